Source: an optimization exercise on an open RTL-to-GDS flow (aim: small area and a short achievable clock period). Production flows keep margins and buffers that such runs may drop. In this exercise RTL edits were held to simulation tests only and were not proved equivalent to the original. Runs are listed by start time; runs that overlapped did not see each other's results, and the first one shown may already differ from the original design. Some runs may be left out. An edit can pass the tests and still lose a function that they never use. Power and IR drop assume default switching activity.

## design/flow/run.sh

```bash
#!/bin/bash
# synth_recipe.tcl (not shown) runs the flow's synth.tcl, then flattens the netlist and writes it again
# the make line also repeats each setting of config.mk as NAME=value (left out here)
make -C /OpenROAD-flow-scripts/flow DESIGN_CONFIG=/design/flow/config.mk WORK_HOME=/design/flow/orfs CLKGATE_MAP_FILE= SYNTH_SCRIPT=/design/flow/synth_recipe.tcl finish
```

## design/flow/config.mk

```make
export PLATFORM = sky130hd
export DESIGN_NAME = PE_array
export DESIGN_NICKNAME = PE_array
export VERILOG_FILES = /design/flow/design.v
export SDC_FILE = /design/flow/constraint.sdc
export NUM_CORES = 4
export LEC_CHECK = 0
export CAP_MARGIN = 20
export CORE_MARGIN = 2
export CORE_UTILIZATION = 40
export PLACE_DENSITY = 0.6
export SLEW_MARGIN = 20
```

## design/flow/constraint.sdc

```tcl
create_clock -name core_clock -period 6.5 [get_ports {clk}]
set_input_delay 1.3000 -clock core_clock [delete_from_list [all_inputs] [get_ports {clk}]]
set_output_delay 1.3000 -clock core_clock [all_outputs]
set_load 0.01 [all_outputs]
```

## design/flow/design.v

```verilog
module PE #(
	parameter DATA_WIDTH = 16
) (
	input                           clk          ,
	input                           rst_n        ,
	input                           reset_pe     ,
	input                           write_out_en ,
	input      [DATA_WIDTH - 1 : 0] top_in       ,
	input      [DATA_WIDTH - 1 : 0] left_in      ,
	input      [DATA_WIDTH - 1 : 0] mac_in       ,
	output reg [DATA_WIDTH - 1 : 0] bottom_out   ,
	output reg [DATA_WIDTH - 1 : 0] right_out    ,
	output reg [DATA_WIDTH - 1 : 0] mac_out
);
	reg  [DATA_WIDTH - 1 : 0] result ;
	wire [DATA_WIDTH - 1 : 0] mult   ;
	always @(posedge clk or negedge rst_n) begin
		if (!rst_n) begin
			result     <= {DATA_WIDTH{1'b0}} ;
			bottom_out <= {DATA_WIDTH{1'b0}} ;
			right_out  <= {DATA_WIDTH{1'b0}} ;
			mac_out    <= {DATA_WIDTH{1'b0}} ;
		end
		else begin
			result     <= (reset_pe) ? {DATA_WIDTH{1'b0}} : (mult + result) ;  
			bottom_out <= top_in                                            ;
			right_out  <= left_in                                           ;
			mac_out    <= (write_out_en) ? mac_in : result                  ;
		end
	end
	assign mult = $signed(top_in) * $signed(left_in) ;
endmodule
module PE_array #(
    parameter DATA_WIDTH    = 16 , 
    parameter SYSTOLIC_SIZE = 4 
) (
    input                                       clk          ,
    input                                       rst_n        ,
    input                                       reset_pe     ,
    input                                       write_out_en ,
    input  [SYSTOLIC_SIZE * DATA_WIDTH - 1 : 0] wgt_in       ,
    input  [SYSTOLIC_SIZE * DATA_WIDTH - 1 : 0] ifm_in       ,
    output [SYSTOLIC_SIZE * DATA_WIDTH - 1 : 0] ofm_out
);
    wire [SYSTOLIC_SIZE * SYSTOLIC_SIZE * DATA_WIDTH - 1 : 0] right_out  ;  
    wire [SYSTOLIC_SIZE * SYSTOLIC_SIZE * DATA_WIDTH - 1 : 0] bottom_out ;
    wire [SYSTOLIC_SIZE * SYSTOLIC_SIZE * DATA_WIDTH - 1 : 0] mac_out    ;
    genvar i, j;
    generate
        for (i = 0; i < SYSTOLIC_SIZE; i = i + 1) begin : row
            for (j = 0; j < SYSTOLIC_SIZE; j = j + 1) begin : col
                PE #(.DATA_WIDTH (DATA_WIDTH)) pe_inst (
                    .clk          ( clk                                                                                                                                ) ,
                    .rst_n        ( rst_n                                                                                                                              ) ,
                    .write_out_en ( write_out_en                                                                                                                       ) , 
                    .reset_pe     ( reset_pe                                                                                                                           ) ,
                    .top_in       ( (i == 0                ) ? wgt_in [j*DATA_WIDTH +: DATA_WIDTH] : bottom_out [((i-1)*SYSTOLIC_SIZE + j) * DATA_WIDTH +: DATA_WIDTH] ) ,
                    .left_in      ( (j == 0                ) ? ifm_in [i*DATA_WIDTH +: DATA_WIDTH] : right_out  [(i*SYSTOLIC_SIZE + (j-1)) * DATA_WIDTH +: DATA_WIDTH] ) ,
                    .mac_in       ( (j == SYSTOLIC_SIZE - 1) ? {DATA_WIDTH{1'b0}}                  : mac_out    [(i*SYSTOLIC_SIZE + (j+1)) * DATA_WIDTH +: DATA_WIDTH] ) ,
                    .bottom_out   ( bottom_out [(i*SYSTOLIC_SIZE + j) * DATA_WIDTH +: DATA_WIDTH]                                                                      ) ,
                    .right_out    ( right_out  [(i*SYSTOLIC_SIZE + j) * DATA_WIDTH +: DATA_WIDTH]                                                                      ) ,
                    .mac_out      ( mac_out    [(i*SYSTOLIC_SIZE + j) * DATA_WIDTH +: DATA_WIDTH]                                                                      )
                );
            end
        end
    endgenerate
    generate
        for (i = 0; i < SYSTOLIC_SIZE; i = i + 1) begin : ofm
            assign ofm_out[i*DATA_WIDTH +: DATA_WIDTH] = mac_out[i*SYSTOLIC_SIZE*DATA_WIDTH +: DATA_WIDTH];
        end
    endgenerate    
endmodule
```

==> metrics.csv, run 1 <==
metric;value;unit
status;timing/DRC/antenna clean;
r2r_cells;19;
cp.arrival;6750;ps
hold_violations;0;
ctsLongestPathBuffers;3;
die_w;510;µm
dominantRegCellSynth;dfrtp_1;
skew;33.9;ps
antenna_left;0;
synth_area_leaders;fa_1, dfrtp_1, ha_1;
grt_pass1_vias;76000;
drt_iter0_markers;3867;
ys_ff_latch;896;
max_freq;163;MHz
path_max_fanout;9;
routed_wl;264000;µm
cts_setup_buffers;0;
worstHoldPathType;register to register;
drive_gt1_share;7.01;%
dp_hpwl;212000;µm
antenna_found_initial;27;
period_share;94.4;%
synth_edf_count;0;
yosysUniqueCellTypes;43;
area_growth;10.6;%
async_flop_share;100;%
grtUsageTotal;21.1;%
route.met3.wl;12500;µm
cts_hold_buf;0;
insertion_delay;760;ps
slew_headroom;39.3;%
grt_remaining_overflow;0;
worstPathRequired;7110;ps
ys_warn_count;1;
yosys.area.top_type_share;29.1;%
tritoncts;done;
portBuffers;195;
yosysSeqAreaShare;21.9;%
path_clk_slew;70;ps
place_congestion;0.908;
coreArea;254000;µm²
firstDrtPassIters;5;
cts_sinks;896;
rsz0062_at_grt;no;
met2_length;127000;µm
initial_core_util;40.3;%
path_common_cell;fa_1;
grt_max_degree;137;
layout_min_cycle_time;6140;ps
dieArea;260000;µm²
via_count;68100;
synth_top_area_cell;fa_1;
final_nets;13400;
cts-root-buf;clkbuf_16;
slew_violations;0;
met1_length;115000;µm
synth_area_per_cell;9.81;µm²
final_core_util;44.5;%
route.detailed.drc;0;
max_stage_delay;610;ps
vias_per_cell;4.80;
htreeDepth;3;
finalSetupTns;0;ps
grt_pass1_wl;428000;µm
end_kind;register;
syn-instance-count;10400;
worst_pin_slew;911;ps
slowest_stage;clkdlybuf4s50_1;
syn-cell-area;102000;µm²
layoutNonFillerInstCount;14200;
startpoint_type;input pin;
io_pins;196;
cts_resized;0;
maxCapViolations;0;
worstPathCellList;clkdlybuf4s50_1, and2_1, fa_1, inv_1, fa_1, fa_1, fa_1, inv_1, fa_1, inv_1, fa_1, inv_1, ha_1, a21o_1, a21o_1, a21oi_1, nor2b_1, a211oi_1, xnor2_1, nor2_1;
wl_per_cell;18.6;µm
cts_buffers;101;
num_rows;185;
fp.dieH;510;µm
reg2reg_slack;510;ps
min_delay_path_depth;0;
dp.cells;14000;
path_class;input pin to register;
top_layer;met5;
setup_viol;0;
worst paths after layout:
kind	startpoint	endpoint
worst max-delay path	ifm_in[20]	row[1].col[0].pe_inst.result[15]$_DFF_PN0_
worst min-delay path	row[1].col[0].pe_inst.right_out[14]$_DFF_PN0_	row[1].col[1].pe_inst.right_out[14]$_DFF_PN0_
worst max register to register	row[3].col[2].pe_inst.right_out[1]$_DFF_PN0_	row[3].col[3].pe_inst.result[15]$_DFF_PN0_
worst min register to register	row[1].col[0].pe_inst.right_out[14]$_DFF_PN0_	row[1].col[1].pe_inst.right_out[14]$_DFF_PN0_
max in group asynchronous	rst_n	row[3].col[0].pe_inst.result[4]$_DFF_PN0_
min in group asynchronous	rst_n	row[0].col[0].pe_inst.right_out[9]$_DFF_PN0_
final cells by class:
cell class                 count  area [µm²]
sequential                   896       22400
antenna                       12        30.0
fill                       24100      141000
multi-input combinational   6461       68200
inverter                    2753       10300
tap                         3366        4210
clock inverter                60         708
clock buffer                 126        2780
timing repair buffer         510        4670
flip-flops by register name, indices dropped and copies added (netlist names):
| signal | flops |
|---|---|
| row.col.pe_inst.right_out | 192 |
| row.col.pe_inst.mac_out | 256 |
| row.col.pe_inst.result | 256 |
| row.col.pe_inst.bottom_out | 192 |
placed cells by master, fill, tap and decap left out, drive strengths merged, types with 42 or more instances in the layout:
cell type,synthesis,layout
nor2,195,195
a21oi,123,123
nand2b,42,42
ha,1056,1056
xnor2,456,456
inv,2753,2768
a21o,128,128
nor2b,167,167
mux2,192,192
nand2,869,869
dfrtp,896,896
fa,1488,1488
o21ai,71,71
buf,75,318
xor2,168,168
clkdlybuf4s50,0,192
and2,1296,1296
clkbuf,256,126
per-stage QoR:
step	instance area [µm²]	hold WS, ps	setup slack (ps)
final	113000	421	364
after global routing	113000	428	159
after CTS	113000	423	381
after floorplan	102000	352	328
after detailed placement	110000	410	-393
after global placement	110000	412	-416
worst max-delay path: cells and delay by family:
kind / cells / cell delay [ps]
XOR/XNOR: 1 / 150
AO/OA/AOI/OAI: 4 / 830
AND/OR/NAND/NOR: 3 / 400
buffers and inverters: 5 / 800
adder cells (fa/ha/maj): 7 / 3260
Yosys cell counts (3+ instances only):
cell         n
buf_4       66
xor2_1     168
and2_2      42
fa_1      1488
nand2_2     16
nor4b_1     12
ha_1      1056
nor2b_2      7
nand2_1    851
xnor2_1    456
nand2b_1    42
a21o_1     128
a211oi_2     6
buf_1        3
dfrtp_1    896
buf_2        3
o21a_1       8
clkbuf_1   245
clkbuf_2    11
and4_1      16
a21oi_1    123
nor2b_1    160
nor4_1      10
and2_1    1254
xnor3_1     32
a32oi_1      7
nor3_1      18
nand3_1     19
inv_1     2753
nor2_1     195
buf_6        3
o21ai_0     71
o211ai_1    13
a221oi_1     3
a211oi_1    15
mux2_2     192
o41ai_1      6
a311o_1      7
a31oi_1     23
o311a_1     14
logic make-up after synthesis:
logic type / count (synthesis) / synth area share, %
AO/OA/AOI/OAI: 424 / 2.71
XOR/XNOR: 656 / 6.04
adder cells (fa/ha/maj): 2544 / 42.0
buffers and inverters: 3085 / 11.6
flip-flops: 896 / 21.9
multiplexers: 192 / 2.11
AND/OR/NAND/NOR: 2645 / 13.7
per-layer routing:
layer,up-vias,global-route usage (%)
met5,-,0
met4,8,5.99
met3,397,2.79
met2,1561,35.6
met1,35100,28.4
li1,31000,-
Power of run 1 is not shown: the default activity estimate is doubtful for this run.
==> run 2: changes to the inputs <==
==> design/flow/design.v (replaced) <==
module PE (
	input              clk          ,
	input              rst_n        ,
	input              reset_pe     ,
	input              write_out_en ,
	input      [15:0]  top_in       ,
	input      [15:0]  left_in      ,
	input      [15:0]  mac_in       ,
	output reg [15:0]  bottom_out   ,
	output reg [15:0]  right_out    ,
	output reg [15:0]  mac_out
);
	wire [15:0] pp [0:15];
	genvar gi;
	generate
		for (gi = 0; gi < 16; gi = gi + 1) begin : g_pp
			assign pp[gi] = left_in[gi] ? top_in : 16'd0;
		end
	endgenerate
	reg  [15:0] acc ;
	wire n0 = acc[1] ^ pp[0][1];
	wire n1 = acc[1] & pp[0][1];
	wire n2 = acc[2] ^ pp[0][2] ^ pp[1][1];
	wire n3 = (acc[2] & pp[0][2]) | (acc[2] & pp[1][1]) | (pp[0][2] & pp[1][1]);
	wire n4 = pp[2][0] ^ n1;
	wire n5 = pp[2][0] & n1;
	wire n6 = acc[3] ^ pp[0][3] ^ pp[1][2];
	wire n7 = (acc[3] & pp[0][3]) | (acc[3] & pp[1][2]) | (pp[0][3] & pp[1][2]);
	wire n8 = pp[2][1] ^ pp[3][0] ^ n3;
	wire n9 = (pp[2][1] & pp[3][0]) | (pp[2][1] & n3) | (pp[3][0] & n3);
	wire n10 = n5 ^ n6;
	wire n11 = n5 & n6;
	wire n12 = acc[4] ^ pp[0][4] ^ pp[1][3];
	wire n13 = (acc[4] & pp[0][4]) | (acc[4] & pp[1][3]) | (pp[0][4] & pp[1][3]);
	wire n14 = pp[2][2] ^ pp[3][1] ^ pp[4][0];
	wire n15 = (pp[2][2] & pp[3][1]) | (pp[2][2] & pp[4][0]) | (pp[3][1] & pp[4][0]);
	wire n16 = n7 ^ n12 ^ n14;
	wire n17 = (n7 & n12) | (n7 & n14) | (n12 & n14);
	wire n18 = n11 ^ n9;
	wire n19 = n11 & n9;
	wire n20 = acc[5] ^ pp[0][5] ^ pp[1][4];
	wire n21 = (acc[5] & pp[0][5]) | (acc[5] & pp[1][4]) | (pp[0][5] & pp[1][4]);
	wire n22 = pp[2][3] ^ pp[3][2] ^ pp[4][1];
	wire n23 = (pp[2][3] & pp[3][2]) | (pp[2][3] & pp[4][1]) | (pp[3][2] & pp[4][1]);
	wire n24 = pp[5][0] ^ n13 ^ n15;
	wire n25 = (pp[5][0] & n13) | (pp[5][0] & n15) | (n13 & n15);
	wire n26 = n20 ^ n22 ^ n17;
	wire n27 = (n20 & n22) | (n20 & n17) | (n22 & n17);
	wire n28 = n24 ^ n19;
	wire n29 = n24 & n19;
	wire n30 = acc[6] ^ pp[0][6] ^ pp[1][5];
	wire n31 = (acc[6] & pp[0][6]) | (acc[6] & pp[1][5]) | (pp[0][6] & pp[1][5]);
	wire n32 = pp[2][4] ^ pp[3][3] ^ pp[4][2];
	wire n33 = (pp[2][4] & pp[3][3]) | (pp[2][4] & pp[4][2]) | (pp[3][3] & pp[4][2]);
	wire n34 = pp[5][1] ^ pp[6][0] ^ n21;
	wire n35 = (pp[5][1] & pp[6][0]) | (pp[5][1] & n21) | (pp[6][0] & n21);
	wire n36 = n23 ^ n30 ^ n32;
	wire n37 = (n23 & n30) | (n23 & n32) | (n30 & n32);
	wire n38 = n25 ^ n34 ^ n36;
	wire n39 = (n25 & n34) | (n25 & n36) | (n34 & n36);
	wire n40 = n27 ^ n29;
	wire n41 = n27 & n29;
	wire n42 = acc[7] ^ pp[0][7] ^ pp[1][6];
	wire n43 = (acc[7] & pp[0][7]) | (acc[7] & pp[1][6]) | (pp[0][7] & pp[1][6]);
	wire n44 = pp[2][5] ^ pp[3][4] ^ pp[4][3];
	wire n45 = (pp[2][5] & pp[3][4]) | (pp[2][5] & pp[4][3]) | (pp[3][4] & pp[4][3]);
	wire n46 = pp[5][2] ^ pp[6][1] ^ pp[7][0];
	wire n47 = (pp[5][2] & pp[6][1]) | (pp[5][2] & pp[7][0]) | (pp[6][1] & pp[7][0]);
	wire n48 = n31 ^ n33 ^ n42;
	wire n49 = (n31 & n33) | (n31 & n42) | (n33 & n42);
	wire n50 = n44 ^ n46 ^ n35;
	wire n51 = (n44 & n46) | (n44 & n35) | (n46 & n35);
	wire n52 = n37 ^ n48 ^ n50;
	wire n53 = (n37 & n48) | (n37 & n50) | (n48 & n50);
	wire n54 = n39 ^ n41;
	wire n55 = n39 & n41;
	wire n56 = acc[8] ^ pp[0][8] ^ pp[1][7];
	wire n57 = (acc[8] & pp[0][8]) | (acc[8] & pp[1][7]) | (pp[0][8] & pp[1][7]);
	wire n58 = pp[2][6] ^ pp[3][5] ^ pp[4][4];
	wire n59 = (pp[2][6] & pp[3][5]) | (pp[2][6] & pp[4][4]) | (pp[3][5] & pp[4][4]);
	wire n60 = pp[5][3] ^ pp[6][2] ^ pp[7][1];
	wire n61 = (pp[5][3] & pp[6][2]) | (pp[5][3] & pp[7][1]) | (pp[6][2] & pp[7][1]);
	wire n62 = pp[8][0] ^ n43 ^ n45;
	wire n63 = (pp[8][0] & n43) | (pp[8][0] & n45) | (n43 & n45);
	wire n64 = n47 ^ n56 ^ n58;
	wire n65 = (n47 & n56) | (n47 & n58) | (n56 & n58);
	wire n66 = n60 ^ n49 ^ n62;
	wire n67 = (n60 & n49) | (n60 & n62) | (n49 & n62);
	wire n68 = n64 ^ n51 ^ n66;
	wire n69 = (n64 & n51) | (n64 & n66) | (n51 & n66);
	wire n70 = n53 ^ n55;
	wire n71 = n53 & n55;
	wire n72 = acc[9] ^ pp[0][9] ^ pp[1][8];
	wire n73 = (acc[9] & pp[0][9]) | (acc[9] & pp[1][8]) | (pp[0][9] & pp[1][8]);
	wire n74 = pp[2][7] ^ pp[3][6] ^ pp[4][5];
	wire n75 = (pp[2][7] & pp[3][6]) | (pp[2][7] & pp[4][5]) | (pp[3][6] & pp[4][5]);
	wire n76 = pp[5][4] ^ pp[6][3] ^ pp[7][2];
	wire n77 = (pp[5][4] & pp[6][3]) | (pp[5][4] & pp[7][2]) | (pp[6][3] & pp[7][2]);
	wire n78 = pp[8][1] ^ pp[9][0] ^ n57;
	wire n79 = (pp[8][1] & pp[9][0]) | (pp[8][1] & n57) | (pp[9][0] & n57);
	wire n80 = n59 ^ n61 ^ n72;
	wire n81 = (n59 & n61) | (n59 & n72) | (n61 & n72);
	wire n82 = n74 ^ n76 ^ n63;
	wire n83 = (n74 & n76) | (n74 & n63) | (n76 & n63);
	wire n84 = n65 ^ n78 ^ n80;
	wire n85 = (n65 & n78) | (n65 & n80) | (n78 & n80);
	wire n86 = n67 ^ n82 ^ n84;
	wire n87 = (n67 & n82) | (n67 & n84) | (n82 & n84);
	wire n88 = n69 ^ n86;
	wire n89 = n69 & n86;
	wire n90 = acc[10] ^ pp[0][10] ^ pp[10][0];
	wire n91 = (acc[10] & pp[0][10]) | (acc[10] & pp[10][0]) | (pp[0][10] & pp[10][0]);
	wire n92 = pp[1][9] ^ pp[2][8] ^ pp[3][7];
	wire n93 = (pp[1][9] & pp[2][8]) | (pp[1][9] & pp[3][7]) | (pp[2][8] & pp[3][7]);
	wire n94 = pp[4][6] ^ pp[5][5] ^ pp[6][4];
	wire n95 = (pp[4][6] & pp[5][5]) | (pp[4][6] & pp[6][4]) | (pp[5][5] & pp[6][4]);
	wire n96 = pp[7][3] ^ pp[8][2] ^ pp[9][1];
	wire n97 = (pp[7][3] & pp[8][2]) | (pp[7][3] & pp[9][1]) | (pp[8][2] & pp[9][1]);
	wire n98 = n73 ^ n75 ^ n77;
	wire n99 = (n73 & n75) | (n73 & n77) | (n75 & n77);
	wire n100 = n90 ^ n92 ^ n94;
	wire n101 = (n90 & n92) | (n90 & n94) | (n92 & n94);
	wire n102 = n96 ^ n79 ^ n81;
	wire n103 = (n96 & n79) | (n96 & n81) | (n79 & n81);
	wire n104 = n98 ^ n100 ^ n83;
	wire n105 = (n98 & n100) | (n98 & n83) | (n100 & n83);
	wire n106 = n102 ^ n85 ^ n104;
	wire n107 = (n102 & n85) | (n102 & n104) | (n85 & n104);
	wire n108 = n87 ^ n89;
	wire n109 = n87 & n89;
	wire n110 = acc[11] ^ pp[0][11] ^ pp[10][1];
	wire n111 = (acc[11] & pp[0][11]) | (acc[11] & pp[10][1]) | (pp[0][11] & pp[10][1]);
	wire n112 = pp[11][0] ^ pp[1][10] ^ pp[2][9];
	wire n113 = (pp[11][0] & pp[1][10]) | (pp[11][0] & pp[2][9]) | (pp[1][10] & pp[2][9]);
	wire n114 = pp[3][8] ^ pp[4][7] ^ pp[5][6];
	wire n115 = (pp[3][8] & pp[4][7]) | (pp[3][8] & pp[5][6]) | (pp[4][7] & pp[5][6]);
	wire n116 = pp[6][5] ^ pp[7][4] ^ pp[8][3];
	wire n117 = (pp[6][5] & pp[7][4]) | (pp[6][5] & pp[8][3]) | (pp[7][4] & pp[8][3]);
	wire n118 = pp[9][2] ^ n91 ^ n93;
	wire n119 = (pp[9][2] & n91) | (pp[9][2] & n93) | (n91 & n93);
	wire n120 = n95 ^ n97 ^ n110;
	wire n121 = (n95 & n97) | (n95 & n110) | (n97 & n110);
	wire n122 = n112 ^ n114 ^ n116;
	wire n123 = (n112 & n114) | (n112 & n116) | (n114 & n116);
	wire n124 = n99 ^ n101 ^ n118;
	wire n125 = (n99 & n101) | (n99 & n118) | (n101 & n118);
	wire n126 = n120 ^ n122 ^ n103;
	wire n127 = (n120 & n122) | (n120 & n103) | (n122 & n103);
	wire n128 = n124 ^ n105 ^ n126;
	wire n129 = (n124 & n105) | (n124 & n126) | (n105 & n126);
	wire n130 = n107 ^ n128;
	wire n131 = n107 & n128;
	wire n132 = acc[12] ^ pp[0][12] ^ pp[10][2];
	wire n133 = (acc[12] & pp[0][12]) | (acc[12] & pp[10][2]) | (pp[0][12] & pp[10][2]);
	wire n134 = pp[11][1] ^ pp[12][0] ^ pp[1][11];
	wire n135 = (pp[11][1] & pp[12][0]) | (pp[11][1] & pp[1][11]) | (pp[12][0] & pp[1][11]);
	wire n136 = pp[2][10] ^ pp[3][9] ^ pp[4][8];
	wire n137 = (pp[2][10] & pp[3][9]) | (pp[2][10] & pp[4][8]) | (pp[3][9] & pp[4][8]);
	wire n138 = pp[5][7] ^ pp[6][6] ^ pp[7][5];
	wire n139 = (pp[5][7] & pp[6][6]) | (pp[5][7] & pp[7][5]) | (pp[6][6] & pp[7][5]);
	wire n140 = pp[8][4] ^ pp[9][3] ^ n111;
	wire n141 = (pp[8][4] & pp[9][3]) | (pp[8][4] & n111) | (pp[9][3] & n111);
	wire n142 = n113 ^ n115 ^ n117;
	wire n143 = (n113 & n115) | (n113 & n117) | (n115 & n117);
	wire n144 = n132 ^ n134 ^ n136;
	wire n145 = (n132 & n134) | (n132 & n136) | (n134 & n136);
	wire n146 = n138 ^ n119 ^ n121;
	wire n147 = (n138 & n119) | (n138 & n121) | (n119 & n121);
	wire n148 = n123 ^ n140 ^ n142;
	wire n149 = (n123 & n140) | (n123 & n142) | (n140 & n142);
	wire n150 = n144 ^ n125 ^ n146;
	wire n151 = (n144 & n125) | (n144 & n146) | (n125 & n146);
	wire n152 = n148 ^ n127 ^ n150;
	wire n153 = (n148 & n127) | (n148 & n150) | (n127 & n150);
	wire n154 = n129 ^ n152;
	wire n155 = n129 & n152;
	wire n156 = acc[13] ^ pp[0][13] ^ pp[10][3];
	wire n157 = (acc[13] & pp[0][13]) | (acc[13] & pp[10][3]) | (pp[0][13] & pp[10][3]);
	wire n158 = pp[11][2] ^ pp[12][1] ^ pp[13][0];
	wire n159 = (pp[11][2] & pp[12][1]) | (pp[11][2] & pp[13][0]) | (pp[12][1] & pp[13][0]);
	wire n160 = pp[1][12] ^ pp[2][11] ^ pp[3][10];
	wire n161 = (pp[1][12] & pp[2][11]) | (pp[1][12] & pp[3][10]) | (pp[2][11] & pp[3][10]);
	wire n162 = pp[4][9] ^ pp[5][8] ^ pp[6][7];
	wire n163 = (pp[4][9] & pp[5][8]) | (pp[4][9] & pp[6][7]) | (pp[5][8] & pp[6][7]);
	wire n164 = pp[7][6] ^ pp[8][5] ^ pp[9][4];
	wire n165 = (pp[7][6] & pp[8][5]) | (pp[7][6] & pp[9][4]) | (pp[8][5] & pp[9][4]);
	wire n166 = n133 ^ n135 ^ n137;
	wire n167 = (n133 & n135) | (n133 & n137) | (n135 & n137);
	wire n168 = n139 ^ n156 ^ n158;
	wire n169 = (n139 & n156) | (n139 & n158) | (n156 & n158);
	wire n170 = n160 ^ n162 ^ n164;
	wire n171 = (n160 & n162) | (n160 & n164) | (n162 & n164);
	wire n172 = n141 ^ n143 ^ n145;
	wire n173 = (n141 & n143) | (n141 & n145) | (n143 & n145);
	wire n174 = n166 ^ n168 ^ n170;
	wire n175 = (n166 & n168) | (n166 & n170) | (n168 & n170);
	wire n176 = n147 ^ n149 ^ n172;
	wire n177 = (n147 & n149) | (n147 & n172) | (n149 & n172);
	wire n178 = n174 ^ n151 ^ n176;
	wire n179 = (n174 & n151) | (n174 & n176) | (n151 & n176);
	wire n180 = n153 ^ n178;
	wire n181 = n153 & n178;
	wire n182 = acc[14] ^ pp[0][14] ^ pp[10][4];
	wire n183 = (acc[14] & pp[0][14]) | (acc[14] & pp[10][4]) | (pp[0][14] & pp[10][4]);
	wire n184 = pp[11][3] ^ pp[12][2] ^ pp[13][1];
	wire n185 = (pp[11][3] & pp[12][2]) | (pp[11][3] & pp[13][1]) | (pp[12][2] & pp[13][1]);
	wire n186 = pp[14][0] ^ pp[1][13] ^ pp[2][12];
	wire n187 = (pp[14][0] & pp[1][13]) | (pp[14][0] & pp[2][12]) | (pp[1][13] & pp[2][12]);
	wire n188 = pp[3][11] ^ pp[4][10] ^ pp[5][9];
	wire n189 = (pp[3][11] & pp[4][10]) | (pp[3][11] & pp[5][9]) | (pp[4][10] & pp[5][9]);
	wire n190 = pp[6][8] ^ pp[7][7] ^ pp[8][6];
	wire n191 = (pp[6][8] & pp[7][7]) | (pp[6][8] & pp[8][6]) | (pp[7][7] & pp[8][6]);
	wire n192 = pp[9][5] ^ n157 ^ n159;
	wire n193 = (pp[9][5] & n157) | (pp[9][5] & n159) | (n157 & n159);
	wire n194 = n161 ^ n163 ^ n165;
	wire n195 = (n161 & n163) | (n161 & n165) | (n163 & n165);
	wire n196 = n182 ^ n184 ^ n186;
	wire n197 = (n182 & n184) | (n182 & n186) | (n184 & n186);
	wire n198 = n188 ^ n190 ^ n167;
	wire n199 = (n188 & n190) | (n188 & n167) | (n190 & n167);
	wire n200 = n169 ^ n171 ^ n192;
	wire n201 = (n169 & n171) | (n169 & n192) | (n171 & n192);
	wire n202 = n194 ^ n196 ^ n173;
	wire n203 = (n194 & n196) | (n194 & n173) | (n196 & n173);
	wire n204 = n198 ^ n175 ^ n200;
	wire n205 = (n198 & n175) | (n198 & n200) | (n175 & n200);
	wire n206 = n177 ^ n202 ^ n204;
	wire n207 = (n177 & n202) | (n177 & n204) | (n202 & n204);
	wire n208 = n179 ^ n206;
	wire n209 = n179 & n206;
	wire n210 = acc[15] ^ pp[0][15] ^ pp[10][5];
	wire n211 = pp[11][4] ^ pp[12][3] ^ pp[13][2];
	wire n212 = pp[14][1] ^ pp[15][0] ^ pp[1][14];
	wire n213 = pp[2][13] ^ pp[3][12] ^ pp[4][11];
	wire n214 = pp[5][10] ^ pp[6][9] ^ pp[7][8];
	wire n215 = pp[8][7] ^ pp[9][6] ^ n183;
	wire n216 = n185 ^ n187 ^ n189;
	wire n217 = n191 ^ n210 ^ n211;
	wire n218 = n212 ^ n213 ^ n214;
	wire n219 = n193 ^ n195 ^ n197;
	wire n220 = n215 ^ n216 ^ n217;
	wire n221 = n218 ^ n199 ^ n201;
	wire n222 = n219 ^ n220 ^ n203;
	wire n223 = n205 ^ n221 ^ n222;
	wire n224 = n207 ^ n209;
	wire [15:0] ra = {n223, n181, n155, n131, n109, n106, n71, n68, n52, n38, n28, n16, n10, n2, pp[1][0], acc[0]};
	wire [15:0] rb = {n224, n208, n180, n154, n130, n108, n88, n70, n54, n40, n26, n18, n8, n4, n0, pp[0][0]};
	always @(posedge clk or negedge rst_n) begin
		if (!rst_n) begin
			acc        <= 16'd0 ;
			bottom_out <= 16'd0 ;
			right_out  <= 16'd0 ;
			mac_out    <= 16'd0 ;
		end
		else begin
			acc        <= reset_pe ? 16'd0 : (ra + rb) ;
			bottom_out <= top_in ;
			right_out  <= left_in ;
			mac_out    <= write_out_en ? mac_in : acc ;
		end
	end
endmodule
module PE_cs (
	input              clk          ,
	input              rst_n        ,
	input              reset_pe     ,
	input              write_out_en ,
	input      [15:0]  top_in       ,
	input      [15:0]  left_in      ,
	input      [15:0]  mac_in       ,
	output reg [15:0]  bottom_out   ,
	output reg [15:0]  right_out    ,
	output reg [15:0]  mac_out
);
	wire [15:0] pp [0:15];
	genvar gi;
	generate
		for (gi = 0; gi < 16; gi = gi + 1) begin : g_pp
			assign pp[gi] = left_in[gi] ? top_in : 16'd0;
		end
	endgenerate
	reg  [15:0] accs ;
	reg  [15:1] accc ;
	wire n0 = accc[1] ^ accs[1] ^ pp[0][1];
	wire n1 = (accc[1] & accs[1]) | (accc[1] & pp[0][1]) | (accs[1] & pp[0][1]);
	wire n2 = accc[2] ^ accs[2] ^ pp[0][2];
	wire n3 = (accc[2] & accs[2]) | (accc[2] & pp[0][2]) | (accs[2] & pp[0][2]);
	wire n4 = pp[1][1] ^ pp[2][0] ^ n1;
	wire n5 = (pp[1][1] & pp[2][0]) | (pp[1][1] & n1) | (pp[2][0] & n1);
	wire n6 = accc[3] ^ accs[3] ^ pp[0][3];
	wire n7 = (accc[3] & accs[3]) | (accc[3] & pp[0][3]) | (accs[3] & pp[0][3]);
	wire n8 = pp[1][2] ^ pp[2][1] ^ pp[3][0];
	wire n9 = (pp[1][2] & pp[2][1]) | (pp[1][2] & pp[3][0]) | (pp[2][1] & pp[3][0]);
	wire n10 = n3 ^ n6 ^ n8;
	wire n11 = (n3 & n6) | (n3 & n8) | (n6 & n8);
	wire n12 = accc[4] ^ accs[4] ^ pp[0][4];
	wire n13 = (accc[4] & accs[4]) | (accc[4] & pp[0][4]) | (accs[4] & pp[0][4]);
	wire n14 = pp[1][3] ^ pp[2][2] ^ pp[3][1];
	wire n15 = (pp[1][3] & pp[2][2]) | (pp[1][3] & pp[3][1]) | (pp[2][2] & pp[3][1]);
	wire n16 = pp[4][0] ^ n7 ^ n9;
	wire n17 = (pp[4][0] & n7) | (pp[4][0] & n9) | (n7 & n9);
	wire n18 = n12 ^ n14 ^ n11;
	wire n19 = (n12 & n14) | (n12 & n11) | (n14 & n11);
	wire n20 = accc[5] ^ accs[5] ^ pp[0][5];
	wire n21 = (accc[5] & accs[5]) | (accc[5] & pp[0][5]) | (accs[5] & pp[0][5]);
	wire n22 = pp[1][4] ^ pp[2][3] ^ pp[3][2];
	wire n23 = (pp[1][4] & pp[2][3]) | (pp[1][4] & pp[3][2]) | (pp[2][3] & pp[3][2]);
	wire n24 = pp[4][1] ^ pp[5][0] ^ n13;
	wire n25 = (pp[4][1] & pp[5][0]) | (pp[4][1] & n13) | (pp[5][0] & n13);
	wire n26 = n15 ^ n20 ^ n22;
	wire n27 = (n15 & n20) | (n15 & n22) | (n20 & n22);
	wire n28 = n17 ^ n24 ^ n26;
	wire n29 = (n17 & n24) | (n17 & n26) | (n24 & n26);
	wire n30 = accc[6] ^ accs[6] ^ pp[0][6];
	wire n31 = (accc[6] & accs[6]) | (accc[6] & pp[0][6]) | (accs[6] & pp[0][6]);
	wire n32 = pp[1][5] ^ pp[2][4] ^ pp[3][3];
	wire n33 = (pp[1][5] & pp[2][4]) | (pp[1][5] & pp[3][3]) | (pp[2][4] & pp[3][3]);
	wire n34 = pp[4][2] ^ pp[5][1] ^ pp[6][0];
	wire n35 = (pp[4][2] & pp[5][1]) | (pp[4][2] & pp[6][0]) | (pp[5][1] & pp[6][0]);
	wire n36 = n21 ^ n23 ^ n30;
	wire n37 = (n21 & n23) | (n21 & n30) | (n23 & n30);
	wire n38 = n32 ^ n34 ^ n25;
	wire n39 = (n32 & n34) | (n32 & n25) | (n34 & n25);
	wire n40 = n27 ^ n36 ^ n38;
	wire n41 = (n27 & n36) | (n27 & n38) | (n36 & n38);
	wire n42 = accc[7] ^ accs[7] ^ pp[0][7];
	wire n43 = (accc[7] & accs[7]) | (accc[7] & pp[0][7]) | (accs[7] & pp[0][7]);
	wire n44 = pp[1][6] ^ pp[2][5] ^ pp[3][4];
	wire n45 = (pp[1][6] & pp[2][5]) | (pp[1][6] & pp[3][4]) | (pp[2][5] & pp[3][4]);
	wire n46 = pp[4][3] ^ pp[5][2] ^ pp[6][1];
	wire n47 = (pp[4][3] & pp[5][2]) | (pp[4][3] & pp[6][1]) | (pp[5][2] & pp[6][1]);
	wire n48 = pp[7][0] ^ n31 ^ n33;
	wire n49 = (pp[7][0] & n31) | (pp[7][0] & n33) | (n31 & n33);
	wire n50 = n35 ^ n42 ^ n44;
	wire n51 = (n35 & n42) | (n35 & n44) | (n42 & n44);
	wire n52 = n46 ^ n37 ^ n48;
	wire n53 = (n46 & n37) | (n46 & n48) | (n37 & n48);
	wire n54 = n50 ^ n39 ^ n52;
	wire n55 = (n50 & n39) | (n50 & n52) | (n39 & n52);
	wire n56 = accc[8] ^ accs[8] ^ pp[0][8];
	wire n57 = (accc[8] & accs[8]) | (accc[8] & pp[0][8]) | (accs[8] & pp[0][8]);
	wire n58 = pp[1][7] ^ pp[2][6] ^ pp[3][5];
	wire n59 = (pp[1][7] & pp[2][6]) | (pp[1][7] & pp[3][5]) | (pp[2][6] & pp[3][5]);
	wire n60 = pp[4][4] ^ pp[5][3] ^ pp[6][2];
	wire n61 = (pp[4][4] & pp[5][3]) | (pp[4][4] & pp[6][2]) | (pp[5][3] & pp[6][2]);
	wire n62 = pp[7][1] ^ pp[8][0] ^ n43;
	wire n63 = (pp[7][1] & pp[8][0]) | (pp[7][1] & n43) | (pp[8][0] & n43);
	wire n64 = n45 ^ n47 ^ n56;
	wire n65 = (n45 & n47) | (n45 & n56) | (n47 & n56);
	wire n66 = n58 ^ n60 ^ n49;
	wire n67 = (n58 & n60) | (n58 & n49) | (n60 & n49);
	wire n68 = n51 ^ n62 ^ n64;
	wire n69 = (n51 & n62) | (n51 & n64) | (n62 & n64);
	wire n70 = n53 ^ n66 ^ n68;
	wire n71 = (n53 & n66) | (n53 & n68) | (n66 & n68);
	wire n72 = accc[9] ^ accs[9] ^ pp[0][9];
	wire n73 = (accc[9] & accs[9]) | (accc[9] & pp[0][9]) | (accs[9] & pp[0][9]);
	wire n74 = pp[1][8] ^ pp[2][7] ^ pp[3][6];
	wire n75 = (pp[1][8] & pp[2][7]) | (pp[1][8] & pp[3][6]) | (pp[2][7] & pp[3][6]);
	wire n76 = pp[4][5] ^ pp[5][4] ^ pp[6][3];
	wire n77 = (pp[4][5] & pp[5][4]) | (pp[4][5] & pp[6][3]) | (pp[5][4] & pp[6][3]);
	wire n78 = pp[7][2] ^ pp[8][1] ^ pp[9][0];
	wire n79 = (pp[7][2] & pp[8][1]) | (pp[7][2] & pp[9][0]) | (pp[8][1] & pp[9][0]);
	wire n80 = n57 ^ n59 ^ n61;
	wire n81 = (n57 & n59) | (n57 & n61) | (n59 & n61);
	wire n82 = n72 ^ n74 ^ n76;
	wire n83 = (n72 & n74) | (n72 & n76) | (n74 & n76);
	wire n84 = n78 ^ n63 ^ n65;
	wire n85 = (n78 & n63) | (n78 & n65) | (n63 & n65);
	wire n86 = n80 ^ n82 ^ n67;
	wire n87 = (n80 & n82) | (n80 & n67) | (n82 & n67);
	wire n88 = n69 ^ n84 ^ n86;
	wire n89 = (n69 & n84) | (n69 & n86) | (n84 & n86);
	wire n90 = accc[10] ^ accs[10] ^ pp[0][10];
	wire n91 = (accc[10] & accs[10]) | (accc[10] & pp[0][10]) | (accs[10] & pp[0][10]);
	wire n92 = pp[10][0] ^ pp[1][9] ^ pp[2][8];
	wire n93 = (pp[10][0] & pp[1][9]) | (pp[10][0] & pp[2][8]) | (pp[1][9] & pp[2][8]);
	wire n94 = pp[3][7] ^ pp[4][6] ^ pp[5][5];
	wire n95 = (pp[3][7] & pp[4][6]) | (pp[3][7] & pp[5][5]) | (pp[4][6] & pp[5][5]);
	wire n96 = pp[6][4] ^ pp[7][3] ^ pp[8][2];
	wire n97 = (pp[6][4] & pp[7][3]) | (pp[6][4] & pp[8][2]) | (pp[7][3] & pp[8][2]);
	wire n98 = pp[9][1] ^ n73 ^ n75;
	wire n99 = (pp[9][1] & n73) | (pp[9][1] & n75) | (n73 & n75);
	wire n100 = n77 ^ n79 ^ n90;
	wire n101 = (n77 & n79) | (n77 & n90) | (n79 & n90);
	wire n102 = n92 ^ n94 ^ n96;
	wire n103 = (n92 & n94) | (n92 & n96) | (n94 & n96);
	wire n104 = n81 ^ n83 ^ n98;
	wire n105 = (n81 & n83) | (n81 & n98) | (n83 & n98);
	wire n106 = n100 ^ n102 ^ n85;
	wire n107 = (n100 & n102) | (n100 & n85) | (n102 & n85);
	wire n108 = n104 ^ n87 ^ n106;
	wire n109 = (n104 & n87) | (n104 & n106) | (n87 & n106);
	wire n110 = accc[11] ^ accs[11] ^ pp[0][11];
	wire n111 = (accc[11] & accs[11]) | (accc[11] & pp[0][11]) | (accs[11] & pp[0][11]);
	wire n112 = pp[10][1] ^ pp[11][0] ^ pp[1][10];
	wire n113 = (pp[10][1] & pp[11][0]) | (pp[10][1] & pp[1][10]) | (pp[11][0] & pp[1][10]);
	wire n114 = pp[2][9] ^ pp[3][8] ^ pp[4][7];
	wire n115 = (pp[2][9] & pp[3][8]) | (pp[2][9] & pp[4][7]) | (pp[3][8] & pp[4][7]);
	wire n116 = pp[5][6] ^ pp[6][5] ^ pp[7][4];
	wire n117 = (pp[5][6] & pp[6][5]) | (pp[5][6] & pp[7][4]) | (pp[6][5] & pp[7][4]);
	wire n118 = pp[8][3] ^ pp[9][2] ^ n91;
	wire n119 = (pp[8][3] & pp[9][2]) | (pp[8][3] & n91) | (pp[9][2] & n91);
	wire n120 = n93 ^ n95 ^ n97;
	wire n121 = (n93 & n95) | (n93 & n97) | (n95 & n97);
	wire n122 = n110 ^ n112 ^ n114;
	wire n123 = (n110 & n112) | (n110 & n114) | (n112 & n114);
	wire n124 = n116 ^ n99 ^ n101;
	wire n125 = (n116 & n99) | (n116 & n101) | (n99 & n101);
	wire n126 = n103 ^ n118 ^ n120;
	wire n127 = (n103 & n118) | (n103 & n120) | (n118 & n120);
	wire n128 = n122 ^ n105 ^ n124;
	wire n129 = (n122 & n105) | (n122 & n124) | (n105 & n124);
	wire n130 = n126 ^ n107 ^ n128;
	wire n131 = (n126 & n107) | (n126 & n128) | (n107 & n128);
	wire n132 = accc[12] ^ accs[12] ^ pp[0][12];
	wire n133 = (accc[12] & accs[12]) | (accc[12] & pp[0][12]) | (accs[12] & pp[0][12]);
	wire n134 = pp[10][2] ^ pp[11][1] ^ pp[12][0];
	wire n135 = (pp[10][2] & pp[11][1]) | (pp[10][2] & pp[12][0]) | (pp[11][1] & pp[12][0]);
	wire n136 = pp[1][11] ^ pp[2][10] ^ pp[3][9];
	wire n137 = (pp[1][11] & pp[2][10]) | (pp[1][11] & pp[3][9]) | (pp[2][10] & pp[3][9]);
	wire n138 = pp[4][8] ^ pp[5][7] ^ pp[6][6];
	wire n139 = (pp[4][8] & pp[5][7]) | (pp[4][8] & pp[6][6]) | (pp[5][7] & pp[6][6]);
	wire n140 = pp[7][5] ^ pp[8][4] ^ pp[9][3];
	wire n141 = (pp[7][5] & pp[8][4]) | (pp[7][5] & pp[9][3]) | (pp[8][4] & pp[9][3]);
	wire n142 = n111 ^ n113 ^ n115;
	wire n143 = (n111 & n113) | (n111 & n115) | (n113 & n115);
	wire n144 = n117 ^ n132 ^ n134;
	wire n145 = (n117 & n132) | (n117 & n134) | (n132 & n134);
	wire n146 = n136 ^ n138 ^ n140;
	wire n147 = (n136 & n138) | (n136 & n140) | (n138 & n140);
	wire n148 = n119 ^ n121 ^ n123;
	wire n149 = (n119 & n121) | (n119 & n123) | (n121 & n123);
	wire n150 = n142 ^ n144 ^ n146;
	wire n151 = (n142 & n144) | (n142 & n146) | (n144 & n146);
	wire n152 = n125 ^ n127 ^ n148;
	wire n153 = (n125 & n127) | (n125 & n148) | (n127 & n148);
	wire n154 = n150 ^ n129 ^ n152;
	wire n155 = (n150 & n129) | (n150 & n152) | (n129 & n152);
	wire n156 = accc[13] ^ accs[13] ^ pp[0][13];
	wire n157 = (accc[13] & accs[13]) | (accc[13] & pp[0][13]) | (accs[13] & pp[0][13]);
	wire n158 = pp[10][3] ^ pp[11][2] ^ pp[12][1];
	wire n159 = (pp[10][3] & pp[11][2]) | (pp[10][3] & pp[12][1]) | (pp[11][2] & pp[12][1]);
	wire n160 = pp[13][0] ^ pp[1][12] ^ pp[2][11];
	wire n161 = (pp[13][0] & pp[1][12]) | (pp[13][0] & pp[2][11]) | (pp[1][12] & pp[2][11]);
	wire n162 = pp[3][10] ^ pp[4][9] ^ pp[5][8];
	wire n163 = (pp[3][10] & pp[4][9]) | (pp[3][10] & pp[5][8]) | (pp[4][9] & pp[5][8]);
	wire n164 = pp[6][7] ^ pp[7][6] ^ pp[8][5];
	wire n165 = (pp[6][7] & pp[7][6]) | (pp[6][7] & pp[8][5]) | (pp[7][6] & pp[8][5]);
	wire n166 = pp[9][4] ^ n133 ^ n135;
	wire n167 = (pp[9][4] & n133) | (pp[9][4] & n135) | (n133 & n135);
	wire n168 = n137 ^ n139 ^ n141;
	wire n169 = (n137 & n139) | (n137 & n141) | (n139 & n141);
	wire n170 = n156 ^ n158 ^ n160;
	wire n171 = (n156 & n158) | (n156 & n160) | (n158 & n160);
	wire n172 = n162 ^ n164 ^ n143;
	wire n173 = (n162 & n164) | (n162 & n143) | (n164 & n143);
	wire n174 = n145 ^ n147 ^ n166;
	wire n175 = (n145 & n147) | (n145 & n166) | (n147 & n166);
	wire n176 = n168 ^ n170 ^ n149;
	wire n177 = (n168 & n170) | (n168 & n149) | (n170 & n149);
	wire n178 = n172 ^ n151 ^ n174;
	wire n179 = (n172 & n151) | (n172 & n174) | (n151 & n174);
	wire n180 = n153 ^ n176 ^ n178;
	wire n181 = (n153 & n176) | (n153 & n178) | (n176 & n178);
	wire n182 = accc[14] ^ accs[14] ^ pp[0][14];
	wire n183 = (accc[14] & accs[14]) | (accc[14] & pp[0][14]) | (accs[14] & pp[0][14]);
	wire n184 = pp[10][4] ^ pp[11][3] ^ pp[12][2];
	wire n185 = (pp[10][4] & pp[11][3]) | (pp[10][4] & pp[12][2]) | (pp[11][3] & pp[12][2]);
	wire n186 = pp[13][1] ^ pp[14][0] ^ pp[1][13];
	wire n187 = (pp[13][1] & pp[14][0]) | (pp[13][1] & pp[1][13]) | (pp[14][0] & pp[1][13]);
	wire n188 = pp[2][12] ^ pp[3][11] ^ pp[4][10];
	wire n189 = (pp[2][12] & pp[3][11]) | (pp[2][12] & pp[4][10]) | (pp[3][11] & pp[4][10]);
	wire n190 = pp[5][9] ^ pp[6][8] ^ pp[7][7];
	wire n191 = (pp[5][9] & pp[6][8]) | (pp[5][9] & pp[7][7]) | (pp[6][8] & pp[7][7]);
	wire n192 = pp[8][6] ^ pp[9][5] ^ n157;
	wire n193 = (pp[8][6] & pp[9][5]) | (pp[8][6] & n157) | (pp[9][5] & n157);
	wire n194 = n159 ^ n161 ^ n163;
	wire n195 = (n159 & n161) | (n159 & n163) | (n161 & n163);
	wire n196 = n165 ^ n182 ^ n184;
	wire n197 = (n165 & n182) | (n165 & n184) | (n182 & n184);
	wire n198 = n186 ^ n188 ^ n190;
	wire n199 = (n186 & n188) | (n186 & n190) | (n188 & n190);
	wire n200 = n167 ^ n169 ^ n171;
	wire n201 = (n167 & n169) | (n167 & n171) | (n169 & n171);
	wire n202 = n192 ^ n194 ^ n196;
	wire n203 = (n192 & n194) | (n192 & n196) | (n194 & n196);
	wire n204 = n198 ^ n173 ^ n175;
	wire n205 = (n198 & n173) | (n198 & n175) | (n173 & n175);
	wire n206 = n200 ^ n202 ^ n177;
	wire n207 = (n200 & n202) | (n200 & n177) | (n202 & n177);
	wire n208 = n179 ^ n204 ^ n206;
	wire n209 = (n179 & n204) | (n179 & n206) | (n204 & n206);
	wire n210 = accc[15] ^ accs[15] ^ pp[0][15];
	wire n211 = pp[10][5] ^ pp[11][4] ^ pp[12][3];
	wire n212 = pp[13][2] ^ pp[14][1] ^ pp[15][0];
	wire n213 = pp[1][14] ^ pp[2][13] ^ pp[3][12];
	wire n214 = pp[4][11] ^ pp[5][10] ^ pp[6][9];
	wire n215 = pp[7][8] ^ pp[8][7] ^ pp[9][6];
	wire n216 = n183 ^ n185 ^ n187;
	wire n217 = n189 ^ n191 ^ n210;
	wire n218 = n211 ^ n212 ^ n213;
	wire n219 = n214 ^ n215 ^ n193;
	wire n220 = n195 ^ n197 ^ n199;
	wire n221 = n216 ^ n217 ^ n218;
	wire n222 = n201 ^ n219 ^ n203;
	wire n223 = n220 ^ n221 ^ n205;
	wire n224 = n222 ^ n207 ^ n223;
	wire [15:0] ra = {n209, n181, n155, n131, n109, n89, n71, n55, n41, n29, n19, n16, n5, n2, pp[1][0], accs[0]};
	wire [15:0] rb = {n224, n208, n180, n154, n130, n108, n88, n70, n54, n40, n28, n18, n10, n4, n0, pp[0][0]};
	wire [15:0] acc = accs + {accc, 1'b0} ;
	always @(posedge clk or negedge rst_n) begin
		if (!rst_n) begin
			accs       <= 16'd0 ;
			accc       <= 15'd0 ;
			bottom_out <= 16'd0 ;
			right_out  <= 16'd0 ;
			mac_out    <= 16'd0 ;
		end
		else begin
			accs       <= reset_pe ? 16'd0 : ra ;
			accc       <= reset_pe ? 15'd0 : rb[15:1] ;
			bottom_out <= top_in ;
			right_out  <= left_in ;
			mac_out    <= write_out_en ? mac_in : acc ;
		end
	end
endmodule
module PE_array #(
    parameter DATA_WIDTH    = 16 ,
    parameter SYSTOLIC_SIZE = 4
) (
    input                                       clk          ,
    input                                       rst_n        ,
    input                                       reset_pe     ,
    input                                       write_out_en ,
    input  [SYSTOLIC_SIZE * DATA_WIDTH - 1 : 0] wgt_in       ,
    input  [SYSTOLIC_SIZE * DATA_WIDTH - 1 : 0] ifm_in       ,
    output [SYSTOLIC_SIZE * DATA_WIDTH - 1 : 0] ofm_out
);
    wire [SYSTOLIC_SIZE * SYSTOLIC_SIZE * DATA_WIDTH - 1 : 0] right_out  ;
    wire [SYSTOLIC_SIZE * SYSTOLIC_SIZE * DATA_WIDTH - 1 : 0] bottom_out ;
    wire [SYSTOLIC_SIZE * SYSTOLIC_SIZE * DATA_WIDTH - 1 : 0] mac_out    ;
    genvar i, j;
    generate
        for (i = 0; i < SYSTOLIC_SIZE; i = i + 1) begin : row
            for (j = 0; j < SYSTOLIC_SIZE; j = j + 1) begin : col
                wire [DATA_WIDTH - 1 : 0] t_in = (i == 0) ? wgt_in [j*DATA_WIDTH +: DATA_WIDTH] : bottom_out [((i-1)*SYSTOLIC_SIZE + j) * DATA_WIDTH +: DATA_WIDTH] ;
                wire [DATA_WIDTH - 1 : 0] l_in = (j == 0) ? ifm_in [i*DATA_WIDTH +: DATA_WIDTH] : right_out  [(i*SYSTOLIC_SIZE + (j-1)) * DATA_WIDTH +: DATA_WIDTH] ;
                wire [DATA_WIDTH - 1 : 0] m_in = (j == SYSTOLIC_SIZE - 1) ? {DATA_WIDTH{1'b0}} : mac_out [(i*SYSTOLIC_SIZE + (j+1)) * DATA_WIDTH +: DATA_WIDTH] ;
                if (0) begin : cs
                    PE_cs pe_inst (
                        .clk (clk), .rst_n (rst_n), .reset_pe (reset_pe), .write_out_en (write_out_en),
                        .top_in (t_in), .left_in (l_in), .mac_in (m_in),
                        .bottom_out (bottom_out [(i*SYSTOLIC_SIZE + j) * DATA_WIDTH +: DATA_WIDTH]),
                        .right_out  (right_out  [(i*SYSTOLIC_SIZE + j) * DATA_WIDTH +: DATA_WIDTH]),
                        .mac_out    (mac_out    [(i*SYSTOLIC_SIZE + j) * DATA_WIDTH +: DATA_WIDTH])
                    );
                end else begin : pl
                    PE pe_inst (
                        .clk (clk), .rst_n (rst_n), .reset_pe (reset_pe), .write_out_en (write_out_en),
                        .top_in (t_in), .left_in (l_in), .mac_in (m_in),
                        .bottom_out (bottom_out [(i*SYSTOLIC_SIZE + j) * DATA_WIDTH +: DATA_WIDTH]),
                        .right_out  (right_out  [(i*SYSTOLIC_SIZE + j) * DATA_WIDTH +: DATA_WIDTH]),
                        .mac_out    (mac_out    [(i*SYSTOLIC_SIZE + j) * DATA_WIDTH +: DATA_WIDTH])
                    );
                end
            end
        end
    endgenerate
    generate
        for (i = 0; i < SYSTOLIC_SIZE; i = i + 1) begin : ofm
            assign ofm_out[i*DATA_WIDTH +: DATA_WIDTH] = mac_out[i*SYSTOLIC_SIZE*DATA_WIDTH +: DATA_WIDTH];
        end
    endgenerate
endmodule
==> run 2 against run 1 <==
  * Sequential share of layout area grew 2.5 points
  * First-iteration DRC count is 6.2% higher
  * Still clean on timing, DRC and antenna
  * Design area down 11%
  * Area after synthesis is 11% lower
  * Via count is 8.9% lower
  * Non-clock buffer count is 101 lower
  * Sequential cell count did not move
  * Synthesized cell count shrank 14%
  * Count of clock-buffer cells in the layout decreased by 7
==> metrics.csv, run 2 <==
metric;value;unit
ctsLongestPathBuffers;3;
worstPathCellList;clkdlybuf4s50_1, and2_1, fa_1, inv_1, fa_1, inv_1, fa_1, inv_1, fa_1, fa_1, inv_1, ha_1, ha_1, nand3_1, nor2_1, a211oi_1, a21o_1, a31oi_1, xnor2_1, nor2_1;
fp.dieH;481;µm
synth.most_common_cell;inv_1;
slew_headroom;43.0;%
syn-instance-count;8985;
vias_per_cell;5.06;
cts_setup_buffers;0;
synth_area_leaders;fa_1, dfrtp_1, and2_1;
dominantRegCellSynth;dfrtp_1;
skew;31.8;ps
die_w;481;µm
cts_buffers;98;
synth.top_cells.by_count;inv_1, fa_1, and2_1, nand2_1, dfrtp_1;
route.detailed.drc;0;
wl_per_cell;20.4;µm
grt_pass1_vias;69000;
ys_ff_latch;896;
via_count;62100;
finalSetupTns;0;ps
routed_wl;251000;µm
mostFrequentLayoutCells;inv_1, fa_1, and2_1, nand2_1, dfrtp_1;
max_stage_delay;630;ps
yosysSeqAreaShare;24.7;%
grt_max_degree;135;
regArea;22400;µm²
cts_hold_buf;0;
worstPathRequired;7090;ps
rsz0062_at_grt;no;
yosysUniqueCellTypes;62;
drive_gt1_share;6.16;%
maxCapViolations;0;
path_common_cell;fa_1;
cts_sinks;896;
portBuffers;195;
num_rows;175;
insertion_delay;750;ps
hold_violations;0;
grtUsageTotal;22.4;%
area_growth;10.8;%
async_flop_share;100;%
tritoncts;done;
cts_resized;0;
drt_iter0_markers;4107;
synth_area_per_cell;10.1;µm²
grt_pass1_wl;399000;µm
multi_input_area;61500;µm²
cp.arrival;6370;ps
syn-cell-area;90900;µm²
grt_remaining_overflow;0;
slowest_stage;clkdlybuf4s50_1;
status;timing/DRC/antenna clean;
max_freq;173;MHz
startpoint_type;input pin;
path_class;input pin to register;
dieArea;231000;µm²
setup_viol;0;
fillers;21500;
place_congestion;0.903;
layout_min_cycle_time;5780;ps
path_max_fanout;10;
synth_top_area_cell;fa_1;
antenna_left;0;
firstDrtPassIters;6;
yosys.area.top_type_share;32.4;%
path_clk_slew;60;ps
dp_hpwl;194000;µm
cts-root-buf;clkbuf_16;
worstHoldPathType;register to register;
ys_warn_count;1;
period_share;88.9;%
coreArea;227000;µm²
antenna_found_initial;13;
layout_commonest_cell;inv_1;
io_pins;196;
cp_num_buf_inv;5;
final_nets;11300;
htreeDepth;3;
top_regs;row.col.pl.pe_inst.acc: 256 flops, row.col.pl.pe_inst.mac_out: 256 flops;
worst_pin_slew;833;ps
critPathTopFamily;adder cells;
end_kind;register;
initial_core_util;40.1;%
slew_violations;0;
synth_edf_count;0;
run 2: cell type report:
type / instances / area share (%)
antenna: 5 / 0.0124
inverter: 1561 / 5.82
tap: 3009 / 3.74
timing repair buffer: 409 / 3.75
clock inverter: 64 / 0.757
sequential: 896 / 22.3
clock buffer: 119 / 2.64
multi-input combinational: 6216 / 61.0
run 2: metal layers:
layer	vias up	GRT usage [%]	share of wire (%)
li1	27300	-	-
met1	32500	29.9	42
met2	1821	37.7	49
met3	442	2.96	5.5
met4	2	6.97	3.3
met5	-	0	0.0040
run 2: worst paths after layout:
path	from	to	slack [ps]	cells after the start
min in group asynchronous	rst_n	row[3].col[3].pl.pe_inst.acc[4]$_DFF_PN0_	560	1
hold / removal	row[0].col[1].pl.pe_inst.bottom_out[15]$_DFF_PN0_	row[1].col[1].pl.pe_inst.bottom_out[15]$_DFF_PN0_	410	0
setup / recovery	wgt_in[20]	row[0].col[1].pl.pe_inst.acc[15]$_DFF_PN0_	720	20
hold reg to reg	row[0].col[1].pl.pe_inst.bottom_out[15]$_DFF_PN0_	row[1].col[1].pl.pe_inst.bottom_out[15]$_DFF_PN0_	410	0
setup reg to reg	row[1].col[2].pl.pe_inst.right_out[1]$_DFF_PN0_	row[1].col[3].pl.pe_inst.acc[15]$_DFF_PN0_	960	17
max in group asynchronous	rst_n	row[0].col[0].pl.pe_inst.acc[6]$_DFF_PN0_	4600	2
run 2: cell families (layout without fill, tap and decap cells):
family | Yosys count | in the layout | share of synthesized area [%]
buffers and inverters | 1873 | 2153 | 7.74
AO/OA/AOI/OAI | 556 | 556 | 4.09
adder cells (fa/ha/maj) | 1936 | 1936 | 38.8
flip-flops | 896 | 896 | 24.7
multiplexers | 161 | 161 | 1.99
AND/OR/NAND/NOR | 2964 | 2964 | 16.7
other | 0 | 5 | 0
XOR/XNOR | 599 | 599 | 6.01
run 2: metrics by stage:
| step | setup slack [ps] | cells | utilization, % | instance area (µm²) | hold WS, ps |
|---|---|---|---|---|---|
| global route | 463 | 12300 | 44.4 | 101000 | 423 |
| finish | 718 | 12300 | 44.4 | 101000 | 413 |
| CTS | 746 | 12300 | 44.4 | 101000 | 419 |
| detailed placement | -48.0 | 12100 | 42.9 | 97300 | 402 |
| floorplan | 554 | 8985 | - | 90900 | 349 |
| global placement | -28.3 | 12100 | 42.9 | 97300 | 391 |
Power of run 2 is not shown: the default activity estimate is doubtful for this run.
==> run 3: changes to the inputs <==
==> design/flow/design.v (replaced) <==
module PE (
	input              clk          ,
	input              rst_n        ,
	input              reset_pe     ,
	input              write_out_en ,
	input      [15:0]  top_in       ,
	input      [15:0]  left_in      ,
	input      [15:0]  mac_in       ,
	output reg [15:0]  bottom_out   ,
	output reg [15:0]  right_out    ,
	output reg [15:0]  mac_out
);
	wire [15:0] pp0 = {16{left_in[0]}} & top_in[15:0];
	wire [14:0] pp1 = {15{left_in[1]}} & top_in[14:0];
	wire [13:0] pp2 = {14{left_in[2]}} & top_in[13:0];
	wire [12:0] pp3 = {13{left_in[3]}} & top_in[12:0];
	wire [11:0] pp4 = {12{left_in[4]}} & top_in[11:0];
	wire [10:0] pp5 = {11{left_in[5]}} & top_in[10:0];
	wire [9:0] pp6 = {10{left_in[6]}} & top_in[9:0];
	wire [8:0] pp7 = {9{left_in[7]}} & top_in[8:0];
	wire [7:0] pp8 = {8{left_in[8]}} & top_in[7:0];
	wire [6:0] pp9 = {7{left_in[9]}} & top_in[6:0];
	wire [5:0] pp10 = {6{left_in[10]}} & top_in[5:0];
	wire [4:0] pp11 = {5{left_in[11]}} & top_in[4:0];
	wire [3:0] pp12 = {4{left_in[12]}} & top_in[3:0];
	wire [2:0] pp13 = {3{left_in[13]}} & top_in[2:0];
	wire [1:0] pp14 = {2{left_in[14]}} & top_in[1:0];
	wire [0:0] pp15 = {1{left_in[15]}} & top_in[0:0];
	reg  [15:0] acc ;
	wire n0, n1;
	HA u_n0 (.a(acc[0]), .b(pp0[0]), .s(n0), .co(n1));
	wire n2, n3;
	FA u_n2 (.a(acc[1]), .b(pp0[1]), .c(pp1[0]), .s(n2), .co(n3));
	wire n4, n5;
	HA u_n4 (.a(n1), .b(n2), .s(n4), .co(n5));
	wire n6, n7;
	FA u_n6 (.a(acc[2]), .b(pp0[2]), .c(pp1[1]), .s(n6), .co(n7));
	wire n8, n9;
	FA u_n8 (.a(pp2[0]), .b(n3), .c(n6), .s(n8), .co(n9));
	wire n10, n11;
	HA u_n10 (.a(n5), .b(n8), .s(n10), .co(n11));
	wire n12, n13;
	FA u_n12 (.a(acc[3]), .b(pp0[3]), .c(pp1[2]), .s(n12), .co(n13));
	wire n14, n15;
	FA u_n14 (.a(pp2[1]), .b(pp3[0]), .c(n7), .s(n14), .co(n15));
	wire n16, n17;
	FA u_n16 (.a(n12), .b(n14), .c(n9), .s(n16), .co(n17));
	wire n18, n19;
	HA u_n18 (.a(n11), .b(n16), .s(n18), .co(n19));
	wire n20, n21;
	FA u_n20 (.a(acc[4]), .b(pp0[4]), .c(pp1[3]), .s(n20), .co(n21));
	wire n22, n23;
	FA u_n22 (.a(pp2[2]), .b(pp3[1]), .c(pp4[0]), .s(n22), .co(n23));
	wire n24, n25;
	FA u_n24 (.a(n13), .b(n20), .c(n22), .s(n24), .co(n25));
	wire n26, n27;
	FA u_n26 (.a(n15), .b(n24), .c(n17), .s(n26), .co(n27));
	wire n28, n29;
	HA u_n28 (.a(n19), .b(n26), .s(n28), .co(n29));
	wire n30, n31;
	FA u_n30 (.a(acc[5]), .b(pp0[5]), .c(pp1[4]), .s(n30), .co(n31));
	wire n32, n33;
	FA u_n32 (.a(pp2[3]), .b(pp3[2]), .c(pp4[1]), .s(n32), .co(n33));
	wire n34, n35;
	FA u_n34 (.a(pp5[0]), .b(n21), .c(n23), .s(n34), .co(n35));
	wire n36, n37;
	FA u_n36 (.a(n30), .b(n32), .c(n25), .s(n36), .co(n37));
	wire n38, n39;
	FA u_n38 (.a(n34), .b(n36), .c(n27), .s(n38), .co(n39));
	wire n40, n41;
	HA u_n40 (.a(n29), .b(n38), .s(n40), .co(n41));
	wire n42, n43;
	FA u_n42 (.a(acc[6]), .b(pp0[6]), .c(pp1[5]), .s(n42), .co(n43));
	wire n44, n45;
	FA u_n44 (.a(pp2[4]), .b(pp3[3]), .c(pp4[2]), .s(n44), .co(n45));
	wire n46, n47;
	FA u_n46 (.a(pp5[1]), .b(pp6[0]), .c(n31), .s(n46), .co(n47));
	wire n48, n49;
	FA u_n48 (.a(n33), .b(n42), .c(n44), .s(n48), .co(n49));
	wire n50, n51;
	FA u_n50 (.a(n35), .b(n46), .c(n48), .s(n50), .co(n51));
	wire n52, n53;
	FA u_n52 (.a(n37), .b(n50), .c(n39), .s(n52), .co(n53));
	wire n54, n55;
	FA u_n54 (.a(acc[7]), .b(pp0[7]), .c(pp1[6]), .s(n54), .co(n55));
	wire n56, n57;
	FA u_n56 (.a(pp2[5]), .b(pp3[4]), .c(pp4[3]), .s(n56), .co(n57));
	wire n58, n59;
	FA u_n58 (.a(pp5[2]), .b(pp6[1]), .c(pp7[0]), .s(n58), .co(n59));
	wire n60, n61;
	FA u_n60 (.a(n43), .b(n45), .c(n54), .s(n60), .co(n61));
	wire n62, n63;
	FA u_n62 (.a(n56), .b(n58), .c(n47), .s(n62), .co(n63));
	wire n64, n65;
	FA u_n64 (.a(n49), .b(n60), .c(n62), .s(n64), .co(n65));
	wire n66, n67;
	HA u_n66 (.a(n51), .b(n64), .s(n66), .co(n67));
	wire n68, n69;
	FA u_n68 (.a(acc[8]), .b(pp0[8]), .c(pp1[7]), .s(n68), .co(n69));
	wire n70, n71;
	FA u_n70 (.a(pp2[6]), .b(pp3[5]), .c(pp4[4]), .s(n70), .co(n71));
	wire n72, n73;
	FA u_n72 (.a(pp5[3]), .b(pp6[2]), .c(pp7[1]), .s(n72), .co(n73));
	wire n74, n75;
	FA u_n74 (.a(pp8[0]), .b(n55), .c(n57), .s(n74), .co(n75));
	wire n76, n77;
	FA u_n76 (.a(n59), .b(n68), .c(n70), .s(n76), .co(n77));
	wire n78, n79;
	FA u_n78 (.a(n72), .b(n61), .c(n74), .s(n78), .co(n79));
	wire n80, n81;
	FA u_n80 (.a(n76), .b(n63), .c(n78), .s(n80), .co(n81));
	wire n82, n83;
	HA u_n82 (.a(n65), .b(n80), .s(n82), .co(n83));
	wire n84, n85;
	FA u_n84 (.a(acc[9]), .b(pp0[9]), .c(pp1[8]), .s(n84), .co(n85));
	wire n86, n87;
	FA u_n86 (.a(pp2[7]), .b(pp3[6]), .c(pp4[5]), .s(n86), .co(n87));
	wire n88, n89;
	FA u_n88 (.a(pp5[4]), .b(pp6[3]), .c(pp7[2]), .s(n88), .co(n89));
	wire n90, n91;
	FA u_n90 (.a(pp8[1]), .b(pp9[0]), .c(n69), .s(n90), .co(n91));
	wire n92, n93;
	FA u_n92 (.a(n71), .b(n73), .c(n84), .s(n92), .co(n93));
	wire n94, n95;
	FA u_n94 (.a(n86), .b(n88), .c(n75), .s(n94), .co(n95));
	wire n96, n97;
	FA u_n96 (.a(n77), .b(n90), .c(n92), .s(n96), .co(n97));
	wire n98, n99;
	FA u_n98 (.a(n79), .b(n94), .c(n96), .s(n98), .co(n99));
	wire n100, n101;
	HA u_n100 (.a(n81), .b(n98), .s(n100), .co(n101));
	wire n102, n103;
	FA u_n102 (.a(acc[10]), .b(pp0[10]), .c(pp10[0]), .s(n102), .co(n103));
	wire n104, n105;
	FA u_n104 (.a(pp1[9]), .b(pp2[8]), .c(pp3[7]), .s(n104), .co(n105));
	wire n106, n107;
	FA u_n106 (.a(pp4[6]), .b(pp5[5]), .c(pp6[4]), .s(n106), .co(n107));
	wire n108, n109;
	FA u_n108 (.a(pp7[3]), .b(pp8[2]), .c(pp9[1]), .s(n108), .co(n109));
	wire n110, n111;
	FA u_n110 (.a(n85), .b(n87), .c(n89), .s(n110), .co(n111));
	wire n112, n113;
	FA u_n112 (.a(n102), .b(n104), .c(n106), .s(n112), .co(n113));
	wire n114, n115;
	FA u_n114 (.a(n108), .b(n91), .c(n110), .s(n114), .co(n115));
	wire n116, n117;
	FA u_n116 (.a(n93), .b(n112), .c(n95), .s(n116), .co(n117));
	wire n118, n119;
	FA u_n118 (.a(n114), .b(n97), .c(n116), .s(n118), .co(n119));
	wire n120, n121;
	HA u_n120 (.a(n99), .b(n101), .s(n120), .co(n121));
	wire n122, n123;
	FA u_n122 (.a(acc[11]), .b(pp0[11]), .c(pp10[1]), .s(n122), .co(n123));
	wire n124, n125;
	FA u_n124 (.a(pp11[0]), .b(pp1[10]), .c(pp2[9]), .s(n124), .co(n125));
	wire n126, n127;
	FA u_n126 (.a(pp3[8]), .b(pp4[7]), .c(pp5[6]), .s(n126), .co(n127));
	wire n128, n129;
	FA u_n128 (.a(pp6[5]), .b(pp7[4]), .c(pp8[3]), .s(n128), .co(n129));
	wire n130, n131;
	FA u_n130 (.a(pp9[2]), .b(n103), .c(n105), .s(n130), .co(n131));
	wire n132, n133;
	FA u_n132 (.a(n107), .b(n109), .c(n122), .s(n132), .co(n133));
	wire n134, n135;
	FA u_n134 (.a(n124), .b(n126), .c(n128), .s(n134), .co(n135));
	wire n136, n137;
	FA u_n136 (.a(n111), .b(n113), .c(n130), .s(n136), .co(n137));
	wire n138, n139;
	FA u_n138 (.a(n132), .b(n134), .c(n115), .s(n138), .co(n139));
	wire n140, n141;
	FA u_n140 (.a(n136), .b(n117), .c(n138), .s(n140), .co(n141));
	wire n142, n143;
	HA u_n142 (.a(n119), .b(n140), .s(n142), .co(n143));
	wire n144, n145;
	FA u_n144 (.a(acc[12]), .b(pp0[12]), .c(pp10[2]), .s(n144), .co(n145));
	wire n146, n147;
	FA u_n146 (.a(pp11[1]), .b(pp12[0]), .c(pp1[11]), .s(n146), .co(n147));
	wire n148, n149;
	FA u_n148 (.a(pp2[10]), .b(pp3[9]), .c(pp4[8]), .s(n148), .co(n149));
	wire n150, n151;
	FA u_n150 (.a(pp5[7]), .b(pp6[6]), .c(pp7[5]), .s(n150), .co(n151));
	wire n152, n153;
	FA u_n152 (.a(pp8[4]), .b(pp9[3]), .c(n123), .s(n152), .co(n153));
	wire n154, n155;
	FA u_n154 (.a(n125), .b(n127), .c(n129), .s(n154), .co(n155));
	wire n156, n157;
	FA u_n156 (.a(n144), .b(n146), .c(n148), .s(n156), .co(n157));
	wire n158, n159;
	FA u_n158 (.a(n150), .b(n131), .c(n133), .s(n158), .co(n159));
	wire n160, n161;
	FA u_n160 (.a(n135), .b(n152), .c(n154), .s(n160), .co(n161));
	wire n162, n163;
	FA u_n162 (.a(n156), .b(n137), .c(n158), .s(n162), .co(n163));
	wire n164, n165;
	FA u_n164 (.a(n160), .b(n139), .c(n162), .s(n164), .co(n165));
	wire n166, n167;
	HA u_n166 (.a(n141), .b(n164), .s(n166), .co(n167));
	wire n168, n169;
	FA u_n168 (.a(acc[13]), .b(pp0[13]), .c(pp10[3]), .s(n168), .co(n169));
	wire n170, n171;
	FA u_n170 (.a(pp11[2]), .b(pp12[1]), .c(pp13[0]), .s(n170), .co(n171));
	wire n172, n173;
	FA u_n172 (.a(pp1[12]), .b(pp2[11]), .c(pp3[10]), .s(n172), .co(n173));
	wire n174, n175;
	FA u_n174 (.a(pp4[9]), .b(pp5[8]), .c(pp6[7]), .s(n174), .co(n175));
	wire n176, n177;
	FA u_n176 (.a(pp7[6]), .b(pp8[5]), .c(pp9[4]), .s(n176), .co(n177));
	wire n178, n179;
	FA u_n178 (.a(n145), .b(n147), .c(n149), .s(n178), .co(n179));
	wire n180, n181;
	FA u_n180 (.a(n151), .b(n168), .c(n170), .s(n180), .co(n181));
	wire n182, n183;
	FA u_n182 (.a(n172), .b(n174), .c(n176), .s(n182), .co(n183));
	wire n184, n185;
	FA u_n184 (.a(n153), .b(n155), .c(n157), .s(n184), .co(n185));
	wire n186, n187;
	FA u_n186 (.a(n178), .b(n180), .c(n182), .s(n186), .co(n187));
	wire n188, n189;
	FA u_n188 (.a(n159), .b(n161), .c(n184), .s(n188), .co(n189));
	wire n190, n191;
	FA u_n190 (.a(n186), .b(n163), .c(n188), .s(n190), .co(n191));
	wire n192, n193;
	HA u_n192 (.a(n165), .b(n190), .s(n192), .co(n193));
	wire n194, n195;
	FA u_n194 (.a(acc[14]), .b(pp0[14]), .c(pp10[4]), .s(n194), .co(n195));
	wire n196, n197;
	FA u_n196 (.a(pp11[3]), .b(pp12[2]), .c(pp13[1]), .s(n196), .co(n197));
	wire n198, n199;
	FA u_n198 (.a(pp14[0]), .b(pp1[13]), .c(pp2[12]), .s(n198), .co(n199));
	wire n200, n201;
	FA u_n200 (.a(pp3[11]), .b(pp4[10]), .c(pp5[9]), .s(n200), .co(n201));
	wire n202, n203;
	FA u_n202 (.a(pp6[8]), .b(pp7[7]), .c(pp8[6]), .s(n202), .co(n203));
	wire n204, n205;
	FA u_n204 (.a(pp9[5]), .b(n169), .c(n171), .s(n204), .co(n205));
	wire n206, n207;
	FA u_n206 (.a(n173), .b(n175), .c(n177), .s(n206), .co(n207));
	wire n208, n209;
	FA u_n208 (.a(n194), .b(n196), .c(n198), .s(n208), .co(n209));
	wire n210, n211;
	FA u_n210 (.a(n200), .b(n202), .c(n179), .s(n210), .co(n211));
	wire n212, n213;
	FA u_n212 (.a(n181), .b(n183), .c(n204), .s(n212), .co(n213));
	wire n214, n215;
	FA u_n214 (.a(n206), .b(n208), .c(n185), .s(n214), .co(n215));
	wire n216, n217;
	FA u_n216 (.a(n210), .b(n187), .c(n212), .s(n216), .co(n217));
	wire n218, n219;
	FA u_n218 (.a(n189), .b(n214), .c(n216), .s(n218), .co(n219));
	wire n220, n221;
	HA u_n220 (.a(n191), .b(n218), .s(n220), .co(n221));
	wire n222 = acc[15] ^ pp0[15] ^ pp10[5] ^ pp11[4] ^ pp12[3] ^ pp13[2] ^ pp14[1] ^ pp15[0] ^ pp1[14] ^ pp2[13] ^ pp3[12] ^ pp4[11] ^ pp5[10] ^ pp6[9] ^ pp7[8] ^ pp8[7] ^ pp9[6] ^ n195 ^ n197 ^ n199 ^ n201 ^ n203 ^ n205 ^ n207 ^ n209 ^ n211 ^ n213 ^ n215 ^ n217 ^ n219;
	wire [15:0] ra = {n221, n193, n167, n143, n121, n118, n83, n67, n66, n41, n40, n28, n18, n10, n4, n0};
	wire [15:0] rb = {n222, n220, n192, n166, n142, n120, n100, n82, n53, n52, 1'b0, 1'b0, 1'b0, 1'b0, 1'b0, 1'b0};
	wire [15:0] nxt;
	assign nxt[5:0] = ra[5:0];
	assign nxt[15:6] = ra[15:6] + rb[15:6];
	always @(posedge clk or negedge rst_n) begin
		if (!rst_n) begin
			acc        <= 16'd0 ;
			bottom_out <= 16'd0 ;
			right_out  <= 16'd0 ;
			mac_out    <= 16'd0 ;
		end
		else begin
			acc        <= reset_pe ? 16'd0 : nxt ;
			bottom_out <= top_in ;
			right_out  <= left_in ;
			mac_out    <= write_out_en ? mac_in : acc ;
		end
	end
endmodule
module FA (input a, input b, input c, output s, output co);
	assign s  = a ^ b ^ c ;
	assign co = (a & b) | (a & c) | (b & c) ;
endmodule
module HA (input a, input b, output s, output co);
	assign s  = a ^ b ;
	assign co = a & b ;
endmodule
module PE_array #(
    parameter DATA_WIDTH    = 16 ,
    parameter SYSTOLIC_SIZE = 4
) (
    input                                       clk          ,
    input                                       rst_n        ,
    input                                       reset_pe     ,
    input                                       write_out_en ,
    input  [SYSTOLIC_SIZE * DATA_WIDTH - 1 : 0] wgt_in       ,
    input  [SYSTOLIC_SIZE * DATA_WIDTH - 1 : 0] ifm_in       ,
    output [SYSTOLIC_SIZE * DATA_WIDTH - 1 : 0] ofm_out
);
    wire [15:0] dn  [0:3][0:3] ;
    wire [15:0] rt  [0:3][0:3] ;
    wire [15:0] mo  [0:3][0:3] ;
    PE pe_0_0 (
        .clk (clk), .rst_n (rst_n), .reset_pe (reset_pe), .write_out_en (write_out_en),
        .top_in (wgt_in[15:0]), .left_in (ifm_in[15:0]), .mac_in (mo[0][1]),
        .bottom_out (dn[0][0]), .right_out (rt[0][0]), .mac_out (mo[0][0])
    );
    PE pe_0_1 (
        .clk (clk), .rst_n (rst_n), .reset_pe (reset_pe), .write_out_en (write_out_en),
        .top_in (wgt_in[31:16]), .left_in (rt[0][0]), .mac_in (mo[0][2]),
        .bottom_out (dn[0][1]), .right_out (rt[0][1]), .mac_out (mo[0][1])
    );
    PE pe_0_2 (
        .clk (clk), .rst_n (rst_n), .reset_pe (reset_pe), .write_out_en (write_out_en),
        .top_in (wgt_in[47:32]), .left_in (rt[0][1]), .mac_in (mo[0][3]),
        .bottom_out (dn[0][2]), .right_out (rt[0][2]), .mac_out (mo[0][2])
    );
    PE pe_0_3 (
        .clk (clk), .rst_n (rst_n), .reset_pe (reset_pe), .write_out_en (write_out_en),
        .top_in (wgt_in[63:48]), .left_in (rt[0][2]), .mac_in (16'd0),
        .bottom_out (dn[0][3]), .right_out (rt[0][3]), .mac_out (mo[0][3])
    );
    PE pe_1_0 (
        .clk (clk), .rst_n (rst_n), .reset_pe (reset_pe), .write_out_en (write_out_en),
        .top_in (dn[0][0]), .left_in (ifm_in[31:16]), .mac_in (mo[1][1]),
        .bottom_out (dn[1][0]), .right_out (rt[1][0]), .mac_out (mo[1][0])
    );
    PE pe_1_1 (
        .clk (clk), .rst_n (rst_n), .reset_pe (reset_pe), .write_out_en (write_out_en),
        .top_in (dn[0][1]), .left_in (rt[1][0]), .mac_in (mo[1][2]),
        .bottom_out (dn[1][1]), .right_out (rt[1][1]), .mac_out (mo[1][1])
    );
    PE pe_1_2 (
        .clk (clk), .rst_n (rst_n), .reset_pe (reset_pe), .write_out_en (write_out_en),
        .top_in (dn[0][2]), .left_in (rt[1][1]), .mac_in (mo[1][3]),
        .bottom_out (dn[1][2]), .right_out (rt[1][2]), .mac_out (mo[1][2])
    );
    PE pe_1_3 (
        .clk (clk), .rst_n (rst_n), .reset_pe (reset_pe), .write_out_en (write_out_en),
        .top_in (dn[0][3]), .left_in (rt[1][2]), .mac_in (16'd0),
        .bottom_out (dn[1][3]), .right_out (rt[1][3]), .mac_out (mo[1][3])
    );
    PE pe_2_0 (
        .clk (clk), .rst_n (rst_n), .reset_pe (reset_pe), .write_out_en (write_out_en),
        .top_in (dn[1][0]), .left_in (ifm_in[47:32]), .mac_in (mo[2][1]),
        .bottom_out (dn[2][0]), .right_out (rt[2][0]), .mac_out (mo[2][0])
    );
    PE pe_2_1 (
        .clk (clk), .rst_n (rst_n), .reset_pe (reset_pe), .write_out_en (write_out_en),
        .top_in (dn[1][1]), .left_in (rt[2][0]), .mac_in (mo[2][2]),
        .bottom_out (dn[2][1]), .right_out (rt[2][1]), .mac_out (mo[2][1])
    );
    PE pe_2_2 (
        .clk (clk), .rst_n (rst_n), .reset_pe (reset_pe), .write_out_en (write_out_en),
        .top_in (dn[1][2]), .left_in (rt[2][1]), .mac_in (mo[2][3]),
        .bottom_out (dn[2][2]), .right_out (rt[2][2]), .mac_out (mo[2][2])
    );
    PE pe_2_3 (
        .clk (clk), .rst_n (rst_n), .reset_pe (reset_pe), .write_out_en (write_out_en),
        .top_in (dn[1][3]), .left_in (rt[2][2]), .mac_in (16'd0),
        .bottom_out (dn[2][3]), .right_out (rt[2][3]), .mac_out (mo[2][3])
    );
    PE pe_3_0 (
        .clk (clk), .rst_n (rst_n), .reset_pe (reset_pe), .write_out_en (write_out_en),
        .top_in (dn[2][0]), .left_in (ifm_in[63:48]), .mac_in (mo[3][1]),
        .bottom_out (dn[3][0]), .right_out (rt[3][0]), .mac_out (mo[3][0])
    );
    PE pe_3_1 (
        .clk (clk), .rst_n (rst_n), .reset_pe (reset_pe), .write_out_en (write_out_en),
        .top_in (dn[2][1]), .left_in (rt[3][0]), .mac_in (mo[3][2]),
        .bottom_out (dn[3][1]), .right_out (rt[3][1]), .mac_out (mo[3][1])
    );
    PE pe_3_2 (
        .clk (clk), .rst_n (rst_n), .reset_pe (reset_pe), .write_out_en (write_out_en),
        .top_in (dn[2][2]), .left_in (rt[3][1]), .mac_in (mo[3][3]),
        .bottom_out (dn[3][2]), .right_out (rt[3][2]), .mac_out (mo[3][2])
    );
    PE pe_3_3 (
        .clk (clk), .rst_n (rst_n), .reset_pe (reset_pe), .write_out_en (write_out_en),
        .top_in (dn[2][3]), .left_in (rt[3][2]), .mac_in (16'd0),
        .bottom_out (dn[3][3]), .right_out (rt[3][3]), .mac_out (mo[3][3])
    );
    assign ofm_out[15:0] = mo[0][0] ;
    assign ofm_out[31:16] = mo[1][0] ;
    assign ofm_out[47:32] = mo[2][0] ;
    assign ofm_out[63:48] = mo[3][0] ;
endmodule
--- a/design/flow/config.mk
+++ b/design/flow/config.mk
@@ -12 +12,3 @@
 export SLEW_MARGIN = 20
+export SYNTH_HIERARCHICAL = 1
+export SYNTH_MINIMUM_KEEP_SIZE = 0
==> run 3 against run 2 <==
  * Final cell count is 20% lower
  * Non-clock buffer count is 53 lower
  * Sequential cell count stayed put
  * Worst setup slack better by 68 ps
  * Wire length is 9.9% lower
  * Area after synthesis is 8.1% lower
  * First-iteration DRC count is 26% lower
  * Sequential share of layout area is 1.8 points higher
  * Register-to-register slack worse by 50 ps
  * Utilization is 0.47 points higher
  * Via count is 19% lower
  * Critical path depth is 3 lower
==> metrics.csv, run 3 <==
metric;value;unit
grt_pass1_vias;58100;
layoutNonFillerInstCount;9812;
r2r_start;pe_2_0.right_out[0]$_DFF_PN0_;
cp.arrival;6270;ps
skew;34.3;ps
layout_min_cycle_time;5710;ps
firstDrtPassIters;5;
setup_viol;0;
dp_hpwl;171000;µm
drt_iter0_markers;3044;
finalSetupTns;0;ps
wl_per_cell;23.1;µm
ctsLongestPathBuffers;3;
place_congestion;0.889;
die_w;461;µm
period_share;87.9;%
path_class;input pin to register;
dp.cells;9624;
startpoint_type;input pin;
grt_max_degree;169;
coreArea;207000;µm²
grt_remaining_overflow;0;
rsz0062_at_grt;no;
slew_headroom;29.6;%
cts-root-buf;clkbuf_16;
reg2reg_slack;910;ps
htreeDepth;3;
portBuffers;195;
worst_pin_slew;1060;ps
tritoncts;done;
route.detailed.drc;0;
slew_violations;0;
initial_core_util;40.3;%
cts_sinks;896;
ys_warn_count;8;
routed_wl;226000;µm
dieArea;213000;µm²
path_max_fanout;5;
io_pins;196;
maxCapViolations;0;
worstHoldPathType;register to register;
status;timing/DRC/antenna clean;
layout_commonest_cell;and2_1;
drive_gt1_share;8.75;%
insertion_delay;740;ps
grtUsageTotal;22.1;%
mostFrequentLayoutCells;and2_1, fa_1, dfrtp_1, xnor2_1, ha_1;
final_nets;9006;
r2r_cells;16;
cts_hold_buf;0;
end_kind;register;
antenna_found_initial;10;
min_to;pe_1_1.bottom_out[15]$_DFF_PN0_;
num_rows;167;
syn-cell-area;83500;µm²
grt_pass1_wl;357000;µm
min_delay_path_depth;0;
vias_per_cell;5.13;
worstPathRequired;7050;ps
worstReg2RegEnd;pe_2_1.acc[14]$_DFF_PN0_;
cts_resized;0;
hold_violations;0;
antenna_left;0;
cts_buffers;100;
cts_setup_buffers;0;
via_count;50300;
area_growth;11.4;%
path_clk_slew;70;ps
fp.dieH;461;µm
min_from;pe_0_1.bottom_out[15]$_DFF_PN0_;
syn-instance-count;6657;
max_freq;175;MHz
synth_area_per_cell;12.5;µm²
[run 3: layout make-up]
class | instances | area (µm²)
Timing Repair Buffer | 356 | 3290
Clock buffer | 117 | 2670
Multi-Input combinational cell | 5568 | 60400
Clock inverter | 68 | 763
Antenna cell | 3 | 7.51
Inverter | 16 | 60.1
Tap cell | 2788 | 3490
Fill cell | 19100 | 114000
Sequential cell | 896 | 22400
[run 3: worst max path at each step]
| stage | from | endpoint | slack (ps) | cells past startpoint |
|---|---|---|---|---|
| 3_5_place_dp | ifm_in[16] | pe_1_0.acc[14]$_DFF_PN0_ | 80 | 17 |
| 3_3_place_gp | ifm_in[48] | pe_3_0.acc[14]$_DFF_PN0_ | 20 | 17 |
| 6_report | ifm_in[0] | pe_0_0.acc[14]$_DFF_PN0_ | 790 | 17 |
| 4_1_cts | ifm_in[0] | pe_0_0.acc[14]$_DFF_PN0_ | 870 | 17 |
| 2_1_floorplan | ifm_in[0] | pe_0_0.acc[14]$_DFF_PN0_ | 930 | 16 |
| 5_1_grt | ifm_in[0] | pe_0_0.acc[14]$_DFF_PN0_ | 550 | 17 |
[run 3: metrics by stage]
stage | setup slack [ps] | instance area (µm²) | util, % | hold WS, ps
floorplan | 929 | 83800 | - | 354
global placement | 17.7 | 89700 | 43.3 | 380
detailed placement | 81.3 | 89700 | 43.3 | 380
CTS | 869 | 93100 | 44.9 | 403
global route | 548 | 93100 | 44.9 | 409
finish | 786 | 93100 | 44.9 | 407
[run 3: routing by layer]
metal / GRT usage, % / wire, µm / share of wire (%) / up-vias
met5: 0 / 13 / 0.0057 / -
met2: 36.8 / 111000 / 49 / 1514
met3: 3.15 / 11400 / 5.0 / 425
met4: 6.76 / 7470 / 3.3 / 2
met1: 30.0 / 95900 / 42 / 27000
li1: - / - / - / 21300
[run 3: critical path, cell delays in order]
cell and delay (ps):
clkdlybuf4s50_1 470, and2_1 200, fa_1 420, fa_1 470, fa_1 450, fa_1 410, fa_1 410, fa_1 440
ha_1 220, fa_1 420, a21o_1 180, a21oi_1 210, o21bai_1 90, a21oi_1 220, o21ai_0 150, xnor2_1 160
nor2_1 60
Power of run 3 is not shown: the default activity estimate is doubtful for this run.
==> run 4: changes to the inputs <==
--- a/design/flow/design.v
+++ b/design/flow/design.v
@@ -272,2 +272,326 @@
 endmodule
+module PE_cs (
+	input              clk          ,
+	input              rst_n        ,
+	input              reset_pe     ,
+	input              write_out_en ,
+	input      [15:0]  top_in       ,
+	input      [15:0]  left_in      ,
+	input      [15:0]  mac_in       ,
+	output reg [15:0]  bottom_out   ,
+	output reg [15:0]  right_out    ,
+	output reg [15:0]  mac_out
+);
+	wire [15:0] pp0 = {16{left_in[0]}} & top_in[15:0];
+	wire [14:0] pp1 = {15{left_in[1]}} & top_in[14:0];
+	wire [13:0] pp2 = {14{left_in[2]}} & top_in[13:0];
+	wire [12:0] pp3 = {13{left_in[3]}} & top_in[12:0];
+	wire [11:0] pp4 = {12{left_in[4]}} & top_in[11:0];
+	wire [10:0] pp5 = {11{left_in[5]}} & top_in[10:0];
+	wire [9:0] pp6 = {10{left_in[6]}} & top_in[9:0];
+	wire [8:0] pp7 = {9{left_in[7]}} & top_in[8:0];
+	wire [7:0] pp8 = {8{left_in[8]}} & top_in[7:0];
+	wire [6:0] pp9 = {7{left_in[9]}} & top_in[6:0];
+	wire [5:0] pp10 = {6{left_in[10]}} & top_in[5:0];
+	wire [4:0] pp11 = {5{left_in[11]}} & top_in[4:0];
+	wire [3:0] pp12 = {4{left_in[12]}} & top_in[3:0];
+	wire [2:0] pp13 = {3{left_in[13]}} & top_in[2:0];
+	wire [1:0] pp14 = {2{left_in[14]}} & top_in[1:0];
+	wire [0:0] pp15 = {1{left_in[15]}} & top_in[0:0];
+	reg  [15:0] accs ;
+	reg  [15:1] accc ;
+	wire n0, n1;
+	HA u_n0 (.a(accs[0]), .b(pp0[0]), .s(n0), .co(n1));
+	wire n2, n3;
+	FA u_n2 (.a(accc[1]), .b(accs[1]), .c(pp0[1]), .s(n2), .co(n3));
+	wire n4, n5;
+	HA u_n4 (.a(pp1[0]), .b(n1), .s(n4), .co(n5));
+	wire n6, n7;
+	FA u_n6 (.a(accc[2]), .b(accs[2]), .c(pp0[2]), .s(n6), .co(n7));
+	wire n8, n9;
+	FA u_n8 (.a(pp1[1]), .b(pp2[0]), .c(n3), .s(n8), .co(n9));
+	wire n10, n11;
+	HA u_n10 (.a(n6), .b(n5), .s(n10), .co(n11));
+	wire n12, n13;
+	FA u_n12 (.a(accc[3]), .b(accs[3]), .c(pp0[3]), .s(n12), .co(n13));
+	wire n14, n15;
+	FA u_n14 (.a(pp1[2]), .b(pp2[1]), .c(pp3[0]), .s(n14), .co(n15));
+	wire n16, n17;
+	FA u_n16 (.a(n7), .b(n12), .c(n14), .s(n16), .co(n17));
+	wire n18, n19;
+	HA u_n18 (.a(n11), .b(n9), .s(n18), .co(n19));
+	wire n20, n21;
+	FA u_n20 (.a(accc[4]), .b(accs[4]), .c(pp0[4]), .s(n20), .co(n21));
+	wire n22, n23;
+	FA u_n22 (.a(pp1[3]), .b(pp2[2]), .c(pp3[1]), .s(n22), .co(n23));
+	wire n24, n25;
+	FA u_n24 (.a(pp4[0]), .b(n13), .c(n15), .s(n24), .co(n25));
+	wire n26, n27;
+	FA u_n26 (.a(n20), .b(n22), .c(n17), .s(n26), .co(n27));
+	wire n28, n29;
+	HA u_n28 (.a(n24), .b(n19), .s(n28), .co(n29));
+	wire n30, n31;
+	FA u_n30 (.a(accc[5]), .b(accs[5]), .c(pp0[5]), .s(n30), .co(n31));
+	wire n32, n33;
+	FA u_n32 (.a(pp1[4]), .b(pp2[3]), .c(pp3[2]), .s(n32), .co(n33));
+	wire n34, n35;
+	FA u_n34 (.a(pp4[1]), .b(pp5[0]), .c(n21), .s(n34), .co(n35));
+	wire n36, n37;
+	FA u_n36 (.a(n23), .b(n30), .c(n32), .s(n36), .co(n37));
+	wire n38, n39;
+	FA u_n38 (.a(n25), .b(n34), .c(n36), .s(n38), .co(n39));
+	wire n40, n41;
+	HA u_n40 (.a(n27), .b(n29), .s(n40), .co(n41));
+	wire n42, n43;
+	FA u_n42 (.a(accc[6]), .b(accs[6]), .c(pp0[6]), .s(n42), .co(n43));
+	wire n44, n45;
+	FA u_n44 (.a(pp1[5]), .b(pp2[4]), .c(pp3[3]), .s(n44), .co(n45));
+	wire n46, n47;
+	FA u_n46 (.a(pp4[2]), .b(pp5[1]), .c(pp6[0]), .s(n46), .co(n47));
+	wire n48, n49;
+	FA u_n48 (.a(n31), .b(n33), .c(n42), .s(n48), .co(n49));
+	wire n50, n51;
+	FA u_n50 (.a(n44), .b(n46), .c(n35), .s(n50), .co(n51));
+	wire n52, n53;
+	FA u_n52 (.a(n37), .b(n48), .c(n50), .s(n52), .co(n53));
+	wire n54, n55;
+	HA u_n54 (.a(n39), .b(n41), .s(n54), .co(n55));
+	wire n56, n57;
+	FA u_n56 (.a(accc[7]), .b(accs[7]), .c(pp0[7]), .s(n56), .co(n57));
+	wire n58, n59;
+	FA u_n58 (.a(pp1[6]), .b(pp2[5]), .c(pp3[4]), .s(n58), .co(n59));
+	wire n60, n61;
+	FA u_n60 (.a(pp4[3]), .b(pp5[2]), .c(pp6[1]), .s(n60), .co(n61));
+	wire n62, n63;
+	FA u_n62 (.a(pp7[0]), .b(n43), .c(n45), .s(n62), .co(n63));
+	wire n64, n65;
+	FA u_n64 (.a(n47), .b(n56), .c(n58), .s(n64), .co(n65));
+	wire n66, n67;
+	FA u_n66 (.a(n60), .b(n49), .c(n62), .s(n66), .co(n67));
+	wire n68, n69;
+	FA u_n68 (.a(n64), .b(n51), .c(n66), .s(n68), .co(n69));
+	wire n70, n71;
+	HA u_n70 (.a(n53), .b(n68), .s(n70), .co(n71));
+	wire n72, n73;
+	FA u_n72 (.a(accc[8]), .b(accs[8]), .c(pp0[8]), .s(n72), .co(n73));
+	wire n74, n75;
+	FA u_n74 (.a(pp1[7]), .b(pp2[6]), .c(pp3[5]), .s(n74), .co(n75));
+	wire n76, n77;
+	FA u_n76 (.a(pp4[4]), .b(pp5[3]), .c(pp6[2]), .s(n76), .co(n77));
+	wire n78, n79;
+	FA u_n78 (.a(pp7[1]), .b(pp8[0]), .c(n57), .s(n78), .co(n79));
+	wire n80, n81;
+	FA u_n80 (.a(n59), .b(n61), .c(n72), .s(n80), .co(n81));
+	wire n82, n83;
+	FA u_n82 (.a(n74), .b(n76), .c(n63), .s(n82), .co(n83));
+	wire n84, n85;
+	FA u_n84 (.a(n65), .b(n78), .c(n80), .s(n84), .co(n85));
+	wire n86, n87;
+	FA u_n86 (.a(n67), .b(n82), .c(n84), .s(n86), .co(n87));
+	wire n88, n89;
+	HA u_n88 (.a(n69), .b(n86), .s(n88), .co(n89));
+	wire n90, n91;
+	FA u_n90 (.a(accc[9]), .b(accs[9]), .c(pp0[9]), .s(n90), .co(n91));
+	wire n92, n93;
+	FA u_n92 (.a(pp1[8]), .b(pp2[7]), .c(pp3[6]), .s(n92), .co(n93));
+	wire n94, n95;
+	FA u_n94 (.a(pp4[5]), .b(pp5[4]), .c(pp6[3]), .s(n94), .co(n95));
+	wire n96, n97;
+	FA u_n96 (.a(pp7[2]), .b(pp8[1]), .c(pp9[0]), .s(n96), .co(n97));
+	wire n98, n99;
+	FA u_n98 (.a(n73), .b(n75), .c(n77), .s(n98), .co(n99));
+	wire n100, n101;
+	FA u_n100 (.a(n90), .b(n92), .c(n94), .s(n100), .co(n101));
+	wire n102, n103;
+	FA u_n102 (.a(n96), .b(n79), .c(n81), .s(n102), .co(n103));
+	wire n104, n105;
+	FA u_n104 (.a(n98), .b(n100), .c(n83), .s(n104), .co(n105));
+	wire n106, n107;
+	FA u_n106 (.a(n102), .b(n85), .c(n104), .s(n106), .co(n107));
+	wire n108, n109;
+	HA u_n108 (.a(n87), .b(n89), .s(n108), .co(n109));
+	wire n110, n111;
+	FA u_n110 (.a(accc[10]), .b(accs[10]), .c(pp0[10]), .s(n110), .co(n111));
+	wire n112, n113;
+	FA u_n112 (.a(pp10[0]), .b(pp1[9]), .c(pp2[8]), .s(n112), .co(n113));
+	wire n114, n115;
+	FA u_n114 (.a(pp3[7]), .b(pp4[6]), .c(pp5[5]), .s(n114), .co(n115));
+	wire n116, n117;
+	FA u_n116 (.a(pp6[4]), .b(pp7[3]), .c(pp8[2]), .s(n116), .co(n117));
+	wire n118, n119;
+	FA u_n118 (.a(pp9[1]), .b(n91), .c(n93), .s(n118), .co(n119));
+	wire n120, n121;
+	FA u_n120 (.a(n95), .b(n97), .c(n110), .s(n120), .co(n121));
+	wire n122, n123;
+	FA u_n122 (.a(n112), .b(n114), .c(n116), .s(n122), .co(n123));
+	wire n124, n125;
+	FA u_n124 (.a(n99), .b(n101), .c(n118), .s(n124), .co(n125));
+	wire n126, n127;
+	FA u_n126 (.a(n120), .b(n122), .c(n103), .s(n126), .co(n127));
+	wire n128, n129;
+	FA u_n128 (.a(n124), .b(n105), .c(n126), .s(n128), .co(n129));
+	wire n130, n131;
+	HA u_n130 (.a(n107), .b(n128), .s(n130), .co(n131));
+	wire n132, n133;
+	FA u_n132 (.a(accc[11]), .b(accs[11]), .c(pp0[11]), .s(n132), .co(n133));
+	wire n134, n135;
+	FA u_n134 (.a(pp10[1]), .b(pp11[0]), .c(pp1[10]), .s(n134), .co(n135));
+	wire n136, n137;
+	FA u_n136 (.a(pp2[9]), .b(pp3[8]), .c(pp4[7]), .s(n136), .co(n137));
+	wire n138, n139;
+	FA u_n138 (.a(pp5[6]), .b(pp6[5]), .c(pp7[4]), .s(n138), .co(n139));
+	wire n140, n141;
+	FA u_n140 (.a(pp8[3]), .b(pp9[2]), .c(n111), .s(n140), .co(n141));
+	wire n142, n143;
+	FA u_n142 (.a(n113), .b(n115), .c(n117), .s(n142), .co(n143));
+	wire n144, n145;
+	FA u_n144 (.a(n132), .b(n134), .c(n136), .s(n144), .co(n145));
+	wire n146, n147;
+	FA u_n146 (.a(n138), .b(n119), .c(n121), .s(n146), .co(n147));
+	wire n148, n149;
+	FA u_n148 (.a(n123), .b(n140), .c(n142), .s(n148), .co(n149));
+	wire n150, n151;
+	FA u_n150 (.a(n144), .b(n125), .c(n146), .s(n150), .co(n151));
+	wire n152, n153;
+	FA u_n152 (.a(n148), .b(n127), .c(n150), .s(n152), .co(n153));
+	wire n154, n155;
+	HA u_n154 (.a(n129), .b(n152), .s(n154), .co(n155));
+	wire n156, n157;
+	FA u_n156 (.a(accc[12]), .b(accs[12]), .c(pp0[12]), .s(n156), .co(n157));
+	wire n158, n159;
+	FA u_n158 (.a(pp10[2]), .b(pp11[1]), .c(pp12[0]), .s(n158), .co(n159));
+	wire n160, n161;
+	FA u_n160 (.a(pp1[11]), .b(pp2[10]), .c(pp3[9]), .s(n160), .co(n161));
+	wire n162, n163;
+	FA u_n162 (.a(pp4[8]), .b(pp5[7]), .c(pp6[6]), .s(n162), .co(n163));
+	wire n164, n165;
+	FA u_n164 (.a(pp7[5]), .b(pp8[4]), .c(pp9[3]), .s(n164), .co(n165));
+	wire n166, n167;
+	FA u_n166 (.a(n133), .b(n135), .c(n137), .s(n166), .co(n167));
+	wire n168, n169;
+	FA u_n168 (.a(n139), .b(n156), .c(n158), .s(n168), .co(n169));
+	wire n170, n171;
+	FA u_n170 (.a(n160), .b(n162), .c(n164), .s(n170), .co(n171));
+	wire n172, n173;
+	FA u_n172 (.a(n141), .b(n143), .c(n145), .s(n172), .co(n173));
+	wire n174, n175;
+	FA u_n174 (.a(n166), .b(n168), .c(n170), .s(n174), .co(n175));
+	wire n176, n177;
+	FA u_n176 (.a(n147), .b(n149), .c(n172), .s(n176), .co(n177));
+	wire n178, n179;
+	FA u_n178 (.a(n174), .b(n151), .c(n176), .s(n178), .co(n179));
+	wire n180, n181;
+	HA u_n180 (.a(n153), .b(n178), .s(n180), .co(n181));
+	wire n182, n183;
+	FA u_n182 (.a(accc[13]), .b(accs[13]), .c(pp0[13]), .s(n182), .co(n183));
+	wire n184, n185;
+	FA u_n184 (.a(pp10[3]), .b(pp11[2]), .c(pp12[1]), .s(n184), .co(n185));
+	wire n186, n187;
+	FA u_n186 (.a(pp13[0]), .b(pp1[12]), .c(pp2[11]), .s(n186), .co(n187));
+	wire n188, n189;
+	FA u_n188 (.a(pp3[10]), .b(pp4[9]), .c(pp5[8]), .s(n188), .co(n189));
+	wire n190, n191;
+	FA u_n190 (.a(pp6[7]), .b(pp7[6]), .c(pp8[5]), .s(n190), .co(n191));
+	wire n192, n193;
+	FA u_n192 (.a(pp9[4]), .b(n157), .c(n159), .s(n192), .co(n193));
+	wire n194, n195;
+	FA u_n194 (.a(n161), .b(n163), .c(n165), .s(n194), .co(n195));
+	wire n196, n197;
+	FA u_n196 (.a(n182), .b(n184), .c(n186), .s(n196), .co(n197));
+	wire n198, n199;
+	FA u_n198 (.a(n188), .b(n190), .c(n167), .s(n198), .co(n199));
+	wire n200, n201;
+	FA u_n200 (.a(n169), .b(n171), .c(n192), .s(n200), .co(n201));
+	wire n202, n203;
+	FA u_n202 (.a(n194), .b(n196), .c(n173), .s(n202), .co(n203));
+	wire n204, n205;
+	FA u_n204 (.a(n198), .b(n175), .c(n200), .s(n204), .co(n205));
+	wire n206, n207;
+	FA u_n206 (.a(n177), .b(n202), .c(n204), .s(n206), .co(n207));
+	wire n208, n209;
+	HA u_n208 (.a(n179), .b(n206), .s(n208), .co(n209));
+	wire n210, n211;
+	FA u_n210 (.a(accc[14]), .b(accs[14]), .c(pp0[14]), .s(n210), .co(n211));
+	wire n212, n213;
+	FA u_n212 (.a(pp10[4]), .b(pp11[3]), .c(pp12[2]), .s(n212), .co(n213));
+	wire n214, n215;
+	FA u_n214 (.a(pp13[1]), .b(pp14[0]), .c(pp1[13]), .s(n214), .co(n215));
+	wire n216, n217;
+	FA u_n216 (.a(pp2[12]), .b(pp3[11]), .c(pp4[10]), .s(n216), .co(n217));
+	wire n218, n219;
+	FA u_n218 (.a(pp5[9]), .b(pp6[8]), .c(pp7[7]), .s(n218), .co(n219));
+	wire n220, n221;
+	FA u_n220 (.a(pp8[6]), .b(pp9[5]), .c(n183), .s(n220), .co(n221));
+	wire n222, n223;
+	FA u_n222 (.a(n185), .b(n187), .c(n189), .s(n222), .co(n223));
+	wire n224, n225;
+	FA u_n224 (.a(n191), .b(n210), .c(n212), .s(n224), .co(n225));
+	wire n226, n227;
+	FA u_n226 (.a(n214), .b(n216), .c(n218), .s(n226), .co(n227));
+	wire n228, n229;
+	FA u_n228 (.a(n193), .b(n195), .c(n197), .s(n228), .co(n229));
+	wire n230, n231;
+	FA u_n230 (.a(n220), .b(n222), .c(n224), .s(n230), .co(n231));
+	wire n232, n233;
+	FA u_n232 (.a(n226), .b(n199), .c(n201), .s(n232), .co(n233));
+	wire n234, n235;
+	FA u_n234 (.a(n228), .b(n230), .c(n203), .s(n234), .co(n235));
+	wire n236, n237;
+	FA u_n236 (.a(n205), .b(n232), .c(n234), .s(n236), .co(n237));
+	wire n238, n239;
+	HA u_n238 (.a(n207), .b(n209), .s(n238), .co(n239));
+	wire n240, n241;
+	FA u_n240 (.a(accc[15]), .b(accs[15]), .c(pp0[15]), .s(n240), .co(n241));
+	wire n242, n243;
+	FA u_n242 (.a(pp10[5]), .b(pp11[4]), .c(pp12[3]), .s(n242), .co(n243));
+	wire n244, n245;
+	FA u_n244 (.a(pp13[2]), .b(pp14[1]), .c(pp15[0]), .s(n244), .co(n245));
+	wire n246, n247;
+	FA u_n246 (.a(pp1[14]), .b(pp2[13]), .c(pp3[12]), .s(n246), .co(n247));
+	wire n248, n249;
+	FA u_n248 (.a(pp4[11]), .b(pp5[10]), .c(pp6[9]), .s(n248), .co(n249));
+	wire n250, n251;
+	FA u_n250 (.a(pp7[8]), .b(pp8[7]), .c(pp9[6]), .s(n250), .co(n251));
+	wire n252, n253;
+	FA u_n252 (.a(n211), .b(n213), .c(n215), .s(n252), .co(n253));
+	wire n254, n255;
+	FA u_n254 (.a(n217), .b(n219), .c(n240), .s(n254), .co(n255));
+	wire n256, n257;
+	FA u_n256 (.a(n242), .b(n244), .c(n246), .s(n256), .co(n257));
+	wire n258, n259;
+	FA u_n258 (.a(n248), .b(n250), .c(n221), .s(n258), .co(n259));
+	wire n260, n261;
+	FA u_n260 (.a(n223), .b(n225), .c(n227), .s(n260), .co(n261));
+	wire n262, n263;
+	FA u_n262 (.a(n252), .b(n254), .c(n256), .s(n262), .co(n263));
+	wire n264, n265;
+	FA u_n264 (.a(n229), .b(n258), .c(n231), .s(n264), .co(n265));
+	wire n266, n267;
+	FA u_n266 (.a(n260), .b(n262), .c(n233), .s(n266), .co(n267));
+	wire n268, n269;
+	FA u_n268 (.a(n264), .b(n235), .c(n266), .s(n268), .co(n269));
+	wire n270, n271;
+	HA u_n270 (.a(n237), .b(n268), .s(n270), .co(n271));
+	wire [15:0] ra = {n239, n236, n181, n155, n131, n109, n106, n71, n55, n52, n38, n26, n16, n10, n2, n0};
+	wire [15:0] rb = {n270, n238, n208, n180, n154, n130, n108, n88, n70, n54, n40, n28, n18, n8, n4, 1'b0};
+	wire [15:0] nxs = ra;
+	wire [15:1] nxc = rb[15:1];
+	wire [15:0] acc = accs + {accc, 1'b0} ;
+	always @(posedge clk or negedge rst_n) begin
+		if (!rst_n) begin
+			accs       <= 16'd0 ;
+			accc       <= 15'd0 ;
+			bottom_out <= 16'd0 ;
+			right_out  <= 16'd0 ;
+			mac_out    <= 16'd0 ;
+		end
+		else begin
+			accs       <= reset_pe ? 16'd0 : nxs ;
+			accc       <= reset_pe ? 15'd0 : nxc ;
+			bottom_out <= top_in ;
+			right_out  <= left_in ;
+			mac_out    <= write_out_en ? mac_in : acc ;
+		end
+	end
+endmodule
 module FA (input a, input b, input c, output s, output co);
@@ -295,3 +619,3 @@
     wire [15:0] mo  [0:3][0:3] ;
-    PE pe_0_0 (
+    PE_cs pe_0_0 (
         .clk (clk), .rst_n (rst_n), .reset_pe (reset_pe), .write_out_en (write_out_en),
@@ -300,3 +624,3 @@
     );
-    PE pe_0_1 (
+    PE_cs pe_0_1 (
         .clk (clk), .rst_n (rst_n), .reset_pe (reset_pe), .write_out_en (write_out_en),
@@ -305,3 +629,3 @@
     );
-    PE pe_0_2 (
+    PE_cs pe_0_2 (
         .clk (clk), .rst_n (rst_n), .reset_pe (reset_pe), .write_out_en (write_out_en),
@@ -310,3 +634,3 @@
     );
-    PE pe_0_3 (
+    PE_cs pe_0_3 (
         .clk (clk), .rst_n (rst_n), .reset_pe (reset_pe), .write_out_en (write_out_en),
@@ -315,3 +639,3 @@
     );
-    PE pe_1_0 (
+    PE_cs pe_1_0 (
         .clk (clk), .rst_n (rst_n), .reset_pe (reset_pe), .write_out_en (write_out_en),
@@ -335,3 +659,3 @@
     );
-    PE pe_2_0 (
+    PE_cs pe_2_0 (
         .clk (clk), .rst_n (rst_n), .reset_pe (reset_pe), .write_out_en (write_out_en),
@@ -355,3 +679,3 @@
     );
-    PE pe_3_0 (
+    PE_cs pe_3_0 (
         .clk (clk), .rst_n (rst_n), .reset_pe (reset_pe), .write_out_en (write_out_en),
==> run 4 against run 3 <==
  * Final cell count is 8.2% higher
  * Utilization is 0.40 points lower
  * Critical path depth is 1 lower
  * Synthesized cell count is 9.7% higher
  * Maximum frequency is 5.3% higher
  * Register-to-register slack better by 160 ps
  * Non-clock buffer count is 80 lower
  * Largest cell class unchanged
==> metrics.csv, run 4 <==
metric;value;unit
status;timing/DRC/antenna clean;
critPathLaunch;pe_2_1.right_out[1]$_DFF_PN0_;
path_depth;16;
syn-cell-area;91100;µm²
grtUsageTotal;22.1;%
cp_num_buf_inv;0;
post-route-cell-area;101000;µm²
period_share;83.5;%
path_class;register to register;
vias_per_cell;5.19;
place_congestion;0.876;
fp.dieH;481;µm
coreArea;227000;µm²
hold_violations;0;
mostFrequentLayoutCells;and2_1, fa_1, dfrtp_1, ha_1, nand2_1;
path_common_cell;fa_1;
wl_per_cell;23.1;µm
rsz0062_at_grt;no;
path_clk_slew;70;ps
synth_area_per_cell;12.5;µm²
maxCapViolations;0;
worstPathCellList;and2_1, fa_1, fa_1, fa_1, fa_1, fa_1, fa_1, ha_1, fa_1, a21o_1, a21oi_1, o21bai_1, a21oi_1, o21ai_0, xnor2_1, nor2_1;
syn-instance-count;7301;
die_w;481;µm
power_density;480;nW/µm²
slowest_stage;dfrtp_1;
regArea;25000;µm²
p_total;48.5;mW
cts_sinks;1001;
initial_core_util;40.2;%
r2r_cells;16;
ys_warn_count;9;
setup_viol;0;
dp.cells;10400;
worstPathRequired;7120;ps
layout_min_cycle_time;5430;ps
max_freq;184;MHz
fillers;20700;
drt_iter0_markers;3095;
dieArea;232000;µm²
worst_pin_slew;946;ps
hold_slack;382;ps
firstDrtPassIters;7;
antenna_left;0;
worstHoldPathType;register to register;
crit_path_end;pe_2_2.acc[14]$_DFF_PN0_;
cp.arrival;6040;ps
final_nets;9775;
area_growth;10.8;%
end_kind;register;
grt_pass1_vias;64300;
finalSetupTns;0;ps
htreeDepth;3;
dp_hpwl;186000;µm
path_max_fanout;16;
portBuffers;195;
r2r_start;pe_2_1.right_out[1]$_DFF_PN0_;
cts_setup_buffers;0;
multi_input_area;65200;µm²
via_count;55100;
slew_violations;0;
grt_max_degree;157;
cts_resized;0;
io_pins;196;
skew;45.2;ps
worstReg2RegEnd;pe_2_2.acc[14]$_DFF_PN0_;
cts-root-buf;clkbuf_16;
route.detailed.drc;0;
startpoint_type;register;
grt_pass1_wl;390000;µm
place_area;96900;µm²
ctsLongestPathBuffers;3;
routed_wl;245000;µm
slew_headroom;36.9;%
layout_commonest_cell;and2_1;
critPathTopFamily;adder cells;
num_rows;175;
grt_remaining_overflow;0;
antenna_found_initial;21;
insertion_delay;800;ps
cts_hold_buf;0;
drive_gt1_share;6.57;%
layoutNonFillerInstCount;10600;
tritoncts;done;
reg2reg_slack;1070;ps
max_stage_delay;830;ps
p_leak;45.5;nW
min_from;pe_3_1.right_out[15]$_DFF_PN0_;
cts_buffers;116;
worst_ir_drop_vdd;0.000411;V
run 4: through the flow:
step / utilization [%] / worst slack [ps]
5_1_grt: 44.5 / 826
3_3_place_gp: 42.7 / 760
3_5_place_dp: 42.7 / 701
4_1_cts: 44.5 / 1100
6_report: 44.5 / 1070
2_1_floorplan: - / 1750
run 4: worst min path at each step:
stage | endpoint | cells after the start
global route | pe_3_2.right_out[15]$_DFF_PN0_ | 0
finish | pe_3_2.right_out[15]$_DFF_PN0_ | 0
floorplan | pe_0_1.right_out[15]$_DFF_PN0_ | 0
detailed placement | pe_3_2.right_out[15]$_DFF_PN0_ | 0
global placement | pe_3_2.right_out[15]$_DFF_PN0_ | 0
CTS | pe_3_2.right_out[15]$_DFF_PN0_ | 0
run 4: where the power goes:
group	switching, mW	internal [mW]	leakage [nW]	total (mW)
registers	1.44	7.89	12.4	9.33
clock network	2.97	4.04	1.98	7.00
logic	16.1	16.1	31.1	32.2
run 4: final cells by class:
type | count | share of cell area, %
Sequential cell | 1001 | 24.8
Multi-Input combinational cell | 6058 | 64.5
Timing Repair Buffer | 276 | 2.69
Tap cell | 3009 | 3.73
Clock buffer | 146 | 3.16
Clock inverter | 72 | 0.880
Inverter | 44 | 0.164
Antenna cell | 9 | 0.0223
run 4: metal layers:
metal  wire (µm)  GRT usage (%)  share of wire (%)  vias to the layer above
met5          69              0              0.028                        -
met4        7940           6.66                3.2                       12
met3       12300           3.25                5.0                      455
met2      122000           37.2                 50                     1561
met1      103000           29.6                 42                    29700
li1            -              -                  -                    23300
==> run 5: changes to the inputs <==
--- a/design/flow/design.v
+++ b/design/flow/design.v
@@ -1,273 +1 @@
-module PE (
-	input              clk          ,
-	input              rst_n        ,
-	input              reset_pe     ,
-	input              write_out_en ,
-	input      [15:0]  top_in       ,
-	input      [15:0]  left_in      ,
-	input      [15:0]  mac_in       ,
-	output reg [15:0]  bottom_out   ,
-	output reg [15:0]  right_out    ,
-	output reg [15:0]  mac_out
-);
-	wire [15:0] pp0 = {16{left_in[0]}} & top_in[15:0];
-	wire [14:0] pp1 = {15{left_in[1]}} & top_in[14:0];
-	wire [13:0] pp2 = {14{left_in[2]}} & top_in[13:0];
-	wire [12:0] pp3 = {13{left_in[3]}} & top_in[12:0];
-	wire [11:0] pp4 = {12{left_in[4]}} & top_in[11:0];
-	wire [10:0] pp5 = {11{left_in[5]}} & top_in[10:0];
-	wire [9:0] pp6 = {10{left_in[6]}} & top_in[9:0];
-	wire [8:0] pp7 = {9{left_in[7]}} & top_in[8:0];
-	wire [7:0] pp8 = {8{left_in[8]}} & top_in[7:0];
-	wire [6:0] pp9 = {7{left_in[9]}} & top_in[6:0];
-	wire [5:0] pp10 = {6{left_in[10]}} & top_in[5:0];
-	wire [4:0] pp11 = {5{left_in[11]}} & top_in[4:0];
-	wire [3:0] pp12 = {4{left_in[12]}} & top_in[3:0];
-	wire [2:0] pp13 = {3{left_in[13]}} & top_in[2:0];
-	wire [1:0] pp14 = {2{left_in[14]}} & top_in[1:0];
-	wire [0:0] pp15 = {1{left_in[15]}} & top_in[0:0];
-	reg  [15:0] acc ;
-	wire n0, n1;
-	HA u_n0 (.a(acc[0]), .b(pp0[0]), .s(n0), .co(n1));
-	wire n2, n3;
-	FA u_n2 (.a(acc[1]), .b(pp0[1]), .c(pp1[0]), .s(n2), .co(n3));
-	wire n4, n5;
-	HA u_n4 (.a(n1), .b(n2), .s(n4), .co(n5));
-	wire n6, n7;
-	FA u_n6 (.a(acc[2]), .b(pp0[2]), .c(pp1[1]), .s(n6), .co(n7));
-	wire n8, n9;
-	FA u_n8 (.a(pp2[0]), .b(n3), .c(n6), .s(n8), .co(n9));
-	wire n10, n11;
-	HA u_n10 (.a(n5), .b(n8), .s(n10), .co(n11));
-	wire n12, n13;
-	FA u_n12 (.a(acc[3]), .b(pp0[3]), .c(pp1[2]), .s(n12), .co(n13));
-	wire n14, n15;
-	FA u_n14 (.a(pp2[1]), .b(pp3[0]), .c(n7), .s(n14), .co(n15));
-	wire n16, n17;
-	FA u_n16 (.a(n12), .b(n14), .c(n9), .s(n16), .co(n17));
-	wire n18, n19;
-	HA u_n18 (.a(n11), .b(n16), .s(n18), .co(n19));
-	wire n20, n21;
-	FA u_n20 (.a(acc[4]), .b(pp0[4]), .c(pp1[3]), .s(n20), .co(n21));
-	wire n22, n23;
-	FA u_n22 (.a(pp2[2]), .b(pp3[1]), .c(pp4[0]), .s(n22), .co(n23));
-	wire n24, n25;
-	FA u_n24 (.a(n13), .b(n20), .c(n22), .s(n24), .co(n25));
-	wire n26, n27;
-	FA u_n26 (.a(n15), .b(n24), .c(n17), .s(n26), .co(n27));
-	wire n28, n29;
-	HA u_n28 (.a(n19), .b(n26), .s(n28), .co(n29));
-	wire n30, n31;
-	FA u_n30 (.a(acc[5]), .b(pp0[5]), .c(pp1[4]), .s(n30), .co(n31));
-	wire n32, n33;
-	FA u_n32 (.a(pp2[3]), .b(pp3[2]), .c(pp4[1]), .s(n32), .co(n33));
-	wire n34, n35;
-	FA u_n34 (.a(pp5[0]), .b(n21), .c(n23), .s(n34), .co(n35));
-	wire n36, n37;
-	FA u_n36 (.a(n30), .b(n32), .c(n25), .s(n36), .co(n37));
-	wire n38, n39;
-	FA u_n38 (.a(n34), .b(n36), .c(n27), .s(n38), .co(n39));
-	wire n40, n41;
-	HA u_n40 (.a(n29), .b(n38), .s(n40), .co(n41));
-	wire n42, n43;
-	FA u_n42 (.a(acc[6]), .b(pp0[6]), .c(pp1[5]), .s(n42), .co(n43));
-	wire n44, n45;
-	FA u_n44 (.a(pp2[4]), .b(pp3[3]), .c(pp4[2]), .s(n44), .co(n45));
-	wire n46, n47;
-	FA u_n46 (.a(pp5[1]), .b(pp6[0]), .c(n31), .s(n46), .co(n47));
-	wire n48, n49;
-	FA u_n48 (.a(n33), .b(n42), .c(n44), .s(n48), .co(n49));
-	wire n50, n51;
-	FA u_n50 (.a(n35), .b(n46), .c(n48), .s(n50), .co(n51));
-	wire n52, n53;
-	FA u_n52 (.a(n37), .b(n50), .c(n39), .s(n52), .co(n53));
-	wire n54, n55;
-	FA u_n54 (.a(acc[7]), .b(pp0[7]), .c(pp1[6]), .s(n54), .co(n55));
-	wire n56, n57;
-	FA u_n56 (.a(pp2[5]), .b(pp3[4]), .c(pp4[3]), .s(n56), .co(n57));
-	wire n58, n59;
-	FA u_n58 (.a(pp5[2]), .b(pp6[1]), .c(pp7[0]), .s(n58), .co(n59));
-	wire n60, n61;
-	FA u_n60 (.a(n43), .b(n45), .c(n54), .s(n60), .co(n61));
-	wire n62, n63;
-	FA u_n62 (.a(n56), .b(n58), .c(n47), .s(n62), .co(n63));
-	wire n64, n65;
-	FA u_n64 (.a(n49), .b(n60), .c(n62), .s(n64), .co(n65));
-	wire n66, n67;
-	HA u_n66 (.a(n51), .b(n64), .s(n66), .co(n67));
-	wire n68, n69;
-	FA u_n68 (.a(acc[8]), .b(pp0[8]), .c(pp1[7]), .s(n68), .co(n69));
-	wire n70, n71;
-	FA u_n70 (.a(pp2[6]), .b(pp3[5]), .c(pp4[4]), .s(n70), .co(n71));
-	wire n72, n73;
-	FA u_n72 (.a(pp5[3]), .b(pp6[2]), .c(pp7[1]), .s(n72), .co(n73));
-	wire n74, n75;
-	FA u_n74 (.a(pp8[0]), .b(n55), .c(n57), .s(n74), .co(n75));
-	wire n76, n77;
-	FA u_n76 (.a(n59), .b(n68), .c(n70), .s(n76), .co(n77));
-	wire n78, n79;
-	FA u_n78 (.a(n72), .b(n61), .c(n74), .s(n78), .co(n79));
-	wire n80, n81;
-	FA u_n80 (.a(n76), .b(n63), .c(n78), .s(n80), .co(n81));
-	wire n82, n83;
-	HA u_n82 (.a(n65), .b(n80), .s(n82), .co(n83));
-	wire n84, n85;
-	FA u_n84 (.a(acc[9]), .b(pp0[9]), .c(pp1[8]), .s(n84), .co(n85));
-	wire n86, n87;
-	FA u_n86 (.a(pp2[7]), .b(pp3[6]), .c(pp4[5]), .s(n86), .co(n87));
-	wire n88, n89;
-	FA u_n88 (.a(pp5[4]), .b(pp6[3]), .c(pp7[2]), .s(n88), .co(n89));
-	wire n90, n91;
-	FA u_n90 (.a(pp8[1]), .b(pp9[0]), .c(n69), .s(n90), .co(n91));
-	wire n92, n93;
-	FA u_n92 (.a(n71), .b(n73), .c(n84), .s(n92), .co(n93));
-	wire n94, n95;
-	FA u_n94 (.a(n86), .b(n88), .c(n75), .s(n94), .co(n95));
-	wire n96, n97;
-	FA u_n96 (.a(n77), .b(n90), .c(n92), .s(n96), .co(n97));
-	wire n98, n99;
-	FA u_n98 (.a(n79), .b(n94), .c(n96), .s(n98), .co(n99));
-	wire n100, n101;
-	HA u_n100 (.a(n81), .b(n98), .s(n100), .co(n101));
-	wire n102, n103;
-	FA u_n102 (.a(acc[10]), .b(pp0[10]), .c(pp10[0]), .s(n102), .co(n103));
-	wire n104, n105;
-	FA u_n104 (.a(pp1[9]), .b(pp2[8]), .c(pp3[7]), .s(n104), .co(n105));
-	wire n106, n107;
-	FA u_n106 (.a(pp4[6]), .b(pp5[5]), .c(pp6[4]), .s(n106), .co(n107));
-	wire n108, n109;
-	FA u_n108 (.a(pp7[3]), .b(pp8[2]), .c(pp9[1]), .s(n108), .co(n109));
-	wire n110, n111;
-	FA u_n110 (.a(n85), .b(n87), .c(n89), .s(n110), .co(n111));
-	wire n112, n113;
-	FA u_n112 (.a(n102), .b(n104), .c(n106), .s(n112), .co(n113));
-	wire n114, n115;
-	FA u_n114 (.a(n108), .b(n91), .c(n110), .s(n114), .co(n115));
-	wire n116, n117;
-	FA u_n116 (.a(n93), .b(n112), .c(n95), .s(n116), .co(n117));
-	wire n118, n119;
-	FA u_n118 (.a(n114), .b(n97), .c(n116), .s(n118), .co(n119));
-	wire n120, n121;
-	HA u_n120 (.a(n99), .b(n101), .s(n120), .co(n121));
-	wire n122, n123;
-	FA u_n122 (.a(acc[11]), .b(pp0[11]), .c(pp10[1]), .s(n122), .co(n123));
-	wire n124, n125;
-	FA u_n124 (.a(pp11[0]), .b(pp1[10]), .c(pp2[9]), .s(n124), .co(n125));
-	wire n126, n127;
-	FA u_n126 (.a(pp3[8]), .b(pp4[7]), .c(pp5[6]), .s(n126), .co(n127));
-	wire n128, n129;
-	FA u_n128 (.a(pp6[5]), .b(pp7[4]), .c(pp8[3]), .s(n128), .co(n129));
-	wire n130, n131;
-	FA u_n130 (.a(pp9[2]), .b(n103), .c(n105), .s(n130), .co(n131));
-	wire n132, n133;
-	FA u_n132 (.a(n107), .b(n109), .c(n122), .s(n132), .co(n133));
-	wire n134, n135;
-	FA u_n134 (.a(n124), .b(n126), .c(n128), .s(n134), .co(n135));
-	wire n136, n137;
-	FA u_n136 (.a(n111), .b(n113), .c(n130), .s(n136), .co(n137));
-	wire n138, n139;
-	FA u_n138 (.a(n132), .b(n134), .c(n115), .s(n138), .co(n139));
-	wire n140, n141;
-	FA u_n140 (.a(n136), .b(n117), .c(n138), .s(n140), .co(n141));
-	wire n142, n143;
-	HA u_n142 (.a(n119), .b(n140), .s(n142), .co(n143));
-	wire n144, n145;
-	FA u_n144 (.a(acc[12]), .b(pp0[12]), .c(pp10[2]), .s(n144), .co(n145));
-	wire n146, n147;
-	FA u_n146 (.a(pp11[1]), .b(pp12[0]), .c(pp1[11]), .s(n146), .co(n147));
-	wire n148, n149;
-	FA u_n148 (.a(pp2[10]), .b(pp3[9]), .c(pp4[8]), .s(n148), .co(n149));
-	wire n150, n151;
-	FA u_n150 (.a(pp5[7]), .b(pp6[6]), .c(pp7[5]), .s(n150), .co(n151));
-	wire n152, n153;
-	FA u_n152 (.a(pp8[4]), .b(pp9[3]), .c(n123), .s(n152), .co(n153));
-	wire n154, n155;
-	FA u_n154 (.a(n125), .b(n127), .c(n129), .s(n154), .co(n155));
-	wire n156, n157;
-	FA u_n156 (.a(n144), .b(n146), .c(n148), .s(n156), .co(n157));
-	wire n158, n159;
-	FA u_n158 (.a(n150), .b(n131), .c(n133), .s(n158), .co(n159));
-	wire n160, n161;
-	FA u_n160 (.a(n135), .b(n152), .c(n154), .s(n160), .co(n161));
-	wire n162, n163;
-	FA u_n162 (.a(n156), .b(n137), .c(n158), .s(n162), .co(n163));
-	wire n164, n165;
-	FA u_n164 (.a(n160), .b(n139), .c(n162), .s(n164), .co(n165));
-	wire n166, n167;
-	HA u_n166 (.a(n141), .b(n164), .s(n166), .co(n167));
-	wire n168, n169;
-	FA u_n168 (.a(acc[13]), .b(pp0[13]), .c(pp10[3]), .s(n168), .co(n169));
-	wire n170, n171;
-	FA u_n170 (.a(pp11[2]), .b(pp12[1]), .c(pp13[0]), .s(n170), .co(n171));
-	wire n172, n173;
-	FA u_n172 (.a(pp1[12]), .b(pp2[11]), .c(pp3[10]), .s(n172), .co(n173));
-	wire n174, n175;
-	FA u_n174 (.a(pp4[9]), .b(pp5[8]), .c(pp6[7]), .s(n174), .co(n175));
-	wire n176, n177;
-	FA u_n176 (.a(pp7[6]), .b(pp8[5]), .c(pp9[4]), .s(n176), .co(n177));
-	wire n178, n179;
-	FA u_n178 (.a(n145), .b(n147), .c(n149), .s(n178), .co(n179));
-	wire n180, n181;
-	FA u_n180 (.a(n151), .b(n168), .c(n170), .s(n180), .co(n181));
-	wire n182, n183;
-	FA u_n182 (.a(n172), .b(n174), .c(n176), .s(n182), .co(n183));
-	wire n184, n185;
-	FA u_n184 (.a(n153), .b(n155), .c(n157), .s(n184), .co(n185));
-	wire n186, n187;
-	FA u_n186 (.a(n178), .b(n180), .c(n182), .s(n186), .co(n187));
-	wire n188, n189;
-	FA u_n188 (.a(n159), .b(n161), .c(n184), .s(n188), .co(n189));
-	wire n190, n191;
-	FA u_n190 (.a(n186), .b(n163), .c(n188), .s(n190), .co(n191));
-	wire n192, n193;
-	HA u_n192 (.a(n165), .b(n190), .s(n192), .co(n193));
-	wire n194, n195;
-	FA u_n194 (.a(acc[14]), .b(pp0[14]), .c(pp10[4]), .s(n194), .co(n195));
-	wire n196, n197;
-	FA u_n196 (.a(pp11[3]), .b(pp12[2]), .c(pp13[1]), .s(n196), .co(n197));
-	wire n198, n199;
-	FA u_n198 (.a(pp14[0]), .b(pp1[13]), .c(pp2[12]), .s(n198), .co(n199));
-	wire n200, n201;
-	FA u_n200 (.a(pp3[11]), .b(pp4[10]), .c(pp5[9]), .s(n200), .co(n201));
-	wire n202, n203;
-	FA u_n202 (.a(pp6[8]), .b(pp7[7]), .c(pp8[6]), .s(n202), .co(n203));
-	wire n204, n205;
-	FA u_n204 (.a(pp9[5]), .b(n169), .c(n171), .s(n204), .co(n205));
-	wire n206, n207;
-	FA u_n206 (.a(n173), .b(n175), .c(n177), .s(n206), .co(n207));
-	wire n208, n209;
-	FA u_n208 (.a(n194), .b(n196), .c(n198), .s(n208), .co(n209));
-	wire n210, n211;
-	FA u_n210 (.a(n200), .b(n202), .c(n179), .s(n210), .co(n211));
-	wire n212, n213;
-	FA u_n212 (.a(n181), .b(n183), .c(n204), .s(n212), .co(n213));
-	wire n214, n215;
-	FA u_n214 (.a(n206), .b(n208), .c(n185), .s(n214), .co(n215));
-	wire n216, n217;
-	FA u_n216 (.a(n210), .b(n187), .c(n212), .s(n216), .co(n217));
-	wire n218, n219;
-	FA u_n218 (.a(n189), .b(n214), .c(n216), .s(n218), .co(n219));
-	wire n220, n221;
-	HA u_n220 (.a(n191), .b(n218), .s(n220), .co(n221));
-	wire n222 = acc[15] ^ pp0[15] ^ pp10[5] ^ pp11[4] ^ pp12[3] ^ pp13[2] ^ pp14[1] ^ pp15[0] ^ pp1[14] ^ pp2[13] ^ pp3[12] ^ pp4[11] ^ pp5[10] ^ pp6[9] ^ pp7[8] ^ pp8[7] ^ pp9[6] ^ n195 ^ n197 ^ n199 ^ n201 ^ n203 ^ n205 ^ n207 ^ n209 ^ n211 ^ n213 ^ n215 ^ n217 ^ n219;
-	wire [15:0] ra = {n221, n193, n167, n143, n121, n118, n83, n67, n66, n41, n40, n28, n18, n10, n4, n0};
-	wire [15:0] rb = {n222, n220, n192, n166, n142, n120, n100, n82, n53, n52, 1'b0, 1'b0, 1'b0, 1'b0, 1'b0, 1'b0};
-	wire [15:0] nxt;
-	assign nxt[5:0] = ra[5:0];
-	assign nxt[15:6] = ra[15:6] + rb[15:6];
-	always @(posedge clk or negedge rst_n) begin
-		if (!rst_n) begin
-			acc        <= 16'd0 ;
-			bottom_out <= 16'd0 ;
-			right_out  <= 16'd0 ;
-			mac_out    <= 16'd0 ;
-		end
-		else begin
-			acc        <= reset_pe ? 16'd0 : nxt ;
-			bottom_out <= top_in ;
-			right_out  <= left_in ;
-			mac_out    <= write_out_en ? mac_in : acc ;
-		end
-	end
-endmodule
 module PE_cs (
@@ -644,3 +372,3 @@
     );
-    PE pe_1_1 (
+    PE_cs pe_1_1 (
         .clk (clk), .rst_n (rst_n), .reset_pe (reset_pe), .write_out_en (write_out_en),
@@ -649,3 +377,3 @@
     );
-    PE pe_1_2 (
+    PE_cs pe_1_2 (
         .clk (clk), .rst_n (rst_n), .reset_pe (reset_pe), .write_out_en (write_out_en),
@@ -654,3 +382,3 @@
     );
-    PE pe_1_3 (
+    PE_cs pe_1_3 (
         .clk (clk), .rst_n (rst_n), .reset_pe (reset_pe), .write_out_en (write_out_en),
@@ -664,3 +392,3 @@
     );
-    PE pe_2_1 (
+    PE_cs pe_2_1 (
         .clk (clk), .rst_n (rst_n), .reset_pe (reset_pe), .write_out_en (write_out_en),
@@ -669,3 +397,3 @@
     );
-    PE pe_2_2 (
+    PE_cs pe_2_2 (
         .clk (clk), .rst_n (rst_n), .reset_pe (reset_pe), .write_out_en (write_out_en),
@@ -674,3 +402,3 @@
     );
-    PE pe_2_3 (
+    PE_cs pe_2_3 (
         .clk (clk), .rst_n (rst_n), .reset_pe (reset_pe), .write_out_en (write_out_en),
@@ -684,3 +412,3 @@
     );
-    PE pe_3_1 (
+    PE_cs pe_3_1 (
         .clk (clk), .rst_n (rst_n), .reset_pe (reset_pe), .write_out_en (write_out_en),
@@ -689,3 +417,3 @@
     );
-    PE pe_3_2 (
+    PE_cs pe_3_2 (
         .clk (clk), .rst_n (rst_n), .reset_pe (reset_pe), .write_out_en (write_out_en),
@@ -694,3 +422,3 @@
     );
-    PE pe_3_3 (
+    PE_cs pe_3_3 (
         .clk (clk), .rst_n (rst_n), .reset_pe (reset_pe), .write_out_en (write_out_en),
==> run 5 against run 4 <==
  * Still clean
  * Clock power grew 12%
  * Maximum frequency grew 9.4%
  * Sequential power grew 13%
  * Hold slack lost 6.1 ps
  * Utilization shrank 0.20 points
  * Critical endpoint is now pe_1_0.accc[15]$_DFF_PN0_
==> metrics.csv, run 5 <==
metric;value;unit
cts_setup_buffers;0;
cts_resized;0;
dp_hpwl;203000;µm
route.detailed.drc;0;
reg2reg_slack;2100;ps
io_pins;196;
hold_slack;376;ps
via_count;60800;
cts_buffers;135;
p_leak;50.6;nW
grt_pass1_wl;426000;µm
skew;33.3;ps
fp.dieH;506;µm
drive_gt1_share;4.83;%
maxCapViolations;0;
initial_core_util;40.2;%
startpoint_type;input pin;
ys_warn_count;8;
path_class;input pin to register;
synth_area_per_cell;12.4;µm²
area_growth;10.3;%
syn-cell-area;101000;µm²
grt_max_degree;155;
worst_pin_slew;913;ps
worstHoldPathType;register to register;
dieArea;256000;µm²
slew_headroom;39.1;%
cts_sinks;1136;
hold_violations;0;
period_share;76.3;%
firstDrtPassIters;5;
final_nets;10800;
max_freq;202;MHz
grtUsageTotal;21.7;%
cts_hold_buf;0;
comb_power_share;56.3;%
setup_viol;0;
grt_pass1_vias;71000;
p_int;25.3;mW
num_rows;184;
power_frac_clock;18.8;%
layout_min_cycle_time;4960;ps
place_congestion;0.892;
routed_wl;267000;µm
die_w;506;µm
mostFrequentLayoutCells;and2_1, fa_1, dfrtp_1, nor2b_1, ha_1;
cts-root-buf;clkbuf_16;
final_core_util;44.3;%
drt_iter0_markers;3966;
antenna_found_initial;33;
worstPathRequired;7140;ps
dp.cells;11500;
worst_ir_drop_vdd;0.000308;V
rsz0062_at_grt;no;
wl_per_cell;22.7;µm
finalSetupTns;0;ps
cp.arrival;5600;ps
power_switching;16.7;mW
portBuffers;195;
status;timing/DRC/antenna clean;
layout_commonest_cell;and2_1;
insertion_delay;810;ps
r2r_cells;9;
htreeDepth;4;
slew_violations;0;
min_delay_path_depth;0;
antenna_left;0;
syn-instance-count;8129;
power_density;377;nW/µm²
path_max_fanout;15;
seq_power_share;25.0;%
ctsLongestPathBuffers;3;
layoutNonFillerInstCount;11700;
path_clk_slew;50;ps
vias_per_cell;5.17;
grt_remaining_overflow;0;
end_kind;register;
tritoncts;done;
switching_share;39.7;%
coreArea;251000;µm²
==> run 5: routing by layer <==
layer	up-vias	global-route usage, %	part of all wire, %
met2	1622	36.7	50
li1	25900	-	-
met4	10	6.55	3.1
met3	486	3.15	4.7
met5	-	0	0.021
met1	32700	28.9	42
==> run 5: power groups by stage <==
stage | clock [mW] | combinational (mW) | sequential [mW]
finish | 7.87 | 23.6 | 10.5
global route | 8.40 | 27.5 | 10.7
CTS | 8.08 | 24.0 | 10.5
detailed placement | 0 | 23.8 | 10.6
global placement | 0 | 23.2 | 10.6
floorplan | 0 | 17.5 | 9.89
==> run 5: path summary, 6_finish.rpt <==
path	startpoint	endpoint
min reg2reg	pe_0_0.right_out[15]$_DFF_PN0_	pe_0_1.right_out[15]$_DFF_PN0_
min in group asynchronous	rst_n	pe_3_3.accc[6]$_DFF_PN0_
max in group asynchronous	rst_n	pe_1_3.bottom_out[6]$_DFF_PN0_
max	ifm_in[18]	pe_1_0.accc[15]$_DFF_PN0_
max reg2reg	pe_2_0.right_out[2]$_DFF_PN0_	pe_2_1.accc[15]$_DFF_PN0_
min	pe_0_0.right_out[15]$_DFF_PN0_	pe_0_1.right_out[15]$_DFF_PN0_
==> run 5: cell type report <==
cell class                 count  area (µm²)
multi-input combinational   6688       71300
clock buffer                 168        3700
timing repair buffer         241        2480
inverter                      80         300
tap                         3348        4190
clock inverter                74         862
sequential                  1136       28400
antenna                       10        25.0
fill                       22800      140000
==> run 5: per-stage QoR <==
| stage | instance area [µm²] | setup WS, ps | total power, mW |
|---|---|---|---|
| 6_report | 111000 | 1540 | 41.9 |
| 5_1_grt | 111000 | 1470 | 46.6 |
| 4_1_cts | 111000 | 1590 | 42.6 |
| 3_5_place_dp | 107000 | 758 | 34.4 |
| 3_3_place_gp | 107000 | 786 | 33.8 |
| 2_1_floorplan | 101000 | 1750 | 27.4 |
==> run 5: worst max-delay path, cell delays in order <==
cell             delay, ps
clkdlybuf4s50_1        770
and2_1                 370
fa_1                   510
fa_1                   480
fa_1                   420
fa_1                   390
fa_1                   510
fa_1                   420
ha_1                   290
nor2b_1                130
==> run 6: changes to the inputs <==
==> design/flow/design.v: back to that of run 3 <==
--- a/design/flow/config.mk
+++ b/design/flow/config.mk
@@ -11,2 +11,3 @@
 export PLACE_DENSITY = 0.6
+export SETUP_SLACK_MARGIN = 1.0
 export SLEW_MARGIN = 20
==> run 6 against run 5 <==
  * Utilization is 0.89 points higher
  * Area after synthesis fell by 17%
  * Still clean on timing, DRC and antenna
  * Highest routed layer unchanged
  * Non-clock buffer count increased by 115
  * Worst setup slack lost 460 ps
  * Register-to-register slack worse by 910 ps
==> metrics.csv, run 6 <==
metric;value;unit
min_delay_path_depth;0;
hold_violations;0;
ctsLongestPathBuffers;3;
worstPathRequired;7090;ps
path_clk_slew;70;ps
insertion_delay;770;ps
min_to;pe_0_1.right_out[15]$_DFF_PN0_;
regArea;22500;µm²
grt_pass1_vias;58600;
syn-cell-area;83500;µm²
drt_iter0_markers;3034;
tritoncts;done;
coreArea;207000;µm²
worst_pin_slew;904;ps
max_freq;185;MHz
grt_max_degree;184;
hold_slack;403;ps
htreeDepth;3;
die_w;461;µm
vias_per_cell;5.13;
path_class;input pin to register;
slew_headroom;39.7;%
end_kind;register;
slew_violations;0;
num_rows;167;
rsz0062_at_grt;yes;
initial_core_util;40.3;%
mostFrequentLayoutCells;and2_1, fa_1, dfrtp_1, xnor2_1, ha_1;
cts-root-buf;clkbuf_16;
grtUsageTotal;22.3;%
cp.arrival;6010;ps
wl_per_cell;23.3;µm
status;timing/DRC/antenna clean;
cts_sinks;896;
dp_hpwl;173000;µm
layout_commonest_cell;and2_1;
final_core_util;45.2;%
place_congestion;0.888;
min_from;pe_0_0.right_out[15]$_DFF_PN0_;
path_max_fanout;5;
fillers;18900;
layout_min_cycle_time;5420;ps
worstReg2RegEnd;pe_3_3.acc[14]$_DFF_PN0_;
reg2reg_slack;1190;ps
startpoint_type;input pin;
portBuffers;195;
cts_hold_buf;0;
finalSetupTns;0;ps
multi_input_area;60600;µm²
route.detailed.drc;0;
via_count;50300;
antenna_left;0;
dieArea;213000;µm²
maxCapViolations;0;
grt_remaining_overflow;0;
firstDrtPassIters;7;
period_share;83.4;%
synth_area_per_cell;12.5;µm²
fp.dieH;461;µm
r2r_cells;16;
area_growth;12.2;%
final_nets;9007;
routed_wl;229000;µm
drive_gt1_share;9.71;%
io_pins;196;
worstHoldPathType;register to register;
antenna_found_initial;12;
setup_viol;0;
skew;45.0;ps
r2r_start;pe_3_2.right_out[0]$_DFF_PN0_;
cts_buffers;101;
ys_warn_count;8;
syn-instance-count;6657;
grt_pass1_wl;359000;µm
[run 6: per-stage QoR]
step / std cells / setup slack, ps / instance area (µm²)
2_1_floorplan: 6720 / 1000 / 83800
3_3_place_gp: 9606 / 178 / 89500
3_5_place_dp: 9606 / 116 / 89500
4_1_cts: 9793 / 1010 / 93200
5_1_grt: 9812 / 986 / 93700
6_report: 9819 / 1080 / 93700
[run 6: what timing repair did]
item | 4_1_cts | 5_1_grt
pin swaps | 0 | 15
setup buffers | 0 | 17
resized for setup | 10 | 133
endpoints found under the setup margin | 6 | 48
[run 6: layout make-up]
class,count,area share (%)
Tap cell,2788,3.72
Timing Repair Buffer,356,3.73
Clock buffer,126,2.98
Sequential cell,896,24.0
Antenna cell,8,0.0214
Inverter,16,0.0641
Clock inverter,61,0.868
Multi-Input combinational cell,5568,64.6
[run 6: how the worst max path moves through the flow]
| stage | startpoint | to | slack [ps] | depth (start not counted) |
|---|---|---|---|---|
| finish | ifm_in[44] | pe_2_0.acc[15]$_DFF_PN0_ | 1080 | 15 |
| global route | ifm_in[44] | pe_2_0.acc[15]$_DFF_PN0_ | 990 | 15 |
| CTS | ifm_in[20] | pe_1_0.acc[15]$_DFF_PN0_ | 1010 | 15 |
| detailed placement | ifm_in[39] | pe_2_0.acc[15]$_DFF_PN0_ | 120 | 15 |
| global placement | ifm_in[50] | pe_3_0.acc[15]$_DFF_PN0_ | 180 | 15 |
| floorplan | ifm_in[0] | pe_0_0.acc[14]$_DFF_PN0_ | 1000 | 16 |
[run 6: critical path, cell delays in order]
cell             delay [ps]
clkdlybuf4s50_1         550
and2_1                  250
fa_1                    540
fa_1                    440
fa_1                    430
fa_1                    550
fa_1                    450
ha_1                    240
xnor2_2                 160
xnor2_2                 140
xnor2_1                 200
xnor2_1                 140
xnor3_1                 410
xnor2_1                 150
nor2_1                   50
[run 6: metal layers]
metal | vias to the layer above | wire length (µm) | GRT usage [%]
met5 | - | 15 | 0
met4 | 2 | 6860 | 6.33
met1 | 27200 | 95600 | 29.7
met3 | 403 | 11400 | 3.14
li1 | 21300 | - | -
met2 | 1456 | 115000 | 38.0
Power of run 6 is not shown: the default activity estimate is doubtful for this run.
==> run 7: changes to the inputs <==
--- a/design/flow/config.mk
+++ b/design/flow/config.mk
@@ -11,3 +11,3 @@
 export PLACE_DENSITY = 0.6
-export SETUP_SLACK_MARGIN = 1.0
+export SETUP_SLACK_MARGIN = 1.5
 export SLEW_MARGIN = 20
==> run 7 against run 6 <==
  * First-iteration DRC count is 13% lower
  * Final cell count is 0.22% higher
  * Count of clock-buffer cells in the layout is 8 higher
  * Area after synthesis stayed put
  * Global-route usage is 0.17 points lower
  * Sequential cell count stayed put
  * Synthesized cell count stayed put
  * Utilization is 0.37 points higher
  * Non-clock buffer count is 36 higher
  * Maximum frequency is 9.1% higher
  * Critical path depth is 1 higher
==> metrics.csv, run 7 <==
metric;value;unit
status;timing/DRC/antenna clean;
slew_violations;0;
place_area;90100;µm²
syn-instance-count;6657;
post-route-cell-area;94500;µm²
grt_pass1_wl;358000;µm
ctsLongestPathBuffers;3;
mostFrequentLayoutCells;and2_1, fa_1, dfrtp_1, xnor2_1, ha_1;
worstHoldPathType;register to register;
reg2reg_slack;1580;ps
tritoncts;done;
syn-cell-area;83500;µm²
grt_pass1_vias;59000;
skew;45.0;ps
setup_viol;0;
fillers;18900;
slew_headroom;32.9;%
layout_min_cycle_time;4970;ps
final_core_util;45.6;%
cts_hold_buf;0;
antenna_found_initial;20;
maxCapViolations;0;
startpoint_type;input pin;
path_clk_slew;60;ps
grt_max_degree;153;
drive_gt1_share;16.3;%
vias_per_cell;5.11;
insertion_delay;740;ps
layout_commonest_cell;and2_1;
coreArea;207000;µm²
finalSetupTns;0;ps
dieArea;213000;µm²
route.detailed.drc;0;
cts-root-buf;clkbuf_16;
routed_wl;227000;µm
place_congestion;0.883;
wl_per_cell;23.0;µm
rsz0062_at_grt;yes;
num_rows;167;
firstDrtPassIters;7;
max_freq;201;MHz
grtUsageTotal;22.1;%
synth_area_per_cell;12.5;µm²
via_count;50300;
fp.dieH;461;µm
worst_pin_slew;1010;ps
hold_violations;0;
dp_hpwl;170000;µm
drt_iter0_markers;2637;
worstPathRequired;7080;ps
portBuffers;195;
final_nets;9040;
grt_remaining_overflow;0;
ys_warn_count;8;
antenna_left;0;
end_kind;register;
period_share;76.4;%
path_max_fanout;8;
cp.arrival;5540;ps
initial_core_util;40.3;%
area_growth;13.1;%
path_class;input pin to register;
die_w;461;µm
htreeDepth;3;
cts_buffers;98;
io_pins;196;
cts_sinks;896;
==> run 7: final timing paths <==
| check | start | end | depth (start not counted) |
|---|---|---|---|
| setup / recovery | wgt_in[38] | pe_0_2.acc[15]$_DFF_PN0_ | 16 |
| hold / removal | pe_0_1.bottom_out[15]$_DFF_PN0_ | pe_1_1.bottom_out[15]$_DFF_PN0_ | 0 |
| setup reg to reg | pe_3_1.right_out[7]$_DFF_PN0_ | pe_3_2.acc[15]$_DFF_PN0_ | 14 |
| hold reg to reg | pe_0_1.bottom_out[15]$_DFF_PN0_ | pe_1_1.bottom_out[15]$_DFF_PN0_ | 0 |
| max in group asynchronous | rst_n | pe_3_2.right_out[2]$_DFF_PN0_ | 3 |
| min in group asynchronous | rst_n | pe_3_3.acc[7]$_DFF_PN0_ | 1 |
==> run 7: layout make-up <==
| cell class | count | area (µm²) | area share [%] |
|---|---|---|---|
| antenna | 3 | 7.51 | 0.00795 |
| clock inverter | 44 | 571 | 0.604 |
| tap | 2788 | 3490 | 3.69 |
| timing repair buffer | 392 | 3320 | 3.52 |
| clock buffer | 134 | 2760 | 2.92 |
| sequential | 896 | 22500 | 23.9 |
| multi-input combinational | 5568 | 61700 | 65.3 |
| inverter | 16 | 60.1 | 0.0636 |
==> run 7: stage by stage <==
step | hold WS, ps | setup WS [ps] | std cells
2_1_floorplan | 354 | 1300 | 6720
3_3_place_gp | 430 | 268 | 9584
3_5_place_dp | 430 | 221 | 9584
4_1_cts | 437 | 1450 | 9812
5_1_grt | 450 | 1380 | 9839
6_report | 427 | 1530 | 9841
==> run 7: what timing repair did <==
| item | in CTS | in global routing |
|---|---|---|
| pin swaps | 35 | 123 |
| hold endpoints to repair | 0 | 0 |
| buffers inserted | 47 | 25 |
| gates resized for setup | 318 | 344 |
| gates cloned | 3 | 1 |
| endpoints found under the setup margin | 71 | 59 |
==> run 7: critical path: stages <==
cell	delay [ps]
dlygate4sd2_1	310
buf_6	180
and2_1	160
fa_1	510
fa_1	410
fa_1	430
fa_1	530
fa_1	420
ha_1	320
ha_4	290
o21ai_0	80
nand2b_1	130
o31ai_4	100
o21ai_2	180
xnor2_1	140
nor2_1	60
==> run 7: per-layer routing <==
metal,global-route usage (%),share of wire (%),vias up
li1,-,-,21400
met1,29.4,42,27100
met3,3.14,4.5,432
met5,0,0.014,-
met4,7.18,3.7,6
met2,37.4,50,1359
Power of run 7 is not shown: the default activity estimate is doubtful for this run.
==> run 8: changes to the inputs <==
--- a/design/flow/config.mk
+++ b/design/flow/config.mk
@@ -11,3 +11,3 @@
 export PLACE_DENSITY = 0.6
-export SETUP_SLACK_MARGIN = 1.5
+export SETUP_SLACK_MARGIN = 2.0
 export SLEW_MARGIN = 20
==> run 8 against run 7 <==
  * Still clean
  * Final cell count increased by 2.5%
  * First-iteration DRC count increased by 18%
  * Worst setup slack improved by 72 ps
  * Die area unchanged
  * Wire length increased by 3.4%
  * Critical endpoint is now pe_0_0.acc[15]$_DFF_PN0_
  * Highest routed layer unchanged
==> metrics.csv, run 8 <==
metric;value;unit
status;timing/DRC/antenna clean;
hold_slack;407;ps
period_share;75.3;%
rsz0062_at_grt;yes;
drt_iter0_markers;3102;
ctsLongestPathBuffers;3;
tritoncts;done;
slew_violations;0;
path_max_fanout;5;
max_freq;204;MHz
insertion_delay;750;ps
drive_gt1_share;27.0;%
cts_sinks;896;
portBuffers;195;
maxCapViolations;0;
routed_wl;234000;µm
firstDrtPassIters;7;
ys_warn_count;8;
grt_max_degree;161;
use_met2;38.2;%
coreArea;207000;µm²
dp_hpwl;170000;µm
worstPathRequired;7080;ps
antenna_found_initial;10;
finalSetupTns;0;ps
layout_commonest_cell;and2_1;
critPathTopFamily;adder cells;
area_growth;19.2;%
via_count;51700;
layoutNonFillerInstCount;10100;
fp.dieH;461;µm
setup_viol;0;
dieArea;213000;µm²
hold_violations;0;
grt_use_met1;29.9;%
mostFrequentLayoutCells;and2_1, fa_1, dfrtp_1, fa_2, xnor2_1;
grt_use_met3;3.20;%
vias_per_cell;5.12;
cp.arrival;5480;ps
worst_pin_slew;959;ps
grt_pass1_vias;60400;
syn-instance-count;6657;
path_class;input pin to register;
final_nets;9282;
cts-root-buf;clkbuf_16;
place_area;90600;µm²
antenna_left;0;
max_stage_delay;550;ps
cp_num_buf_inv;2;
skew;32.4;ps
post-route-cell-area;99600;µm²
die_w;461;µm
grt.busiest_layer;met2;
route.detailed.drc;0;
syn-cell-area;83500;µm²
htreeDepth;3;
synth_area_per_cell;12.5;µm²
worstHoldPathType;register to register;
layout_min_cycle_time;4890;ps
dp.cells;9556;
end_kind;register;
grtUsageTotal;22.7;%
grt_pass1_wl;365000;µm
num_rows;167;
wl_per_cell;23.2;µm
startpoint_type;input pin;
worstPathCellList;buf_6, buf_8, and2_4, fa_1, fa_2, fa_1, fa_1, fa_1, ha_2, xnor2_2, xnor2_1, xnor2_1, xnor2_1, xnor3_1, xnor2_1, nor2_1;
io_pins;196;
cts_buffers;101;
path_clk_slew;60;ps
place_congestion;0.876;
slew_headroom;36.1;%
grt_remaining_overflow;0;
initial_core_util;40.3;%
slowest_stage;fa_1;
-- run 8: final cells by class --
type	count	area [µm²]
inverter	16	60.1
sequential	896	22700
multi-input combinational	5568	64000
antenna	5	12.5
clock buffer	134	2820
fill	18400	108000
tap	2788	3490
clock inverter	49	641
timing repair buffer	631	5760
-- run 8: worst paths after layout --
path	from	to	slack (ps)	cells after the start
worst max-delay path	ifm_in[4]	pe_0_0.acc[15]$_DFF_PN0_	1610	16
worst min-delay path	pe_0_2.bottom_out[15]$_DFF_PN0_	pe_1_2.bottom_out[15]$_DFF_PN0_	410	0
worst max register to register	pe_0_1.bottom_out[1]$_DFF_PN0_	pe_1_1.acc[14]$_DFF_PN0_	1690	17
worst min register to register	pe_0_2.bottom_out[15]$_DFF_PN0_	pe_1_2.bottom_out[15]$_DFF_PN0_	410	0
max in group asynchronous	rst_n	pe_0_0.bottom_out[2]$_DFF_PN0_	4370	2
min in group asynchronous	rst_n	pe_3_3.acc[14]$_DFF_PN0_	600	1
-- run 8: layer usage --
layer | vias to the layer above | share of wire (%)
met4 | 6 | 3.8
met1 | 27900 | 42
met2 | 1445 | 50
met3 | 452 | 4.7
met5 | - | 0.015
li1 | 21900 | -
-- run 8: what timing repair did --
item,CTS,global route
endpoints found under the setup margin,129,76
gates resized for setup,1225,252
pin swaps,335,295
hold buffers,0,0
buffers inserted,253,89
cloned,0,1
-- run 8: stage by stage --
step	util [%]	worst slack [ps]
6_report	48.0	1610
5_1_grt	48.0	1480
2_1_floorplan	-	1300
3_5_place_dp	43.7	194
3_3_place_gp	43.7	242
4_1_cts	47.2	1580
Power of run 8 is not shown: the default activity estimate is doubtful for this run.
==> run 9: changes to the inputs <==
--- a/design/flow/design.v
+++ b/design/flow/design.v
@@ -12,27 +12,28 @@
 );
-	wire [15:0] pp0 = {16{left_in[0]}} & top_in[15:0];
-	wire [14:0] pp1 = {15{left_in[1]}} & top_in[14:0];
-	wire [13:0] pp2 = {14{left_in[2]}} & top_in[13:0];
-	wire [12:0] pp3 = {13{left_in[3]}} & top_in[12:0];
-	wire [11:0] pp4 = {12{left_in[4]}} & top_in[11:0];
-	wire [10:0] pp5 = {11{left_in[5]}} & top_in[10:0];
-	wire [9:0] pp6 = {10{left_in[6]}} & top_in[9:0];
-	wire [8:0] pp7 = {9{left_in[7]}} & top_in[8:0];
-	wire [7:0] pp8 = {8{left_in[8]}} & top_in[7:0];
-	wire [6:0] pp9 = {7{left_in[9]}} & top_in[6:0];
-	wire [5:0] pp10 = {6{left_in[10]}} & top_in[5:0];
-	wire [4:0] pp11 = {5{left_in[11]}} & top_in[4:0];
-	wire [3:0] pp12 = {4{left_in[12]}} & top_in[3:0];
-	wire [2:0] pp13 = {3{left_in[13]}} & top_in[2:0];
-	wire [1:0] pp14 = {2{left_in[14]}} & top_in[1:0];
-	wire [0:0] pp15 = {1{left_in[15]}} & top_in[0:0];
+	wire [15:0] pp0 = ~({16{left_in[0]}} & top_in[15:0]);
+	wire [14:0] pp1 = ~({15{left_in[1]}} & top_in[14:0]);
+	wire [13:0] pp2 = ~({14{left_in[2]}} & top_in[13:0]);
+	wire [12:0] pp3 = ~({13{left_in[3]}} & top_in[12:0]);
+	wire [11:0] pp4 = ~({12{left_in[4]}} & top_in[11:0]);
+	wire [10:0] pp5 = ~({11{left_in[5]}} & top_in[10:0]);
+	wire [9:0] pp6 = ~({10{left_in[6]}} & top_in[9:0]);
+	wire [8:0] pp7 = ~({9{left_in[7]}} & top_in[8:0]);
+	wire [7:0] pp8 = ~({8{left_in[8]}} & top_in[7:0]);
+	wire [6:0] pp9 = ~({7{left_in[9]}} & top_in[6:0]);
+	wire [5:0] pp10 = ~({6{left_in[10]}} & top_in[5:0]);
+	wire [4:0] pp11 = ~({5{left_in[11]}} & top_in[4:0]);
+	wire [3:0] pp12 = ~({4{left_in[12]}} & top_in[3:0]);
+	wire [2:0] pp13 = ~({3{left_in[13]}} & top_in[2:0]);
+	wire [1:0] pp14 = ~({2{left_in[14]}} & top_in[1:0]);
+	wire [0:0] pp15 = ~({1{left_in[15]}} & top_in[0:0]);
 	reg  [15:0] acc ;
+	wire [15:0] acc_n = ~acc ;
 	wire n0, n1;
-	HA u_n0 (.a(acc[0]), .b(pp0[0]), .s(n0), .co(n1));
+	FA u_n0 (.a(acc_n[0]), .b(pp0[0]), .c(1'b1), .s(n0), .co(n1));
 	wire n2, n3;
-	FA u_n2 (.a(acc[1]), .b(pp0[1]), .c(pp1[0]), .s(n2), .co(n3));
+	FA u_n2 (.a(acc_n[1]), .b(pp0[1]), .c(pp1[0]), .s(n2), .co(n3));
 	wire n4, n5;
-	HA u_n4 (.a(n1), .b(n2), .s(n4), .co(n5));
+	FA u_n4 (.a(n1), .b(n2), .c(1'b1), .s(n4), .co(n5));
 	wire n6, n7;
-	FA u_n6 (.a(acc[2]), .b(pp0[2]), .c(pp1[1]), .s(n6), .co(n7));
+	FA u_n6 (.a(acc_n[2]), .b(pp0[2]), .c(pp1[1]), .s(n6), .co(n7));
 	wire n8, n9;
@@ -40,5 +41,5 @@
 	wire n10, n11;
-	HA u_n10 (.a(n5), .b(n8), .s(n10), .co(n11));
+	FA u_n10 (.a(n5), .b(n8), .c(1'b1), .s(n10), .co(n11));
 	wire n12, n13;
-	FA u_n12 (.a(acc[3]), .b(pp0[3]), .c(pp1[2]), .s(n12), .co(n13));
+	FA u_n12 (.a(acc_n[3]), .b(pp0[3]), .c(pp1[2]), .s(n12), .co(n13));
 	wire n14, n15;
@@ -48,5 +49,5 @@
 	wire n18, n19;
-	HA u_n18 (.a(n11), .b(n16), .s(n18), .co(n19));
+	FA u_n18 (.a(n11), .b(n16), .c(1'b1), .s(n18), .co(n19));
 	wire n20, n21;
-	FA u_n20 (.a(acc[4]), .b(pp0[4]), .c(pp1[3]), .s(n20), .co(n21));
+	FA u_n20 (.a(acc_n[4]), .b(pp0[4]), .c(pp1[3]), .s(n20), .co(n21));
 	wire n22, n23;
@@ -58,5 +59,5 @@
 	wire n28, n29;
-	HA u_n28 (.a(n19), .b(n26), .s(n28), .co(n29));
+	FA u_n28 (.a(n19), .b(n26), .c(1'b1), .s(n28), .co(n29));
 	wire n30, n31;
-	FA u_n30 (.a(acc[5]), .b(pp0[5]), .c(pp1[4]), .s(n30), .co(n31));
+	FA u_n30 (.a(acc_n[5]), .b(pp0[5]), .c(pp1[4]), .s(n30), .co(n31));
 	wire n32, n33;
@@ -70,5 +71,5 @@
 	wire n40, n41;
-	HA u_n40 (.a(n29), .b(n38), .s(n40), .co(n41));
+	FA u_n40 (.a(n29), .b(n38), .c(1'b1), .s(n40), .co(n41));
 	wire n42, n43;
-	FA u_n42 (.a(acc[6]), .b(pp0[6]), .c(pp1[5]), .s(n42), .co(n43));
+	FA u_n42 (.a(acc_n[6]), .b(pp0[6]), .c(pp1[5]), .s(n42), .co(n43));
 	wire n44, n45;
@@ -84,3 +85,3 @@
 	wire n54, n55;
-	FA u_n54 (.a(acc[7]), .b(pp0[7]), .c(pp1[6]), .s(n54), .co(n55));
+	FA u_n54 (.a(acc_n[7]), .b(pp0[7]), .c(pp1[6]), .s(n54), .co(n55));
 	wire n56, n57;
@@ -96,5 +97,5 @@
 	wire n66, n67;
-	HA u_n66 (.a(n51), .b(n64), .s(n66), .co(n67));
+	FA u_n66 (.a(n51), .b(n64), .c(1'b1), .s(n66), .co(n67));
 	wire n68, n69;
-	FA u_n68 (.a(acc[8]), .b(pp0[8]), .c(pp1[7]), .s(n68), .co(n69));
+	FA u_n68 (.a(acc_n[8]), .b(pp0[8]), .c(pp1[7]), .s(n68), .co(n69));
 	wire n70, n71;
@@ -112,5 +113,5 @@
 	wire n82, n83;
-	HA u_n82 (.a(n65), .b(n80), .s(n82), .co(n83));
+	FA u_n82 (.a(n65), .b(n80), .c(1'b1), .s(n82), .co(n83));
 	wire n84, n85;
-	FA u_n84 (.a(acc[9]), .b(pp0[9]), .c(pp1[8]), .s(n84), .co(n85));
+	FA u_n84 (.a(acc_n[9]), .b(pp0[9]), .c(pp1[8]), .s(n84), .co(n85));
 	wire n86, n87;
@@ -130,5 +131,5 @@
 	wire n100, n101;
-	HA u_n100 (.a(n81), .b(n98), .s(n100), .co(n101));
+	FA u_n100 (.a(n81), .b(n98), .c(1'b1), .s(n100), .co(n101));
 	wire n102, n103;
-	FA u_n102 (.a(acc[10]), .b(pp0[10]), .c(pp10[0]), .s(n102), .co(n103));
+	FA u_n102 (.a(acc_n[10]), .b(pp0[10]), .c(pp10[0]), .s(n102), .co(n103));
 	wire n104, n105;
@@ -150,5 +151,5 @@
 	wire n120, n121;
-	HA u_n120 (.a(n99), .b(n101), .s(n120), .co(n121));
+	FA u_n120 (.a(n99), .b(n101), .c(1'b1), .s(n120), .co(n121));
 	wire n122, n123;
-	FA u_n122 (.a(acc[11]), .b(pp0[11]), .c(pp10[1]), .s(n122), .co(n123));
+	FA u_n122 (.a(acc_n[11]), .b(pp0[11]), .c(pp10[1]), .s(n122), .co(n123));
 	wire n124, n125;
@@ -172,5 +173,5 @@
 	wire n142, n143;
-	HA u_n142 (.a(n119), .b(n140), .s(n142), .co(n143));
+	FA u_n142 (.a(n119), .b(n140), .c(1'b1), .s(n142), .co(n143));
 	wire n144, n145;
-	FA u_n144 (.a(acc[12]), .b(pp0[12]), .c(pp10[2]), .s(n144), .co(n145));
+	FA u_n144 (.a(acc_n[12]), .b(pp0[12]), .c(pp10[2]), .s(n144), .co(n145));
 	wire n146, n147;
@@ -196,5 +197,5 @@
 	wire n166, n167;
-	HA u_n166 (.a(n141), .b(n164), .s(n166), .co(n167));
+	FA u_n166 (.a(n141), .b(n164), .c(1'b1), .s(n166), .co(n167));
 	wire n168, n169;
-	FA u_n168 (.a(acc[13]), .b(pp0[13]), .c(pp10[3]), .s(n168), .co(n169));
+	FA u_n168 (.a(acc_n[13]), .b(pp0[13]), .c(pp10[3]), .s(n168), .co(n169));
 	wire n170, n171;
@@ -222,5 +223,5 @@
 	wire n192, n193;
-	HA u_n192 (.a(n165), .b(n190), .s(n192), .co(n193));
+	FA u_n192 (.a(n165), .b(n190), .c(1'b1), .s(n192), .co(n193));
 	wire n194, n195;
-	FA u_n194 (.a(acc[14]), .b(pp0[14]), .c(pp10[4]), .s(n194), .co(n195));
+	FA u_n194 (.a(acc_n[14]), .b(pp0[14]), .c(pp10[4]), .s(n194), .co(n195));
 	wire n196, n197;
@@ -250,9 +251,9 @@
 	wire n220, n221;
-	HA u_n220 (.a(n191), .b(n218), .s(n220), .co(n221));
-	wire n222 = acc[15] ^ pp0[15] ^ pp10[5] ^ pp11[4] ^ pp12[3] ^ pp13[2] ^ pp14[1] ^ pp15[0] ^ pp1[14] ^ pp2[13] ^ pp3[12] ^ pp4[11] ^ pp5[10] ^ pp6[9] ^ pp7[8] ^ pp8[7] ^ pp9[6] ^ n195 ^ n197 ^ n199 ^ n201 ^ n203 ^ n205 ^ n207 ^ n209 ^ n211 ^ n213 ^ n215 ^ n217 ^ n219;
+	FA u_n220 (.a(n191), .b(n218), .c(1'b1), .s(n220), .co(n221));
+	wire n222 = ~(acc_n[15] ^ pp0[15] ^ pp10[5] ^ pp11[4] ^ pp12[3] ^ pp13[2] ^ pp14[1] ^ pp15[0] ^ pp1[14] ^ pp2[13] ^ pp3[12] ^ pp4[11] ^ pp5[10] ^ pp6[9] ^ pp7[8] ^ pp8[7] ^ pp9[6] ^ n195 ^ n197 ^ n199 ^ n201 ^ n203 ^ n205 ^ n207 ^ n209 ^ n211 ^ n213 ^ n215 ^ n217 ^ n219);
 	wire [15:0] ra = {n221, n193, n167, n143, n121, n118, n83, n67, n66, n41, n40, n28, n18, n10, n4, n0};
-	wire [15:0] rb = {n222, n220, n192, n166, n142, n120, n100, n82, n53, n52, 1'b0, 1'b0, 1'b0, 1'b0, 1'b0, 1'b0};
+	wire [15:0] rb = {n222, n220, n192, n166, n142, n120, n100, n82, n53, n52, 1'b1, 1'b1, 1'b1, 1'b1, 1'b1, 1'b1};
 	wire [15:0] nxt;
-	assign nxt[5:0] = ra[5:0];
-	assign nxt[15:6] = ra[15:6] + rb[15:6];
+	assign nxt[5:0] = ~ra[5:0];
+	assign nxt[15:6] = ~(ra[15:6] + rb[15:6] + 1'b1);
 	always @(posedge clk or negedge rst_n) begin
@@ -276,2 +277,5 @@
 endmodule
+module BS (input a1, input a0, input one, input two, input neg, output y);
+	assign y = ((one & a1) | (two & a0)) ^ neg ;
+endmodule
 module HA (input a, input b, output s, output co);
--- a/design/flow/config.mk
+++ b/design/flow/config.mk
@@ -11,3 +11,3 @@
 export PLACE_DENSITY = 0.6
-export SETUP_SLACK_MARGIN = 2.0
+export SETUP_SLACK_MARGIN = 1.5
 export SLEW_MARGIN = 20
==> run 9 against run 8 <==
  * Maximum frequency decreased by 5.2%
  * Clock skew increased by 4.3 ps
  * Design area increased by 0.18%
  * Utilization increased by 0.87 points
  * Area after synthesis decreased by 2.0%
  * Register-to-register slack got worse by 270 ps
  * Wire length increased by 1.3%
  * Critical path depth decreased by 2
  * Sequential share of layout area decreased by 0.11 points
  * First-iteration DRC count increased by 36%
  * Sequential cell count unchanged
  * Critical endpoint is now pe_0_2.acc[15]$_DFF_PN0_
  * Largest cell class unchanged
  * Highest routed layer unchanged
==> metrics.csv, run 9 <==
metric;value;unit
period_share;79.4;%
coreArea;204000;µm²
fp.dieH;456;µm
fillers;18400;
status;timing/DRC/antenna clean;
dp.cells;10500;
via_count;56900;
finalSetupTns;0;ps
cts-root-buf;clkbuf_16;
die_w;456;µm
path_clk_slew;70;ps
worstPathRequired;7080;ps
routed_wl;238000;µm
slew_headroom;23.7;%
skew;36.8;ps
maxCapViolations;0;
grt_pass1_vias;63900;
ys_warn_count;8;
grt_pass1_wl;372000;µm
mostFrequentLayoutCells;nand2_1, fa_1, dfrtp_1, buf_4, fa_2;
route.detailed.drc;0;
cts_buffers;101;
htreeDepth;3;
grt_remaining_overflow;0;
min_from;pe_0_1.mac_out[12]$_DFF_PN0_;
path_max_fanout;3;
io_pins;196;
final_core_util;48.9;%
dp_hpwl;178000;µm
setup_viol;0;
drt_iter0_markers;4231;
syn-cell-area;81800;µm²
worstHoldPathType;register to register;
startpoint_type;input pin;
r2r_start;pe_2_0.right_out[1]$_DFF_PN0_;
grtUsageTotal;23.2;%
vias_per_cell;5.16;
synth_area_per_cell;11.0;µm²
layoutNonFillerInstCount;11000;
slew_violations;0;
cts_hold_buf;0;
insertion_delay;760;ps
cts_sinks;896;
dieArea;208000;µm²
grt_max_degree;173;
final_nets;10300;
hold_slack;452;ps
path_class;input pin to register;
wl_per_cell;21.5;µm
area_growth;21.9;%
tritoncts;done;
portBuffers;195;
num_rows;166;
initial_core_util;40.1;%
max_freq;194;MHz
rsz0062_at_grt;yes;
antenna_found_initial;4;
layout_commonest_cell;nand2_1;
layout_min_cycle_time;5160;ps
critPathLaunch;wgt_in[46];
drive_gt1_share;22.9;%
syn-instance-count;7425;
worst_pin_slew;1140;ps
cp.arrival;5750;ps
firstDrtPassIters;6;
ctsLongestPathBuffers;3;
end_kind;register;
hold_violations;0;
place_congestion;0.928;
antenna_left;0;
run 9: stage by stage:
| stage | setup slack [ps] | area, µm² |
|---|---|---|
| floorplan | 1150 | 84300 |
| CTS | 1390 | 97200 |
| finish | 1340 | 99700 |
| global route | 1290 | 99700 |
| global placement | -24.0 | 90000 |
| detailed placement | -52.7 | 90000 |
run 9: layout make-up:
class	count	area (µm²)	share of cell area, %
clock buffers	124	2790	2.79
well taps	2688	3360	3.37
inverters	304	1140	1.14
multi-input cells	6112	61000	61.2
clock inverters	65	821	0.823
repair buffers	833	7940	7.96
flip-flops and latches	896	22700	22.7
diodes	2	5.00	0.00502
run 9: final timing paths:
path	to	slack, ps	depth (start not counted)
worst max-delay path	pe_0_2.acc[15]$_DFF_PN0_	1340	14
worst min-delay path	pe_0_0.mac_out[12]$_DFF_PN0_	450	2
worst max register to register	pe_2_1.acc[15]$_DFF_PN0_	1420	15
worst min register to register	pe_0_0.mac_out[12]$_DFF_PN0_	450	2
max in group asynchronous	pe_2_0.bottom_out[3]$_DFF_PN0_	4200	2
min in group asynchronous	pe_2_3.acc[13]$_DFF_PN0_	620	1
run 9: worst max-delay path, cell delays in order:
cell and delay, ps:
clkdlybuf4s50_1 610, nand2_1 120, fa_1 510, fa_1 620
fa_1 470, fa_1 530, fa_2 420, xnor2_2 160
xnor2_1 140, xnor2_1 300, xnor2_2 190, xnor2_1 170
xnor2_1 140, nor2_1 60
run 9: repair_timing:
action / 4_1_cts / 5_1_grt
cloned: 9 / 0
pin swaps: 306 / 420
resized for setup: 1017 / 425
setup buffers: 222 / 148
endpoints found under the setup margin: 87 / 59
run 9: metal layers:
layer	global-route usage, %	up-vias	wire length (µm)
li1	-	23800	-
met1	30.2	30000	92800
met2	38.9	2469	118000
met3	3.63	636	15100
met4	9.70	10	11300
met5	0	-	62
Power of run 9 is left out: the tool's default activity adds up to more than one toggle a clock period on the data nets, which glitch-free logic cannot reach.
==> run 10: changes to the inputs <==
==> design/flow/design.v: back to that of run 3 <==
--- a/design/flow/config.mk
+++ b/design/flow/config.mk
@@ -9,4 +9,4 @@
 export CORE_MARGIN = 2
-export CORE_UTILIZATION = 40
-export PLACE_DENSITY = 0.6
+export CORE_UTILIZATION = 55
+export PLACE_DENSITY = 0.75
 export SETUP_SLACK_MARGIN = 1.5
==> run 10 against run 9 <==
  * Sequential cell count unchanged
  * Synthesized cell count down 10%
  * Maximum frequency up 2.9%
  * Sequential share of layout area rose by 1.3 points
  * Global-route usage up 6.1 points
  * Clock skew decreased by 6.0 ps
  * Worst setup slack improved by 150 ps
  * Non-clock buffer count decreased by 439
  * Design area fell by 6.1%
  * Utilization increased by 13 points
  * Largest cell class unchanged
  * Final cell count down 18%
==> metrics.csv, run 10 <==
metric;value;unit
status;timing/DRC/antenna clean;
skew;30.8;ps
cts_buffers;98;
grt_max_degree;168;
fillers;11600;
tritoncts;done;
cts-root-buf;clkbuf_16;
multi_input_area;61700;µm²
end_kind;register;
grt_pass1_vias;60100;
firstDrtPassIters;5;
regArea;22500;µm²
route.detailed.drc;0;
cts_hold_buf;0;
path_max_fanout;11;
initial_core_util;55.2;%
hold_violations;0;
slew_headroom;42.2;%
fp.dieH;394;µm
antenna_found_initial;8;
grt_pass1_wl;349000;µm
max_freq;199;MHz
io_pins;196;
path_clk_slew;60;ps
area_growth;12.1;%
path_class;input pin to register;
vias_per_cell;5.68;
finalSetupTns;0;ps
rsz0062_at_grt;yes;
setup_viol;0;
grt_remaining_overflow;0;
maxCapViolations;0;
final_nets;9042;
coreArea;151000;µm²
drive_gt1_share;16.9;%
portBuffers;195;
dp_hpwl;164000;µm
via_count;51700;
mostFrequentLayoutCells;and2_1, fa_1, dfrtp_1, xnor2_1, ha_1;
syn-instance-count;6657;
place_congestion;0.942;
slew_violations;0;
synth_area_per_cell;12.5;µm²
worstPathRequired;7070;ps
grt_use_met3;4.99;%
drt_iter0_markers;3395;
startpoint_type;input pin;
cts_sinks;896;
layout_min_cycle_time;5020;ps
hold_slack;440;ps
die_w;394;µm
syn-cell-area;83500;µm²
dieArea;155000;µm²
routed_wl;220000;µm
antenna_left;0;
htreeDepth;3;
layout_commonest_cell;and2_1;
num_rows;143;
ys_warn_count;8;
grt.busiest_layer;met2;
grtUsageTotal;29.3;%
use_met2;48.5;%
cp.arrival;5590;ps
grt_use_met1;37.1;%
wl_per_cell;24.2;µm
ctsLongestPathBuffers;3;
worstHoldPathType;register to register;
worst_pin_slew;867;ps
period_share;77.2;%
insertion_delay;720;ps
==> run 10: cell count changes in the layout (fill, tap and decap cells not counted), sizes merged, moves of 34 or more <==
cell	before	now
nand2	2432	304
o21ai	256	64
nor2b	32	128
clkbuf	142	176
fa	1792	1568
nor2	304	128
conb	288	64
inv	317	34
mux2	16	256
ha	144	368
buf	698	250
and2	0	1920
==> run 10: worst paths after layout <==
path                                                  from                         endpoint  slack [ps]  cells after the start
hold / removal             pe_1_2.bottom_out[15]$_DFF_PN0_  pe_2_2.bottom_out[15]$_DFF_PN0_         440                      0
min in group asynchronous                            rst_n          pe_3_3.acc[7]$_DFF_PN0_         650                      1
setup / recovery                                wgt_in[17]         pe_0_1.acc[14]$_DFF_PN0_        1480                     17
max in group asynchronous                            rst_n    pe_0_1.right_out[2]$_DFF_PN0_        4440                      2
hold reg to reg            pe_1_2.bottom_out[15]$_DFF_PN0_  pe_2_2.bottom_out[15]$_DFF_PN0_         440                      0
setup reg to reg             pe_0_0.right_out[1]$_DFF_PN0_         pe_0_1.acc[14]$_DFF_PN0_        1520                     16
==> run 10: through the flow <==
stage          setup WS (ps)  util (%)  instance area [µm²]  instances
2_1_floorplan           1300         -                84500       6720
3_3_place_gp             326      58.8                89000       8809
3_5_place_dp             224      58.8                89000       8809
4_1_cts                 1390      61.4                93000       9046
5_1_grt                 1380      61.8                93600       9085
6_report                1480      61.8                93600       9090
==> run 10: critical path, stage by stage <==
cell and delay, ps:
buf_6 120, and2_4 150, fa_2 460, fa_2 390, fa_2 360, fa_2 380, fa_2 390, fa_2 440
ha_4 180, fa_2 380, a21o_1 170, a21oi_2 150, o21bai_1 110, a21oi_2 210, o21ai_2 120, xnor2_1 200
nor2_1 70
==> run 10: what timing repair did <==
| item | 4_1_cts | 5_1_grt |
|---|---|---|
| endpoints found under the setup margin | 73 | 61 |
| cloned | 2 | 1 |
| setup buffers | 54 | 38 |
| resized for setup | 360 | 412 |
| pin swaps | 59 | 155 |
==> run 10: layout make-up <==
type,instances,share of cell area (%)
diodes,5,0.0134
clock buffers,123,2.90
clock inverters,58,0.712
inverters,16,0.0642
multi-input cells,5568,66.0
flip-flops and latches,896,24.1
well taps,2030,2.71
repair buffers,394,3.57
==> run 10: metal layers <==
metal | part of all wire [%] | wire length [µm]
met1 | 38 | 82700
met2 | 50 | 110000
met3 | 6.0 | 13100
met4 | 6.2 | 13600
met5 | 0.0096 | 21
Power of run 10 is not shown: the default activity estimate is doubtful for this run.
==> run 11: changes to the inputs <==
--- a/design/flow/design.v
+++ b/design/flow/design.v
@@ -70,189 +70,244 @@
 	wire n40, n41;
-	HA u_n40 (.a(n29), .b(n38), .s(n40), .co(n41));
+	FA u_n40 (.a(acc[6]), .b(pp0[6]), .c(pp1[5]), .s(n40), .co(n41));
 	wire n42, n43;
-	FA u_n42 (.a(acc[6]), .b(pp0[6]), .c(pp1[5]), .s(n42), .co(n43));
+	FA u_n42 (.a(pp2[4]), .b(pp3[3]), .c(pp4[2]), .s(n42), .co(n43));
 	wire n44, n45;
-	FA u_n44 (.a(pp2[4]), .b(pp3[3]), .c(pp4[2]), .s(n44), .co(n45));
+	FA u_n44 (.a(pp5[1]), .b(pp6[0]), .c(n31), .s(n44), .co(n45));
 	wire n46, n47;
-	FA u_n46 (.a(pp5[1]), .b(pp6[0]), .c(n31), .s(n46), .co(n47));
+	FA u_n46 (.a(n33), .b(n40), .c(n42), .s(n46), .co(n47));
 	wire n48, n49;
-	FA u_n48 (.a(n33), .b(n42), .c(n44), .s(n48), .co(n49));
+	FA u_n48 (.a(n35), .b(n44), .c(n46), .s(n48), .co(n49));
 	wire n50, n51;
-	FA u_n50 (.a(n35), .b(n46), .c(n48), .s(n50), .co(n51));
+	HA u_n50 (.a(n37), .b(n48), .s(n50), .co(n51));
 	wire n52, n53;
-	FA u_n52 (.a(n37), .b(n50), .c(n39), .s(n52), .co(n53));
+	FA u_n52 (.a(acc[7]), .b(pp0[7]), .c(pp1[6]), .s(n52), .co(n53));
 	wire n54, n55;
-	FA u_n54 (.a(acc[7]), .b(pp0[7]), .c(pp1[6]), .s(n54), .co(n55));
+	FA u_n54 (.a(pp2[5]), .b(pp3[4]), .c(pp4[3]), .s(n54), .co(n55));
 	wire n56, n57;
-	FA u_n56 (.a(pp2[5]), .b(pp3[4]), .c(pp4[3]), .s(n56), .co(n57));
+	FA u_n56 (.a(pp5[2]), .b(pp6[1]), .c(pp7[0]), .s(n56), .co(n57));
 	wire n58, n59;
-	FA u_n58 (.a(pp5[2]), .b(pp6[1]), .c(pp7[0]), .s(n58), .co(n59));
+	FA u_n58 (.a(n41), .b(n43), .c(n52), .s(n58), .co(n59));
 	wire n60, n61;
-	FA u_n60 (.a(n43), .b(n45), .c(n54), .s(n60), .co(n61));
+	FA u_n60 (.a(n54), .b(n56), .c(n45), .s(n60), .co(n61));
 	wire n62, n63;
-	FA u_n62 (.a(n56), .b(n58), .c(n47), .s(n62), .co(n63));
+	FA u_n62 (.a(n47), .b(n58), .c(n60), .s(n62), .co(n63));
 	wire n64, n65;
-	FA u_n64 (.a(n49), .b(n60), .c(n62), .s(n64), .co(n65));
+	HA u_n64 (.a(n49), .b(n51), .s(n64), .co(n65));
 	wire n66, n67;
-	HA u_n66 (.a(n51), .b(n64), .s(n66), .co(n67));
+	FA u_n66 (.a(acc[8]), .b(pp0[8]), .c(pp1[7]), .s(n66), .co(n67));
 	wire n68, n69;
-	FA u_n68 (.a(acc[8]), .b(pp0[8]), .c(pp1[7]), .s(n68), .co(n69));
+	FA u_n68 (.a(pp2[6]), .b(pp3[5]), .c(pp4[4]), .s(n68), .co(n69));
 	wire n70, n71;
-	FA u_n70 (.a(pp2[6]), .b(pp3[5]), .c(pp4[4]), .s(n70), .co(n71));
+	FA u_n70 (.a(pp5[3]), .b(pp6[2]), .c(pp7[1]), .s(n70), .co(n71));
 	wire n72, n73;
-	FA u_n72 (.a(pp5[3]), .b(pp6[2]), .c(pp7[1]), .s(n72), .co(n73));
+	FA u_n72 (.a(pp8[0]), .b(n53), .c(n55), .s(n72), .co(n73));
 	wire n74, n75;
-	FA u_n74 (.a(pp8[0]), .b(n55), .c(n57), .s(n74), .co(n75));
+	FA u_n74 (.a(n57), .b(n66), .c(n68), .s(n74), .co(n75));
 	wire n76, n77;
-	FA u_n76 (.a(n59), .b(n68), .c(n70), .s(n76), .co(n77));
+	FA u_n76 (.a(n70), .b(n59), .c(n72), .s(n76), .co(n77));
 	wire n78, n79;
-	FA u_n78 (.a(n72), .b(n61), .c(n74), .s(n78), .co(n79));
+	FA u_n78 (.a(n74), .b(n61), .c(n76), .s(n78), .co(n79));
 	wire n80, n81;
-	FA u_n80 (.a(n76), .b(n63), .c(n78), .s(n80), .co(n81));
+	HA u_n80 (.a(n63), .b(n78), .s(n80), .co(n81));
 	wire n82, n83;
-	HA u_n82 (.a(n65), .b(n80), .s(n82), .co(n83));
+	FA u_n82 (.a(acc[9]), .b(pp0[9]), .c(pp1[8]), .s(n82), .co(n83));
 	wire n84, n85;
-	FA u_n84 (.a(acc[9]), .b(pp0[9]), .c(pp1[8]), .s(n84), .co(n85));
+	FA u_n84 (.a(pp2[7]), .b(pp3[6]), .c(pp4[5]), .s(n84), .co(n85));
 	wire n86, n87;
-	FA u_n86 (.a(pp2[7]), .b(pp3[6]), .c(pp4[5]), .s(n86), .co(n87));
+	FA u_n86 (.a(pp5[4]), .b(pp6[3]), .c(pp7[2]), .s(n86), .co(n87));
 	wire n88, n89;
-	FA u_n88 (.a(pp5[4]), .b(pp6[3]), .c(pp7[2]), .s(n88), .co(n89));
+	FA u_n88 (.a(pp8[1]), .b(pp9[0]), .c(n67), .s(n88), .co(n89));
 	wire n90, n91;
-	FA u_n90 (.a(pp8[1]), .b(pp9[0]), .c(n69), .s(n90), .co(n91));
+	FA u_n90 (.a(n69), .b(n71), .c(n82), .s(n90), .co(n91));
 	wire n92, n93;
-	FA u_n92 (.a(n71), .b(n73), .c(n84), .s(n92), .co(n93));
+	FA u_n92 (.a(n84), .b(n86), .c(n73), .s(n92), .co(n93));
 	wire n94, n95;
-	FA u_n94 (.a(n86), .b(n88), .c(n75), .s(n94), .co(n95));
+	FA u_n94 (.a(n75), .b(n88), .c(n90), .s(n94), .co(n95));
 	wire n96, n97;
-	FA u_n96 (.a(n77), .b(n90), .c(n92), .s(n96), .co(n97));
+	FA u_n96 (.a(n77), .b(n92), .c(n94), .s(n96), .co(n97));
 	wire n98, n99;
-	FA u_n98 (.a(n79), .b(n94), .c(n96), .s(n98), .co(n99));
+	HA u_n98 (.a(n79), .b(n96), .s(n98), .co(n99));
 	wire n100, n101;
-	HA u_n100 (.a(n81), .b(n98), .s(n100), .co(n101));
+	FA u_n100 (.a(acc[10]), .b(pp0[10]), .c(pp10[0]), .s(n100), .co(n101));
 	wire n102, n103;
-	FA u_n102 (.a(acc[10]), .b(pp0[10]), .c(pp10[0]), .s(n102), .co(n103));
+	FA u_n102 (.a(pp1[9]), .b(pp2[8]), .c(pp3[7]), .s(n102), .co(n103));
 	wire n104, n105;
-	FA u_n104 (.a(pp1[9]), .b(pp2[8]), .c(pp3[7]), .s(n104), .co(n105));
+	FA u_n104 (.a(pp4[6]), .b(pp5[5]), .c(pp6[4]), .s(n104), .co(n105));
 	wire n106, n107;
-	FA u_n106 (.a(pp4[6]), .b(pp5[5]), .c(pp6[4]), .s(n106), .co(n107));
+	FA u_n106 (.a(pp7[3]), .b(pp8[2]), .c(pp9[1]), .s(n106), .co(n107));
 	wire n108, n109;
-	FA u_n108 (.a(pp7[3]), .b(pp8[2]), .c(pp9[1]), .s(n108), .co(n109));
+	FA u_n108 (.a(n83), .b(n85), .c(n87), .s(n108), .co(n109));
 	wire n110, n111;
-	FA u_n110 (.a(n85), .b(n87), .c(n89), .s(n110), .co(n111));
+	FA u_n110 (.a(n100), .b(n102), .c(n104), .s(n110), .co(n111));
 	wire n112, n113;
-	FA u_n112 (.a(n102), .b(n104), .c(n106), .s(n112), .co(n113));
+	FA u_n112 (.a(n106), .b(n89), .c(n108), .s(n112), .co(n113));
 	wire n114, n115;
-	FA u_n114 (.a(n108), .b(n91), .c(n110), .s(n114), .co(n115));
+	FA u_n114 (.a(n91), .b(n110), .c(n93), .s(n114), .co(n115));
 	wire n116, n117;
-	FA u_n116 (.a(n93), .b(n112), .c(n95), .s(n116), .co(n117));
+	FA u_n116 (.a(n112), .b(n95), .c(n114), .s(n116), .co(n117));
 	wire n118, n119;
-	FA u_n118 (.a(n114), .b(n97), .c(n116), .s(n118), .co(n119));
+	HA u_n118 (.a(n97), .b(n99), .s(n118), .co(n119));
 	wire n120, n121;
-	HA u_n120 (.a(n99), .b(n101), .s(n120), .co(n121));
+	FA u_n120 (.a(acc[11]), .b(pp0[11]), .c(pp10[1]), .s(n120), .co(n121));
 	wire n122, n123;
-	FA u_n122 (.a(acc[11]), .b(pp0[11]), .c(pp10[1]), .s(n122), .co(n123));
+	FA u_n122 (.a(pp11[0]), .b(pp1[10]), .c(pp2[9]), .s(n122), .co(n123));
 	wire n124, n125;
-	FA u_n124 (.a(pp11[0]), .b(pp1[10]), .c(pp2[9]), .s(n124), .co(n125));
+	FA u_n124 (.a(pp3[8]), .b(pp4[7]), .c(pp5[6]), .s(n124), .co(n125));
 	wire n126, n127;
-	FA u_n126 (.a(pp3[8]), .b(pp4[7]), .c(pp5[6]), .s(n126), .co(n127));
+	FA u_n126 (.a(pp6[5]), .b(pp7[4]), .c(pp8[3]), .s(n126), .co(n127));
 	wire n128, n129;
-	FA u_n128 (.a(pp6[5]), .b(pp7[4]), .c(pp8[3]), .s(n128), .co(n129));
+	FA u_n128 (.a(pp9[2]), .b(n101), .c(n103), .s(n128), .co(n129));
 	wire n130, n131;
-	FA u_n130 (.a(pp9[2]), .b(n103), .c(n105), .s(n130), .co(n131));
+	FA u_n130 (.a(n105), .b(n107), .c(n120), .s(n130), .co(n131));
 	wire n132, n133;
-	FA u_n132 (.a(n107), .b(n109), .c(n122), .s(n132), .co(n133));
+	FA u_n132 (.a(n122), .b(n124), .c(n126), .s(n132), .co(n133));
 	wire n134, n135;
-	FA u_n134 (.a(n124), .b(n126), .c(n128), .s(n134), .co(n135));
+	FA u_n134 (.a(n109), .b(n111), .c(n128), .s(n134), .co(n135));
 	wire n136, n137;
-	FA u_n136 (.a(n111), .b(n113), .c(n130), .s(n136), .co(n137));
+	FA u_n136 (.a(n130), .b(n132), .c(n113), .s(n136), .co(n137));
 	wire n138, n139;
-	FA u_n138 (.a(n132), .b(n134), .c(n115), .s(n138), .co(n139));
+	FA u_n138 (.a(n134), .b(n115), .c(n136), .s(n138), .co(n139));
 	wire n140, n141;
-	FA u_n140 (.a(n136), .b(n117), .c(n138), .s(n140), .co(n141));
+	HA u_n140 (.a(n117), .b(n138), .s(n140), .co(n141));
 	wire n142, n143;
-	HA u_n142 (.a(n119), .b(n140), .s(n142), .co(n143));
+	FA u_n142 (.a(acc[12]), .b(pp0[12]), .c(pp10[2]), .s(n142), .co(n143));
 	wire n144, n145;
-	FA u_n144 (.a(acc[12]), .b(pp0[12]), .c(pp10[2]), .s(n144), .co(n145));
+	FA u_n144 (.a(pp11[1]), .b(pp12[0]), .c(pp1[11]), .s(n144), .co(n145));
 	wire n146, n147;
-	FA u_n146 (.a(pp11[1]), .b(pp12[0]), .c(pp1[11]), .s(n146), .co(n147));
+	FA u_n146 (.a(pp2[10]), .b(pp3[9]), .c(pp4[8]), .s(n146), .co(n147));
 	wire n148, n149;
-	FA u_n148 (.a(pp2[10]), .b(pp3[9]), .c(pp4[8]), .s(n148), .co(n149));
+	FA u_n148 (.a(pp5[7]), .b(pp6[6]), .c(pp7[5]), .s(n148), .co(n149));
 	wire n150, n151;
-	FA u_n150 (.a(pp5[7]), .b(pp6[6]), .c(pp7[5]), .s(n150), .co(n151));
+	FA u_n150 (.a(pp8[4]), .b(pp9[3]), .c(n121), .s(n150), .co(n151));
 	wire n152, n153;
-	FA u_n152 (.a(pp8[4]), .b(pp9[3]), .c(n123), .s(n152), .co(n153));
+	FA u_n152 (.a(n123), .b(n125), .c(n127), .s(n152), .co(n153));
 	wire n154, n155;
-	FA u_n154 (.a(n125), .b(n127), .c(n129), .s(n154), .co(n155));
+	FA u_n154 (.a(n142), .b(n144), .c(n146), .s(n154), .co(n155));
 	wire n156, n157;
-	FA u_n156 (.a(n144), .b(n146), .c(n148), .s(n156), .co(n157));
+	FA u_n156 (.a(n148), .b(n129), .c(n131), .s(n156), .co(n157));
 	wire n158, n159;
-	FA u_n158 (.a(n150), .b(n131), .c(n133), .s(n158), .co(n159));
+	FA u_n158 (.a(n133), .b(n150), .c(n152), .s(n158), .co(n159));
 	wire n160, n161;
-	FA u_n160 (.a(n135), .b(n152), .c(n154), .s(n160), .co(n161));
+	FA u_n160 (.a(n154), .b(n135), .c(n156), .s(n160), .co(n161));
 	wire n162, n163;
-	FA u_n162 (.a(n156), .b(n137), .c(n158), .s(n162), .co(n163));
+	FA u_n162 (.a(n158), .b(n137), .c(n160), .s(n162), .co(n163));
 	wire n164, n165;
-	FA u_n164 (.a(n160), .b(n139), .c(n162), .s(n164), .co(n165));
+	HA u_n164 (.a(n139), .b(n162), .s(n164), .co(n165));
 	wire n166, n167;
-	HA u_n166 (.a(n141), .b(n164), .s(n166), .co(n167));
+	FA u_n166 (.a(acc[13]), .b(pp0[13]), .c(pp10[3]), .s(n166), .co(n167));
 	wire n168, n169;
-	FA u_n168 (.a(acc[13]), .b(pp0[13]), .c(pp10[3]), .s(n168), .co(n169));
+	FA u_n168 (.a(pp11[2]), .b(pp12[1]), .c(pp13[0]), .s(n168), .co(n169));
 	wire n170, n171;
-	FA u_n170 (.a(pp11[2]), .b(pp12[1]), .c(pp13[0]), .s(n170), .co(n171));
+	FA u_n170 (.a(pp1[12]), .b(pp2[11]), .c(pp3[10]), .s(n170), .co(n171));
 	wire n172, n173;
-	FA u_n172 (.a(pp1[12]), .b(pp2[11]), .c(pp3[10]), .s(n172), .co(n173));
+	FA u_n172 (.a(pp4[9]), .b(pp5[8]), .c(pp6[7]), .s(n172), .co(n173));
 	wire n174, n175;
-	FA u_n174 (.a(pp4[9]), .b(pp5[8]), .c(pp6[7]), .s(n174), .co(n175));
+	FA u_n174 (.a(pp7[6]), .b(pp8[5]), .c(pp9[4]), .s(n174), .co(n175));
 	wire n176, n177;
-	FA u_n176 (.a(pp7[6]), .b(pp8[5]), .c(pp9[4]), .s(n176), .co(n177));
+	FA u_n176 (.a(n143), .b(n145), .c(n147), .s(n176), .co(n177));
 	wire n178, n179;
-	FA u_n178 (.a(n145), .b(n147), .c(n149), .s(n178), .co(n179));
+	FA u_n178 (.a(n149), .b(n166), .c(n168), .s(n178), .co(n179));
 	wire n180, n181;
-	FA u_n180 (.a(n151), .b(n168), .c(n170), .s(n180), .co(n181));
+	FA u_n180 (.a(n170), .b(n172), .c(n174), .s(n180), .co(n181));
 	wire n182, n183;
-	FA u_n182 (.a(n172), .b(n174), .c(n176), .s(n182), .co(n183));
+	FA u_n182 (.a(n151), .b(n153), .c(n155), .s(n182), .co(n183));
 	wire n184, n185;
-	FA u_n184 (.a(n153), .b(n155), .c(n157), .s(n184), .co(n185));
+	FA u_n184 (.a(n176), .b(n178), .c(n180), .s(n184), .co(n185));
 	wire n186, n187;
-	FA u_n186 (.a(n178), .b(n180), .c(n182), .s(n186), .co(n187));
+	FA u_n186 (.a(n157), .b(n159), .c(n182), .s(n186), .co(n187));
 	wire n188, n189;
-	FA u_n188 (.a(n159), .b(n161), .c(n184), .s(n188), .co(n189));
+	FA u_n188 (.a(n184), .b(n161), .c(n186), .s(n188), .co(n189));
 	wire n190, n191;
-	FA u_n190 (.a(n186), .b(n163), .c(n188), .s(n190), .co(n191));
+	HA u_n190 (.a(n163), .b(n188), .s(n190), .co(n191));
 	wire n192, n193;
-	HA u_n192 (.a(n165), .b(n190), .s(n192), .co(n193));
+	FA u_n192 (.a(acc[14]), .b(pp0[14]), .c(pp10[4]), .s(n192), .co(n193));
 	wire n194, n195;
-	FA u_n194 (.a(acc[14]), .b(pp0[14]), .c(pp10[4]), .s(n194), .co(n195));
+	FA u_n194 (.a(pp11[3]), .b(pp12[2]), .c(pp13[1]), .s(n194), .co(n195));
 	wire n196, n197;
-	FA u_n196 (.a(pp11[3]), .b(pp12[2]), .c(pp13[1]), .s(n196), .co(n197));
+	FA u_n196 (.a(pp14[0]), .b(pp1[13]), .c(pp2[12]), .s(n196), .co(n197));
 	wire n198, n199;
-	FA u_n198 (.a(pp14[0]), .b(pp1[13]), .c(pp2[12]), .s(n198), .co(n199));
+	FA u_n198 (.a(pp3[11]), .b(pp4[10]), .c(pp5[9]), .s(n198), .co(n199));
 	wire n200, n201;
-	FA u_n200 (.a(pp3[11]), .b(pp4[10]), .c(pp5[9]), .s(n200), .co(n201));
+	FA u_n200 (.a(pp6[8]), .b(pp7[7]), .c(pp8[6]), .s(n200), .co(n201));
 	wire n202, n203;
-	FA u_n202 (.a(pp6[8]), .b(pp7[7]), .c(pp8[6]), .s(n202), .co(n203));
+	FA u_n202 (.a(pp9[5]), .b(n167), .c(n169), .s(n202), .co(n203));
 	wire n204, n205;
-	FA u_n204 (.a(pp9[5]), .b(n169), .c(n171), .s(n204), .co(n205));
+	FA u_n204 (.a(n171), .b(n173), .c(n175), .s(n204), .co(n205));
 	wire n206, n207;
-	FA u_n206 (.a(n173), .b(n175), .c(n177), .s(n206), .co(n207));
+	FA u_n206 (.a(n192), .b(n194), .c(n196), .s(n206), .co(n207));
 	wire n208, n209;
-	FA u_n208 (.a(n194), .b(n196), .c(n198), .s(n208), .co(n209));
+	FA u_n208 (.a(n198), .b(n200), .c(n177), .s(n208), .co(n209));
 	wire n210, n211;
-	FA u_n210 (.a(n200), .b(n202), .c(n179), .s(n210), .co(n211));
+	FA u_n210 (.a(n179), .b(n181), .c(n202), .s(n210), .co(n211));
 	wire n212, n213;
-	FA u_n212 (.a(n181), .b(n183), .c(n204), .s(n212), .co(n213));
+	FA u_n212 (.a(n204), .b(n206), .c(n183), .s(n212), .co(n213));
 	wire n214, n215;
-	FA u_n214 (.a(n206), .b(n208), .c(n185), .s(n214), .co(n215));
+	FA u_n214 (.a(n208), .b(n185), .c(n210), .s(n214), .co(n215));
 	wire n216, n217;
-	FA u_n216 (.a(n210), .b(n187), .c(n212), .s(n216), .co(n217));
+	FA u_n216 (.a(n187), .b(n212), .c(n214), .s(n216), .co(n217));
 	wire n218, n219;
-	FA u_n218 (.a(n189), .b(n214), .c(n216), .s(n218), .co(n219));
-	wire n220, n221;
-	HA u_n220 (.a(n191), .b(n218), .s(n220), .co(n221));
-	wire n222 = acc[15] ^ pp0[15] ^ pp10[5] ^ pp11[4] ^ pp12[3] ^ pp13[2] ^ pp14[1] ^ pp15[0] ^ pp1[14] ^ pp2[13] ^ pp3[12] ^ pp4[11] ^ pp5[10] ^ pp6[9] ^ pp7[8] ^ pp8[7] ^ pp9[6] ^ n195 ^ n197 ^ n199 ^ n201 ^ n203 ^ n205 ^ n207 ^ n209 ^ n211 ^ n213 ^ n215 ^ n217 ^ n219;
-	wire [15:0] ra = {n221, n193, n167, n143, n121, n118, n83, n67, n66, n41, n40, n28, n18, n10, n4, n0};
-	wire [15:0] rb = {n222, n220, n192, n166, n142, n120, n100, n82, n53, n52, 1'b0, 1'b0, 1'b0, 1'b0, 1'b0, 1'b0};
+	HA u_n218 (.a(n189), .b(n216), .s(n218), .co(n219));
+	wire n220;
+	X2 u_n220 (.a(acc[15]), .b(pp0[15]), .y(n220));
+	wire n221;
+	X2 u_n221 (.a(pp10[5]), .b(pp11[4]), .y(n221));
+	wire n222;
+	X2 u_n222 (.a(pp12[3]), .b(pp13[2]), .y(n222));
+	wire n223;
+	X2 u_n223 (.a(pp14[1]), .b(pp15[0]), .y(n223));
+	wire n224;
+	X2 u_n224 (.a(pp1[14]), .b(pp2[13]), .y(n224));
+	wire n225;
+	X2 u_n225 (.a(pp3[12]), .b(pp4[11]), .y(n225));
+	wire n226;
+	X2 u_n226 (.a(pp5[10]), .b(pp6[9]), .y(n226));
+	wire n227;
+	X2 u_n227 (.a(pp7[8]), .b(pp8[7]), .y(n227));
+	wire n228;
+	X2 u_n228 (.a(pp9[6]), .b(n220), .y(n228));
+	wire n229;
+	X2 u_n229 (.a(n221), .b(n222), .y(n229));
+	wire n230;
+	X2 u_n230 (.a(n223), .b(n224), .y(n230));
+	wire n231;
+	X2 u_n231 (.a(n225), .b(n226), .y(n231));
+	wire n232;
+	X2 u_n232 (.a(n227), .b(n228), .y(n232));
+	wire n233;
+	X2 u_n233 (.a(n229), .b(n230), .y(n233));
+	wire n234;
+	X2 u_n234 (.a(n231), .b(n193), .y(n234));
+	wire n235;
+	X2 u_n235 (.a(n195), .b(n197), .y(n235));
+	wire n236;
+	X2 u_n236 (.a(n199), .b(n201), .y(n236));
+	wire n237;
+	X2 u_n237 (.a(n232), .b(n233), .y(n237));
+	wire n238;
+	X2 u_n238 (.a(n234), .b(n235), .y(n238));
+	wire n239;
+	X2 u_n239 (.a(n236), .b(n237), .y(n239));
+	wire n240;
+	X2 u_n240 (.a(n238), .b(n203), .y(n240));
+	wire n241;
+	X2 u_n241 (.a(n205), .b(n207), .y(n241));
+	wire n242;
+	X2 u_n242 (.a(n239), .b(n240), .y(n242));
+	wire n243;
+	X2 u_n243 (.a(n241), .b(n242), .y(n243));
+	wire n244;
+	X2 u_n244 (.a(n209), .b(n211), .y(n244));
+	wire n245;
+	X2 u_n245 (.a(n243), .b(n244), .y(n245));
+	wire n246;
+	X2 u_n246 (.a(n245), .b(n213), .y(n246));
+	wire n247;
+	X2 u_n247 (.a(n215), .b(n246), .y(n247));
+	wire n248;
+	X2 u_n248 (.a(n247), .b(n217), .y(n248));
+	wire [15:0] ra = {n248, n191, n165, n141, n119, n116, n81, n65, n62, n50, n29, n28, n18, n10, n4, n0};
+	wire [15:0] rb = {n219, n218, n190, n164, n140, n118, n98, n80, n64, n39, n38, 1'b0, 1'b0, 1'b0, 1'b0, 1'b0};
 	wire [15:0] nxt;
-	assign nxt[5:0] = ra[5:0];
-	assign nxt[15:6] = ra[15:6] + rb[15:6];
+	assign nxt[4:0] = ra[4:0];
+	assign nxt[15:5] = ra[15:5] + rb[15:5];
 	always @(posedge clk or negedge rst_n) begin
@@ -276,2 +331,11 @@
 endmodule
+module BS (input a1, input a0, input one, input two, input neg, output y);
+	assign y = ((one & a1) | (two & a0)) ^ neg ;
+endmodule
+module X2 (input a, input b, output y);
+	assign y = a ^ b ;
+endmodule
+module XN2 (input a, input b, output y);
+	assign y = ~(a ^ b) ;
+endmodule
 module HA (input a, input b, output s, output co);
--- a/design/flow/config.mk
+++ b/design/flow/config.mk
@@ -9,4 +9,4 @@
 export CORE_MARGIN = 2
-export CORE_UTILIZATION = 55
-export PLACE_DENSITY = 0.75
+export CORE_UTILIZATION = 40
+export PLACE_DENSITY = 0.6
 export SETUP_SLACK_MARGIN = 1.5
==> run 11 against run 10 <==
  * Synthesized cell count grew 2.9%
  * Sequential cell count stayed put
  * Global-route usage is 7.6 points lower
  * Clock skew is 3.0 ps lower
  * Maximum frequency is 0.94% higher
  * Sequential share of layout area shrank 0.49 points
  * Design area grew 2.2%
  * Die area increased by 40%
  * Area after synthesis up 2.4%
==> metrics.csv, run 11 <==
metric;value;unit
status;timing/DRC/antenna clean;
grtUsageTotal;21.7;%
slowest_stage;fa_1;
worstPathCellList;dlygate4sd2_1, and2_1, fa_1, fa_2, fa_1, fa_1, fa_1, ha_4, ha_4, and4_4, a221oi_2, xnor2_1, nor2_1;
initial_core_util;40.3;%
rsz0062_at_grt;yes;
startpoint_type;input pin;
ctsLongestPathBuffers;3;
max_stage_delay;540;ps
tritoncts;done;
cts_sinks;896;
path_max_fanout;9;
maxCapViolations;0;
path_class;input pin to register;
drt_iter0_markers;2794;
area_growth;11.8;%
final_nets;9142;
firstDrtPassIters;5;
period_share;76.4;%
hold_violations;0;
coreArea;212000;µm²
path_clk_slew;60;ps
routed_wl;229000;µm
worstPathRequired;7080;ps
route.detailed.drc;0;
place_congestion;0.876;
cts_buffers;99;
dp_hpwl;174000;µm
ys_warn_count;8;
vias_per_cell;5.18;
portBuffers;195;
finalSetupTns;0;ps
post-route-cell-area;95700;µm²
path_common_cell;fa_1;
layout_commonest_cell;and2_1;
mostFrequentLayoutCells;and2_1, fa_1, dfrtp_1, xor2_1, ha_1;
cp.arrival;5550;ps
worstHoldPathType;register to register;
skew;27.7;ps
num_rows;169;
end_kind;register;
worst_pin_slew;967;ps
insertion_delay;730;ps
place_area;92000;µm²
slew_headroom;35.6;%
grt_pass1_vias;60400;
grt_remaining_overflow;0;
wl_per_cell;22.9;µm
die_w;467;µm
via_count;51700;
fp.dieH;467;µm
grt_max_degree;174;
htreeDepth;3;
slew_violations;0;
synth_area_per_cell;12.5;µm²
antenna_found_initial;21;
grt_pass1_wl;363000;µm
syn-instance-count;6849;
max_freq;201;MHz
antenna_left;0;
cts-root-buf;clkbuf_16;
setup_viol;0;
layout_min_cycle_time;4970;ps
io_pins;196;
dieArea;218000;µm²
syn-cell-area;85600;µm²
drive_gt1_share;13.0;%
run 11: routing by layer:
metal / wire length (µm) / vias up / global-route usage (%)
met5: 93 / - / 0
met4: 8060 / 16 / 7.11
met3: 10200 / 400 / 2.97
met2: 115000 / 1330 / 37.2
met1: 95400 / 27800 / 28.4
li1: - / 22200 / -
run 11: layout make-up:
cell class,instances,area [µm²]
Multi-Input combinational cell,5776,63600
Sequential cell,896,22600
Timing Repair Buffer,301,2570
Clock inverter,47,594
Clock buffer,135,2810
Antenna cell,6,15.0
Fill cell,19400,117000
Tap cell,2821,3530
run 11: repair_timing:
action	in CTS	in global routing
hold buffers	0	0
setup endpoints to repair	48	60
resized for setup	153	257
pin swaps	7	16
buffers inserted	4	31
run 11: path summary, 6_finish.rpt:
kind | slack (ps) | depth (start not counted) | startpoint | end
max reg2reg | 1650 | 13 | pe_0_1.bottom_out[6]$_DFF_PN0_ | pe_1_1.acc[15]$_DFF_PN0_
min | 410 | 0 | pe_1_1.bottom_out[14]$_DFF_PN0_ | pe_2_1.bottom_out[14]$_DFF_PN0_
max in group asynchronous | 4390 | 2 | rst_n | pe_1_1.right_out[0]$_DFF_PN0_
min in group asynchronous | 560 | 1 | rst_n | pe_3_3.acc[0]$_DFF_PN0_
max | 1530 | 13 | ifm_in[8] | pe_0_0.acc[15]$_DFF_PN0_
min reg2reg | 410 | 0 | pe_1_1.bottom_out[14]$_DFF_PN0_ | pe_2_1.bottom_out[14]$_DFF_PN0_
run 11: per-stage QoR:
step	std cells	worst slack (ps)	hold WS, ps	utilization [%]
final	9982	1530	411	45.1
after global routing	9977	1460	423	45.1
after CTS	9945	1430	404	44.9
after detailed placement	9759	247	397	43.3
after global placement	9759	274	393	43.3
after floorplan	6912	1300	347	-
run 11: worst max-delay path: cells and delay by family:
family                   cells  cell delay, ps
AO/OA/AOI/OAI                1             270
XOR/XNOR                     1             140
adder cells (fa/ha/maj)      7            2850
buffers and inverters        1             510
AND/OR/NAND/NOR              3             460
Power of run 11 is not shown: the default activity estimate is doubtful for this run.
==> run 12: changes to the inputs <==
--- a/design/flow/design.v
+++ b/design/flow/design.v
@@ -28,7 +28,8 @@
 	wire [0:0] pp15 = {1{left_in[15]}} & top_in[0:0];
-	reg  [15:0] acc ;
+	reg  [15:0] accs ;
+	reg  [15:9] accc ;
 	wire n0, n1;
-	HA u_n0 (.a(acc[0]), .b(pp0[0]), .s(n0), .co(n1));
+	HA u_n0 (.a(accs[0]), .b(pp0[0]), .s(n0), .co(n1));
 	wire n2, n3;
-	FA u_n2 (.a(acc[1]), .b(pp0[1]), .c(pp1[0]), .s(n2), .co(n3));
+	FA u_n2 (.a(accs[1]), .b(pp0[1]), .c(pp1[0]), .s(n2), .co(n3));
 	wire n4, n5;
@@ -36,3 +37,3 @@
 	wire n6, n7;
-	FA u_n6 (.a(acc[2]), .b(pp0[2]), .c(pp1[1]), .s(n6), .co(n7));
+	FA u_n6 (.a(accs[2]), .b(pp0[2]), .c(pp1[1]), .s(n6), .co(n7));
 	wire n8, n9;
@@ -42,3 +43,3 @@
 	wire n12, n13;
-	FA u_n12 (.a(acc[3]), .b(pp0[3]), .c(pp1[2]), .s(n12), .co(n13));
+	FA u_n12 (.a(accs[3]), .b(pp0[3]), .c(pp1[2]), .s(n12), .co(n13));
 	wire n14, n15;
@@ -50,3 +51,3 @@
 	wire n20, n21;
-	FA u_n20 (.a(acc[4]), .b(pp0[4]), .c(pp1[3]), .s(n20), .co(n21));
+	FA u_n20 (.a(accs[4]), .b(pp0[4]), .c(pp1[3]), .s(n20), .co(n21));
 	wire n22, n23;
@@ -60,3 +61,3 @@
 	wire n30, n31;
-	FA u_n30 (.a(acc[5]), .b(pp0[5]), .c(pp1[4]), .s(n30), .co(n31));
+	FA u_n30 (.a(accs[5]), .b(pp0[5]), .c(pp1[4]), .s(n30), .co(n31));
 	wire n32, n33;
@@ -70,3 +71,3 @@
 	wire n40, n41;
-	FA u_n40 (.a(acc[6]), .b(pp0[6]), .c(pp1[5]), .s(n40), .co(n41));
+	FA u_n40 (.a(accs[6]), .b(pp0[6]), .c(pp1[5]), .s(n40), .co(n41));
 	wire n42, n43;
@@ -82,3 +83,3 @@
 	wire n52, n53;
-	FA u_n52 (.a(acc[7]), .b(pp0[7]), .c(pp1[6]), .s(n52), .co(n53));
+	FA u_n52 (.a(accs[7]), .b(pp0[7]), .c(pp1[6]), .s(n52), .co(n53));
 	wire n54, n55;
@@ -96,3 +97,3 @@
 	wire n66, n67;
-	FA u_n66 (.a(acc[8]), .b(pp0[8]), .c(pp1[7]), .s(n66), .co(n67));
+	FA u_n66 (.a(accs[8]), .b(pp0[8]), .c(pp1[7]), .s(n66), .co(n67));
 	wire n68, n69;
@@ -112,205 +113,223 @@
 	wire n82, n83;
-	FA u_n82 (.a(acc[9]), .b(pp0[9]), .c(pp1[8]), .s(n82), .co(n83));
+	FA u_n82 (.a(accc[9]), .b(accs[9]), .c(pp0[9]), .s(n82), .co(n83));
 	wire n84, n85;
-	FA u_n84 (.a(pp2[7]), .b(pp3[6]), .c(pp4[5]), .s(n84), .co(n85));
+	FA u_n84 (.a(pp1[8]), .b(pp2[7]), .c(pp3[6]), .s(n84), .co(n85));
 	wire n86, n87;
-	FA u_n86 (.a(pp5[4]), .b(pp6[3]), .c(pp7[2]), .s(n86), .co(n87));
+	FA u_n86 (.a(pp4[5]), .b(pp5[4]), .c(pp6[3]), .s(n86), .co(n87));
 	wire n88, n89;
-	FA u_n88 (.a(pp8[1]), .b(pp9[0]), .c(n67), .s(n88), .co(n89));
+	FA u_n88 (.a(pp7[2]), .b(pp8[1]), .c(pp9[0]), .s(n88), .co(n89));
 	wire n90, n91;
-	FA u_n90 (.a(n69), .b(n71), .c(n82), .s(n90), .co(n91));
+	FA u_n90 (.a(n67), .b(n69), .c(n71), .s(n90), .co(n91));
 	wire n92, n93;
-	FA u_n92 (.a(n84), .b(n86), .c(n73), .s(n92), .co(n93));
+	FA u_n92 (.a(n82), .b(n84), .c(n86), .s(n92), .co(n93));
 	wire n94, n95;
-	FA u_n94 (.a(n75), .b(n88), .c(n90), .s(n94), .co(n95));
+	FA u_n94 (.a(n88), .b(n73), .c(n75), .s(n94), .co(n95));
 	wire n96, n97;
-	FA u_n96 (.a(n77), .b(n92), .c(n94), .s(n96), .co(n97));
+	FA u_n96 (.a(n90), .b(n92), .c(n77), .s(n96), .co(n97));
 	wire n98, n99;
-	HA u_n98 (.a(n79), .b(n96), .s(n98), .co(n99));
+	FA u_n98 (.a(n94), .b(n79), .c(n96), .s(n98), .co(n99));
 	wire n100, n101;
-	FA u_n100 (.a(acc[10]), .b(pp0[10]), .c(pp10[0]), .s(n100), .co(n101));
+	HA u_n100 (.a(n81), .b(n98), .s(n100), .co(n101));
 	wire n102, n103;
-	FA u_n102 (.a(pp1[9]), .b(pp2[8]), .c(pp3[7]), .s(n102), .co(n103));
+	FA u_n102 (.a(accc[10]), .b(accs[10]), .c(pp0[10]), .s(n102), .co(n103));
 	wire n104, n105;
-	FA u_n104 (.a(pp4[6]), .b(pp5[5]), .c(pp6[4]), .s(n104), .co(n105));
+	FA u_n104 (.a(pp10[0]), .b(pp1[9]), .c(pp2[8]), .s(n104), .co(n105));
 	wire n106, n107;
-	FA u_n106 (.a(pp7[3]), .b(pp8[2]), .c(pp9[1]), .s(n106), .co(n107));
+	FA u_n106 (.a(pp3[7]), .b(pp4[6]), .c(pp5[5]), .s(n106), .co(n107));
 	wire n108, n109;
-	FA u_n108 (.a(n83), .b(n85), .c(n87), .s(n108), .co(n109));
+	FA u_n108 (.a(pp6[4]), .b(pp7[3]), .c(pp8[2]), .s(n108), .co(n109));
 	wire n110, n111;
-	FA u_n110 (.a(n100), .b(n102), .c(n104), .s(n110), .co(n111));
+	FA u_n110 (.a(pp9[1]), .b(n83), .c(n85), .s(n110), .co(n111));
 	wire n112, n113;
-	FA u_n112 (.a(n106), .b(n89), .c(n108), .s(n112), .co(n113));
+	FA u_n112 (.a(n87), .b(n89), .c(n102), .s(n112), .co(n113));
 	wire n114, n115;
-	FA u_n114 (.a(n91), .b(n110), .c(n93), .s(n114), .co(n115));
+	FA u_n114 (.a(n104), .b(n106), .c(n108), .s(n114), .co(n115));
 	wire n116, n117;
-	FA u_n116 (.a(n112), .b(n95), .c(n114), .s(n116), .co(n117));
+	FA u_n116 (.a(n91), .b(n110), .c(n93), .s(n116), .co(n117));
 	wire n118, n119;
-	HA u_n118 (.a(n97), .b(n99), .s(n118), .co(n119));
+	FA u_n118 (.a(n112), .b(n114), .c(n95), .s(n118), .co(n119));
 	wire n120, n121;
-	FA u_n120 (.a(acc[11]), .b(pp0[11]), .c(pp10[1]), .s(n120), .co(n121));
+	FA u_n120 (.a(n116), .b(n97), .c(n118), .s(n120), .co(n121));
 	wire n122, n123;
-	FA u_n122 (.a(pp11[0]), .b(pp1[10]), .c(pp2[9]), .s(n122), .co(n123));
+	HA u_n122 (.a(n99), .b(n120), .s(n122), .co(n123));
 	wire n124, n125;
-	FA u_n124 (.a(pp3[8]), .b(pp4[7]), .c(pp5[6]), .s(n124), .co(n125));
+	FA u_n124 (.a(accc[11]), .b(accs[11]), .c(pp0[11]), .s(n124), .co(n125));
 	wire n126, n127;
-	FA u_n126 (.a(pp6[5]), .b(pp7[4]), .c(pp8[3]), .s(n126), .co(n127));
+	FA u_n126 (.a(pp10[1]), .b(pp11[0]), .c(pp1[10]), .s(n126), .co(n127));
 	wire n128, n129;
-	FA u_n128 (.a(pp9[2]), .b(n101), .c(n103), .s(n128), .co(n129));
+	FA u_n128 (.a(pp2[9]), .b(pp3[8]), .c(pp4[7]), .s(n128), .co(n129));
 	wire n130, n131;
-	FA u_n130 (.a(n105), .b(n107), .c(n120), .s(n130), .co(n131));
+	FA u_n130 (.a(pp5[6]), .b(pp6[5]), .c(pp7[4]), .s(n130), .co(n131));
 	wire n132, n133;
-	FA u_n132 (.a(n122), .b(n124), .c(n126), .s(n132), .co(n133));
+	FA u_n132 (.a(pp8[3]), .b(pp9[2]), .c(n103), .s(n132), .co(n133));
 	wire n134, n135;
-	FA u_n134 (.a(n109), .b(n111), .c(n128), .s(n134), .co(n135));
+	FA u_n134 (.a(n105), .b(n107), .c(n109), .s(n134), .co(n135));
 	wire n136, n137;
-	FA u_n136 (.a(n130), .b(n132), .c(n113), .s(n136), .co(n137));
+	FA u_n136 (.a(n124), .b(n126), .c(n128), .s(n136), .co(n137));
 	wire n138, n139;
-	FA u_n138 (.a(n134), .b(n115), .c(n136), .s(n138), .co(n139));
+	FA u_n138 (.a(n130), .b(n111), .c(n113), .s(n138), .co(n139));
 	wire n140, n141;
-	HA u_n140 (.a(n117), .b(n138), .s(n140), .co(n141));
+	FA u_n140 (.a(n115), .b(n132), .c(n134), .s(n140), .co(n141));
 	wire n142, n143;
-	FA u_n142 (.a(acc[12]), .b(pp0[12]), .c(pp10[2]), .s(n142), .co(n143));
+	FA u_n142 (.a(n136), .b(n117), .c(n138), .s(n142), .co(n143));
 	wire n144, n145;
-	FA u_n144 (.a(pp11[1]), .b(pp12[0]), .c(pp1[11]), .s(n144), .co(n145));
+	FA u_n144 (.a(n140), .b(n119), .c(n142), .s(n144), .co(n145));
 	wire n146, n147;
-	FA u_n146 (.a(pp2[10]), .b(pp3[9]), .c(pp4[8]), .s(n146), .co(n147));
+	HA u_n146 (.a(n121), .b(n144), .s(n146), .co(n147));
 	wire n148, n149;
-	FA u_n148 (.a(pp5[7]), .b(pp6[6]), .c(pp7[5]), .s(n148), .co(n149));
+	FA u_n148 (.a(accc[12]), .b(accs[12]), .c(pp0[12]), .s(n148), .co(n149));
 	wire n150, n151;
-	FA u_n150 (.a(pp8[4]), .b(pp9[3]), .c(n121), .s(n150), .co(n151));
+	FA u_n150 (.a(pp10[2]), .b(pp11[1]), .c(pp12[0]), .s(n150), .co(n151));
 	wire n152, n153;
-	FA u_n152 (.a(n123), .b(n125), .c(n127), .s(n152), .co(n153));
+	FA u_n152 (.a(pp1[11]), .b(pp2[10]), .c(pp3[9]), .s(n152), .co(n153));
 	wire n154, n155;
-	FA u_n154 (.a(n142), .b(n144), .c(n146), .s(n154), .co(n155));
+	FA u_n154 (.a(pp4[8]), .b(pp5[7]), .c(pp6[6]), .s(n154), .co(n155));
 	wire n156, n157;
-	FA u_n156 (.a(n148), .b(n129), .c(n131), .s(n156), .co(n157));
+	FA u_n156 (.a(pp7[5]), .b(pp8[4]), .c(pp9[3]), .s(n156), .co(n157));
 	wire n158, n159;
-	FA u_n158 (.a(n133), .b(n150), .c(n152), .s(n158), .co(n159));
+	FA u_n158 (.a(n125), .b(n127), .c(n129), .s(n158), .co(n159));
 	wire n160, n161;
-	FA u_n160 (.a(n154), .b(n135), .c(n156), .s(n160), .co(n161));
+	FA u_n160 (.a(n131), .b(n148), .c(n150), .s(n160), .co(n161));
 	wire n162, n163;
-	FA u_n162 (.a(n158), .b(n137), .c(n160), .s(n162), .co(n163));
+	FA u_n162 (.a(n152), .b(n154), .c(n156), .s(n162), .co(n163));
 	wire n164, n165;
-	HA u_n164 (.a(n139), .b(n162), .s(n164), .co(n165));
+	FA u_n164 (.a(n133), .b(n135), .c(n137), .s(n164), .co(n165));
 	wire n166, n167;
-	FA u_n166 (.a(acc[13]), .b(pp0[13]), .c(pp10[3]), .s(n166), .co(n167));
+	FA u_n166 (.a(n158), .b(n160), .c(n162), .s(n166), .co(n167));
 	wire n168, n169;
-	FA u_n168 (.a(pp11[2]), .b(pp12[1]), .c(pp13[0]), .s(n168), .co(n169));
+	FA u_n168 (.a(n139), .b(n141), .c(n164), .s(n168), .co(n169));
 	wire n170, n171;
-	FA u_n170 (.a(pp1[12]), .b(pp2[11]), .c(pp3[10]), .s(n170), .co(n171));
+	FA u_n170 (.a(n166), .b(n143), .c(n168), .s(n170), .co(n171));
 	wire n172, n173;
-	FA u_n172 (.a(pp4[9]), .b(pp5[8]), .c(pp6[7]), .s(n172), .co(n173));
+	HA u_n172 (.a(n145), .b(n170), .s(n172), .co(n173));
 	wire n174, n175;
-	FA u_n174 (.a(pp7[6]), .b(pp8[5]), .c(pp9[4]), .s(n174), .co(n175));
+	FA u_n174 (.a(accc[13]), .b(accs[13]), .c(pp0[13]), .s(n174), .co(n175));
 	wire n176, n177;
-	FA u_n176 (.a(n143), .b(n145), .c(n147), .s(n176), .co(n177));
+	FA u_n176 (.a(pp10[3]), .b(pp11[2]), .c(pp12[1]), .s(n176), .co(n177));
 	wire n178, n179;
-	FA u_n178 (.a(n149), .b(n166), .c(n168), .s(n178), .co(n179));
+	FA u_n178 (.a(pp13[0]), .b(pp1[12]), .c(pp2[11]), .s(n178), .co(n179));
 	wire n180, n181;
-	FA u_n180 (.a(n170), .b(n172), .c(n174), .s(n180), .co(n181));
+	FA u_n180 (.a(pp3[10]), .b(pp4[9]), .c(pp5[8]), .s(n180), .co(n181));
 	wire n182, n183;
-	FA u_n182 (.a(n151), .b(n153), .c(n155), .s(n182), .co(n183));
+	FA u_n182 (.a(pp6[7]), .b(pp7[6]), .c(pp8[5]), .s(n182), .co(n183));
 	wire n184, n185;
-	FA u_n184 (.a(n176), .b(n178), .c(n180), .s(n184), .co(n185));
+	FA u_n184 (.a(pp9[4]), .b(n149), .c(n151), .s(n184), .co(n185));
 	wire n186, n187;
-	FA u_n186 (.a(n157), .b(n159), .c(n182), .s(n186), .co(n187));
+	FA u_n186 (.a(n153), .b(n155), .c(n157), .s(n186), .co(n187));
 	wire n188, n189;
-	FA u_n188 (.a(n184), .b(n161), .c(n186), .s(n188), .co(n189));
+	FA u_n188 (.a(n174), .b(n176), .c(n178), .s(n188), .co(n189));
 	wire n190, n191;
-	HA u_n190 (.a(n163), .b(n188), .s(n190), .co(n191));
+	FA u_n190 (.a(n180), .b(n182), .c(n159), .s(n190), .co(n191));
 	wire n192, n193;
-	FA u_n192 (.a(acc[14]), .b(pp0[14]), .c(pp10[4]), .s(n192), .co(n193));
+	FA u_n192 (.a(n161), .b(n163), .c(n184), .s(n192), .co(n193));
 	wire n194, n195;
-	FA u_n194 (.a(pp11[3]), .b(pp12[2]), .c(pp13[1]), .s(n194), .co(n195));
+	FA u_n194 (.a(n186), .b(n188), .c(n165), .s(n194), .co(n195));
 	wire n196, n197;
-	FA u_n196 (.a(pp14[0]), .b(pp1[13]), .c(pp2[12]), .s(n196), .co(n197));
+	FA u_n196 (.a(n190), .b(n167), .c(n192), .s(n196), .co(n197));
 	wire n198, n199;
-	FA u_n198 (.a(pp3[11]), .b(pp4[10]), .c(pp5[9]), .s(n198), .co(n199));
+	FA u_n198 (.a(n169), .b(n194), .c(n196), .s(n198), .co(n199));
 	wire n200, n201;
-	FA u_n200 (.a(pp6[8]), .b(pp7[7]), .c(pp8[6]), .s(n200), .co(n201));
+	HA u_n200 (.a(n171), .b(n198), .s(n200), .co(n201));
 	wire n202, n203;
-	FA u_n202 (.a(pp9[5]), .b(n167), .c(n169), .s(n202), .co(n203));
+	FA u_n202 (.a(accc[14]), .b(accs[14]), .c(pp0[14]), .s(n202), .co(n203));
 	wire n204, n205;
-	FA u_n204 (.a(n171), .b(n173), .c(n175), .s(n204), .co(n205));
+	FA u_n204 (.a(pp10[4]), .b(pp11[3]), .c(pp12[2]), .s(n204), .co(n205));
 	wire n206, n207;
-	FA u_n206 (.a(n192), .b(n194), .c(n196), .s(n206), .co(n207));
+	FA u_n206 (.a(pp13[1]), .b(pp14[0]), .c(pp1[13]), .s(n206), .co(n207));
 	wire n208, n209;
-	FA u_n208 (.a(n198), .b(n200), .c(n177), .s(n208), .co(n209));
+	FA u_n208 (.a(pp2[12]), .b(pp3[11]), .c(pp4[10]), .s(n208), .co(n209));
 	wire n210, n211;
-	FA u_n210 (.a(n179), .b(n181), .c(n202), .s(n210), .co(n211));
+	FA u_n210 (.a(pp5[9]), .b(pp6[8]), .c(pp7[7]), .s(n210), .co(n211));
 	wire n212, n213;
-	FA u_n212 (.a(n204), .b(n206), .c(n183), .s(n212), .co(n213));
+	FA u_n212 (.a(pp8[6]), .b(pp9[5]), .c(n175), .s(n212), .co(n213));
 	wire n214, n215;
-	FA u_n214 (.a(n208), .b(n185), .c(n210), .s(n214), .co(n215));
+	FA u_n214 (.a(n177), .b(n179), .c(n181), .s(n214), .co(n215));
 	wire n216, n217;
-	FA u_n216 (.a(n187), .b(n212), .c(n214), .s(n216), .co(n217));
+	FA u_n216 (.a(n183), .b(n202), .c(n204), .s(n216), .co(n217));
 	wire n218, n219;
-	HA u_n218 (.a(n189), .b(n216), .s(n218), .co(n219));
-	wire n220;
-	X2 u_n220 (.a(acc[15]), .b(pp0[15]), .y(n220));
-	wire n221;
-	X2 u_n221 (.a(pp10[5]), .b(pp11[4]), .y(n221));
-	wire n222;
-	X2 u_n222 (.a(pp12[3]), .b(pp13[2]), .y(n222));
-	wire n223;
-	X2 u_n223 (.a(pp14[1]), .b(pp15[0]), .y(n223));
-	wire n224;
-	X2 u_n224 (.a(pp1[14]), .b(pp2[13]), .y(n224));
-	wire n225;
-	X2 u_n225 (.a(pp3[12]), .b(pp4[11]), .y(n225));
-	wire n226;
-	X2 u_n226 (.a(pp5[10]), .b(pp6[9]), .y(n226));
-	wire n227;
-	X2 u_n227 (.a(pp7[8]), .b(pp8[7]), .y(n227));
-	wire n228;
-	X2 u_n228 (.a(pp9[6]), .b(n220), .y(n228));
-	wire n229;
-	X2 u_n229 (.a(n221), .b(n222), .y(n229));
-	wire n230;
-	X2 u_n230 (.a(n223), .b(n224), .y(n230));
-	wire n231;
-	X2 u_n231 (.a(n225), .b(n226), .y(n231));
+	FA u_n218 (.a(n206), .b(n208), .c(n210), .s(n218), .co(n219));
+	wire n220, n221;
+	FA u_n220 (.a(n185), .b(n187), .c(n189), .s(n220), .co(n221));
+	wire n222, n223;
+	FA u_n222 (.a(n212), .b(n214), .c(n216), .s(n222), .co(n223));
+	wire n224, n225;
+	FA u_n224 (.a(n218), .b(n191), .c(n193), .s(n224), .co(n225));
+	wire n226, n227;
+	FA u_n226 (.a(n220), .b(n222), .c(n195), .s(n226), .co(n227));
+	wire n228, n229;
+	FA u_n228 (.a(n197), .b(n224), .c(n226), .s(n228), .co(n229));
+	wire n230, n231;
+	HA u_n230 (.a(n199), .b(n201), .s(n230), .co(n231));
 	wire n232;
-	X2 u_n232 (.a(n227), .b(n228), .y(n232));
+	X2 u_n232 (.a(accc[15]), .b(accs[15]), .y(n232));
 	wire n233;
-	X2 u_n233 (.a(n229), .b(n230), .y(n233));
+	X2 u_n233 (.a(n232), .b(pp0[15]), .y(n233));
 	wire n234;
-	X2 u_n234 (.a(n231), .b(n193), .y(n234));
+	X2 u_n234 (.a(pp10[5]), .b(pp11[4]), .y(n234));
 	wire n235;
-	X2 u_n235 (.a(n195), .b(n197), .y(n235));
+	X2 u_n235 (.a(pp12[3]), .b(pp13[2]), .y(n235));
 	wire n236;
-	X2 u_n236 (.a(n199), .b(n201), .y(n236));
+	X2 u_n236 (.a(pp14[1]), .b(pp15[0]), .y(n236));
 	wire n237;
-	X2 u_n237 (.a(n232), .b(n233), .y(n237));
+	X2 u_n237 (.a(pp1[14]), .b(pp2[13]), .y(n237));
 	wire n238;
-	X2 u_n238 (.a(n234), .b(n235), .y(n238));
+	X2 u_n238 (.a(pp3[12]), .b(pp4[11]), .y(n238));
 	wire n239;
-	X2 u_n239 (.a(n236), .b(n237), .y(n239));
+	X2 u_n239 (.a(pp5[10]), .b(pp6[9]), .y(n239));
 	wire n240;
-	X2 u_n240 (.a(n238), .b(n203), .y(n240));
+	X2 u_n240 (.a(pp7[8]), .b(pp8[7]), .y(n240));
 	wire n241;
-	X2 u_n241 (.a(n205), .b(n207), .y(n241));
+	X2 u_n241 (.a(pp9[6]), .b(n233), .y(n241));
 	wire n242;
-	X2 u_n242 (.a(n239), .b(n240), .y(n242));
+	X2 u_n242 (.a(n234), .b(n235), .y(n242));
 	wire n243;
-	X2 u_n243 (.a(n241), .b(n242), .y(n243));
+	X2 u_n243 (.a(n236), .b(n237), .y(n243));
 	wire n244;
-	X2 u_n244 (.a(n209), .b(n211), .y(n244));
+	X2 u_n244 (.a(n238), .b(n239), .y(n244));
 	wire n245;
-	X2 u_n245 (.a(n243), .b(n244), .y(n245));
+	X2 u_n245 (.a(n240), .b(n241), .y(n245));
 	wire n246;
-	X2 u_n246 (.a(n245), .b(n213), .y(n246));
+	X2 u_n246 (.a(n242), .b(n243), .y(n246));
 	wire n247;
-	X2 u_n247 (.a(n215), .b(n246), .y(n247));
+	X2 u_n247 (.a(n244), .b(n203), .y(n247));
 	wire n248;
-	X2 u_n248 (.a(n247), .b(n217), .y(n248));
-	wire [15:0] ra = {n248, n191, n165, n141, n119, n116, n81, n65, n62, n50, n29, n28, n18, n10, n4, n0};
-	wire [15:0] rb = {n219, n218, n190, n164, n140, n118, n98, n80, n64, n39, n38, 1'b0, 1'b0, 1'b0, 1'b0, 1'b0};
-	wire [15:0] nxt;
-	assign nxt[4:0] = ra[4:0];
-	assign nxt[15:5] = ra[15:5] + rb[15:5];
+	X2 u_n248 (.a(n205), .b(n207), .y(n248));
+	wire n249;
+	X2 u_n249 (.a(n209), .b(n211), .y(n249));
+	wire n250;
+	X2 u_n250 (.a(n245), .b(n246), .y(n250));
+	wire n251;
+	X2 u_n251 (.a(n247), .b(n248), .y(n251));
+	wire n252;
+	X2 u_n252 (.a(n249), .b(n250), .y(n252));
+	wire n253;
+	X2 u_n253 (.a(n251), .b(n213), .y(n253));
+	wire n254;
+	X2 u_n254 (.a(n215), .b(n217), .y(n254));
+	wire n255;
+	X2 u_n255 (.a(n219), .b(n252), .y(n255));
+	wire n256;
+	X2 u_n256 (.a(n253), .b(n254), .y(n256));
+	wire n257;
+	X2 u_n257 (.a(n255), .b(n256), .y(n257));
+	wire n258;
+	X2 u_n258 (.a(n221), .b(n223), .y(n258));
+	wire n259;
+	X2 u_n259 (.a(n257), .b(n258), .y(n259));
+	wire n260;
+	X2 u_n260 (.a(n225), .b(n259), .y(n260));
+	wire n261;
+	X2 u_n261 (.a(n260), .b(n227), .y(n261));
+	wire n262;
+	X2 u_n262 (.a(n261), .b(n229), .y(n262));
+	wire [15:0] ra = {n231, n228, n173, n147, n123, n101, n100, n65, n62, n50, n29, n28, n18, n10, n4, n0};
+	wire [15:0] rb = {n262, n230, n200, n172, n146, n122, 1'b0, n80, n64, n39, n38, 1'b0, 1'b0, 1'b0, 1'b0, 1'b0};
+	wire [4:0] blk = ra[8:5] + rb[8:5];
+	wire [15:0] nxs = {ra[15:9], blk[3:0], ra[4:0]};
+	wire [15:9] nxc = {rb[15:10], blk[4]};
+	wire [15:0] acc = {accs[15:9] + accc[15:9], accs[8:0]} ;
 	always @(posedge clk or negedge rst_n) begin
 		if (!rst_n) begin
-			acc        <= 16'd0 ;
+			accs       <= 16'd0 ;
+			accc       <= 7'd0 ;
 			bottom_out <= 16'd0 ;
@@ -320,3 +339,4 @@
 		else begin
-			acc        <= reset_pe ? 16'd0 : nxt ;
+			accs       <= reset_pe ? 16'd0 : nxs ;
+			accc       <= reset_pe ? 7'd0 : nxc ;
 			bottom_out <= top_in ;
--- a/design/flow/config.mk
+++ b/design/flow/config.mk
@@ -11,3 +11,3 @@
 export PLACE_DENSITY = 0.6
-export SETUP_SLACK_MARGIN = 1.5
+export SETUP_SLACK_MARGIN = 2.2
 export SLEW_MARGIN = 20
==> run 12 against run 11 <==
  * Maximum frequency up 16%
  * Worst setup slack better by 680 ps
  * Sequential share of layout area up 1.7 points
  * Final cell count up 3.8%
  * Largest cell class unchanged
==> metrics.csv, run 12 <==
metric;value;unit
status;timing/DRC/antenna clean;
dp_hpwl;179000;µm
skew;47.6;ps
io_pins;196;
finalSetupTns;0;ps
antenna_left;0;
max_freq;233;MHz
grt_pass1_vias;61300;
r2r_start;pe_1_0.right_out[2]$_DFF_PN0_;
worst_pin_slew;995;ps
path_clk_slew;60;ps
grtUsageTotal;21.4;%
maxCapViolations;0;
rsz0062_at_grt;no;
power_density;418;nW/µm²
setup_viol;0;
path_max_fanout;10;
route.detailed.drc;0;
multi_input_area;64800;µm²
slew_violations;0;
tritoncts;done;
portBuffers;195;
slew_headroom;33.7;%
num_rows;174;
htreeDepth;3;
vias_per_cell;5.10;
syn-cell-area;90200;µm²
wl_per_cell;22.9;µm
crit_path_end;pe_1_0.accc[14]$_DFF_PN0_;
cp.arrival;4900;ps
cts-root-buf;clkbuf_16;
end_kind;register;
initial_core_util;40.2;%
ys_warn_count;8;
reg2reg_slack;2310;ps
pre_cts_slack;957;ps
ctsLongestPathBuffers;3;
cts_sinks;1008;
p_leak;46.1;nW
fillers;20400;
period_share;66.0;%
drive_gt1_share;10.7;%
path_class;input pin to register;
syn-instance-count;7121;
regArea;25300;µm²
via_count;52900;
grt_pass1_wl;374000;µm
cts_hold_buf;0;
area_growth;10.7;%
hold_slack;394;ps
dieArea;229000;µm²
worstHoldPathType;register to register;
grt_remaining_overflow;0;
worstReg2RegEnd;pe_1_1.accc[14]$_DFF_PN0_;
coreArea;224000;µm²
finalWorstSetupSlack;2210;ps
routed_wl;237000;µm
worst_ir_drop_vdd;0.000328;V
layout_commonest_cell;and2_1;
mostFrequentLayoutCells;and2_1, fa_1, dfrtp_1, xor2_1, ha_1;
startpoint_type;input pin;
hold_violations;0;
cts_buffers;114;
r2r_cells;9;
antenna_found_initial;22;
place_congestion;0.883;
final_nets;9459;
p_total;41.8;mW
fp.dieH;479;µm
layout_min_cycle_time;4290;ps
grt_max_degree;169;
critPathLaunch;ifm_in[23];
insertion_delay;770;ps
firstDrtPassIters;5;
die_w;479;µm
final_core_util;44.5;%
synth_area_per_cell;12.7;µm²
worstPathRequired;7110;ps
drt_iter0_markers;2835;
run 12: changes by cell type in the layout (fill, tap and decap cells not counted), sizes merged, moves of 64 or more:
cell   delta
nor2     -80
mux2     -80
fa      +112
nor2b   +192
nand2    +64
buf      -74
dfrtp   +112
run 12: layout make-up:
cell class / instances / share of cell area [%]
Clock buffer: 144 / 3.23
Tap cell: 2992 / 3.75
Clock inverter: 62 / 0.623
Timing Repair Buffer: 235 / 2.12
Sequential cell: 1008 / 25.3
Multi-Input combinational cell: 5904 / 64.9
Inverter: 16 / 0.0601
Antenna cell: 5 / 0.0125
run 12: power by group:
| part | internal, mW | total, mW | switching, mW |
|---|---|---|---|
| combinational | 13.2 | 25.5 | 12.3 |
| clock | 3.80 | 6.65 | 2.85 |
| sequential | 7.99 | 9.58 | 1.59 |
| total | 25.0 | 41.8 | 16.8 |
run 12: repair_timing:
| action | in CTS | in global routing |
|---|---|---|
| buffers inserted | 4 | 6 |
| pin swaps | 6 | 26 |
| gates resized for setup | 151 | 151 |
| endpoints found under the setup margin | 118 | 47 |
run 12: metrics by stage:
| stage | instances | instance area (µm²) |
|---|---|---|
| 2_1_floorplan | 7184 | 91400 |
| 5_1_grt | 10400 | 99900 |
| 4_1_cts | 10400 | 100000 |
| 3_3_place_gp | 10100 | 96100 |
| 3_5_place_dp | 10100 | 96100 |
| 6_report | 10400 | 99900 |
run 12: layer usage:
layer / track usage (%) / share of wire [%] / up-vias
met5: 0 / 0.042 / -
met4: 5.84 / 2.9 / 18
met3: 3.49 / 5.1 / 384
met2: 35.7 / 49 / 1323
met1: 28.9 / 43 / 28600
li1: - / - / 22600
run 12: worst min-delay path by stage:
| stage | depth (start not counted) | slack [ps] | end | startpoint |
|---|---|---|---|---|
| floorplan | 0 | 350 | pe_0_1.right_out[15]$_DFF_PN0_ | pe_0_0.right_out[15]$_DFF_PN0_ |
| global placement | 0 | 380 | pe_2_1.bottom_out[15]$_DFF_PN0_ | pe_1_1.bottom_out[15]$_DFF_PN0_ |
| detailed placement | 0 | 380 | pe_2_1.bottom_out[15]$_DFF_PN0_ | pe_1_1.bottom_out[15]$_DFF_PN0_ |
| CTS | 0 | 400 | pe_2_1.bottom_out[15]$_DFF_PN0_ | pe_1_1.bottom_out[15]$_DFF_PN0_ |
| global route | 0 | 410 | pe_0_1.right_out[15]$_DFF_PN0_ | pe_0_0.right_out[15]$_DFF_PN0_ |
| finish | 0 | 390 | pe_1_1.right_out[15]$_DFF_PN0_ | pe_1_0.right_out[15]$_DFF_PN0_ |
run 12: worst max-delay path: stages:
cell and delay (ps):
dlygate4sd2_1 400, and2_1 270, fa_1 570, fa_2 450, fa_2 360, fa_1 490, fa_1 560, ha_4 130
ha_2 250, nor2b_1 120
==> run 13: changes to the inputs <==
--- a/design/flow/config.mk
+++ b/design/flow/config.mk
@@ -11,3 +11,3 @@
 export PLACE_DENSITY = 0.6
-export SETUP_SLACK_MARGIN = 2.2
+export SETUP_SLACK_MARGIN = 2.6
 export SLEW_MARGIN = 20
==> run 13 against run 12 <==
  * Critical endpoint is now pe_0_0.accc[9]$_DFF_PN0_
  * First-iteration DRC count increased by 2.3%
  * Area after synthesis is the same
  * Design area increased by 4.7%
  * Largest cell class unchanged
  * Count of clock-buffer cells in the layout fell by 5
  * Still clean on timing, DRC and antenna
  * Largest power group unchanged
  * Clock power is 2% higher
==> metrics.csv, run 13 <==
metric;value;unit
status;timing/DRC/antenna clean;
htreeDepth;3;
firstDrtPassIters;7;
maxCapViolations;0;
path_clk_slew;70;ps
place_congestion;0.883;
mostFrequentLayoutCells;and2_1, fa_1, dfrtp_1, xor2_1, fa_2;
insertion_delay;760;ps
end_kind;register;
die_w;479;µm
critPathTopFamily;adder cells;
power_density;425;nW/µm²
path_common_cell;fa_2;
startpoint_type;input pin;
final_nets;9665;
r2r_cells;10;
synth_area_per_cell;12.7;µm²
slowest_stage;fa_1;
p_leak;47.0;nW
syn-cell-area;90200;µm²
grt_pass1_vias;62900;
ctsLongestPathBuffers;3;
reg2reg_slack;2580;ps
syn-instance-count;7121;
min_delay_path_depth;0;
cp_num_buf_inv;1;
vias_per_cell;5.08;
cp.arrival;4530;ps
io_pins;196;
via_count;53800;
pre_cts_slack;928;ps
initial_core_util;40.2;%
max_stage_delay;490;ps
worstPathCellList;buf_8, and2_4, fa_2, fa_1, fa_2, fa_2, fa_2, ha_4, fa_2, a21o_1, a21oi_2, nor2_1;
cts-root-buf;clkbuf_16;
antenna_left;0;
cts_sinks;1008;
skew;31.1;ps
worst_ir_drop_vdd;0.000370;V
wl_per_cell;23.1;µm
slew_headroom;36.8;%
route.detailed.drc;0;
cts_buffers;114;
dp.cells;10100;
r2r_start;pe_1_0.right_out[0]$_DFF_PN0_;
portBuffers;195;
layoutNonFillerInstCount;10600;
layout_commonest_cell;and2_1;
dieArea;229000;µm²
layout_min_cycle_time;3930;ps
fillers;20000;
worstHoldPathType;register to register;
rsz0062_at_grt;yes;
num_rows;174;
path_class;input pin to register;
min_from;pe_1_1.bottom_out[15]$_DFF_PN0_;
hold_violations;0;
tritoncts;done;
fp.dieH;479;µm
max_freq;254;MHz
grt_remaining_overflow;0;
slew_violations;0;
grt_pass1_wl;383000;µm
worstPathRequired;7100;ps
worst_pin_slew;947;ps
drt_iter0_markers;2899;
antenna_found_initial;21;
final_core_util;46.6;%
period_share;60.5;%
setup_viol;0;
finalWorstSetupSlack;2570;ps
routed_wl;245000;µm
area_growth;15.9;%
finalSetupTns;0;ps
path_max_fanout;17;
drive_gt1_share;22.8;%
ys_warn_count;8;
dp_hpwl;179000;µm
min_to;pe_2_1.bottom_out[15]$_DFF_PN0_;
grtUsageTotal;21.9;%
coreArea;224000;µm²
worstReg2RegEnd;pe_1_1.accc[14]$_DFF_PN0_;
grt_max_degree;160;
==> run 13: worst max-delay path by stage <==
stage | start | endpoint | slack, ps | depth (start not counted)
finish | ifm_in[0] | pe_0_0.accc[9]$_DFF_PN0_ | 2570 | 12
global route | pe_1_0.right_out[0]$_DFF_PN0_ | pe_1_1.accc[14]$_DFF_PN0_ | 2480 | 10
CTS | pe_2_1.right_out[1]$_DFF_PN0_ | pe_2_2.accc[9]$_DFF_PN0_ | 2510 | 13
detailed placement | ifm_in[0] | pe_0_0.accc[9]$_DFF_PN0_ | 930 | 12
global placement | ifm_in[16] | pe_1_0.accc[9]$_DFF_PN0_ | 970 | 12
floorplan | wgt_in[3] | pe_0_0.accc[14]$_DFF_PN0_ | 1980 | 10
==> run 13: stage by stage <==
| stage | hold slack (ps) | area, µm² | total power [mW] |
|---|---|---|---|
| after floorplan | 347 | 92200 | 29.2 |
| after global placement | 380 | 96800 | 35.5 |
| after detailed placement | 377 | 96800 | 36.1 |
| after CTS | 383 | 103000 | 43.9 |
| after global routing | 390 | 105000 | 49.4 |
| final | 382 | 105000 | 44.5 |
==> run 13: worst reg2reg max path, stage by stage, from the launching register on <==
cell and delay, ps:
dfrtp_4 510, buf_6 150, and2_4 160, fa_2 570
fa_2 460, fa_2 380, fa_1 490, fa_1 560
ha_2 200, ha_4 190, nor2b_4 110
==> run 13: cell type report <==
type	count	area [µm²]	area share, %
antenna	8	20.0	0.0191
clock buffer	139	3150	3.01
clock inverter	76	797	0.762
inverter	16	60.1	0.0574
multi-input combinational	5904	66700	63.8
sequential	1008	25600	24.5
tap	2992	3740	3.58
timing repair buffer	441	4500	4.31
==> run 13: metal layers <==
metal	GRT usage, %	up-vias	wire (µm)
met5	0	-	80
met4	5.97	12	6910
li1	-	23000	-
met3	3.39	380	11500
met1	29.4	29100	105000
met2	36.8	1302	121000
==> run 13: power by group <==
part,internal (mW),leakage (nW),switching [mW]
Sequential,8.01,12.3,1.52
Clock,3.88,1.89,2.87
Combinational,14.8,32.8,13.4
Total,26.7,47.0,17.8
==> run 13: what timing repair did <==
item / in CTS / in global routing
hold buffers: 0 / 0
gates resized for setup: 998 / 381
pin swaps: 120 / 223
gates cloned: 1 / 2
endpoints found under the setup margin: 218 / 100
setup buffers: 145 / 73
==> run 14: changes to the inputs <==
--- a/design/flow/design.v
+++ b/design/flow/design.v
@@ -29,3 +29,3 @@
 	reg  [15:0] accs ;
-	reg  [15:9] accc ;
+	reg  [15:10] accc ;
 	wire n0, n1;
@@ -113,201 +113,203 @@
 	wire n82, n83;
-	FA u_n82 (.a(accc[9]), .b(accs[9]), .c(pp0[9]), .s(n82), .co(n83));
+	FA u_n82 (.a(accs[9]), .b(pp0[9]), .c(pp1[8]), .s(n82), .co(n83));
 	wire n84, n85;
-	FA u_n84 (.a(pp1[8]), .b(pp2[7]), .c(pp3[6]), .s(n84), .co(n85));
+	FA u_n84 (.a(pp2[7]), .b(pp3[6]), .c(pp4[5]), .s(n84), .co(n85));
 	wire n86, n87;
-	FA u_n86 (.a(pp4[5]), .b(pp5[4]), .c(pp6[3]), .s(n86), .co(n87));
+	FA u_n86 (.a(pp5[4]), .b(pp6[3]), .c(pp7[2]), .s(n86), .co(n87));
 	wire n88, n89;
-	FA u_n88 (.a(pp7[2]), .b(pp8[1]), .c(pp9[0]), .s(n88), .co(n89));
+	FA u_n88 (.a(pp8[1]), .b(pp9[0]), .c(n67), .s(n88), .co(n89));
 	wire n90, n91;
-	FA u_n90 (.a(n67), .b(n69), .c(n71), .s(n90), .co(n91));
+	FA u_n90 (.a(n69), .b(n71), .c(n82), .s(n90), .co(n91));
 	wire n92, n93;
-	FA u_n92 (.a(n82), .b(n84), .c(n86), .s(n92), .co(n93));
+	FA u_n92 (.a(n84), .b(n86), .c(n73), .s(n92), .co(n93));
 	wire n94, n95;
-	FA u_n94 (.a(n88), .b(n73), .c(n75), .s(n94), .co(n95));
+	FA u_n94 (.a(n75), .b(n88), .c(n90), .s(n94), .co(n95));
 	wire n96, n97;
-	FA u_n96 (.a(n90), .b(n92), .c(n77), .s(n96), .co(n97));
+	FA u_n96 (.a(n77), .b(n92), .c(n94), .s(n96), .co(n97));
 	wire n98, n99;
-	FA u_n98 (.a(n94), .b(n79), .c(n96), .s(n98), .co(n99));
+	HA u_n98 (.a(n79), .b(n96), .s(n98), .co(n99));
 	wire n100, n101;
-	HA u_n100 (.a(n81), .b(n98), .s(n100), .co(n101));
+	FA u_n100 (.a(accc[10]), .b(accs[10]), .c(pp0[10]), .s(n100), .co(n101));
 	wire n102, n103;
-	FA u_n102 (.a(accc[10]), .b(accs[10]), .c(pp0[10]), .s(n102), .co(n103));
+	FA u_n102 (.a(pp10[0]), .b(pp1[9]), .c(pp2[8]), .s(n102), .co(n103));
 	wire n104, n105;
-	FA u_n104 (.a(pp10[0]), .b(pp1[9]), .c(pp2[8]), .s(n104), .co(n105));
+	FA u_n104 (.a(pp3[7]), .b(pp4[6]), .c(pp5[5]), .s(n104), .co(n105));
 	wire n106, n107;
-	FA u_n106 (.a(pp3[7]), .b(pp4[6]), .c(pp5[5]), .s(n106), .co(n107));
+	FA u_n106 (.a(pp6[4]), .b(pp7[3]), .c(pp8[2]), .s(n106), .co(n107));
 	wire n108, n109;
-	FA u_n108 (.a(pp6[4]), .b(pp7[3]), .c(pp8[2]), .s(n108), .co(n109));
+	FA u_n108 (.a(pp9[1]), .b(n83), .c(n85), .s(n108), .co(n109));
 	wire n110, n111;
-	FA u_n110 (.a(pp9[1]), .b(n83), .c(n85), .s(n110), .co(n111));
+	FA u_n110 (.a(n87), .b(n100), .c(n102), .s(n110), .co(n111));
 	wire n112, n113;
-	FA u_n112 (.a(n87), .b(n89), .c(n102), .s(n112), .co(n113));
+	FA u_n112 (.a(n104), .b(n106), .c(n89), .s(n112), .co(n113));
 	wire n114, n115;
-	FA u_n114 (.a(n104), .b(n106), .c(n108), .s(n114), .co(n115));
+	FA u_n114 (.a(n108), .b(n91), .c(n110), .s(n114), .co(n115));
 	wire n116, n117;
-	FA u_n116 (.a(n91), .b(n110), .c(n93), .s(n116), .co(n117));
+	FA u_n116 (.a(n93), .b(n112), .c(n95), .s(n116), .co(n117));
 	wire n118, n119;
-	FA u_n118 (.a(n112), .b(n114), .c(n95), .s(n118), .co(n119));
+	FA u_n118 (.a(n114), .b(n116), .c(n97), .s(n118), .co(n119));
 	wire n120, n121;
-	FA u_n120 (.a(n116), .b(n97), .c(n118), .s(n120), .co(n121));
+	HA u_n120 (.a(n99), .b(n118), .s(n120), .co(n121));
 	wire n122, n123;
-	HA u_n122 (.a(n99), .b(n120), .s(n122), .co(n123));
+	FA u_n122 (.a(accc[11]), .b(accs[11]), .c(pp0[11]), .s(n122), .co(n123));
 	wire n124, n125;
-	FA u_n124 (.a(accc[11]), .b(accs[11]), .c(pp0[11]), .s(n124), .co(n125));
+	FA u_n124 (.a(pp10[1]), .b(pp11[0]), .c(pp1[10]), .s(n124), .co(n125));
 	wire n126, n127;
-	FA u_n126 (.a(pp10[1]), .b(pp11[0]), .c(pp1[10]), .s(n126), .co(n127));
+	FA u_n126 (.a(pp2[9]), .b(pp3[8]), .c(pp4[7]), .s(n126), .co(n127));
 	wire n128, n129;
-	FA u_n128 (.a(pp2[9]), .b(pp3[8]), .c(pp4[7]), .s(n128), .co(n129));
+	FA u_n128 (.a(pp5[6]), .b(pp6[5]), .c(pp7[4]), .s(n128), .co(n129));
 	wire n130, n131;
-	FA u_n130 (.a(pp5[6]), .b(pp6[5]), .c(pp7[4]), .s(n130), .co(n131));
+	FA u_n130 (.a(pp8[3]), .b(pp9[2]), .c(n101), .s(n130), .co(n131));
 	wire n132, n133;
-	FA u_n132 (.a(pp8[3]), .b(pp9[2]), .c(n103), .s(n132), .co(n133));
+	FA u_n132 (.a(n103), .b(n105), .c(n107), .s(n132), .co(n133));
 	wire n134, n135;
-	FA u_n134 (.a(n105), .b(n107), .c(n109), .s(n134), .co(n135));
+	FA u_n134 (.a(n122), .b(n124), .c(n126), .s(n134), .co(n135));
 	wire n136, n137;
-	FA u_n136 (.a(n124), .b(n126), .c(n128), .s(n136), .co(n137));
+	FA u_n136 (.a(n128), .b(n109), .c(n111), .s(n136), .co(n137));
 	wire n138, n139;
-	FA u_n138 (.a(n130), .b(n111), .c(n113), .s(n138), .co(n139));
+	FA u_n138 (.a(n130), .b(n132), .c(n134), .s(n138), .co(n139));
 	wire n140, n141;
-	FA u_n140 (.a(n115), .b(n132), .c(n134), .s(n140), .co(n141));
+	FA u_n140 (.a(n113), .b(n115), .c(n136), .s(n140), .co(n141));
 	wire n142, n143;
-	FA u_n142 (.a(n136), .b(n117), .c(n138), .s(n142), .co(n143));
+	FA u_n142 (.a(n138), .b(n117), .c(n140), .s(n142), .co(n143));
 	wire n144, n145;
-	FA u_n144 (.a(n140), .b(n119), .c(n142), .s(n144), .co(n145));
+	HA u_n144 (.a(n119), .b(n142), .s(n144), .co(n145));
 	wire n146, n147;
-	HA u_n146 (.a(n121), .b(n144), .s(n146), .co(n147));
+	FA u_n146 (.a(accc[12]), .b(accs[12]), .c(pp0[12]), .s(n146), .co(n147));
 	wire n148, n149;
-	FA u_n148 (.a(accc[12]), .b(accs[12]), .c(pp0[12]), .s(n148), .co(n149));
+	FA u_n148 (.a(pp10[2]), .b(pp11[1]), .c(pp12[0]), .s(n148), .co(n149));
 	wire n150, n151;
-	FA u_n150 (.a(pp10[2]), .b(pp11[1]), .c(pp12[0]), .s(n150), .co(n151));
+	FA u_n150 (.a(pp1[11]), .b(pp2[10]), .c(pp3[9]), .s(n150), .co(n151));
 	wire n152, n153;
-	FA u_n152 (.a(pp1[11]), .b(pp2[10]), .c(pp3[9]), .s(n152), .co(n153));
+	FA u_n152 (.a(pp4[8]), .b(pp5[7]), .c(pp6[6]), .s(n152), .co(n153));
 	wire n154, n155;
-	FA u_n154 (.a(pp4[8]), .b(pp5[7]), .c(pp6[6]), .s(n154), .co(n155));
+	FA u_n154 (.a(pp7[5]), .b(pp8[4]), .c(pp9[3]), .s(n154), .co(n155));
 	wire n156, n157;
-	FA u_n156 (.a(pp7[5]), .b(pp8[4]), .c(pp9[3]), .s(n156), .co(n157));
+	FA u_n156 (.a(n123), .b(n125), .c(n127), .s(n156), .co(n157));
 	wire n158, n159;
-	FA u_n158 (.a(n125), .b(n127), .c(n129), .s(n158), .co(n159));
+	FA u_n158 (.a(n129), .b(n146), .c(n148), .s(n158), .co(n159));
 	wire n160, n161;
-	FA u_n160 (.a(n131), .b(n148), .c(n150), .s(n160), .co(n161));
+	FA u_n160 (.a(n150), .b(n152), .c(n154), .s(n160), .co(n161));
 	wire n162, n163;
-	FA u_n162 (.a(n152), .b(n154), .c(n156), .s(n162), .co(n163));
+	FA u_n162 (.a(n131), .b(n133), .c(n135), .s(n162), .co(n163));
 	wire n164, n165;
-	FA u_n164 (.a(n133), .b(n135), .c(n137), .s(n164), .co(n165));
+	FA u_n164 (.a(n156), .b(n158), .c(n160), .s(n164), .co(n165));
 	wire n166, n167;
-	FA u_n166 (.a(n158), .b(n160), .c(n162), .s(n166), .co(n167));
+	FA u_n166 (.a(n137), .b(n139), .c(n162), .s(n166), .co(n167));
 	wire n168, n169;
-	FA u_n168 (.a(n139), .b(n141), .c(n164), .s(n168), .co(n169));
+	FA u_n168 (.a(n164), .b(n141), .c(n166), .s(n168), .co(n169));
 	wire n170, n171;
-	FA u_n170 (.a(n166), .b(n143), .c(n168), .s(n170), .co(n171));
+	HA u_n170 (.a(n143), .b(n168), .s(n170), .co(n171));
 	wire n172, n173;
-	HA u_n172 (.a(n145), .b(n170), .s(n172), .co(n173));
+	FA u_n172 (.a(accc[13]), .b(accs[13]), .c(pp0[13]), .s(n172), .co(n173));
 	wire n174, n175;
-	FA u_n174 (.a(accc[13]), .b(accs[13]), .c(pp0[13]), .s(n174), .co(n175));
+	FA u_n174 (.a(pp10[3]), .b(pp11[2]), .c(pp12[1]), .s(n174), .co(n175));
 	wire n176, n177;
-	FA u_n176 (.a(pp10[3]), .b(pp11[2]), .c(pp12[1]), .s(n176), .co(n177));
+	FA u_n176 (.a(pp13[0]), .b(pp1[12]), .c(pp2[11]), .s(n176), .co(n177));
 	wire n178, n179;
-	FA u_n178 (.a(pp13[0]), .b(pp1[12]), .c(pp2[11]), .s(n178), .co(n179));
+	FA u_n178 (.a(pp3[10]), .b(pp4[9]), .c(pp5[8]), .s(n178), .co(n179));
 	wire n180, n181;
-	FA u_n180 (.a(pp3[10]), .b(pp4[9]), .c(pp5[8]), .s(n180), .co(n181));
+	FA u_n180 (.a(pp6[7]), .b(pp7[6]), .c(pp8[5]), .s(n180), .co(n181));
 	wire n182, n183;
-	FA u_n182 (.a(pp6[7]), .b(pp7[6]), .c(pp8[5]), .s(n182), .co(n183));
+	FA u_n182 (.a(pp9[4]), .b(n147), .c(n149), .s(n182), .co(n183));
 	wire n184, n185;
-	FA u_n184 (.a(pp9[4]), .b(n149), .c(n151), .s(n184), .co(n185));
+	FA u_n184 (.a(n151), .b(n153), .c(n155), .s(n184), .co(n185));
 	wire n186, n187;
-	FA u_n186 (.a(n153), .b(n155), .c(n157), .s(n186), .co(n187));
+	FA u_n186 (.a(n172), .b(n174), .c(n176), .s(n186), .co(n187));
 	wire n188, n189;
-	FA u_n188 (.a(n174), .b(n176), .c(n178), .s(n188), .co(n189));
+	FA u_n188 (.a(n178), .b(n180), .c(n157), .s(n188), .co(n189));
 	wire n190, n191;
-	FA u_n190 (.a(n180), .b(n182), .c(n159), .s(n190), .co(n191));
+	FA u_n190 (.a(n159), .b(n161), .c(n182), .s(n190), .co(n191));
 	wire n192, n193;
-	FA u_n192 (.a(n161), .b(n163), .c(n184), .s(n192), .co(n193));
+	FA u_n192 (.a(n184), .b(n186), .c(n163), .s(n192), .co(n193));
 	wire n194, n195;
-	FA u_n194 (.a(n186), .b(n188), .c(n165), .s(n194), .co(n195));
+	FA u_n194 (.a(n188), .b(n165), .c(n190), .s(n194), .co(n195));
 	wire n196, n197;
-	FA u_n196 (.a(n190), .b(n167), .c(n192), .s(n196), .co(n197));
+	FA u_n196 (.a(n167), .b(n192), .c(n194), .s(n196), .co(n197));
 	wire n198, n199;
-	FA u_n198 (.a(n169), .b(n194), .c(n196), .s(n198), .co(n199));
+	HA u_n198 (.a(n169), .b(n196), .s(n198), .co(n199));
 	wire n200, n201;
-	HA u_n200 (.a(n171), .b(n198), .s(n200), .co(n201));
+	FA u_n200 (.a(accc[14]), .b(accs[14]), .c(pp0[14]), .s(n200), .co(n201));
 	wire n202, n203;
-	FA u_n202 (.a(accc[14]), .b(accs[14]), .c(pp0[14]), .s(n202), .co(n203));
+	FA u_n202 (.a(pp10[4]), .b(pp11[3]), .c(pp12[2]), .s(n202), .co(n203));
 	wire n204, n205;
-	FA u_n204 (.a(pp10[4]), .b(pp11[3]), .c(pp12[2]), .s(n204), .co(n205));
+	FA u_n204 (.a(pp13[1]), .b(pp14[0]), .c(pp1[13]), .s(n204), .co(n205));
 	wire n206, n207;
-	FA u_n206 (.a(pp13[1]), .b(pp14[0]), .c(pp1[13]), .s(n206), .co(n207));
+	FA u_n206 (.a(pp2[12]), .b(pp3[11]), .c(pp4[10]), .s(n206), .co(n207));
 	wire n208, n209;
-	FA u_n208 (.a(pp2[12]), .b(pp3[11]), .c(pp4[10]), .s(n208), .co(n209));
+	FA u_n208 (.a(pp5[9]), .b(pp6[8]), .c(pp7[7]), .s(n208), .co(n209));
 	wire n210, n211;
-	FA u_n210 (.a(pp5[9]), .b(pp6[8]), .c(pp7[7]), .s(n210), .co(n211));
+	FA u_n210 (.a(pp8[6]), .b(pp9[5]), .c(n173), .s(n210), .co(n211));
 	wire n212, n213;
-	FA u_n212 (.a(pp8[6]), .b(pp9[5]), .c(n175), .s(n212), .co(n213));
+	FA u_n212 (.a(n175), .b(n177), .c(n179), .s(n212), .co(n213));
 	wire n214, n215;
-	FA u_n214 (.a(n177), .b(n179), .c(n181), .s(n214), .co(n215));
+	FA u_n214 (.a(n181), .b(n200), .c(n202), .s(n214), .co(n215));
 	wire n216, n217;
-	FA u_n216 (.a(n183), .b(n202), .c(n204), .s(n216), .co(n217));
+	FA u_n216 (.a(n204), .b(n206), .c(n208), .s(n216), .co(n217));
 	wire n218, n219;
-	FA u_n218 (.a(n206), .b(n208), .c(n210), .s(n218), .co(n219));
+	FA u_n218 (.a(n183), .b(n185), .c(n187), .s(n218), .co(n219));
 	wire n220, n221;
-	FA u_n220 (.a(n185), .b(n187), .c(n189), .s(n220), .co(n221));
+	FA u_n220 (.a(n210), .b(n212), .c(n214), .s(n220), .co(n221));
 	wire n222, n223;
-	FA u_n222 (.a(n212), .b(n214), .c(n216), .s(n222), .co(n223));
+	FA u_n222 (.a(n216), .b(n189), .c(n191), .s(n222), .co(n223));
 	wire n224, n225;
-	FA u_n224 (.a(n218), .b(n191), .c(n193), .s(n224), .co(n225));
+	FA u_n224 (.a(n218), .b(n220), .c(n193), .s(n224), .co(n225));
 	wire n226, n227;
-	FA u_n226 (.a(n220), .b(n222), .c(n195), .s(n226), .co(n227));
+	FA u_n226 (.a(n195), .b(n222), .c(n224), .s(n226), .co(n227));
 	wire n228, n229;
-	FA u_n228 (.a(n197), .b(n224), .c(n226), .s(n228), .co(n229));
-	wire n230, n231;
-	HA u_n230 (.a(n199), .b(n201), .s(n230), .co(n231));
+	HA u_n228 (.a(n197), .b(n199), .s(n228), .co(n229));
+	wire n230;
+	X2 u_n230 (.a(accc[15]), .b(accs[15]), .y(n230));
+	wire n231;
+	X2 u_n231 (.a(n230), .b(pp0[15]), .y(n231));
 	wire n232;
-	X2 u_n232 (.a(accc[15]), .b(accs[15]), .y(n232));
+	X2 u_n232 (.a(pp10[5]), .b(pp11[4]), .y(n232));
 	wire n233;
-	X2 u_n233 (.a(n232), .b(pp0[15]), .y(n233));
+	X2 u_n233 (.a(pp12[3]), .b(pp13[2]), .y(n233));
 	wire n234;
-	X2 u_n234 (.a(pp10[5]), .b(pp11[4]), .y(n234));
+	X2 u_n234 (.a(pp14[1]), .b(pp15[0]), .y(n234));
 	wire n235;
-	X2 u_n235 (.a(pp12[3]), .b(pp13[2]), .y(n235));
+	X2 u_n235 (.a(pp1[14]), .b(pp2[13]), .y(n235));
 	wire n236;
-	X2 u_n236 (.a(pp14[1]), .b(pp15[0]), .y(n236));
+	X2 u_n236 (.a(pp3[12]), .b(pp4[11]), .y(n236));
 	wire n237;
-	X2 u_n237 (.a(pp1[14]), .b(pp2[13]), .y(n237));
+	X2 u_n237 (.a(pp5[10]), .b(pp6[9]), .y(n237));
 	wire n238;
-	X2 u_n238 (.a(pp3[12]), .b(pp4[11]), .y(n238));
+	X2 u_n238 (.a(pp7[8]), .b(pp8[7]), .y(n238));
 	wire n239;
-	X2 u_n239 (.a(pp5[10]), .b(pp6[9]), .y(n239));
+	X2 u_n239 (.a(pp9[6]), .b(n231), .y(n239));
 	wire n240;
-	X2 u_n240 (.a(pp7[8]), .b(pp8[7]), .y(n240));
+	X2 u_n240 (.a(n232), .b(n233), .y(n240));
 	wire n241;
-	X2 u_n241 (.a(pp9[6]), .b(n233), .y(n241));
+	X2 u_n241 (.a(n234), .b(n235), .y(n241));
 	wire n242;
-	X2 u_n242 (.a(n234), .b(n235), .y(n242));
+	X2 u_n242 (.a(n236), .b(n237), .y(n242));
 	wire n243;
-	X2 u_n243 (.a(n236), .b(n237), .y(n243));
+	X2 u_n243 (.a(n238), .b(n239), .y(n243));
 	wire n244;
-	X2 u_n244 (.a(n238), .b(n239), .y(n244));
+	X2 u_n244 (.a(n240), .b(n241), .y(n244));
 	wire n245;
-	X2 u_n245 (.a(n240), .b(n241), .y(n245));
+	X2 u_n245 (.a(n242), .b(n201), .y(n245));
 	wire n246;
-	X2 u_n246 (.a(n242), .b(n243), .y(n246));
+	X2 u_n246 (.a(n203), .b(n205), .y(n246));
 	wire n247;
-	X2 u_n247 (.a(n244), .b(n203), .y(n247));
+	X2 u_n247 (.a(n207), .b(n209), .y(n247));
 	wire n248;
-	X2 u_n248 (.a(n205), .b(n207), .y(n248));
+	X2 u_n248 (.a(n243), .b(n244), .y(n248));
 	wire n249;
-	X2 u_n249 (.a(n209), .b(n211), .y(n249));
+	X2 u_n249 (.a(n245), .b(n246), .y(n249));
 	wire n250;
-	X2 u_n250 (.a(n245), .b(n246), .y(n250));
+	X2 u_n250 (.a(n247), .b(n248), .y(n250));
 	wire n251;
-	X2 u_n251 (.a(n247), .b(n248), .y(n251));
+	X2 u_n251 (.a(n249), .b(n211), .y(n251));
 	wire n252;
-	X2 u_n252 (.a(n249), .b(n250), .y(n252));
+	X2 u_n252 (.a(n213), .b(n215), .y(n252));
 	wire n253;
-	X2 u_n253 (.a(n251), .b(n213), .y(n253));
+	X2 u_n253 (.a(n217), .b(n250), .y(n253));
 	wire n254;
-	X2 u_n254 (.a(n215), .b(n217), .y(n254));
+	X2 u_n254 (.a(n251), .b(n252), .y(n254));
 	wire n255;
-	X2 u_n255 (.a(n219), .b(n252), .y(n255));
+	X2 u_n255 (.a(n253), .b(n254), .y(n255));
 	wire n256;
-	X2 u_n256 (.a(n253), .b(n254), .y(n256));
+	X2 u_n256 (.a(n219), .b(n221), .y(n256));
 	wire n257;
@@ -315,17 +317,13 @@
 	wire n258;
-	X2 u_n258 (.a(n221), .b(n223), .y(n258));
+	X2 u_n258 (.a(n223), .b(n257), .y(n258));
 	wire n259;
-	X2 u_n259 (.a(n257), .b(n258), .y(n259));
+	X2 u_n259 (.a(n258), .b(n225), .y(n259));
 	wire n260;
-	X2 u_n260 (.a(n225), .b(n259), .y(n260));
-	wire n261;
-	X2 u_n261 (.a(n260), .b(n227), .y(n261));
-	wire n262;
-	X2 u_n262 (.a(n261), .b(n229), .y(n262));
-	wire [15:0] ra = {n231, n228, n173, n147, n123, n101, n100, n65, n62, n50, n29, n28, n18, n10, n4, n0};
-	wire [15:0] rb = {n262, n230, n200, n172, n146, n122, 1'b0, n80, n64, n39, n38, 1'b0, 1'b0, 1'b0, 1'b0, 1'b0};
-	wire [4:0] blk = ra[8:5] + rb[8:5];
-	wire [15:0] nxs = {ra[15:9], blk[3:0], ra[4:0]};
-	wire [15:9] nxc = {rb[15:10], blk[4]};
-	wire [15:0] acc = {accs[15:9] + accc[15:9], accs[8:0]} ;
+	X2 u_n260 (.a(n259), .b(n227), .y(n260));
+	wire [15:0] ra = {n229, n226, n171, n145, n121, n120, n81, n65, n62, n50, n29, n28, n18, n10, n4, n0};
+	wire [15:0] rb = {n260, n228, n198, n170, n144, 1'b0, n98, n80, n64, n39, n38, 1'b0, 1'b0, 1'b0, 1'b0, 1'b0};
+	wire [5:0] blk = ra[9:5] + rb[9:5];
+	wire [15:0] nxs = {ra[15:10], blk[4:0], ra[4:0]};
+	wire [15:10] nxc = {rb[15:11], blk[5]};
+	wire [15:0] acc = {accs[15:10] + accc[15:10], accs[9:0]} ;
 	always @(posedge clk or negedge rst_n) begin
@@ -333,3 +331,3 @@
 			accs       <= 16'd0 ;
-			accc       <= 7'd0 ;
+			accc       <= 6'd0 ;
 			bottom_out <= 16'd0 ;
@@ -340,3 +338,3 @@
 			accs       <= reset_pe ? 16'd0 : nxs ;
-			accc       <= reset_pe ? 7'd0 : nxc ;
+			accc       <= reset_pe ? 6'd0 : nxc ;
 			bottom_out <= top_in ;
--- a/design/flow/config.mk
+++ b/design/flow/config.mk
@@ -11,3 +11,3 @@
 export PLACE_DENSITY = 0.6
-export SETUP_SLACK_MARGIN = 2.6
+export SETUP_SLACK_MARGIN = 2.2
 export SLEW_MARGIN = 20
==> run 14 against run 13 <==
  * Still clean
  * Via count shrank 1.5%
  * Die area shrank 0.46%
  * Critical path depth shrank 1
  * Register-to-register slack lost 260 ps
  * Count of clock-buffer cells in the layout grew 10
  * Area after synthesis shrank 0.47%
  * Critical path type unchanged
  * Critical endpoint is now pe_0_3.accc[14]$_DFF_PN0_
  * Highest routed layer unchanged
==> metrics.csv, run 14 <==
metric;value;unit
vias_per_cell;5.05;
seq_power_share;21.5;%
cts_hold_buf;0;
hold_violations;0;
syn-instance-count;7201;
antenna_left;0;
maxCapViolations;0;
power_switching;17.3;mW
path_class;input pin to register;
ctsLongestPathBuffers;3;
cp.arrival;4880;ps
grt_pass1_wl;374000;µm
die_w;478;µm
wl_per_cell;22.5;µm
worstHoldPathType;register to register;
tritoncts;done;
portBuffers;195;
end_kind;register;
p_int;25.5;mW
skew;42.2;ps
grt_max_degree;146;
route.detailed.drc;0;
htreeDepth;3;
layout_commonest_cell;and2_1;
initial_core_util;40.3;%
firstDrtPassIters;5;
fp.dieH;478;µm
power_density;426;nW/µm²
syn-cell-area;89800;µm²
cts_buffers;111;
worst_ir_drop_vdd;0.000291;V
rsz0062_at_grt;yes;
via_count;53000;
dieArea;228000;µm²
final_nets;9597;
cts-root-buf;clkbuf_16;
antenna_found_initial;13;
p_total;42.8;mW
slew_violations;0;
max_freq;234;MHz
mostFrequentLayoutCells;and2_1, fa_1, dfrtp_1, xor2_1, ha_1;
routed_wl;236000;µm
synth_area_per_cell;12.5;µm²
path_max_fanout;5;
dp_hpwl;178000;µm
worst_pin_slew;926;ps
grt_pass1_vias;61800;
power_frac_clock;15.9;%
setup_viol;0;
p_leak;46.1;nW
layout_min_cycle_time;4270;ps
slew_headroom;38.3;%
drive_gt1_share;12.4;%
grt_remaining_overflow;0;
comb_power_share;62.6;%
period_share;65.7;%
insertion_delay;760;ps
status;timing/DRC/antenna clean;
startpoint_type;input pin;
area_growth;11.8;%
num_rows;173;
drt_iter0_markers;2794;
coreArea;223000;µm²
cts_sinks;992;
finalSetupTns;0;ps
io_pins;196;
grtUsageTotal;21.3;%
place_congestion;0.871;
switching_share;40.4;%
ys_warn_count;8;
path_clk_slew;70;ps
worstPathRequired;7120;ps
==> run 14: final cells by class <==
type,count,area (µm²)
Sequential cell,992,24900
Multi-Input combinational cell,5872,64600
Inverter,144,541
Clock inverter,53,713
Tap cell,2975,3720
Antenna cell,8,20.0
Fill cell,20300,122000
Timing Repair Buffer,312,2730
Clock buffer,149,3190
==> run 14: power groups by stage <==
stage	clock (mW)	combinational (mW)	sequential (mW)
after detailed placement	0	26.5	9.37
after floorplan	0	20.2	8.68
final	6.78	26.8	9.21
after global placement	0	26.0	9.37
after global routing	7.21	30.9	9.41
after CTS	6.97	26.9	9.27
==> run 14: path summary, 6_finish.rpt <==
kind                       cells past startpoint                        endpoint  slack (ps)                            from
setup / recovery                              11       pe_0_3.accc[14]$_DFF_PN0_        2230                      wgt_in[60]
hold / removal                                 0  pe_0_1.right_out[13]$_DFF_PN0_         420  pe_0_0.right_out[13]$_DFF_PN0_
setup reg to reg                              13        pe_0_3.accs[9]$_DFF_PN0_        2320   pe_0_2.right_out[1]$_DFF_PN0_
hold reg to reg                                0  pe_0_1.right_out[13]$_DFF_PN0_         420  pe_0_0.right_out[13]$_DFF_PN0_
max in group asynchronous                      2   pe_3_1.right_out[1]$_DFF_PN0_        4350                           rst_n
min in group asynchronous                      1     pe_3_3.mac_out[2]$_DFF_PN0_         610                           rst_n
==> run 14: metal layers <==
layer | part of all wire (%) | GRT usage (%) | vias to the layer above | wire [µm]
met1 | 43 | 28.4 | 28600 | 101000
met5 | 0.019 | 0 | - | 44
li1 | - | - | 22900 | -
met3 | 4.6 | 3.42 | 321 | 10900
met2 | 50 | 36.1 | 1174 | 118000
met4 | 2.4 | 5.31 | 10 | 5620
==> run 14: repair_timing <==
item	in CTS	in global routing
pin swaps	33	54
gates resized for setup	209	247
setup endpoints to repair	118	36
hold endpoints to repair	0	0
setup buffers	17	54
==> run 14: stage by stage <==
stage                     area (µm²)  hold slack, ps  setup WS [ps]  cells  util [%]
after floorplan                91000             347           1970   7264         -
after global placement         95800             427            868  10200      43.0
after detailed placement       95800             411            844  10200      43.0
after CTS                     100000             420           2170  10400      44.9
after global routing          100000             423           2170  10500      45.1
final                         100000             423           2230  10500      45.1
==> run 14: worst max-delay path, stage by stage <==
cell	delay, ps
clkdlybuf4s50_1	470
buf_6	130
and2_4	150
fa_2	450
fa_2	350
fa_1	520
fa_1	440
fa_1	560
ha_4	130
ha_2	250
nor2b_1	130
==> run 15: changes to the inputs <==
==> design/flow/design.v: back to that of run 12 <==
--- a/design/flow/config.mk
+++ b/design/flow/config.mk
@@ -11,3 +11,3 @@
 export PLACE_DENSITY = 0.6
-export SETUP_SLACK_MARGIN = 2.2
+export SETUP_SLACK_MARGIN = 3.0
 export SLEW_MARGIN = 20
==> run 15 against run 14 <==
  * First-iteration DRC count is 8.0% higher
  * Maximum frequency is 8.8% higher
  * Highest routed layer unchanged
  * Final cell count increased by 4.4%
  * Still clean on timing, DRC and antenna
  * Non-clock buffer count up 511
==> metrics.csv, run 15 <==
metric;value;unit
path_clk_slew;60;ps
portBuffers;195;
path_class;input pin to register;
place_area;97300;µm²
worstHoldPathType;register to register;
period_share;60.4;%
drive_gt1_share;37.2;%
final_core_util;50.0;%
cp.arrival;4550;ps
drt_iter0_markers;3017;
finalWorstSetupSlack;2580;ps
setup_viol;0;
cts_buffers;115;
hold_slack;342;ps
io_pins;196;
path_common_cell;fa_2;
layout_min_cycle_time;3920;ps
place_congestion;0.881;
startpoint_type;input pin;
worst_ir_drop_vdd;0.000329;V
final_nets;10000;
die_w;479;µm
comb_power_share;66.8;%
fillers;19200;
multi_input_area;70100;µm²
route.detailed.drc;0;
synth_area_per_cell;12.7;µm²
via_count;55800;
coreArea;224000;µm²
worstPathCellList;buf_6, buf_6, and2_4, fa_2, fa_1, fa_2, fa_2, fa_2, ha_4, fa_2, a21o_1, a21oi_2, nor2_1;
area_growth;24.3;%
dieArea;229000;µm²
grt_pass1_vias;64500;
num_rows;174;
fp.dieH;479;µm
rsz0062_at_grt;yes;
grt_max_degree;157;
max_stage_delay;480;ps
path_max_fanout;5;
p_int;30.6;mW
end_kind;register;
initial_core_util;40.2;%
slew_violations;0;
grt_remaining_overflow;0;
status;timing/DRC/antenna clean;
worstPathRequired;7130;ps
power_frac_clock;14.1;%
dp_hpwl;180000;µm
switching_share;38.7;%
routed_wl;260000;µm
seq_power_share;19.1;%
syn-instance-count;7121;
syn-cell-area;90200;µm²
mostFrequentLayoutCells;and2_1, fa_2, fa_1, dfrtp_1, xor2_1;
cts_sinks;1008;
power_density;446;nW/µm²
maxCapViolations;0;
tritoncts;done;
ys_warn_count;8;
regArea;25600;µm²
ctsLongestPathBuffers;3;
post-route-cell-area;112000;µm²
hold_violations;0;
firstDrtPassIters;5;
grt_pass1_wl;401000;µm
max_freq;255;MHz
p_total;50.0;mW
antenna_left;0;
slew_headroom;35.0;%
skew;46.6;ps
p_leak;49.4;nW
layoutNonFillerInstCount;11000;
insertion_delay;780;ps
dp.cells;10100;
worst_pin_slew;976;ps
pre_cts_slack;908;ps
grtUsageTotal;23.0;%
htreeDepth;3;
vias_per_cell;5.09;
antenna_found_initial;20;
power_switching;19.3;mW
cts_hold_buf;0;
cts-root-buf;clkbuf_16;
slowest_stage;fa_1;
wl_per_cell;23.7;µm
finalSetupTns;0;ps
layout_commonest_cell;and2_1;
## run 15: routing by layer
metal	global-route usage, %	vias to the layer above	share of wire (%)
li1	-	23800	-
met1	30.8	30100	42
met2	38.7	1434	50
met3	3.48	475	4.8
met4	6.81	8	3.4
met5	0	-	0.015
## run 15: critical path: cells and delay by family
kind | cells | cell delay [ps]
AOI/OAI and AO/OA | 2 | 320
adders and majority gates | 7 | 2510
buffers and inverters | 2 | 230
and+or+nand+nor | 2 | 200
## run 15: power by group through the flow
stage               Clock [mW]  Combinational (mW)  Sequential (mW)
finish                    7.04                33.4             9.53
global route              7.48                37.8             9.71
CTS                       7.19                30.4             9.56
detailed placement           0                26.6             9.72
global placement             0                26.1             9.72
floorplan                    0                20.5             8.95
## run 15: final timing paths
path | start | end | slack, ps | cells after the start
worst min register to register | pe_1_0.right_out[15]$_DFF_PN0_ | pe_1_1.right_out[15]$_DFF_PN0_ | 340 | 0
worst min-delay path | pe_1_0.right_out[15]$_DFF_PN0_ | pe_1_1.right_out[15]$_DFF_PN0_ | 340 | 0
worst max register to register | pe_1_1.right_out[0]$_DFF_PN0_ | pe_1_2.accc[9]$_DFF_PN0_ | 2620 | 12
max in group asynchronous | rst_n | pe_0_0.right_out[0]$_DFF_PN0_ | 4280 | 2
min in group asynchronous | rst_n | pe_3_3.accs[6]$_DFF_PN0_ | 590 | 1
worst max-delay path | wgt_in[49] | pe_0_3.accc[9]$_DFF_PN0_ | 2580 | 13
## run 15: layout make-up
type                            count  share of cell area, %
Clock inverter                     70                  0.789
Sequential cell                  1008                   22.8
Multi-Input combinational cell   5904                   62.5
Timing Repair Buffer              823                   7.58
Clock buffer                      142                   2.84
Inverter                           16                 0.0535
Antenna cell                        8                 0.0178
Tap cell                         2992                   3.34
## run 15: repair_timing
action                                   CTS  global route
resized for setup                       1847           505
setup buffers                            459           127
endpoints found under the setup margin   298           272
gates cloned                               6             4
endpoints found under the hold margin      0             0
pin swaps                                542           495
==> run 16: changes to the inputs <==
--- a/design/flow/config.mk
+++ b/design/flow/config.mk
@@ -9,5 +9,5 @@
 export CORE_MARGIN = 2
-export CORE_UTILIZATION = 40
-export PLACE_DENSITY = 0.6
-export SETUP_SLACK_MARGIN = 3.0
+export CORE_UTILIZATION = 50
+export PLACE_DENSITY = 0.75
+export SETUP_SLACK_MARGIN = 2.6
 export SLEW_MARGIN = 20
==> run 16 against run 15 <==
  * Maximum frequency is 1.5% lower
  * Utilization rose by 7.8 points
  * Worst setup slack worse by 58 ps
  * Non-clock buffer count shrank 395
  * Design area is 7.9% lower
  * Critical path depth shrank 3
  * Critical path type unchanged
  * Critical endpoint is now pe_2_0.accc[14]$_DFF_PN0_
  * Highest routed layer unchanged
==> metrics.csv, run 16 <==
metric;value;unit
worst_pin_slew;929;ps
drive_gt1_share;22.1;%
maxCapViolations;0;
worst_ir_drop_vdd;0.000396;V
slew_violations;0;
setup_viol;0;
antenna_left;0;
post-route-cell-area;103000;µm²
switching_share;40.0;%
grt_pass1_wl;376000;µm
layout_min_cycle_time;3980;ps
grt_max_degree;162;
grt_pass1_vias;64100;
comb_power_share;63.4;%
place_congestion;0.914;
place_area;96000;µm²
max_freq;251;MHz
layout_commonest_cell;and2_1;
dp_hpwl;172000;µm
critPathLaunch;ifm_in[33];
max_stage_delay;580;ps
r2r_cells;10;
antenna_found_initial;11;
cts_sinks;1008;
power_switching;17.8;mW
area_growth;14.5;%
path_max_fanout;5;
grtUsageTotal;26.5;%
insertion_delay;770;ps
r2r_start;pe_1_0.right_out[0]$_DFF_PN0_;
worstHoldPathType;register to register;
slowest_stage;fa_1;
synth_area_per_cell;12.7;µm²
crit_path_end;pe_2_0.accc[14]$_DFF_PN0_;
dieArea;184000;µm²
skew;32.9;ps
syn-cell-area;90200;µm²
tritoncts;done;
p_int;26.7;mW
end_kind;register;
slew_headroom;38.0;%
startpoint_type;input pin;
worstReg2RegEnd;pe_1_1.accc[14]$_DFF_PN0_;
p_total;44.6;mW
vias_per_cell;5.58;
htreeDepth;3;
routed_wl;238000;µm
cts-root-buf;clkbuf_16;
wl_per_cell;24.0;µm
ctsLongestPathBuffers;3;
path_clk_slew;60;ps
syn-instance-count;7121;
status;timing/DRC/antenna clean;
path_class;input pin to register;
worstPathCellList;buf_12, and2_4, fa_1, fa_2, fa_1, fa_1, fa_1, ha_4, ha_4, nor2b_4;
worstPathRequired;7110;ps
portBuffers;195;
route.detailed.drc;0;
die_w;429;µm
path_common_cell;fa_1;
grt_remaining_overflow;0;
firstDrtPassIters;6;
period_share;61.2;%
hold_violations;0;
cp.arrival;4590;ps
finalSetupTns;0;ps
mostFrequentLayoutCells;and2_1, fa_1, dfrtp_1, xor2_1, fa_2;
fp.dieH;429;µm
io_pins;196;
final_nets;9647;
coreArea;179000;µm²
power_density;432;nW/µm²
via_count;55300;
reg2reg_slack;2530;ps
drt_iter0_markers;3770;
ys_warn_count;8;
initial_core_util;50.5;%
p_leak;46.9;nW
fillers;14000;
hold_slack;390;ps
num_rows;155;
power_frac_clock;15.2;%
cts_buffers;109;
seq_power_share;21.4;%
rsz0062_at_grt;yes;
-- run 16: changes by cell type in the layout (fill, tap and decap cells not counted), moves of 40 or more --
cell,change
fa_1,+410
fa_2,-410
and2_1,+214
and2_4,-214
buf_4,-212
buf_6,-129
ha_4,-103
ha_1,+97
nor2b_1,+81
nor2b_4,-79
dfrtp_1,+54
buf_12,-45
dfrtp_2,-40
-- run 16: power groups by stage --
stage	registers, mW	clock network (mW)	logic, mW
4_1_cts	9.56	6.91	27.4
5_1_grt	9.71	7.16	32.2
3_5_place_dp	9.67	0	26.5
6_report	9.54	6.78	28.2
3_3_place_gp	9.66	0	25.4
2_1_floorplan	8.94	0	20.3
-- run 16: per-layer routing --
layer | global-route usage [%] | part of all wire [%] | vias up | routed length (µm)
met5 | 0 | 0.025 | - | 59
met4 | 11.0 | 4.7 | 10 | 11200
met3 | 3.67 | 5.8 | 620 | 13900
met2 | 44.9 | 50 | 2168 | 120000
met1 | 34.5 | 39 | 29500 | 93200
li1 | - | - | 23000 | -
-- run 16: worst min-delay path by stage --
stage / to / start / cells after the start
2_1_floorplan: pe_0_1.right_out[15]$_DFF_PN0_ / pe_0_0.right_out[15]$_DFF_PN0_ / 0
3_3_place_gp: pe_1_1.right_out[15]$_DFF_PN0_ / pe_1_0.right_out[15]$_DFF_PN0_ / 0
3_5_place_dp: pe_1_1.right_out[15]$_DFF_PN0_ / pe_1_0.right_out[15]$_DFF_PN0_ / 0
4_1_cts: pe_1_1.right_out[15]$_DFF_PN0_ / pe_1_0.right_out[15]$_DFF_PN0_ / 0
5_1_grt: pe_1_1.right_out[15]$_DFF_PN0_ / pe_1_0.right_out[15]$_DFF_PN0_ / 0
6_report: pe_1_1.right_out[15]$_DFF_PN0_ / pe_1_0.right_out[15]$_DFF_PN0_ / 0
-- run 16: what timing repair did --
item	in CTS	in global routing
gates resized for setup	923	394
hold buffers	0	0
cloned	1	2
endpoints found under the setup margin	209	90
buffers inserted	120	89
pin swaps	108	208
-- run 16: per-stage QoR --
step | std cells | utilization, % | setup WS [ps]
CTS | 9822 | 56.7 | 2490
global route | 9915 | 57.7 | 2450
detailed placement | 9499 | 53.7 | 908
finish | 9920 | 57.8 | 2520
global placement | 9499 | 53.7 | 999
floorplan | 7184 | - | 1980
-- run 16: cell type report --
class                   instances  area [µm²]  area share, %
clock inverters                60         818          0.792
well taps                    2355        2950           2.85
inverters                      16        60.1         0.0582
multi-input cells            5904       66600           64.5
clock buffers                 142        3100           3.01
diodes                          7        17.5         0.0170
flip-flops and latches       1008       25500           24.7
repair buffers                428        4210           4.07
-- run 16: critical path: cells and delay by family --
kind | cells | cell delay, ps
adders and majority gates | 7 | 2900
and+or+nand+nor | 2 | 260
buffers and inverters | 1 | 120
==> run 17: changes to the inputs <==
--- a/design/flow/design.v
+++ b/design/flow/design.v
@@ -57,3 +57,3 @@
 	wire n26, n27;
-	FA u_n26 (.a(n15), .b(n24), .c(n17), .s(n26), .co(n27));
+	FAX u_n26 (.a(n15), .b(n24), .c(n17), .s(n26), .co(n27));
 	wire n28, n29;
@@ -69,3 +69,3 @@
 	wire n38, n39;
-	FA u_n38 (.a(n34), .b(n36), .c(n27), .s(n38), .co(n39));
+	FAX u_n38 (.a(n34), .b(n36), .c(n27), .s(n38), .co(n39));
 	wire n40, n41;
@@ -93,3 +93,3 @@
 	wire n62, n63;
-	FA u_n62 (.a(n47), .b(n58), .c(n60), .s(n62), .co(n63));
+	FAX u_n62 (.a(n47), .b(n58), .c(n60), .s(n62), .co(n63));
 	wire n64, n65;
@@ -109,5 +109,5 @@
 	wire n78, n79;
-	FA u_n78 (.a(n74), .b(n61), .c(n76), .s(n78), .co(n79));
+	FAX u_n78 (.a(n74), .b(n61), .c(n76), .s(n78), .co(n79));
 	wire n80, n81;
-	HA u_n80 (.a(n63), .b(n78), .s(n80), .co(n81));
+	HA u_n80 (.a(n78), .b(n63), .s(n80), .co(n81));
 	wire n82, n83;
@@ -127,5 +127,5 @@
 	wire n96, n97;
-	FA u_n96 (.a(n90), .b(n92), .c(n77), .s(n96), .co(n97));
+	FAX u_n96 (.a(n90), .b(n92), .c(n77), .s(n96), .co(n97));
 	wire n98, n99;
-	FA u_n98 (.a(n94), .b(n79), .c(n96), .s(n98), .co(n99));
+	FAX u_n98 (.a(n94), .b(n96), .c(n79), .s(n98), .co(n99));
 	wire n100, n101;
@@ -149,7 +149,7 @@
 	wire n118, n119;
-	FA u_n118 (.a(n112), .b(n114), .c(n95), .s(n118), .co(n119));
+	FAX u_n118 (.a(n112), .b(n114), .c(n95), .s(n118), .co(n119));
 	wire n120, n121;
-	FA u_n120 (.a(n116), .b(n97), .c(n118), .s(n120), .co(n121));
+	FAX u_n120 (.a(n116), .b(n118), .c(n97), .s(n120), .co(n121));
 	wire n122, n123;
-	HA u_n122 (.a(n99), .b(n120), .s(n122), .co(n123));
+	HA u_n122 (.a(n120), .b(n99), .s(n122), .co(n123));
 	wire n124, n125;
@@ -173,7 +173,7 @@
 	wire n142, n143;
-	FA u_n142 (.a(n136), .b(n117), .c(n138), .s(n142), .co(n143));
+	FAX u_n142 (.a(n136), .b(n117), .c(n138), .s(n142), .co(n143));
 	wire n144, n145;
-	FA u_n144 (.a(n140), .b(n119), .c(n142), .s(n144), .co(n145));
+	FAX u_n144 (.a(n140), .b(n142), .c(n119), .s(n144), .co(n145));
 	wire n146, n147;
-	HA u_n146 (.a(n121), .b(n144), .s(n146), .co(n147));
+	HA u_n146 (.a(n144), .b(n121), .s(n146), .co(n147));
 	wire n148, n149;
@@ -199,7 +199,7 @@
 	wire n168, n169;
-	FA u_n168 (.a(n139), .b(n141), .c(n164), .s(n168), .co(n169));
+	FAX u_n168 (.a(n139), .b(n141), .c(n164), .s(n168), .co(n169));
 	wire n170, n171;
-	FA u_n170 (.a(n166), .b(n143), .c(n168), .s(n170), .co(n171));
+	FAX u_n170 (.a(n166), .b(n168), .c(n143), .s(n170), .co(n171));
 	wire n172, n173;
-	HA u_n172 (.a(n145), .b(n170), .s(n172), .co(n173));
+	HA u_n172 (.a(n170), .b(n145), .s(n172), .co(n173));
 	wire n174, n175;
@@ -225,9 +225,9 @@
 	wire n194, n195;
-	FA u_n194 (.a(n186), .b(n188), .c(n165), .s(n194), .co(n195));
+	FAX u_n194 (.a(n186), .b(n188), .c(n165), .s(n194), .co(n195));
 	wire n196, n197;
-	FA u_n196 (.a(n190), .b(n167), .c(n192), .s(n196), .co(n197));
+	FAX u_n196 (.a(n190), .b(n167), .c(n192), .s(n196), .co(n197));
 	wire n198, n199;
-	FA u_n198 (.a(n169), .b(n194), .c(n196), .s(n198), .co(n199));
+	FAX u_n198 (.a(n194), .b(n196), .c(n169), .s(n198), .co(n199));
 	wire n200, n201;
-	HA u_n200 (.a(n171), .b(n198), .s(n200), .co(n201));
+	HA u_n200 (.a(n198), .b(n171), .s(n200), .co(n201));
 	wire n202, n203;
@@ -255,9 +255,9 @@
 	wire n224, n225;
-	FA u_n224 (.a(n218), .b(n191), .c(n193), .s(n224), .co(n225));
+	FAX u_n224 (.a(n218), .b(n191), .c(n193), .s(n224), .co(n225));
 	wire n226, n227;
-	FA u_n226 (.a(n220), .b(n222), .c(n195), .s(n226), .co(n227));
+	FAX u_n226 (.a(n220), .b(n222), .c(n224), .s(n226), .co(n227));
 	wire n228, n229;
-	FA u_n228 (.a(n197), .b(n224), .c(n226), .s(n228), .co(n229));
+	FAX u_n228 (.a(n195), .b(n197), .c(n226), .s(n228), .co(n229));
 	wire n230, n231;
-	HA u_n230 (.a(n199), .b(n201), .s(n230), .co(n231));
+	HA u_n230 (.a(n199), .b(n228), .s(n230), .co(n231));
 	wire n232;
@@ -324,4 +324,4 @@
 	X2 u_n262 (.a(n261), .b(n229), .y(n262));
-	wire [15:0] ra = {n231, n228, n173, n147, n123, n101, n100, n65, n62, n50, n29, n28, n18, n10, n4, n0};
-	wire [15:0] rb = {n262, n230, n200, n172, n146, n122, 1'b0, n80, n64, n39, n38, 1'b0, 1'b0, 1'b0, 1'b0, 1'b0};
+	wire [15:0] ra = {n231, n201, n173, n147, n146, n101, n100, n65, n62, n50, n29, n28, n18, n10, n4, n0};
+	wire [15:0] rb = {n262, n230, n200, n172, n123, n122, 1'b0, n80, n64, n39, n38, 1'b0, 1'b0, 1'b0, 1'b0, 1'b0};
 	wire [4:0] blk = ra[8:5] + rb[8:5];
@@ -354,2 +354,11 @@
 endmodule
+module FAX (input a, input b, input c, output s, output co);
+	wire ab ;
+	X2 u_x0 (.a(a), .b(b), .y(ab));
+	X2 u_x1 (.a(ab), .b(c), .y(s));
+	MJ u_mj (.a(a), .b(b), .c(c), .y(co));
+endmodule
+module MJ (input a, input b, input c, output y);
+	assign y = (a & b) | (a & c) | (b & c) ;
+endmodule
 module X2 (input a, input b, output y);
--- a/design/flow/config.mk
+++ b/design/flow/config.mk
@@ -9,5 +9,5 @@
 export CORE_MARGIN = 2
-export CORE_UTILIZATION = 50
-export PLACE_DENSITY = 0.75
-export SETUP_SLACK_MARGIN = 2.6
+export CORE_UTILIZATION = 40
+export PLACE_DENSITY = 0.6
+export SETUP_SLACK_MARGIN = 2.9
 export SLEW_MARGIN = 20
==> run 17 against run 16 <==
  * Still clean
  * Non-clock buffer count grew 137
  * Design area rose by 5.7%
  * Worst setup slack gained 300 ps
  * Clock power grew 7.5%
  * First-iteration DRC count down 24%
  * Register-to-register slack better by 350 ps
  * Utilization down 10 points
  * Critical path type unchanged
  * Largest cell class unchanged
==> metrics.csv, run 17 <==
metric;value;unit
dieArea;236000;µm²
die_w;485;µm
end_kind;register;
path_max_fanout;8;
final_core_util;47.4;%
period_share;56.6;%
mostFrequentLayoutCells;and2_1, xor2_1, fa_1, dfrtp_1, fa_2;
reg2reg_slack;2880;ps
portBuffers;195;
finalWorstSetupSlack;2820;ps
grt_pass1_wl;391000;µm
drive_gt1_share;26.7;%
io_pins;196;
finalSetupTns;0;ps
coreArea;230000;µm²
cts_sinks;1008;
cts_buffers;116;
pre_cts_slack;1140;ps
place_congestion;0.860;
fp.dieH;485;µm
worst_ir_drop_vdd;0.000320;V
firstDrtPassIters;5;
wl_per_cell;22.6;µm
grtUsageTotal;21.5;%
status;timing/DRC/antenna clean;
ctsLongestPathBuffers;3;
worstPathRequired;7130;ps
p_total;50.0;mW
worst_pin_slew;896;ps
grt_pass1_vias;65100;
syn-cell-area;92700;µm²
area_growth;17.8;%
dp_hpwl;184000;µm
post-route-cell-area;109000;µm²
path_clk_slew;60;ps
initial_core_util;40.3;%
ys_warn_count;8;
fillers;20600;
slew_violations;0;
via_count;58000;
path_class;input pin to register;
layout_min_cycle_time;3680;ps
slew_headroom;40.2;%
hold_violations;0;
max_freq;272;MHz
setup_viol;0;
grt_remaining_overflow;0;
syn-instance-count;7697;
grt_max_degree;159;
worstHoldPathType;register to register;
vias_per_cell;5.12;
synth_area_per_cell;12.0;µm²
layout_commonest_cell;and2_1;
htreeDepth;3;
drt_iter0_markers;2878;
rsz0062_at_grt;yes;
tritoncts;done;
p_leak;49.6;nW
antenna_left;0;
antenna_found_initial;16;
startpoint_type;input pin;
route.detailed.drc;0;
cts-root-buf;clkbuf_16;
maxCapViolations;0;
cp.arrival;4310;ps
skew;36.3;ps
place_area;99300;µm²
routed_wl;256000;µm
num_rows;176;
cts_hold_buf;0;
power_density;458;nW/µm²
insertion_delay;780;ps
final_nets;10100;
-- run 17: cell type report --
cell class              count  area (µm²)  share of cell area (%)
diodes                     14        35.0                  0.0321
repair buffers            565        5660                    5.18
clock inverters            62         917                   0.840
inverters                  16        60.1                  0.0550
multi-input cells        6480       69900                    64.0
well taps                3026        3790                    3.47
flip-flops and latches   1008       25500                    23.4
clock buffers             155        3350                    3.07
-- run 17: power by group --
part,switching (mW),internal [mW]
logic,15.6,17.5
registers,1.55,8.01
clock network,2.90,4.39
-- run 17: critical path, cell delays in order --
cell     delay [ps]
buf_12          120
buf_12          130
and2_4          160
fa_2            560
fa_2            440
fa_2            380
xor2_1          190
xor2_1          270
xor2_1          200
xor2_1          180
ha_1            250
nor2b_4         120
-- run 17: final timing paths --
path / start / to / cells after the start
min in group asynchronous: rst_n / pe_3_3.accc[9]$_DFF_PN0_ / 1
max: ifm_in[48] / pe_3_0.accc[13]$_DFF_PN0_ / 12
max reg2reg: pe_0_0.right_out[0]$_DFF_PN0_ / pe_0_1.accc[15]$_DFF_PN0_ / 11
max in group asynchronous: rst_n / pe_0_3.bottom_out[1]$_DFF_PN0_ / 3
min reg2reg: pe_3_0.right_out[15]$_DFF_PN0_ / pe_3_1.right_out[15]$_DFF_PN0_ / 0
min: pe_3_0.right_out[15]$_DFF_PN0_ / pe_3_1.right_out[15]$_DFF_PN0_ / 0
-- run 17: repair_timing --
item / CTS / global route
setup endpoints to repair: 235 / 171
gates resized for setup: 913 / 693
setup buffers: 151 / 180
pin swaps: 200 / 704
cloned: 0 / 12
-- run 17: metrics by stage --
| step | hold WS [ps] | std cells |
|---|---|---|
| 6_report | 393 | 11300 |
| 5_1_grt | 416 | 11300 |
| 2_1_floorplan | 347 | 7760 |
| 3_3_place_gp | 372 | 10800 |
| 4_1_cts | 399 | 11100 |
| 3_5_place_dp | 366 | 10800 |
-- run 17: routing by layer --
layer  share of wire, %  global-route usage, %  vias up
met5              0.026                      0        -
met4                2.8                   5.62       12
met3                4.9                   3.26      427
met2                 49                   36.7     1455
met1                 43                   28.7    30800
li1                   -                      -    25300
==> run 18: changes to the inputs <==
--- a/design/flow/design.v
+++ b/design/flow/design.v
@@ -57,3 +57,3 @@
 	wire n26, n27;
-	FAX u_n26 (.a(n15), .b(n24), .c(n17), .s(n26), .co(n27));
+	FA u_n26 (.a(n15), .b(n24), .c(n17), .s(n26), .co(n27));
 	wire n28, n29;
@@ -93,3 +93,3 @@
 	wire n62, n63;
-	FAX u_n62 (.a(n47), .b(n58), .c(n60), .s(n62), .co(n63));
+	FA u_n62 (.a(n47), .b(n58), .c(n60), .s(n62), .co(n63));
 	wire n64, n65;
@@ -109,5 +109,5 @@
 	wire n78, n79;
-	FAX u_n78 (.a(n74), .b(n61), .c(n76), .s(n78), .co(n79));
+	FA u_n78 (.a(n74), .b(n61), .c(n76), .s(n78), .co(n79));
 	wire n80, n81;
-	HA u_n80 (.a(n78), .b(n63), .s(n80), .co(n81));
+	HA u_n80 (.a(n63), .b(n78), .s(n80), .co(n81));
 	wire n82, n83;
@@ -127,5 +127,5 @@
 	wire n96, n97;
-	FAX u_n96 (.a(n90), .b(n92), .c(n77), .s(n96), .co(n97));
+	FA u_n96 (.a(n90), .b(n92), .c(n77), .s(n96), .co(n97));
 	wire n98, n99;
-	FAX u_n98 (.a(n94), .b(n96), .c(n79), .s(n98), .co(n99));
+	FAX u_n98 (.a(n94), .b(n79), .c(n96), .s(n98), .co(n99));
 	wire n100, n101;
@@ -149,5 +149,5 @@
 	wire n118, n119;
-	FAX u_n118 (.a(n112), .b(n114), .c(n95), .s(n118), .co(n119));
+	FA u_n118 (.a(n112), .b(n114), .c(n95), .s(n118), .co(n119));
 	wire n120, n121;
-	FAX u_n120 (.a(n116), .b(n118), .c(n97), .s(n120), .co(n121));
+	FAX u_n120 (.a(n116), .b(n97), .c(n118), .s(n120), .co(n121));
 	wire n122, n123;
@@ -173,5 +173,5 @@
 	wire n142, n143;
-	FAX u_n142 (.a(n136), .b(n117), .c(n138), .s(n142), .co(n143));
+	FA u_n142 (.a(n136), .b(n117), .c(n138), .s(n142), .co(n143));
 	wire n144, n145;
-	FAX u_n144 (.a(n140), .b(n142), .c(n119), .s(n144), .co(n145));
+	FAX u_n144 (.a(n140), .b(n119), .c(n142), .s(n144), .co(n145));
 	wire n146, n147;
@@ -199,5 +199,5 @@
 	wire n168, n169;
-	FAX u_n168 (.a(n139), .b(n141), .c(n164), .s(n168), .co(n169));
+	FA u_n168 (.a(n139), .b(n141), .c(n164), .s(n168), .co(n169));
 	wire n170, n171;
-	FAX u_n170 (.a(n166), .b(n168), .c(n143), .s(n170), .co(n171));
+	FAX u_n170 (.a(n166), .b(n143), .c(n168), .s(n170), .co(n171));
 	wire n172, n173;
@@ -225,7 +225,7 @@
 	wire n194, n195;
-	FAX u_n194 (.a(n186), .b(n188), .c(n165), .s(n194), .co(n195));
+	FA u_n194 (.a(n186), .b(n188), .c(n165), .s(n194), .co(n195));
 	wire n196, n197;
-	FAX u_n196 (.a(n190), .b(n167), .c(n192), .s(n196), .co(n197));
+	FA u_n196 (.a(n190), .b(n167), .c(n192), .s(n196), .co(n197));
 	wire n198, n199;
-	FAX u_n198 (.a(n194), .b(n196), .c(n169), .s(n198), .co(n199));
+	FAX u_n198 (.a(n169), .b(n194), .c(n196), .s(n198), .co(n199));
 	wire n200, n201;
@@ -255,7 +255,7 @@
 	wire n224, n225;
-	FAX u_n224 (.a(n218), .b(n191), .c(n193), .s(n224), .co(n225));
+	FA u_n224 (.a(n218), .b(n191), .c(n193), .s(n224), .co(n225));
 	wire n226, n227;
-	FAX u_n226 (.a(n220), .b(n222), .c(n224), .s(n226), .co(n227));
+	FAX u_n226 (.a(n220), .b(n222), .c(n195), .s(n226), .co(n227));
 	wire n228, n229;
-	FAX u_n228 (.a(n195), .b(n197), .c(n226), .s(n228), .co(n229));
+	FAX u_n228 (.a(n197), .b(n224), .c(n226), .s(n228), .co(n229));
 	wire n230, n231;
@@ -324,4 +324,4 @@
 	X2 u_n262 (.a(n261), .b(n229), .y(n262));
-	wire [15:0] ra = {n231, n201, n173, n147, n146, n101, n100, n65, n62, n50, n29, n28, n18, n10, n4, n0};
-	wire [15:0] rb = {n262, n230, n200, n172, n123, n122, 1'b0, n80, n64, n39, n38, 1'b0, 1'b0, 1'b0, 1'b0, 1'b0};
+	wire [15:0] ra = {n231, n201, n173, n147, n123, n101, n100, n65, n62, n50, n29, n28, n18, n10, n4, n0};
+	wire [15:0] rb = {n262, n230, n200, n172, n146, n122, 1'b0, n80, n64, n39, n38, 1'b0, 1'b0, 1'b0, 1'b0, 1'b0};
 	wire [4:0] blk = ra[8:5] + rb[8:5];
--- a/design/flow/config.mk
+++ b/design/flow/config.mk
@@ -11,3 +11,3 @@
 export PLACE_DENSITY = 0.6
-export SETUP_SLACK_MARGIN = 2.9
+export SETUP_SLACK_MARGIN = 2.8
 export SLEW_MARGIN = 20
==> run 18 against run 17 <==
  * Still clean on timing, DRC and antenna
  * Final cell count fell by 4.1%
  * Design area fell by 2.4%
  * Sequential power barely moved
  * Worst setup slack got worse by 70 ps
  * Clock power fell by 1%
  * Critical endpoint is now pe_0_0.accc[14]$_DFF_PN0_
==> metrics.csv, run 18 <==
metric;value;unit
dieArea;232000;µm²
status;timing/DRC/antenna clean;
slew_headroom;23.7;%
ctsLongestPathBuffers;3;
worstHoldPathType;register to register;
switching_share;39.7;%
rsz0062_at_grt;yes;
antenna_left;0;
path_common_cell;fa_2;
worst_ir_drop_vdd;0.000314;V
power_density;453;nW/µm²
via_count;55600;
grt_pass1_wl;385000;µm
power_switching;19.2;mW
tritoncts;done;
path_class;input pin to register;
max_stage_delay;590;ps
fp.dieH;482;µm
cp.arrival;4340;ps
drive_gt1_share;23.5;%
final_core_util;46.9;%
hold_violations;0;
dp_hpwl;181000;µm
syn-instance-count;7377;
io_pins;196;
place_congestion;0.862;
cts-root-buf;clkbuf_16;
end_kind;register;
antenna_found_initial;20;
ys_warn_count;8;
worstPathCellList;clkdlybuf4s15_2, and2_4, fa_2, fa_2, fa_2, fa_2, maj3_2, ha_2, nor2b_1;
htreeDepth;3;
final_nets;9799;
routed_wl;250000;µm
setup_viol;0;
layout_commonest_cell;and2_1;
initial_core_util;40.2;%
grtUsageTotal;21.7;%
post-route-cell-area;107000;µm²
area_growth;16.7;%
portBuffers;195;
cts_buffers;114;
mostFrequentLayoutCells;and2_1, fa_1, dfrtp_1, xor2_1, fa_2;
cts_sinks;1008;
grt_max_degree;169;
route.detailed.drc;0;
path_clk_slew;70;ps
insertion_delay;770;ps
grt_pass1_vias;63400;
syn-cell-area;91300;µm²
maxCapViolations;0;
firstDrtPassIters;5;
skew;40.1;ps
worstPathRequired;7090;ps
p_int;29.1;mW
p_leak;47.9;nW
finalSetupTns;0;ps
layout_min_cycle_time;3750;ps
place_area;97900;µm²
coreArea;227000;µm²
drt_iter0_markers;2737;
power_frac_clock;14.9;%
worst_pin_slew;1140;ps
num_rows;175;
cts_hold_buf;0;
wl_per_cell;23.0;µm
max_freq;267;MHz
grt_remaining_overflow;0;
synth_area_per_cell;12.4;µm²
startpoint_type;input pin;
die_w;482;µm
period_share;57.7;%
vias_per_cell;5.12;
comb_power_share;65.3;%
slew_violations;0;
seq_power_share;19.8;%
slowest_stage;fa_2;
path_max_fanout;5;
run 18: power groups by stage:
stage | clock (mW) | sequential [mW] | combinational, mW
floorplan | 0 | 8.94 | 23.0
global placement | 0 | 9.74 | 28.0
detailed placement | 0 | 9.73 | 28.7
CTS | 7.39 | 9.61 | 29.6
global route | 7.64 | 9.75 | 35.8
finish | 7.19 | 9.57 | 31.5
run 18: final cells by class:
| cell class | count | area [µm²] |
|---|---|---|
| tap | 3009 | 3760 |
| inverter | 16 | 60.1 |
| clock inverter | 69 | 1010 |
| timing repair buffer | 447 | 4540 |
| clock buffer | 143 | 3160 |
| fill | 20300 | 121000 |
| multi-input combinational | 6160 | 68500 |
| antenna | 12 | 30.0 |
| sequential | 1008 | 25500 |
run 18: what timing repair did:
action                                  CTS  global route
gates resized for setup                 804           674
buffers inserted                        105           119
endpoints found under the setup margin  221           134
pin swaps                                79           495
gates cloned                              0             7
run 18: per-layer routing:
layer | track usage, % | vias up | wire (µm)
met5 | 0 | - | 63
met2 | 36.8 | 1410 | 124000
met1 | 29.4 | 29900 | 108000
met4 | 5.45 | 10 | 6630
met3 | 3.04 | 377 | 11400
li1 | - | 24000 | -
run 18: stage by stage:
| stage | instances | setup slack, ps | power [mW] | hold slack, ps |
|---|---|---|---|---|
| floorplan | 7440 | 2280 | 31.9 | 347 |
| global placement | 10400 | 1160 | 37.7 | 365 |
| detailed placement | 10400 | 1160 | 38.4 | 371 |
| CTS | 10700 | 2760 | 46.6 | 388 |
| global route | 10900 | 2640 | 53.1 | 400 |
| finish | 10900 | 2750 | 48.3 | 381 |
run 18: worst paths after layout:
| kind | start | to | slack (ps) | cells past startpoint |
|---|---|---|---|---|
| worst max-delay path | ifm_in[12] | pe_0_0.accc[14]$_DFF_PN0_ | 2750 | 9 |
| worst min-delay path | pe_3_0.right_out[15]$_DFF_PN0_ | pe_3_1.right_out[15]$_DFF_PN0_ | 380 | 0 |
| worst max register to register | pe_3_0.right_out[1]$_DFF_PN0_ | pe_3_1.accc[11]$_DFF_PN0_ | 2750 | 11 |
| worst min register to register | pe_3_0.right_out[15]$_DFF_PN0_ | pe_3_1.right_out[15]$_DFF_PN0_ | 380 | 0 |
| max in group asynchronous | rst_n | pe_0_0.bottom_out[2]$_DFF_PN0_ | 4390 | 2 |
| min in group asynchronous | rst_n | pe_3_3.accc[9]$_DFF_PN0_ | 540 | 1 |
run 18: critical path, delay by kind of cell:
| kind | cells | cell delay (ps) |
|---|---|---|
| adders and majority gates | 6 | 2470 |
| buffers and inverters | 1 | 250 |
| and+or+nand+nor | 2 | 310 |
==> run 19: changes to the inputs <==
==> design/flow/design.v (replaced) <==
module PE (
	input              clk          ,
	input              rst_n        ,
	input              reset_pe     ,
	input              write_out_en ,
	input      [15:0]  top_in       ,
	input      [15:0]  left_in      ,
	input      [15:0]  mac_in       ,
	output reg [15:0]  bottom_out   ,
	output reg [15:0]  right_out    ,
	output reg [15:0]  mac_out
);
	wire [15:0] pp0 = {16{left_in[0]}} & top_in[15:0];
	wire [14:0] pp1 = {15{left_in[1]}} & top_in[14:0];
	wire [13:0] pp2 = {14{left_in[2]}} & top_in[13:0];
	wire [12:0] pp3 = {13{left_in[3]}} & top_in[12:0];
	wire [11:0] pp4 = {12{left_in[4]}} & top_in[11:0];
	wire [10:0] pp5 = {11{left_in[5]}} & top_in[10:0];
	wire [9:0] pp6 = {10{left_in[6]}} & top_in[9:0];
	wire [8:0] pp7 = {9{left_in[7]}} & top_in[8:0];
	wire [7:0] pp8 = {8{left_in[8]}} & top_in[7:0];
	wire [6:0] pp9 = {7{left_in[9]}} & top_in[6:0];
	wire [5:0] pp10 = {6{left_in[10]}} & top_in[5:0];
	wire [4:0] pp11 = {5{left_in[11]}} & top_in[4:0];
	wire [3:0] pp12 = {4{left_in[12]}} & top_in[3:0];
	wire [2:0] pp13 = {3{left_in[13]}} & top_in[2:0];
	wire [1:0] pp14 = {2{left_in[14]}} & top_in[1:0];
	wire [0:0] pp15 = {1{left_in[15]}} & top_in[0:0];
	reg  [15:0] accs ;
	reg  [15:9] accc ;
	wire n0, n1;
	HA u_n0 (.a(accs[0]), .b(pp0[0]), .s(n0), .co(n1));
	wire n2, n3;
	FA u_n2 (.a(accs[1]), .b(pp0[1]), .c(pp1[0]), .s(n2), .co(n3));
	wire n4, n5;
	HA u_n4 (.a(n1), .b(n2), .s(n4), .co(n5));
	wire n6, n7;
	FA u_n6 (.a(accs[2]), .b(pp0[2]), .c(pp1[1]), .s(n6), .co(n7));
	wire n8, n9;
	FA u_n8 (.a(pp2[0]), .b(n3), .c(n6), .s(n8), .co(n9));
	wire n10, n11;
	HA u_n10 (.a(n5), .b(n8), .s(n10), .co(n11));
	wire n12, n13;
	FA u_n12 (.a(accs[3]), .b(pp0[3]), .c(pp1[2]), .s(n12), .co(n13));
	wire n14, n15;
	FA u_n14 (.a(pp2[1]), .b(pp3[0]), .c(n7), .s(n14), .co(n15));
	wire n16, n17;
	FA u_n16 (.a(n12), .b(n14), .c(n9), .s(n16), .co(n17));
	wire n18, n19;
	HA u_n18 (.a(n11), .b(n16), .s(n18), .co(n19));
	wire n20, n21;
	FA u_n20 (.a(accs[4]), .b(pp0[4]), .c(pp1[3]), .s(n20), .co(n21));
	wire n22, n23;
	FA u_n22 (.a(pp2[2]), .b(pp3[1]), .c(pp4[0]), .s(n22), .co(n23));
	wire n24, n25;
	FA u_n24 (.a(n13), .b(n20), .c(n22), .s(n24), .co(n25));
	wire n26, n27;
	FA u_n26 (.a(n15), .b(n24), .c(n17), .s(n26), .co(n27));
	wire n28, n29;
	FA u_n28 (.a(accs[5]), .b(pp0[5]), .c(pp1[4]), .s(n28), .co(n29));
	wire n30, n31;
	FA u_n30 (.a(pp2[3]), .b(pp3[2]), .c(pp4[1]), .s(n30), .co(n31));
	wire n32, n33;
	FA u_n32 (.a(pp5[0]), .b(n21), .c(n23), .s(n32), .co(n33));
	wire n34, n35;
	FA u_n34 (.a(n28), .b(n30), .c(n25), .s(n34), .co(n35));
	wire n36, n37;
	HA u_n36 (.a(n32), .b(n34), .s(n36), .co(n37));
	wire n38, n39;
	FA u_n38 (.a(accs[6]), .b(pp0[6]), .c(pp1[5]), .s(n38), .co(n39));
	wire n40, n41;
	FA u_n40 (.a(pp2[4]), .b(pp3[3]), .c(pp4[2]), .s(n40), .co(n41));
	wire n42, n43;
	FA u_n42 (.a(pp5[1]), .b(pp6[0]), .c(n29), .s(n42), .co(n43));
	wire n44, n45;
	FA u_n44 (.a(n31), .b(n38), .c(n40), .s(n44), .co(n45));
	wire n46, n47;
	FA u_n46 (.a(n33), .b(n42), .c(n44), .s(n46), .co(n47));
	wire n48, n49;
	HA u_n48 (.a(n35), .b(n46), .s(n48), .co(n49));
	wire n50, n51;
	FA u_n50 (.a(accs[7]), .b(pp0[7]), .c(pp1[6]), .s(n50), .co(n51));
	wire n52, n53;
	FA u_n52 (.a(pp2[5]), .b(pp3[4]), .c(pp4[3]), .s(n52), .co(n53));
	wire n54, n55;
	FA u_n54 (.a(pp5[2]), .b(pp6[1]), .c(pp7[0]), .s(n54), .co(n55));
	wire n56, n57;
	FA u_n56 (.a(n39), .b(n41), .c(n50), .s(n56), .co(n57));
	wire n58, n59;
	FA u_n58 (.a(n52), .b(n54), .c(n43), .s(n58), .co(n59));
	wire n60, n61;
	FA u_n60 (.a(n45), .b(n56), .c(n58), .s(n60), .co(n61));
	wire n62, n63;
	HA u_n62 (.a(n47), .b(n49), .s(n62), .co(n63));
	wire n64, n65;
	FA u_n64 (.a(accs[8]), .b(pp0[8]), .c(pp1[7]), .s(n64), .co(n65));
	wire n66, n67;
	FA u_n66 (.a(pp2[6]), .b(pp3[5]), .c(pp4[4]), .s(n66), .co(n67));
	wire n68, n69;
	FA u_n68 (.a(pp5[3]), .b(pp6[2]), .c(pp7[1]), .s(n68), .co(n69));
	wire n70, n71;
	FA u_n70 (.a(pp8[0]), .b(n51), .c(n53), .s(n70), .co(n71));
	wire n72, n73;
	FA u_n72 (.a(n55), .b(n64), .c(n66), .s(n72), .co(n73));
	wire n74, n75;
	FA u_n74 (.a(n68), .b(n57), .c(n70), .s(n74), .co(n75));
	wire n76, n77;
	FA u_n76 (.a(n72), .b(n59), .c(n74), .s(n76), .co(n77));
	wire n78, n79;
	HA u_n78 (.a(n61), .b(n76), .s(n78), .co(n79));
	wire n80, n81;
	FA u_n80 (.a(accc[9]), .b(accs[9]), .c(pp0[9]), .s(n80), .co(n81));
	wire n82, n83;
	FA u_n82 (.a(pp1[8]), .b(pp2[7]), .c(pp3[6]), .s(n82), .co(n83));
	wire n84, n85;
	FA u_n84 (.a(pp4[5]), .b(pp5[4]), .c(pp6[3]), .s(n84), .co(n85));
	wire n86, n87;
	FA u_n86 (.a(pp7[2]), .b(pp8[1]), .c(pp9[0]), .s(n86), .co(n87));
	wire n88, n89;
	FA u_n88 (.a(n65), .b(n67), .c(n69), .s(n88), .co(n89));
	wire n90, n91;
	FA u_n90 (.a(n80), .b(n82), .c(n84), .s(n90), .co(n91));
	wire n92, n93;
	FA u_n92 (.a(n86), .b(n71), .c(n73), .s(n92), .co(n93));
	wire n94, n95;
	FA u_n94 (.a(n88), .b(n90), .c(n75), .s(n94), .co(n95));
	wire n96, n97;
	FAX u_n96 (.a(n92), .b(n77), .c(n94), .s(n96), .co(n97));
	wire n98, n99;
	HA u_n98 (.a(n79), .b(n96), .s(n98), .co(n99));
	wire n100, n101;
	FA u_n100 (.a(accc[10]), .b(accs[10]), .c(pp0[10]), .s(n100), .co(n101));
	wire n102, n103;
	FA u_n102 (.a(pp10[0]), .b(pp1[9]), .c(pp2[8]), .s(n102), .co(n103));
	wire n104, n105;
	FA u_n104 (.a(pp3[7]), .b(pp4[6]), .c(pp5[5]), .s(n104), .co(n105));
	wire n106, n107;
	FA u_n106 (.a(pp6[4]), .b(pp7[3]), .c(pp8[2]), .s(n106), .co(n107));
	wire n108, n109;
	FA u_n108 (.a(pp9[1]), .b(n81), .c(n83), .s(n108), .co(n109));
	wire n110, n111;
	FA u_n110 (.a(n85), .b(n87), .c(n100), .s(n110), .co(n111));
	wire n112, n113;
	FA u_n112 (.a(n102), .b(n104), .c(n106), .s(n112), .co(n113));
	wire n114, n115;
	FA u_n114 (.a(n89), .b(n108), .c(n91), .s(n114), .co(n115));
	wire n116, n117;
	FA u_n116 (.a(n110), .b(n112), .c(n93), .s(n116), .co(n117));
	wire n118, n119;
	FAX u_n118 (.a(n114), .b(n95), .c(n116), .s(n118), .co(n119));
	wire n120, n121;
	HA u_n120 (.a(n118), .b(n97), .s(n120), .co(n121));
	wire n122, n123;
	FA u_n122 (.a(accc[11]), .b(accs[11]), .c(pp0[11]), .s(n122), .co(n123));
	wire n124, n125;
	FA u_n124 (.a(pp10[1]), .b(pp11[0]), .c(pp1[10]), .s(n124), .co(n125));
	wire n126, n127;
	FA u_n126 (.a(pp2[9]), .b(pp3[8]), .c(pp4[7]), .s(n126), .co(n127));
	wire n128, n129;
	FA u_n128 (.a(pp5[6]), .b(pp6[5]), .c(pp7[4]), .s(n128), .co(n129));
	wire n130, n131;
	FA u_n130 (.a(pp8[3]), .b(pp9[2]), .c(n101), .s(n130), .co(n131));
	wire n132, n133;
	FA u_n132 (.a(n103), .b(n105), .c(n107), .s(n132), .co(n133));
	wire n134, n135;
	FA u_n134 (.a(n122), .b(n124), .c(n126), .s(n134), .co(n135));
	wire n136, n137;
	FA u_n136 (.a(n128), .b(n109), .c(n111), .s(n136), .co(n137));
	wire n138, n139;
	FA u_n138 (.a(n113), .b(n130), .c(n132), .s(n138), .co(n139));
	wire n140, n141;
	FA u_n140 (.a(n134), .b(n115), .c(n136), .s(n140), .co(n141));
	wire n142, n143;
	FAX u_n142 (.a(n138), .b(n117), .c(n140), .s(n142), .co(n143));
	wire n144, n145;
	HA u_n144 (.a(n142), .b(n119), .s(n144), .co(n145));
	wire n146, n147;
	FA u_n146 (.a(accc[12]), .b(accs[12]), .c(pp0[12]), .s(n146), .co(n147));
	wire n148, n149;
	FA u_n148 (.a(pp10[2]), .b(pp11[1]), .c(pp12[0]), .s(n148), .co(n149));
	wire n150, n151;
	FA u_n150 (.a(pp1[11]), .b(pp2[10]), .c(pp3[9]), .s(n150), .co(n151));
	wire n152, n153;
	FA u_n152 (.a(pp4[8]), .b(pp5[7]), .c(pp6[6]), .s(n152), .co(n153));
	wire n154, n155;
	FA u_n154 (.a(pp7[5]), .b(pp8[4]), .c(pp9[3]), .s(n154), .co(n155));
	wire n156, n157;
	FA u_n156 (.a(n123), .b(n125), .c(n127), .s(n156), .co(n157));
	wire n158, n159;
	FA u_n158 (.a(n129), .b(n146), .c(n148), .s(n158), .co(n159));
	wire n160, n161;
	FA u_n160 (.a(n150), .b(n152), .c(n154), .s(n160), .co(n161));
	wire n162, n163;
	FA u_n162 (.a(n131), .b(n133), .c(n135), .s(n162), .co(n163));
	wire n164, n165;
	FA u_n164 (.a(n156), .b(n158), .c(n160), .s(n164), .co(n165));
	wire n166, n167;
	FA u_n166 (.a(n137), .b(n139), .c(n162), .s(n166), .co(n167));
	wire n168, n169;
	FAX u_n168 (.a(n164), .b(n141), .c(n166), .s(n168), .co(n169));
	wire n170, n171;
	HA u_n170 (.a(n168), .b(n143), .s(n170), .co(n171));
	wire n172, n173;
	FA u_n172 (.a(accc[13]), .b(accs[13]), .c(pp0[13]), .s(n172), .co(n173));
	wire n174, n175;
	FA u_n174 (.a(pp10[3]), .b(pp11[2]), .c(pp12[1]), .s(n174), .co(n175));
	wire n176, n177;
	FA u_n176 (.a(pp13[0]), .b(pp1[12]), .c(pp2[11]), .s(n176), .co(n177));
	wire n178, n179;
	FA u_n178 (.a(pp3[10]), .b(pp4[9]), .c(pp5[8]), .s(n178), .co(n179));
	wire n180, n181;
	FA u_n180 (.a(pp6[7]), .b(pp7[6]), .c(pp8[5]), .s(n180), .co(n181));
	wire n182, n183;
	FA u_n182 (.a(pp9[4]), .b(n147), .c(n149), .s(n182), .co(n183));
	wire n184, n185;
	FA u_n184 (.a(n151), .b(n153), .c(n155), .s(n184), .co(n185));
	wire n186, n187;
	FA u_n186 (.a(n172), .b(n174), .c(n176), .s(n186), .co(n187));
	wire n188, n189;
	FA u_n188 (.a(n178), .b(n180), .c(n157), .s(n188), .co(n189));
	wire n190, n191;
	FA u_n190 (.a(n159), .b(n161), .c(n182), .s(n190), .co(n191));
	wire n192, n193;
	FA u_n192 (.a(n184), .b(n186), .c(n163), .s(n192), .co(n193));
	wire n194, n195;
	FA u_n194 (.a(n188), .b(n165), .c(n190), .s(n194), .co(n195));
	wire n196, n197;
	FAX u_n196 (.a(n167), .b(n192), .c(n194), .s(n196), .co(n197));
	wire n198, n199;
	HA u_n198 (.a(n196), .b(n169), .s(n198), .co(n199));
	wire n200, n201;
	FA u_n200 (.a(accc[14]), .b(accs[14]), .c(pp0[14]), .s(n200), .co(n201));
	wire n202, n203;
	FA u_n202 (.a(pp10[4]), .b(pp11[3]), .c(pp12[2]), .s(n202), .co(n203));
	wire n204, n205;
	FA u_n204 (.a(pp13[1]), .b(pp14[0]), .c(pp1[13]), .s(n204), .co(n205));
	wire n206, n207;
	FA u_n206 (.a(pp2[12]), .b(pp3[11]), .c(pp4[10]), .s(n206), .co(n207));
	wire n208, n209;
	FA u_n208 (.a(pp5[9]), .b(pp6[8]), .c(pp7[7]), .s(n208), .co(n209));
	wire n210, n211;
	FA u_n210 (.a(pp8[6]), .b(pp9[5]), .c(n173), .s(n210), .co(n211));
	wire n212, n213;
	FA u_n212 (.a(n175), .b(n177), .c(n179), .s(n212), .co(n213));
	wire n214, n215;
	FA u_n214 (.a(n181), .b(n200), .c(n202), .s(n214), .co(n215));
	wire n216, n217;
	FA u_n216 (.a(n204), .b(n206), .c(n208), .s(n216), .co(n217));
	wire n218, n219;
	FA u_n218 (.a(n183), .b(n185), .c(n187), .s(n218), .co(n219));
	wire n220, n221;
	FA u_n220 (.a(n210), .b(n212), .c(n214), .s(n220), .co(n221));
	wire n222, n223;
	FA u_n222 (.a(n216), .b(n189), .c(n191), .s(n222), .co(n223));
	wire n224, n225;
	FAX u_n224 (.a(n218), .b(n220), .c(n193), .s(n224), .co(n225));
	wire n226, n227;
	FAX u_n226 (.a(n195), .b(n222), .c(n224), .s(n226), .co(n227));
	wire n228, n229;
	HA u_n228 (.a(n197), .b(n226), .s(n228), .co(n229));
	wire n230;
	X2 u_n230 (.a(accc[15]), .b(accs[15]), .y(n230));
	wire n231;
	X2 u_n231 (.a(n230), .b(pp0[15]), .y(n231));
	wire n232;
	X2 u_n232 (.a(pp10[5]), .b(pp11[4]), .y(n232));
	wire n233;
	X2 u_n233 (.a(pp12[3]), .b(pp13[2]), .y(n233));
	wire n234;
	X2 u_n234 (.a(pp14[1]), .b(pp15[0]), .y(n234));
	wire n235;
	X2 u_n235 (.a(pp1[14]), .b(pp2[13]), .y(n235));
	wire n236;
	X2 u_n236 (.a(pp3[12]), .b(pp4[11]), .y(n236));
	wire n237;
	X2 u_n237 (.a(pp5[10]), .b(pp6[9]), .y(n237));
	wire n238;
	X2 u_n238 (.a(pp7[8]), .b(pp8[7]), .y(n238));
	wire n239;
	X2 u_n239 (.a(pp9[6]), .b(n231), .y(n239));
	wire n240;
	X2 u_n240 (.a(n232), .b(n233), .y(n240));
	wire n241;
	X2 u_n241 (.a(n234), .b(n235), .y(n241));
	wire n242;
	X2 u_n242 (.a(n236), .b(n237), .y(n242));
	wire n243;
	X2 u_n243 (.a(n238), .b(n239), .y(n243));
	wire n244;
	X2 u_n244 (.a(n240), .b(n241), .y(n244));
	wire n245;
	X2 u_n245 (.a(n242), .b(n201), .y(n245));
	wire n246;
	X2 u_n246 (.a(n203), .b(n205), .y(n246));
	wire n247;
	X2 u_n247 (.a(n207), .b(n209), .y(n247));
	wire n248;
	X2 u_n248 (.a(n243), .b(n244), .y(n248));
	wire n249;
	X2 u_n249 (.a(n245), .b(n246), .y(n249));
	wire n250;
	X2 u_n250 (.a(n247), .b(n248), .y(n250));
	wire n251;
	X2 u_n251 (.a(n249), .b(n211), .y(n251));
	wire n252;
	X2 u_n252 (.a(n213), .b(n215), .y(n252));
	wire n253;
	X2 u_n253 (.a(n217), .b(n250), .y(n253));
	wire n254;
	X2 u_n254 (.a(n251), .b(n252), .y(n254));
	wire n255;
	X2 u_n255 (.a(n253), .b(n254), .y(n255));
	wire n256;
	X2 u_n256 (.a(n219), .b(n221), .y(n256));
	wire n257;
	X2 u_n257 (.a(n255), .b(n256), .y(n257));
	wire n258;
	X2 u_n258 (.a(n223), .b(n257), .y(n258));
	wire n259;
	X2 u_n259 (.a(n258), .b(n225), .y(n259));
	wire n260;
	X2 u_n260 (.a(n259), .b(n227), .y(n260));
	wire [15:0] ra = {n229, n199, n171, n145, n121, n99, n98, n63, n60, n37, n36, n19, n18, n10, n4, n0};
	wire [15:0] rb = {n260, n228, n198, n170, n144, n120, 1'b0, n78, n62, n48, n27, n26, 1'b0, 1'b0, 1'b0, 1'b0};
	wire [5:0] blk = ra[8:4] + rb[8:4];
	wire [15:0] nxs = {ra[15:9], blk[4:0], ra[3:0]};
	wire [15:9] nxc = {rb[15:10], blk[5]};
	wire [15:0] acc = {accs[15:9] + accc[15:9], accs[8:0]} ;
	always @(posedge clk or negedge rst_n) begin
		if (!rst_n) begin
			accs       <= 16'd0 ;
			accc       <= 7'd0 ;
			bottom_out <= 16'd0 ;
			right_out  <= 16'd0 ;
			mac_out    <= 16'd0 ;
		end
		else begin
			accs       <= reset_pe ? 16'd0 : nxs ;
			accc       <= reset_pe ? 7'd0 : nxc ;
			bottom_out <= top_in ;
			right_out  <= left_in ;
			mac_out    <= write_out_en ? mac_in : acc ;
		end
	end
endmodule
module FA (input a, input b, input c, output s, output co);
	assign s  = a ^ b ^ c ;
	assign co = (a & b) | (a & c) | (b & c) ;
endmodule
module BS (input a1, input a0, input one, input two, input neg, output y);
	assign y = ((one & a1) | (two & a0)) ^ neg ;
endmodule
module FAX (input a, input b, input c, output s, output co);
	wire ab ;
	X2 u_x0 (.a(a), .b(b), .y(ab));
	X2 u_x1 (.a(ab), .b(c), .y(s));
	MJ u_mj (.a(a), .b(b), .c(c), .y(co));
endmodule
module MJ (input a, input b, input c, output y);
	assign y = (a & b) | (a & c) | (b & c) ;
endmodule
module X2 (input a, input b, output y);
	assign y = a ^ b ;
endmodule
module XN2 (input a, input b, output y);
	assign y = ~(a ^ b) ;
endmodule
module HA (input a, input b, output s, output co);
	assign s  = a ^ b ;
	assign co = a & b ;
endmodule
module PE_array #(
    parameter DATA_WIDTH    = 16 ,
    parameter SYSTOLIC_SIZE = 4
) (
    input                                       clk          ,
    input                                       rst_n        ,
    input                                       reset_pe     ,
    input                                       write_out_en ,
    input  [SYSTOLIC_SIZE * DATA_WIDTH - 1 : 0] wgt_in       ,
    input  [SYSTOLIC_SIZE * DATA_WIDTH - 1 : 0] ifm_in       ,
    output [SYSTOLIC_SIZE * DATA_WIDTH - 1 : 0] ofm_out
);
    wire [15:0] dn  [0:3][0:3] ;
    wire [15:0] rt  [0:3][0:3] ;
    wire [15:0] mo  [0:3][0:3] ;
    PE pe_0_0 (
        .clk (clk), .rst_n (rst_n), .reset_pe (reset_pe), .write_out_en (write_out_en),
        .top_in (wgt_in[15:0]), .left_in (ifm_in[15:0]), .mac_in (mo[0][1]),
        .bottom_out (dn[0][0]), .right_out (rt[0][0]), .mac_out (mo[0][0])
    );
    PE pe_0_1 (
        .clk (clk), .rst_n (rst_n), .reset_pe (reset_pe), .write_out_en (write_out_en),
        .top_in (wgt_in[31:16]), .left_in (rt[0][0]), .mac_in (mo[0][2]),
        .bottom_out (dn[0][1]), .right_out (rt[0][1]), .mac_out (mo[0][1])
    );
    PE pe_0_2 (
        .clk (clk), .rst_n (rst_n), .reset_pe (reset_pe), .write_out_en (write_out_en),
        .top_in (wgt_in[47:32]), .left_in (rt[0][1]), .mac_in (mo[0][3]),
        .bottom_out (dn[0][2]), .right_out (rt[0][2]), .mac_out (mo[0][2])
    );
    PE pe_0_3 (
        .clk (clk), .rst_n (rst_n), .reset_pe (reset_pe), .write_out_en (write_out_en),
        .top_in (wgt_in[63:48]), .left_in (rt[0][2]), .mac_in (16'd0),
        .bottom_out (dn[0][3]), .right_out (rt[0][3]), .mac_out (mo[0][3])
    );
    PE pe_1_0 (
        .clk (clk), .rst_n (rst_n), .reset_pe (reset_pe), .write_out_en (write_out_en),
        .top_in (dn[0][0]), .left_in (ifm_in[31:16]), .mac_in (mo[1][1]),
        .bottom_out (dn[1][0]), .right_out (rt[1][0]), .mac_out (mo[1][0])
    );
    PE pe_1_1 (
        .clk (clk), .rst_n (rst_n), .reset_pe (reset_pe), .write_out_en (write_out_en),
        .top_in (dn[0][1]), .left_in (rt[1][0]), .mac_in (mo[1][2]),
        .bottom_out (dn[1][1]), .right_out (rt[1][1]), .mac_out (mo[1][1])
    );
    PE pe_1_2 (
        .clk (clk), .rst_n (rst_n), .reset_pe (reset_pe), .write_out_en (write_out_en),
        .top_in (dn[0][2]), .left_in (rt[1][1]), .mac_in (mo[1][3]),
        .bottom_out (dn[1][2]), .right_out (rt[1][2]), .mac_out (mo[1][2])
    );
    PE pe_1_3 (
        .clk (clk), .rst_n (rst_n), .reset_pe (reset_pe), .write_out_en (write_out_en),
        .top_in (dn[0][3]), .left_in (rt[1][2]), .mac_in (16'd0),
        .bottom_out (dn[1][3]), .right_out (rt[1][3]), .mac_out (mo[1][3])
    );
    PE pe_2_0 (
        .clk (clk), .rst_n (rst_n), .reset_pe (reset_pe), .write_out_en (write_out_en),
        .top_in (dn[1][0]), .left_in (ifm_in[47:32]), .mac_in (mo[2][1]),
        .bottom_out (dn[2][0]), .right_out (rt[2][0]), .mac_out (mo[2][0])
    );
    PE pe_2_1 (
        .clk (clk), .rst_n (rst_n), .reset_pe (reset_pe), .write_out_en (write_out_en),
        .top_in (dn[1][1]), .left_in (rt[2][0]), .mac_in (mo[2][2]),
        .bottom_out (dn[2][1]), .right_out (rt[2][1]), .mac_out (mo[2][1])
    );
    PE pe_2_2 (
        .clk (clk), .rst_n (rst_n), .reset_pe (reset_pe), .write_out_en (write_out_en),
        .top_in (dn[1][2]), .left_in (rt[2][1]), .mac_in (mo[2][3]),
        .bottom_out (dn[2][2]), .right_out (rt[2][2]), .mac_out (mo[2][2])
    );
    PE pe_2_3 (
        .clk (clk), .rst_n (rst_n), .reset_pe (reset_pe), .write_out_en (write_out_en),
        .top_in (dn[1][3]), .left_in (rt[2][2]), .mac_in (16'd0),
        .bottom_out (dn[2][3]), .right_out (rt[2][3]), .mac_out (mo[2][3])
    );
    PE pe_3_0 (
        .clk (clk), .rst_n (rst_n), .reset_pe (reset_pe), .write_out_en (write_out_en),
        .top_in (dn[2][0]), .left_in (ifm_in[63:48]), .mac_in (mo[3][1]),
        .bottom_out (dn[3][0]), .right_out (rt[3][0]), .mac_out (mo[3][0])
    );
    PE pe_3_1 (
        .clk (clk), .rst_n (rst_n), .reset_pe (reset_pe), .write_out_en (write_out_en),
        .top_in (dn[2][1]), .left_in (rt[3][0]), .mac_in (mo[3][2]),
        .bottom_out (dn[3][1]), .right_out (rt[3][1]), .mac_out (mo[3][1])
    );
    PE pe_3_2 (
        .clk (clk), .rst_n (rst_n), .reset_pe (reset_pe), .write_out_en (write_out_en),
        .top_in (dn[2][2]), .left_in (rt[3][1]), .mac_in (mo[3][3]),
        .bottom_out (dn[3][2]), .right_out (rt[3][2]), .mac_out (mo[3][2])
    );
    PE pe_3_3 (
        .clk (clk), .rst_n (rst_n), .reset_pe (reset_pe), .write_out_en (write_out_en),
        .top_in (dn[2][3]), .left_in (rt[3][2]), .mac_in (16'd0),
        .bottom_out (dn[3][3]), .right_out (rt[3][3]), .mac_out (mo[3][3])
    );
    assign ofm_out[15:0] = mo[0][0] ;
    assign ofm_out[31:16] = mo[1][0] ;
    assign ofm_out[47:32] = mo[2][0] ;
    assign ofm_out[63:48] = mo[3][0] ;
endmodule
==> run 19 against run 18 <==
  * Sequential power about the same
  * Largest power group unchanged
  * Non-clock buffer count rose by 27
  * Global-route usage decreased by 0.055 points
  * Worst setup slack got worse by 8.4 ps
  * Clock power shrank 6.1%
  * Still clean
  * Utilization fell by 0.24 points
  * Combinational power about the same
  * Final cell count increased by 1.2%
  * Die area up 0.41%
  * Count of clock-buffer cells in the layout grew 1
==> metrics.csv, run 19 <==
metric;value;unit
ctsLongestPathBuffers;3;
path_max_fanout;5;
cts_hold_buf;0;
worst_ir_drop_vdd;0.000310;V
reg2reg_slack;2770;ps
period_share;57.8;%
slew_headroom;31.7;%
dp_hpwl;182000;µm
max_freq;266;MHz
r2r_start;pe_0_1.right_out[0]$_DFF_PN0_;
route.detailed.drc;0;
drive_gt1_share;23.3;%
end_kind;register;
wl_per_cell;22.8;µm
cts_sinks;1008;
finalSetupTns;0;ps
min_from;pe_1_2.bottom_out[15]$_DFF_PN0_;
cp_num_buf_inv;3;
firstDrtPassIters;5;
min_delay_path_depth;0;
mostFrequentLayoutCells;and2_1, fa_1, dfrtp_1, xor2_1, fa_2;
via_count;56300;
routed_wl;251000;µm
ys_warn_count;8;
place_area;98300;µm²
portBuffers;195;
path_class;input pin to register;
rsz0062_at_grt;yes;
tritoncts;done;
initial_core_util;40.3;%
layout_commonest_cell;and2_1;
area_growth;15.8;%
vias_per_cell;5.12;
worstPathRequired;7130;ps
worstReg2RegEnd;pe_0_2.accs[8]$_DFF_PN0_;
startpoint_type;input pin;
grt_max_degree;159;
drt_iter0_markers;2847;
cts-root-buf;clkbuf_16;
max_stage_delay;490;ps
place_congestion;0.856;
syn-instance-count;7489;
slew_violations;0;
post-route-cell-area;106000;µm²
slowest_stage;fa_1;
dieArea;233000;µm²
critPathTopFamily;adder cells;
hold_violations;0;
p_leak;47.9;nW
worstHoldPathType;register to register;
r2r_cells;14;
path_common_cell;fa_2;
antenna_found_initial;21;
fp.dieH;483;µm
num_rows;175;
layout_min_cycle_time;3760;ps
min_to;pe_2_2.bottom_out[15]$_DFF_PN0_;
grt_remaining_overflow;0;
worstPathCellList;buf_8, buf_8, and2_4, fa_2, fa_1, fa_2, fa_1, ha_2, inv_2, fa_2, nor2b_4, o21ai_2, a21oi_2, nor3b_2;
power_density;449;nW/µm²
grtUsageTotal;21.7;%
path_clk_slew;60;ps
synth_area_per_cell;12.2;µm²
final_nets;9953;
coreArea;228000;µm²
syn-cell-area;91700;µm²
skew;28.0;ps
maxCapViolations;0;
status;timing/DRC/antenna clean;
critPathLaunch;ifm_in[32];
finalWorstSetupSlack;2740;ps
cts_buffers;113;
grt_pass1_wl;386000;µm
setup_viol;0;
htreeDepth;3;
cp.arrival;4390;ps
grt_pass1_vias;63700;
pre_cts_slack;1100;ps
die_w;483;µm
io_pins;196;
antenna_left;0;
insertion_delay;780;ps
worst_pin_slew;1020;ps
## run 19: changes by cell type in the layout (fill, tap and decap cells not counted), sizes merged, moves of 32 or more
cell,change
buf,+33
nor3,+32
xor2,-48
inv,+77
## run 19: worst register-to-register path: cells and delay by family (launching register included)
family / cells / cell delay (ps)
AND/OR/NAND/NOR: 4 / 540
AO/OA/AOI/OAI: 1 / 70
adder cells (fa/ha/maj): 6 / 2200
flip-flops: 1 / 500
buffers and inverters: 3 / 330
## run 19: report_power, final
| part | switching, mW | internal, mW | total, mW |
|---|---|---|---|
| Sequential | 1.56 | 8.01 | 9.57 |
| Combinational | 14.7 | 16.6 | 31.3 |
| Clock | 2.90 | 3.84 | 6.75 |
## run 19: worst max path at each step
stage,to,slack (ps),depth (start not counted)
6_report,pe_2_0.accs[8]$_DFF_PN0_,2740,14
2_1_floorplan,pe_0_0.accs[8]$_DFF_PN0_,2250,11
4_1_cts,pe_2_0.accs[8]$_DFF_PN0_,2730,14
5_1_grt,pe_0_0.accs[8]$_DFF_PN0_,2660,13
3_5_place_dp,pe_1_0.accs[8]$_DFF_PN0_,1100,13
3_3_place_gp,pe_1_0.accs[8]$_DFF_PN0_,1050,13
## run 19: final cells by class
class | count | area (µm²)
Multi-Input combinational cell | 6192 | 68300
Clock inverter | 66 | 803
Inverter | 96 | 360
Sequential cell | 1008 | 25500
Timing Repair Buffer | 474 | 4390
Clock buffer | 144 | 3090
Fill cell | 20500 | 122000
Antenna cell | 1 | 2.50
Tap cell | 3009 | 3760
## run 19: timing repair
item,CTS,global route
setup endpoints to repair,219,117
pin swaps,77,318
buffers inserted,118,136
resized for setup,751,653
cloned,1,1
## run 19: per-layer routing
layer	track usage (%)	up-vias	wire length [µm]
met4	5.18	8	6530
met1	29.2	30200	108000
li1	-	24300	-
met3	3.27	363	11700
met5	0	-	49
met2	36.8	1386	124000
## run 19: per-stage QoR
| step | power, mW | utilization, % | hold WS (ps) | std cells |
|---|---|---|---|---|
| floorplan | 32.0 | - | 347 | 7552 |
| global placement | 37.9 | 43.2 | 392 | 10500 |
| detailed placement | 38.5 | 43.2 | 389 | 10500 |
| CTS | 46.1 | 45.3 | 398 | 10900 |
| global route | 52.5 | 46.6 | 404 | 11000 |
| finish | 47.6 | 46.6 | 404 | 11000 |
==> run 20: changes to the inputs <==
==> design/flow/design.v: back to that of run 18 <==
--- a/design/flow/config.mk
+++ b/design/flow/config.mk
@@ -11,3 +11,3 @@
 export PLACE_DENSITY = 0.6
-export SETUP_SLACK_MARGIN = 2.8
+export SETUP_SLACK_MARGIN = 2.6
 export SLEW_MARGIN = 20
==> run 20 against run 19 <==
  * Via count down 2.5%
  * Wire length down 3.2%
  * First-iteration DRC count up 2.2%
  * Count of clock-buffer cells in the layout down 2
  * Critical endpoint is now pe_0_0.accc[14]$_DFF_PN0_
  * Largest power group unchanged
==> metrics.csv, run 20 <==
metric;value;unit
pre_cts_slack;1150;ps
worst_pin_slew;933;ps
io_pins;196;
synth_area_per_cell;12.4;µm²
layout_min_cycle_time;3860;ps
firstDrtPassIters;8;
slew_headroom;37.8;%
slowest_stage;fa_1;
slew_violations;0;
syn-instance-count;7377;
min_from;pe_3_0.right_out[15]$_DFF_PN0_;
cp.arrival;4460;ps
reg2reg_slack;2670;ps
mostFrequentLayoutCells;and2_1, fa_1, dfrtp_1, xor2_1, nor2b_1;
route.detailed.drc;0;
startpoint_type;input pin;
p_int;27.1;mW
final_core_util;45.1;%
path_common_cell;fa_1;
skew;43.1;ps
coreArea;227000;µm²
path_max_fanout;5;
power_switching;18.2;mW
switching_share;40.2;%
tritoncts;done;
worst_ir_drop_vdd;0.000335;V
max_freq;259;MHz
cts-root-buf;clkbuf_16;
p_leak;47.1;nW
worstPathRequired;7100;ps
min_to;pe_3_1.right_out[15]$_DFF_PN0_;
htreeDepth;3;
grt_pass1_vias;62800;
ys_warn_count;8;
grt_remaining_overflow;0;
layoutNonFillerInstCount;10700;
wl_per_cell;22.6;µm
dp.cells;10400;
finalWorstSetupSlack;2640;ps
period_share;59.3;%
worstReg2RegEnd;pe_2_3.accc[14]$_DFF_PN0_;
drt_iter0_markers;2911;
worstPathCellList;dlygate4sd2_1, and2_4, fa_2, fa_1, fa_1, fa_1, xor2_1, xor2_1, ha_2, nor2b_1;
fillers;20700;
comb_power_share;63.5;%
path_clk_slew;70;ps
power_density;442;nW/µm²
regArea;25400;µm²
layout_commonest_cell;and2_1;
min_delay_path_depth;0;
cts_hold_buf;0;
hold_violations;0;
dieArea;232000;µm²
num_rows;175;
p_total;45.3;mW
routed_wl;242000;µm
portBuffers;195;
via_count;54900;
initial_core_util;40.2;%
end_kind;register;
place_congestion;0.865;
seq_power_share;21.1;%
grt_max_degree;158;
antenna_found_initial;23;
ctsLongestPathBuffers;3;
multi_input_area;66700;µm²
r2r_cells;10;
dp_hpwl;181000;µm
max_stage_delay;530;ps
fp.dieH;482;µm
vias_per_cell;5.11;
syn-cell-area;91300;µm²
final_nets;9661;
die_w;482;µm
antenna_left;0;
cts_buffers;116;
area_growth;12.3;%
power_frac_clock;15.4;%
rsz0062_at_grt;yes;
finalSetupTns;0;ps
maxCapViolations;0;
path_class;input pin to register;
drive_gt1_share;15.7;%
insertion_delay;770;ps
r2r_start;pe_2_2.right_out[0]$_DFF_PN0_;
grtUsageTotal;21.5;%
status;timing/DRC/antenna clean;
grt_pass1_wl;381000;µm
cts_sinks;1008;
setup_viol;0;
worstHoldPathType;register to register;
-- run 20: critical path: cells and delay by family --
kind | cells | cell delay [ps]
fa+ha+maj | 5 | 2130
simple gates | 2 | 330
buf+inv | 1 | 330
xor+xnor | 2 | 370
-- run 20: through the flow --
stage	instance area [µm²]	hold slack, ps
3_5_place_dp	98000	362
2_1_floorplan	93300	347
6_report	103000	387
3_3_place_gp	98000	368
5_1_grt	103000	400
4_1_cts	102000	390
-- run 20: cell type report --
| class | instances | share of cell area (%) |
|---|---|---|
| antenna | 11 | 0.0268 |
| clock buffer | 142 | 3.12 |
| clock inverter | 76 | 0.855 |
| inverter | 16 | 0.0586 |
| multi-input combinational | 6160 | 65.1 |
| sequential | 1008 | 24.7 |
| tap | 3009 | 3.67 |
| timing repair buffer | 307 | 2.45 |
-- run 20: power groups by stage --
stage | Clock (mW) | Sequential, mW | Combinational, mW
after floorplan | 0 | 8.94 | 23.0
after global placement | 0 | 9.71 | 28.0
after detailed placement | 0 | 9.72 | 28.7
after CTS | 7.18 | 9.60 | 29.0
after global routing | 7.45 | 9.75 | 33.0
final | 6.98 | 9.54 | 28.8
-- run 20: repair_timing --
| action | in CTS | in global routing |
|---|---|---|
| gates resized for setup | 339 | 264 |
| buffers inserted | 34 | 47 |
| endpoints found under the setup margin | 151 | 80 |
| pin swaps | 1 | 21 |
-- run 20: layer usage --
layer	track usage, %	share of wire, %
met1	28.9	43
met4	5.73	2.8
met3	3.40	5.2
met2	36.1	49
met5	0	0.035
-- run 20: worst max path at each step --
stage / start / endpoint / slack [ps] / depth (start not counted)
after floorplan: ifm_in[0] / pe_0_0.accc[13]$_DFF_PN0_ / 2280 / 10
after global placement: ifm_in[16] / pe_1_0.accs[8]$_DFF_PN0_ / 1130 / 12
after detailed placement: ifm_in[16] / pe_1_0.accs[8]$_DFF_PN0_ / 1150 / 12
after CTS: wgt_in[25] / pe_0_1.accc[12]$_DFF_PN0_ / 2600 / 10
after global routing: pe_2_2.right_out[0]$_DFF_PN0_ / pe_2_3.accc[14]$_DFF_PN0_ / 2550 / 10
final: ifm_in[12] / pe_0_0.accc[14]$_DFF_PN0_ / 2640 / 10
==> run 21: changes to the inputs <==
--- a/design/flow/config.mk
+++ b/design/flow/config.mk
@@ -11,3 +11,3 @@
 export PLACE_DENSITY = 0.6
-export SETUP_SLACK_MARGIN = 2.6
+export SETUP_SLACK_MARGIN = 2.4
 export SLEW_MARGIN = 20
==> run 21 against run 20 <==
  * Sequential share of layout area grew 0.14 points
  * Via count shrank 1.1%
  * First-iteration DRC count shrank 0.31%
  * Sequential power grew 0.4%
  * Clock power grew 1%
  * Design area shrank 0.92%
  * Largest cell class unchanged
  * Largest power group unchanged
==> metrics.csv, run 21 <==
metric;value;unit
period_share;62.4;%
syn-instance-count;7377;
grt_pass1_wl;378000;µm
comb_power_share;63.0;%
power_density;442;nW/µm²
rsz0062_at_grt;no;
path_class;input pin to register;
end_kind;register;
min_to;pe_1_1.right_out[15]$_DFF_PN0_;
insertion_delay;770;ps
ctsLongestPathBuffers;3;
antenna_found_initial;27;
cts_hold_buf;0;
initial_core_util;40.2;%
worstReg2RegEnd;pe_1_3.accc[9]$_DFF_PN0_;
min_delay_path_depth;0;
cp.arrival;4670;ps
fillers;20800;
grt_remaining_overflow;0;
fp.dieH;482;µm
reg2reg_slack;2560;ps
grt_max_degree;149;
vias_per_cell;5.10;
r2r_start;pe_1_2.right_out[1]$_DFF_PN0_;
slowest_stage;dlygate4sd2_1;
pre_cts_slack;1090;ps
final_nets;9578;
area_growth;11.2;%
switching_share;40.0;%
finalSetupTns;0;ps
finalWorstSetupSlack;2440;ps
power_frac_clock;15.7;%
htreeDepth;3;
drt_iter0_markers;2902;
slew_violations;0;
worstPathRequired;7110;ps
p_leak;46.9;nW
worst_pin_slew;1020;ps
num_rows;175;
mostFrequentLayoutCells;and2_1, fa_1, dfrtp_1, xor2_1, ha_1;
worst_ir_drop_vdd;0.000287;V
path_common_cell;fa_1;
regArea;25300;µm²
final_core_util;44.7;%
routed_wl;239000;µm
path_clk_slew;70;ps
tritoncts;done;
grtUsageTotal;21.3;%
cts_buffers;113;
die_w;482;µm
power_switching;18.0;mW
grt_pass1_vias;62800;
dp_hpwl;180000;µm
wl_per_cell;22.4;µm
firstDrtPassIters;5;
r2r_cells;11;
drive_gt1_share;11.9;%
maxCapViolations;0;
ys_warn_count;8;
status;timing/DRC/antenna clean;
p_int;26.9;mW
multi_input_area;66300;µm²
p_total;44.9;mW
cts_sinks;1008;
seq_power_share;21.3;%
skew;40.3;ps
coreArea;227000;µm²
max_freq;246;MHz
dieArea;232000;µm²
path_max_fanout;11;
critPathTopFamily;adder cells;
synth_area_per_cell;12.4;µm²
cp_num_buf_inv;1;
slew_headroom;32.3;%
startpoint_type;input pin;
min_from;pe_1_0.right_out[15]$_DFF_PN0_;
layout_commonest_cell;and2_1;
worstPathCellList;dlygate4sd2_1, and2_1, fa_1, fa_2, fa_1, fa_1, maj3_2, ha_1, nor2b_1;
portBuffers;195;
via_count;54300;
place_congestion;0.869;
io_pins;196;
antenna_left;0;
max_stage_delay;590;ps
route.detailed.drc;0;
hold_violations;0;
cts-root-buf;clkbuf_16;
worstHoldPathType;register to register;
setup_viol;0;
layout_min_cycle_time;4060;ps
syn-cell-area;91300;µm²
run 21: final cells by class:
class,instances,share of cell area (%)
tap,3009,3.71
timing repair buffer,227,2.01
inverter,16,0.0591
antenna,10,0.0246
multi-input combinational,6160,65.3
clock buffer,150,3.18
clock inverter,64,0.884
sequential,1008,24.9
run 21: timing repair:
action / in CTS / in global routing
resized for setup: 132 / 155
setup buffers: 0 / 9
setup endpoints to repair: 121 / 60
pin swaps: 0 / 1
run 21: worst register-to-register path: stages (launching register included):
cell and delay [ps]:
dfrtp_2 550, and2_1 240, fa_1 370, fa_1 470, fa_1 420, fa_1 450
ha_1 200, ha_1 220, fa_1 410, a21o_1 200, a21oi_1 200, nor2_1 60
run 21: through the flow:
step	hold WS, ps	instances	area (µm²)
after floorplan	347	7440	92800
after global placement	374	10400	97600
after detailed placement	377	10400	97600
after CTS	380	10600	102000
after global routing	391	10600	102000
final	385	10600	102000
run 21: power by group through the flow:
stage          sequential, mW  clock, mW  combinational [mW]
6_report                 9.58       7.06                28.3
5_1_grt                  9.78       7.53                32.5
4_1_cts                  9.62       7.26                28.7
3_5_place_dp             9.72          0                28.4
3_3_place_gp             9.72          0                27.8
2_1_floorplan            8.94          0                22.8
run 21: how the worst max path moves through the flow:
stage / from / endpoint / slack [ps] / depth (start not counted)
after floorplan: ifm_in[0] / pe_0_0.accc[13]$_DFF_PN0_ / 2280 / 10
after global placement: ifm_in[0] / pe_0_0.accs[8]$_DFF_PN0_ / 1180 / 12
after detailed placement: ifm_in[17] / pe_1_0.accs[8]$_DFF_PN0_ / 1090 / 12
after CTS: wgt_in[42] / pe_0_2.accc[12]$_DFF_PN0_ / 2400 / 10
after global routing: wgt_in[46] / pe_0_2.accc[14]$_DFF_PN0_ / 2400 / 10
final: ifm_in[22] / pe_1_0.accc[14]$_DFF_PN0_ / 2440 / 9
run 21: metal layers:
layer  global-route usage, %  vias to the layer above  share of wire [%]
met5                       0                        -              0.037
met4                    5.30                       16                2.6
met3                    2.91                      357                4.4
met2                    36.5                     1308                 50
met1                    28.5                    29100                 43
li1                        -                    23500                  -
==> run 22: changes to the inputs <==
==> design/flow/design.v: back to that of run 19 <==
--- a/design/flow/config.mk
+++ b/design/flow/config.mk
@@ -11,3 +11,3 @@
 export PLACE_DENSITY = 0.6
-export SETUP_SLACK_MARGIN = 2.4
+export SETUP_SLACK_MARGIN = 2.6
 export SLEW_MARGIN = 20
==> run 22 against run 21 <==
  * Still clean
  * Final cell count up 1.6%
  * Sequential share of layout area down 0.19 points
  * Via count increased by 1.6%
  * Critical path depth up 4
  * Maximum frequency grew 4.5%
  * Hold slack better by 21 ps
  * First-iteration DRC count decreased by 5.3%
  * Sequential power barely moved
  * Design area is 1.1% higher
  * Utilization grew 0.41 points
  * Global-route usage grew 0.053 points
  * Area after synthesis rose by 0.42%
  * Critical endpoint is now pe_0_0.accs[8]$_DFF_PN0_
==> metrics.csv, run 22 <==
metric;value;unit
reg2reg_slack;2690;ps
initial_core_util;40.3;%
drt_iter0_markers;2747;
via_count;55200;
critPathLaunch;wgt_in[2];
ys_warn_count;8;
period_share;59.7;%
layout_commonest_cell;and2_1;
worst_pin_slew;1010;ps
synth_area_per_cell;12.2;µm²
place_congestion;0.856;
grt_pass1_vias;63200;
worstPathRequired;7120;ps
max_stage_delay;490;ps
worstReg2RegEnd;pe_2_0.accs[8]$_DFF_PN0_;
io_pins;196;
portBuffers;195;
slowest_stage;fa_1;
setup_viol;0;
path_depth;13;
worstPathCellList;buf_2, and2_1, fa_2, fa_2, fa_2, fa_1, ha_2, inv_2, fa_2, nor2b_1, o21ai_0, a21oi_1, nor3b_1;
layout_min_cycle_time;3880;ps
routed_wl;243000;µm
worstHoldPathType;register to register;
final_nets;9772;
grt_remaining_overflow;0;
power_density;441;nW/µm²
p_leak;47.1;nW
finalSetupTns;0;ps
syn-cell-area;91700;µm²
insertion_delay;780;ps
vias_per_cell;5.10;
slew_headroom;32.9;%
grtUsageTotal;21.4;%
startpoint_type;input pin;
finalWorstSetupSlack;2620;ps
crit_path_end;pe_0_0.accs[8]$_DFF_PN0_;
cts-root-buf;clkbuf_16;
cp_num_buf_inv;2;
fp.dieH;483;µm
cts_sinks;1008;
worst_ir_drop_vdd;0.000309;V
path_common_cell;fa_2;
skew;27.6;ps
dp_hpwl;182000;µm
wl_per_cell;22.4;µm
critPathTopFamily;adder cells;
mostFrequentLayoutCells;and2_1, fa_1, dfrtp_1, xor2_1, ha_1;
pre_cts_slack;1100;ps
maxCapViolations;0;
hold_violations;0;
cts_buffers;113;
end_kind;register;
dieArea;233000;µm²
area_growth;12.0;%
cp.arrival;4500;ps
coreArea;228000;µm²
die_w;483;µm
cts_hold_buf;0;
grt_pass1_wl;381000;µm
hold_slack;406;ps
r2r_start;pe_1_0.bottom_out[1]$_DFF_PN0_;
path_max_fanout;15;
syn-instance-count;7489;
drive_gt1_share;15.6;%
max_freq;258;MHz
num_rows;175;
antenna_found_initial;21;
htreeDepth;3;
antenna_left;0;
r2r_cells;12;
slew_violations;0;
status;timing/DRC/antenna clean;
grt_max_degree;159;
route.detailed.drc;0;
rsz0062_at_grt;yes;
firstDrtPassIters;6;
ctsLongestPathBuffers;3;
tritoncts;done;
path_clk_slew;70;ps
path_class;input pin to register;
p_total;45.3;mW
[run 22: how the worst min path moves through the flow]
stage                                    startpoint                               to  cells past startpoint
floorplan            pe_0_0.right_out[15]$_DFF_PN0_   pe_0_1.right_out[15]$_DFF_PN0_                      0
global placement    pe_1_2.bottom_out[15]$_DFF_PN0_  pe_2_2.bottom_out[15]$_DFF_PN0_                      0
detailed placement  pe_1_2.bottom_out[15]$_DFF_PN0_  pe_2_2.bottom_out[15]$_DFF_PN0_                      0
CTS                 pe_1_2.bottom_out[15]$_DFF_PN0_  pe_2_2.bottom_out[15]$_DFF_PN0_                      0
global route        pe_1_2.bottom_out[15]$_DFF_PN0_  pe_2_2.bottom_out[15]$_DFF_PN0_                      0
finish               pe_1_0.right_out[15]$_DFF_PN0_   pe_1_1.right_out[15]$_DFF_PN0_                      0
[run 22: per-layer routing]
| metal | wire length (µm) | GRT usage [%] | up-vias |
|---|---|---|---|
| li1 | - | - | 24000 |
| met3 | 11100 | 3.05 | 360 |
| met5 | 65 | 0 | - |
| met1 | 105000 | 28.9 | 29500 |
| met4 | 6320 | 5.26 | 10 |
| met2 | 120000 | 36.2 | 1314 |
[run 22: stage by stage]
step | cells | util (%) | instance area (µm²)
after floorplan | 7552 | - | 93700
after global placement | 10500 | 43.2 | 98300
after detailed placement | 10500 | 43.2 | 98300
after CTS | 10700 | 44.9 | 102000
after global routing | 10800 | 45.1 | 103000
final | 10800 | 45.1 | 103000
[run 22: where the power goes]
part	internal (mW)	switching, mW
clock network	3.84	2.88
logic	15.1	13.9
registers	8.00	1.59
total	26.9	18.4
[run 22: what timing repair did]
action,CTS,global route
resized for setup,330,300
endpoints found under the setup margin,139,71
pin swaps,3,41
gates cloned,1,0
endpoints found under the hold margin,0,0
setup buffers,5,69
[run 22: final cells by class]
| class | instances | area, µm² |
|---|---|---|
| clock buffer | 144 | 3090 |
| timing repair buffer | 293 | 2460 |
| inverter | 96 | 360 |
| clock inverter | 66 | 803 |
| sequential | 1008 | 25400 |
| multi-input combinational | 6192 | 66900 |
| tap | 3009 | 3760 |
| antenna | 10 | 25.0 |
| fill | 20700 | 125000 |

[port drivers added, routing unchanged]
The results above use ideal ports. As a check the final layouts listed here were re-extracted and re-timed, cells and wires unchanged. Step 1: set_driving_cell puts a clkbuf_16 on clk and a buf_2 on each other input, an assumption about the parent block. Step 2 adds t to the input delays and takes it off the output delays; t is the mean of the earliest and latest rising clock arrival at the registers after step 1. Input paths then give back, and output paths get back, about the clock's delay inside the block. Three values: ideal ports, drivers, drivers and shift; two values: the first two.
| run | t (ns) | setup slack, ns | hold WS [ns] | worst setup path at the end | latest minus earliest clock arrival (ns) |
|---|---|---|---|---|---|
| run 1 | 0.831 | 0.364 / 0.405 / -0.426 | 0.421 / 0.421 / 0.421 | input to register | 0.035 / 0.035 |
| run 2 | 0.814 | 0.718 / 0.762 / -0.052 | 0.413 / 0.413 / 0.413 | input to register | 0.037 / 0.037 |
| run 3 | 0.808 | 0.786 / 0.840 / 0.032 | 0.407 / 0.407 / 0.407 | input to register | 0.048 / 0.048 |
| run 4 | 0.851 | 1.074 / 1.074 / 0.614 | 0.382 / 0.382 / 0.382 | input to register | 0.051 / 0.051 |
| run 5 | 0.877 | 1.540 / 1.578 / 0.701 | 0.376 / 0.376 / 0.376 | input to register | 0.038 / 0.038 |
| run 6 | 0.832 | 1.080 / 1.141 / 0.309 | 0.403 / 0.403 / 0.403 | input to register | 0.048 / 0.047 |
| run 7 | 0.800 | 1.534 / 1.581 / 0.801 | 0.427 / 0.427 / 0.427 | input to register | 0.049 / 0.050 |
| run 8 | 0.821 | 1.606 / 1.664 / 0.843 | 0.407 / 0.407 / 0.407 | input to register | 0.037 / 0.036 |
| run 9 | 0.825 | 1.338 / 1.390 / 0.566 | 0.452 / 0.452 / 0.452 | input to register | 0.046 / 0.045 |
| run 10 | 0.788 | 1.485 / 1.518 / 0.729 | 0.440 / 0.440 / 0.440 | input to register | 0.037 / 0.037 |
| run 11 | 0.795 | 1.531 / 1.587 / 0.792 | 0.411 / 0.411 / 0.411 | input to register | 0.031 / 0.030 |
| run 12 | 0.827 | 2.208 / 2.223 / 1.396 | 0.394 / 0.394 / 0.394 | input to register | 0.051 / 0.052 |
| run 13 | 0.826 | 2.571 / 2.522 / 1.696 | 0.382 / 0.382 / 0.382 | input to register | 0.033 / 0.034 |
| run 14 | 0.822 | 2.233 / 2.238 / 1.416 | 0.423 / 0.423 / 0.423 | input to register | 0.046 / 0.046 |
| run 15 | 0.840 | 2.577 / 2.596 / 1.756 | 0.342 / 0.342 / 0.342 | input to register | 0.051 / 0.052 |
| run 16 | 0.833 | 2.519 / 2.505 / 1.673 | 0.390 / 0.390 / 0.390 | input to register | 0.035 / 0.035 |
| run 17 | 0.851 | 2.821 / 2.850 / 2.000 | 0.393 / 0.393 / 0.393 | input to register | 0.043 / 0.043 |
| run 18 | 0.837 | 2.750 / 2.678 / 1.840 | 0.381 / 0.381 / 0.381 | input to register | 0.045 / 0.045 |
| run 19 | 0.849 | 2.742 / 2.726 / 1.876 | 0.404 / 0.404 / 0.404 | input to register | 0.031 / 0.031 |
| run 20 | 0.837 | 2.642 / 2.648 / 1.812 | 0.387 / 0.387 / 0.387 | input to register | 0.044 / 0.043 |
| run 21 | 0.834 | 2.443 / 2.499 / 1.666 | 0.385 / 0.385 / 0.385 | input to register | 0.047 / 0.047 |
| run 22 | 0.851 | 2.617 / 2.609 / 1.757 | 0.406 / 0.406 / 0.406 | input to register | 0.031 / 0.031 |
With both steps, setup timing fails in run 1 and run 2, where it was met with ideal ports. The setup slack of run 18, which loses most, moves by -0.072 ns with the drivers and by -0.910 ns with both steps.
